From an optimization exercise on the open Yosys and OpenROAD flow, aimed at small area and a short achievable clock period; shortcuts taken in it are not production practice.
Where RTL was checked, it was by simulation tests only, not by an equivalence proof against the original.
The runs stand in the order in which they began. Some may have run side by side, so a run need not build on the results above it, and the first need not be the original design.
Not every run is shown, and edits may drop behaviour that the tests do not exercise.
For runs 5, 8, 9, 15, 28 and 30, only the layout was checked, not whether the RTL still works.
The clock port is modelled as an ideal driver; clocking choices that lean on that would not hold on a real chip.

==> flow/design.v <==
module pe (
    input wire clk,
    input wire rst,
    input wire [31:0] a,
    input wire [31:0] b,
    output reg [31:0] c
);
always @(posedge clk or posedge rst) begin
    if (rst)
        c <= 0;
    else
        c <= c + (a * b);
end
endmodule
==> flow/run.sh <==
#!/bin/bash
# synth_recipe.tcl (not shown) runs the flow's synth.tcl, then flattens the netlist and writes it again
# the make line also repeats each setting of config.mk as NAME=value (left out here)
make -C /OpenROAD-flow-scripts/flow DESIGN_CONFIG=/design/flow/config.mk WORK_HOME=/design/flow/orfs CLKGATE_MAP_FILE= SYNTH_SCRIPT=/design/flow/synth_recipe.tcl finish
==> flow/config.mk <==
export PLATFORM = sky130hd
export DESIGN_NAME = pe
export DESIGN_NICKNAME = pe
export VERILOG_FILES = /design/flow/design.v
export SDC_FILE = /design/flow/constraint.sdc
export NUM_CORES = 4
export LEC_CHECK = 0
export CAP_MARGIN = 20
export CORE_MARGIN = 2
export CORE_UTILIZATION = 40
export SLEW_MARGIN = 20
==> flow/constraint.sdc <==
create_clock -name core_clock -period 9.0 [get_ports {clk}]
set_input_delay 1.8000 -clock core_clock [delete_from_list [all_inputs] [get_ports {clk}]]
set_output_delay 1.8000 -clock core_clock [all_outputs]
set_load 0.01 [all_outputs]
==> results of run 1 <==
[metal layers]
metal  share of wire [%]  GRT usage, %  wire, um  up-vias
met2                  48          37.5     22800      340
li1                    -             -         -     5530
met5               0.048             0        23        -
met1                  44          31.8     21200     6459
met3                 6.0          3.25      2880       53
met4                 1.8          4.12       864        4
[metrics by stage]
step,setup WS [ns],area [um^2],util (%),setup TNS [ns]
after floorplan,0.671,17600,-,0
after global placement,0.0326,19800,45.7,0
final,0.318,20000,46.2,0
after CTS,0.242,20000,46.2,0
after global routing,0.00762,20000,46.2,0
after detailed placement,-0.0193,19800,45.7,-0.0193
[worst paths after layout]
| path | startpoint | to | slack, ns | depth (start not counted) |
|---|---|---|---|---|
| worst min-delay path | c[0] | c[0] | 0.53 | 1 |
| worst max register to register | c[21] | c[30] | 2.18 | 23 |
| max in group asynchronous | rst | c[7] | 6.71 | 3 |
| min in group asynchronous | rst | c[13] | 1.95 | 3 |
| worst max-delay path | a[19] | c[30] | 0.32 | 24 |
| worst min register to register | c[0] | c[0] | 0.53 | 1 |
[what timing repair did]
item / in CTS / in global routing
hold buffers: 0 / 0
gates resized for setup: 0 / 5
endpoints found under the setup margin: 0 / 3
[area by class of cell]
type	count	area (um^2)	share of cell area, %
clock buffers	7	153	0.763
multi-input cells	1287	14700	73.6
repair buffers	169	1750	8.77
flip-flops and latches	32	801	4.00
well taps	585	732	3.66
diodes	1	2.50	0.0125
clock inverters	1	30.0	0.150
inverters	483	1810	9.06
[Yosys cell counts (2+ instances only)]
cell,n,area share [%]
a211oi_1,2,0.085
a211oi_2,2,0.14
a21o_1,17,0.72
a21oi_1,17,0.48
a31oi_1,2,0.071
and2_1,366,13
buf_2,2,0.057
clkbuf_1,80,1.7
dfrtp_1,32,4.5
fa_1,438,50
ha_1,124,8.8
inv_1,483,10
nand2_1,172,3.7
nand2b_1,2,0.071
nand4_1,2,0.071
nor2_1,12,0.26
nor3_1,3,0.085
o211a_1,2,0.11
o211ai_1,2,0.085
o21a_1,2,0.085
o21ai_0,4,0.11
o21ai_1,4,0.11
o21bai_1,3,0.13
o41ai_1,2,0.099
or2_2,4,0.14
xnor2_1,69,3.4
xor2_1,19,0.94
[cells by family (layout without fill, tap and decap cells)]
family | after synthesis | after routing | synth area share [%]
adders and majority gates | 562 | 562 | 58.6
DFF | 32 | 32 | 4.54
xor gates and xnor gates | 88 | 88 | 4.37
and+or+nand+nor | 568 | 568 | 17.6
other | 0 | 1 | 0
buffers and inverters | 565 | 660 | 12.1
AOI/OAI and AO/OA | 69 | 69 | 2.88
[worst max-delay path, stage by stage]
cell and delay (ns):
clkdlybuf4s50_1 0.57, buf_4 0.22, and2_1 0.17, fa_1 0.45, fa_1 0.50, fa_1 0.52, inv_1 0.07, fa_1 0.54
inv_1 0.05, fa_1 0.49, fa_1 0.50, fa_1 0.49, inv_1 0.05, fa_1 0.48, inv_1 0.06, ha_1 0.34
and3_1 0.21, nand2_1 0.11, nor4_2 0.25, o2111a_2 0.29, a211oi_4 0.07, o41ai_1 0.36, a21oi_1 0.13, xnor2_1 0.13
==> summary.txt, run 1 <==
Drt
  • WL/cell: 18.6 um
  • Residual DRC: 0
  • Antenna Violating Nets Remaining: 0
  • Via density: 4.83
  • DR vias: 12400
  • TritonRoute pass-1 iters: 5
  • DR iter-0 viols: approximately 750
  • Routed wire length: approximately 48000 um

Cells and area
  • Reg with most FFs: c
  • Largest regs: c x32
  • Share of cells above drive strength 1: 4.90%
  • Final non-filler cell total: between 2000 and 3000
  • Filler cells: between 4000 and 5000
  • Commonest non-fill, non-tap cell in the layout: inv_1
  • Most frequent cells in the layout: inv_1, fa_1, and2_1, nand2_1, ha_1
  • Final net count: approximately 2600
  • Largest register FFs: 32
  • Syn-to-layout area delta: 13.5%

Clock tree
  • H-tree depth: 2
  • CTS Buf Count: 5
  • CTS tree: yes
  • Post-CTS Setup Inserts: 0
  • Worst-path clk slew: 0.06 ns
  • Clock sink count: 32
  • Max clock buf depth: 2
  • Clock latency on the worst-skew pair: 0.29 ns
  • CTS Root Cell: clkbuf_16

Setup path
  • Crit path capture type: flop
  • CP Launch Type: input port
  • Critical path peak fanout: 10
  • Critical path class: in -> reg
  • Critical Path RT: 9.17 ns
  • Worst EP arrival: 8.85 ns

Yosys
  • Cell Area, Synth: about 0.018 mm^2
  • Yosys warnings: 1
  • Synth Net Count: 2512
  • Post-synthesis sequential area ratio: 4.54%
  • Unique masters post-synth: 44
  • Mapped Cells: 1884
  • FFs w/ async S/R, synth: 100%
  • FF+latch count, synth: 32
  • Post-synth EDFFs: 0
  • Ys flop type: dfrtp_1
  • Syn avg cell area: just over 9 um^2

Hold path
  • Hold/Removal Path Class: reg -> reg

Global routing
  • Largest net degree at the start of global routing: 33
  • GRT overflow: 0
  • Initial antenna violation count: 4
  • First-pass GRT wire length: 78300 um
  • Vias in the first global route: 14000
  • Gr usage total: 22.6%

Timing
  • Worst Tran Pin Value: 0.579 ns
  • Final Hold Viols: 0
  • Final worst-path cycle share: 96.5%
  • Max Clock Freq: 115 MHz
  • Final setup violation count: 0
  • Fin. max-slew vios: 0
  • Slew HR: slightly above 60%
  • Unrepaired setup endpoints after global routing: false
  • Hold WS: 0.533 ns
  • Clk_skew: between 0.007 and 0.008 ns
  • Fin crit period: 8.68 ns

Place
  • Cells after DPL: about 2600
  • Final Wtd Congestion: 0.906
  • I/O Buffers: 97
  • DPL Wire Length: 41600 um

Floorplan
  • Core footprint: 0.0433 mm^2
  • Initial Util: around 41%
  • Die area: 0.0457 mm^2
  • Chip Height: ~210 um
  • # rows: 76
  • Die W: 214 um
  • I/O pin count: 98

Flow run
  • # Max-Cap Violations: 0

Run status
  • Status: complete, no violations
Power of run 1 is left out: the tool's default activity adds up to more than one toggle a clock period on the data nets, which glitch-free logic cannot reach.
==> run 2, diff against run 1 <==
==> flow/design.v (replaced) <==
module pe (
    input wire clk,
    input wire rst,
    input wire [31:0] a,
    input wire [31:0] b,
    output wire [31:0] c
);
  reg [31:0] r0;
  reg [31:7] r1;
  reg [31:20] r2;
  reg [31:28] r3;
  wire [32:0] bx = {b, 1'b0};
  wire [15:0] one, two, neg;
  genvar gi;
  generate
    for (gi = 0; gi < 16; gi = gi + 1) begin : enc
      assign one[gi] = bx[2*gi+1] ^ bx[2*gi];
      assign two[gi] = (bx[2*gi+2] & ~bx[2*gi+1] & ~bx[2*gi]) | (~bx[2*gi+2] & bx[2*gi+1] & bx[2*gi]);
      assign neg[gi] = bx[2*gi+2];
    end
  endgenerate
  wire [31:0] pp0;
  wire x0 = one[0] & a[0];
  wire e0 = neg[0] & ~x0;
  assign pp0[31:1] = ((a[31:1] & {31{one[0]}}) | (a[30:0] & {31{two[0]}})) ^ {31{neg[0]}};
  assign pp0[0] = x0;
  wire [29:0] pp1;
  wire x1 = one[1] & a[0];
  wire e1 = neg[1] & ~x1;
  assign pp1[29:1] = ((a[29:1] & {29{one[1]}}) | (a[28:0] & {29{two[1]}})) ^ {29{neg[1]}};
  assign pp1[0] = x1;
  wire [27:0] pp2;
  wire x2 = one[2] & a[0];
  wire e2 = neg[2] & ~x2;
  assign pp2[27:1] = ((a[27:1] & {27{one[2]}}) | (a[26:0] & {27{two[2]}})) ^ {27{neg[2]}};
  assign pp2[0] = x2;
  wire [25:0] pp3;
  wire x3 = one[3] & a[0];
  wire e3 = neg[3] & ~x3;
  assign pp3[25:1] = ((a[25:1] & {25{one[3]}}) | (a[24:0] & {25{two[3]}})) ^ {25{neg[3]}};
  assign pp3[0] = x3;
  wire [23:0] pp4;
  wire x4 = one[4] & a[0];
  wire e4 = neg[4] & ~x4;
  assign pp4[23:1] = ((a[23:1] & {23{one[4]}}) | (a[22:0] & {23{two[4]}})) ^ {23{neg[4]}};
  assign pp4[0] = x4;
  wire [21:0] pp5;
  wire x5 = one[5] & a[0];
  wire e5 = neg[5] & ~x5;
  assign pp5[21:1] = ((a[21:1] & {21{one[5]}}) | (a[20:0] & {21{two[5]}})) ^ {21{neg[5]}};
  assign pp5[0] = x5;
  wire [19:0] pp6;
  wire x6 = one[6] & a[0];
  wire e6 = neg[6] & ~x6;
  assign pp6[19:1] = ((a[19:1] & {19{one[6]}}) | (a[18:0] & {19{two[6]}})) ^ {19{neg[6]}};
  assign pp6[0] = x6;
  wire [17:0] pp7;
  wire x7 = one[7] & a[0];
  wire e7 = neg[7] & ~x7;
  assign pp7[17:1] = ((a[17:1] & {17{one[7]}}) | (a[16:0] & {17{two[7]}})) ^ {17{neg[7]}};
  assign pp7[0] = x7;
  wire [15:0] pp8;
  wire x8 = one[8] & a[0];
  wire e8 = neg[8] & ~x8;
  assign pp8[15:1] = ((a[15:1] & {15{one[8]}}) | (a[14:0] & {15{two[8]}})) ^ {15{neg[8]}};
  assign pp8[0] = x8;
  wire [13:0] pp9;
  wire x9 = one[9] & a[0];
  wire e9 = neg[9] & ~x9;
  assign pp9[13:1] = ((a[13:1] & {13{one[9]}}) | (a[12:0] & {13{two[9]}})) ^ {13{neg[9]}};
  assign pp9[0] = x9;
  wire [11:0] pp10;
  wire x10 = one[10] & a[0];
  wire e10 = neg[10] & ~x10;
  assign pp10[11:1] = ((a[11:1] & {11{one[10]}}) | (a[10:0] & {11{two[10]}})) ^ {11{neg[10]}};
  assign pp10[0] = x10;
  wire [9:0] pp11;
  wire x11 = one[11] & a[0];
  wire e11 = neg[11] & ~x11;
  assign pp11[9:1] = ((a[9:1] & {9{one[11]}}) | (a[8:0] & {9{two[11]}})) ^ {9{neg[11]}};
  assign pp11[0] = x11;
  wire [7:0] pp12;
  wire x12 = one[12] & a[0];
  wire e12 = neg[12] & ~x12;
  assign pp12[7:1] = ((a[7:1] & {7{one[12]}}) | (a[6:0] & {7{two[12]}})) ^ {7{neg[12]}};
  assign pp12[0] = x12;
  wire [5:0] pp13;
  wire x13 = one[13] & a[0];
  wire e13 = neg[13] & ~x13;
  assign pp13[5:1] = ((a[5:1] & {5{one[13]}}) | (a[4:0] & {5{two[13]}})) ^ {5{neg[13]}};
  assign pp13[0] = x13;
  wire [3:0] pp14;
  wire x14 = one[14] & a[0];
  wire e14 = neg[14] & ~x14;
  assign pp14[3:1] = ((a[3:1] & {3{one[14]}}) | (a[2:0] & {3{two[14]}})) ^ {3{neg[14]}};
  assign pp14[0] = x14;
  wire [1:0] pp15;
  wire x15 = one[15] & a[0];
  wire e15 = neg[15] & ~x15;
  assign pp15[1:1] = ((a[1:1] & {1{one[15]}}) | (a[0:0] & {1{two[15]}})) ^ {1{neg[15]}};
  assign pp15[0] = x15;
  wire s1, k2;
  ha u1 (.a(r0[0]), .b(x0), .s(s1), .co(k2));
  wire s3, k4;
  fa u3 (.a(r0[1]), .b(e0), .c(pp0[1]), .s(s3), .co(k4));
  wire s5, k6;
  ha u5 (.a(k2), .b(s3), .s(s5), .co(k6));
  wire s7, k8;
  fa u7 (.a(r0[2]), .b(pp0[2]), .c(x1), .s(s7), .co(k8));
  wire s9, k10;
  fa u9 (.a(k4), .b(s7), .c(k6), .s(s9), .co(k10));
  wire s11, k12;
  fa u11 (.a(r0[3]), .b(e1), .c(pp0[3]), .s(s11), .co(k12));
  wire s13, k14;
  fa u13 (.a(pp1[1]), .b(k8), .c(s11), .s(s13), .co(k14));
  wire s15, k16;
  ha u15 (.a(s13), .b(k10), .s(s15), .co(k16));
  wire s17, k18;
  fa u17 (.a(r0[4]), .b(pp0[4]), .c(pp1[2]), .s(s17), .co(k18));
  wire s19, k20;
  fa u19 (.a(x2), .b(k12), .c(s17), .s(s19), .co(k20));
  wire s21, k22;
  fa u21 (.a(k14), .b(s19), .c(k16), .s(s21), .co(k22));
  wire s23, k24;
  fa u23 (.a(r0[5]), .b(e2), .c(pp0[5]), .s(s23), .co(k24));
  wire s25, k26;
  fa u25 (.a(pp1[3]), .b(pp2[1]), .c(k18), .s(s25), .co(k26));
  wire s27, k28;
  fa u27 (.a(s23), .b(k20), .c(s25), .s(s27), .co(k28));
  wire s29, k30;
  ha u29 (.a(s27), .b(k22), .s(s29), .co(k30));
  wire s31, k32;
  fa u31 (.a(r0[6]), .b(pp0[6]), .c(pp1[4]), .s(s31), .co(k32));
  wire s33, k34;
  fa u33 (.a(pp2[2]), .b(x3), .c(k24), .s(s33), .co(k34));
  wire s35, k36;
  fa u35 (.a(s31), .b(k26), .c(s33), .s(s35), .co(k36));
  wire s37, k38;
  fa u37 (.a(k28), .b(s35), .c(k30), .s(s37), .co(k38));
  wire s39, k40;
  fa u39 (.a(r0[7]), .b(r1[7]), .c(e3), .s(s39), .co(k40));
  wire s41, k42;
  fa u41 (.a(pp0[7]), .b(pp1[5]), .c(pp2[3]), .s(s41), .co(k42));
  wire s43, k44;
  fa u43 (.a(pp3[1]), .b(s39), .c(k32), .s(s43), .co(k44));
  wire s45, k46;
  fa u45 (.a(s41), .b(k34), .c(s43), .s(s45), .co(k46));
  wire s47, k48;
  ha u47 (.a(k36), .b(s45), .s(s47), .co(k48));
  wire s49, k50;
  fa u49 (.a(r0[8]), .b(r1[8]), .c(pp0[8]), .s(s49), .co(k50));
  wire s51, k52;
  fa u51 (.a(pp1[6]), .b(pp2[4]), .c(pp3[2]), .s(s51), .co(k52));
  wire s53, k54;
  fa u53 (.a(x4), .b(k40), .c(k42), .s(s53), .co(k54));
  wire s55, k56;
  fa u55 (.a(s49), .b(s51), .c(k44), .s(s55), .co(k56));
  wire s57, k58;
  fa u57 (.a(s53), .b(k46), .c(s55), .s(s57), .co(k58));
  wire s59, k60;
  fa u59 (.a(r0[9]), .b(r1[9]), .c(e4), .s(s59), .co(k60));
  wire s61, k62;
  fa u61 (.a(pp0[9]), .b(pp1[7]), .c(pp2[5]), .s(s61), .co(k62));
  wire s63, k64;
  fa u63 (.a(pp3[3]), .b(pp4[1]), .c(s59), .s(s63), .co(k64));
  wire s65, k66;
  fa u65 (.a(k50), .b(k52), .c(s61), .s(s65), .co(k66));
  wire s67, k68;
  fa u67 (.a(s63), .b(k54), .c(s65), .s(s67), .co(k68));
  wire s69, k70;
  ha u69 (.a(k56), .b(s67), .s(s69), .co(k70));
  wire s71, k72;
  fa u71 (.a(r0[10]), .b(r1[10]), .c(pp0[10]), .s(s71), .co(k72));
  wire s73, k74;
  fa u73 (.a(pp1[8]), .b(pp2[6]), .c(pp3[4]), .s(s73), .co(k74));
  wire s75, k76;
  fa u75 (.a(pp4[2]), .b(x5), .c(k60), .s(s75), .co(k76));
  wire s77, k78;
  fa u77 (.a(k62), .b(s71), .c(s73), .s(s77), .co(k78));
  wire s79, k80;
  fa u79 (.a(k64), .b(s75), .c(k66), .s(s79), .co(k80));
  wire s81, k82;
  fa u81 (.a(s77), .b(k68), .c(s79), .s(s81), .co(k82));
  wire s83, k84;
  fa u83 (.a(r0[11]), .b(r1[11]), .c(e5), .s(s83), .co(k84));
  wire s85, k86;
  fa u85 (.a(pp0[11]), .b(pp1[9]), .c(pp2[7]), .s(s85), .co(k86));
  wire s87, k88;
  fa u87 (.a(pp3[5]), .b(pp4[3]), .c(pp5[1]), .s(s87), .co(k88));
  wire s89, k90;
  fa u89 (.a(s83), .b(k72), .c(k74), .s(s89), .co(k90));
  wire s91, k92;
  fa u91 (.a(s85), .b(s87), .c(k76), .s(s91), .co(k92));
  wire s93, k94;
  fa u93 (.a(s89), .b(k78), .c(s91), .s(s93), .co(k94));
  wire s95, k96;
  ha u95 (.a(k80), .b(s93), .s(s95), .co(k96));
  wire s97, k98;
  fa u97 (.a(r0[12]), .b(r1[12]), .c(pp0[12]), .s(s97), .co(k98));
  wire s99, k100;
  fa u99 (.a(pp1[10]), .b(pp2[8]), .c(pp3[6]), .s(s99), .co(k100));
  wire s101, k102;
  fa u101 (.a(pp4[4]), .b(pp5[2]), .c(x6), .s(s101), .co(k102));
  wire s103, k104;
  fa u103 (.a(k84), .b(k86), .c(k88), .s(s103), .co(k104));
  wire s105, k106;
  fa u105 (.a(s97), .b(s101), .c(s99), .s(s105), .co(k106));
  wire s107, k108;
  fa u107 (.a(k90), .b(s103), .c(k92), .s(s107), .co(k108));
  wire s109, k110;
  fa u109 (.a(s105), .b(k94), .c(s107), .s(s109), .co(k110));
  wire s111, k112;
  fa u111 (.a(r0[13]), .b(r1[13]), .c(e6), .s(s111), .co(k112));
  wire s113, k114;
  fa u113 (.a(pp0[13]), .b(pp1[11]), .c(pp2[9]), .s(s113), .co(k114));
  wire s115, k116;
  fa u115 (.a(pp3[7]), .b(pp4[5]), .c(pp5[3]), .s(s115), .co(k116));
  wire s117, k118;
  fa u117 (.a(pp6[1]), .b(s111), .c(k98), .s(s117), .co(k118));
  wire s119, k120;
  fa u119 (.a(k100), .b(k102), .c(s113), .s(s119), .co(k120));
  wire s121, k122;
  fa u121 (.a(s115), .b(k104), .c(s117), .s(s121), .co(k122));
  wire s123, k124;
  fa u123 (.a(k106), .b(s119), .c(s121), .s(s123), .co(k124));
  wire s125, k126;
  ha u125 (.a(k108), .b(s123), .s(s125), .co(k126));
  wire s127, k128;
  fa u127 (.a(r0[14]), .b(r1[14]), .c(pp0[14]), .s(s127), .co(k128));
  wire s129, k130;
  fa u129 (.a(pp1[12]), .b(pp2[10]), .c(pp3[8]), .s(s129), .co(k130));
  wire s131, k132;
  fa u131 (.a(pp4[6]), .b(pp5[4]), .c(pp6[2]), .s(s131), .co(k132));
  wire s133, k134;
  fa u133 (.a(x7), .b(k112), .c(k114), .s(s133), .co(k134));
  wire s135, k136;
  fa u135 (.a(k116), .b(s127), .c(s129), .s(s135), .co(k136));
  wire s137, k138;
  fa u137 (.a(s131), .b(k118), .c(s133), .s(s137), .co(k138));
  wire s139, k140;
  fa u139 (.a(k120), .b(s135), .c(k122), .s(s139), .co(k140));
  wire s141, k142;
  fa u141 (.a(s137), .b(k124), .c(s139), .s(s141), .co(k142));
  wire s143, k144;
  fa u143 (.a(r0[15]), .b(r1[15]), .c(e7), .s(s143), .co(k144));
  wire s145, k146;
  fa u145 (.a(pp0[15]), .b(pp1[13]), .c(pp2[11]), .s(s145), .co(k146));
  wire s147, k148;
  fa u147 (.a(pp3[9]), .b(pp4[7]), .c(pp5[5]), .s(s147), .co(k148));
  wire s149, k150;
  fa u149 (.a(pp6[3]), .b(pp7[1]), .c(s143), .s(s149), .co(k150));
  wire s151, k152;
  fa u151 (.a(k128), .b(k130), .c(k132), .s(s151), .co(k152));
  wire s153, k154;
  fa u153 (.a(s145), .b(s147), .c(s149), .s(s153), .co(k154));
  wire s155, k156;
  fa u155 (.a(k134), .b(k136), .c(s151), .s(s155), .co(k156));
  wire s157, k158;
  fa u157 (.a(s153), .b(k138), .c(s155), .s(s157), .co(k158));
  wire s159, k160;
  ha u159 (.a(k140), .b(s157), .s(s159), .co(k160));
  wire s161, k162;
  fa u161 (.a(r0[16]), .b(r1[16]), .c(pp0[16]), .s(s161), .co(k162));
  wire s163, k164;
  fa u163 (.a(pp1[14]), .b(pp2[12]), .c(pp3[10]), .s(s163), .co(k164));
  wire s165, k166;
  fa u165 (.a(pp4[8]), .b(pp5[6]), .c(pp6[4]), .s(s165), .co(k166));
  wire s167, k168;
  fa u167 (.a(pp7[2]), .b(x8), .c(k144), .s(s167), .co(k168));
  wire s169, k170;
  fa u169 (.a(k146), .b(k148), .c(s161), .s(s169), .co(k170));
  wire s171, k172;
  fa u171 (.a(s163), .b(s165), .c(k150), .s(s171), .co(k172));
  wire s173, k174;
  fa u173 (.a(s167), .b(k152), .c(s169), .s(s173), .co(k174));
  wire s175, k176;
  fa u175 (.a(k154), .b(s171), .c(k156), .s(s175), .co(k176));
  wire s177, k178;
  fa u177 (.a(s173), .b(k158), .c(s175), .s(s177), .co(k178));
  wire s179, k180;
  fa u179 (.a(r0[17]), .b(r1[17]), .c(e8), .s(s179), .co(k180));
  wire s181, k182;
  fa u181 (.a(pp0[17]), .b(pp1[15]), .c(pp2[13]), .s(s181), .co(k182));
  wire s183, k184;
  fa u183 (.a(pp3[11]), .b(pp4[9]), .c(pp5[7]), .s(s183), .co(k184));
  wire s185, k186;
  fa u185 (.a(pp6[5]), .b(pp7[3]), .c(pp8[1]), .s(s185), .co(k186));
  wire s187, k188;
  fa u187 (.a(s179), .b(k162), .c(k164), .s(s187), .co(k188));
  wire s189, k190;
  fa u189 (.a(k166), .b(s181), .c(s183), .s(s189), .co(k190));
  wire s191, k192;
  fa u191 (.a(s185), .b(k168), .c(k170), .s(s191), .co(k192));
  wire s193, k194;
  fa u193 (.a(s187), .b(s189), .c(k172), .s(s193), .co(k194));
  wire s195, k196;
  fa u195 (.a(k174), .b(s191), .c(s193), .s(s195), .co(k196));
  wire s197, k198;
  ha u197 (.a(k176), .b(s195), .s(s197), .co(k198));
  wire s199, k200;
  fa u199 (.a(r0[18]), .b(r1[18]), .c(pp0[18]), .s(s199), .co(k200));
  wire s201, k202;
  fa u201 (.a(pp1[16]), .b(pp2[14]), .c(pp3[12]), .s(s201), .co(k202));
  wire s203, k204;
  fa u203 (.a(pp4[10]), .b(pp5[8]), .c(pp6[6]), .s(s203), .co(k204));
  wire s205, k206;
  fa u205 (.a(pp7[4]), .b(pp8[2]), .c(x9), .s(s205), .co(k206));
  wire s207, k208;
  fa u207 (.a(k180), .b(k182), .c(k184), .s(s207), .co(k208));
  wire s209, k210;
  fa u209 (.a(k186), .b(s199), .c(s201), .s(s209), .co(k210));
  wire s211, k212;
  fa u211 (.a(s203), .b(s205), .c(k188), .s(s211), .co(k212));
  wire s213, k214;
  fa u213 (.a(k190), .b(s207), .c(s209), .s(s213), .co(k214));
  wire s215, k216;
  fa u215 (.a(k192), .b(s211), .c(k194), .s(s215), .co(k216));
  wire s217, k218;
  fa u217 (.a(s213), .b(k196), .c(s215), .s(s217), .co(k218));
  wire s219, k220;
  fa u219 (.a(r0[19]), .b(r1[19]), .c(e9), .s(s219), .co(k220));
  wire s221, k222;
  fa u221 (.a(pp0[19]), .b(pp1[17]), .c(pp2[15]), .s(s221), .co(k222));
  wire s223, k224;
  fa u223 (.a(pp3[13]), .b(pp4[11]), .c(pp5[9]), .s(s223), .co(k224));
  wire s225, k226;
  fa u225 (.a(pp6[7]), .b(pp7[5]), .c(pp8[3]), .s(s225), .co(k226));
  wire s227, k228;
  fa u227 (.a(pp9[1]), .b(s219), .c(k200), .s(s227), .co(k228));
  wire s229, k230;
  fa u229 (.a(k202), .b(k204), .c(k206), .s(s229), .co(k230));
  wire s231, k232;
  fa u231 (.a(s221), .b(s223), .c(s225), .s(s231), .co(k232));
  wire s233, k234;
  fa u233 (.a(k208), .b(s227), .c(k210), .s(s233), .co(k234));
  wire s235, k236;
  fa u235 (.a(s229), .b(s231), .c(k212), .s(s235), .co(k236));
  wire s237, k238;
  fa u237 (.a(k214), .b(s233), .c(s235), .s(s237), .co(k238));
  wire s239, k240;
  ha u239 (.a(k216), .b(s237), .s(s239), .co(k240));
  wire s241, k242;
  fa u241 (.a(r0[20]), .b(r1[20]), .c(r2[20]), .s(s241), .co(k242));
  wire s243, k244;
  fa u243 (.a(s241), .b(pp0[20]), .c(pp1[18]), .s(s243), .co(k244));
  wire s245, k246;
  fa u245 (.a(pp2[16]), .b(pp3[14]), .c(pp4[12]), .s(s245), .co(k246));
  wire s247, k248;
  fa u247 (.a(pp5[10]), .b(pp6[8]), .c(pp7[6]), .s(s247), .co(k248));
  wire s249, k250;
  fa u249 (.a(pp8[4]), .b(pp9[2]), .c(x10), .s(s249), .co(k250));
  wire s251, k252;
  fa u251 (.a(k220), .b(k222), .c(k224), .s(s251), .co(k252));
  wire s253, k254;
  fa u253 (.a(k226), .b(s243), .c(s245), .s(s253), .co(k254));
  wire s255, k256;
  fa u255 (.a(s247), .b(s249), .c(k228), .s(s255), .co(k256));
  wire s257, k258;
  fa u257 (.a(k230), .b(s251), .c(k232), .s(s257), .co(k258));
  wire s259, k260;
  fa u259 (.a(s253), .b(s255), .c(k234), .s(s259), .co(k260));
  wire s261, k262;
  fa u261 (.a(s257), .b(k236), .c(s259), .s(s261), .co(k262));
  wire s263, k264;
  fa u263 (.a(r0[21]), .b(r1[21]), .c(r2[21]), .s(s263), .co(k264));
  wire s265, k266;
  fa u265 (.a(k242), .b(s263), .c(e10), .s(s265), .co(k266));
  wire s267, k268;
  fa u267 (.a(pp0[21]), .b(pp10[1]), .c(pp1[19]), .s(s267), .co(k268));
  wire s269, k270;
  fa u269 (.a(pp2[17]), .b(pp3[15]), .c(pp4[13]), .s(s269), .co(k270));
  wire s271, k272;
  fa u271 (.a(pp5[11]), .b(pp6[9]), .c(pp7[7]), .s(s271), .co(k272));
  wire s273, k274;
  fa u273 (.a(pp8[5]), .b(pp9[3]), .c(s265), .s(s273), .co(k274));
  wire s275, k276;
  fa u275 (.a(k244), .b(k246), .c(k248), .s(s275), .co(k276));
  wire s277, k278;
  fa u277 (.a(k250), .b(s267), .c(s269), .s(s277), .co(k278));
  wire s279, k280;
  fa u279 (.a(s271), .b(s273), .c(k252), .s(s279), .co(k280));
  wire s281, k282;
  fa u281 (.a(k254), .b(s275), .c(s277), .s(s281), .co(k282));
  wire s283, k284;
  fa u283 (.a(k256), .b(s279), .c(k258), .s(s283), .co(k284));
  wire s285, k286;
  ha u285 (.a(s281), .b(k260), .s(s285), .co(k286));
  wire s287, k288;
  fa u287 (.a(r0[22]), .b(r1[22]), .c(r2[22]), .s(s287), .co(k288));
  wire s289, k290;
  fa u289 (.a(k264), .b(s287), .c(pp0[22]), .s(s289), .co(k290));
  wire s291, k292;
  fa u291 (.a(pp10[2]), .b(pp1[20]), .c(pp2[18]), .s(s291), .co(k292));
  wire s293, k294;
  fa u293 (.a(pp3[16]), .b(pp4[14]), .c(pp5[12]), .s(s293), .co(k294));
  wire s295, k296;
  fa u295 (.a(pp6[10]), .b(pp7[8]), .c(pp8[6]), .s(s295), .co(k296));
  wire s297, k298;
  fa u297 (.a(pp9[4]), .b(x11), .c(k266), .s(s297), .co(k298));
  wire s299, k300;
  fa u299 (.a(k268), .b(k270), .c(k272), .s(s299), .co(k300));
  wire s301, k302;
  fa u301 (.a(s289), .b(s291), .c(s293), .s(s301), .co(k302));
  wire s303, k304;
  fa u303 (.a(s295), .b(k274), .c(s297), .s(s303), .co(k304));
  wire s305, k306;
  fa u305 (.a(k276), .b(k278), .c(s299), .s(s305), .co(k306));
  wire s307, k308;
  fa u307 (.a(s301), .b(s303), .c(k280), .s(s307), .co(k308));
  wire s309, k310;
  fa u309 (.a(k282), .b(s305), .c(s307), .s(s309), .co(k310));
  wire s311, k312;
  fa u311 (.a(r0[23]), .b(r1[23]), .c(r2[23]), .s(s311), .co(k312));
  wire s313, k314;
  fa u313 (.a(k288), .b(s311), .c(e11), .s(s313), .co(k314));
  wire s315, k316;
  fa u315 (.a(pp0[23]), .b(pp10[3]), .c(pp11[1]), .s(s315), .co(k316));
  wire s317, k318;
  fa u317 (.a(pp1[21]), .b(pp2[19]), .c(pp3[17]), .s(s317), .co(k318));
  wire s319, k320;
  fa u319 (.a(pp4[15]), .b(pp5[13]), .c(pp6[11]), .s(s319), .co(k320));
  wire s321, k322;
  fa u321 (.a(pp7[9]), .b(pp8[7]), .c(pp9[5]), .s(s321), .co(k322));
  wire s323, k324;
  fa u323 (.a(s313), .b(k290), .c(k292), .s(s323), .co(k324));
  wire s325, k326;
  fa u325 (.a(k294), .b(k296), .c(s315), .s(s325), .co(k326));
  wire s327, k328;
  fa u327 (.a(s317), .b(s319), .c(s321), .s(s327), .co(k328));
  wire s329, k330;
  fa u329 (.a(k298), .b(k300), .c(s323), .s(s329), .co(k330));
  wire s331, k332;
  fa u331 (.a(k302), .b(s325), .c(s327), .s(s331), .co(k332));
  wire s333, k334;
  fa u333 (.a(k304), .b(k306), .c(s329), .s(s333), .co(k334));
  wire s335, k336;
  ha u335 (.a(s331), .b(k308), .s(s335), .co(k336));
  wire s337, k338;
  fa u337 (.a(r0[24]), .b(r1[24]), .c(r2[24]), .s(s337), .co(k338));
  wire s339, k340;
  fa u339 (.a(k312), .b(s337), .c(pp0[24]), .s(s339), .co(k340));
  wire s341, k342;
  fa u341 (.a(pp10[4]), .b(pp11[2]), .c(pp1[22]), .s(s341), .co(k342));
  wire s343, k344;
  fa u343 (.a(pp2[20]), .b(pp3[18]), .c(pp4[16]), .s(s343), .co(k344));
  wire s345, k346;
  fa u345 (.a(pp5[14]), .b(pp6[12]), .c(pp7[10]), .s(s345), .co(k346));
  wire s347, k348;
  fa u347 (.a(pp8[8]), .b(pp9[6]), .c(x12), .s(s347), .co(k348));
  wire s349, k350;
  fa u349 (.a(k314), .b(k316), .c(k318), .s(s349), .co(k350));
  wire s351, k352;
  fa u351 (.a(k320), .b(k322), .c(s339), .s(s351), .co(k352));
  wire s353, k354;
  fa u353 (.a(s341), .b(s343), .c(s345), .s(s353), .co(k354));
  wire s355, k356;
  fa u355 (.a(s347), .b(k324), .c(k326), .s(s355), .co(k356));
  wire s357, k358;
  fa u357 (.a(s349), .b(s351), .c(k328), .s(s357), .co(k358));
  wire s359, k360;
  fa u359 (.a(s353), .b(k330), .c(s355), .s(s359), .co(k360));
  wire s361, k362;
  fa u361 (.a(k332), .b(s357), .c(k334), .s(s361), .co(k362));
  wire s363, k364;
  fa u363 (.a(r0[25]), .b(r1[25]), .c(r2[25]), .s(s363), .co(k364));
  wire s365, k366;
  fa u365 (.a(k338), .b(s363), .c(e12), .s(s365), .co(k366));
  wire s367, k368;
  fa u367 (.a(pp0[25]), .b(pp10[5]), .c(pp11[3]), .s(s367), .co(k368));
  wire s369, k370;
  fa u369 (.a(pp12[1]), .b(pp1[23]), .c(pp2[21]), .s(s369), .co(k370));
  wire s371, k372;
  fa u371 (.a(pp3[19]), .b(pp4[17]), .c(pp5[15]), .s(s371), .co(k372));
  wire s373, k374;
  fa u373 (.a(pp6[13]), .b(pp7[11]), .c(pp8[9]), .s(s373), .co(k374));
  wire s375, k376;
  fa u375 (.a(pp9[7]), .b(s365), .c(k340), .s(s375), .co(k376));
  wire s377, k378;
  fa u377 (.a(k342), .b(k344), .c(k346), .s(s377), .co(k378));
  wire s379, k380;
  fa u379 (.a(k348), .b(s367), .c(s369), .s(s379), .co(k380));
  wire s381, k382;
  fa u381 (.a(s371), .b(s373), .c(k350), .s(s381), .co(k382));
  wire s383, k384;
  fa u383 (.a(k352), .b(s375), .c(s377), .s(s383), .co(k384));
  wire s385, k386;
  fa u385 (.a(k354), .b(s379), .c(k356), .s(s385), .co(k386));
  wire s387, k388;
  fa u387 (.a(s381), .b(k358), .c(s383), .s(s387), .co(k388));
  wire s389, k390;
  ha u389 (.a(s385), .b(k360), .s(s389), .co(k390));
  wire s391, k392;
  fa u391 (.a(r0[26]), .b(r1[26]), .c(r2[26]), .s(s391), .co(k392));
  wire s393, k394;
  fa u393 (.a(k364), .b(s391), .c(pp0[26]), .s(s393), .co(k394));
  wire s395, k396;
  fa u395 (.a(pp10[6]), .b(pp11[4]), .c(pp12[2]), .s(s395), .co(k396));
  wire s397, k398;
  fa u397 (.a(pp1[24]), .b(pp2[22]), .c(pp3[20]), .s(s397), .co(k398));
  wire s399, k400;
  fa u399 (.a(pp4[18]), .b(pp5[16]), .c(pp6[14]), .s(s399), .co(k400));
  wire s401, k402;
  fa u401 (.a(pp7[12]), .b(pp8[10]), .c(pp9[8]), .s(s401), .co(k402));
  wire s403, k404;
  fa u403 (.a(x13), .b(k366), .c(k368), .s(s403), .co(k404));
  wire s405, k406;
  fa u405 (.a(k370), .b(k372), .c(k374), .s(s405), .co(k406));
  wire s407, k408;
  fa u407 (.a(s393), .b(s395), .c(s397), .s(s407), .co(k408));
  wire s409, k410;
  fa u409 (.a(s399), .b(s401), .c(k376), .s(s409), .co(k410));
  wire s411, k412;
  fa u411 (.a(k378), .b(s403), .c(k380), .s(s411), .co(k412));
  wire s413, k414;
  fa u413 (.a(s405), .b(s407), .c(k382), .s(s413), .co(k414));
  wire s415, k416;
  fa u415 (.a(s409), .b(k384), .c(s411), .s(s415), .co(k416));
  wire s417, k418;
  fa u417 (.a(k386), .b(s413), .c(k388), .s(s417), .co(k418));
  wire s419, k420;
  fa u419 (.a(r0[27]), .b(r1[27]), .c(r2[27]), .s(s419), .co(k420));
  wire s421, k422;
  fa u421 (.a(k392), .b(s419), .c(e13), .s(s421), .co(k422));
  wire s423, k424;
  fa u423 (.a(pp0[27]), .b(pp10[7]), .c(pp11[5]), .s(s423), .co(k424));
  wire s425, k426;
  fa u425 (.a(pp12[3]), .b(pp13[1]), .c(pp1[25]), .s(s425), .co(k426));
  wire s427, k428;
  fa u427 (.a(pp2[23]), .b(pp3[21]), .c(pp4[19]), .s(s427), .co(k428));
  wire s429, k430;
  fa u429 (.a(pp5[17]), .b(pp6[15]), .c(pp7[13]), .s(s429), .co(k430));
  wire s431, k432;
  fa u431 (.a(pp8[11]), .b(pp9[9]), .c(s421), .s(s431), .co(k432));
  wire s433, k434;
  fa u433 (.a(k394), .b(k396), .c(k398), .s(s433), .co(k434));
  wire s435, k436;
  fa u435 (.a(k400), .b(k402), .c(s423), .s(s435), .co(k436));
  wire s437, k438;
  fa u437 (.a(s425), .b(s427), .c(s429), .s(s437), .co(k438));
  wire s439, k440;
  fa u439 (.a(s431), .b(k404), .c(k406), .s(s439), .co(k440));
  wire s441, k442;
  fa u441 (.a(k408), .b(s433), .c(s435), .s(s441), .co(k442));
  wire s443, k444;
  fa u443 (.a(s437), .b(k410), .c(k412), .s(s443), .co(k444));
  wire s445, k446;
  fa u445 (.a(s439), .b(s441), .c(k414), .s(s445), .co(k446));
  wire s447, k448;
  ha u447 (.a(k416), .b(s443), .s(s447), .co(k448));
  wire s449, k450;
  fa u449 (.a(r0[28]), .b(r1[28]), .c(r2[28]), .s(s449), .co(k450));
  wire s451, k452;
  fa u451 (.a(r3[28]), .b(k420), .c(s449), .s(s451), .co(k452));
  wire s453, k454;
  fa u453 (.a(s451), .b(pp0[28]), .c(pp10[8]), .s(s453), .co(k454));
  wire s455, k456;
  fa u455 (.a(pp11[6]), .b(pp12[4]), .c(pp13[2]), .s(s455), .co(k456));
  wire s457, k458;
  fa u457 (.a(pp1[26]), .b(pp2[24]), .c(pp3[22]), .s(s457), .co(k458));
  wire s459, k460;
  fa u459 (.a(pp4[20]), .b(pp5[18]), .c(pp6[16]), .s(s459), .co(k460));
  wire s461, k462;
  fa u461 (.a(pp7[14]), .b(pp8[12]), .c(pp9[10]), .s(s461), .co(k462));
  wire s463, k464;
  fa u463 (.a(x14), .b(k422), .c(k424), .s(s463), .co(k464));
  wire s465, k466;
  fa u465 (.a(k426), .b(k428), .c(k430), .s(s465), .co(k466));
  wire s467, k468;
  fa u467 (.a(s453), .b(s455), .c(s457), .s(s467), .co(k468));
  wire s469, k470;
  fa u469 (.a(s459), .b(s461), .c(k432), .s(s469), .co(k470));
  wire s471, k472;
  fa u471 (.a(k434), .b(s463), .c(k436), .s(s471), .co(k472));
  wire s473, k474;
  fa u473 (.a(s465), .b(k438), .c(s467), .s(s473), .co(k474));
  wire s475, k476;
  fa u475 (.a(s469), .b(k440), .c(k442), .s(s475), .co(k476));
  wire s477, k478;
  fa u477 (.a(s471), .b(s473), .c(k444), .s(s477), .co(k478));
  wire s479, k480;
  fa u479 (.a(r0[29]), .b(r1[29]), .c(r2[29]), .s(s479), .co(k480));
  wire s481, k482;
  fa u481 (.a(r3[29]), .b(k450), .c(s479), .s(s481), .co(k482));
  wire s483, k484;
  fa u483 (.a(k452), .b(s481), .c(e14), .s(s483), .co(k484));
  wire s485, k486;
  fa u485 (.a(pp0[29]), .b(pp10[9]), .c(pp11[7]), .s(s485), .co(k486));
  wire s487, k488;
  fa u487 (.a(pp12[5]), .b(pp13[3]), .c(pp14[1]), .s(s487), .co(k488));
  wire s489, k490;
  fa u489 (.a(pp1[27]), .b(pp2[25]), .c(pp3[23]), .s(s489), .co(k490));
  wire s491, k492;
  fa u491 (.a(pp4[21]), .b(pp5[19]), .c(pp6[17]), .s(s491), .co(k492));
  wire s493, k494;
  fa u493 (.a(pp7[15]), .b(pp8[13]), .c(pp9[11]), .s(s493), .co(k494));
  wire s495, k496;
  fa u495 (.a(s483), .b(k454), .c(k456), .s(s495), .co(k496));
  wire s497, k498;
  fa u497 (.a(k458), .b(k460), .c(k462), .s(s497), .co(k498));
  wire s499, k500;
  fa u499 (.a(s485), .b(s487), .c(s489), .s(s499), .co(k500));
  wire s501, k502;
  fa u501 (.a(s491), .b(s493), .c(k464), .s(s501), .co(k502));
  wire s503, k504;
  fa u503 (.a(k466), .b(s495), .c(k468), .s(s503), .co(k504));
  wire s505, k506;
  fa u505 (.a(s497), .b(s499), .c(k470), .s(s505), .co(k506));
  wire s507, k508;
  fa u507 (.a(s501), .b(k472), .c(k474), .s(s507), .co(k508));
  wire s509, k510;
  ha u509 (.a(s503), .b(s505), .s(s509), .co(k510));
  wire s511, k512;
  fa u511 (.a(r0[30]), .b(r1[30]), .c(r2[30]), .s(s511), .co(k512));
  wire s513, k514;
  fa u513 (.a(r3[30]), .b(k480), .c(s511), .s(s513), .co(k514));
  wire s515, k516;
  fa u515 (.a(k482), .b(s513), .c(pp0[30]), .s(s515), .co(k516));
  wire s517, k518;
  fa u517 (.a(pp10[10]), .b(pp11[8]), .c(pp12[6]), .s(s517), .co(k518));
  wire s519, k520;
  fa u519 (.a(pp13[4]), .b(pp14[2]), .c(pp1[28]), .s(s519), .co(k520));
  wire s521, k522;
  fa u521 (.a(pp2[26]), .b(pp3[24]), .c(pp4[22]), .s(s521), .co(k522));
  wire s523, k524;
  fa u523 (.a(pp5[20]), .b(pp6[18]), .c(pp7[16]), .s(s523), .co(k524));
  wire s525, k526;
  fa u525 (.a(pp8[14]), .b(pp9[12]), .c(x15), .s(s525), .co(k526));
  wire s527, k528;
  fa u527 (.a(k484), .b(k486), .c(k488), .s(s527), .co(k528));
  wire s529, k530;
  fa u529 (.a(k490), .b(k492), .c(k494), .s(s529), .co(k530));
  wire s531, k532;
  fa u531 (.a(s515), .b(s517), .c(s519), .s(s531), .co(k532));
  wire s533, k534;
  fa u533 (.a(s521), .b(s523), .c(s525), .s(s533), .co(k534));
  wire s535, k536;
  fa u535 (.a(k496), .b(k498), .c(s527), .s(s535), .co(k536));
  wire s537, k538;
  fa u537 (.a(s529), .b(k500), .c(s531), .s(s537), .co(k538));
  wire s539, k540;
  fa u539 (.a(s533), .b(k502), .c(k504), .s(s539), .co(k540));
  wire s541, k542;
  fa u541 (.a(s535), .b(k506), .c(s537), .s(s541), .co(k542));
  wire s543, k544;
  fa u543 (.a(r0[31]), .b(r1[31]), .c(r2[31]), .s(s543), .co(k544));
  wire s545, k546;
  fa u545 (.a(r3[31]), .b(k512), .c(s543), .s(s545), .co(k546));
  wire s547, k548;
  fa u547 (.a(k514), .b(s545), .c(e15), .s(s547), .co(k548));
  wire s549, k550;
  fa u549 (.a(pp0[31]), .b(pp10[11]), .c(pp11[9]), .s(s549), .co(k550));
  wire s551, k552;
  fa u551 (.a(pp12[7]), .b(pp13[5]), .c(pp14[3]), .s(s551), .co(k552));
  wire s553, k554;
  fa u553 (.a(pp15[1]), .b(pp1[29]), .c(pp2[27]), .s(s553), .co(k554));
  wire s555, k556;
  fa u555 (.a(pp3[25]), .b(pp4[23]), .c(pp5[21]), .s(s555), .co(k556));
  wire s557, k558;
  fa u557 (.a(pp6[19]), .b(pp7[17]), .c(pp8[15]), .s(s557), .co(k558));
  wire s559, k560;
  fa u559 (.a(pp9[13]), .b(s547), .c(k516), .s(s559), .co(k560));
  wire s561, k562;
  fa u561 (.a(k518), .b(k520), .c(k522), .s(s561), .co(k562));
  wire s563, k564;
  fa u563 (.a(k524), .b(k526), .c(s549), .s(s563), .co(k564));
  wire s565, k566;
  fa u565 (.a(s551), .b(s553), .c(s555), .s(s565), .co(k566));
  wire s567, k568;
  fa u567 (.a(s557), .b(k528), .c(k530), .s(s567), .co(k568));
  wire s569, k570;
  fa u569 (.a(s559), .b(k532), .c(s561), .s(s569), .co(k570));
  wire s571, k572;
  fa u571 (.a(k534), .b(s563), .c(s565), .s(s571), .co(k572));
  wire s573, k574;
  fa u573 (.a(k536), .b(s567), .c(k538), .s(s573), .co(k574));
  wire s575, k576;
  ha u575 (.a(s569), .b(s571), .s(s575), .co(k576));
  wire [31:0] n0;
  wire [31:7] n1;
  wire [31:20] n2;
  wire [31:28] n3;
  assign n0[0] = s1;
  assign n0[1] = s5;
  assign n0[2] = s9;
  assign n0[3] = s15;
  assign n0[4] = s21;
  assign n0[5] = s29;
  assign n0[6] = s37;
  assign n0[7] = s47;
  assign n1[7] = k38;
  assign n0[8] = k48;
  assign n1[8] = s57;
  assign n0[9] = k58;
  assign n1[9] = s69;
  assign n0[10] = k70;
  assign n1[10] = s81;
  assign n0[11] = k82;
  assign n1[11] = s95;
  assign n0[12] = k96;
  assign n1[12] = s109;
  assign n0[13] = k110;
  assign n1[13] = s125;
  assign n0[14] = k126;
  assign n1[14] = s141;
  assign n0[15] = k142;
  assign n1[15] = s159;
  assign n0[16] = k160;
  assign n1[16] = s177;
  assign n0[17] = k178;
  assign n1[17] = s197;
  assign n0[18] = k198;
  assign n1[18] = s217;
  assign n0[19] = k218;
  assign n1[19] = s239;
  assign n0[20] = k238;
  assign n1[20] = s261;
  assign n2[20] = k240;
  assign n0[21] = s283;
  assign n1[21] = s285;
  assign n2[21] = k262;
  assign n0[22] = k284;
  assign n1[22] = k286;
  assign n2[22] = s309;
  assign n0[23] = s333;
  assign n1[23] = s335;
  assign n2[23] = k310;
  assign n0[24] = k336;
  assign n1[24] = s359;
  assign n2[24] = s361;
  assign n0[25] = s387;
  assign n1[25] = s389;
  assign n2[25] = k362;
  assign n0[26] = s415;
  assign n1[26] = k390;
  assign n2[26] = s417;
  assign n0[27] = s445;
  assign n1[27] = s447;
  assign n2[27] = k418;
  assign n0[28] = s475;
  assign n1[28] = k446;
  assign n2[28] = k448;
  assign n3[28] = s477;
  assign n0[29] = k476;
  assign n1[29] = s509;
  assign n2[29] = s507;
  assign n3[29] = k478;
  assign n0[30] = k510;
  assign n1[30] = k508;
  assign n2[30] = s539;
  assign n3[30] = s541;
  assign n0[31] = k540;
  assign n1[31] = s575;
  assign n2[31] = k542;
  assign n3[31] = s573;
  always @(posedge clk or posedge rst) begin
    if (rst) begin
      r0 <= 32'd0;
      r1 <= 25'd0;
      r2 <= 12'd0;
      r3 <= 4'd0;
    end else begin
      r0 <= n0;
      r1 <= n1;
      r2 <= n2;
      r3 <= n3;
    end
  end
  assign c[6:0] = r0[6:0];
  wire s100001, k100002;
  fa u100001 (.a(r0[20]), .b(r1[20]), .c(r2[20]), .s(s100001), .co(k100002));
  wire s100003, k100004;
  fa u100003 (.a(r0[21]), .b(r1[21]), .c(r2[21]), .s(s100003), .co(k100004));
  wire s100005, k100006;
  fa u100005 (.a(r0[22]), .b(r1[22]), .c(r2[22]), .s(s100005), .co(k100006));
  wire s100007, k100008;
  fa u100007 (.a(r0[23]), .b(r1[23]), .c(r2[23]), .s(s100007), .co(k100008));
  wire s100009, k100010;
  fa u100009 (.a(r0[24]), .b(r1[24]), .c(r2[24]), .s(s100009), .co(k100010));
  wire s100011, k100012;
  fa u100011 (.a(r0[25]), .b(r1[25]), .c(r2[25]), .s(s100011), .co(k100012));
  wire s100013, k100014;
  fa u100013 (.a(r0[26]), .b(r1[26]), .c(r2[26]), .s(s100013), .co(k100014));
  wire s100015, k100016;
  fa u100015 (.a(r0[27]), .b(r1[27]), .c(r2[27]), .s(s100015), .co(k100016));
  wire s100017, k100018;
  fa u100017 (.a(r0[28]), .b(r1[28]), .c(r2[28]), .s(s100017), .co(k100018));
  wire s100019, k100020;
  fa u100019 (.a(r3[28]), .b(k100016), .c(s100017), .s(s100019), .co(k100020));
  wire s100021, k100022;
  fa u100021 (.a(r0[29]), .b(r1[29]), .c(r2[29]), .s(s100021), .co(k100022));
  wire s100023, k100024;
  fa u100023 (.a(r3[29]), .b(k100018), .c(s100021), .s(s100023), .co(k100024));
  wire s100025, k100026;
  fa u100025 (.a(r0[30]), .b(r1[30]), .c(r2[30]), .s(s100025), .co(k100026));
  wire s100027, k100028;
  fa u100027 (.a(r3[30]), .b(k100022), .c(s100025), .s(s100027), .co(k100028));
  wire s100029, k100030;
  fa u100029 (.a(r0[31]), .b(r1[31]), .c(r2[31]), .s(s100029), .co(k100030));
  wire s100031, k100032;
  fa u100031 (.a(r3[31]), .b(k100026), .c(s100029), .s(s100031), .co(k100032));
  wire [24:0] ax = {k100028, k100024, k100020, s100019, k100014, k100012, k100010, k100008, k100006, k100004, k100002, s100001, r0[19], r0[18], r0[17], r0[16], r0[15], r0[14], r0[13], r0[12], r0[11], r0[10], r0[9], r0[8], r0[7]};
  wire [24:0] bxx = {s100031, s100027, s100023, 1'b0, s100015, s100013, s100011, s100009, s100007, s100005, s100003, 1'b0, r1[19], r1[18], r1[17], r1[16], r1[15], r1[14], r1[13], r1[12], r1[11], r1[10], r1[9], r1[8], r1[7]};
  wire [24:0] p0 = ax ^ bxx;
  wire [24:0] g0 = ax & bxx;
  wire bg1 = g0[1] | (p0[1] & g0[0]);
  wire bg2 = g0[3] | (p0[3] & g0[2]);
  wire bp2 = p0[3] & p0[2];
  wire bg3 = g0[5] | (p0[5] & g0[4]);
  wire bp3 = p0[5] & p0[4];
  wire bg4 = g0[7] | (p0[7] & g0[6]);
  wire bp4 = p0[7] & p0[6];
  wire bg5 = g0[9] | (p0[9] & g0[8]);
  wire bp5 = p0[9] & p0[8];
  wire bg6 = g0[11] | (p0[11] & g0[10]);
  wire bp6 = p0[11] & p0[10];
  wire bg7 = g0[13] | (p0[13] & g0[12]);
  wire bp7 = p0[13] & p0[12];
  wire bg8 = g0[15] | (p0[15] & g0[14]);
  wire bp8 = p0[15] & p0[14];
  wire bg9 = g0[17] | (p0[17] & g0[16]);
  wire bp9 = p0[17] & p0[16];
  wire bg10 = g0[19] | (p0[19] & g0[18]);
  wire bp10 = p0[19] & p0[18];
  wire bg11 = g0[21] | (p0[21] & g0[20]);
  wire bp11 = p0[21] & p0[20];
  wire bg12 = g0[23] | (p0[23] & g0[22]);
  wire bp12 = p0[23] & p0[22];
  wire bg13 = bg2 | (bp2 & bg1);
  wire bg14 = bg4 | (bp4 & bg3);
  wire bp14 = bp4 & bp3;
  wire bg15 = bg6 | (bp6 & bg5);
  wire bp15 = bp6 & bp5;
  wire bg16 = bg8 | (bp8 & bg7);
  wire bp16 = bp8 & bp7;
  wire bg17 = bg10 | (bp10 & bg9);
  wire bp17 = bp10 & bp9;
  wire bg18 = bg12 | (bp12 & bg11);
  wire bp18 = bp12 & bp11;
  wire bg19 = bg14 | (bp14 & bg13);
  wire bg20 = bg16 | (bp16 & bg15);
  wire bp20 = bp16 & bp15;
  wire bg21 = bg18 | (bp18 & bg17);
  wire bp21 = bp18 & bp17;
  wire bg22 = bg20 | (bp20 & bg19);
  wire bg23 = bg21 | (bp21 & bg22);
  wire bg24 = bg15 | (bp15 & bg19);
  wire bg25 = bg17 | (bp17 & bg22);
  wire bg26 = bg3 | (bp3 & bg13);
  wire bg27 = bg5 | (bp5 & bg19);
  wire bg28 = bg7 | (bp7 & bg24);
  wire bg29 = bg9 | (bp9 & bg22);
  wire bg30 = bg11 | (bp11 & bg25);
  wire bg31 = g0[2] | (p0[2] & bg1);
  wire bg32 = g0[4] | (p0[4] & bg13);
  wire bg33 = g0[6] | (p0[6] & bg26);
  wire bg34 = g0[8] | (p0[8] & bg19);
  wire bg35 = g0[10] | (p0[10] & bg27);
  wire bg36 = g0[12] | (p0[12] & bg24);
  wire bg37 = g0[14] | (p0[14] & bg28);
  wire bg38 = g0[16] | (p0[16] & bg22);
  wire bg39 = g0[18] | (p0[18] & bg29);
  wire bg40 = g0[20] | (p0[20] & bg25);
  wire bg41 = g0[22] | (p0[22] & bg30);
  wire bg42 = g0[24] | (p0[24] & bg23);
  assign c[7] = p0[0];
  assign c[8] = p0[1] ^ g0[0];
  assign c[9] = p0[2] ^ bg1;
  assign c[10] = p0[3] ^ bg31;
  assign c[11] = p0[4] ^ bg13;
  assign c[12] = p0[5] ^ bg32;
  assign c[13] = p0[6] ^ bg26;
  assign c[14] = p0[7] ^ bg33;
  assign c[15] = p0[8] ^ bg19;
  assign c[16] = p0[9] ^ bg34;
  assign c[17] = p0[10] ^ bg27;
  assign c[18] = p0[11] ^ bg35;
  assign c[19] = p0[12] ^ bg24;
  assign c[20] = p0[13] ^ bg36;
  assign c[21] = p0[14] ^ bg28;
  assign c[22] = p0[15] ^ bg37;
  assign c[23] = p0[16] ^ bg22;
  assign c[24] = p0[17] ^ bg38;
  assign c[25] = p0[18] ^ bg29;
  assign c[26] = p0[19] ^ bg39;
  assign c[27] = p0[20] ^ bg25;
  assign c[28] = p0[21] ^ bg40;
  assign c[29] = p0[22] ^ bg30;
  assign c[30] = p0[23] ^ bg41;
  assign c[31] = p0[24] ^ bg23;
endmodule
module fa (
    input wire a,
    input wire b,
    input wire c,
    output wire s,
    output wire co
);
  assign s = a ^ b ^ c;
  assign co = (a & b) | (a & c) | (b & c);
endmodule
module ha (
    input wire a,
    input wire b,
    output wire s,
    output wire co
);
  assign s = a ^ b;
  assign co = a & b;
endmodule
==> flow/flow/run.sh (new file) <==
#!/bin/bash
set -euo pipefail
export BUFFER_PORTS_ARGS="-buffer_cell sky130_fd_sc_hd__buf_2"
bash standard.sh > standard.log 2>&1
==> flow/standard.sh (new file) <==
#!/bin/bash
# synth_recipe.tcl (not shown) runs the flow's synth.tcl, then flattens the netlist and writes it again
# the make line also repeats each setting of config.mk as NAME=value (left out here)
make -C /OpenROAD-flow-scripts/flow DESIGN_CONFIG=/design/flow/config.mk WORK_HOME=/design/flow/orfs CLKGATE_MAP_FILE= SYNTH_SCRIPT=/design/flow/synth_recipe.tcl "${@:-finish}"
--- a/flow/config.mk
+++ b/flow/config.mk
@@ -5,7 +5,10 @@
 export SDC_FILE = /design/flow/constraint.sdc
 export NUM_CORES = 4
 export LEC_CHECK = 0
+export ABC_AREA = 1
 export CAP_MARGIN = 20
 export CORE_MARGIN = 2
 export CORE_UTILIZATION = 40
+export SETUP_SLACK_MARGIN = 3.4
 export SLEW_MARGIN = 20
+export SYNTH_HIERARCHICAL = 1
removed: flow/run.sh
==> summary.txt, run 2 <==
Drt
  • Via density: 5.79 (+20%)
  • DR iter-0 viols: 935 (+25%)
  • Residual DRC: 0 (unchanged)
  • WL/cell: 23.4 um (+26%)
  • DR vias: 10400 (-16%)
  • Antenna Violating Nets Remaining: 0 (unchanged)
  • TritonRoute pass-1 iters: 6 (+1)
  • Routed wire length: 42000 um (-12%)

Place
  • DPL Wire Length: 31000 um (-25%)
  • Pre-CTS WS: 2.77 ns (+2.79 ns)
  • Placed inst area: 0.0147 mm^2 (-26%)
  • Final Wtd Congestion: 0.892 (-1.6%)
  • I/O Buffers: 97 (unchanged)

Timing
  • Max Clock Freq: 183 MHz (+59%)
  • Clk_skew: 0.0125 ns (+0.00480 ns)
  • Final Hold Viols: 0 (unchanged)
  • Setup_tns: 0 ns (unchanged)
  • Slew HR: 30.7% (-31 points)
  • Unrepaired setup endpoints after global routing: true
  • Worst Tran Pin Value: 1.04 ns (+0.459 ns)
  • Final worst-path cycle share: 60.8% (-36 points)
  • Final setup violation count: 0 (unchanged)
  • Fin worst setup slack: 3.53 ns (+3.21 ns)
  • Fin crit period: 5.47 ns (-3.21 ns)
  • Fin. max-slew vios: 0 (unchanged)

Yosys
  • Top-count cell post-synth: fa_1
  • Syn avg cell area: 10.7 um^2 (+14%)
  • Synth Net Count: 1728 (-31%)
  • Ys flop type: dfrtp_1
  • Yosys warnings: 7 (+6)
  • Area leader, netlist: fa_1
  • Cell Area, Synth: 0.0141 mm^2 (-20%)
  • Unique masters post-synth: 29 (-34%)
  • Mapped Cells: 1325 (-30%)
  • FFs w/ async S/R, synth: 100% (unchanged)
  • Yosys top cell area share: 42.3% (-7.4 points)
  • Synth cell count leaders: fa_1, xor2_1, o22ai_1
  • Post-synthesis sequential area ratio: 12.9% (+8.4 points)
  • Post-synth EDFFs: 0 (unchanged)
  • Top cells by area, synth: fa_1, xor2_1, dfrtp_1
  • FF+latch count, synth: 73 (+130%)

Setup path
  • Capture point of the critical path: r1[19]
  • CP Launch Type: input port
  • Critical Path RT: 9.24 ns (+0.07 ns)
  • Worst r2r dst: r3[28]
  • Critical path peak fanout: 34 (+24)
  • Launch point of the worst path: b[3]
  • FF-to-FF Start: r0[28]
  • Worst EP arrival: 5.71 ns (-3.14 ns)
  • Crit path capture type: flop
  • FF-to-FF setup slack: 5.36 ns (+3.18 ns)
  • Critical path class: in -> reg
  • R2R depth: 6 (-74%)

Cells and area
  • Post-Route Utilization: 43.4% (-2.9 points)
  • Fin area: 0.0150 mm^2 (-25%)
  • Commonest non-fill, non-tap cell in the layout: fa_1
  • Final net count: 1736 (-33%)
  • Syn-to-layout area delta: 6.40%
  • Area occupied by registers: 0.00183 mm^2 (+130%)
  • Largest regs: r0 x32, r1 x25, r2 x12
  • Reg with most FFs: r0
  • Most frequent cells in the layout: fa_1, xor2_1, o22ai_1, buf_2, inv_1
  • Largest register FFs: 32 (unchanged)
  • Area occupied by multi-input gates: 0.0113 mm^2 (-23%)
  • Diodes inserted: 0 (-1)
  • Share of cells above drive strength 1: 13.4% (+8.5 points)
  • Filler cells: 3380 (-19%)

Clock tree
  • Max clock buf depth: 2 (unchanged)
  • H-tree depth: 3 (+1)
  • CTS tree: yes
  • CTS Root Cell: clkbuf_16
  • Worst-path clk slew: 0.07 ns (about the same)
  • CTS Buf Count: 9 (+4)
  • Clock latency on the worst-skew pair: 0.37 ns (+0.08 ns)
  • Clock sink count: 73 (+130%)

Flow run
  • # Max-Cap Violations: 0 (unchanged)

Hold path
  • Hold/Removal Path Class: reg -> reg
  • Hold path start: r0[0]

Floorplan
  • Die area: 0.0369 mm^2 (-19%)
  • Core footprint: 0.0347 mm^2 (-20%)
  • # rows: 68 (-11%)
  • I/O pin count: 98 (unchanged)
  • Chip Height: 192 um (-10%)
  • Initial Util: 40.7% (about the same)
  • Die W: 192 um (-10%)

Global routing
  • First-pass GRT wire length: 66100 um (-16%)
  • Largest net degree at the start of global routing: 74 (+120%)
  • Vias in the first global route: 11000 (-21%)
  • GRT overflow: 0 (unchanged)
  • Gr usage total: 24.0% (+1.4 points)
  • Initial antenna violation count: 0 (-4)

Run status
  • Status: complete, no violations
==> run 2: cell types whose count changed in the layout (fill, tap and decap cells not counted), sizes merged, moves of 13 or more <==
cell	change
a21o	-17
and2	-367
buf	+46
clkdlybuf4s50	-95
dfrtp	+41
fa	-139
ha	-86
inv	-395
nand2	-105
nor2	+38
o21ai	+13
o22ai	+252
xnor2	-64
xor2	+244
==> run 2: worst min path at each step <==
stage	endpoint	slack, ns	cells past startpoint
global route	r0[0]	0.56	1
CTS	r0[0]	0.50	1
finish	r0[0]	0.50	1
detailed placement	r0[0]	0.49	1
global placement	r0[0]	0.49	1
floorplan	r0[0]	0.48	1
==> run 2: metal layers <==
metal / global-route usage [%] / part of all wire [%] / wire [um]
met1: 32.4 / 41 / 17100
met2: 39.2 / 49 / 20600
met3: 4.92 / 7.8 / 3300
met4: 6.64 / 2.4 / 1000
met5: 0 / 0 / 0
==> run 2: cell type report <==
| cell class | count | share of cell area, % |
|---|---|---|
| multi-input cells | 1034 | 75.3 |
| flip-flops and latches | 73 | 12.1 |
| inverters | 95 | 2.37 |
| clock buffers | 10 | 1.52 |
| repair buffers | 120 | 4.75 |
| well taps | 455 | 3.78 |
| clock inverters | 4 | 0.150 |
==> run 2: critical path: stages <==
cell,delay [ns]
buf_2,0.08
clkbuf_8,0.37
nor2_1,0.11
a21oi_2,0.14
buf_6,0.32
o22ai_1,0.13
xor2_1,0.19
fa_1,0.52
fa_1,0.41
fa_1,0.40
fa_1,0.51
fa_1,0.41
ha_1,0.29
==> run 2: cell families (layout without fill, tap and decap cells) <==
logic type | after synthesis | count (layout) | synth area share (%)
AO/OA/AOI/OAI | 301 | 303 | 13.9
XOR/XNOR | 268 | 268 | 16.6
adder cells (fa/ha/maj) | 337 | 337 | 45.7
buffers and inverters | 220 | 229 | 7.33
flip-flops | 73 | 73 | 12.9
AND/OR/NAND/NOR | 126 | 126 | 3.61
==> run 2: stage by stage <==
step	instances	hold WS, ns
after floorplan	1325	0.480
after CTS	1787	0.505
after detailed placement	1771	0.490
final	1791	0.498
after global placement	1771	0.490
after global routing	1791	0.561
==> run 2: Yosys stat by module, one instance, submodules excluded <==
module | copies in the design | cell area (um^2) | flops+latches
fa | 287 | 20.0 | 0
ha | 17 | 12.5 | 0
pe | 1 | 8190 | 73
==> run 2: repair_timing <==
item / 4_1_cts / 5_1_grt
buffers inserted: 0 / 3
gates cloned: 2 / 0
resized for setup: 9 / 11
endpoints found under the setup margin: 23 / 11
pin swaps: 1 / 0
hold buffers: 0 / 0
Power of run 2 is not shown: the default activity estimate is doubtful for this run.
==> run 3, diff against run 2 <==
--- a/flow/config.mk
+++ b/flow/config.mk
@@ -8,7 +8,8 @@
 export ABC_AREA = 1
 export CAP_MARGIN = 20
 export CORE_MARGIN = 2
-export CORE_UTILIZATION = 40
+export CORE_UTILIZATION = 65
+export PLACE_DENSITY = 0.8
 export SETUP_SLACK_MARGIN = 3.4
 export SLEW_MARGIN = 20
 export SYNTH_HIERARCHICAL = 1
==> summary.txt, run 3 <==
Run status
  • Status: complete, no violations

Setup path
  • Crit path capture type: flop
  • Critical path peak fanout: 31 (-8.8%)
  • Crit path buffers/inverters: 4 (+1)
  • FF-to-FF Start: r0[28]
  • Worst EP arrival: 5.74 ns (+0.03 ns)
  • CP max stage delay: 0.56 ns (+0.04 ns)
  • CP Launch Type: input port
  • Most numerous cell on the critical path: fa_1
  • Critical-path cell list: buf_2 > inv_1 > buf_4 > nand2_2 > buf_4 > o22ai_1 > xor2_1 > fa_1 > fa_1 > fa_1 > fa_1 > fa_1
  • CP top delay family: adder cells
  • Critical Path RT: 9.22 ns (-0.02 ns)
  • Crit-path slowest cell: fa_1
  • Launch point of the worst path: b[0]
  • Critical path class: in -> reg

Timing
  • Slew HR: 30.4% (-0.38 points)
  • Fin crit period: 5.52 ns (+0.0455 ns)
  • Unrepaired setup endpoints after global routing: true
  • Worst Tran Pin Value: 1.04 ns (+0.000468 ns)
  • Final setup violation count: 0 (unchanged)
  • Clk_skew: 0.00946 ns (-0.00302 ns)
  • Final Hold Viols: 0 (unchanged)
  • Setup_tns: 0 ns (unchanged)
  • Fin. max-slew vios: 0 (unchanged)
  • Max Clock Freq: 181 MHz (-0.82%)
  • Final worst-path cycle share: 61.3% (+0.51 points)

Floorplan
  • Core footprint: 0.0212 mm^2 (-39%)
  • Die W: 152 um (-21%)
  • Die area: 0.0230 mm^2 (-38%)
  • I/O pin count: 98 (unchanged)
  • Initial Util: 66.7% (+26 points)
  • # rows: 53 (-22%)
  • Chip Height: 152 um (-21%)

Yosys
  • Post-synthesis sequential area ratio: 12.9% (unchanged)
  • Post-synth EDFFs: 0 (unchanged)
  • Ys flop type: dfrtp_1
  • Cell Area, Synth: 0.0141 mm^2 (unchanged)
  • Yosys top cell area share: 42.3% (unchanged)
  • Syn avg cell area: 10.7 um^2 (unchanged)
  • Synth Net Count: 1728 (unchanged)
  • Unique masters post-synth: 29 (unchanged)
  • Synth cell count leaders: fa_1, xor2_1, o22ai_1
  • FFs w/ async S/R, synth: 100% (unchanged)
  • FF+latch count, synth: 73 (unchanged)
  • Area leader, netlist: fa_1
  • Top-count cell post-synth: fa_1
  • Mapped Cells: 1325 (unchanged)
  • Top cells by area, synth: fa_1, xor2_1, dfrtp_1
  • Yosys warnings: 7 (unchanged)

Cells and area
  • Share of cells above drive strength 1: 13.1% (-0.26 points)
  • Reg with most FFs: r0
  • Most frequent cells in the layout: fa_1, xor2_1, o22ai_1, buf_2, inv_1
  • Diodes inserted: 0 (unchanged)
  • Largest regs: r0 x32, r1 x25, r2 x12
  • Final net count: 1730 (-0.35%)
  • Syn-to-layout area delta: 4.46%
  • Commonest non-fill, non-tap cell in the layout: fa_1
  • Largest register FFs: 32 (unchanged)

Drt
  • DR iter-0 viols: 1104 (+18%)
  • Antenna Violating Nets Remaining: 0 (unchanged)
  • WL/cell: 24.1 um (+2.9%)
  • Via density: 6.63 (+15%)
  • DR vias: 10700 (+2.8%)
  • TritonRoute pass-1 iters: 7 (+1)
  • Residual DRC: 0 (unchanged)
  • Routed wire length: 38800 um (-7.7%)

Flow run
  • # Max-Cap Violations: 0 (unchanged)

Place
  • I/O Buffers: 97 (unchanged)
  • Final Wtd Congestion: 0.891 (about the same)
  • DPL Wire Length: 28200 um (-9.0%)

Hold path
  • Hold path start: r0[0]
  • Hold/Removal Path Class: reg -> reg

Clock tree
  • Clock sink count: 73 (unchanged)
  • CTS Buf Count: 9 (unchanged)
  • CTS Root Cell: clkbuf_16
  • # hold bufs at CTS: 0 (unchanged)
  • H-tree depth: 3 (unchanged)
  • CTS tree: yes
  • Max clock buf depth: 2 (unchanged)
  • Worst-path clk slew: 0.07 ns (about the same)
  • Clock latency on the worst-skew pair: 0.36 ns (about the same)
  • Post-CTS Setup Inserts: 0 (unchanged)

Global routing
  • Initial antenna violation count: 0 (unchanged)
  • GRT overflow: 0 (unchanged)
  • Vias in the first global route: 11400 (+3.5%)
  • Gr usage total: 36.3% (+12 points)
  • First-pass GRT wire length: 61900 um (-6.3%)
  • Largest net degree at the start of global routing: 74 (unchanged)
==> run 3: cell counts after synthesis <==
Identical to the previous run, type by type.
==> run 3: area by class of cell <==
class | instances | area (um^2)
Fill cell | 1582 | 6450
Clock inverter | 3 | 17.5
Inverter | 95 | 357
Timing Repair Buffer | 114 | 648
Multi-Input combinational cell | 1034 | 11300
Clock buffer | 13 | 240
Sequential cell | 73 | 1830
Tap cell | 275 | 344
==> run 3: repair_timing <==
action	4_1_cts	5_1_grt
cloned	1	1
gates resized for setup	12	7
endpoints found under the setup margin	26	20
endpoints found under the hold margin	0	0
pin swaps	1	1
==> run 3: worst paths after layout <==
path,slack [ns],cells past startpoint,endpoint
max,3.48,12,r1[18]
min,0.54,1,r0[0]
max reg2reg,5.34,6,r3[28]
min reg2reg,0.54,1,r0[0]
max in group asynchronous,6.87,4,r0[25]
min in group asynchronous,1.54,3,r1[8]
==> run 3: cells by family (layout without fill, tap and decap cells) <==
kind of cell | count (synthesis) | after routing | synth area share (%)
buf+inv | 220 | 225 | 7.33
simple gates | 126 | 126 | 3.61
xor+xnor | 268 | 268 | 16.6
fa+ha+maj | 337 | 337 | 45.7
flops | 73 | 73 | 12.9
compound gates | 301 | 303 | 13.9
==> run 3: per-layer routing <==
layer,GRT usage (%),vias up,part of all wire [%]
met5,0,-,0
met4,15.3,0,4.2
met3,7.34,159,10
met2,59.9,700,49
met1,47.4,5399,36
li1,-,4394,-
==> run 3: Yosys stat by module (local to each module, per instance) <==
module	cell area [um^2]	cells
fa	20.0	1
ha	12.5	1
pe	8190	1021
==> run 3: metrics by stage <==
step / cell area (um^2) / hold slack [ns] / std cells / utilization, % / setup WS [ns]
after floorplan: 14100 / 0.480 / 1325 / - / 3.78
after global placement: 14400 / 0.487 / 1588 / 67.9 / 2.87
after detailed placement: 14400 / 0.520 / 1588 / 67.9 / 2.78
after CTS: 14700 / 0.535 / 1605 / 69.4 / 3.36
after global routing: 14800 / 0.556 / 1607 / 69.6 / 3.38
final: 14800 / 0.537 / 1607 / 69.6 / 3.48
Power of run 3 is not shown: the default activity estimate is doubtful for this run.
==> run 4, diff against run 3 <==
--- a/flow/design.v
+++ b/flow/design.v
@@ -6,9 +6,9 @@
     output wire [31:0] c
 );
   reg [31:0] r0;
-  reg [31:7] r1;
-  reg [31:20] r2;
-  reg [31:28] r3;
+  reg [31:6] r1;
+  reg [31:16] r2;
+  reg [31:26] r3;
   wire [32:0] bx = {b, 1'b0};
   wire [15:0] one, two, neg;
   genvar gi;
@@ -130,13 +130,13 @@
   wire s29, k30;
   ha u29 (.a(s27), .b(k22), .s(s29), .co(k30));
   wire s31, k32;
-  fa u31 (.a(r0[6]), .b(pp0[6]), .c(pp1[4]), .s(s31), .co(k32));
+  fa u31 (.a(r0[6]), .b(r1[6]), .c(pp0[6]), .s(s31), .co(k32));
   wire s33, k34;
-  fa u33 (.a(pp2[2]), .b(x3), .c(k24), .s(s33), .co(k34));
+  fa u33 (.a(pp1[4]), .b(pp2[2]), .c(x3), .s(s33), .co(k34));
   wire s35, k36;
-  fa u35 (.a(s31), .b(k26), .c(s33), .s(s35), .co(k36));
+  fa u35 (.a(k24), .b(s31), .c(s33), .s(s35), .co(k36));
   wire s37, k38;
-  fa u37 (.a(k28), .b(s35), .c(k30), .s(s37), .co(k38));
+  fa u37 (.a(k26), .b(s35), .c(k28), .s(s37), .co(k38));
   wire s39, k40;
   fa u39 (.a(r0[7]), .b(r1[7]), .c(e3), .s(s39), .co(k40));
   wire s41, k42;
@@ -144,7 +144,7 @@
   wire s43, k44;
   fa u43 (.a(pp3[1]), .b(s39), .c(k32), .s(s43), .co(k44));
   wire s45, k46;
-  fa u45 (.a(s41), .b(k34), .c(s43), .s(s45), .co(k46));
+  fa u45 (.a(k34), .b(s41), .c(s43), .s(s45), .co(k46));
   wire s47, k48;
   ha u47 (.a(k36), .b(s45), .s(s47), .co(k48));
   wire s49, k50;
@@ -260,107 +260,107 @@
   wire s159, k160;
   ha u159 (.a(k140), .b(s157), .s(s159), .co(k160));
   wire s161, k162;
-  fa u161 (.a(r0[16]), .b(r1[16]), .c(pp0[16]), .s(s161), .co(k162));
+  fa u161 (.a(r0[16]), .b(r1[16]), .c(r2[16]), .s(s161), .co(k162));
   wire s163, k164;
-  fa u163 (.a(pp1[14]), .b(pp2[12]), .c(pp3[10]), .s(s163), .co(k164));
+  fa u163 (.a(s161), .b(pp0[16]), .c(pp1[14]), .s(s163), .co(k164));
   wire s165, k166;
-  fa u165 (.a(pp4[8]), .b(pp5[6]), .c(pp6[4]), .s(s165), .co(k166));
+  fa u165 (.a(pp2[12]), .b(pp3[10]), .c(pp4[8]), .s(s165), .co(k166));
   wire s167, k168;
-  fa u167 (.a(pp7[2]), .b(x8), .c(k144), .s(s167), .co(k168));
+  fa u167 (.a(pp5[6]), .b(pp6[4]), .c(pp7[2]), .s(s167), .co(k168));
   wire s169, k170;
-  fa u169 (.a(k146), .b(k148), .c(s161), .s(s169), .co(k170));
+  fa u169 (.a(x8), .b(k144), .c(k146), .s(s169), .co(k170));
   wire s171, k172;
-  fa u171 (.a(s163), .b(s165), .c(k150), .s(s171), .co(k172));
+  fa u171 (.a(k148), .b(s163), .c(s165), .s(s171), .co(k172));
   wire s173, k174;
-  fa u173 (.a(s167), .b(k152), .c(s169), .s(s173), .co(k174));
+  fa u173 (.a(s167), .b(k150), .c(k152), .s(s173), .co(k174));
   wire s175, k176;
-  fa u175 (.a(k154), .b(s171), .c(k156), .s(s175), .co(k176));
+  fa u175 (.a(s169), .b(s171), .c(k154), .s(s175), .co(k176));
   wire s177, k178;
-  fa u177 (.a(s173), .b(k158), .c(s175), .s(s177), .co(k178));
+  fa u177 (.a(k156), .b(s173), .c(s175), .s(s177), .co(k178));
   wire s179, k180;
-  fa u179 (.a(r0[17]), .b(r1[17]), .c(e8), .s(s179), .co(k180));
+  fa u179 (.a(r0[17]), .b(r1[17]), .c(r2[17]), .s(s179), .co(k180));
   wire s181, k182;
-  fa u181 (.a(pp0[17]), .b(pp1[15]), .c(pp2[13]), .s(s181), .co(k182));
+  fa u181 (.a(k162), .b(s179), .c(e8), .s(s181), .co(k182));
   wire s183, k184;
-  fa u183 (.a(pp3[11]), .b(pp4[9]), .c(pp5[7]), .s(s183), .co(k184));
+  fa u183 (.a(pp0[17]), .b(pp1[15]), .c(pp2[13]), .s(s183), .co(k184));
   wire s185, k186;
-  fa u185 (.a(pp6[5]), .b(pp7[3]), .c(pp8[1]), .s(s185), .co(k186));
+  fa u185 (.a(pp3[11]), .b(pp4[9]), .c(pp5[7]), .s(s185), .co(k186));
   wire s187, k188;
-  fa u187 (.a(s179), .b(k162), .c(k164), .s(s187), .co(k188));
+  fa u187 (.a(pp6[5]), .b(pp7[3]), .c(pp8[1]), .s(s187), .co(k188));
   wire s189, k190;
-  fa u189 (.a(k166), .b(s181), .c(s183), .s(s189), .co(k190));
+  fa u189 (.a(s181), .b(k164), .c(k166), .s(s189), .co(k190));
   wire s191, k192;
-  fa u191 (.a(s185), .b(k168), .c(k170), .s(s191), .co(k192));
+  fa u191 (.a(k168), .b(s183), .c(s185), .s(s191), .co(k192));
   wire s193, k194;
-  fa u193 (.a(s187), .b(s189), .c(k172), .s(s193), .co(k194));
+  fa u193 (.a(s187), .b(k170), .c(s189), .s(s193), .co(k194));
   wire s195, k196;
-  fa u195 (.a(k174), .b(s191), .c(s193), .s(s195), .co(k196));
+  fa u195 (.a(k172), .b(s191), .c(k174), .s(s195), .co(k196));
   wire s197, k198;
-  ha u197 (.a(k176), .b(s195), .s(s197), .co(k198));
+  ha u197 (.a(s193), .b(k176), .s(s197), .co(k198));
   wire s199, k200;
-  fa u199 (.a(r0[18]), .b(r1[18]), .c(pp0[18]), .s(s199), .co(k200));
+  fa u199 (.a(r0[18]), .b(r1[18]), .c(r2[18]), .s(s199), .co(k200));
   wire s201, k202;
-  fa u201 (.a(pp1[16]), .b(pp2[14]), .c(pp3[12]), .s(s201), .co(k202));
+  fa u201 (.a(k180), .b(s199), .c(pp0[18]), .s(s201), .co(k202));
   wire s203, k204;
-  fa u203 (.a(pp4[10]), .b(pp5[8]), .c(pp6[6]), .s(s203), .co(k204));
+  fa u203 (.a(pp1[16]), .b(pp2[14]), .c(pp3[12]), .s(s203), .co(k204));
   wire s205, k206;
-  fa u205 (.a(pp7[4]), .b(pp8[2]), .c(x9), .s(s205), .co(k206));
+  fa u205 (.a(pp4[10]), .b(pp5[8]), .c(pp6[6]), .s(s205), .co(k206));
   wire s207, k208;
-  fa u207 (.a(k180), .b(k182), .c(k184), .s(s207), .co(k208));
+  fa u207 (.a(pp7[4]), .b(pp8[2]), .c(x9), .s(s207), .co(k208));
   wire s209, k210;
-  fa u209 (.a(k186), .b(s199), .c(s201), .s(s209), .co(k210));
+  fa u209 (.a(k182), .b(k184), .c(k186), .s(s209), .co(k210));
   wire s211, k212;
-  fa u211 (.a(s203), .b(s205), .c(k188), .s(s211), .co(k212));
+  fa u211 (.a(k188), .b(s201), .c(s203), .s(s211), .co(k212));
   wire s213, k214;
-  fa u213 (.a(k190), .b(s207), .c(s209), .s(s213), .co(k214));
+  fa u213 (.a(s205), .b(s207), .c(k190), .s(s213), .co(k214));
   wire s215, k216;
-  fa u215 (.a(k192), .b(s211), .c(k194), .s(s215), .co(k216));
+  fa u215 (.a(k192), .b(s209), .c(s211), .s(s215), .co(k216));
   wire s217, k218;
-  fa u217 (.a(s213), .b(k196), .c(s215), .s(s217), .co(k218));
+  fa u217 (.a(k194), .b(s213), .c(s215), .s(s217), .co(k218));
   wire s219, k220;
-  fa u219 (.a(r0[19]), .b(r1[19]), .c(e9), .s(s219), .co(k220));
+  fa u219 (.a(r0[19]), .b(r1[19]), .c(r2[19]), .s(s219), .co(k220));
   wire s221, k222;
-  fa u221 (.a(pp0[19]), .b(pp1[17]), .c(pp2[15]), .s(s221), .co(k222));
+  fa u221 (.a(k200), .b(s219), .c(e9), .s(s221), .co(k222));
   wire s223, k224;
-  fa u223 (.a(pp3[13]), .b(pp4[11]), .c(pp5[9]), .s(s223), .co(k224));
+  fa u223 (.a(pp0[19]), .b(pp1[17]), .c(pp2[15]), .s(s223), .co(k224));
   wire s225, k226;
-  fa u225 (.a(pp6[7]), .b(pp7[5]), .c(pp8[3]), .s(s225), .co(k226));
+  fa u225 (.a(pp3[13]), .b(pp4[11]), .c(pp5[9]), .s(s225), .co(k226));
   wire s227, k228;
-  fa u227 (.a(pp9[1]), .b(s219), .c(k200), .s(s227), .co(k228));
+  fa u227 (.a(pp6[7]), .b(pp7[5]), .c(pp8[3]), .s(s227), .co(k228));
   wire s229, k230;
-  fa u229 (.a(k202), .b(k204), .c(k206), .s(s229), .co(k230));
+  fa u229 (.a(pp9[1]), .b(s221), .c(k202), .s(s229), .co(k230));
   wire s231, k232;
-  fa u231 (.a(s221), .b(s223), .c(s225), .s(s231), .co(k232));
+  fa u231 (.a(k204), .b(k206), .c(k208), .s(s231), .co(k232));
   wire s233, k234;
-  fa u233 (.a(k208), .b(s227), .c(k210), .s(s233), .co(k234));
+  fa u233 (.a(s223), .b(s225), .c(s227), .s(s233), .co(k234));
   wire s235, k236;
-  fa u235 (.a(s229), .b(s231), .c(k212), .s(s235), .co(k236));
+  fa u235 (.a(k210), .b(s229), .c(k212), .s(s235), .co(k236));
   wire s237, k238;
-  fa u237 (.a(k214), .b(s233), .c(s235), .s(s237), .co(k238));
+  fa u237 (.a(s231), .b(s233), .c(k214), .s(s237), .co(k238));
   wire s239, k240;
-  ha u239 (.a(k216), .b(s237), .s(s239), .co(k240));
+  ha u239 (.a(k216), .b(s235), .s(s239), .co(k240));
   wire s241, k242;
   fa u241 (.a(r0[20]), .b(r1[20]), .c(r2[20]), .s(s241), .co(k242));
   wire s243, k244;
-  fa u243 (.a(s241), .b(pp0[20]), .c(pp1[18]), .s(s243), .co(k244));
+  fa u243 (.a(k220), .b(s241), .c(pp0[20]), .s(s243), .co(k244));
   wire s245, k246;
-  fa u245 (.a(pp2[16]), .b(pp3[14]), .c(pp4[12]), .s(s245), .co(k246));
+  fa u245 (.a(pp1[18]), .b(pp2[16]), .c(pp3[14]), .s(s245), .co(k246));
   wire s247, k248;
-  fa u247 (.a(pp5[10]), .b(pp6[8]), .c(pp7[6]), .s(s247), .co(k248));
+  fa u247 (.a(pp4[12]), .b(pp5[10]), .c(pp6[8]), .s(s247), .co(k248));
   wire s249, k250;
-  fa u249 (.a(pp8[4]), .b(pp9[2]), .c(x10), .s(s249), .co(k250));
+  fa u249 (.a(pp7[6]), .b(pp8[4]), .c(pp9[2]), .s(s249), .co(k250));
   wire s251, k252;
-  fa u251 (.a(k220), .b(k222), .c(k224), .s(s251), .co(k252));
+  fa u251 (.a(x10), .b(k222), .c(k224), .s(s251), .co(k252));
   wire s253, k254;
-  fa u253 (.a(k226), .b(s243), .c(s245), .s(s253), .co(k254));
+  fa u253 (.a(k226), .b(k228), .c(s243), .s(s253), .co(k254));
   wire s255, k256;
-  fa u255 (.a(s247), .b(s249), .c(k228), .s(s255), .co(k256));
+  fa u255 (.a(s245), .b(s247), .c(s249), .s(s255), .co(k256));
   wire s257, k258;
-  fa u257 (.a(k230), .b(s251), .c(k232), .s(s257), .co(k258));
+  fa u257 (.a(k230), .b(k232), .c(s251), .s(s257), .co(k258));
   wire s259, k260;
-  fa u259 (.a(s253), .b(s255), .c(k234), .s(s259), .co(k260));
+  fa u259 (.a(s253), .b(k234), .c(s255), .s(s259), .co(k260));
   wire s261, k262;
-  fa u261 (.a(s257), .b(k236), .c(s259), .s(s261), .co(k262));
+  fa u261 (.a(k236), .b(s257), .c(s259), .s(s261), .co(k262));
   wire s263, k264;
   fa u263 (.a(r0[21]), .b(r1[21]), .c(r2[21]), .s(s263), .co(k264));
   wire s265, k266;
@@ -380,11 +380,11 @@
   wire s279, k280;
   fa u279 (.a(s271), .b(s273), .c(k252), .s(s279), .co(k280));
   wire s281, k282;
-  fa u281 (.a(k254), .b(s275), .c(s277), .s(s281), .co(k282));
+  fa u281 (.a(k254), .b(s275), .c(k256), .s(s281), .co(k282));
   wire s283, k284;
-  fa u283 (.a(k256), .b(s279), .c(k258), .s(s283), .co(k284));
+  fa u283 (.a(s277), .b(k258), .c(s279), .s(s283), .co(k284));
   wire s285, k286;
-  ha u285 (.a(s281), .b(k260), .s(s285), .co(k286));
+  ha u285 (.a(k260), .b(s281), .s(s285), .co(k286));
   wire s287, k288;
   fa u287 (.a(r0[22]), .b(r1[22]), .c(r2[22]), .s(s287), .co(k288));
   wire s289, k290;
@@ -408,7 +408,7 @@
   wire s307, k308;
   fa u307 (.a(s301), .b(s303), .c(k280), .s(s307), .co(k308));
   wire s309, k310;
-  fa u309 (.a(k282), .b(s305), .c(s307), .s(s309), .co(k310));
+  fa u309 (.a(k282), .b(s305), .c(k286), .s(s309), .co(k310));
   wire s311, k312;
   fa u311 (.a(r0[23]), .b(r1[23]), .c(r2[23]), .s(s311), .co(k312));
   wire s313, k314;
@@ -492,91 +492,91 @@
   wire s391, k392;
   fa u391 (.a(r0[26]), .b(r1[26]), .c(r2[26]), .s(s391), .co(k392));
   wire s393, k394;
-  fa u393 (.a(k364), .b(s391), .c(pp0[26]), .s(s393), .co(k394));
+  fa u393 (.a(r3[26]), .b(k364), .c(s391), .s(s393), .co(k394));
   wire s395, k396;
-  fa u395 (.a(pp10[6]), .b(pp11[4]), .c(pp12[2]), .s(s395), .co(k396));
+  fa u395 (.a(s393), .b(pp0[26]), .c(pp10[6]), .s(s395), .co(k396));
   wire s397, k398;
-  fa u397 (.a(pp1[24]), .b(pp2[22]), .c(pp3[20]), .s(s397), .co(k398));
+  fa u397 (.a(pp11[4]), .b(pp12[2]), .c(pp1[24]), .s(s397), .co(k398));
   wire s399, k400;
-  fa u399 (.a(pp4[18]), .b(pp5[16]), .c(pp6[14]), .s(s399), .co(k400));
+  fa u399 (.a(pp2[22]), .b(pp3[20]), .c(pp4[18]), .s(s399), .co(k400));
   wire s401, k402;
-  fa u401 (.a(pp7[12]), .b(pp8[10]), .c(pp9[8]), .s(s401), .co(k402));
+  fa u401 (.a(pp5[16]), .b(pp6[14]), .c(pp7[12]), .s(s401), .co(k402));
   wire s403, k404;
-  fa u403 (.a(x13), .b(k366), .c(k368), .s(s403), .co(k404));
+  fa u403 (.a(pp8[10]), .b(pp9[8]), .c(x13), .s(s403), .co(k404));
   wire s405, k406;
-  fa u405 (.a(k370), .b(k372), .c(k374), .s(s405), .co(k406));
+  fa u405 (.a(k366), .b(k368), .c(k370), .s(s405), .co(k406));
   wire s407, k408;
-  fa u407 (.a(s393), .b(s395), .c(s397), .s(s407), .co(k408));
+  fa u407 (.a(k372), .b(k374), .c(s395), .s(s407), .co(k408));
   wire s409, k410;
-  fa u409 (.a(s399), .b(s401), .c(k376), .s(s409), .co(k410));
+  fa u409 (.a(s397), .b(s399), .c(s401), .s(s409), .co(k410));
   wire s411, k412;
-  fa u411 (.a(k378), .b(s403), .c(k380), .s(s411), .co(k412));
+  fa u411 (.a(s403), .b(k376), .c(k378), .s(s411), .co(k412));
   wire s413, k414;
-  fa u413 (.a(s405), .b(s407), .c(k382), .s(s413), .co(k414));
+  fa u413 (.a(k380), .b(s405), .c(s407), .s(s413), .co(k414));
   wire s415, k416;
-  fa u415 (.a(s409), .b(k384), .c(s411), .s(s415), .co(k416));
+  fa u415 (.a(s409), .b(k382), .c(k384), .s(s415), .co(k416));
   wire s417, k418;
-  fa u417 (.a(k386), .b(s413), .c(k388), .s(s417), .co(k418));
+  fa u417 (.a(s411), .b(s413), .c(k386), .s(s417), .co(k418));
   wire s419, k420;
   fa u419 (.a(r0[27]), .b(r1[27]), .c(r2[27]), .s(s419), .co(k420));
   wire s421, k422;
-  fa u421 (.a(k392), .b(s419), .c(e13), .s(s421), .co(k422));
+  fa u421 (.a(r3[27]), .b(k392), .c(s419), .s(s421), .co(k422));
   wire s423, k424;
-  fa u423 (.a(pp0[27]), .b(pp10[7]), .c(pp11[5]), .s(s423), .co(k424));
+  fa u423 (.a(k394), .b(s421), .c(e13), .s(s423), .co(k424));
   wire s425, k426;
-  fa u425 (.a(pp12[3]), .b(pp13[1]), .c(pp1[25]), .s(s425), .co(k426));
+  fa u425 (.a(pp0[27]), .b(pp10[7]), .c(pp11[5]), .s(s425), .co(k426));
   wire s427, k428;
-  fa u427 (.a(pp2[23]), .b(pp3[21]), .c(pp4[19]), .s(s427), .co(k428));
+  fa u427 (.a(pp12[3]), .b(pp13[1]), .c(pp1[25]), .s(s427), .co(k428));
   wire s429, k430;
-  fa u429 (.a(pp5[17]), .b(pp6[15]), .c(pp7[13]), .s(s429), .co(k430));
+  fa u429 (.a(pp2[23]), .b(pp3[21]), .c(pp4[19]), .s(s429), .co(k430));
   wire s431, k432;
-  fa u431 (.a(pp8[11]), .b(pp9[9]), .c(s421), .s(s431), .co(k432));
+  fa u431 (.a(pp5[17]), .b(pp6[15]), .c(pp7[13]), .s(s431), .co(k432));
   wire s433, k434;
-  fa u433 (.a(k394), .b(k396), .c(k398), .s(s433), .co(k434));
+  fa u433 (.a(pp8[11]), .b(pp9[9]), .c(s423), .s(s433), .co(k434));
   wire s435, k436;
-  fa u435 (.a(k400), .b(k402), .c(s423), .s(s435), .co(k436));
+  fa u435 (.a(k396), .b(k398), .c(k400), .s(s435), .co(k436));
   wire s437, k438;
-  fa u437 (.a(s425), .b(s427), .c(s429), .s(s437), .co(k438));
+  fa u437 (.a(k402), .b(k404), .c(s425), .s(s437), .co(k438));
   wire s439, k440;
-  fa u439 (.a(s431), .b(k404), .c(k406), .s(s439), .co(k440));
+  fa u439 (.a(s427), .b(s429), .c(s431), .s(s439), .co(k440));
   wire s441, k442;
-  fa u441 (.a(k408), .b(s433), .c(s435), .s(s441), .co(k442));
+  fa u441 (.a(s433), .b(k406), .c(k408), .s(s441), .co(k442));
   wire s443, k444;
-  fa u443 (.a(s437), .b(k410), .c(k412), .s(s443), .co(k444));
+  fa u443 (.a(s435), .b(k410), .c(s437), .s(s443), .co(k444));
   wire s445, k446;
-  fa u445 (.a(s439), .b(s441), .c(k414), .s(s445), .co(k446));
+  fa u445 (.a(s439), .b(k412), .c(k414), .s(s445), .co(k446));
   wire s447, k448;
-  ha u447 (.a(k416), .b(s443), .s(s447), .co(k448));
+  ha u447 (.a(s441), .b(s443), .s(s447), .co(k448));
   wire s449, k450;
   fa u449 (.a(r0[28]), .b(r1[28]), .c(r2[28]), .s(s449), .co(k450));
   wire s451, k452;
   fa u451 (.a(r3[28]), .b(k420), .c(s449), .s(s451), .co(k452));
   wire s453, k454;
-  fa u453 (.a(s451), .b(pp0[28]), .c(pp10[8]), .s(s453), .co(k454));
+  fa u453 (.a(k422), .b(s451), .c(pp0[28]), .s(s453), .co(k454));
   wire s455, k456;
-  fa u455 (.a(pp11[6]), .b(pp12[4]), .c(pp13[2]), .s(s455), .co(k456));
+  fa u455 (.a(pp10[8]), .b(pp11[6]), .c(pp12[4]), .s(s455), .co(k456));
   wire s457, k458;
-  fa u457 (.a(pp1[26]), .b(pp2[24]), .c(pp3[22]), .s(s457), .co(k458));
+  fa u457 (.a(pp13[2]), .b(pp1[26]), .c(pp2[24]), .s(s457), .co(k458));
   wire s459, k460;
-  fa u459 (.a(pp4[20]), .b(pp5[18]), .c(pp6[16]), .s(s459), .co(k460));
+  fa u459 (.a(pp3[22]), .b(pp4[20]), .c(pp5[18]), .s(s459), .co(k460));
   wire s461, k462;
-  fa u461 (.a(pp7[14]), .b(pp8[12]), .c(pp9[10]), .s(s461), .co(k462));
+  fa u461 (.a(pp6[16]), .b(pp7[14]), .c(pp8[12]), .s(s461), .co(k462));
   wire s463, k464;
-  fa u463 (.a(x14), .b(k422), .c(k424), .s(s463), .co(k464));
+  fa u463 (.a(pp9[10]), .b(x14), .c(k424), .s(s463), .co(k464));
   wire s465, k466;
   fa u465 (.a(k426), .b(k428), .c(k430), .s(s465), .co(k466));
   wire s467, k468;
-  fa u467 (.a(s453), .b(s455), .c(s457), .s(s467), .co(k468));
+  fa u467 (.a(k432), .b(s453), .c(s455), .s(s467), .co(k468));
   wire s469, k470;
-  fa u469 (.a(s459), .b(s461), .c(k432), .s(s469), .co(k470));
+  fa u469 (.a(s457), .b(s459), .c(s461), .s(s469), .co(k470));
   wire s471, k472;
   fa u471 (.a(k434), .b(s463), .c(k436), .s(s471), .co(k472));
   wire s473, k474;
-  fa u473 (.a(s465), .b(k438), .c(s467), .s(s473), .co(k474));
+  fa u473 (.a(k438), .b(s465), .c(k440), .s(s473), .co(k474));
   wire s475, k476;
-  fa u475 (.a(s469), .b(k440), .c(k442), .s(s475), .co(k476));
+  fa u475 (.a(s467), .b(s469), .c(k442), .s(s475), .co(k476));
   wire s477, k478;
-  fa u477 (.a(s471), .b(s473), .c(k444), .s(s477), .co(k478));
+  fa u477 (.a(s471), .b(k444), .c(s473), .s(s477), .co(k478));
   wire s479, k480;
   fa u479 (.a(r0[29]), .b(r1[29]), .c(r2[29]), .s(s479), .co(k480));
   wire s481, k482;
@@ -604,7 +604,7 @@
   wire s503, k504;
   fa u503 (.a(k466), .b(s495), .c(k468), .s(s503), .co(k504));
   wire s505, k506;
-  fa u505 (.a(s497), .b(s499), .c(k470), .s(s505), .co(k506));
+  fa u505 (.a(s497), .b(k470), .c(s499), .s(s505), .co(k506));
   wire s507, k508;
   fa u507 (.a(s501), .b(k472), .c(k474), .s(s507), .co(k508));
   wire s509, k510;
@@ -636,9 +636,9 @@
   wire s535, k536;
   fa u535 (.a(k496), .b(k498), .c(s527), .s(s535), .co(k536));
   wire s537, k538;
-  fa u537 (.a(s529), .b(k500), .c(s531), .s(s537), .co(k538));
+  fa u537 (.a(s529), .b(k500), .c(k502), .s(s537), .co(k538));
   wire s539, k540;
-  fa u539 (.a(s533), .b(k502), .c(k504), .s(s539), .co(k540));
+  fa u539 (.a(s531), .b(s533), .c(k504), .s(s539), .co(k540));
   wire s541, k542;
   fa u541 (.a(s535), .b(k506), .c(s537), .s(s541), .co(k542));
   wire s543, k544;
@@ -676,9 +676,9 @@
   wire s575, k576;
   ha u575 (.a(s569), .b(s571), .s(s575), .co(k576));
   wire [31:0] n0;
-  wire [31:7] n1;
-  wire [31:20] n2;
-  wire [31:28] n3;
+  wire [31:6] n1;
+  wire [31:16] n2;
+  wire [31:26] n3;
   assign n0[0] = s1;
   assign n0[1] = s5;
   assign n0[2] = s9;
@@ -686,6 +686,7 @@
   assign n0[4] = s21;
   assign n0[5] = s29;
   assign n0[6] = s37;
+  assign n1[6] = k30;
   assign n0[7] = s47;
   assign n1[7] = k38;
   assign n0[8] = k48;
@@ -704,22 +705,26 @@
   assign n1[14] = s141;
   assign n0[15] = k142;
   assign n1[15] = s159;
-  assign n0[16] = k160;
+  assign n0[16] = k158;
   assign n1[16] = s177;
-  assign n0[17] = k178;
+  assign n2[16] = k160;
+  assign n0[17] = s195;
   assign n1[17] = s197;
-  assign n0[18] = k198;
-  assign n1[18] = s217;
-  assign n0[19] = k218;
+  assign n2[17] = k178;
+  assign n0[18] = k196;
+  assign n1[18] = k198;
+  assign n2[18] = s217;
+  assign n0[19] = s237;
   assign n1[19] = s239;
+  assign n2[19] = k218;
   assign n0[20] = k238;
-  assign n1[20] = s261;
-  assign n2[20] = k240;
-  assign n0[21] = s283;
-  assign n1[21] = s285;
+  assign n1[20] = k240;
+  assign n2[20] = s261;
+  assign n0[21] = s285;
+  assign n1[21] = s283;
   assign n2[21] = k262;
-  assign n0[22] = k284;
-  assign n1[22] = k286;
+  assign n0[22] = s307;
+  assign n1[22] = k284;
   assign n2[22] = s309;
   assign n0[23] = s333;
   assign n1[23] = s335;
@@ -730,34 +735,36 @@
   assign n0[25] = s387;
   assign n1[25] = s389;
   assign n2[25] = k362;
-  assign n0[26] = s415;
-  assign n1[26] = k390;
-  assign n2[26] = s417;
-  assign n0[27] = s445;
+  assign n0[26] = k388;
+  assign n1[26] = s415;
+  assign n2[26] = k390;
+  assign n3[26] = s417;
+  assign n0[27] = k416;
   assign n1[27] = s447;
-  assign n2[27] = k418;
-  assign n0[28] = s475;
+  assign n2[27] = s445;
+  assign n3[27] = k418;
+  assign n0[28] = k448;
   assign n1[28] = k446;
-  assign n2[28] = k448;
+  assign n2[28] = s475;
   assign n3[28] = s477;
   assign n0[29] = k476;
-  assign n1[29] = s509;
-  assign n2[29] = s507;
-  assign n3[29] = k478;
-  assign n0[30] = k510;
-  assign n1[30] = k508;
+  assign n1[29] = s507;
+  assign n2[29] = k478;
+  assign n3[29] = s509;
+  assign n0[30] = k508;
+  assign n1[30] = k510;
   assign n2[30] = s539;
   assign n3[30] = s541;
   assign n0[31] = k540;
   assign n1[31] = s575;
-  assign n2[31] = k542;
-  assign n3[31] = s573;
+  assign n2[31] = s573;
+  assign n3[31] = k542;
   always @(posedge clk or posedge rst) begin
     if (rst) begin
       r0 <= 32'd0;
-      r1 <= 25'd0;
-      r2 <= 12'd0;
-      r3 <= 4'd0;
+      r1 <= 26'd0;
+      r2 <= 16'd0;
+      r3 <= 6'd0;
     end else begin
       r0 <= n0;
       r1 <= n1;
@@ -765,43 +772,55 @@
       r3 <= n3;
     end
   end
-  assign c[6:0] = r0[6:0];
+  assign c[5:0] = r0[5:0];
   wire s100001, k100002;
-  fa u100001 (.a(r0[20]), .b(r1[20]), .c(r2[20]), .s(s100001), .co(k100002));
+  fa u100001 (.a(r0[16]), .b(r1[16]), .c(r2[16]), .s(s100001), .co(k100002));
   wire s100003, k100004;
-  fa u100003 (.a(r0[21]), .b(r1[21]), .c(r2[21]), .s(s100003), .co(k100004));
+  fa u100003 (.a(r0[17]), .b(r1[17]), .c(r2[17]), .s(s100003), .co(k100004));
   wire s100005, k100006;
-  fa u100005 (.a(r0[22]), .b(r1[22]), .c(r2[22]), .s(s100005), .co(k100006));
+  fa u100005 (.a(r0[18]), .b(r1[18]), .c(r2[18]), .s(s100005), .co(k100006));
   wire s100007, k100008;
-  fa u100007 (.a(r0[23]), .b(r1[23]), .c(r2[23]), .s(s100007), .co(k100008));
+  fa u100007 (.a(r0[19]), .b(r1[19]), .c(r2[19]), .s(s100007), .co(k100008));
   wire s100009, k100010;
-  fa u100009 (.a(r0[24]), .b(r1[24]), .c(r2[24]), .s(s100009), .co(k100010));
+  fa u100009 (.a(r0[20]), .b(r1[20]), .c(r2[20]), .s(s100009), .co(k100010));
   wire s100011, k100012;
-  fa u100011 (.a(r0[25]), .b(r1[25]), .c(r2[25]), .s(s100011), .co(k100012));
+  fa u100011 (.a(r0[21]), .b(r1[21]), .c(r2[21]), .s(s100011), .co(k100012));
   wire s100013, k100014;
-  fa u100013 (.a(r0[26]), .b(r1[26]), .c(r2[26]), .s(s100013), .co(k100014));
+  fa u100013 (.a(r0[22]), .b(r1[22]), .c(r2[22]), .s(s100013), .co(k100014));
   wire s100015, k100016;
-  fa u100015 (.a(r0[27]), .b(r1[27]), .c(r2[27]), .s(s100015), .co(k100016));
+  fa u100015 (.a(r0[23]), .b(r1[23]), .c(r2[23]), .s(s100015), .co(k100016));
   wire s100017, k100018;
-  fa u100017 (.a(r0[28]), .b(r1[28]), .c(r2[28]), .s(s100017), .co(k100018));
+  fa u100017 (.a(r0[24]), .b(r1[24]), .c(r2[24]), .s(s100017), .co(k100018));
   wire s100019, k100020;
-  fa u100019 (.a(r3[28]), .b(k100016), .c(s100017), .s(s100019), .co(k100020));
+  fa u100019 (.a(r0[25]), .b(r1[25]), .c(r2[25]), .s(s100019), .co(k100020));
   wire s100021, k100022;
-  fa u100021 (.a(r0[29]), .b(r1[29]), .c(r2[29]), .s(s100021), .co(k100022));
+  fa u100021 (.a(r0[26]), .b(r1[26]), .c(r2[26]), .s(s100021), .co(k100022));
   wire s100023, k100024;
-  fa u100023 (.a(r3[29]), .b(k100018), .c(s100021), .s(s100023), .co(k100024));
+  fa u100023 (.a(r3[26]), .b(k100020), .c(s100021), .s(s100023), .co(k100024));
   wire s100025, k100026;
-  fa u100025 (.a(r0[30]), .b(r1[30]), .c(r2[30]), .s(s100025), .co(k100026));
+  fa u100025 (.a(r0[27]), .b(r1[27]), .c(r2[27]), .s(s100025), .co(k100026));
   wire s100027, k100028;
-  fa u100027 (.a(r3[30]), .b(k100022), .c(s100025), .s(s100027), .co(k100028));
+  fa u100027 (.a(r3[27]), .b(k100022), .c(s100025), .s(s100027), .co(k100028));
   wire s100029, k100030;
-  fa u100029 (.a(r0[31]), .b(r1[31]), .c(r2[31]), .s(s100029), .co(k100030));
+  fa u100029 (.a(r0[28]), .b(r1[28]), .c(r2[28]), .s(s100029), .co(k100030));
   wire s100031, k100032;
-  fa u100031 (.a(r3[31]), .b(k100026), .c(s100029), .s(s100031), .co(k100032));
-  wire [24:0] ax = {k100028, k100024, k100020, s100019, k100014, k100012, k100010, k100008, k100006, k100004, k100002, s100001, r0[19], r0[18], r0[17], r0[16], r0[15], r0[14], r0[13], r0[12], r0[11], r0[10], r0[9], r0[8], r0[7]};
-  wire [24:0] bxx = {s100031, s100027, s100023, 1'b0, s100015, s100013, s100011, s100009, s100007, s100005, s100003, 1'b0, r1[19], r1[18], r1[17], r1[16], r1[15], r1[14], r1[13], r1[12], r1[11], r1[10], r1[9], r1[8], r1[7]};
-  wire [24:0] p0 = ax ^ bxx;
-  wire [24:0] g0 = ax & bxx;
+  fa u100031 (.a(r3[28]), .b(k100026), .c(s100029), .s(s100031), .co(k100032));
+  wire s100033, k100034;
+  fa u100033 (.a(r0[29]), .b(r1[29]), .c(r2[29]), .s(s100033), .co(k100034));
+  wire s100035, k100036;
+  fa u100035 (.a(r3[29]), .b(k100030), .c(s100033), .s(s100035), .co(k100036));
+  wire s100037, k100038;
+  fa u100037 (.a(r0[30]), .b(r1[30]), .c(r2[30]), .s(s100037), .co(k100038));
+  wire s100039, k100040;
+  fa u100039 (.a(r3[30]), .b(k100034), .c(s100037), .s(s100039), .co(k100040));
+  wire s100041, k100042;
+  fa u100041 (.a(r0[31]), .b(r1[31]), .c(r2[31]), .s(s100041), .co(k100042));
+  wire s100043, k100044;
+  fa u100043 (.a(r3[31]), .b(k100038), .c(s100041), .s(s100043), .co(k100044));
+  wire [25:0] ax = {k100040, k100036, k100032, k100028, k100024, s100023, k100018, k100016, k100014, k100012, k100010, k100008, k100006, k100004, k100002, s100001, r0[15], r0[14], r0[13], r0[12], r0[11], r0[10], r0[9], r0[8], r0[7], r0[6]};
+  wire [25:0] bxx = {s100043, s100039, s100035, s100031, s100027, 1'b0, s100019, s100017, s100015, s100013, s100011, s100009, s100007, s100005, s100003, 1'b0, r1[15], r1[14], r1[13], r1[12], r1[11], r1[10], r1[9], r1[8], r1[7], r1[6]};
+  wire [25:0] p0 = ax ^ bxx;
+  wire [25:0] g0 = ax & bxx;
   wire bg1 = g0[1] | (p0[1] & g0[0]);
   wire bg2 = g0[3] | (p0[3] & g0[2]);
   wire bp2 = p0[3] & p0[2];
@@ -825,68 +844,72 @@
   wire bp11 = p0[21] & p0[20];
   wire bg12 = g0[23] | (p0[23] & g0[22]);
   wire bp12 = p0[23] & p0[22];
-  wire bg13 = bg2 | (bp2 & bg1);
-  wire bg14 = bg4 | (bp4 & bg3);
-  wire bp14 = bp4 & bp3;
-  wire bg15 = bg6 | (bp6 & bg5);
-  wire bp15 = bp6 & bp5;
-  wire bg16 = bg8 | (bp8 & bg7);
-  wire bp16 = bp8 & bp7;
-  wire bg17 = bg10 | (bp10 & bg9);
-  wire bp17 = bp10 & bp9;
-  wire bg18 = bg12 | (bp12 & bg11);
-  wire bp18 = bp12 & bp11;
-  wire bg19 = bg14 | (bp14 & bg13);
-  wire bg20 = bg16 | (bp16 & bg15);
-  wire bp20 = bp16 & bp15;
-  wire bg21 = bg18 | (bp18 & bg17);
-  wire bp21 = bp18 & bp17;
-  wire bg22 = bg20 | (bp20 & bg19);
-  wire bg23 = bg21 | (bp21 & bg22);
-  wire bg24 = bg15 | (bp15 & bg19);
-  wire bg25 = bg17 | (bp17 & bg22);
-  wire bg26 = bg3 | (bp3 & bg13);
-  wire bg27 = bg5 | (bp5 & bg19);
-  wire bg28 = bg7 | (bp7 & bg24);
-  wire bg29 = bg9 | (bp9 & bg22);
-  wire bg30 = bg11 | (bp11 & bg25);
-  wire bg31 = g0[2] | (p0[2] & bg1);
-  wire bg32 = g0[4] | (p0[4] & bg13);
-  wire bg33 = g0[6] | (p0[6] & bg26);
-  wire bg34 = g0[8] | (p0[8] & bg19);
-  wire bg35 = g0[10] | (p0[10] & bg27);
-  wire bg36 = g0[12] | (p0[12] & bg24);
-  wire bg37 = g0[14] | (p0[14] & bg28);
-  wire bg38 = g0[16] | (p0[16] & bg22);
-  wire bg39 = g0[18] | (p0[18] & bg29);
-  wire bg40 = g0[20] | (p0[20] & bg25);
-  wire bg41 = g0[22] | (p0[22] & bg30);
-  wire bg42 = g0[24] | (p0[24] & bg23);
-  assign c[7] = p0[0];
-  assign c[8] = p0[1] ^ g0[0];
-  assign c[9] = p0[2] ^ bg1;
-  assign c[10] = p0[3] ^ bg31;
-  assign c[11] = p0[4] ^ bg13;
-  assign c[12] = p0[5] ^ bg32;
-  assign c[13] = p0[6] ^ bg26;
-  assign c[14] = p0[7] ^ bg33;
-  assign c[15] = p0[8] ^ bg19;
-  assign c[16] = p0[9] ^ bg34;
-  assign c[17] = p0[10] ^ bg27;
-  assign c[18] = p0[11] ^ bg35;
-  assign c[19] = p0[12] ^ bg24;
-  assign c[20] = p0[13] ^ bg36;
-  assign c[21] = p0[14] ^ bg28;
-  assign c[22] = p0[15] ^ bg37;
-  assign c[23] = p0[16] ^ bg22;
-  assign c[24] = p0[17] ^ bg38;
-  assign c[25] = p0[18] ^ bg29;
-  assign c[26] = p0[19] ^ bg39;
-  assign c[27] = p0[20] ^ bg25;
-  assign c[28] = p0[21] ^ bg40;
-  assign c[29] = p0[22] ^ bg30;
-  assign c[30] = p0[23] ^ bg41;
-  assign c[31] = p0[24] ^ bg23;
+  wire bg13 = g0[25] | (p0[25] & g0[24]);
+  wire bp13 = p0[25] & p0[24];
+  wire bg14 = bg2 | (bp2 & bg1);
+  wire bg15 = bg4 | (bp4 & bg3);
+  wire bp15 = bp4 & bp3;
+  wire bg16 = bg6 | (bp6 & bg5);
+  wire bp16 = bp6 & bp5;
+  wire bg17 = bg8 | (bp8 & bg7);
+  wire bp17 = bp8 & bp7;
+  wire bg18 = bg10 | (bp10 & bg9);
+  wire bp18 = bp10 & bp9;
+  wire bg19 = bg12 | (bp12 & bg11);
+  wire bp19 = bp12 & bp11;
+  wire bg20 = bg15 | (bp15 & bg14);
+  wire bg21 = bg17 | (bp17 & bg16);
+  wire bp21 = bp17 & bp16;
+  wire bg22 = bg19 | (bp19 & bg18);
+  wire bp22 = bp19 & bp18;
+  wire bg23 = bg21 | (bp21 & bg20);
+  wire bg24 = bg22 | (bp22 & bg23);
+  wire bg25 = bg16 | (bp16 & bg20);
+  wire bg26 = bg18 | (bp18 & bg23);
+  wire bg27 = bg3 | (bp3 & bg14);
+  wire bg28 = bg5 | (bp5 & bg20);
+  wire bg29 = bg7 | (bp7 & bg25);
+  wire bg30 = bg9 | (bp9 & bg23);
+  wire bg31 = bg11 | (bp11 & bg26);
+  wire bg32 = bg13 | (bp13 & bg24);
+  wire bg33 = g0[2] | (p0[2] & bg1);
+  wire bg34 = g0[4] | (p0[4] & bg14);
+  wire bg35 = g0[6] | (p0[6] & bg27);
+  wire bg36 = g0[8] | (p0[8] & bg20);
+  wire bg37 = g0[10] | (p0[10] & bg28);
+  wire bg38 = g0[12] | (p0[12] & bg25);
+  wire bg39 = g0[14] | (p0[14] & bg29);
+  wire bg40 = g0[16] | (p0[16] & bg23);
+  wire bg41 = g0[18] | (p0[18] & bg30);
+  wire bg42 = g0[20] | (p0[20] & bg26);
+  wire bg43 = g0[22] | (p0[22] & bg31);
+  wire bg44 = g0[24] | (p0[24] & bg24);
+  assign c[6] = p0[0];
+  assign c[7] = p0[1] ^ g0[0];
+  assign c[8] = p0[2] ^ bg1;
+  assign c[9] = p0[3] ^ bg33;
+  assign c[10] = p0[4] ^ bg14;
+  assign c[11] = p0[5] ^ bg34;
+  assign c[12] = p0[6] ^ bg27;
+  assign c[13] = p0[7] ^ bg35;
+  assign c[14] = p0[8] ^ bg20;
+  assign c[15] = p0[9] ^ bg36;
+  assign c[16] = p0[10] ^ bg28;
+  assign c[17] = p0[11] ^ bg37;
+  assign c[18] = p0[12] ^ bg25;
+  assign c[19] = p0[13] ^ bg38;
+  assign c[20] = p0[14] ^ bg29;
+  assign c[21] = p0[15] ^ bg39;
+  assign c[22] = p0[16] ^ bg23;
+  assign c[23] = p0[17] ^ bg40;
+  assign c[24] = p0[18] ^ bg30;
+  assign c[25] = p0[19] ^ bg41;
+  assign c[26] = p0[20] ^ bg26;
+  assign c[27] = p0[21] ^ bg42;
+  assign c[28] = p0[22] ^ bg31;
+  assign c[29] = p0[23] ^ bg43;
+  assign c[30] = p0[24] ^ bg24;
+  assign c[31] = p0[25] ^ bg44;
 endmodule
 module fa (
     input wire a,
--- a/flow/config.mk
+++ b/flow/config.mk
@@ -8,8 +8,8 @@
 export ABC_AREA = 1
 export CAP_MARGIN = 20
 export CORE_MARGIN = 2
-export CORE_UTILIZATION = 65
-export PLACE_DENSITY = 0.8
-export SETUP_SLACK_MARGIN = 3.4
+export CORE_UTILIZATION = 40
+export SETUP_SLACK_MARGIN = 3.9
 export SLEW_MARGIN = 20
 export SYNTH_HIERARCHICAL = 1
+export TNS_END_PERCENT = 0
==> summary.txt, run 4 <==
Run status
  • Status: complete, no violations

Timing
  • Hold WS: 0.508 ns (-0.0287 ns)
  • Fin. max-slew vios: 0 (unchanged)
  • Slew HR: 35.3% (+4.9 points)
  • Max Clock Freq: 195 MHz (+7.9%)
  • Final setup violation count: 0 (unchanged)
  • Clk_skew: 0.0137 ns (+0.00426 ns)
  • Unrepaired setup endpoints after global routing: true
  • Final worst-path cycle share: 56.8% (-4.5 points)
  • Fin worst setup slack: 3.88 ns (+0.402 ns)
  • Final Hold Viols: 0 (unchanged)
  • Fin crit period: 5.12 ns (-0.402 ns)
  • Worst Tran Pin Value: 0.970 ns (-0.0680 ns)
  • Setup_tns: 0 ns (unchanged)

Cells and area
  • Final net count: 1767 (+2.1%)
  • Largest regs: r0 x32, r1 x26, r2 x16
  • Most frequent cells in the layout: fa_1, xor2_1, o22ai_1, buf_2, inv_1
  • Syn-to-layout area delta: 9.56%
  • Diodes inserted: 0 (unchanged)
  • Largest register FFs: 32 (unchanged)
  • Commonest non-fill, non-tap cell in the layout: fa_1
  • Share of cells above drive strength 1: 15.9% (+2.8 points)
  • Reg with most FFs: r0

Place
  • I/O Buffers: 97 (unchanged)
  • DPL Wire Length: 31600 um (+12%)
  • Final Wtd Congestion: 0.899 (+0.84%)
  • Pre-CTS WS: 2.75 ns (-0.0274 ns)

Hold path
  • Hold Path Depth: 1 (unchanged)
  • Hold path start: r0[0]
  • Hold/Removal Path Class: reg -> reg
  • Worst Hold End: r0[0]

Drt
  • Highest Signal Layer: met4
  • Antenna Violating Nets Remaining: 0 (unchanged)
  • TritonRoute pass-1 iters: 5 (-2)
  • Met1 wire length: 18300 um (+31%)
  • DR iter-0 viols: 1132 (+2.5%)
  • DR vias: 10700 (+0.21%)
  • Metal2 WL: 19700 um (+2.8%)
  • Routed wire length: 44800 um (+16%)
  • WL/cell: 24.6 um (+2.0%)
  • Met3 WL post-DR: 5210 um (+31%)
  • Via density: 5.86 (-12%)
  • Residual DRC: 0 (unchanged)

Setup path
  • Crit path capture type: flop
  • Most numerous cell on the critical path: fa_1
  • Crit path buffers/inverters: 3 (-1)
  • CP top delay family: adder cells
  • CP Launch Type: input port
  • Crit-path slowest cell: fa_1
  • R2R depth: 7 (+1)
  • Worst r2r dst: r3[30]
  • Critical Path RT: 9.23 ns (about the same)
  • Critical path class: in -> reg
  • Critical path peak fanout: 17 (-45%)
  • CP max stage delay: 0.50 ns (-0.06 ns)
  • Critical-path cell list: buf_2 > clkinvlp_4 > buf_4 > o22ai_1 > xor2_1 > fa_1 > fa_1 > fa_1 > fa_1 > fa_1
  • FF-to-FF Start: r0[27]
  • Worst EP arrival: 5.34 ns (-0.40 ns)
  • FF-to-FF setup slack: 5.19 ns (-0.15 ns)

Global routing
  • GRT overflow: 0 (unchanged)
  • Gr usage total: 24.2% (-12 points)
  • First-pass GRT wire length: 68600 um (+11%)
  • Initial antenna violation count: 0 (unchanged)
  • Vias in the first global route: 11200 (-2.3%)
  • Largest net degree at the start of global routing: 47 (-36%)

Yosys
  • Mapped Cells: 1336 (+0.83%)
  • FFs w/ async S/R, synth: 100% (unchanged)
  • Post-synthesis sequential area ratio: 13.9% (+0.96 points)
  • Top cells by area, synth: fa_1, xor2_1, dfrtp_1
  • Top-count cell post-synth: fa_1
  • Post-synth EDFFs: 0 (unchanged)
  • Yosys top cell area share: 42.2% (-0.14 points)
  • Syn avg cell area: 10.8 um^2 (+1.2%)
  • Ys flop type: dfrtp_1
  • Synth Net Count: 1746 (+1.0%)
  • Synth cell count leaders: fa_1, xor2_1, o22ai_1
  • FF+latch count, synth: 80 (+9.6%)
  • Unique masters post-synth: 28 (-3.4%)
  • Cell Area, Synth: 0.0144 mm^2 (+2.0%)
  • Yosys warnings: 7 (unchanged)
  • Area leader, netlist: fa_1

Floorplan
  • I/O pin count: 98 (unchanged)
  • Die area: 0.0376 mm^2 (+64%)
  • Die W: 194 um (+28%)
  • # rows: 69 (+30%)
  • Core footprint: 0.0356 mm^2 (+68%)
  • Initial Util: 40.6% (-26 points)
  • Chip Height: 194 um (+28%)

Clock tree
  • Clock latency on the worst-skew pair: 0.36 ns (about the same)
  • CTS tree: yes
  • CTS Root Cell: clkbuf_16
  • Worst-path clk slew: 0.06 ns (about the same)
  • # hold bufs at CTS: 0 (unchanged)
  • H-tree depth: 3 (unchanged)
  • CTS Buf Count: 9 (unchanged)
  • Clock sink count: 80 (+9.6%)
  • Max clock buf depth: 2 (unchanged)

Flow run
  • # Max-Cap Violations: 0 (unchanged)
-- run 4: cell count changes in the layout (fill, tap and decap cells not counted), moves of 3 or more --
cell	previous run	this run
dfrtp_1	73	79
nand2_4	0	5
a21oi_1	12	8
o21ai_0	21	18
buf_4	20	25
buf_6	2	7
clkbuf_1	4	1
clkbuf_16	9	12
nand2_1	56	50
buf_12	1	7
fa_2	0	4
nor2_4	0	3
clkinvlp_4	1	4
buf_2	91	87
-- run 4: Yosys stat by module, one instance, submodules excluded --
module | area [um^2] | cells | copies in the design
fa | 20.0 | 1 | 293
ha | 12.5 | 1 | 17
pe | 8350 | 1026 | 1
-- run 4: worst max-delay path by stage --
| stage | startpoint | endpoint | slack (ns) | cells after the start |
|---|---|---|---|---|
| 2_1_floorplan | b[1] | r2[24] | 4.02 | 13 |
| 3_3_place_gp | b[3] | r1[14] | 2.86 | 11 |
| 3_5_place_dp | b[3] | r1[14] | 2.75 | 11 |
| 4_1_cts | a[13] | r2[24] | 3.84 | 9 |
| 5_1_grt | r0[21] | c[25] | 3.82 | 13 |
| 6_report | a[1] | r2[24] | 3.88 | 10 |
-- run 4: kinds of logic after synthesis --
group / share of synthesized area [%]
AOI/OAI and AO/OA: 13.5
xor gates and xnor gates: 16.3
adders and majority gates: 45.7
buffers and inverters: 7.19
DFF: 13.9
and+or+nand+nor: 3.47
-- run 4: what timing repair did --
action,in CTS,in global routing
buffers inserted,3,10
cloned,2,3
pin swaps,4,8
resized for setup,42,45
endpoints found under the setup margin,76,34
-- run 4: per-stage QoR --
step / std cells / area (um^2) / util (%)
after floorplan: 1336 / 14400 / -
after global placement: 1789 / 15000 / 42.1
after detailed placement: 1789 / 15000 / 42.1
after CTS: 1809 / 15500 / 43.5
after global routing: 1822 / 15800 / 44.4
final: 1822 / 15800 / 44.4
-- run 4: routing by layer --
metal | global-route usage (%) | vias up
met4 | 7.88 | 0
met2 | 35.1 | 663
met5 | 0 | -
met3 | 8.31 | 100
li1 | - | 4449
met1 | 33.9 | 5462
-- run 4: final cells by class --
class / count / area, um^2
timing repair buffer: 132 / 955
tap: 461 / 577
multi-input combinational: 1037 / 11600
inverter: 97 / 382
clock inverter: 5 / 82.6
sequential: 80 / 2000
clock buffer: 10 / 229
fill: 3372 / 19800
Power of run 4 is not shown: the default activity estimate is doubtful for this run.
==> run 5, diff against run 4 <==
--- a/flow/design.v
+++ b/flow/design.v
@@ -6,9 +6,9 @@
     output wire [31:0] c
 );
   reg [31:0] r0;
-  reg [31:6] r1;
-  reg [31:16] r2;
-  reg [31:26] r3;
+  reg [31:5] r1;
+  reg [31:12] r2;
+  reg [31:22] r3;
   wire [32:0] bx = {b, 1'b0};
   wire [15:0] one, two, neg;
   genvar gi;
@@ -122,21 +122,21 @@
   wire s21, k22;
   fa u21 (.a(k14), .b(s19), .c(k16), .s(s21), .co(k22));
   wire s23, k24;
-  fa u23 (.a(r0[5]), .b(e2), .c(pp0[5]), .s(s23), .co(k24));
+  fa u23 (.a(r0[5]), .b(r1[5]), .c(e2), .s(s23), .co(k24));
   wire s25, k26;
-  fa u25 (.a(pp1[3]), .b(pp2[1]), .c(k18), .s(s25), .co(k26));
+  fa u25 (.a(pp0[5]), .b(pp1[3]), .c(pp2[1]), .s(s25), .co(k26));
   wire s27, k28;
-  fa u27 (.a(s23), .b(k20), .c(s25), .s(s27), .co(k28));
+  fa u27 (.a(s23), .b(k18), .c(s25), .s(s27), .co(k28));
   wire s29, k30;
-  ha u29 (.a(s27), .b(k22), .s(s29), .co(k30));
+  ha u29 (.a(k20), .b(s27), .s(s29), .co(k30));
   wire s31, k32;
   fa u31 (.a(r0[6]), .b(r1[6]), .c(pp0[6]), .s(s31), .co(k32));
   wire s33, k34;
   fa u33 (.a(pp1[4]), .b(pp2[2]), .c(x3), .s(s33), .co(k34));
   wire s35, k36;
-  fa u35 (.a(k24), .b(s31), .c(s33), .s(s35), .co(k36));
+  fa u35 (.a(k24), .b(k26), .c(s31), .s(s35), .co(k36));
   wire s37, k38;
-  fa u37 (.a(k26), .b(s35), .c(k28), .s(s37), .co(k38));
+  fa u37 (.a(s33), .b(k28), .c(s35), .s(s37), .co(k38));
   wire s39, k40;
   fa u39 (.a(r0[7]), .b(r1[7]), .c(e3), .s(s39), .co(k40));
   wire s41, k42;
@@ -144,9 +144,9 @@
   wire s43, k44;
   fa u43 (.a(pp3[1]), .b(s39), .c(k32), .s(s43), .co(k44));
   wire s45, k46;
-  fa u45 (.a(k34), .b(s41), .c(s43), .s(s45), .co(k46));
+  fa u45 (.a(k34), .b(s41), .c(k36), .s(s45), .co(k46));
   wire s47, k48;
-  ha u47 (.a(k36), .b(s45), .s(s47), .co(k48));
+  ha u47 (.a(s43), .b(k38), .s(s47), .co(k48));
   wire s49, k50;
   fa u49 (.a(r0[8]), .b(r1[8]), .c(pp0[8]), .s(s49), .co(k50));
   wire s51, k52;
@@ -196,87 +196,87 @@
   wire s95, k96;
   ha u95 (.a(k80), .b(s93), .s(s95), .co(k96));
   wire s97, k98;
-  fa u97 (.a(r0[12]), .b(r1[12]), .c(pp0[12]), .s(s97), .co(k98));
+  fa u97 (.a(r0[12]), .b(r1[12]), .c(r2[12]), .s(s97), .co(k98));
   wire s99, k100;
-  fa u99 (.a(pp1[10]), .b(pp2[8]), .c(pp3[6]), .s(s99), .co(k100));
+  fa u99 (.a(s97), .b(pp0[12]), .c(pp1[10]), .s(s99), .co(k100));
   wire s101, k102;
-  fa u101 (.a(pp4[4]), .b(pp5[2]), .c(x6), .s(s101), .co(k102));
+  fa u101 (.a(pp2[8]), .b(pp3[6]), .c(pp4[4]), .s(s101), .co(k102));
   wire s103, k104;
-  fa u103 (.a(k84), .b(k86), .c(k88), .s(s103), .co(k104));
+  fa u103 (.a(pp5[2]), .b(x6), .c(k84), .s(s103), .co(k104));
   wire s105, k106;
-  fa u105 (.a(s97), .b(s101), .c(s99), .s(s105), .co(k106));
+  fa u105 (.a(k86), .b(k88), .c(s99), .s(s105), .co(k106));
   wire s107, k108;
-  fa u107 (.a(k90), .b(s103), .c(k92), .s(s107), .co(k108));
+  fa u107 (.a(s101), .b(s103), .c(k90), .s(s107), .co(k108));
   wire s109, k110;
-  fa u109 (.a(s105), .b(k94), .c(s107), .s(s109), .co(k110));
+  fa u109 (.a(k92), .b(s105), .c(s107), .s(s109), .co(k110));
   wire s111, k112;
-  fa u111 (.a(r0[13]), .b(r1[13]), .c(e6), .s(s111), .co(k112));
+  fa u111 (.a(r0[13]), .b(r1[13]), .c(r2[13]), .s(s111), .co(k112));
   wire s113, k114;
-  fa u113 (.a(pp0[13]), .b(pp1[11]), .c(pp2[9]), .s(s113), .co(k114));
+  fa u113 (.a(k98), .b(s111), .c(e6), .s(s113), .co(k114));
   wire s115, k116;
-  fa u115 (.a(pp3[7]), .b(pp4[5]), .c(pp5[3]), .s(s115), .co(k116));
+  fa u115 (.a(pp0[13]), .b(pp1[11]), .c(pp2[9]), .s(s115), .co(k116));
   wire s117, k118;
-  fa u117 (.a(pp6[1]), .b(s111), .c(k98), .s(s117), .co(k118));
+  fa u117 (.a(pp3[7]), .b(pp4[5]), .c(pp5[3]), .s(s117), .co(k118));
   wire s119, k120;
-  fa u119 (.a(k100), .b(k102), .c(s113), .s(s119), .co(k120));
+  fa u119 (.a(pp6[1]), .b(s113), .c(k100), .s(s119), .co(k120));
   wire s121, k122;
-  fa u121 (.a(s115), .b(k104), .c(s117), .s(s121), .co(k122));
+  fa u121 (.a(k102), .b(s115), .c(s117), .s(s121), .co(k122));
   wire s123, k124;
-  fa u123 (.a(k106), .b(s119), .c(s121), .s(s123), .co(k124));
+  fa u123 (.a(k104), .b(k106), .c(s119), .s(s123), .co(k124));
   wire s125, k126;
-  ha u125 (.a(k108), .b(s123), .s(s125), .co(k126));
+  ha u125 (.a(s121), .b(k108), .s(s125), .co(k126));
   wire s127, k128;
-  fa u127 (.a(r0[14]), .b(r1[14]), .c(pp0[14]), .s(s127), .co(k128));
+  fa u127 (.a(r0[14]), .b(r1[14]), .c(r2[14]), .s(s127), .co(k128));
   wire s129, k130;
-  fa u129 (.a(pp1[12]), .b(pp2[10]), .c(pp3[8]), .s(s129), .co(k130));
+  fa u129 (.a(k112), .b(s127), .c(pp0[14]), .s(s129), .co(k130));
   wire s131, k132;
-  fa u131 (.a(pp4[6]), .b(pp5[4]), .c(pp6[2]), .s(s131), .co(k132));
+  fa u131 (.a(pp1[12]), .b(pp2[10]), .c(pp3[8]), .s(s131), .co(k132));
   wire s133, k134;
-  fa u133 (.a(x7), .b(k112), .c(k114), .s(s133), .co(k134));
+  fa u133 (.a(pp4[6]), .b(pp5[4]), .c(pp6[2]), .s(s133), .co(k134));
   wire s135, k136;
-  fa u135 (.a(k116), .b(s127), .c(s129), .s(s135), .co(k136));
+  fa u135 (.a(x7), .b(k114), .c(k116), .s(s135), .co(k136));
   wire s137, k138;
-  fa u137 (.a(s131), .b(k118), .c(s133), .s(s137), .co(k138));
+  fa u137 (.a(k118), .b(s129), .c(s131), .s(s137), .co(k138));
   wire s139, k140;
-  fa u139 (.a(k120), .b(s135), .c(k122), .s(s139), .co(k140));
+  fa u139 (.a(s133), .b(k120), .c(s135), .s(s139), .co(k140));
   wire s141, k142;
-  fa u141 (.a(s137), .b(k124), .c(s139), .s(s141), .co(k142));
+  fa u141 (.a(k122), .b(s137), .c(k124), .s(s141), .co(k142));
   wire s143, k144;
-  fa u143 (.a(r0[15]), .b(r1[15]), .c(e7), .s(s143), .co(k144));
+  fa u143 (.a(r0[15]), .b(r1[15]), .c(r2[15]), .s(s143), .co(k144));
   wire s145, k146;
-  fa u145 (.a(pp0[15]), .b(pp1[13]), .c(pp2[11]), .s(s145), .co(k146));
+  fa u145 (.a(k128), .b(s143), .c(e7), .s(s145), .co(k146));
   wire s147, k148;
-  fa u147 (.a(pp3[9]), .b(pp4[7]), .c(pp5[5]), .s(s147), .co(k148));
+  fa u147 (.a(pp0[15]), .b(pp1[13]), .c(pp2[11]), .s(s147), .co(k148));
   wire s149, k150;
-  fa u149 (.a(pp6[3]), .b(pp7[1]), .c(s143), .s(s149), .co(k150));
+  fa u149 (.a(pp3[9]), .b(pp4[7]), .c(pp5[5]), .s(s149), .co(k150));
   wire s151, k152;
-  fa u151 (.a(k128), .b(k130), .c(k132), .s(s151), .co(k152));
+  fa u151 (.a(pp6[3]), .b(pp7[1]), .c(s145), .s(s151), .co(k152));
   wire s153, k154;
-  fa u153 (.a(s145), .b(s147), .c(s149), .s(s153), .co(k154));
+  fa u153 (.a(k130), .b(k132), .c(k134), .s(s153), .co(k154));
   wire s155, k156;
-  fa u155 (.a(k134), .b(k136), .c(s151), .s(s155), .co(k156));
+  fa u155 (.a(s147), .b(s149), .c(s151), .s(s155), .co(k156));
   wire s157, k158;
-  fa u157 (.a(s153), .b(k138), .c(s155), .s(s157), .co(k158));
+  fa u157 (.a(k136), .b(k138), .c(s153), .s(s157), .co(k158));
   wire s159, k160;
-  ha u159 (.a(k140), .b(s157), .s(s159), .co(k160));
+  ha u159 (.a(s155), .b(k140), .s(s159), .co(k160));
   wire s161, k162;
   fa u161 (.a(r0[16]), .b(r1[16]), .c(r2[16]), .s(s161), .co(k162));
   wire s163, k164;
-  fa u163 (.a(s161), .b(pp0[16]), .c(pp1[14]), .s(s163), .co(k164));
+  fa u163 (.a(k144), .b(s161), .c(pp0[16]), .s(s163), .co(k164));
   wire s165, k166;
-  fa u165 (.a(pp2[12]), .b(pp3[10]), .c(pp4[8]), .s(s165), .co(k166));
+  fa u165 (.a(pp1[14]), .b(pp2[12]), .c(pp3[10]), .s(s165), .co(k166));
   wire s167, k168;
-  fa u167 (.a(pp5[6]), .b(pp6[4]), .c(pp7[2]), .s(s167), .co(k168));
+  fa u167 (.a(pp4[8]), .b(pp5[6]), .c(pp6[4]), .s(s167), .co(k168));
   wire s169, k170;
-  fa u169 (.a(x8), .b(k144), .c(k146), .s(s169), .co(k170));
+  fa u169 (.a(pp7[2]), .b(x8), .c(k146), .s(s169), .co(k170));
   wire s171, k172;
-  fa u171 (.a(k148), .b(s163), .c(s165), .s(s171), .co(k172));
+  fa u171 (.a(k148), .b(k150), .c(s163), .s(s171), .co(k172));
   wire s173, k174;
-  fa u173 (.a(s167), .b(k150), .c(k152), .s(s173), .co(k174));
+  fa u173 (.a(s165), .b(s167), .c(k152), .s(s173), .co(k174));
   wire s175, k176;
-  fa u175 (.a(s169), .b(s171), .c(k154), .s(s175), .co(k176));
+  fa u175 (.a(s169), .b(k154), .c(s171), .s(s175), .co(k176));
   wire s177, k178;
-  fa u177 (.a(k156), .b(s173), .c(s175), .s(s177), .co(k178));
+  fa u177 (.a(k156), .b(s173), .c(k158), .s(s177), .co(k178));
   wire s179, k180;
   fa u179 (.a(r0[17]), .b(r1[17]), .c(r2[17]), .s(s179), .co(k180));
   wire s181, k182;
@@ -292,11 +292,11 @@
   wire s191, k192;
   fa u191 (.a(k168), .b(s183), .c(s185), .s(s191), .co(k192));
   wire s193, k194;
-  fa u193 (.a(s187), .b(k170), .c(s189), .s(s193), .co(k194));
+  fa u193 (.a(s187), .b(k170), .c(k172), .s(s193), .co(k194));
   wire s195, k196;
-  fa u195 (.a(k172), .b(s191), .c(k174), .s(s195), .co(k196));
+  fa u195 (.a(s189), .b(s191), .c(k174), .s(s195), .co(k196));
   wire s197, k198;
-  ha u197 (.a(s193), .b(k176), .s(s197), .co(k198));
+  ha u197 (.a(k176), .b(s193), .s(s197), .co(k198));
   wire s199, k200;
   fa u199 (.a(r0[18]), .b(r1[18]), .c(r2[18]), .s(s199), .co(k200));
   wire s201, k202;
@@ -316,7 +316,7 @@
   wire s215, k216;
   fa u215 (.a(k192), .b(s209), .c(s211), .s(s215), .co(k216));
   wire s217, k218;
-  fa u217 (.a(k194), .b(s213), .c(s215), .s(s217), .co(k218));
+  fa u217 (.a(k194), .b(s213), .c(k196), .s(s217), .co(k218));
   wire s219, k220;
   fa u219 (.a(r0[19]), .b(r1[19]), .c(r2[19]), .s(s219), .co(k220));
   wire s221, k222;
@@ -388,135 +388,135 @@
   wire s287, k288;
   fa u287 (.a(r0[22]), .b(r1[22]), .c(r2[22]), .s(s287), .co(k288));
   wire s289, k290;
-  fa u289 (.a(k264), .b(s287), .c(pp0[22]), .s(s289), .co(k290));
+  fa u289 (.a(r3[22]), .b(k264), .c(s287), .s(s289), .co(k290));
   wire s291, k292;
-  fa u291 (.a(pp10[2]), .b(pp1[20]), .c(pp2[18]), .s(s291), .co(k292));
+  fa u291 (.a(s289), .b(pp0[22]), .c(pp10[2]), .s(s291), .co(k292));
   wire s293, k294;
-  fa u293 (.a(pp3[16]), .b(pp4[14]), .c(pp5[12]), .s(s293), .co(k294));
+  fa u293 (.a(pp1[20]), .b(pp2[18]), .c(pp3[16]), .s(s293), .co(k294));
   wire s295, k296;
-  fa u295 (.a(pp6[10]), .b(pp7[8]), .c(pp8[6]), .s(s295), .co(k296));
+  fa u295 (.a(pp4[14]), .b(pp5[12]), .c(pp6[10]), .s(s295), .co(k296));
   wire s297, k298;
-  fa u297 (.a(pp9[4]), .b(x11), .c(k266), .s(s297), .co(k298));
+  fa u297 (.a(pp7[8]), .b(pp8[6]), .c(pp9[4]), .s(s297), .co(k298));
   wire s299, k300;
-  fa u299 (.a(k268), .b(k270), .c(k272), .s(s299), .co(k300));
+  fa u299 (.a(x11), .b(k266), .c(k268), .s(s299), .co(k300));
   wire s301, k302;
-  fa u301 (.a(s289), .b(s291), .c(s293), .s(s301), .co(k302));
+  fa u301 (.a(k270), .b(k272), .c(s291), .s(s301), .co(k302));
   wire s303, k304;
-  fa u303 (.a(s295), .b(k274), .c(s297), .s(s303), .co(k304));
+  fa u303 (.a(s293), .b(s295), .c(s297), .s(s303), .co(k304));
   wire s305, k306;
-  fa u305 (.a(k276), .b(k278), .c(s299), .s(s305), .co(k306));
+  fa u305 (.a(k274), .b(k276), .c(s299), .s(s305), .co(k306));
   wire s307, k308;
-  fa u307 (.a(s301), .b(s303), .c(k280), .s(s307), .co(k308));
+  fa u307 (.a(k278), .b(s301), .c(s303), .s(s307), .co(k308));
   wire s309, k310;
-  fa u309 (.a(k282), .b(s305), .c(k286), .s(s309), .co(k310));
+  fa u309 (.a(k280), .b(k282), .c(s305), .s(s309), .co(k310));
   wire s311, k312;
   fa u311 (.a(r0[23]), .b(r1[23]), .c(r2[23]), .s(s311), .co(k312));
   wire s313, k314;
-  fa u313 (.a(k288), .b(s311), .c(e11), .s(s313), .co(k314));
+  fa u313 (.a(r3[23]), .b(k288), .c(s311), .s(s313), .co(k314));
   wire s315, k316;
-  fa u315 (.a(pp0[23]), .b(pp10[3]), .c(pp11[1]), .s(s315), .co(k316));
+  fa u315 (.a(k290), .b(s313), .c(e11), .s(s315), .co(k316));
   wire s317, k318;
-  fa u317 (.a(pp1[21]), .b(pp2[19]), .c(pp3[17]), .s(s317), .co(k318));
+  fa u317 (.a(pp0[23]), .b(pp10[3]), .c(pp11[1]), .s(s317), .co(k318));
   wire s319, k320;
-  fa u319 (.a(pp4[15]), .b(pp5[13]), .c(pp6[11]), .s(s319), .co(k320));
+  fa u319 (.a(pp1[21]), .b(pp2[19]), .c(pp3[17]), .s(s319), .co(k320));
   wire s321, k322;
-  fa u321 (.a(pp7[9]), .b(pp8[7]), .c(pp9[5]), .s(s321), .co(k322));
+  fa u321 (.a(pp4[15]), .b(pp5[13]), .c(pp6[11]), .s(s321), .co(k322));
   wire s323, k324;
-  fa u323 (.a(s313), .b(k290), .c(k292), .s(s323), .co(k324));
+  fa u323 (.a(pp7[9]), .b(pp8[7]), .c(pp9[5]), .s(s323), .co(k324));
   wire s325, k326;
-  fa u325 (.a(k294), .b(k296), .c(s315), .s(s325), .co(k326));
+  fa u325 (.a(s315), .b(k292), .c(k294), .s(s325), .co(k326));
   wire s327, k328;
-  fa u327 (.a(s317), .b(s319), .c(s321), .s(s327), .co(k328));
+  fa u327 (.a(k296), .b(k298), .c(s317), .s(s327), .co(k328));
   wire s329, k330;
-  fa u329 (.a(k298), .b(k300), .c(s323), .s(s329), .co(k330));
+  fa u329 (.a(s319), .b(s321), .c(s323), .s(s329), .co(k330));
   wire s331, k332;
-  fa u331 (.a(k302), .b(s325), .c(s327), .s(s331), .co(k332));
+  fa u331 (.a(k300), .b(k302), .c(s325), .s(s331), .co(k332));
   wire s333, k334;
-  fa u333 (.a(k304), .b(k306), .c(s329), .s(s333), .co(k334));
+  fa u333 (.a(k304), .b(s327), .c(s329), .s(s333), .co(k334));
   wire s335, k336;
-  ha u335 (.a(s331), .b(k308), .s(s335), .co(k336));
+  ha u335 (.a(k306), .b(s331), .s(s335), .co(k336));
   wire s337, k338;
   fa u337 (.a(r0[24]), .b(r1[24]), .c(r2[24]), .s(s337), .co(k338));
   wire s339, k340;
-  fa u339 (.a(k312), .b(s337), .c(pp0[24]), .s(s339), .co(k340));
+  fa u339 (.a(r3[24]), .b(k312), .c(s337), .s(s339), .co(k340));
   wire s341, k342;
-  fa u341 (.a(pp10[4]), .b(pp11[2]), .c(pp1[22]), .s(s341), .co(k342));
+  fa u341 (.a(k314), .b(s339), .c(pp0[24]), .s(s341), .co(k342));
   wire s343, k344;
-  fa u343 (.a(pp2[20]), .b(pp3[18]), .c(pp4[16]), .s(s343), .co(k344));
+  fa u343 (.a(pp10[4]), .b(pp11[2]), .c(pp1[22]), .s(s343), .co(k344));
   wire s345, k346;
-  fa u345 (.a(pp5[14]), .b(pp6[12]), .c(pp7[10]), .s(s345), .co(k346));
+  fa u345 (.a(pp2[20]), .b(pp3[18]), .c(pp4[16]), .s(s345), .co(k346));
   wire s347, k348;
-  fa u347 (.a(pp8[8]), .b(pp9[6]), .c(x12), .s(s347), .co(k348));
+  fa u347 (.a(pp5[14]), .b(pp6[12]), .c(pp7[10]), .s(s347), .co(k348));
   wire s349, k350;
-  fa u349 (.a(k314), .b(k316), .c(k318), .s(s349), .co(k350));
+  fa u349 (.a(pp8[8]), .b(pp9[6]), .c(x12), .s(s349), .co(k350));
   wire s351, k352;
-  fa u351 (.a(k320), .b(k322), .c(s339), .s(s351), .co(k352));
+  fa u351 (.a(k316), .b(k318), .c(k320), .s(s351), .co(k352));
   wire s353, k354;
-  fa u353 (.a(s341), .b(s343), .c(s345), .s(s353), .co(k354));
+  fa u353 (.a(k322), .b(k324), .c(s341), .s(s353), .co(k354));
   wire s355, k356;
-  fa u355 (.a(s347), .b(k324), .c(k326), .s(s355), .co(k356));
+  fa u355 (.a(s343), .b(s345), .c(s347), .s(s355), .co(k356));
   wire s357, k358;
-  fa u357 (.a(s349), .b(s351), .c(k328), .s(s357), .co(k358));
+  fa u357 (.a(s349), .b(k326), .c(k328), .s(s357), .co(k358));
   wire s359, k360;
-  fa u359 (.a(s353), .b(k330), .c(s355), .s(s359), .co(k360));
+  fa u359 (.a(s351), .b(s353), .c(k330), .s(s359), .co(k360));
   wire s361, k362;
-  fa u361 (.a(k332), .b(s357), .c(k334), .s(s361), .co(k362));
+  fa u361 (.a(s355), .b(k332), .c(s357), .s(s361), .co(k362));
   wire s363, k364;
   fa u363 (.a(r0[25]), .b(r1[25]), .c(r2[25]), .s(s363), .co(k364));
   wire s365, k366;
-  fa u365 (.a(k338), .b(s363), .c(e12), .s(s365), .co(k366));
+  fa u365 (.a(r3[25]), .b(k338), .c(s363), .s(s365), .co(k366));
   wire s367, k368;
-  fa u367 (.a(pp0[25]), .b(pp10[5]), .c(pp11[3]), .s(s367), .co(k368));
+  fa u367 (.a(k340), .b(s365), .c(e12), .s(s367), .co(k368));
   wire s369, k370;
-  fa u369 (.a(pp12[1]), .b(pp1[23]), .c(pp2[21]), .s(s369), .co(k370));
+  fa u369 (.a(pp0[25]), .b(pp10[5]), .c(pp11[3]), .s(s369), .co(k370));
   wire s371, k372;
-  fa u371 (.a(pp3[19]), .b(pp4[17]), .c(pp5[15]), .s(s371), .co(k372));
+  fa u371 (.a(pp12[1]), .b(pp1[23]), .c(pp2[21]), .s(s371), .co(k372));
   wire s373, k374;
-  fa u373 (.a(pp6[13]), .b(pp7[11]), .c(pp8[9]), .s(s373), .co(k374));
+  fa u373 (.a(pp3[19]), .b(pp4[17]), .c(pp5[15]), .s(s373), .co(k374));
   wire s375, k376;
-  fa u375 (.a(pp9[7]), .b(s365), .c(k340), .s(s375), .co(k376));
+  fa u375 (.a(pp6[13]), .b(pp7[11]), .c(pp8[9]), .s(s375), .co(k376));
   wire s377, k378;
-  fa u377 (.a(k342), .b(k344), .c(k346), .s(s377), .co(k378));
+  fa u377 (.a(pp9[7]), .b(s367), .c(k342), .s(s377), .co(k378));
   wire s379, k380;
-  fa u379 (.a(k348), .b(s367), .c(s369), .s(s379), .co(k380));
+  fa u379 (.a(k344), .b(k346), .c(k348), .s(s379), .co(k380));
   wire s381, k382;
-  fa u381 (.a(s371), .b(s373), .c(k350), .s(s381), .co(k382));
+  fa u381 (.a(k350), .b(s369), .c(s371), .s(s381), .co(k382));
   wire s383, k384;
-  fa u383 (.a(k352), .b(s375), .c(s377), .s(s383), .co(k384));
+  fa u383 (.a(s373), .b(s375), .c(k352), .s(s383), .co(k384));
   wire s385, k386;
-  fa u385 (.a(k354), .b(s379), .c(k356), .s(s385), .co(k386));
+  fa u385 (.a(k354), .b(s377), .c(s379), .s(s385), .co(k386));
   wire s387, k388;
-  fa u387 (.a(s381), .b(k358), .c(s383), .s(s387), .co(k388));
+  fa u387 (.a(k356), .b(s381), .c(k358), .s(s387), .co(k388));
   wire s389, k390;
-  ha u389 (.a(s385), .b(k360), .s(s389), .co(k390));
+  ha u389 (.a(s383), .b(k360), .s(s389), .co(k390));
   wire s391, k392;
   fa u391 (.a(r0[26]), .b(r1[26]), .c(r2[26]), .s(s391), .co(k392));
   wire s393, k394;
   fa u393 (.a(r3[26]), .b(k364), .c(s391), .s(s393), .co(k394));
   wire s395, k396;
-  fa u395 (.a(s393), .b(pp0[26]), .c(pp10[6]), .s(s395), .co(k396));
+  fa u395 (.a(k366), .b(s393), .c(pp0[26]), .s(s395), .co(k396));
   wire s397, k398;
-  fa u397 (.a(pp11[4]), .b(pp12[2]), .c(pp1[24]), .s(s397), .co(k398));
+  fa u397 (.a(pp10[6]), .b(pp11[4]), .c(pp12[2]), .s(s397), .co(k398));
   wire s399, k400;
-  fa u399 (.a(pp2[22]), .b(pp3[20]), .c(pp4[18]), .s(s399), .co(k400));
+  fa u399 (.a(pp1[24]), .b(pp2[22]), .c(pp3[20]), .s(s399), .co(k400));
   wire s401, k402;
-  fa u401 (.a(pp5[16]), .b(pp6[14]), .c(pp7[12]), .s(s401), .co(k402));
+  fa u401 (.a(pp4[18]), .b(pp5[16]), .c(pp6[14]), .s(s401), .co(k402));
   wire s403, k404;
-  fa u403 (.a(pp8[10]), .b(pp9[8]), .c(x13), .s(s403), .co(k404));
+  fa u403 (.a(pp7[12]), .b(pp8[10]), .c(pp9[8]), .s(s403), .co(k404));
   wire s405, k406;
-  fa u405 (.a(k366), .b(k368), .c(k370), .s(s405), .co(k406));
+  fa u405 (.a(x13), .b(k368), .c(k370), .s(s405), .co(k406));
   wire s407, k408;
-  fa u407 (.a(k372), .b(k374), .c(s395), .s(s407), .co(k408));
+  fa u407 (.a(k372), .b(k374), .c(k376), .s(s407), .co(k408));
   wire s409, k410;
-  fa u409 (.a(s397), .b(s399), .c(s401), .s(s409), .co(k410));
+  fa u409 (.a(s395), .b(s397), .c(s399), .s(s409), .co(k410));
   wire s411, k412;
-  fa u411 (.a(s403), .b(k376), .c(k378), .s(s411), .co(k412));
+  fa u411 (.a(s401), .b(s403), .c(k378), .s(s411), .co(k412));
   wire s413, k414;
-  fa u413 (.a(k380), .b(s405), .c(s407), .s(s413), .co(k414));
+  fa u413 (.a(k380), .b(s405), .c(k382), .s(s413), .co(k414));
   wire s415, k416;
-  fa u415 (.a(s409), .b(k382), .c(k384), .s(s415), .co(k416));
+  fa u415 (.a(s407), .b(s409), .c(k384), .s(s415), .co(k416));
   wire s417, k418;
-  fa u417 (.a(s411), .b(s413), .c(k386), .s(s417), .co(k418));
+  fa u417 (.a(s411), .b(k386), .c(s413), .s(s417), .co(k418));
   wire s419, k420;
   fa u419 (.a(r0[27]), .b(r1[27]), .c(r2[27]), .s(s419), .co(k420));
   wire s421, k422;
@@ -542,7 +542,7 @@
   wire s441, k442;
   fa u441 (.a(s433), .b(k406), .c(k408), .s(s441), .co(k442));
   wire s443, k444;
-  fa u443 (.a(s435), .b(k410), .c(s437), .s(s443), .co(k444));
+  fa u443 (.a(k410), .b(s435), .c(s437), .s(s443), .co(k444));
   wire s445, k446;
   fa u445 (.a(s439), .b(k412), .c(k414), .s(s445), .co(k446));
   wire s447, k448;
@@ -676,19 +676,20 @@
   wire s575, k576;
   ha u575 (.a(s569), .b(s571), .s(s575), .co(k576));
   wire [31:0] n0;
-  wire [31:6] n1;
-  wire [31:16] n2;
-  wire [31:26] n3;
+  wire [31:5] n1;
+  wire [31:12] n2;
+  wire [31:22] n3;
   assign n0[0] = s1;
   assign n0[1] = s5;
   assign n0[2] = s9;
   assign n0[3] = s15;
   assign n0[4] = s21;
   assign n0[5] = s29;
-  assign n0[6] = s37;
-  assign n1[6] = k30;
-  assign n0[7] = s47;
-  assign n1[7] = k38;
+  assign n1[5] = k22;
+  assign n0[6] = k30;
+  assign n1[6] = s37;
+  assign n0[7] = s45;
+  assign n1[7] = s47;
   assign n0[8] = k48;
   assign n1[8] = s57;
   assign n0[9] = k58;
@@ -697,21 +698,25 @@
   assign n1[10] = s81;
   assign n0[11] = k82;
   assign n1[11] = s95;
-  assign n0[12] = k96;
-  assign n1[12] = s109;
-  assign n0[13] = k110;
+  assign n0[12] = k94;
+  assign n1[12] = k96;
+  assign n2[12] = s109;
+  assign n0[13] = s123;
   assign n1[13] = s125;
-  assign n0[14] = k126;
-  assign n1[14] = s141;
-  assign n0[15] = k142;
+  assign n2[13] = k110;
+  assign n0[14] = s139;
+  assign n1[14] = k126;
+  assign n2[14] = s141;
+  assign n0[15] = s157;
   assign n1[15] = s159;
-  assign n0[16] = k158;
-  assign n1[16] = s177;
-  assign n2[16] = k160;
+  assign n2[15] = k142;
+  assign n0[16] = s175;
+  assign n1[16] = k160;
+  assign n2[16] = s177;
   assign n0[17] = s195;
   assign n1[17] = s197;
   assign n2[17] = k178;
-  assign n0[18] = k196;
+  assign n0[18] = s215;
   assign n1[18] = k198;
   assign n2[18] = s217;
   assign n0[19] = s237;
@@ -724,27 +729,31 @@
   assign n1[21] = s283;
   assign n2[21] = k262;
   assign n0[22] = s307;
-  assign n1[22] = k284;
-  assign n2[22] = s309;
-  assign n0[23] = s333;
-  assign n1[23] = s335;
-  assign n2[23] = k310;
-  assign n0[24] = k336;
+  assign n1[22] = k286;
+  assign n2[22] = k284;
+  assign n3[22] = s309;
+  assign n0[23] = k308;
+  assign n1[23] = s333;
+  assign n2[23] = s335;
+  assign n3[23] = k310;
+  assign n0[24] = k334;
   assign n1[24] = s359;
-  assign n2[24] = s361;
-  assign n0[25] = s387;
+  assign n2[24] = k336;
+  assign n3[24] = s361;
+  assign n0[25] = s385;
   assign n1[25] = s389;
-  assign n2[25] = k362;
-  assign n0[26] = k388;
-  assign n1[26] = s415;
-  assign n2[26] = k390;
+  assign n2[25] = s387;
+  assign n3[25] = k362;
+  assign n0[26] = k390;
+  assign n1[26] = k388;
+  assign n2[26] = s415;
   assign n3[26] = s417;
   assign n0[27] = k416;
-  assign n1[27] = s447;
+  assign n1[27] = k418;
   assign n2[27] = s445;
-  assign n3[27] = k418;
-  assign n0[28] = k448;
-  assign n1[28] = k446;
+  assign n3[27] = s447;
+  assign n0[28] = k446;
+  assign n1[28] = k448;
   assign n2[28] = s475;
   assign n3[28] = s477;
   assign n0[29] = k476;
@@ -762,9 +771,9 @@
   always @(posedge clk or posedge rst) begin
     if (rst) begin
       r0 <= 32'd0;
-      r1 <= 26'd0;
-      r2 <= 16'd0;
-      r3 <= 6'd0;
+      r1 <= 27'd0;
+      r2 <= 20'd0;
+      r3 <= 10'd0;
     end else begin
       r0 <= n0;
       r1 <= n1;
@@ -772,55 +781,71 @@
       r3 <= n3;
     end
   end
-  assign c[5:0] = r0[5:0];
+  assign c[4:0] = r0[4:0];
   wire s100001, k100002;
-  fa u100001 (.a(r0[16]), .b(r1[16]), .c(r2[16]), .s(s100001), .co(k100002));
+  fa u100001 (.a(r0[12]), .b(r1[12]), .c(r2[12]), .s(s100001), .co(k100002));
   wire s100003, k100004;
-  fa u100003 (.a(r0[17]), .b(r1[17]), .c(r2[17]), .s(s100003), .co(k100004));
+  fa u100003 (.a(r0[13]), .b(r1[13]), .c(r2[13]), .s(s100003), .co(k100004));
   wire s100005, k100006;
-  fa u100005 (.a(r0[18]), .b(r1[18]), .c(r2[18]), .s(s100005), .co(k100006));
+  fa u100005 (.a(r0[14]), .b(r1[14]), .c(r2[14]), .s(s100005), .co(k100006));
   wire s100007, k100008;
-  fa u100007 (.a(r0[19]), .b(r1[19]), .c(r2[19]), .s(s100007), .co(k100008));
+  fa u100007 (.a(r0[15]), .b(r1[15]), .c(r2[15]), .s(s100007), .co(k100008));
   wire s100009, k100010;
-  fa u100009 (.a(r0[20]), .b(r1[20]), .c(r2[20]), .s(s100009), .co(k100010));
+  fa u100009 (.a(r0[16]), .b(r1[16]), .c(r2[16]), .s(s100009), .co(k100010));
   wire s100011, k100012;
-  fa u100011 (.a(r0[21]), .b(r1[21]), .c(r2[21]), .s(s100011), .co(k100012));
+  fa u100011 (.a(r0[17]), .b(r1[17]), .c(r2[17]), .s(s100011), .co(k100012));
   wire s100013, k100014;
-  fa u100013 (.a(r0[22]), .b(r1[22]), .c(r2[22]), .s(s100013), .co(k100014));
+  fa u100013 (.a(r0[18]), .b(r1[18]), .c(r2[18]), .s(s100013), .co(k100014));
   wire s100015, k100016;
-  fa u100015 (.a(r0[23]), .b(r1[23]), .c(r2[23]), .s(s100015), .co(k100016));
+  fa u100015 (.a(r0[19]), .b(r1[19]), .c(r2[19]), .s(s100015), .co(k100016));
   wire s100017, k100018;
-  fa u100017 (.a(r0[24]), .b(r1[24]), .c(r2[24]), .s(s100017), .co(k100018));
+  fa u100017 (.a(r0[20]), .b(r1[20]), .c(r2[20]), .s(s100017), .co(k100018));
   wire s100019, k100020;
-  fa u100019 (.a(r0[25]), .b(r1[25]), .c(r2[25]), .s(s100019), .co(k100020));
+  fa u100019 (.a(r0[21]), .b(r1[21]), .c(r2[21]), .s(s100019), .co(k100020));
   wire s100021, k100022;
-  fa u100021 (.a(r0[26]), .b(r1[26]), .c(r2[26]), .s(s100021), .co(k100022));
+  fa u100021 (.a(r0[22]), .b(r1[22]), .c(r2[22]), .s(s100021), .co(k100022));
   wire s100023, k100024;
-  fa u100023 (.a(r3[26]), .b(k100020), .c(s100021), .s(s100023), .co(k100024));
+  fa u100023 (.a(r3[22]), .b(k100020), .c(s100021), .s(s100023), .co(k100024));
   wire s100025, k100026;
-  fa u100025 (.a(r0[27]), .b(r1[27]), .c(r2[27]), .s(s100025), .co(k100026));
+  fa u100025 (.a(r0[23]), .b(r1[23]), .c(r2[23]), .s(s100025), .co(k100026));
   wire s100027, k100028;
-  fa u100027 (.a(r3[27]), .b(k100022), .c(s100025), .s(s100027), .co(k100028));
+  fa u100027 (.a(r3[23]), .b(k100022), .c(s100025), .s(s100027), .co(k100028));
   wire s100029, k100030;
-  fa u100029 (.a(r0[28]), .b(r1[28]), .c(r2[28]), .s(s100029), .co(k100030));
+  fa u100029 (.a(r0[24]), .b(r1[24]), .c(r2[24]), .s(s100029), .co(k100030));
   wire s100031, k100032;
-  fa u100031 (.a(r3[28]), .b(k100026), .c(s100029), .s(s100031), .co(k100032));
+  fa u100031 (.a(r3[24]), .b(k100026), .c(s100029), .s(s100031), .co(k100032));
   wire s100033, k100034;
-  fa u100033 (.a(r0[29]), .b(r1[29]), .c(r2[29]), .s(s100033), .co(k100034));
+  fa u100033 (.a(r0[25]), .b(r1[25]), .c(r2[25]), .s(s100033), .co(k100034));
   wire s100035, k100036;
-  fa u100035 (.a(r3[29]), .b(k100030), .c(s100033), .s(s100035), .co(k100036));
+  fa u100035 (.a(r3[25]), .b(k100030), .c(s100033), .s(s100035), .co(k100036));
   wire s100037, k100038;
-  fa u100037 (.a(r0[30]), .b(r1[30]), .c(r2[30]), .s(s100037), .co(k100038));
+  fa u100037 (.a(r0[26]), .b(r1[26]), .c(r2[26]), .s(s100037), .co(k100038));
   wire s100039, k100040;
-  fa u100039 (.a(r3[30]), .b(k100034), .c(s100037), .s(s100039), .co(k100040));
+  fa u100039 (.a(r3[26]), .b(k100034), .c(s100037), .s(s100039), .co(k100040));
   wire s100041, k100042;
-  fa u100041 (.a(r0[31]), .b(r1[31]), .c(r2[31]), .s(s100041), .co(k100042));
+  fa u100041 (.a(r0[27]), .b(r1[27]), .c(r2[27]), .s(s100041), .co(k100042));
   wire s100043, k100044;
-  fa u100043 (.a(r3[31]), .b(k100038), .c(s100041), .s(s100043), .co(k100044));
-  wire [25:0] ax = {k100040, k100036, k100032, k100028, k100024, s100023, k100018, k100016, k100014, k100012, k100010, k100008, k100006, k100004, k100002, s100001, r0[15], r0[14], r0[13], r0[12], r0[11], r0[10], r0[9], r0[8], r0[7], r0[6]};
-  wire [25:0] bxx = {s100043, s100039, s100035, s100031, s100027, 1'b0, s100019, s100017, s100015, s100013, s100011, s100009, s100007, s100005, s100003, 1'b0, r1[15], r1[14], r1[13], r1[12], r1[11], r1[10], r1[9], r1[8], r1[7], r1[6]};
-  wire [25:0] p0 = ax ^ bxx;
-  wire [25:0] g0 = ax & bxx;
+  fa u100043 (.a(r3[27]), .b(k100038), .c(s100041), .s(s100043), .co(k100044));
+  wire s100045, k100046;
+  fa u100045 (.a(r0[28]), .b(r1[28]), .c(r2[28]), .s(s100045), .co(k100046));
+  wire s100047, k100048;
+  fa u100047 (.a(r3[28]), .b(k100042), .c(s100045), .s(s100047), .co(k100048));
+  wire s100049, k100050;
+  fa u100049 (.a(r0[29]), .b(r1[29]), .c(r2[29]), .s(s100049), .co(k100050));
+  wire s100051, k100052;
+  fa u100051 (.a(r3[29]), .b(k100046), .c(s100049), .s(s100051), .co(k100052));
+  wire s100053, k100054;
+  fa u100053 (.a(r0[30]), .b(r1[30]), .c(r2[30]), .s(s100053), .co(k100054));
+  wire s100055, k100056;
+  fa u100055 (.a(r3[30]), .b(k100050), .c(s100053), .s(s100055), .co(k100056));
+  wire s100057, k100058;
+  fa u100057 (.a(r0[31]), .b(r1[31]), .c(r2[31]), .s(s100057), .co(k100058));
+  wire s100059, k100060;
+  fa u100059 (.a(r3[31]), .b(k100054), .c(s100057), .s(s100059), .co(k100060));
+  wire [26:0] ax = {k100056, k100052, k100048, k100044, k100040, k100036, k100032, k100028, k100024, s100023, k100018, k100016, k100014, k100012, k100010, k100008, k100006, k100004, k100002, s100001, r0[11], r0[10], r0[9], r0[8], r0[7], r0[6], r0[5]};
+  wire [26:0] bxx = {s100059, s100055, s100051, s100047, s100043, s100039, s100035, s100031, s100027, 1'b0, s100019, s100017, s100015, s100013, s100011, s100009, s100007, s100005, s100003, 1'b0, r1[11], r1[10], r1[9], r1[8], r1[7], r1[6], r1[5]};
+  wire [26:0] p0 = ax ^ bxx;
+  wire [26:0] g0 = ax & bxx;
   wire bg1 = g0[1] | (p0[1] & g0[0]);
   wire bg2 = g0[3] | (p0[3] & g0[2]);
   wire bp2 = p0[3] & p0[2];
@@ -884,32 +909,34 @@
   wire bg42 = g0[20] | (p0[20] & bg26);
   wire bg43 = g0[22] | (p0[22] & bg31);
   wire bg44 = g0[24] | (p0[24] & bg24);
-  assign c[6] = p0[0];
-  assign c[7] = p0[1] ^ g0[0];
-  assign c[8] = p0[2] ^ bg1;
-  assign c[9] = p0[3] ^ bg33;
-  assign c[10] = p0[4] ^ bg14;
-  assign c[11] = p0[5] ^ bg34;
-  assign c[12] = p0[6] ^ bg27;
-  assign c[13] = p0[7] ^ bg35;
-  assign c[14] = p0[8] ^ bg20;
-  assign c[15] = p0[9] ^ bg36;
-  assign c[16] = p0[10] ^ bg28;
-  assign c[17] = p0[11] ^ bg37;
-  assign c[18] = p0[12] ^ bg25;
-  assign c[19] = p0[13] ^ bg38;
-  assign c[20] = p0[14] ^ bg29;
-  assign c[21] = p0[15] ^ bg39;
-  assign c[22] = p0[16] ^ bg23;
-  assign c[23] = p0[17] ^ bg40;
-  assign c[24] = p0[18] ^ bg30;
-  assign c[25] = p0[19] ^ bg41;
-  assign c[26] = p0[20] ^ bg26;
-  assign c[27] = p0[21] ^ bg42;
-  assign c[28] = p0[22] ^ bg31;
-  assign c[29] = p0[23] ^ bg43;
-  assign c[30] = p0[24] ^ bg24;
-  assign c[31] = p0[25] ^ bg44;
+  wire bg45 = g0[26] | (p0[26] & bg32);
+  assign c[5] = p0[0];
+  assign c[6] = p0[1] ^ g0[0];
+  assign c[7] = p0[2] ^ bg1;
+  assign c[8] = p0[3] ^ bg33;
+  assign c[9] = p0[4] ^ bg14;
+  assign c[10] = p0[5] ^ bg34;
+  assign c[11] = p0[6] ^ bg27;
+  assign c[12] = p0[7] ^ bg35;
+  assign c[13] = p0[8] ^ bg20;
+  assign c[14] = p0[9] ^ bg36;
+  assign c[15] = p0[10] ^ bg28;
+  assign c[16] = p0[11] ^ bg37;
+  assign c[17] = p0[12] ^ bg25;
+  assign c[18] = p0[13] ^ bg38;
+  assign c[19] = p0[14] ^ bg29;
+  assign c[20] = p0[15] ^ bg39;
+  assign c[21] = p0[16] ^ bg23;
+  assign c[22] = p0[17] ^ bg40;
+  assign c[23] = p0[18] ^ bg30;
+  assign c[24] = p0[19] ^ bg41;
+  assign c[25] = p0[20] ^ bg26;
+  assign c[26] = p0[21] ^ bg42;
+  assign c[27] = p0[22] ^ bg31;
+  assign c[28] = p0[23] ^ bg43;
+  assign c[29] = p0[24] ^ bg24;
+  assign c[30] = p0[25] ^ bg44;
+  assign c[31] = p0[26] ^ bg32;
 endmodule
 module fa (
     input wire a,
--- a/flow/config.mk
+++ b/flow/config.mk
@@ -9,7 +9,7 @@
 export CAP_MARGIN = 20
 export CORE_MARGIN = 2
 export CORE_UTILIZATION = 40
-export SETUP_SLACK_MARGIN = 3.9
+export SETUP_SLACK_MARGIN = 4.2
 export SLEW_MARGIN = 20
 export SYNTH_HIERARCHICAL = 1
 export TNS_END_PERCENT = 0
==> summary.txt, run 5 <==
Drt
  • WL/cell: 24.3 um (-1.1%)
  • DR iter-0 viols: 957 (-15%)
  • TritonRoute pass-1 iters: 9 (+4)
  • Antenna Violating Nets Remaining: 0 (unchanged)
  • DR vias: 10700 (+0.70%)
  • Routed wire length: 44300 um (-1.2%)
  • Via density: 5.90 (+0.76%)
  • Residual DRC: 0 (unchanged)

Clock tree
  • CTS Root Cell: clkbuf_16
  • # hold bufs at CTS: 0 (unchanged)
  • CTS Buf Count: 9 (unchanged)
  • CTS tree: yes
  • Worst-path clk slew: 0.07 ns (about the same)
  • Clock latency on the worst-skew pair: 0.36 ns (about the same)
  • H-tree depth: 3 (unchanged)
  • Max clock buf depth: 2 (unchanged)
  • Clock sink count: 89 (+11%)

Yosys
  • Cell Area, Synth: 0.0147 mm^2 (+2.0%)
  • Yosys top cell area share: 42.7% (+0.54 points)
  • FF+latch count, synth: 89 (+11%)
  • Mapped Cells: 1333 (-0.22%)
  • Top cells by area, synth: fa_1, xor2_1, dfrtp_1
  • Unique masters post-synth: 31 (+11%)
  • Syn avg cell area: 11.0 um^2 (+2.2%)
  • Top-count cell post-synth: fa_1
  • Ys flop type: dfrtp_1
  • FFs w/ async S/R, synth: 100% (unchanged)
  • Yosys warnings: 7 (unchanged)
  • Post-synth EDFFs: 0 (unchanged)
  • Post-synthesis sequential area ratio: 15.1% (+1.3 points)
  • Synth Net Count: 1753 (+0.40%)
  • Synth cell count leaders: fa_1, xor2_1, o22ai_1
  • Area leader, netlist: fa_1

Timing
  • Setup_tns: 0 ns (unchanged)
  • Fin crit period: 5.06 ns (-0.0592 ns)
  • Slew HR: 27.8% (-7.4 points)
  • Fin. max-slew vios: 0 (unchanged)
  • Final worst-path cycle share: 56.2% (-0.66 points)
  • Clk_skew: 0.0139 ns (+0.000158 ns)
  • Final setup violation count: 0 (unchanged)
  • Fin worst setup slack: 3.94 ns (+0.0592 ns)
  • Max Clock Freq: 198 MHz (+1.2%)
  • Unrepaired setup endpoints after global routing: true
  • Worst Tran Pin Value: 1.08 ns (+0.111 ns)
  • Final Hold Viols: 0 (unchanged)

Cells and area
  • Largest regs: r0 x32, r1 x27, r2 x20
  • Post-Route Utilization: 44.0% (-0.43 points)
  • Final net count: 1770 (+0.17%)
  • Diodes inserted: 0 (unchanged)
  • Commonest non-fill, non-tap cell in the layout: fa_1
  • Reg with most FFs: r0
  • Most frequent cells in the layout: fa_1, xor2_1, o22ai_1, dfrtp_1, buf_2
  • Final non-filler cell total: 1821 (-0.055%)
  • Share of cells above drive strength 1: 16.4% (+0.46 points)
  • Syn-to-layout area delta: 8.99%
  • Largest register FFs: 32 (unchanged)

Place
  • Final Wtd Congestion: 0.856 (-4.8%)
  • Pre-CTS WS: 2.86 ns (+0.107 ns)
  • Cells after DPL: 1787 (-0.11%)
  • I/O Buffers: 97 (unchanged)
  • DPL Wire Length: 31400 um (-0.73%)

Setup path
  • CP Launch Type: input port
  • FF-to-FF Start: r0[27]
  • Worst EP arrival: 5.28 ns (-0.06 ns)
  • R2R depth: 8 (+1)
  • FF-to-FF setup slack: 5.16 ns (-0.03 ns)
  • Crit path capture type: flop
  • Critical path class: in -> reg
  • Worst r2r dst: r3[30]
  • Critical Path RT: 9.22 ns (about the same)
  • Critical path peak fanout: 21 (+4)

Hold path
  • Hold/Removal Path Class: reg -> reg
  • Hold path start: r0[0]
  • Hold Path Depth: 1 (unchanged)
  • Worst Hold End: r0[0]

Floorplan
  • Initial Util: 40.4% (-0.18 points)
  • Die area: 0.0383 mm^2 (+1.9%)
  • I/O pin count: 98 (unchanged)
  • # rows: 70 (+1.4%)
  • Die W: 196 um (+0.96%)
  • Chip Height: 196 um (+0.96%)
  • Core footprint: 0.0364 mm^2 (+2.4%)

Global routing
  • Largest net degree at the start of global routing: 49 (+4.3%)
  • Vias in the first global route: 11600 (+4.3%)
  • GRT overflow: 0 (unchanged)
  • Initial antenna violation count: 0 (unchanged)
  • Gr usage total: 23.9% (-0.26 points)
  • First-pass GRT wire length: 69500 um (+1.2%)

Flow run
  • # Max-Cap Violations: 0 (unchanged)

Run status
  • Status: complete, no violations
[run 5: final cells by class]
cell class                      instances  area (um^2)
Clock buffer                           11          243
Clock inverter                          3         42.5
Fill cell                            3466        20400
Inverter                               83          323
Multi-Input combinational cell       1040        11900
Sequential cell                        89         2230
Tap cell                              468          586
Timing Repair Buffer                  126          749
Timing Repair inverter                  1         5.00
[run 5: how the worst max path moves through the flow]
| stage | to | slack (ns) | cells past startpoint | start |
|---|---|---|---|---|
| after floorplan | r2[20] | 4.16 | 10 | b[3] |
| after global placement | r1[31] | 2.49 | 9 | b[0] |
| after detailed placement | r2[18] | 2.86 | 10 | b[0] |
| after CTS | c[30] | 3.92 | 11 | r2[26] |
| after global routing | c[30] | 3.84 | 14 | r0[14] |
| final | r2[20] | 3.94 | 9 | b[15] |
[run 5: what timing repair did]
item                       4_1_cts  5_1_grt
pin swaps                       16       15
buffers inserted                13        6
setup endpoints to repair      101       81
cloned                           1        0
resized for setup               37       13
[run 5: critical path, cell delays in order]
cell     delay, ns
buf_4         0.34
or2_2         0.19
nand2_1       0.44
o22ai_1       0.38
xor2_1        0.22
fa_1          0.48
fa_1          0.49
fa_1          0.51
fa_1          0.42
[run 5: cells by family after synthesis]
family,Yosys count,share of synthesized area (%)
fa+ha+maj,354,46.1
compound gates,288,12.5
xor+xnor,269,16.0
buf+inv,204,5.83
simple gates,116,3.33
flops,89,15.1
mux,13,1.05
[run 5: per-stage QoR]
| step | hold slack, ns | instance area, um^2 |
|---|---|---|
| floorplan | 0.480 | 14800 |
| global placement | 0.498 | 15400 |
| detailed placement | 0.499 | 15400 |
| CTS | 0.519 | 15900 |
| global route | 0.536 | 16000 |
| finish | 0.523 | 16000 |
[run 5: layer usage]
metal  vias up  wire (um)  track usage (%)
met3       102       3550             3.92
met1      5598      18000             32.4
met4         0       1290             7.55
met5         -          0                0
met2       597      21500             39.5
li1       4452          -                -
[run 5: modules after synthesis, one instance, submodules excluded]
| module | cells | flops+latches | times used | cell area, um^2 |
|---|---|---|---|---|
| pe | 1015 | 89 | 1 | 8470 |
| fa | 1 | 0 | 301 | 20.0 |
| ha | 1 | 0 | 17 | 12.5 |
Power of run 5 is not shown: default switching activity piles up to over one toggle a cycle in this logic, so the estimate is an artifact.
==> run 6, diff against run 5 <==
==> flow/design.v: back to that of run 4 <==
==> summary.txt, run 6 <==
Cells and area
  • Final net count: 1782 (+0.68%)
  • Diodes inserted: 0 (unchanged)
  • Reg with most FFs: r0
  • Commonest non-fill, non-tap cell in the layout: fa_1
  • Largest register FFs: 32 (unchanged)
  • Syn-to-layout area delta: 11.6%
  • Filler cells: 3333 (-3.8%)
  • Most frequent cells in the layout: fa_1, xor2_1, o22ai_1, buf_2, inv_1
  • Largest regs: r0 x32, r1 x26, r2 x16
  • Share of cells above drive strength 1: 18.9% (+2.5 points)
  • Post-Route Utilization: 45.3% (+1.2 points)

Timing
  • Slew HR: 42.7% (+15 points)
  • Final setup violation count: 0 (unchanged)
  • Setup_tns: 0 ns (unchanged)
  • Fin crit period: 5.01 ns (-0.0452 ns)
  • Hold WS: 0.507 ns (-0.0162 ns)
  • Max Clock Freq: 200 MHz (+0.90%)
  • Final Hold Viols: 0 (unchanged)
  • Fin. max-slew vios: 0 (unchanged)
  • Unrepaired setup endpoints after global routing: true
  • Final worst-path cycle share: 55.7% (-0.50 points)
  • Clk_skew: 0.0119 ns (-0.00201 ns)
  • Worst Tran Pin Value: 0.859 ns (-0.222 ns)

Yosys
  • Top-count cell post-synth: fa_1
  • Ys flop type: dfrtp_1
  • Post-synth EDFFs: 0 (unchanged)
  • Mapped Cells: 1336 (+0.23%)
  • FFs w/ async S/R, synth: 100% (unchanged)
  • Yosys top cell area share: 42.2% (-0.54 points)
  • Post-synthesis mux area share: 0% (-1.0 points)
  • Cell Area, Synth: 0.0144 mm^2 (-1.9%)
  • Simple-Gate Fraction of Synth Area: 3.47% (+0.14 points)
  • Unique masters post-synth: 28 (-9.7%)
  • Synth Area in XOR/XNOR: 16.3% (+0.32 points)
  • Post-synthesis sequential area ratio: 13.9% (-1.3 points)
  • Area leader, netlist: fa_1
  • Syn avg cell area: 10.8 um^2 (-2.2%)
  • Synth Net Count: 1746 (-0.40%)
  • Yosys warnings: 7 (unchanged)
  • Synth cell count leaders: fa_1, xor2_1, o22ai_1
  • Synth Area in Compound Gates: 13.5% (+0.97 points)
  • FF+latch count, synth: 80 (-10%)
  • Top cells by area, synth: fa_1, xor2_1, dfrtp_1
  • Main combinational cell family by area after synthesis: adder cells
  • Adder-cell share of the synthesized area: 45.7% (-0.48 points)

Setup path
  • Critical Path RT: 9.23 ns (about the same)
  • Crit-path slowest cell: fa_1
  • Crit path buffers/inverters: 2 (+1)
  • Critical path peak fanout: 28 (+33%)
  • Critical path class: in -> reg
  • CP Launch Type: input port
  • Worst EP arrival: 5.24 ns (-0.04 ns)
  • Most numerous cell on the critical path: fa_1
  • CP max stage delay: 0.50 ns (about the same)
  • CP top delay family: adder cells
  • Crit path capture type: flop
  • Critical-path cell list: buf_6 > nor2_1 > a21oi_1 > buf_4 > o22ai_1 > xor2_1 > fa_1 > fa_2 > fa_1 > fa_2 > fa_1

Floorplan
  • I/O pin count: 98 (unchanged)
  • Initial Util: 40.6% (+0.18 points)
  • Die area: 0.0376 mm^2 (-1.9%)
  • # rows: 69 (-1.4%)
  • Core footprint: 0.0356 mm^2 (-2.4%)
  • Chip Height: 194 um (-0.95%)
  • Die W: 194 um (-0.95%)

Clock tree
  • CTS tree: yes
  • Clock sink count: 80 (-10%)
  • Max clock buf depth: 2 (unchanged)
  • CTS Root Cell: clkbuf_16
  • Clock latency on the worst-skew pair: 0.36 ns (about the same)
  • H-tree depth: 3 (unchanged)
  • CTS Buf Count: 9 (unchanged)
  • Worst-path clk slew: 0.06 ns (about the same)

Place
  • I/O Buffers: 97 (unchanged)
  • DPL Wire Length: 31700 um (+1.2%)
  • Final Wtd Congestion: 0.903 (+5.6%)

Drt
  • DR vias: 10800 (+0.87%)
  • TritonRoute pass-1 iters: 5 (-4)
  • Antenna Violating Nets Remaining: 0 (unchanged)
  • WL/cell: 24.6 um (+1.3%)
  • Via density: 5.90 (about the same)
  • Residual DRC: 0 (unchanged)
  • DR iter-0 viols: 1415 (+48%)
  • Routed wire length: 45300 um (+2.2%)

Global routing
  • Vias in the first global route: 11500 (-1.4%)
  • Gr usage total: 24.4% (+0.55 points)
  • GRT overflow: 0 (unchanged)
  • Largest net degree at the start of global routing: 47 (-4.1%)
  • First-pass GRT wire length: 69400 um (-0.17%)
  • Initial antenna violation count: 0 (unchanged)

Flow run
  • # Max-Cap Violations: 0 (unchanged)

Run status
  • Status: complete, no violations

Hold path
  • Hold/Removal Path Class: reg -> reg
run 6: layout make-up:
type | instances | area (um^2) | share of cell area (%)
Sequential cell | 80 | 2000 | 12.4
Tap cell | 461 | 577 | 3.58
Clock inverter | 5 | 81.3 | 0.505
Multi-Input combinational cell | 1037 | 11700 | 73.0
Clock buffer | 10 | 239 | 1.48
Timing Repair Buffer | 147 | 1070 | 6.62
Inverter | 97 | 380 | 2.36
run 6: Yosys stat by module (local to each module, per instance):
module	flops+latches	times used	area, um^2
pe	80	1	8350
fa	0	293	20.0
ha	0	17	12.5
run 6: worst reg2reg max path, delay by kind of cell (launching register included):
family | cells | cell delay, ns
flops | 1 | 0.42
fa+ha+maj | 7 | 3.22
run 6: what timing repair did:
item / in CTS / in global routing
hold buffers: 0 / 0
pin swaps: 13 / 22
hold endpoints to repair: 0 / 0
gates cloned: 2 / 1
setup endpoints to repair: 88 / 63
setup buffers: 19 / 12
resized for setup: 78 / 29
run 6: metal layers:
layer / GRT usage [%] / vias to the layer above / routed length (um)
met5: 0 / - / 0
met4: 8.19 / 0 / 1400
met3: 6.99 / 105 / 4820
met2: 36.4 / 702 / 20300
met1: 34.4 / 5553 / 18800
li1: - / 4482 / -
run 6: path summary, 6_finish.rpt:
path                        start  slack [ns]  endpoint  cells past startpoint
max                          b[9]        3.99    r2[24]                     11
min                         r0[0]        0.51     r0[0]                      1
max reg2reg                r0[27]        5.23    r3[30]                      7
min reg2reg                 r0[0]        0.51     r0[0]                      1
max in group asynchronous     rst        6.44    r2[20]                      3
min in group asynchronous     rst        1.51     r0[0]                      2
run 6: cells by family after synthesis:
family / Yosys count
and+or+nand+nor: 125
xor gates and xnor gates: 269
buffers and inverters: 221
AOI/OAI and AO/OA: 297
DFF: 80
adders and majority gates: 344
run 6: through the flow:
stage,cells,cell area (um^2),worst slack (ns)
after global routing,1837,16100,3.92
after global placement,1788,15000,2.72
after floorplan,1336,14500,4.14
final,1837,16100,3.99
after CTS,1824,15800,4.03
after detailed placement,1788,15000,2.71
Power of run 6 is not shown: the default activity estimate is doubtful for this run.
==> run 7, diff against run 6 <==
--- a/flow/config.mk
+++ b/flow/config.mk
@@ -9,7 +9,9 @@
 export CAP_MARGIN = 20
 export CORE_MARGIN = 2
 export CORE_UTILIZATION = 40
-export SETUP_SLACK_MARGIN = 4.2
+export CTS_BUF_LIST = sky130_fd_sc_hd__clkbuf_8
+export CTS_CLUSTER_SIZE = 30
+export SETUP_SLACK_MARGIN = 3.9
 export SLEW_MARGIN = 20
 export SYNTH_HIERARCHICAL = 1
 export TNS_END_PERCENT = 0
==> summary.txt, run 7 <==
Setup path
  • Worst EP arrival: 5.33 ns (+0.09 ns)
  • CP Launch Type: input port
  • Most numerous cell on the critical path: fa_1
  • Crit-path slowest cell: fa_1
  • Crit path capture type: flop
  • Critical path class: in -> reg
  • Crit path buffers/inverters: 2 (unchanged)
  • Critical-path cell list: buf_6 > nor2_1 > inv_1 > nand2_2 > o22ai_1 > xor2_1 > fa_1 > fa_1 > fa_1 > fa_1 > fa_1
  • Critical path peak fanout: 26 (-7.1%)
  • CP top delay family: adder cells
  • CP max stage delay: 0.49 ns (about the same)
  • Critical Path RT: 9.27 ns (+0.04 ns)

Drt
  • Routed wire length: 44400 um (-1.9%)
  • Antenna Violating Nets Remaining: 0 (unchanged)
  • TritonRoute pass-1 iters: 8 (+3)
  • DR vias: 10600 (-2.3%)
  • Residual DRC: 0 (unchanged)
  • Via density: 5.81 (-1.6%)
  • WL/cell: 24.3 um (-1.2%)
  • DR iter-0 viols: 1187 (-16%)

Floorplan
  • Die area: 0.0376 mm^2 (unchanged)
  • I/O pin count: 98 (unchanged)
  • Die W: 194 um (unchanged)
  • # rows: 69 (unchanged)
  • Initial Util: 40.6% (unchanged)
  • Core footprint: 0.0356 mm^2 (unchanged)
  • Chip Height: 194 um (unchanged)

Cells and area
  • Filler cells: 3378 (+1.4%)
  • Diodes inserted: 0 (unchanged)
  • Reg with most FFs: r0
  • Largest regs: r0 x32, r1 x26, r2 x16
  • Post-Route Utilization: 44.3% (-0.93 points)
  • Final net count: 1769 (-0.73%)
  • Share of cells above drive strength 1: 16.5% (-2.4 points)
  • Largest register FFs: 32 (unchanged)
  • Most frequent cells in the layout: fa_1, xor2_1, o22ai_1, buf_2, inv_1
  • Final non-filler cell total: 1824 (-0.71%)
  • Commonest non-fill, non-tap cell in the layout: fa_1
  • Syn-to-layout area delta: 9.26%

Yosys
  • Syn avg cell area: 10.8 um^2 (unchanged)
  • Top cells by area, synth: fa_1, xor2_1, dfrtp_1
  • Yosys top cell area share: 42.2% (unchanged)
  • Post-synthesis sequential area ratio: 13.9% (unchanged)
  • Top-count cell post-synth: fa_1
  • Cell Area, Synth: 0.0144 mm^2 (unchanged)
  • Area leader, netlist: fa_1
  • Mapped Cells: 1336 (unchanged)
  • Synth Net Count: 1746 (unchanged)
  • FF+latch count, synth: 80 (unchanged)
  • Unique masters post-synth: 28 (unchanged)
  • Ys flop type: dfrtp_1
  • Post-synth EDFFs: 0 (unchanged)
  • FFs w/ async S/R, synth: 100% (unchanged)
  • Yosys warnings: 7 (unchanged)
  • Synth cell count leaders: fa_1, xor2_1, o22ai_1

Clock tree
  • Clock latency on the worst-skew pair: 0.42 ns (+0.06 ns)
  • # hold bufs at CTS: 0 (unchanged)
  • CTS Buf Count: 9 (unchanged)
  • Max clock buf depth: 2 (unchanged)
  • H-tree depth: 3 (unchanged)
  • CTS tree: yes
  • Clock sink count: 80 (unchanged)
  • CTS Root Cell: clkbuf_8
  • Worst-path clk slew: 0.08 ns (+0.02 ns)

Place
  • DPL Wire Length: 31600 um (-0.50%)
  • I/O Buffers: 97 (unchanged)
  • Cells after DPL: 1789 (+0.056%)
  • Final Wtd Congestion: 0.899 (-0.54%)

Global routing
  • GRT overflow: 0 (unchanged)
  • Largest net degree at the start of global routing: 47 (unchanged)
  • Gr usage total: 24.0% (-0.39 points)
  • Initial antenna violation count: 0 (unchanged)
  • First-pass GRT wire length: 68500 um (-1.2%)
  • Vias in the first global route: 11100 (-3.5%)

Timing
  • Final Hold Viols: 0 (unchanged)
  • Clk_skew: 0.0287 ns (+0.0168 ns)
  • Max Clock Freq: 198 MHz (-0.89%)
  • Fin. max-slew vios: 0 (unchanged)
  • Unrepaired setup endpoints after global routing: true
  • Setup_tns: 0 ns (unchanged)
  • Slew HR: 31.4% (-11 points)
  • Hold WS: 0.514 ns (+0.00654 ns)
  • Final setup violation count: 0 (unchanged)
  • Worst Tran Pin Value: 1.03 ns (+0.169 ns)
  • Fin crit period: 5.06 ns (+0.0451 ns)
  • Final worst-path cycle share: 56.2% (+0.50 points)

Run status
  • Status: complete, no violations

Flow run
  • # Max-Cap Violations: 0 (unchanged)

Hold path
  • Hold/Removal Path Class: reg -> reg
[run 7: changes by cell type in the layout (fill, tap and decap cells not counted), moves of 5 or more]
| cell | change |
|---|---|
| buf_4 | -13 |
| fa_1 | +13 |
| fa_2 | -13 |
| clkbuf_16 | -8 |
| clkbuf_8 | +8 |
| nand2_4 | -5 |
[run 7: cell type report]
class	instances	area [um^2]	area share [%]
Timing Repair Buffer	134	948	6.02
Sequential cell	80	2000	12.7
Inverter	97	378	2.40
Clock buffer	9	124	0.786
Clock inverter	6	86.3	0.548
Multi-Input combinational cell	1037	11600	73.9
Tap cell	461	577	3.66
[run 7: timing repair]
item,CTS,global route
buffers inserted,0,16
pin swaps,4,9
endpoints found under the setup margin,77,33
resized for setup,38,56
cloned,2,2
[run 7: worst register-to-register path: cells and delay by family, from the launching register on]
family | cells | cell delay (ns)
DFF | 1 | 0.42
adders and majority gates | 7 | 3.27
[run 7: cell families after synthesis]
group                      after synthesis  share of synthesized area (%)
adders and majority gates              344                           45.7
AOI/OAI and AO/OA                      297                           13.5
xor gates and xnor gates               269                           16.3
buffers and inverters                  221                           7.19
and+or+nand+nor                        125                           3.47
DFF                                     80                           13.9
[run 7: path summary, 6_finish.rpt]
kind | startpoint | end | slack (ns) | cells after the start
max | b[11] | r2[24] | 3.94 | 11
min | r0[0] | r0[0] | 0.51 | 1
max reg2reg | r0[27] | r3[30] | 5.18 | 7
min reg2reg | r0[0] | r0[0] | 0.51 | 1
max in group asynchronous | rst | r0[15] | 6.46 | 3
min in group asynchronous | rst | r3[27] | 1.46 | 2
[run 7: metrics by stage]
step	setup slack [ns]	area, um^2
finish	3.94	15800
floorplan	4.02	14400
CTS	3.84	15300
detailed placement	2.75	15000
global route	3.82	15800
global placement	2.86	15000
[run 7: per-module statistics from Yosys, one instance, submodules excluded]
module | flops+latches | cell area [um^2] | copies in the design | cells inside
fa | 0 | 20.0 | 293 | 1
pe | 80 | 8350 | 1 | 1026
ha | 0 | 12.5 | 17 | 1
[run 7: per-layer routing]
metal	track usage (%)	wire [um]	part of all wire, %	vias up
li1	-	-	-	4450
met1	34.7	18900	43	5464
met2	35.3	20000	45	618
met3	6.99	4520	10	64
met4	6.96	1030	2.3	0
met5	0	0	0	-
Power of run 7 is not shown: the default activity estimate is doubtful for this run.
==> run 8: too many edits to list; what changed since run 7 <==
flow/design.v: 932 -> 921 lines; modules unchanged: 2
  pe: edited, 913 -> 902 lines, shown in part
==> module pe, changes in run 8, first 50 of 914 lines <==
@@ -5,10 +5,7 @@
     input wire [31:0] b,
     output wire [31:0] c
 );
-  reg [31:0] r0;
-  reg [31:6] r1;
-  reg [31:16] r2;
-  reg [31:26] r3;
+  reg [72:0] st;
   wire [32:0] bx = {b, 1'b0};
   wire [15:0] one, two, neg;
   genvar gi;
@@ -100,29 +97,29 @@
   assign pp15[1:1] = ((a[1:1] & {1{one[15]}}) | (a[0:0] & {1{two[15]}})) ^ {1{neg[15]}};
   assign pp15[0] = x15;
   wire s1, k2;
-  ha u1 (.a(r0[0]), .b(x0), .s(s1), .co(k2));
+  ha u1 (.a(st[0]), .b(x0), .s(s1), .co(k2));
   wire s3, k4;
-  fa u3 (.a(r0[1]), .b(e0), .c(pp0[1]), .s(s3), .co(k4));
+  fa u3 (.a(st[1]), .b(e0), .c(pp0[1]), .s(s3), .co(k4));
   wire s5, k6;
   ha u5 (.a(k2), .b(s3), .s(s5), .co(k6));
   wire s7, k8;
-  fa u7 (.a(r0[2]), .b(pp0[2]), .c(x1), .s(s7), .co(k8));
+  fa u7 (.a(st[2]), .b(pp0[2]), .c(x1), .s(s7), .co(k8));
   wire s9, k10;
   fa u9 (.a(k4), .b(s7), .c(k6), .s(s9), .co(k10));
   wire s11, k12;
-  fa u11 (.a(r0[3]), .b(e1), .c(pp0[3]), .s(s11), .co(k12));
+  fa u11 (.a(st[3]), .b(e1), .c(pp0[3]), .s(s11), .co(k12));
   wire s13, k14;
   fa u13 (.a(pp1[1]), .b(k8), .c(s11), .s(s13), .co(k14));
   wire s15, k16;
   ha u15 (.a(s13), .b(k10), .s(s15), .co(k16));
   wire s17, k18;
-  fa u17 (.a(r0[4]), .b(pp0[4]), .c(pp1[2]), .s(s17), .co(k18));
+  fa u17 (.a(st[4]), .b(pp0[4]), .c(pp1[2]), .s(s17), .co(k18));
   wire s19, k20;
   fa u19 (.a(x2), .b(k12), .c(s17), .s(s19), .co(k20));
   wire s21, k22;
   fa u21 (.a(k14), .b(s19), .c(k16), .s(s21), .co(k22));
   wire s23, k24;
-  fa u23 (.a(r0[5]), .b(e2), .c(pp0[5]), .s(s23), .co(k24));
+  fa u23 (.a(st[5]), .b(e2), .c(pp0[5]), .s(s23), .co(k24));
   wire s25, k26;
   fa u25 (.a(pp1[3]), .b(pp2[1]), .c(k18), .s(s25), .co(k26));
   wire s27, k28;
@@ -130,7 +127,7 @@
   wire s29, k30;
==> summary.txt, run 8 <==
Cells and area
  • Syn-to-layout area delta: 6.37%
  • Largest regs: st x73
  • Final net count: 1725 (-2.5%)
  • Diodes inserted: 0 (unchanged)
  • Largest register FFs: 73 (+130%)
  • Final non-filler cell total: 1780 (-2.4%)
  • Filler cells: 3280 (-2.9%)
  • Commonest non-fill, non-tap cell in the layout: fa_1
  • Share of cells above drive strength 1: 14.3% (-2.2 points)
  • Most frequent cells in the layout: fa_1, xor2_1, o22ai_1, buf_2, inv_1
  • Reg with most FFs: st

Hold path
  • Hold Path Depth: 1 (unchanged)
  • Hold path start: st[0]
  • Hold/Removal Path Class: reg -> reg

Setup path
  • Critical path class: in -> reg
  • Launch point of the worst path: b[9]
  • R2R depth: 10 (+3)
  • Critical path peak fanout: 28 (+7.7%)
  • FF-to-FF Start: st[46]
  • Most numerous cell on the critical path: fa_1
  • Critical-path cell list: buf_4 > nor2_1 > a21oi_1 > buf_4 > o22ai_1 > xor2_1 > fa_1 > fa_1 > fa_1 > fa_1 > ha_1
  • Critical Path RT: 9.28 ns (about the same)
  • Crit path capture type: flop
  • CP Launch Type: input port
  • CP max stage delay: 0.57 ns (+0.08 ns)
  • Worst EP arrival: 5.73 ns (+0.40 ns)
  • Crit-path slowest cell: fa_1

Floorplan
  • Core footprint: 0.0346 mm^2 (-2.6%)
  • Die W: 192 um (-1.0%)
  • # rows: 68 (-1.4%)
  • Initial Util: 40.8% (+0.25 points)
  • Chip Height: 192 um (-1.0%)
  • Die area: 0.0369 mm^2 (-2.0%)
  • I/O pin count: 98 (unchanged)

Drt
  • WL/cell: 25.1 um (+3.1%)
  • Residual DRC: 0 (unchanged)
  • Via density: 5.96 (+2.6%)
  • Antenna Violating Nets Remaining: 0 (unchanged)
  • DR vias: 10600 (+0.11%)
  • DR iter-0 viols: 1323 (+11%)
  • Routed wire length: 44700 um (+0.63%)
  • TritonRoute pass-1 iters: 6 (-2)

Timing
  • Unrepaired setup endpoints after global routing: true
  • Fin. max-slew vios: 0 (unchanged)
  • Final setup violation count: 0 (unchanged)
  • Fin crit period: 5.45 ns (+0.397 ns)
  • Slew HR: 24.5% (-6.9 points)
  • Setup_tns: 0 ns (unchanged)
  • Final worst-path cycle share: 60.6% (+4.4 points)
  • Final Hold Viols: 0 (unchanged)
  • Worst Tran Pin Value: 1.13 ns (+0.103 ns)
  • Max Clock Freq: 183 MHz (-7.3%)
  • Clk_skew: 0.0258 ns (-0.00287 ns)

Yosys
  • Syn avg cell area: 10.8 um^2 (-0.41%)
  • Synth cell count leaders: fa_1, xor2_1, o22ai_1
  • FF+latch count, synth: 73 (-8.8%)
  • Ys flop type: dfrtp_1
  • Area leader, netlist: fa_1
  • Post-synth EDFFs: 0 (unchanged)
  • Yosys top cell area share: 42.9% (+0.74 points)
  • Cell Area, Synth: 0.0141 mm^2 (-2.0%)
  • Top cells by area, synth: fa_1, xor2_1, dfrtp_1
  • Post-synthesis sequential area ratio: 12.9% (-0.95 points)
  • Synth Net Count: 1719 (-1.5%)
  • Top-count cell post-synth: fa_1
  • Yosys warnings: 7 (unchanged)
  • Mapped Cells: 1314 (-1.6%)
  • Unique masters post-synth: 29 (+3.6%)
  • FFs w/ async S/R, synth: 100% (unchanged)

Global routing
  • GRT overflow: 0 (unchanged)
  • Largest net degree at the start of global routing: 74 (+57%)
  • Gr usage total: 25.1% (+1.1 points)
  • Vias in the first global route: 11200 (+1.1%)
  • First-pass GRT wire length: 68300 um (-0.39%)
  • Initial antenna violation count: 0 (unchanged)

Clock tree
  • CTS Root Cell: clkbuf_8
  • Clock sink count: 73 (-8.8%)
  • # hold bufs at CTS: 0 (unchanged)
  • CTS tree: yes
  • Worst-path clk slew: 0.10 ns (+0.02 ns)
  • Max clock buf depth: 2 (unchanged)
  • H-tree depth: 3 (unchanged)
  • CTS Buf Count: 9 (unchanged)
  • Clock latency on the worst-skew pair: 0.39 ns (-0.03 ns)

Place
  • Cells after DPL: 1757 (-1.8%)
  • DPL Wire Length: 31200 um (-1.2%)
  • I/O Buffers: 97 (unchanged)
  • Final Wtd Congestion: 0.934 (+4.0%)

Flow run
  • # Max-Cap Violations: 0 (unchanged)

Run status
  • Status: complete, no violations
## run 8: worst max-delay path, delay by kind of cell
family | cells | cell delay, ns
simple gates | 1 | 0.12
xor+xnor | 1 | 0.26
fa+ha+maj | 5 | 2.18
compound gates | 2 | 0.54
buf+inv | 2 | 0.82
## run 8: what timing repair did
action | 4_1_cts | 5_1_grt
endpoints found under the setup margin | 78 | 69
pin swaps | 3 | 3
resized for setup | 28 | 5
gates cloned | 1 | 1
buffers inserted | 4 | 0
## run 8: area by class of cell
class / instances / area [um^2] / area share [%]
Sequential cell: 73 / 1830 / 12.2
Clock buffer: 9 / 124 / 0.824
Timing Repair Buffer: 117 / 697 / 4.64
Clock inverter: 7 / 72.6 / 0.483
Multi-Input combinational cell: 1024 / 11400 / 75.7
Tap cell: 455 / 569 / 3.79
Inverter: 95 / 358 / 2.38
## run 8: logic make-up after synthesis
family / after synthesis / share of synthesized area (%)
compound gates: 295 / 13.6
xor+xnor: 268 / 16.6
fa+ha+maj: 339 / 46.1
buf+inv: 219 / 7.29
flops: 73 / 12.9
simple gates: 120 / 3.43
## run 8: worst paths after layout
path,endpoint,slack [ns]
worst max-delay path,st[39],3.55
worst max register to register,st[69],4.48
worst min register to register,st[0],0.52
worst min-delay path,st[0],0.52
max in group asynchronous,st[34],6.93
min in group asynchronous,st[1],1.48
## run 8: per-layer routing
layer  vias to the layer above  wire [um]  GRT usage (%)  share of wire (%)
met5                         -          0              0                  0
met3                        76       5410           7.60                 12
met2                       712      20000           37.7                 45
li1                       4348          -              -                  -
met4                         0       1090           7.25                2.4
met1                      5472      18200           35.2                 41
## run 8: Yosys stat by module, one instance, submodules excluded
module | cells | area [um^2] | flip-flops and latches | copies in the design
fa | 1 | 20.0 | 0 | 295
pe | 1002 | 8010 | 73 | 1
ha | 1 | 12.5 | 0 | 17
## run 8: per-stage QoR
stage               setup slack (ns)  hold slack (ns)  util (%)  area [um^2]
CTS                             3.59            0.533      43.2        15000
global route                    3.50            0.556      43.4        15000
finish                          3.55            0.522      43.4        15000
detailed placement              2.70            0.512      42.2        14600
global placement                2.77            0.484      42.2        14600
floorplan                       3.95            0.480         -        14100
Power of run 8 is not shown: the default activity estimate is doubtful for this run.
## Run 9: large edit since run 8, in outline
flow/design.v: 921 -> 941 lines; modules unchanged: 2
  pe: edited, 902 -> 922 lines, shown in part
==> module pe, changes in run 9, first 46 of 875 lines <==
@@ -5,7 +5,7 @@
     input wire [31:0] b,
     output wire [31:0] c
 );
-  reg [72:0] st;
+  reg [80:0] st;
   wire [32:0] bx = {b, 1'b0};
   wire [15:0] one, two, neg;
   genvar gi;
@@ -155,19 +155,19 @@
   wire s57, k58;
   fa u57 (.a(s53), .b(k46), .c(s55), .s(s57), .co(k58));
   wire s59, k60;
-  fa u59 (.a(st[11]), .b(e4), .c(pp0[9]), .s(s59), .co(k60));
+  fa u59 (.a(st[11]), .b(st[12]), .c(e4), .s(s59), .co(k60));
   wire s61, k62;
-  fa u61 (.a(pp1[7]), .b(pp2[5]), .c(pp3[3]), .s(s61), .co(k62));
+  fa u61 (.a(pp0[9]), .b(pp1[7]), .c(pp2[5]), .s(s61), .co(k62));
   wire s63, k64;
-  fa u63 (.a(pp4[1]), .b(k50), .c(k52), .s(s63), .co(k64));
+  fa u63 (.a(pp3[3]), .b(pp4[1]), .c(s59), .s(s63), .co(k64));
   wire s65, k66;
-  fa u65 (.a(s59), .b(s61), .c(k54), .s(s65), .co(k66));
+  fa u65 (.a(k50), .b(k52), .c(s61), .s(s65), .co(k66));
   wire s67, k68;
-  fa u67 (.a(s63), .b(k56), .c(s65), .s(s67), .co(k68));
+  fa u67 (.a(s63), .b(k54), .c(s65), .s(s67), .co(k68));
   wire s69, k70;
-  ha u69 (.a(k58), .b(s67), .s(s69), .co(k70));
+  ha u69 (.a(k56), .b(s67), .s(s69), .co(k70));
   wire s71, k72;
-  fa u71 (.a(st[12]), .b(st[13]), .c(pp0[10]), .s(s71), .co(k72));
+  fa u71 (.a(st[13]), .b(st[14]), .c(pp0[10]), .s(s71), .co(k72));
   wire s73, k74;
   fa u73 (.a(pp1[8]), .b(pp2[6]), .c(pp3[4]), .s(s73), .co(k74));
   wire s75, k76;
@@ -175,11 +175,11 @@
   wire s77, k78;
   fa u77 (.a(k62), .b(s71), .c(s73), .s(s77), .co(k78));
   wire s79, k80;
-  fa u79 (.a(k64), .b(s75), .c(s77), .s(s79), .co(k80));
+  fa u79 (.a(k64), .b(s75), .c(k66), .s(s79), .co(k80));
   wire s81, k82;
-  fa u81 (.a(k66), .b(s79), .c(k68), .s(s81), .co(k82));
+  fa u81 (.a(s77), .b(k68), .c(s79), .s(s81), .co(k82));
   wire s83, k84;
==> summary.txt, run 9 <==
Run status
  • Status: complete, no violations

Yosys
  • Post-synth EDFFs: 0 (unchanged)
  • Cell Area, Synth: 0.0144 mm^2 (+2.2%)
  • Synth Net Count: 1733 (+0.81%)
  • Unique masters post-synth: 29 (unchanged)
  • FFs w/ async S/R, synth: 100% (unchanged)
  • Yosys top cell area share: 42.8% (-0.090 points)
  • Mapped Cells: 1321 (+0.53%)
  • FF+latch count, synth: 81 (+11%)
  • Top cells by area, synth: fa_1, xor2_1, dfrtp_1
  • Post-synthesis sequential area ratio: 14.0% (+1.1 points)
  • Yosys warnings: 7 (unchanged)
  • Syn avg cell area: 10.9 um^2 (+1.7%)
  • Top-count cell post-synth: fa_1
  • Ys flop type: dfrtp_1
  • Synth cell count leaders: fa_1, xor2_1, o22ai_1
  • Area leader, netlist: fa_1

Cells and area
  • Area occupied by multi-input gates: 0.0116 mm^2 (+1.8%)
  • Reg with most FFs: st
  • Syn-to-layout area delta: 6.52%
  • Largest register FFs: 81 (+11%)
  • Area occupied by registers: 0.00203 mm^2 (+11%)
  • Share of cells above drive strength 1: 15.0% (+0.69 points)
  • Fin area: 0.0154 mm^2 (+2.3%)
  • Diodes inserted: 0 (unchanged)
  • Filler cells: 3363 (+2.5%)
  • Most frequent cells in the layout: fa_1, xor2_1, o22ai_1, buf_2, dfrtp_1
  • Final non-filler cell total: 1798 (+1.0%)
  • Largest regs: st x81
  • Commonest non-fill, non-tap cell in the layout: fa_1
  • Final net count: 1744 (+1.1%)

Timing
  • Max Clock Freq: 189 MHz (+3.2%)
  • Fin crit period: 5.29 ns (-0.168 ns)
  • Unrepaired setup endpoints after global routing: true
  • Worst Tran Pin Value: 1.11 ns (-0.0184 ns)
  • Fin worst setup slack: 3.71 ns (+0.168 ns)
  • Slew HR: 25.3% (+0.85 points)
  • Setup_tns: 0 ns (unchanged)
  • Final worst-path cycle share: 58.7% (-1.9 points)
  • Final Hold Viols: 0 (unchanged)
  • Fin. max-slew vios: 0 (unchanged)
  • Clk_skew: 0.0204 ns (-0.00542 ns)
  • Final setup violation count: 0 (unchanged)

Setup path
  • CP max stage delay: 0.58 ns (about the same)
  • CP Launch Type: input port
  • Crit-path slowest cell: fa_1
  • Crit path capture type: flop
  • Worst EP arrival: 5.56 ns (-0.17 ns)
  • Critical-path cell list: buf_4 > nor2_2 > inv_1 > nand2_2 > o22ai_1 > xor2_1 > fa_1 > fa_1 > fa_1 > fa_1
  • Critical Path RT: 9.28 ns (about the same)
  • Most numerous cell on the critical path: fa_1
  • Critical path class: in -> reg
  • Critical path peak fanout: 33 (+18%)

Global routing
  • Largest net degree at the start of global routing: 47 (-36%)
  • Gr usage total: 24.4% (-0.76 points)
  • Vias in the first global route: 11500 (+2.4%)
  • Initial antenna violation count: 0 (unchanged)
  • GRT overflow: 0 (unchanged)
  • First-pass GRT wire length: 69700 um (+2.1%)

Drt
  • DR iter-0 viols: 1108 (-16%)
  • Highest Signal Layer: met4
  • DR vias: 10700 (+0.86%)
  • Met3 WL post-DR: 5670 um (+4.8%)
  • TritonRoute pass-1 iters: 8 (+2)
  • Met1 wire length: 18400 um (+0.84%)
  • Via density: 5.95 (-0.15%)
  • Routed wire length: 45100 um (+0.95%)
  • Antenna Violating Nets Remaining: 0 (unchanged)
  • Metal2 WL: 19700 um (-1.3%)
  • WL/cell: 25.1 um (about the same)
  • Residual DRC: 0 (unchanged)

Place
  • DPL Wire Length: 31700 um (+1.7%)
  • Pre-CTS WS: 2.77 ns (+0.0759 ns)
  • Cells after DPL: 1769 (+0.68%)
  • I/O Buffers: 97 (unchanged)
  • Final Wtd Congestion: 0.894 (-4.3%)
  • Placed inst area: 0.0149 mm^2 (+2.1%)

Floorplan
  • Chip Height: 194 um (+1.1%)
  • Initial Util: 40.6% (-0.21 points)
  • Die W: 194 um (+1.1%)
  • I/O pin count: 98 (unchanged)
  • # rows: 69 (+1.5%)
  • Die area: 0.0376 mm^2 (+2.1%)
  • Core footprint: 0.0356 mm^2 (+2.7%)

Clock tree
  • CTS Buf Count: 9 (unchanged)
  • Max clock buf depth: 2 (unchanged)
  • CTS Root Cell: clkbuf_8
  • H-tree depth: 3 (unchanged)
  • CTS tree: yes
  • Worst-path clk slew: 0.09 ns (about the same)
  • Clock latency on the worst-skew pair: 0.40 ns (about the same)
  • Clock sink count: 81 (+11%)
  • # hold bufs at CTS: 0 (unchanged)

Hold path
  • Hold/Removal Path Class: reg -> reg

Flow run
  • # Max-Cap Violations: 0 (unchanged)
-- run 9: cell types whose count changed in the layout (fill, tap and decap cells not counted), moves of 3 or more --
cell	previous run	this run
buf_4	21	27
nor2_1	44	47
fa_2	7	11
dfrtp_1	72	80
buf_6	3	0
inv_1	84	72
-- run 9: Yosys stat by module (local to each module, per instance) --
module	cell area [um^2]	copies in the design
pe	8200	1
fa	20.0	301
ha	12.5	17
-- run 9: stage by stage --
stage | util (%) | hold slack [ns]
final | 43.3 | 0.514
after global routing | 43.3 | 0.526
after CTS | 42.9 | 0.513
after detailed placement | 42.0 | 0.493
after global placement | 42.0 | 0.493
after floorplan | - | 0.480
-- run 9: path summary, 6_finish.rpt --
check,from,end,slack (ns),depth (start not counted)
setup / recovery,b[5],st[40],3.71,10
hold / removal,st[0],st[0],0.51,1
setup reg to reg,st[60],st[79],4.56,10
hold reg to reg,st[0],st[0],0.51,1
max in group asynchronous,rst,st[48],6.42,3
min in group asynchronous,rst,st[5],1.48,2
-- run 9: layout make-up --
type,instances,share of cell area (%)
clock buffers,9,0.805
clock inverters,7,0.268
inverters,82,2.01
multi-input cells,1036,75.3
flip-flops and latches,81,13.2
well taps,461,3.75
repair buffers,122,4.68
-- run 9: layer usage --
layer	GRT usage, %	vias to the layer above
met1	34.0	5508
met4	8.22	0
met2	35.3	714
met3	8.78	93
li1	-	4384
met5	0	-
-- run 9: cells by family after synthesis --
family	Yosys count	share of synthesized area [%]
simple gates	126	3.53
xor+xnor	269	16.3
compound gates	293	13.3
fa+ha+maj	346	46.0
buf+inv	206	6.79
flops	81	14.0
-- run 9: worst max-delay path: cells and delay by family --
family	cells	cell delay, ns
XOR/XNOR	1	0.22
adder cells (fa/ha/maj)	4	1.97
AO/OA/AOI/OAI	1	0.35
AND/OR/NAND/NOR	2	0.56
buffers and inverters	2	0.61
-- run 9: timing repair --
action                     4_1_cts  5_1_grt
buffers inserted                 5        5
cloned                           1        1
setup endpoints to repair       88       72
gates resized for setup         25       11
pin swaps                        6        6
Power of run 9 is not shown: the default activity estimate is doubtful for this run.
==> run 10, diff against run 9 <==
==> flow/design.v (replaced) <==
module pe (
    input wire clk,
    input wire rst,
    input wire [31:0] a,
    input wire [31:0] b,
    output wire [31:0] c
);
  reg [63:0] st;
  wire [32:0] bx = {b, 1'b0};
  wire [15:0] one, two, neg;
  genvar gi;
  generate
    for (gi = 0; gi < 16; gi = gi + 1) begin : enc
      assign one[gi] = bx[2*gi+1] ^ bx[2*gi];
      assign two[gi] = (bx[2*gi+2] & ~bx[2*gi+1] & ~bx[2*gi]) | (~bx[2*gi+2] & bx[2*gi+1] & bx[2*gi]);
      assign neg[gi] = bx[2*gi+2];
    end
  endgenerate
  wire [31:0] pp0;
  wire x0 = one[0] & a[0];
  wire e0 = neg[0] & ~x0;
  assign pp0[31:1] = ((a[31:1] & {31{one[0]}}) | (a[30:0] & {31{two[0]}})) ^ {31{neg[0]}};
  assign pp0[0] = x0;
  wire [29:0] pp1;
  wire x1 = one[1] & a[0];
  wire e1 = neg[1] & ~x1;
  assign pp1[29:1] = ((a[29:1] & {29{one[1]}}) | (a[28:0] & {29{two[1]}})) ^ {29{neg[1]}};
  assign pp1[0] = x1;
  wire [27:0] pp2;
  wire x2 = one[2] & a[0];
  wire e2 = neg[2] & ~x2;
  assign pp2[27:1] = ((a[27:1] & {27{one[2]}}) | (a[26:0] & {27{two[2]}})) ^ {27{neg[2]}};
  assign pp2[0] = x2;
  wire [25:0] pp3;
  wire x3 = one[3] & a[0];
  wire e3 = neg[3] & ~x3;
  assign pp3[25:1] = ((a[25:1] & {25{one[3]}}) | (a[24:0] & {25{two[3]}})) ^ {25{neg[3]}};
  assign pp3[0] = x3;
  wire [23:0] pp4;
  wire x4 = one[4] & a[0];
  wire e4 = neg[4] & ~x4;
  assign pp4[23:1] = ((a[23:1] & {23{one[4]}}) | (a[22:0] & {23{two[4]}})) ^ {23{neg[4]}};
  assign pp4[0] = x4;
  wire [21:0] pp5;
  wire x5 = one[5] & a[0];
  wire e5 = neg[5] & ~x5;
  assign pp5[21:1] = ((a[21:1] & {21{one[5]}}) | (a[20:0] & {21{two[5]}})) ^ {21{neg[5]}};
  assign pp5[0] = x5;
  wire [19:0] pp6;
  wire x6 = one[6] & a[0];
  wire e6 = neg[6] & ~x6;
  assign pp6[19:1] = ((a[19:1] & {19{one[6]}}) | (a[18:0] & {19{two[6]}})) ^ {19{neg[6]}};
  assign pp6[0] = x6;
  wire [17:0] pp7;
  wire x7 = one[7] & a[0];
  wire e7 = neg[7] & ~x7;
  assign pp7[17:1] = ((a[17:1] & {17{one[7]}}) | (a[16:0] & {17{two[7]}})) ^ {17{neg[7]}};
  assign pp7[0] = x7;
  wire [15:0] pp8;
  wire x8 = one[8] & a[0];
  wire e8 = neg[8] & ~x8;
  assign pp8[15:1] = ((a[15:1] & {15{one[8]}}) | (a[14:0] & {15{two[8]}})) ^ {15{neg[8]}};
  assign pp8[0] = x8;
  wire [13:0] pp9;
  wire x9 = one[9] & a[0];
  wire e9 = neg[9] & ~x9;
  assign pp9[13:1] = ((a[13:1] & {13{one[9]}}) | (a[12:0] & {13{two[9]}})) ^ {13{neg[9]}};
  assign pp9[0] = x9;
  wire [11:0] pp10;
  wire x10 = one[10] & a[0];
  wire e10 = neg[10] & ~x10;
  assign pp10[11:1] = ((a[11:1] & {11{one[10]}}) | (a[10:0] & {11{two[10]}})) ^ {11{neg[10]}};
  assign pp10[0] = x10;
  wire [9:0] pp11;
  wire x11 = one[11] & a[0];
  wire e11 = neg[11] & ~x11;
  assign pp11[9:1] = ((a[9:1] & {9{one[11]}}) | (a[8:0] & {9{two[11]}})) ^ {9{neg[11]}};
  assign pp11[0] = x11;
  wire [7:0] pp12;
  wire x12 = one[12] & a[0];
  wire e12 = neg[12] & ~x12;
  assign pp12[7:1] = ((a[7:1] & {7{one[12]}}) | (a[6:0] & {7{two[12]}})) ^ {7{neg[12]}};
  assign pp12[0] = x12;
  wire [5:0] pp13;
  wire x13 = one[13] & a[0];
  wire e13 = neg[13] & ~x13;
  assign pp13[5:1] = ((a[5:1] & {5{one[13]}}) | (a[4:0] & {5{two[13]}})) ^ {5{neg[13]}};
  assign pp13[0] = x13;
  wire [3:0] pp14;
  wire x14 = one[14] & a[0];
  wire e14 = neg[14] & ~x14;
  assign pp14[3:1] = ((a[3:1] & {3{one[14]}}) | (a[2:0] & {3{two[14]}})) ^ {3{neg[14]}};
  assign pp14[0] = x14;
  wire [1:0] pp15;
  wire x15 = one[15] & a[0];
  wire e15 = neg[15] & ~x15;
  assign pp15[1:1] = ((a[1:1] & {1{one[15]}}) | (a[0:0] & {1{two[15]}})) ^ {1{neg[15]}};
  assign pp15[0] = x15;
  wire s1, k2;
  ha u1 (.a(st[0]), .b(x0), .s(s1), .co(k2));
  wire s3, k4;
  fa u3 (.a(st[1]), .b(e0), .c(pp0[1]), .s(s3), .co(k4));
  wire s5, k6;
  ha u5 (.a(k2), .b(s3), .s(s5), .co(k6));
  wire s7, k8;
  fa u7 (.a(st[2]), .b(pp0[2]), .c(x1), .s(s7), .co(k8));
  wire s9, k10;
  fa u9 (.a(k4), .b(s7), .c(k6), .s(s9), .co(k10));
  wire s11, k12;
  fa u11 (.a(st[3]), .b(e1), .c(pp0[3]), .s(s11), .co(k12));
  wire s13, k14;
  fa u13 (.a(pp1[1]), .b(k8), .c(s11), .s(s13), .co(k14));
  wire s15, k16;
  ha u15 (.a(s13), .b(k10), .s(s15), .co(k16));
  wire s17, k18;
  fa u17 (.a(st[4]), .b(pp0[4]), .c(pp1[2]), .s(s17), .co(k18));
  wire s19, k20;
  fa u19 (.a(x2), .b(k12), .c(s17), .s(s19), .co(k20));
  wire s21, k22;
  fa u21 (.a(k14), .b(s19), .c(k16), .s(s21), .co(k22));
  wire s23, k24;
  fa u23 (.a(st[5]), .b(e2), .c(pp0[5]), .s(s23), .co(k24));
  wire s25, k26;
  fa u25 (.a(pp1[3]), .b(pp2[1]), .c(k18), .s(s25), .co(k26));
  wire s27, k28;
  fa u27 (.a(s23), .b(k20), .c(s25), .s(s27), .co(k28));
  wire s29, k30;
  ha u29 (.a(s27), .b(k22), .s(s29), .co(k30));
  wire s31, k32;
  fa u31 (.a(st[6]), .b(pp0[6]), .c(pp1[4]), .s(s31), .co(k32));
  wire s33, k34;
  fa u33 (.a(pp2[2]), .b(x3), .c(k24), .s(s33), .co(k34));
  wire s35, k36;
  fa u35 (.a(s31), .b(k26), .c(s33), .s(s35), .co(k36));
  wire s37, k38;
  fa u37 (.a(k28), .b(s35), .c(k30), .s(s37), .co(k38));
  wire s39, k40;
  fa u39 (.a(st[7]), .b(st[8]), .c(e3), .s(s39), .co(k40));
  wire s41, k42;
  fa u41 (.a(pp0[7]), .b(pp1[5]), .c(pp2[3]), .s(s41), .co(k42));
  wire s43, k44;
  fa u43 (.a(pp3[1]), .b(s39), .c(k32), .s(s43), .co(k44));
  wire s45, k46;
  fa u45 (.a(s41), .b(k34), .c(s43), .s(s45), .co(k46));
  wire s47, k48;
  ha u47 (.a(k36), .b(s45), .s(s47), .co(k48));
  wire s49, k50;
  fa u49 (.a(st[9]), .b(pp0[8]), .c(pp1[6]), .s(s49), .co(k50));
  wire s51, k52;
  fa u51 (.a(pp2[4]), .b(pp3[2]), .c(x4), .s(s51), .co(k52));
  wire s53, k54;
  fa u53 (.a(k40), .b(k42), .c(s49), .s(s53), .co(k54));
  wire s55, k56;
  fa u55 (.a(s51), .b(k44), .c(s53), .s(s55), .co(k56));
  wire s57, k58;
  fa u57 (.a(k46), .b(s55), .c(k48), .s(s57), .co(k58));
  wire s59, k60;
  fa u59 (.a(st[10]), .b(e4), .c(pp0[9]), .s(s59), .co(k60));
  wire s61, k62;
  fa u61 (.a(pp1[7]), .b(pp2[5]), .c(pp3[3]), .s(s61), .co(k62));
  wire s63, k64;
  fa u63 (.a(pp4[1]), .b(k50), .c(k52), .s(s63), .co(k64));
  wire s65, k66;
  fa u65 (.a(s59), .b(s61), .c(k54), .s(s65), .co(k66));
  wire s67, k68;
  fa u67 (.a(s63), .b(k56), .c(s65), .s(s67), .co(k68));
  wire s69, k70;
  ha u69 (.a(s67), .b(k58), .s(s69), .co(k70));
  wire s71, k72;
  fa u71 (.a(st[11]), .b(st[12]), .c(pp0[10]), .s(s71), .co(k72));
  wire s73, k74;
  fa u73 (.a(pp1[8]), .b(pp2[6]), .c(pp3[4]), .s(s73), .co(k74));
  wire s75, k76;
  fa u75 (.a(pp4[2]), .b(x5), .c(k60), .s(s75), .co(k76));
  wire s77, k78;
  fa u77 (.a(k62), .b(s71), .c(s73), .s(s77), .co(k78));
  wire s79, k80;
  fa u79 (.a(k64), .b(s75), .c(s77), .s(s79), .co(k80));
  wire s81, k82;
  fa u81 (.a(k66), .b(s79), .c(k68), .s(s81), .co(k82));
  wire s83, k84;
  fa u83 (.a(st[13]), .b(st[14]), .c(e5), .s(s83), .co(k84));
  wire s85, k86;
  fa u85 (.a(pp0[11]), .b(pp1[9]), .c(pp2[7]), .s(s85), .co(k86));
  wire s87, k88;
  fa u87 (.a(pp3[5]), .b(pp4[3]), .c(pp5[1]), .s(s87), .co(k88));
  wire s89, k90;
  fa u89 (.a(s83), .b(k72), .c(k74), .s(s89), .co(k90));
  wire s91, k92;
  fa u91 (.a(s85), .b(s87), .c(k76), .s(s91), .co(k92));
  wire s93, k94;
  fa u93 (.a(s89), .b(k78), .c(s91), .s(s93), .co(k94));
  wire s95, k96;
  ha u95 (.a(k80), .b(s93), .s(s95), .co(k96));
  wire s97, k98;
  fa u97 (.a(st[15]), .b(pp0[12]), .c(pp1[10]), .s(s97), .co(k98));
  wire s99, k100;
  fa u99 (.a(pp2[8]), .b(pp3[6]), .c(pp4[4]), .s(s99), .co(k100));
  wire s101, k102;
  fa u101 (.a(pp5[2]), .b(x6), .c(k84), .s(s101), .co(k102));
  wire s103, k104;
  fa u103 (.a(k86), .b(k88), .c(s97), .s(s103), .co(k104));
  wire s105, k106;
  fa u105 (.a(s99), .b(s101), .c(k90), .s(s105), .co(k106));
  wire s107, k108;
  fa u107 (.a(s103), .b(k92), .c(s105), .s(s107), .co(k108));
  wire s109, k110;
  fa u109 (.a(k94), .b(s107), .c(k96), .s(s109), .co(k110));
  wire s111, k112;
  fa u111 (.a(st[16]), .b(st[17]), .c(e6), .s(s111), .co(k112));
  wire s113, k114;
  fa u113 (.a(pp0[13]), .b(pp1[11]), .c(pp2[9]), .s(s113), .co(k114));
  wire s115, k116;
  fa u115 (.a(pp3[7]), .b(pp4[5]), .c(pp5[3]), .s(s115), .co(k116));
  wire s117, k118;
  fa u117 (.a(pp6[1]), .b(s111), .c(k98), .s(s117), .co(k118));
  wire s119, k120;
  fa u119 (.a(k100), .b(s113), .c(s115), .s(s119), .co(k120));
  wire s121, k122;
  fa u121 (.a(k102), .b(k104), .c(s117), .s(s121), .co(k122));
  wire s123, k124;
  fa u123 (.a(s119), .b(k106), .c(s121), .s(s123), .co(k124));
  wire s125, k126;
  ha u125 (.a(k108), .b(s123), .s(s125), .co(k126));
  wire s127, k128;
  fa u127 (.a(st[18]), .b(st[19]), .c(pp0[14]), .s(s127), .co(k128));
  wire s129, k130;
  fa u129 (.a(pp1[12]), .b(pp2[10]), .c(pp3[8]), .s(s129), .co(k130));
  wire s131, k132;
  fa u131 (.a(pp4[6]), .b(pp5[4]), .c(pp6[2]), .s(s131), .co(k132));
  wire s133, k134;
  fa u133 (.a(x7), .b(k112), .c(k114), .s(s133), .co(k134));
  wire s135, k136;
  fa u135 (.a(k116), .b(s127), .c(s129), .s(s135), .co(k136));
  wire s137, k138;
  fa u137 (.a(s131), .b(k118), .c(s133), .s(s137), .co(k138));
  wire s139, k140;
  fa u139 (.a(k120), .b(s135), .c(k122), .s(s139), .co(k140));
  wire s141, k142;
  fa u141 (.a(s137), .b(s139), .c(k124), .s(s141), .co(k142));
  wire s143, k144;
  fa u143 (.a(st[20]), .b(st[21]), .c(e7), .s(s143), .co(k144));
  wire s145, k146;
  fa u145 (.a(pp0[15]), .b(pp1[13]), .c(pp2[11]), .s(s145), .co(k146));
  wire s147, k148;
  fa u147 (.a(pp3[9]), .b(pp4[7]), .c(pp5[5]), .s(s147), .co(k148));
  wire s149, k150;
  fa u149 (.a(pp6[3]), .b(pp7[1]), .c(s143), .s(s149), .co(k150));
  wire s151, k152;
  fa u151 (.a(k128), .b(k130), .c(k132), .s(s151), .co(k152));
  wire s153, k154;
  fa u153 (.a(s145), .b(s147), .c(s149), .s(s153), .co(k154));
  wire s155, k156;
  fa u155 (.a(k134), .b(k136), .c(s151), .s(s155), .co(k156));
  wire s157, k158;
  fa u157 (.a(s153), .b(k138), .c(s155), .s(s157), .co(k158));
  wire s159, k160;
  ha u159 (.a(k140), .b(s157), .s(s159), .co(k160));
  wire s161, k162;
  fa u161 (.a(st[22]), .b(st[23]), .c(pp0[16]), .s(s161), .co(k162));
  wire s163, k164;
  fa u163 (.a(pp1[14]), .b(pp2[12]), .c(pp3[10]), .s(s163), .co(k164));
  wire s165, k166;
  fa u165 (.a(pp4[8]), .b(pp5[6]), .c(pp6[4]), .s(s165), .co(k166));
  wire s167, k168;
  fa u167 (.a(pp7[2]), .b(x8), .c(k144), .s(s167), .co(k168));
  wire s169, k170;
  fa u169 (.a(k146), .b(k148), .c(s161), .s(s169), .co(k170));
  wire s171, k172;
  fa u171 (.a(s163), .b(s165), .c(k150), .s(s171), .co(k172));
  wire s173, k174;
  fa u173 (.a(s167), .b(k152), .c(s169), .s(s173), .co(k174));
  wire s175, k176;
  fa u175 (.a(k154), .b(s171), .c(k156), .s(s175), .co(k176));
  wire s177, k178;
  fa u177 (.a(s173), .b(k158), .c(s175), .s(s177), .co(k178));
  wire s179, k180;
  fa u179 (.a(st[24]), .b(st[25]), .c(e8), .s(s179), .co(k180));
  wire s181, k182;
  fa u181 (.a(pp0[17]), .b(pp1[15]), .c(pp2[13]), .s(s181), .co(k182));
  wire s183, k184;
  fa u183 (.a(pp3[11]), .b(pp4[9]), .c(pp5[7]), .s(s183), .co(k184));
  wire s185, k186;
  fa u185 (.a(pp6[5]), .b(pp7[3]), .c(pp8[1]), .s(s185), .co(k186));
  wire s187, k188;
  fa u187 (.a(s179), .b(k162), .c(k164), .s(s187), .co(k188));
  wire s189, k190;
  fa u189 (.a(k166), .b(s181), .c(s183), .s(s189), .co(k190));
  wire s191, k192;
  fa u191 (.a(s185), .b(k168), .c(k170), .s(s191), .co(k192));
  wire s193, k194;
  fa u193 (.a(s187), .b(s189), .c(k172), .s(s193), .co(k194));
  wire s195, k196;
  fa u195 (.a(k174), .b(s191), .c(s193), .s(s195), .co(k196));
  wire s197, k198;
  ha u197 (.a(k176), .b(s195), .s(s197), .co(k198));
  wire s199, k200;
  fa u199 (.a(st[26]), .b(st[27]), .c(pp0[18]), .s(s199), .co(k200));
  wire s201, k202;
  fa u201 (.a(pp1[16]), .b(pp2[14]), .c(pp3[12]), .s(s201), .co(k202));
  wire s203, k204;
  fa u203 (.a(pp4[10]), .b(pp5[8]), .c(pp6[6]), .s(s203), .co(k204));
  wire s205, k206;
  fa u205 (.a(pp7[4]), .b(pp8[2]), .c(x9), .s(s205), .co(k206));
  wire s207, k208;
  fa u207 (.a(k180), .b(k182), .c(k184), .s(s207), .co(k208));
  wire s209, k210;
  fa u209 (.a(k186), .b(s199), .c(s201), .s(s209), .co(k210));
  wire s211, k212;
  fa u211 (.a(s203), .b(s205), .c(k188), .s(s211), .co(k212));
  wire s213, k214;
  fa u213 (.a(k190), .b(s207), .c(s209), .s(s213), .co(k214));
  wire s215, k216;
  fa u215 (.a(k192), .b(s211), .c(k194), .s(s215), .co(k216));
  wire s217, k218;
  fa u217 (.a(s213), .b(k196), .c(s215), .s(s217), .co(k218));
  wire s219, k220;
  fa u219 (.a(st[28]), .b(st[29]), .c(st[30]), .s(s219), .co(k220));
  wire s221, k222;
  fa u221 (.a(s219), .b(e9), .c(pp0[19]), .s(s221), .co(k222));
  wire s223, k224;
  fa u223 (.a(pp1[17]), .b(pp2[15]), .c(pp3[13]), .s(s223), .co(k224));
  wire s225, k226;
  fa u225 (.a(pp4[11]), .b(pp5[9]), .c(pp6[7]), .s(s225), .co(k226));
  wire s227, k228;
  fa u227 (.a(pp7[5]), .b(pp8[3]), .c(pp9[1]), .s(s227), .co(k228));
  wire s229, k230;
  fa u229 (.a(k200), .b(k202), .c(k204), .s(s229), .co(k230));
  wire s231, k232;
  fa u231 (.a(k206), .b(s221), .c(s223), .s(s231), .co(k232));
  wire s233, k234;
  fa u233 (.a(s225), .b(s227), .c(k208), .s(s233), .co(k234));
  wire s235, k236;
  fa u235 (.a(k210), .b(s229), .c(s231), .s(s235), .co(k236));
  wire s237, k238;
  fa u237 (.a(k212), .b(s233), .c(k214), .s(s237), .co(k238));
  wire s239, k240;
  ha u239 (.a(s235), .b(k216), .s(s239), .co(k240));
  wire s241, k242;
  fa u241 (.a(st[31]), .b(st[32]), .c(k220), .s(s241), .co(k242));
  wire s243, k244;
  fa u243 (.a(s241), .b(pp0[20]), .c(pp1[18]), .s(s243), .co(k244));
  wire s245, k246;
  fa u245 (.a(pp2[16]), .b(pp3[14]), .c(pp4[12]), .s(s245), .co(k246));
  wire s247, k248;
  fa u247 (.a(pp5[10]), .b(pp6[8]), .c(pp7[6]), .s(s247), .co(k248));
  wire s249, k250;
  fa u249 (.a(pp8[4]), .b(pp9[2]), .c(x10), .s(s249), .co(k250));
  wire s251, k252;
  fa u251 (.a(k222), .b(k224), .c(k226), .s(s251), .co(k252));
  wire s253, k254;
  fa u253 (.a(k228), .b(s243), .c(s245), .s(s253), .co(k254));
  wire s255, k256;
  fa u255 (.a(s247), .b(s249), .c(k230), .s(s255), .co(k256));
  wire s257, k258;
  fa u257 (.a(k232), .b(s251), .c(s253), .s(s257), .co(k258));
  wire s259, k260;
  fa u259 (.a(k234), .b(s255), .c(k236), .s(s259), .co(k260));
  wire s261, k262;
  fa u261 (.a(s257), .b(k238), .c(s259), .s(s261), .co(k262));
  wire s263, k264;
  fa u263 (.a(st[33]), .b(st[34]), .c(st[35]), .s(s263), .co(k264));
  wire s265, k266;
  fa u265 (.a(s263), .b(k242), .c(e10), .s(s265), .co(k266));
  wire s267, k268;
  fa u267 (.a(pp0[21]), .b(pp10[1]), .c(pp1[19]), .s(s267), .co(k268));
  wire s269, k270;
  fa u269 (.a(pp2[17]), .b(pp3[15]), .c(pp4[13]), .s(s269), .co(k270));
  wire s271, k272;
  fa u271 (.a(pp5[11]), .b(pp6[9]), .c(pp7[7]), .s(s271), .co(k272));
  wire s273, k274;
  fa u273 (.a(pp8[5]), .b(pp9[3]), .c(s265), .s(s273), .co(k274));
  wire s275, k276;
  fa u275 (.a(k244), .b(k246), .c(k248), .s(s275), .co(k276));
  wire s277, k278;
  fa u277 (.a(k250), .b(s267), .c(s269), .s(s277), .co(k278));
  wire s279, k280;
  fa u279 (.a(s271), .b(s273), .c(k252), .s(s279), .co(k280));
  wire s281, k282;
  fa u281 (.a(k254), .b(s275), .c(s277), .s(s281), .co(k282));
  wire s283, k284;
  fa u283 (.a(k256), .b(s279), .c(k258), .s(s283), .co(k284));
  wire s285, k286;
  ha u285 (.a(s281), .b(k260), .s(s285), .co(k286));
  wire s287, k288;
  fa u287 (.a(st[36]), .b(st[37]), .c(k264), .s(s287), .co(k288));
  wire s289, k290;
  fa u289 (.a(s287), .b(pp0[22]), .c(pp10[2]), .s(s289), .co(k290));
  wire s291, k292;
  fa u291 (.a(pp1[20]), .b(pp2[18]), .c(pp3[16]), .s(s291), .co(k292));
  wire s293, k294;
  fa u293 (.a(pp4[14]), .b(pp5[12]), .c(pp6[10]), .s(s293), .co(k294));
  wire s295, k296;
  fa u295 (.a(pp7[8]), .b(pp8[6]), .c(pp9[4]), .s(s295), .co(k296));
  wire s297, k298;
  fa u297 (.a(x11), .b(k266), .c(k268), .s(s297), .co(k298));
  wire s299, k300;
  fa u299 (.a(k270), .b(k272), .c(s289), .s(s299), .co(k300));
  wire s301, k302;
  fa u301 (.a(s291), .b(s293), .c(s295), .s(s301), .co(k302));
  wire s303, k304;
  fa u303 (.a(k274), .b(k276), .c(s297), .s(s303), .co(k304));
  wire s305, k306;
  fa u305 (.a(k278), .b(s299), .c(s301), .s(s305), .co(k306));
  wire s307, k308;
  fa u307 (.a(k280), .b(s303), .c(k282), .s(s307), .co(k308));
  wire s309, k310;
  fa u309 (.a(s305), .b(k284), .c(s307), .s(s309), .co(k310));
  wire s311, k312;
  fa u311 (.a(st[38]), .b(st[39]), .c(st[40]), .s(s311), .co(k312));
  wire s313, k314;
  fa u313 (.a(s311), .b(k288), .c(e11), .s(s313), .co(k314));
  wire s315, k316;
  fa u315 (.a(pp0[23]), .b(pp10[3]), .c(pp11[1]), .s(s315), .co(k316));
  wire s317, k318;
  fa u317 (.a(pp1[21]), .b(pp2[19]), .c(pp3[17]), .s(s317), .co(k318));
  wire s319, k320;
  fa u319 (.a(pp4[15]), .b(pp5[13]), .c(pp6[11]), .s(s319), .co(k320));
  wire s321, k322;
  fa u321 (.a(pp7[9]), .b(pp8[7]), .c(pp9[5]), .s(s321), .co(k322));
  wire s323, k324;
  fa u323 (.a(s313), .b(k290), .c(k292), .s(s323), .co(k324));
  wire s325, k326;
  fa u325 (.a(k294), .b(k296), .c(s315), .s(s325), .co(k326));
  wire s327, k328;
  fa u327 (.a(s317), .b(s319), .c(s321), .s(s327), .co(k328));
  wire s329, k330;
  fa u329 (.a(k298), .b(k300), .c(s323), .s(s329), .co(k330));
  wire s331, k332;
  fa u331 (.a(k302), .b(s325), .c(s327), .s(s331), .co(k332));
  wire s333, k334;
  fa u333 (.a(k304), .b(s329), .c(k306), .s(s333), .co(k334));
  wire s335, k336;
  ha u335 (.a(s331), .b(k308), .s(s335), .co(k336));
  wire s337, k338;
  fa u337 (.a(st[41]), .b(st[42]), .c(k312), .s(s337), .co(k338));
  wire s339, k340;
  fa u339 (.a(s337), .b(pp0[24]), .c(pp10[4]), .s(s339), .co(k340));
  wire s341, k342;
  fa u341 (.a(pp11[2]), .b(pp1[22]), .c(pp2[20]), .s(s341), .co(k342));
  wire s343, k344;
  fa u343 (.a(pp3[18]), .b(pp4[16]), .c(pp5[14]), .s(s343), .co(k344));
  wire s345, k346;
  fa u345 (.a(pp6[12]), .b(pp7[10]), .c(pp8[8]), .s(s345), .co(k346));
  wire s347, k348;
  fa u347 (.a(pp9[6]), .b(x12), .c(k314), .s(s347), .co(k348));
  wire s349, k350;
  fa u349 (.a(k316), .b(k318), .c(k320), .s(s349), .co(k350));
  wire s351, k352;
  fa u351 (.a(k322), .b(s339), .c(s341), .s(s351), .co(k352));
  wire s353, k354;
  fa u353 (.a(s343), .b(s345), .c(s347), .s(s353), .co(k354));
  wire s355, k356;
  fa u355 (.a(k324), .b(k326), .c(s349), .s(s355), .co(k356));
  wire s357, k358;
  fa u357 (.a(k328), .b(s351), .c(s353), .s(s357), .co(k358));
  wire s359, k360;
  fa u359 (.a(k330), .b(s355), .c(k332), .s(s359), .co(k360));
  wire s361, k362;
  fa u361 (.a(s357), .b(k334), .c(s359), .s(s361), .co(k362));
  wire s363, k364;
  fa u363 (.a(st[43]), .b(st[44]), .c(st[45]), .s(s363), .co(k364));
  wire s365, k366;
  fa u365 (.a(s363), .b(k338), .c(e12), .s(s365), .co(k366));
  wire s367, k368;
  fa u367 (.a(pp0[25]), .b(pp10[5]), .c(pp11[3]), .s(s367), .co(k368));
  wire s369, k370;
  fa u369 (.a(pp12[1]), .b(pp1[23]), .c(pp2[21]), .s(s369), .co(k370));
  wire s371, k372;
  fa u371 (.a(pp3[19]), .b(pp4[17]), .c(pp5[15]), .s(s371), .co(k372));
  wire s373, k374;
  fa u373 (.a(pp6[13]), .b(pp7[11]), .c(pp8[9]), .s(s373), .co(k374));
  wire s375, k376;
  fa u375 (.a(pp9[7]), .b(s365), .c(k340), .s(s375), .co(k376));
  wire s377, k378;
  fa u377 (.a(k342), .b(k344), .c(k346), .s(s377), .co(k378));
  wire s379, k380;
  fa u379 (.a(s367), .b(s369), .c(s371), .s(s379), .co(k380));
  wire s381, k382;
  fa u381 (.a(s373), .b(k348), .c(k350), .s(s381), .co(k382));
  wire s383, k384;
  fa u383 (.a(s375), .b(k352), .c(s377), .s(s383), .co(k384));
  wire s385, k386;
  fa u385 (.a(s379), .b(k354), .c(k356), .s(s385), .co(k386));
  wire s387, k388;
  fa u387 (.a(s381), .b(s383), .c(k358), .s(s387), .co(k388));
  wire s389, k390;
  ha u389 (.a(s385), .b(k360), .s(s389), .co(k390));
  wire s391, k392;
  fa u391 (.a(st[46]), .b(st[47]), .c(st[48]), .s(s391), .co(k392));
  wire s393, k394;
  fa u393 (.a(k364), .b(s391), .c(pp0[26]), .s(s393), .co(k394));
  wire s395, k396;
  fa u395 (.a(pp10[6]), .b(pp11[4]), .c(pp12[2]), .s(s395), .co(k396));
  wire s397, k398;
  fa u397 (.a(pp1[24]), .b(pp2[22]), .c(pp3[20]), .s(s397), .co(k398));
  wire s399, k400;
  fa u399 (.a(pp4[18]), .b(pp5[16]), .c(pp6[14]), .s(s399), .co(k400));
  wire s401, k402;
  fa u401 (.a(pp7[12]), .b(pp8[10]), .c(pp9[8]), .s(s401), .co(k402));
  wire s403, k404;
  fa u403 (.a(x13), .b(k366), .c(k368), .s(s403), .co(k404));
  wire s405, k406;
  fa u405 (.a(k370), .b(k372), .c(k374), .s(s405), .co(k406));
  wire s407, k408;
  fa u407 (.a(s393), .b(s395), .c(s397), .s(s407), .co(k408));
  wire s409, k410;
  fa u409 (.a(s399), .b(s401), .c(k376), .s(s409), .co(k410));
  wire s411, k412;
  fa u411 (.a(k378), .b(s403), .c(s405), .s(s411), .co(k412));
  wire s413, k414;
  fa u413 (.a(k380), .b(s407), .c(k382), .s(s413), .co(k414));
  wire s415, k416;
  fa u415 (.a(s409), .b(k384), .c(s411), .s(s415), .co(k416));
  wire s417, k418;
  fa u417 (.a(k386), .b(s413), .c(s415), .s(s417), .co(k418));
  wire s419, k420;
  fa u419 (.a(st[49]), .b(st[50]), .c(st[51]), .s(s419), .co(k420));
  wire s421, k422;
  fa u421 (.a(k392), .b(s419), .c(e13), .s(s421), .co(k422));
  wire s423, k424;
  fa u423 (.a(pp0[27]), .b(pp10[7]), .c(pp11[5]), .s(s423), .co(k424));
  wire s425, k426;
  fa u425 (.a(pp12[3]), .b(pp13[1]), .c(pp1[25]), .s(s425), .co(k426));
  wire s427, k428;
  fa u427 (.a(pp2[23]), .b(pp3[21]), .c(pp4[19]), .s(s427), .co(k428));
  wire s429, k430;
  fa u429 (.a(pp5[17]), .b(pp6[15]), .c(pp7[13]), .s(s429), .co(k430));
  wire s431, k432;
  fa u431 (.a(pp8[11]), .b(pp9[9]), .c(s421), .s(s431), .co(k432));
  wire s433, k434;
  fa u433 (.a(k394), .b(k396), .c(k398), .s(s433), .co(k434));
  wire s435, k436;
  fa u435 (.a(k400), .b(k402), .c(s423), .s(s435), .co(k436));
  wire s437, k438;
  fa u437 (.a(s425), .b(s427), .c(s429), .s(s437), .co(k438));
  wire s439, k440;
  fa u439 (.a(s431), .b(k404), .c(k406), .s(s439), .co(k440));
  wire s441, k442;
  fa u441 (.a(k408), .b(s433), .c(s435), .s(s441), .co(k442));
  wire s443, k444;
  fa u443 (.a(s437), .b(k410), .c(k412), .s(s443), .co(k444));
  wire s445, k446;
  fa u445 (.a(s439), .b(s441), .c(k414), .s(s445), .co(k446));
  wire s447, k448;
  ha u447 (.a(k416), .b(s443), .s(s447), .co(k448));
  wire s449, k450;
  fa u449 (.a(st[52]), .b(st[53]), .c(st[54]), .s(s449), .co(k450));
  wire s451, k452;
  fa u451 (.a(k420), .b(s449), .c(pp0[28]), .s(s451), .co(k452));
  wire s453, k454;
  fa u453 (.a(pp10[8]), .b(pp11[6]), .c(pp12[4]), .s(s453), .co(k454));
  wire s455, k456;
  fa u455 (.a(pp13[2]), .b(pp1[26]), .c(pp2[24]), .s(s455), .co(k456));
  wire s457, k458;
  fa u457 (.a(pp3[22]), .b(pp4[20]), .c(pp5[18]), .s(s457), .co(k458));
  wire s459, k460;
  fa u459 (.a(pp6[16]), .b(pp7[14]), .c(pp8[12]), .s(s459), .co(k460));
  wire s461, k462;
  fa u461 (.a(pp9[10]), .b(x14), .c(k422), .s(s461), .co(k462));
  wire s463, k464;
  fa u463 (.a(k424), .b(k426), .c(k428), .s(s463), .co(k464));
  wire s465, k466;
  fa u465 (.a(k430), .b(s451), .c(s453), .s(s465), .co(k466));
  wire s467, k468;
  fa u467 (.a(s455), .b(s457), .c(s459), .s(s467), .co(k468));
  wire s469, k470;
  fa u469 (.a(k432), .b(s461), .c(k434), .s(s469), .co(k470));
  wire s471, k472;
  fa u471 (.a(k436), .b(s463), .c(k438), .s(s471), .co(k472));
  wire s473, k474;
  fa u473 (.a(s465), .b(s467), .c(k440), .s(s473), .co(k474));
  wire s475, k476;
  fa u475 (.a(s469), .b(k442), .c(s471), .s(s475), .co(k476));
  wire s477, k478;
  fa u477 (.a(k444), .b(s473), .c(s475), .s(s477), .co(k478));
  wire s479, k480;
  fa u479 (.a(st[55]), .b(st[56]), .c(st[57]), .s(s479), .co(k480));
  wire s481, k482;
  fa u481 (.a(k450), .b(s479), .c(e14), .s(s481), .co(k482));
  wire s483, k484;
  fa u483 (.a(pp0[29]), .b(pp10[9]), .c(pp11[7]), .s(s483), .co(k484));
  wire s485, k486;
  fa u485 (.a(pp12[5]), .b(pp13[3]), .c(pp14[1]), .s(s485), .co(k486));
  wire s487, k488;
  fa u487 (.a(pp1[27]), .b(pp2[25]), .c(pp3[23]), .s(s487), .co(k488));
  wire s489, k490;
  fa u489 (.a(pp4[21]), .b(pp5[19]), .c(pp6[17]), .s(s489), .co(k490));
  wire s491, k492;
  fa u491 (.a(pp7[15]), .b(pp8[13]), .c(pp9[11]), .s(s491), .co(k492));
  wire s493, k494;
  fa u493 (.a(s481), .b(k452), .c(k454), .s(s493), .co(k494));
  wire s495, k496;
  fa u495 (.a(k456), .b(k458), .c(k460), .s(s495), .co(k496));
  wire s497, k498;
  fa u497 (.a(s483), .b(s485), .c(s487), .s(s497), .co(k498));
  wire s499, k500;
  fa u499 (.a(s489), .b(s491), .c(k462), .s(s499), .co(k500));
  wire s501, k502;
  fa u501 (.a(k464), .b(s493), .c(k466), .s(s501), .co(k502));
  wire s503, k504;
  fa u503 (.a(s495), .b(k468), .c(s497), .s(s503), .co(k504));
  wire s505, k506;
  fa u505 (.a(s499), .b(k470), .c(k472), .s(s505), .co(k506));
  wire s507, k508;
  fa u507 (.a(s501), .b(s503), .c(k474), .s(s507), .co(k508));
  wire s509, k510;
  ha u509 (.a(s505), .b(k476), .s(s509), .co(k510));
  wire s511, k512;
  fa u511 (.a(st[58]), .b(st[59]), .c(st[60]), .s(s511), .co(k512));
  wire s513, k514;
  fa u513 (.a(k480), .b(s511), .c(pp0[30]), .s(s513), .co(k514));
  wire s515, k516;
  fa u515 (.a(pp10[10]), .b(pp11[8]), .c(pp12[6]), .s(s515), .co(k516));
  wire s517, k518;
  fa u517 (.a(pp13[4]), .b(pp14[2]), .c(pp1[28]), .s(s517), .co(k518));
  wire s519, k520;
  fa u519 (.a(pp2[26]), .b(pp3[24]), .c(pp4[22]), .s(s519), .co(k520));
  wire s521, k522;
  fa u521 (.a(pp5[20]), .b(pp6[18]), .c(pp7[16]), .s(s521), .co(k522));
  wire s523, k524;
  fa u523 (.a(pp8[14]), .b(pp9[12]), .c(x15), .s(s523), .co(k524));
  wire s525, k526;
  fa u525 (.a(k482), .b(k484), .c(k486), .s(s525), .co(k526));
  wire s527, k528;
  fa u527 (.a(k488), .b(k490), .c(k492), .s(s527), .co(k528));
  wire s529, k530;
  fa u529 (.a(s513), .b(s515), .c(s517), .s(s529), .co(k530));
  wire s531, k532;
  fa u531 (.a(s519), .b(s521), .c(s523), .s(s531), .co(k532));
  wire s533, k534;
  fa u533 (.a(k494), .b(k496), .c(s525), .s(s533), .co(k534));
  wire s535, k536;
  fa u535 (.a(s527), .b(k498), .c(k500), .s(s535), .co(k536));
  wire s537, k538;
  fa u537 (.a(s529), .b(s531), .c(k502), .s(s537), .co(k538));
  wire s539, k540;
  fa u539 (.a(s533), .b(k504), .c(s535), .s(s539), .co(k540));
  wire s541, k542;
  fa u541 (.a(k506), .b(s537), .c(s539), .s(s541), .co(k542));
  wire s543, k544;
  fa u543 (.a(st[61]), .b(st[62]), .c(st[63]), .s(s543), .co(k544));
  wire s545, k546;
  fa u545 (.a(k512), .b(s543), .c(e15), .s(s545), .co(k546));
  wire s547, k548;
  fa u547 (.a(pp0[31]), .b(pp10[11]), .c(pp11[9]), .s(s547), .co(k548));
  wire s549, k550;
  fa u549 (.a(pp12[7]), .b(pp13[5]), .c(pp14[3]), .s(s549), .co(k550));
  wire s551, k552;
  fa u551 (.a(pp15[1]), .b(pp1[29]), .c(pp2[27]), .s(s551), .co(k552));
  wire s553, k554;
  fa u553 (.a(pp3[25]), .b(pp4[23]), .c(pp5[21]), .s(s553), .co(k554));
  wire s555, k556;
  fa u555 (.a(pp6[19]), .b(pp7[17]), .c(pp8[15]), .s(s555), .co(k556));
  wire s557, k558;
  fa u557 (.a(pp9[13]), .b(s545), .c(k514), .s(s557), .co(k558));
  wire s559, k560;
  fa u559 (.a(k516), .b(k518), .c(k520), .s(s559), .co(k560));
  wire s561, k562;
  fa u561 (.a(k522), .b(k524), .c(s547), .s(s561), .co(k562));
  wire s563, k564;
  fa u563 (.a(s549), .b(s551), .c(s553), .s(s563), .co(k564));
  wire s565, k566;
  fa u565 (.a(s555), .b(k526), .c(k528), .s(s565), .co(k566));
  wire s567, k568;
  fa u567 (.a(s557), .b(k530), .c(s559), .s(s567), .co(k568));
  wire s569, k570;
  fa u569 (.a(k532), .b(s561), .c(s563), .s(s569), .co(k570));
  wire s571, k572;
  fa u571 (.a(k534), .b(s565), .c(k536), .s(s571), .co(k572));
  wire s573, k574;
  fa u573 (.a(s567), .b(s569), .c(k538), .s(s573), .co(k574));
  wire s575, k576;
  ha u575 (.a(s571), .b(k540), .s(s575), .co(k576));
  wire [63:0] nx;
  assign nx[0] = s1;
  assign nx[1] = s5;
  assign nx[2] = s9;
  assign nx[3] = s15;
  assign nx[4] = s21;
  assign nx[5] = s29;
  assign nx[6] = s37;
  assign nx[7] = s47;
  assign nx[8] = k38;
  assign nx[9] = s57;
  assign nx[10] = s69;
  assign nx[11] = k70;
  assign nx[12] = s81;
  assign nx[13] = s95;
  assign nx[14] = k82;
  assign nx[15] = s109;
  assign nx[16] = s125;
  assign nx[17] = k110;
  assign nx[18] = k126;
  assign nx[19] = s141;
  assign nx[20] = k142;
  assign nx[21] = s159;
  assign nx[22] = k160;
  assign nx[23] = s177;
  assign nx[24] = k178;
  assign nx[25] = s197;
  assign nx[26] = k198;
  assign nx[27] = s217;
  assign nx[28] = s237;
  assign nx[29] = s239;
  assign nx[30] = k218;
  assign nx[31] = k240;
  assign nx[32] = s261;
  assign nx[33] = s283;
  assign nx[34] = s285;
  assign nx[35] = k262;
  assign nx[36] = k286;
  assign nx[37] = s309;
  assign nx[38] = s333;
  assign nx[39] = s335;
  assign nx[40] = k310;
  assign nx[41] = k336;
  assign nx[42] = s361;
  assign nx[43] = s387;
  assign nx[44] = s389;
  assign nx[45] = k362;
  assign nx[46] = k388;
  assign nx[47] = k390;
  assign nx[48] = s417;
  assign nx[49] = s445;
  assign nx[50] = s447;
  assign nx[51] = k418;
  assign nx[52] = k446;
  assign nx[53] = k448;
  assign nx[54] = s477;
  assign nx[55] = s507;
  assign nx[56] = s509;
  assign nx[57] = k478;
  assign nx[58] = k508;
  assign nx[59] = k510;
  assign nx[60] = s541;
  assign nx[61] = s573;
  assign nx[62] = s575;
  assign nx[63] = k542;
  always @(posedge clk or posedge rst) begin
    if (rst)
      st <= 64'd0;
    else
      st <= nx;
  end
  assign c[0] = st[0];
  assign c[1] = st[1];
  assign c[2] = st[2];
  assign c[3] = st[3];
  assign c[4] = st[4];
  assign c[5] = st[5];
  assign c[6] = st[6];
  wire s100001, k100002;
  fa u100001 (.a(st[28]), .b(st[29]), .c(st[30]), .s(s100001), .co(k100002));
  wire s100003, k100004;
  fa u100003 (.a(st[31]), .b(st[32]), .c(k100002), .s(s100003), .co(k100004));
  wire s100005, k100006;
  fa u100005 (.a(st[33]), .b(st[34]), .c(st[35]), .s(s100005), .co(k100006));
  wire s100007, k100008;
  fa u100007 (.a(st[36]), .b(st[37]), .c(k100006), .s(s100007), .co(k100008));
  wire s100009, k100010;
  fa u100009 (.a(st[38]), .b(st[39]), .c(st[40]), .s(s100009), .co(k100010));
  wire s100011, k100012;
  fa u100011 (.a(st[41]), .b(st[42]), .c(k100010), .s(s100011), .co(k100012));
  wire s100013, k100014;
  fa u100013 (.a(st[43]), .b(st[44]), .c(st[45]), .s(s100013), .co(k100014));
  wire s100015, k100016;
  fa u100015 (.a(st[46]), .b(st[47]), .c(st[48]), .s(s100015), .co(k100016));
  wire s100017, k100018;
  fa u100017 (.a(st[49]), .b(st[50]), .c(st[51]), .s(s100017), .co(k100018));
  wire s100019, k100020;
  fa u100019 (.a(st[52]), .b(st[53]), .c(st[54]), .s(s100019), .co(k100020));
  wire s100021, k100022;
  fa u100021 (.a(st[55]), .b(st[56]), .c(st[57]), .s(s100021), .co(k100022));
  wire s100023, k100024;
  fa u100023 (.a(st[58]), .b(st[59]), .c(st[60]), .s(s100023), .co(k100024));
  wire s100025, k100026;
  fa u100025 (.a(st[61]), .b(st[62]), .c(st[63]), .s(s100025), .co(k100026));
  wire [24:0] ax = {k100024, k100022, k100020, k100018, k100016, k100014, s100013, s100011, s100009, s100007, s100005, s100003, s100001, st[26], st[24], st[22], st[20], st[18], st[16], st[15], st[13], st[11], st[10], st[9], st[7]};
  wire [24:0] bxx = {s100025, s100023, s100021, s100019, s100017, s100015, k100012, 1'b0, k100008, 1'b0, k100004, 1'b0, 1'b0, st[27], st[25], st[23], st[21], st[19], st[17], 1'b0, st[14], st[12], 1'b0, 1'b0, st[8]};
  wire [24:0] p0 = ax ^ bxx;
  wire [24:0] g0 = ax & bxx;
  wire bg1 = g0[1] | (p0[1] & g0[0]);
  wire bg2 = g0[3] | (p0[3] & g0[2]);
  wire bp2 = p0[3] & p0[2];
  wire bg3 = g0[5] | (p0[5] & g0[4]);
  wire bp3 = p0[5] & p0[4];
  wire bg4 = g0[7] | (p0[7] & g0[6]);
  wire bp4 = p0[7] & p0[6];
  wire bg5 = g0[9] | (p0[9] & g0[8]);
  wire bp5 = p0[9] & p0[8];
  wire bg6 = g0[11] | (p0[11] & g0[10]);
  wire bp6 = p0[11] & p0[10];
  wire bg7 = g0[13] | (p0[13] & g0[12]);
  wire bp7 = p0[13] & p0[12];
  wire bg8 = g0[15] | (p0[15] & g0[14]);
  wire bp8 = p0[15] & p0[14];
  wire bg9 = g0[17] | (p0[17] & g0[16]);
  wire bp9 = p0[17] & p0[16];
  wire bg10 = g0[19] | (p0[19] & g0[18]);
  wire bp10 = p0[19] & p0[18];
  wire bg11 = g0[21] | (p0[21] & g0[20]);
  wire bp11 = p0[21] & p0[20];
  wire bg12 = g0[23] | (p0[23] & g0[22]);
  wire bp12 = p0[23] & p0[22];
  wire bg13 = bg2 | (bp2 & bg1);
  wire bg14 = bg4 | (bp4 & bg3);
  wire bp14 = bp4 & bp3;
  wire bg15 = bg6 | (bp6 & bg5);
  wire bp15 = bp6 & bp5;
  wire bg16 = bg8 | (bp8 & bg7);
  wire bp16 = bp8 & bp7;
  wire bg17 = bg10 | (bp10 & bg9);
  wire bp17 = bp10 & bp9;
  wire bg18 = bg12 | (bp12 & bg11);
  wire bp18 = bp12 & bp11;
  wire bg19 = bg14 | (bp14 & bg13);
  wire bg20 = bg16 | (bp16 & bg15);
  wire bp20 = bp16 & bp15;
  wire bg21 = bg18 | (bp18 & bg17);
  wire bp21 = bp18 & bp17;
  wire bg22 = bg20 | (bp20 & bg19);
  wire bg23 = bg21 | (bp21 & bg22);
  wire bg24 = bg15 | (bp15 & bg19);
  wire bg25 = bg17 | (bp17 & bg22);
  wire bg26 = bg3 | (bp3 & bg13);
  wire bg27 = bg5 | (bp5 & bg19);
  wire bg28 = bg7 | (bp7 & bg24);
  wire bg29 = bg9 | (bp9 & bg22);
  wire bg30 = bg11 | (bp11 & bg25);
  wire bg31 = g0[2] | (p0[2] & bg1);
  wire bg32 = g0[4] | (p0[4] & bg13);
  wire bg33 = g0[6] | (p0[6] & bg26);
  wire bg34 = g0[8] | (p0[8] & bg19);
  wire bg35 = g0[10] | (p0[10] & bg27);
  wire bg36 = g0[12] | (p0[12] & bg24);
  wire bg37 = g0[14] | (p0[14] & bg28);
  wire bg38 = g0[16] | (p0[16] & bg22);
  wire bg39 = g0[18] | (p0[18] & bg29);
  wire bg40 = g0[20] | (p0[20] & bg25);
  wire bg41 = g0[22] | (p0[22] & bg30);
  wire bg42 = g0[24] | (p0[24] & bg23);
  assign c[7] = p0[0];
  assign c[8] = p0[1] ^ g0[0];
  assign c[9] = p0[2] ^ bg1;
  assign c[10] = p0[3] ^ bg31;
  assign c[11] = p0[4] ^ bg13;
  assign c[12] = p0[5] ^ bg32;
  assign c[13] = p0[6] ^ bg26;
  assign c[14] = p0[7] ^ bg33;
  assign c[15] = p0[8] ^ bg19;
  assign c[16] = p0[9] ^ bg34;
  assign c[17] = p0[10] ^ bg27;
  assign c[18] = p0[11] ^ bg35;
  assign c[19] = p0[12] ^ bg24;
  assign c[20] = p0[13] ^ bg36;
  assign c[21] = p0[14] ^ bg28;
  assign c[22] = p0[15] ^ bg37;
  assign c[23] = p0[16] ^ bg22;
  assign c[24] = p0[17] ^ bg38;
  assign c[25] = p0[18] ^ bg29;
  assign c[26] = p0[19] ^ bg39;
  assign c[27] = p0[20] ^ bg25;
  assign c[28] = p0[21] ^ bg40;
  assign c[29] = p0[22] ^ bg30;
  assign c[30] = p0[23] ^ bg41;
  assign c[31] = p0[24] ^ bg23;
endmodule
module fa (
    input wire a,
    input wire b,
    input wire c,
    output wire s,
    output wire co
);
  assign s = a ^ b ^ c;
  assign co = (a & b) | (a & c) | (b & c);
endmodule
module ha (
    input wire a,
    input wire b,
    output wire s,
    output wire co
);
  assign s = a ^ b;
  assign co = a & b;
endmodule
==> summary.txt, run 10 <==
Floorplan
  • Core footprint: 0.0336 mm^2 (-5.5%)
  • # rows: 67 (-2.9%)
  • Die area: 0.0358 mm^2 (-4.9%)
  • Initial Util: 40.8% (+0.21 points)
  • Die W: 189 um (-2.5%)
  • Chip Height: 189 um (-2.5%)
  • I/O pin count: 98 (unchanged)

Cells and area
  • Post-Route Utilization: 47.1% (+3.8 points)
  • Share of cells above drive strength 1: 22.2% (+7.3 points)
  • Largest register FFs: 64 (-21%)
  • Fin area: 0.0158 mm^2 (+2.8%)
  • Reg with most FFs: st
  • Commonest non-fill, non-tap cell in the layout: fa_1
  • Largest regs: st x64
  • Filler cells: 3082 (-8.4%)
  • Syn-to-layout area delta: 15.3%
  • Most frequent cells in the layout: fa_1, xor2_1, o22ai_1, buf_2, inv_1
  • Diodes inserted: 0 (unchanged)
  • Final net count: 1754 (+0.57%)

Setup path
  • R2R depth: 8 (-2)
  • Launch point of the worst path: b[5]
  • Capture point of the critical path: st[54]
  • Worst r2r dst: st[37]
  • FF-to-FF Start: st[28]
  • FF-to-FF setup slack: 4.98 ns (+0.42 ns)
  • Critical path class: in -> reg
  • Crit path capture type: flop
  • Critical Path RT: 9.26 ns (-0.02 ns)
  • Critical path peak fanout: 17 (-48%)
  • CP Launch Type: input port
  • Worst EP arrival: 5.38 ns (-0.18 ns)

Yosys
  • Cell Area, Synth: 0.0137 mm^2 (-5.0%)
  • Post-synth EDFFs: 0 (unchanged)
  • Top-count cell post-synth: fa_1
  • Ys flop type: dfrtp_1
  • FFs w/ async S/R, synth: 100% (unchanged)
  • Syn avg cell area: 10.6 um^2 (-3.2%)
  • Area leader, netlist: fa_1
  • Post-synthesis sequential area ratio: 11.7% (-2.4 points)
  • Synth cell count leaders: fa_1, xor2_1, o22ai_1
  • Unique masters post-synth: 30 (+3.4%)
  • FF+latch count, synth: 64 (-21%)
  • Synth Net Count: 1693 (-2.3%)
  • Mapped Cells: 1297 (-1.8%)
  • Yosys top cell area share: 42.8% (-0.077 points)
  • Top cells by area, synth: fa_1, xor2_1, dfrtp_1
  • Yosys warnings: 7 (unchanged)

Timing
  • Final worst-path cycle share: 56.8% (-1.9 points)
  • Clk_skew: 0.0134 ns (-0.00702 ns)
  • Setup_tns: 0 ns (unchanged)
  • Slew HR: 39.0% (+14 points)
  • Final Hold Viols: 0 (unchanged)
  • Worst Tran Pin Value: 0.915 ns (-0.198 ns)
  • Final setup violation count: 0 (unchanged)
  • Fin crit period: 5.12 ns (-0.170 ns)
  • Fin. max-slew vios: 0 (unchanged)
  • Max Clock Freq: 195 MHz (+3.3%)
  • Unrepaired setup endpoints after global routing: true

Clock tree
  • Clock latency on the worst-skew pair: 0.38 ns (-0.02 ns)
  • Worst-path clk slew: 0.09 ns (about the same)
  • Max clock buf depth: 2 (unchanged)
  • # hold bufs at CTS: 0 (unchanged)
  • CTS Root Cell: clkbuf_8
  • CTS Buf Count: 9 (unchanged)
  • CTS tree: yes
  • H-tree depth: 3 (unchanged)
  • Clock sink count: 64 (-21%)

Drt
  • TritonRoute pass-1 iters: 6 (-2)
  • DR vias: 10900 (+1.6%)
  • Via density: 6.00 (+0.89%)
  • WL/cell: 25.2 um (+0.48%)
  • Routed wire length: 45700 um (+1.2%)
  • Antenna Violating Nets Remaining: 0 (unchanged)
  • Residual DRC: 0 (unchanged)
  • DR iter-0 viols: 1831 (+65%)

Hold path
  • Hold/Removal Path Class: reg -> reg
  • Hold Path Depth: 1 (unchanged)

Place
  • Final Wtd Congestion: 0.848 (-5.1%)
  • DPL Wire Length: 29300 um (-7.7%)
  • Placed inst area: 0.0142 mm^2 (-4.7%)
  • I/O Buffers: 97 (unchanged)

Global routing
  • First-pass GRT wire length: 67500 um (-3.1%)
  • Vias in the first global route: 11400 (-0.72%)
  • Gr usage total: 24.8% (+0.43 points)
  • Initial antenna violation count: 0 (unchanged)
  • GRT overflow: 0 (unchanged)
  • Largest net degree at the start of global routing: 65 (+38%)

Flow run
  • # Max-Cap Violations: 0 (unchanged)

Run status
  • Status: complete, no violations
run 10: worst min path at each step:
stage	from	end
4_1_cts	st[0]	st[0]
5_1_grt	st[0]	st[0]
6_report	st[0]	st[0]
3_5_place_dp	st[0]	st[0]
2_1_floorplan	st[0]	st[0]
3_3_place_gp	st[0]	st[0]
run 10: final cells by class:
cell class | instances | area (um^2) | share of cell area, %
multi-input combinational | 1023 | 11600 | 73.3
sequential | 64 | 1600 | 10.1
timing repair buffer | 165 | 1470 | 9.30
tap | 448 | 561 | 3.54
inverter | 90 | 379 | 2.40
clock buffer | 10 | 138 | 0.870
clock inverter | 6 | 43.8 | 0.277
timing repair inverter | 5 | 35.0 | 0.221
run 10: cell families after synthesis:
family	after synthesis	share of synthesized area, %
buffers and inverters	215	7.36
xor gates and xnor gates	268	17.1
DFF	64	11.7
AOI/OAI and AO/OA	296	14.0
adders and majority gates	330	46.1
and+or+nand+nor	124	3.73
run 10: worst max-delay path, stage by stage:
cell	delay [ns]
buf_16	0.16
nor2_4	0.07
buf_4	0.15
a21oi_2	0.42
o22ai_1	0.14
xor2_1	0.19
fa_1	0.48
fa_1	0.55
fa_1	0.44
fa_1	0.55
fa_1	0.42
run 10: per-layer routing:
layer / GRT usage, % / wire (um)
met1: 33.2 / 17700
met2: 40.3 / 21600
met5: 0 / 0
met4: 8.14 / 1150
met3: 5.21 / 5140
run 10: per-module statistics from Yosys, one instance, submodules excluded:
| module | flip-flops and latches | cell area [um^2] | cells | times used |
|---|---|---|---|---|
| fa | 0 | 20.0 | 1 | 284 |
| ha | 0 | 12.5 | 1 | 17 |
| pe | 64 | 7820 | 996 | 1 |
run 10: per-stage QoR:
step                      setup WS, ns  hold WS, ns  instances
after floorplan                   3.89        0.480       1297
after global placement            2.08        0.502       1730
after detailed placement          1.93        0.507       1730
after CTS                         3.82        0.528       1767
after global routing              3.86        0.540       1811
final                             3.88        0.528       1811
run 10: timing repair:
item / CTS / global route
gates cloned: 3 / 15
setup endpoints to repair: 70 / 33
pin swaps: 8 / 29
buffers inserted: 18 / 29
resized for setup: 67 / 113
Power of run 10 is not shown: the default activity estimate is doubtful for this run.
==> run 11, diff against run 10 <==
==> flow/flow/run.sh (replaced) <==
#!/bin/bash
set -euo pipefail
export BUFFER_PORTS_ARGS="-buffer_cell sky130_fd_sc_hd__buf_2"
export POST_CTS_TCL="$(pwd)/flow/post_cts.tcl"
bash standard.sh > standard.log 2>&1
==> flow/flow/post_cts.tcl (new file) <==
# Second setup repair pass after CTS, then legalize again.
puts "post_cts: second repair_timing pass"
repair_timing -setup -setup_margin $::env(SETUP_SLACK_MARGIN) -repair_tns 0 \
  -match_cell_footprint -verbose
detailed_placement
check_placement -verbose
report_worst_slack -max
==> summary.txt, run 11 <==
Run status
  • Status: complete, no violations

Cells and area
  • Commonest non-fill, non-tap cell in the layout: fa_1
  • Largest regs: st x64
  • Final non-filler cell total: 1796 (-0.83%)
  • Largest register FFs: 64 (unchanged)
  • Syn-to-layout area delta: 13.2%
  • Fin area: 0.0155 mm^2 (-1.8%)
  • Share of cells above drive strength 1: 20.3% (-2.0 points)
  • Final net count: 1739 (-0.86%)
  • Diodes inserted: 0 (unchanged)
  • Reg with most FFs: st
  • Most frequent cells in the layout: fa_1, xor2_1, o22ai_1, buf_2, inv_1
  • Filler cells: 3116 (+1.1%)

Timing
  • Clk_skew: 0.0145 ns (+0.00107 ns)
  • Unrepaired setup endpoints after global routing: true
  • Fin crit period: 5.11 ns (-0.00960 ns)
  • Slew HR: 39.3% (+0.34 points)
  • Final setup violation count: 0 (unchanged)
  • Fin. max-slew vios: 0 (unchanged)
  • Max Clock Freq: 196 MHz (+0.19%)
  • Worst Tran Pin Value: 0.910 ns (-0.00514 ns)
  • Setup_tns: 0 ns (unchanged)
  • Fin worst setup slack: 3.89 ns (+0.00960 ns)
  • Final Hold Viols: 0 (unchanged)
  • Final worst-path cycle share: 56.7% (-0.11 points)

Yosys
  • Area leader, netlist: fa_1
  • Cell Area, Synth: 0.0137 mm^2 (unchanged)
  • FFs w/ async S/R, synth: 100% (unchanged)
  • Syn avg cell area: 10.6 um^2 (unchanged)
  • FF+latch count, synth: 64 (unchanged)
  • Unique masters post-synth: 30 (unchanged)
  • Top cells by area, synth: fa_1, xor2_1, dfrtp_1
  • Post-synthesis sequential area ratio: 11.7% (unchanged)
  • Post-synth EDFFs: 0 (unchanged)
  • Ys flop type: dfrtp_1
  • Mapped Cells: 1297 (unchanged)
  • Synth Net Count: 1693 (unchanged)
  • Yosys warnings: 7 (unchanged)
  • Synth cell count leaders: fa_1, xor2_1, o22ai_1
  • Yosys top cell area share: 42.8% (unchanged)
  • Top-count cell post-synth: fa_1

Place
  • DPL Wire Length: 29300 um (unchanged)
  • Final Wtd Congestion: 0.848 (unchanged)
  • I/O Buffers: 97 (unchanged)
  • Placed inst area: 0.0142 mm^2 (unchanged)
  • Pre-CTS WS: 1.93 ns (unchanged)
  • Cells after DPL: 1730 (unchanged)

Drt
  • Via density: 5.91 (-1.5%)
  • WL/cell: 24.7 um (-2.2%)
  • Routed wire length: 44300 um (-3.0%)
  • DR iter-0 viols: 1352 (-26%)
  • Residual DRC: 0 (unchanged)
  • DR vias: 10600 (-2.3%)
  • TritonRoute pass-1 iters: 6 (unchanged)
  • Antenna Violating Nets Remaining: 0 (unchanged)

Global routing
  • First-pass GRT wire length: 67900 um (+0.50%)
  • Vias in the first global route: 11400 (+0.062%)
  • GRT overflow: 0 (unchanged)
  • Gr usage total: 25.0% (+0.20 points)
  • Initial antenna violation count: 0 (unchanged)
  • Largest net degree at the start of global routing: 65 (unchanged)

Setup path
  • Critical Path RT: 9.26 ns (about the same)
  • Critical path peak fanout: 17 (unchanged)
  • Worst EP arrival: 5.37 ns (about the same)
  • CP Launch Type: input port
  • Critical path class: in -> reg
  • Crit path capture type: flop
  • FF-to-FF setup slack: 4.99 ns (about the same)

Floorplan
  • I/O pin count: 98 (unchanged)
  • Chip Height: 189 um (unchanged)
  • Die area: 0.0358 mm^2 (unchanged)
  • # rows: 67 (unchanged)
  • Core footprint: 0.0336 mm^2 (unchanged)
  • Initial Util: 40.8% (unchanged)
  • Die W: 189 um (unchanged)

Clock tree
  • Clock sink count: 64 (unchanged)
  • Worst-path clk slew: 0.09 ns (about the same)
  • Clock latency on the worst-skew pair: 0.38 ns (about the same)
  • CTS tree: yes

Hold path
  • Hold/Removal Path Class: reg -> reg

Flow run
  • # Max-Cap Violations: 0 (unchanged)
## run 11: cells by family after synthesis
logic type / count (synthesis) / synth area share [%]
AND/OR/NAND/NOR: 124 / 3.73
XOR/XNOR: 268 / 17.1
flip-flops: 64 / 11.7
adder cells (fa/ha/maj): 330 / 46.1
AO/OA/AOI/OAI: 296 / 14.0
buffers and inverters: 215 / 7.36
## run 11: Yosys stat by module (local to each module, per instance)
module / flops+latches / cells inside
pe: 64 / 996
fa: 0 / 1
ha: 0 / 1
## run 11: routing by layer
| metal | part of all wire (%) | wire, um | vias up | track usage (%) |
|---|---|---|---|---|
| met2 | 47 | 21000 | 637 | 40.7 |
| met4 | 2.8 | 1230 | 0 | 7.87 |
| met3 | 10 | 4540 | 100 | 5.54 |
| met1 | 40 | 17500 | 5484 | 33.4 |
| li1 | - | - | 4399 | - |
| met5 | 0 | 0 | - | 0 |
## run 11: worst max-delay path, cell delays in order
cell and delay, ns:
buf_16 0.15, nand2_2 0.17, nor2_4 0.09, a21oi_2 0.38, o22ai_1 0.14, xor2_1 0.19, fa_1 0.48, fa_1 0.54
fa_1 0.43, fa_1 0.54, fa_1 0.43
## run 11: final timing paths
kind	startpoint	depth (start not counted)	endpoint
hold reg to reg	st[0]	1	st[0]
hold / removal	st[0]	1	st[0]
max in group asynchronous	rst	3	st[44]
setup / recovery	b[5]	11	st[54]
min in group asynchronous	rst	3	st[7]
setup reg to reg	st[28]	8	st[37]
## run 11: through the flow
stage	utilization (%)	hold slack [ns]
finish	46.2	0.525
global placement	42.3	0.502
global route	46.2	0.540
floorplan	-	0.480
detailed placement	42.3	0.507
## run 11: layout make-up
class                      instances  area, um^2  area share (%)
multi-input combinational       1023       11500            74.1
clock buffer                      10         138           0.886
timing repair inverter             3        22.5           0.145
sequential                        64        1600            10.3
tap                              448         561            3.61
inverter                          90         369            2.38
clock inverter                     6        43.8           0.282
timing repair buffer             152        1290            8.29
Power of run 11 is not shown: the default activity estimate is doubtful for this run.
==> run 12, diff against run 11 <==
==> flow/flow/run.sh (replaced) <==
#!/bin/bash
set -euo pipefail
export BUFFER_PORTS_ARGS="-buffer_cell sky130_fd_sc_hd__buf_2"
bash standard.sh > standard.log 2>&1
--- a/flow/config.mk
+++ b/flow/config.mk
@@ -11,7 +11,7 @@
 export CORE_UTILIZATION = 40
 export CTS_BUF_LIST = sky130_fd_sc_hd__clkbuf_8
 export CTS_CLUSTER_SIZE = 30
-export SETUP_SLACK_MARGIN = 3.9
+export SETUP_SLACK_MARGIN = 3.3
 export SLEW_MARGIN = 20
 export SYNTH_HIERARCHICAL = 1
 export TNS_END_PERCENT = 0
removed: flow/flow/post_cts.tcl
==> summary.txt, run 12 <==
Setup path
  • Critical path class: in -> reg
  • Worst EP arrival: 5.85 ns (+0.48 ns)
  • Critical Path RT: 9.27 ns (about the same)
  • Critical path peak fanout: 34 (+17)
  • CP Launch Type: input port
  • Crit path capture type: flop

Cells and area
  • Largest regs: st x64
  • Share of cells above drive strength 1: 13.6% (-6.7 points)
  • Final non-filler cell total: 1754 (-2.3%)
  • Most frequent cells in the layout: fa_1, xor2_1, o22ai_1, buf_2, inv_1
  • Reg with most FFs: st
  • Commonest non-fill, non-tap cell in the layout: fa_1
  • Syn-to-layout area delta: 6.02%
  • Largest register FFs: 64 (unchanged)
  • Final net count: 1695 (-2.5%)

Yosys
  • Yosys top cell area share: 42.8% (unchanged)
  • Mapped Cells: 1297 (unchanged)
  • Post-synthesis sequential area ratio: 11.7% (unchanged)
  • Unique masters post-synth: 30 (unchanged)
  • Yosys warnings: 7 (unchanged)
  • Top-count cell post-synth: fa_1
  • Cell Area, Synth: 0.0137 mm^2 (unchanged)
  • Top cells by area, synth: fa_1, xor2_1, dfrtp_1
  • FFs w/ async S/R, synth: 100% (unchanged)
  • Synth Net Count: 1693 (unchanged)
  • Syn avg cell area: 10.6 um^2 (unchanged)
  • Ys flop type: dfrtp_1
  • Post-synth EDFFs: 0 (unchanged)
  • Synth cell count leaders: fa_1, xor2_1, o22ai_1
  • FF+latch count, synth: 64 (unchanged)
  • Area leader, netlist: fa_1

Clock tree
  • Clock sink count: 64 (unchanged)
  • Worst-path clk slew: 0.09 ns (about the same)
  • Max clock buf depth: 2
  • CTS tree: yes
  • Clock latency on the worst-skew pair: 0.39 ns (about the same)
  • CTS Root Cell: clkbuf_8
  • CTS Buf Count: 9
  • H-tree depth: 3

Global routing
  • Vias in the first global route: 10600 (-6.7%)
  • Initial antenna violation count: 1 (+1)
  • Gr usage total: 23.9% (-1.1 points)
  • First-pass GRT wire length: 64600 um (-4.8%)
  • GRT overflow: 0 (unchanged)
  • Largest net degree at the start of global routing: 65 (unchanged)

Drt
  • Routed wire length: 42100 um (-5.0%)
  • Via density: 5.83 (-1.5%)
  • Residual DRC: 0 (unchanged)
  • DR iter-0 viols: 918 (-32%)
  • TritonRoute pass-1 iters: 7 (+1)
  • WL/cell: 24.0 um (-2.7%)
  • Antenna Violating Nets Remaining: 0 (unchanged)
  • DR vias: 10200 (-3.8%)

Floorplan
  • I/O pin count: 98 (unchanged)
  • # rows: 67 (unchanged)
  • Initial Util: 40.8% (unchanged)
  • Chip Height: 189 um (unchanged)
  • Core footprint: 0.0336 mm^2 (unchanged)
  • Die area: 0.0358 mm^2 (unchanged)
  • Die W: 189 um (unchanged)

Timing
  • Worst Tran Pin Value: 1.01 ns (+0.105 ns)
  • Fin crit period: 5.58 ns (+0.474 ns)
  • Fin. max-slew vios: 0 (unchanged)
  • Setup_tns: 0 ns (unchanged)
  • Slew HR: 32.3% (-7.1 points)
  • Max Clock Freq: 179 MHz (-8.5%)
  • Final worst-path cycle share: 62.0% (+5.3 points)
  • Final setup violation count: 0 (unchanged)
  • Final Hold Viols: 0 (unchanged)
  • Clk_skew: 0.00926 ns (-0.00521 ns)
  • Unrepaired setup endpoints after global routing: false

Flow run
  • # Max-Cap Violations: 0 (unchanged)

Place
  • DPL Wire Length: 30000 um (+2.3%)
  • I/O Buffers: 97 (unchanged)
  • Final Wtd Congestion: 0.862 (+1.6%)
  • Cells after DPL: 1730 (unchanged)

Run status
  • Status: complete, no violations

Hold path
  • Hold/Removal Path Class: reg -> reg
run 12: changes by cell type in the layout (fill, tap and decap cells not counted), moves of 7 or more:
cell        delta
buf_4         -19
nor2_1        +12
clkinvlp_4     -8
fa_1          +19
nand2_4        -7
fa_2          -19
nand2_1        +7
nor2_4         -7
buf_12        -16
run 12: stage by stage:
stage | area [um^2] | worst slack [ns] | util (%) | hold slack [ns]
after floorplan | 13700 | 3.78 | - | 0.480
final | 14500 | 3.42 | 43.3 | 0.526
after CTS | 14500 | 3.23 | 43.0 | 0.547
after detailed placement | 14200 | 2.18 | 42.2 | 0.527
after global placement | 14200 | 2.34 | 42.2 | 0.521
after global routing | 14500 | 3.31 | 43.3 | 0.545
run 12: area by class of cell:
type / instances / area (um^2)
Clock inverter: 7 / 80.1
Fill cell: 3194 / 19100
Tap cell: 448 / 561
Sequential cell: 64 / 1600
Inverter: 90 / 342
Clock buffer: 9 / 124
Multi-Input combinational cell: 1020 / 11200
Timing Repair Buffer: 114 / 649
Antenna cell: 2 / 5.00
run 12: Yosys stat by module (local to each module, per instance):
module,flops+latches,cells,cell area (um^2)
fa,0,1,20.0
ha,0,1,12.5
pe,64,996,7820
run 12: cell families (layout without fill, tap and decap cells):
group	after synthesis	in the layout	share of synthesized area (%)
adder cells (fa/ha/maj)	330	330	46.1
AO/OA/AOI/OAI	296	298	14.0
XOR/XNOR	268	268	17.1
buffers and inverters	215	220	7.36
AND/OR/NAND/NOR	124	124	3.73
flip-flops	64	64	11.7
other	0	2	0
run 12: final timing paths:
check	from	slack, ns	cells past startpoint	to
hold / removal	st[0]	0.53	1	st[0]
hold reg to reg	st[0]	0.53	1	st[0]
min in group asynchronous	rst	1.66	3	st[1]
setup reg to reg	st[33]	5.06	7	st[42]
max in group asynchronous	rst	6.76	3	st[34]
setup / recovery	b[3]	3.42	11	st[32]
run 12: routing by layer:
metal	vias up	share of wire, %	global-route usage, %
met3	101	10	6.23
met1	5242	41	33.2
met5	-	0	0
met2	572	45	36.2
li1	4306	-	-
met4	0	3.8	8.92
run 12: what timing repair did:
action | 4_1_cts | 5_1_grt
pin swaps | 1 | 1
cloned | 1 | 1
gates resized for setup | 12 | 12
hold buffers | 0 | 0
buffers inserted | 0 | 3
endpoints found under the setup margin | 58 | 27
run 12: worst max-delay path: stages:
cell,delay (ns)
buf_2,0.09
buf_6,0.36
nor2_2,0.16
a21oi_2,0.72
o22ai_1,0.17
xor2_1,0.21
fa_1,0.55
fa_1,0.45
fa_1,0.41
fa_1,0.51
fa_1,0.40
Power of run 12 is not shown: the default activity estimate is doubtful for this run.
==> run 13, diff against run 12 <==
--- a/flow/config.mk
+++ b/flow/config.mk
@@ -11,7 +11,7 @@
 export CORE_UTILIZATION = 40
 export CTS_BUF_LIST = sky130_fd_sc_hd__clkbuf_8
 export CTS_CLUSTER_SIZE = 30
-export SETUP_SLACK_MARGIN = 3.3
+export SETUP_SLACK_MARGIN = 3.6
 export SLEW_MARGIN = 20
 export SYNTH_HIERARCHICAL = 1
 export TNS_END_PERCENT = 0
==> summary.txt, run 13 <==
Global routing
  • Largest net degree at the start of global routing: 65 (unchanged)
  • Gr usage total: 24.1% (+0.17 points)
  • Initial antenna violation count: 1 (unchanged)
  • First-pass GRT wire length: 65100 um (+0.74%)
  • GRT overflow: 0 (unchanged)
  • Vias in the first global route: 10700 (+0.94%)

Flow run
  • # Max-Cap Violations: 0 (unchanged)

Setup path
  • Critical path peak fanout: 32 (-5.9%)
  • CP top delay family: adder cells
  • Crit path buffers/inverters: 2 (unchanged)
  • Critical-path cell list: clkbuf_8 > nand2_1 > nor2_1 > a21oi_2 > buf_4 > o22ai_1 > xor2_1 > fa_1 > fa_1 > fa_1 > fa_1 > fa_1
  • Crit path capture type: flop
  • Launch point of the worst path: b[7]
  • Critical path class: in -> reg
  • FF-to-FF Start: st[33]
  • Worst EP arrival: 5.61 ns (-0.24 ns)
  • Crit-path slowest cell: fa_1
  • Most numerous cell on the critical path: fa_1
  • CP max stage delay: 0.59 ns (-0.13 ns)
  • CP Launch Type: input port
  • Critical Path RT: 9.28 ns (about the same)

Timing
  • Worst Tran Pin Value: 1.02 ns (+0.00857 ns)
  • Setup_tns: 0 ns (unchanged)
  • Final Hold Viols: 0 (unchanged)
  • Slew HR: 31.7% (-0.57 points)
  • Fin crit period: 5.33 ns (-0.250 ns)
  • Final worst-path cycle share: 59.2% (-2.8 points)
  • Clk_skew: 0.00927 ns (+0.00000866 ns)
  • Max Clock Freq: 188 MHz (+4.7%)
  • Unrepaired setup endpoints after global routing: true
  • Final setup violation count: 0 (unchanged)
  • Fin. max-slew vios: 0 (unchanged)

Yosys
  • FFs w/ async S/R, synth: 100% (unchanged)
  • Cell Area, Synth: 0.0137 mm^2 (unchanged)
  • Synth cell count leaders: fa_1, xor2_1, o22ai_1
  • Post-synth EDFFs: 0 (unchanged)
  • Top-count cell post-synth: fa_1
  • Synth Net Count: 1693 (unchanged)
  • FF+latch count, synth: 64 (unchanged)
  • Top cells by area, synth: fa_1, xor2_1, dfrtp_1
  • Ys flop type: dfrtp_1
  • Unique masters post-synth: 30 (unchanged)
  • Yosys warnings: 7 (unchanged)
  • Post-synthesis sequential area ratio: 11.7% (unchanged)
  • Syn avg cell area: 10.6 um^2 (unchanged)
  • Area leader, netlist: fa_1
  • Mapped Cells: 1297 (unchanged)
  • Yosys top cell area share: 42.8% (unchanged)

Place
  • DPL Wire Length: 30000 um (unchanged)
  • I/O Buffers: 97 (unchanged)
  • Final Wtd Congestion: 0.862 (unchanged)

Cells and area
  • Filler cells: 3166 (-0.88%)
  • Syn-to-layout area delta: 7.85%
  • Reg with most FFs: st
  • Most frequent cells in the layout: fa_1, xor2_1, o22ai_1, buf_2, inv_1
  • Largest regs: st x64
  • Final net count: 1705 (+0.59%)
  • Commonest non-fill, non-tap cell in the layout: fa_1
  • Share of cells above drive strength 1: 14.6% (+1.0 points)
  • Largest register FFs: 64 (unchanged)

Clock tree
  • Max clock buf depth: 2 (unchanged)
  • CTS tree: yes
  • Clock latency on the worst-skew pair: 0.39 ns (about the same)
  • Clock sink count: 64 (unchanged)
  • CTS Buf Count: 9 (unchanged)
  • CTS Root Cell: clkbuf_8
  • Worst-path clk slew: 0.09 ns (about the same)
  • H-tree depth: 3 (unchanged)
  • # hold bufs at CTS: 0 (unchanged)

Floorplan
  • Die area: 0.0358 mm^2 (unchanged)
  • I/O pin count: 98 (unchanged)
  • # rows: 67 (unchanged)
  • Initial Util: 40.8% (unchanged)
  • Chip Height: 189 um (unchanged)
  • Die W: 189 um (unchanged)
  • Core footprint: 0.0336 mm^2 (unchanged)

Hold path
  • Hold/Removal Path Class: reg -> reg
  • Hold path start: st[0]

Drt
  • DR vias: 10300 (+0.29%)
  • DR iter-0 viols: 1042 (+14%)
  • Via density: 5.81 (-0.28%)
  • WL/cell: 24.0 um (about the same)
  • TritonRoute pass-1 iters: 5 (-2)
  • Routed wire length: 42300 um (+0.65%)
  • Antenna Violating Nets Remaining: 0 (unchanged)
  • Residual DRC: 0 (unchanged)

Run status
  • Status: complete, no violations
run 13: per-module statistics from Yosys, one instance, submodules excluded:
module / flip-flops and latches / copies in the design / cell area (um^2) / cells inside
pe: 64 / 1 / 7820 / 996
fa: 0 / 284 / 20.0 / 1
ha: 0 / 17 / 12.5 / 1
run 13: metrics by stage:
step | hold WS, ns | worst slack, ns | cells | util, % | instance area, um^2
after floorplan | 0.480 | 3.78 | 1297 | - | 13700
after global placement | 0.521 | 2.34 | 1730 | 42.2 | 14200
after detailed placement | 0.527 | 2.18 | 1730 | 42.2 | 14200
after CTS | 0.547 | 3.52 | 1750 | 43.3 | 14500
after global routing | 0.545 | 3.58 | 1762 | 44.0 | 14800
final | 0.526 | 3.67 | 1764 | 44.0 | 14800
run 13: final cells by class:
class	count	area, um^2	area share (%)
repair buffers	122	808	5.46
diodes	2	5.00	0.0338
flip-flops and latches	64	1600	10.8
repair inverters	1	5.00	0.0338
multi-input cells	1021	11300	76.2
well taps	448	561	3.79
clock buffers	9	124	0.837
inverters	90	342	2.31
clock inverters	7	80.1	0.541
run 13: cell families (layout without fill, tap and decap cells):
logic type | Yosys count | after routing | synth area share, %
other | 0 | 2 | 0
and+or+nand+nor | 124 | 124 | 3.73
adders and majority gates | 330 | 330 | 46.1
AOI/OAI and AO/OA | 296 | 299 | 14.0
xor gates and xnor gates | 268 | 268 | 17.1
buffers and inverters | 215 | 229 | 7.36
DFF | 64 | 64 | 11.7
run 13: layer usage:
metal / track usage [%] / part of all wire [%] / vias to the layer above
met5: 0 / 0 / -
met4: 9.13 / 3.5 / 0
met3: 6.27 / 10 / 91
met2: 36.3 / 45 / 586
met1: 33.4 / 41 / 5241
li1: - / - / 4333
run 13: path summary, 6_finish.rpt:
check	endpoint	slack, ns	cells after the start
max	st[54]	3.67	12
min in group asynchronous	st[1]	1.65	3
max reg2reg	st[42]	5.05	7
min	st[0]	0.53	1
max in group asynchronous	st[34]	6.76	3
min reg2reg	st[0]	0.53	1
run 13: repair_timing:
item,in CTS,in global routing
setup buffers,2,9
setup endpoints to repair,61,35
resized for setup,30,26
cloned,2,2
pin swaps,2,4
Power of run 13 is not shown: the default activity estimate is doubtful for this run.
==> run 14, diff against run 13 <==
--- a/flow/config.mk
+++ b/flow/config.mk
@@ -11,6 +11,7 @@
 export CORE_UTILIZATION = 40
 export CTS_BUF_LIST = sky130_fd_sc_hd__clkbuf_8
 export CTS_CLUSTER_SIZE = 30
+export GPL_ROUTABILITY_DRIVEN = 0
 export SETUP_SLACK_MARGIN = 3.6
 export SLEW_MARGIN = 20
 export SYNTH_HIERARCHICAL = 1
==> summary.txt, run 14 <==
Flow run
  • # Max-Cap Violations: 0 (unchanged)

Global routing
  • First-pass GRT wire length: 65100 um (unchanged)
  • Largest net degree at the start of global routing: 65 (unchanged)
  • Vias in the first global route: 10700 (unchanged)
  • Gr usage total: 24.1% (unchanged)
  • GRT overflow: 0 (unchanged)
  • Initial antenna violation count: 1 (unchanged)

Yosys
  • Yosys warnings: 7 (unchanged)
  • Area leader, netlist: fa_1
  • FFs w/ async S/R, synth: 100% (unchanged)
  • Unique masters post-synth: 30 (unchanged)
  • Mapped Cells: 1297 (unchanged)
  • Cell Area, Synth: 0.0137 mm^2 (unchanged)
  • Ys flop type: dfrtp_1
  • Top cells by area, synth: fa_1, xor2_1, dfrtp_1
  • FF+latch count, synth: 64 (unchanged)
  • Yosys top cell area share: 42.8% (unchanged)
  • Synth cell count leaders: fa_1, xor2_1, o22ai_1
  • Post-synthesis sequential area ratio: 11.7% (unchanged)
  • Post-synth EDFFs: 0 (unchanged)
  • Top-count cell post-synth: fa_1
  • Syn avg cell area: 10.6 um^2 (unchanged)
  • Synth Net Count: 1693 (unchanged)

Timing
  • Worst Tran Pin Value: 1.02 ns (unchanged)
  • Clk_skew: 0.00927 ns (unchanged)
  • Max Clock Freq: 188 MHz (unchanged)
  • Setup_tns: 0 ns (unchanged)
  • Final setup violation count: 0 (unchanged)
  • Final Hold Viols: 0 (unchanged)
  • Unrepaired setup endpoints after global routing: true
  • Final worst-path cycle share: 59.2% (unchanged)
  • Fin crit period: 5.33 ns (unchanged)
  • Hold WS: 0.526 ns (unchanged)
  • Fin. max-slew vios: 0 (unchanged)
  • Slew HR: 31.7% (unchanged)

Clock tree
  • # hold bufs at CTS: 0 (unchanged)
  • H-tree depth: 3 (unchanged)
  • Worst-path clk slew: 0.09 ns (about the same)
  • Clock sink count: 64 (unchanged)
  • Max clock buf depth: 2 (unchanged)
  • Clock latency on the worst-skew pair: 0.39 ns (about the same)
  • CTS Buf Count: 9 (unchanged)
  • CTS Root Cell: clkbuf_8
  • CTS tree: yes

Floorplan
  • Chip Height: 189 um (unchanged)
  • Initial Util: 40.8% (unchanged)
  • Die W: 189 um (unchanged)
  • Core footprint: 0.0336 mm^2 (unchanged)
  • Die area: 0.0358 mm^2 (unchanged)
  • # rows: 67 (unchanged)
  • I/O pin count: 98 (unchanged)

Setup path
  • Crit path capture type: flop
  • CP Launch Type: input port
  • Critical path class: in -> reg
  • Worst EP arrival: 5.61 ns (about the same)
  • Critical Path RT: 9.28 ns (about the same)
  • Critical path peak fanout: 32 (unchanged)

Cells and area
  • Largest regs: st x64
  • Most frequent cells in the layout: fa_1, xor2_1, o22ai_1, buf_2, inv_1
  • Final net count: 1705 (unchanged)
  • Reg with most FFs: st
  • Commonest non-fill, non-tap cell in the layout: fa_1
  • Syn-to-layout area delta: 7.85% (unchanged)
  • Filler cells: 3166 (unchanged)
  • Largest register FFs: 64 (unchanged)
  • Share of cells above drive strength 1: 14.6% (unchanged)

Hold path
  • Hold/Removal Path Class: reg -> reg

Drt
  • DR vias: 10300 (unchanged)
  • WL/cell: 24.0 um (unchanged)
  • Via density: 5.81 (unchanged)
  • DR iter-0 viols: 1042 (unchanged)
  • TritonRoute pass-1 iters: 5 (unchanged)
  • Residual DRC: 0 (unchanged)
  • Antenna Violating Nets Remaining: 0 (unchanged)
  • Routed wire length: 42300 um (unchanged)

Place
  • I/O Buffers: 97 (unchanged)
  • DPL Wire Length: 30000 um (unchanged)

Run status
  • Status: complete, no violations
[run 14: cell counts in the layout (fill, tap and decap cells not counted)]
No cell type changed its count.
[run 14: worst paths after layout]
kind | from | to | slack [ns] | cells after the start
setup / recovery | b[7] | st[54] | 3.67 | 12
hold / removal | st[0] | st[0] | 0.53 | 1
setup reg to reg | st[33] | st[42] | 5.05 | 7
hold reg to reg | st[0] | st[0] | 0.53 | 1
max in group asynchronous | rst | st[34] | 6.76 | 3
min in group asynchronous | rst | st[1] | 1.65 | 3
[run 14: final cells by class]
type	instances	area, um^2	area share [%]
inverter	90	342	2.31
sequential	64	1600	10.8
timing repair buffer	122	808	5.46
antenna	2	5.00	0.0338
clock buffer	9	124	0.837
timing repair inverter	1	5.00	0.0338
tap	448	561	3.79
clock inverter	7	80.1	0.541
multi-input combinational	1021	11300	76.2
[run 14: cells by family after synthesis]
group | after synthesis | share of synthesized area, %
adders and majority gates | 330 | 46.1
AOI/OAI and AO/OA | 296 | 14.0
xor gates and xnor gates | 268 | 17.1
buffers and inverters | 215 | 7.36
and+or+nand+nor | 124 | 3.73
DFF | 64 | 11.7
[run 14: per-module statistics from Yosys (local to each module, per instance)]
| module | copies in the design | cell area (um^2) | cells |
|---|---|---|---|
| fa | 284 | 20.0 | 1 |
| ha | 17 | 12.5 | 1 |
| pe | 1 | 7820 | 996 |
[run 14: layer usage]
metal | global-route usage (%) | vias to the layer above | share of wire, %
met5 | 0 | - | 0
met4 | 9.13 | 0 | 3.5
met3 | 6.27 | 91 | 10
met2 | 36.3 | 586 | 45
met1 | 33.4 | 5241 | 41
li1 | - | 4333 | -
[run 14: repair_timing]
action                     4_1_cts  5_1_grt
resized for setup               30       26
pin swaps                        2        4
setup endpoints to repair       61       35
setup buffers                    2        9
gates cloned                     2        2
[run 14: critical path, cell delays in order]
cell	delay [ns]
clkbuf_8	0.26
nand2_1	0.21
nor2_1	0.07
a21oi_2	0.11
buf_4	0.31
o22ai_1	0.13
xor2_1	0.20
fa_1	0.49
fa_1	0.51
fa_1	0.59
fa_1	0.45
fa_1	0.44
[run 14: metrics by stage]
step / util (%) / std cells / setup slack [ns] / cell area, um^2
floorplan: - / 1297 / 3.78 / 13700
global placement: 42.2 / 1730 / 2.34 / 14200
detailed placement: 42.2 / 1730 / 2.18 / 14200
CTS: 43.3 / 1750 / 3.52 / 14500
global route: 44.0 / 1762 / 3.58 / 14800
finish: 44.0 / 1764 / 3.67 / 14800
Power of run 14 is not shown: the default activity estimate is doubtful for this run.
==> run 15, diff against run 14 <==
--- a/flow/design.v
+++ b/flow/design.v
@@ -13,7 +13,7 @@
     for (gi = 0; gi < 16; gi = gi + 1) begin : enc
       assign one[gi] = bx[2*gi+1] ^ bx[2*gi];
       assign two[gi] = (bx[2*gi+2] & ~bx[2*gi+1] & ~bx[2*gi]) | (~bx[2*gi+2] & bx[2*gi+1] & bx[2*gi]);
-      assign neg[gi] = bx[2*gi+2];
+      assign neg[gi] = bx[2*gi+2] & ~(bx[2*gi+1] & bx[2*gi]);
     end
   endgenerate
   wire [31:0] pp0;
--- a/flow/config.mk
+++ b/flow/config.mk
@@ -11,7 +11,6 @@
 export CORE_UTILIZATION = 40
 export CTS_BUF_LIST = sky130_fd_sc_hd__clkbuf_8
 export CTS_CLUSTER_SIZE = 30
-export GPL_ROUTABILITY_DRIVEN = 0
 export SETUP_SLACK_MARGIN = 3.6
 export SLEW_MARGIN = 20
 export SYNTH_HIERARCHICAL = 1
==> summary.txt, run 15 <==
Run status
  • Status: complete, no violations

Timing
  • Max Clock Freq: 185 MHz (-1.3%)
  • Clk_skew: 0.0173 ns (+0.00800 ns)
  • Final setup violation count: 0 (unchanged)
  • Worst Tran Pin Value: 1.07 ns (+0.0513 ns)
  • Unrepaired setup endpoints after global routing: true
  • Setup_tns: 0 ns (unchanged)
  • Fin. max-slew vios: 0 (unchanged)
  • Final Hold Viols: 0 (unchanged)
  • Final worst-path cycle share: 60.0% (+0.75 points)
  • Slew HR: 28.3% (-3.4 points)
  • Fin crit period: 5.40 ns (+0.0675 ns)

Yosys
  • Post-synth EDFFs: 0 (unchanged)
  • Syn avg cell area: 10.7 um^2 (+1.1%)
  • Area leader, netlist: fa_1
  • Top cells by area, synth: fa_1, xor2_1, dfrtp_1
  • Top-count cell post-synth: fa_1
  • Cell Area, Synth: 0.0138 mm^2 (+0.83%)
  • Mapped Cells: 1293 (-0.31%)
  • FF+latch count, synth: 64 (unchanged)
  • FFs w/ async S/R, synth: 100% (unchanged)
  • Ys flop type: dfrtp_1
  • Unique masters post-synth: 32 (+6.7%)
  • Synth cell count leaders: fa_1, o22ai_1, xor2_1
  • Yosys top cell area share: 42.4% (-0.35 points)
  • Yosys warnings: 7 (unchanged)
  • Post-synthesis sequential area ratio: 11.6% (-0.096 points)
  • Synth Net Count: 1704 (+0.65%)

Setup path
  • FF-to-FF setup slack: 5.10 ns (+0.05 ns)
  • Critical path class: in -> reg
  • Worst EP arrival: 5.66 ns (+0.05 ns)
  • R2R depth: 7 (unchanged)
  • Crit path capture type: flop
  • FF-to-FF Start: st[28]
  • Worst r2r dst: st[37]
  • Critical Path RT: 9.26 ns (-0.02 ns)
  • Critical path peak fanout: 11 (-66%)
  • CP Launch Type: input port

Global routing
  • Gr usage total: 24.6% (+0.46 points)
  • Vias in the first global route: 11100 (+3.4%)
  • Initial antenna violation count: 0 (-1)
  • First-pass GRT wire length: 66800 um (+2.7%)
  • GRT overflow: 0 (unchanged)
  • Largest net degree at the start of global routing: 65 (unchanged)

Clock tree
  • Clock sink count: 64 (unchanged)
  • Clock latency on the worst-skew pair: 0.38 ns (about the same)
  • Max clock buf depth: 2 (unchanged)
  • CTS Root Cell: clkbuf_8
  • Worst-path clk slew: 0.09 ns (about the same)
  • CTS Buf Count: 9 (unchanged)
  • # hold bufs at CTS: 0 (unchanged)
  • CTS tree: yes
  • H-tree depth: 3 (unchanged)

Flow run
  • # Max-Cap Violations: 0 (unchanged)

Floorplan
  • Die W: 190 um (+0.40%)
  • Core footprint: 0.0343 mm^2 (+2.0%)
  • Die area: 0.0361 mm^2 (+0.81%)
  • Initial Util: 40.3% (-0.47 points)
  • Chip Height: 190 um (+0.40%)
  • I/O pin count: 98 (unchanged)
  • # rows: 68 (+1.5%)

Place
  • Final Wtd Congestion: about 0.87
  • Placed inst area: 0.0145 mm^2 (+2.0%)
  • I/O Buffers: 97 (unchanged)
  • DPL Wire Length: 30900 um (+2.9%)

Drt
  • WL/cell: 24.0 um (-0.20%)
  • DR iter-0 viols: 1186 (+14%)
  • Via density: 5.84 (+0.49%)
  • Antenna Violating Nets Remaining: 0 (unchanged)
  • Residual DRC: 0 (unchanged)
  • Routed wire length: 42700 um (+0.87%)
  • TritonRoute pass-1 iters: 5 (unchanged)
  • DR vias: 10400 (+1.6%)

Cells and area
  • Filler cells: 3274 (+3.4%)
  • Final net count: 1734 (+1.7%)
  • Syn-to-layout area delta: 7.71%
  • Diodes inserted: 0 (-2)
  • Most frequent cells in the layout: fa_1, o22ai_1, xor2_1, buf_2, inv_1
  • Largest regs: st x64
  • Reg with most FFs: st
  • Share of cells above drive strength 1: 15.4% (+0.75 points)
  • Largest register FFs: 64 (unchanged)
  • Commonest non-fill, non-tap cell in the layout: fa_1
  • Fin area: 0.0149 mm^2 (+0.69%)

Hold path
  • Hold path start: st[0]
  • Worst Hold End: st[0]
  • Hold Path Depth: 1 (unchanged)
  • Hold/Removal Path Class: reg -> reg
## run 15: cell families after synthesis
logic type / Yosys count / share of synthesized area [%]
compound gates: 295 / 14.0
buf+inv: 211 / 6.91
simple gates: 110 / 3.48
fa+ha+maj: 345 / 47.1
xor+xnor: 268 / 17.0
flops: 64 / 11.6
## run 15: worst max-delay path, stage by stage
cell,delay [ns]
buf_2,0.15
inv_1,0.23
nor2_1,0.09
o21ai_2,0.52
o22ai_1,0.18
xor2_1,0.30
fa_1,0.49
fa_1,0.46
fa_1,0.48
fa_1,0.52
fa_1,0.42
## run 15: worst max path at each step
stage / startpoint / end / depth (start not counted)
after floorplan: b[1] / st[60] / 11
after global placement: b[1] / st[42] / 10
after detailed placement: b[0] / st[60] / 10
after CTS: b[0] / st[54] / 10
after global routing: b[21] / st[54] / 11
final: b[21] / st[60] / 11
## run 15: final cells by class
class,instances,area [um^2],share of cell area (%)
well taps,455,569,3.82
clock buffers,10,138,0.924
multi-input cells,1020,11400,76.4
repair buffers,121,684,4.59
inverters,103,417,2.80
clock inverters,6,76.3,0.512
flip-flops and latches,64,1600,10.7
repair inverters,4,27.5,0.185
## run 15: routing by layer
layer | vias to the layer above | GRT usage [%] | share of wire [%]
li1 | 4377 | - | -
met1 | 5354 | 34.9 | 42
met2 | 600 | 38.1 | 46
met3 | 81 | 4.19 | 9.1
met4 | 0 | 8.56 | 3.5
met5 | - | 0 | 0
## run 15: what timing repair did
action	CTS	global route
pin swaps	3	3
gates cloned	1	5
setup buffers	4	2
resized for setup	13	17
endpoints found under the setup margin	61	44
## run 15: stage by stage
stage	utilization (%)	instances	worst slack (ns)	hold WS, ns
global placement	42.2	1755	2.34	0.507
detailed placement	42.2	1755	2.25	0.498
finish	43.5	1783	3.60	0.516
floorplan	-	1293	3.60	0.480
CTS	43.1	1776	3.53	0.522
global route	43.5	1783	3.55	0.537
## run 15: per-module statistics from Yosys (local to each module, per instance)
module	area, um^2	times used	cells	flip-flops and latches
pe	7940	1	992	64
ha	12.5	17	1	0
fa	20.0	284	1	0
Power of run 15 is not shown: the default activity estimate is doubtful for this run.
==> run 16, diff against run 15 <==
--- a/flow/design.v
+++ b/flow/design.v
@@ -13,7 +13,7 @@
     for (gi = 0; gi < 16; gi = gi + 1) begin : enc
       assign one[gi] = bx[2*gi+1] ^ bx[2*gi];
       assign two[gi] = (bx[2*gi+2] & ~bx[2*gi+1] & ~bx[2*gi]) | (~bx[2*gi+2] & bx[2*gi+1] & bx[2*gi]);
-      assign neg[gi] = bx[2*gi+2] & ~(bx[2*gi+1] & bx[2*gi]);
+      assign neg[gi] = bx[2*gi+2];
     end
   endgenerate
   wire [31:0] pp0;
==> flow/flow/run.sh (replaced) <==
#!/bin/bash
set -euo pipefail
export BUFFER_PORTS_ARGS="-buffer_cell sky130_fd_sc_hd__buf_1"
bash standard.sh > standard.log 2>&1
==> summary.txt, run 16 <==
Clock tree
  • CTS Buf Count: 9 (unchanged)
  • Max clock buf depth: 2 (unchanged)
  • H-tree depth: 3 (unchanged)
  • CTS Root Cell: clkbuf_8
  • Worst-path clk slew: 0.09 ns (about the same)
  • CTS tree: yes
  • Clock sink count: 64 (unchanged)
  • Clock latency on the worst-skew pair: 0.38 ns (about the same)

Setup path
  • Critical path class: in -> reg
  • Crit path capture type: flop
  • Critical path peak fanout: 31 (+20)
  • Worst EP arrival: 5.65 ns (about the same)
  • Critical Path RT: 9.26 ns (about the same)
  • CP Launch Type: input port

Flow run
  • # Max-Cap Violations: 0 (unchanged)

Floorplan
  • Initial Util: 40.8% (+0.47 points)
  • Core footprint: 0.0336 mm^2 (-2.0%)
  • # rows: 67 (-1.5%)
  • Die W: 189 um (-0.40%)
  • Die area: 0.0358 mm^2 (-0.80%)
  • Chip Height: 189 um (-0.40%)
  • I/O pin count: 98 (unchanged)

Cells and area
  • Reg with most FFs: st
  • Largest regs: st x64
  • Commonest non-fill, non-tap cell in the layout: fa_1
  • Syn-to-layout area delta: 7.34%
  • Area occupied by registers: 0.00160 mm^2 (unchanged)
  • Most frequent cells in the layout: fa_1, xor2_1, o22ai_1, buf_1, inv_1
  • Share of cells above drive strength 1: 8.92% (-6.4 points)
  • Filler cells: 3203 (-2.2%)
  • Largest register FFs: 64 (unchanged)
  • Diodes inserted: 0 (unchanged)
  • Final net count: 1714 (-1.2%)
  • Area occupied by multi-input gates: 0.0113 mm^2 (-1.0%)

Timing
  • Unrepaired setup endpoints after global routing: true
  • Final worst-path cycle share: 59.9% (about the same)
  • Final setup violation count: 0 (unchanged)
  • Worst Tran Pin Value: 1.07 ns (-0.00504 ns)
  • Slew HR: 28.6% (+0.34 points)
  • Fin crit period: 5.40 ns (-0.00217 ns)
  • Final Hold Viols: 0 (unchanged)
  • Fin. max-slew vios: 0 (unchanged)
  • Setup_tns: 0 ns (unchanged)
  • Clk_skew: 0.00944 ns (-0.00783 ns)
  • Max Clock Freq: 185 MHz (about the same)

Run status
  • Status: complete, no violations

Yosys
  • Unique masters post-synth: 30 (-6.3%)
  • Mapped Cells: 1297 (+0.31%)
  • Yosys warnings: 7 (unchanged)
  • Ys flop type: dfrtp_1
  • Synth cell count leaders: fa_1, xor2_1, o22ai_1
  • Synth Net Count: 1693 (-0.65%)
  • Cell Area, Synth: 0.0137 mm^2 (-0.82%)
  • Yosys top cell area share: 42.8% (+0.35 points)
  • Area leader, netlist: fa_1
  • Post-synthesis sequential area ratio: 11.7% (+0.096 points)
  • FFs w/ async S/R, synth: 100% (unchanged)
  • FF+latch count, synth: 64 (unchanged)
  • Top-count cell post-synth: fa_1
  • Post-synth EDFFs: 0 (unchanged)
  • Top cells by area, synth: fa_1, xor2_1, dfrtp_1
  • Syn avg cell area: 10.6 um^2 (-1.1%)

Global routing
  • First-pass GRT wire length: 65700 um (-1.7%)
  • M2 GR Usage: 36.8% (-1.2 points)
  • Gr busiest metal: met2
  • Initial antenna violation count: 0 (unchanged)
  • GR Layer Usage met3: 5.17% (+0.98 points)
  • Vias in the first global route: 10900 (-1.2%)
  • GRT overflow: 0 (unchanged)
  • Gr usage total: 24.4% (-0.19 points)
  • Largest net degree at the start of global routing: 65 (unchanged)
  • Grt met1 use: 34.7% (-0.25 points)

Place
  • DPL Wire Length: 30100 um (-2.4%)
  • I/O Buffers: 97 (unchanged)
  • Final Wtd Congestion: 0.866 (-0.70%)

Drt
  • Routed wire length: 42200 um (-1.2%)
  • DR vias: 10400 (-0.41%)
  • DR iter-0 viols: 953 (-20%)
  • WL/cell: 23.8 um (-0.57%)
  • Antenna Violating Nets Remaining: 0 (unchanged)
  • Residual DRC: 0 (unchanged)
  • TritonRoute pass-1 iters: 6 (+1)
  • Via density: 5.85 (+0.26%)

Hold path
  • Hold/Removal Path Class: reg -> reg
-- run 16: changes by cell type after synthesis, moves of 7 or more --
cell / delta
buf_2: +40
xnor2_1: -25
xor2_1: +25
clkbuf_1: -23
nor2_1: +16
ha_1: -15
nor3_1: -10
o21ai_1: -10
buf_4: +9
a21oi_2: +8
nand2_1: +8
o21ai_2: -7
-- run 16: stage by stage --
step	instances	hold slack (ns)	utilization (%)	setup slack [ns]	instance area, um^2
after floorplan	1297	0.480	-	3.78	13700
after CTS	1766	0.527	43.4	3.59	14600
final	1771	0.517	43.8	3.60	14700
after global placement	1739	0.495	42.1	2.71	14100
after global routing	1771	0.547	43.8	3.50	14700
after detailed placement	1739	0.504	42.1	2.66	14100
-- run 16: final timing paths --
| check | depth (start not counted) | to | start | slack (ns) |
|---|---|---|---|---|
| worst min register to register | 1 | st[0] | st[0] | 0.52 |
| worst min-delay path | 1 | st[0] | st[0] | 0.52 |
| worst max register to register | 7 | st[42] | st[33] | 5.05 |
| min in group asynchronous | 3 | st[0] | rst | 1.63 |
| max in group asynchronous | 3 | st[36] | rst | 6.76 |
| worst max-delay path | 10 | st[37] | b[7] | 3.60 |
-- run 16: logic make-up after synthesis --
kind of cell	after synthesis	synth area share, %
AOI/OAI and AO/OA	296	14.0
buffers and inverters	215	7.36
adders and majority gates	330	46.1
and+or+nand+nor	124	3.73
DFF	64	11.7
xor gates and xnor gates	268	17.1
-- run 16: area by class of cell --
class / count / area share (%)
inverters: 90 / 2.33
repair buffers: 132 / 5.03
repair inverters: 1 / 0.0510
multi-input cells: 1020 / 76.5
clock inverters: 6 / 0.459
well taps: 448 / 3.81
flip-flops and latches: 64 / 10.9
clock buffers: 10 / 0.935
-- run 16: modules after synthesis, one instance, submodules excluded --
module,area (um^2),copies in the design,flip-flops and latches
ha,12.5,17,0
fa,20.0,284,0
pe,7820,1,64
-- run 16: per-layer routing --
layer  wire length (um)  vias up  part of all wire [%]
met2              18900      559                    45
met4               1560        0                   3.7
met5                  0        -                     0
met1              17800     5380                    42
met3               3880       89                   9.2
li1                   -     4341                     -
-- run 16: critical path, stage by stage --
cell and delay [ns]:
buf_4 0.45, nor2_2 0.19, a21oi_4 0.44, o22ai_1 0.16
xor2_1 0.19, fa_1 0.45, fa_1 0.45, fa_1 0.50
fa_1 0.55, fa_1 0.44
-- run 16: timing repair --
action,CTS,global route
hold buffers,0,0
setup endpoints to repair,56,29
pin swaps,0,2
resized for setup,26,27
cloned,3,0
buffers inserted,8,5
Power of run 16 is not shown: the default activity estimate is doubtful for this run.
==> run 17, diff against run 16 <==
==> flow/flow/run.sh (replaced) <==
#!/bin/bash
set -euo pipefail
export BUFFER_PORTS_ARGS="-buffer_cell sky130_fd_sc_hd__buf_2"
bash standard.sh > standard.log 2>&1
--- a/flow/config.mk
+++ b/flow/config.mk
@@ -12,6 +12,6 @@
 export CTS_BUF_LIST = sky130_fd_sc_hd__clkbuf_8
 export CTS_CLUSTER_SIZE = 30
 export SETUP_SLACK_MARGIN = 3.6
-export SLEW_MARGIN = 20
+export SLEW_MARGIN = 75
 export SYNTH_HIERARCHICAL = 1
 export TNS_END_PERCENT = 0
==> summary.txt, run 17 <==
Setup path
  • Critical-path cell list: buf_12 > nand2_1 > nor2_2 > a21oi_4 > buf_4 > buf_2 > o22ai_1 > xor2_1 > fa_1 > fa_1 > fa_1 > fa_1 > fa_1
  • Most numerous cell on the critical path: fa_1
  • Critical Path RT: 9.26 ns (about the same)
  • Crit path buffers/inverters: 3 (+2)
  • Launch point of the worst path: b[5]
  • CP max stage delay: 0.58 ns (+0.03 ns)
  • CP top delay family: adder cells
  • Critical path class: in -> reg
  • Crit-path slowest cell: fa_1
  • FF-to-FF Start: st[38]
  • Crit path capture type: flop
  • Critical path peak fanout: 32 (+3.2%)
  • Worst EP arrival: 5.58 ns (-0.07 ns)
  • CP Launch Type: input port

Timing
  • Final setup violation count: 0 (unchanged)
  • Slew HR: 72.6% (+44 points)
  • Setup_tns: 0 ns (unchanged)
  • Fin crit period: 5.33 ns (-0.0675 ns)
  • Clk_skew: 0.0106 ns (+0.00120 ns)
  • Worst Tran Pin Value: 0.409 ns (-0.661 ns)
  • Unrepaired setup endpoints after global routing: true
  • Fin. max-slew vios: 0 (unchanged)
  • Final Hold Viols: 0 (unchanged)
  • Final worst-path cycle share: 59.2% (-0.75 points)
  • Max Clock Freq: 188 MHz (+1.3%)

Floorplan
  • Initial Util: 40.8% (unchanged)
  • Die W: 189 um (unchanged)
  • # rows: 67 (unchanged)
  • Die area: 0.0358 mm^2 (unchanged)
  • I/O pin count: 98 (unchanged)
  • Chip Height: 189 um (unchanged)
  • Core footprint: 0.0336 mm^2 (unchanged)

Global routing
  • Largest net degree at the start of global routing: 47 (-28%)
  • Vias in the first global route: 10700 (-2.1%)
  • GRT overflow: 0 (unchanged)
  • Initial antenna violation count: 0 (unchanged)
  • First-pass GRT wire length: 65700 um (about the same)
  • Gr usage total: 24.3% (-0.091 points)

Place
  • DPL Wire Length: 31100 um (+3.3%)
  • Cells after DPL: 1749 (+0.58%)
  • Final Wtd Congestion: 0.862 (-0.50%)
  • I/O Buffers: 97 (unchanged)
  • Placed inst area: 0.0146 mm^2 (+3.4%)

Hold path
  • Hold path start: st[0]
  • Hold/Removal Path Class: reg -> reg

Cells and area
  • Fin area: 0.0151 mm^2 (+2.4%)
  • Syn-to-layout area delta: 9.90%
  • Share of cells above drive strength 1: 17.4% (+8.5 points)
  • Most frequent cells in the layout: fa_1, xor2_1, o22ai_1, buf_2, inv_1
  • Reg with most FFs: st
  • Final net count: 1721 (+0.41%)
  • Largest regs: st x64
  • Filler cells: 3149 (-1.7%)
  • Commonest non-fill, non-tap cell in the layout: fa_1
  • Final non-filler cell total: 1780 (+0.51%)
  • Largest register FFs: 64 (unchanged)

Yosys
  • Syn avg cell area: 10.6 um^2 (unchanged)
  • Top-count cell post-synth: fa_1
  • Area leader, netlist: fa_1
  • Mapped Cells: 1297 (unchanged)
  • Yosys warnings: 7 (unchanged)
  • FF+latch count, synth: 64 (unchanged)
  • Top cells by area, synth: fa_1, xor2_1, dfrtp_1
  • Synth cell count leaders: fa_1, xor2_1, o22ai_1
  • Ys flop type: dfrtp_1
  • Yosys top cell area share: 42.8% (unchanged)
  • Cell Area, Synth: 0.0137 mm^2 (unchanged)
  • FFs w/ async S/R, synth: 100% (unchanged)
  • Post-synth EDFFs: 0 (unchanged)
  • Unique masters post-synth: 30 (unchanged)
  • Synth Net Count: 1693 (unchanged)
  • Post-synthesis sequential area ratio: 11.7% (unchanged)

Drt
  • Via density: 5.82 (-0.53%)
  • Antenna Violating Nets Remaining: 0 (unchanged)
  • Residual DRC: 0 (unchanged)
  • DR vias: 10400 (-0.029%)
  • TritonRoute pass-1 iters: 5 (-1)
  • WL/cell: 23.8 um (-0.27%)
  • DR iter-0 viols: 913 (-4.2%)
  • Routed wire length: 42300 um (+0.23%)

Flow run
  • # Max-Cap Violations: 0 (unchanged)

Clock tree
  • Worst-path clk slew: 0.09 ns (about the same)
  • H-tree depth: 3 (unchanged)
  • CTS Buf Count: 9 (unchanged)
  • CTS tree: yes
  • Clock sink count: 64 (unchanged)
  • CTS Root Cell: clkbuf_8
  • Max clock buf depth: 2 (unchanged)
  • Clock latency on the worst-skew pair: 0.38 ns (about the same)

Run status
  • Status: complete, no violations
[run 17: cell count changes in the layout (fill, tap and decap cells not counted), moves of 5 or more]
cell / before / now
buf_1: 87 / 0
buf_6: 6 / 11
inv_1: 77 / 65
inv_2: 5 / 10
buf_2: 2 / 94
inv_4: 0 / 6
nand2_4: 2 / 9
[run 17: area by class of cell]
| type | instances | area, um^2 | share of cell area, % |
|---|---|---|---|
| Multi-Input combinational cell | 1018 | 11300 | 74.9 |
| Antenna cell | 2 | 5.00 | 0.0332 |
| Sequential cell | 64 | 1600 | 10.6 |
| Timing Repair Buffer | 142 | 1030 | 6.86 |
| Clock inverter | 7 | 80.1 | 0.531 |
| Clock buffer | 9 | 124 | 0.822 |
| Tap cell | 448 | 561 | 3.72 |
| Inverter | 90 | 373 | 2.47 |
[run 17: metal layers]
layer  wire length [um]  part of all wire, %  up-vias  track usage, %
met5                  0                    0        -               0
met4               1040                  2.5        0            6.16
met3               3630                  8.6       67            4.67
met2              19800                   47      546            38.1
met1              17800                   42     5409            34.7
li1                   -                    -     4344               -
[run 17: kinds of logic (layout without fill, tap and decap cells)]
logic type                 Yosys count  after routing  synth area share, %
other                                0              2                    0
buffers and inverters              215            248                 7.36
xor gates and xnor gates           268            268                 17.1
DFF                                 64             64                 11.7
adders and majority gates          330            330                 46.1
AOI/OAI and AO/OA                  296            296                 14.0
and+or+nand+nor                    124            124                 3.73
[run 17: final timing paths]
path	cells after the start	endpoint	slack, ns
min reg2reg	1	st[0]	0.53
min in group asynchronous	3	st[0]	1.37
min	1	st[0]	0.53
max reg2reg	7	st[48]	5.09
max in group asynchronous	4	st[34]	7.26
max	13	st[27]	3.67
[run 17: worst reg2reg max path: stages (launching register included)]
cell and delay, ns:
dfrtp_1 0.44, fa_1 0.46, fa_1 0.41, fa_1 0.58
fa_1 0.46, fa_1 0.48, fa_1 0.54, fa_1 0.42
[run 17: repair_timing]
action	CTS	global route
setup buffers	0	9
setup endpoints to repair	10	23
hold buffers	0	0
cloned	1	0
pin swaps	0	4
gates resized for setup	2	7
[run 17: per-module statistics from Yosys (local to each module, per instance)]
module / times used / cell area, um^2
fa: 284 / 20.0
ha: 17 / 12.5
pe: 1 / 7820
[run 17: through the flow]
| stage | util [%] | hold slack (ns) | worst slack (ns) |
|---|---|---|---|
| floorplan | - | 0.480 | 3.78 |
| global placement | 42.2 | 0.521 | 2.34 |
| detailed placement | 43.5 | 0.532 | 3.06 |
| CTS | 44.2 | 0.553 | 3.61 |
| global route | 44.8 | 0.551 | 3.56 |
| finish | 44.9 | 0.532 | 3.67 |
Power of run 17 is not shown: the default activity estimate is doubtful for this run.
==> run 18, diff against run 17 <==
--- a/flow/config.mk
+++ b/flow/config.mk
@@ -12,6 +12,6 @@
 export CTS_BUF_LIST = sky130_fd_sc_hd__clkbuf_8
 export CTS_CLUSTER_SIZE = 30
 export SETUP_SLACK_MARGIN = 3.6
-export SLEW_MARGIN = 75
+export SLEW_MARGIN = 60
 export SYNTH_HIERARCHICAL = 1
 export TNS_END_PERCENT = 0
==> summary.txt, run 18 <==
Drt
  • Antenna Violating Nets Remaining: 0 (unchanged)
  • Residual DRC: 0 (unchanged)
  • Via density: 5.77 (-0.95%)
  • WL/cell: 23.6 um (-0.54%)
  • DR iter-0 viols: 972 (+6.5%)
  • DR vias: 10200 (-1.9%)
  • TritonRoute pass-1 iters: 7 (+2)
  • Routed wire length: 41600 um (-1.5%)

Global routing
  • Gr usage total: 24.2% (-0.11 points)
  • First-pass GRT wire length: 65500 um (-0.25%)
  • Initial antenna violation count: 1 (+1)
  • Largest net degree at the start of global routing: 65 (+38%)
  • Vias in the first global route: 10800 (+0.32%)
  • GRT overflow: 0 (unchanged)

Yosys
  • Unique masters post-synth: 30 (unchanged)
  • Synth Net Count: 1693 (unchanged)
  • Cell Area, Synth: 0.0137 mm^2 (unchanged)
  • Post-synthesis sequential area ratio: 11.7% (unchanged)
  • Top-count cell post-synth: fa_1
  • Top cells by area, synth: fa_1, xor2_1, dfrtp_1
  • Yosys warnings: 7 (unchanged)
  • Synth cell count leaders: fa_1, xor2_1, o22ai_1
  • Syn avg cell area: 10.6 um^2 (unchanged)
  • FFs w/ async S/R, synth: 100% (unchanged)
  • Area leader, netlist: fa_1
  • FF+latch count, synth: 64 (unchanged)
  • Mapped Cells: 1297 (unchanged)
  • Post-synth EDFFs: 0 (unchanged)
  • Yosys top cell area share: 42.8% (unchanged)
  • Ys flop type: dfrtp_1

Timing
  • Slew HR: 60.4% (-12 points)
  • Max Clock Freq: 186 MHz (-0.76%)
  • Fin crit period: 5.37 ns (+0.0407 ns)
  • Clk_skew: 0.00993 ns (-0.000715 ns)
  • Final Hold Viols: 0 (unchanged)
  • Final worst-path cycle share: 59.7% (+0.45 points)
  • Fin. max-slew vios: 0 (unchanged)
  • Final setup violation count: 0 (unchanged)
  • Worst Tran Pin Value: 0.593 ns (+0.184 ns)
  • Unrepaired setup endpoints after global routing: true
  • Setup_tns: 0 ns (unchanged)

Floorplan
  • Die area: 0.0358 mm^2 (unchanged)
  • Initial Util: 40.8% (unchanged)
  • Core footprint: 0.0336 mm^2 (unchanged)
  • I/O pin count: 98 (unchanged)
  • Die W: 189 um (unchanged)
  • Chip Height: 189 um (unchanged)
  • # rows: 67 (unchanged)

Setup path
  • CP Launch Type: input port
  • Critical path peak fanout: 16 (-50%)
  • Crit path capture type: flop
  • Critical Path RT: 9.25 ns (about the same)
  • Critical path class: in -> reg
  • Worst EP arrival: 5.62 ns (+0.04 ns)

Cells and area
  • Syn-to-layout area delta: 7.72%
  • Final net count: 1705 (-0.93%)
  • Share of cells above drive strength 1: 15.1% (-2.3 points)
  • Filler cells: 3179 (+0.95%)
  • Post-Route Utilization: 44.0% (-0.89 points)
  • Largest regs: st x64
  • Reg with most FFs: st
  • Largest register FFs: 64 (unchanged)
  • Commonest non-fill, non-tap cell in the layout: fa_1
  • Most frequent cells in the layout: fa_1, xor2_1, o22ai_1, buf_2, inv_1

Run status
  • Status: complete, no violations

Clock tree
  • CTS Buf Count: 9 (unchanged)
  • Clock latency on the worst-skew pair: 0.38 ns (about the same)
  • Worst-path clk slew: 0.09 ns (about the same)
  • CTS Root Cell: clkbuf_8
  • Clock sink count: 64 (unchanged)
  • Max clock buf depth: 2 (unchanged)
  • H-tree depth: 3 (unchanged)
  • # hold bufs at CTS: 0 (unchanged)
  • CTS tree: yes

Flow run
  • # Max-Cap Violations: 0 (unchanged)

Hold path
  • Hold/Removal Path Class: reg -> reg

Place
  • I/O Buffers: 97 (unchanged)
  • Final Wtd Congestion: 0.862 (unchanged)
  • DPL Wire Length: 30700 um (-1.4%)
run 18: metal layers:
metal  track usage, %  vias up  wire length (um)
met2             37.3      536             19200
met4             7.18        0              1010
li1                 -     4317                 -
met1             33.9     5259             17500
met5                0        -                 0
met3             5.76       57              3930
run 18: path summary, 6_finish.rpt:
path	start	endpoint	slack [ns]	cells after the start
min in group asynchronous	rst	st[59]	1.42	3
min	st[0]	st[0]	0.54	1
max reg2reg	st[28]	st[37]	4.99	8
max	b[21]	st[48]	3.63	11
max in group asynchronous	rst	st[36]	7.10	4
min reg2reg	st[0]	st[0]	0.54	1
run 18: per-module statistics from Yosys, one instance, submodules excluded:
module,area [um^2],times used,cells inside
ha,12.5,17,1
pe,7820,1,996
fa,20.0,284,1
run 18: final cells by class:
type / count / area [um^2] / share of cell area, %
Timing Repair Buffer: 126 / 831 / 5.62
Inverter: 90 / 345 / 2.34
Tap cell: 448 / 561 / 3.79
Antenna cell: 1 / 2.50 / 0.0169
Multi-Input combinational cell: 1018 / 11200 / 76.0
Clock buffer: 9 / 124 / 0.838
Sequential cell: 64 / 1600 / 10.8
Clock inverter: 7 / 80.1 / 0.542
run 18: through the flow:
stage	instances	area (um^2)	hold slack [ns]	worst slack, ns
final	1763	14800	0.536	3.63
after global routing	1762	14800	0.555	3.55
after CTS	1756	14600	0.556	3.52
after detailed placement	1738	14400	0.535	2.85
after global placement	1730	14200	0.521	2.34
after floorplan	1297	13700	0.480	3.78
run 18: repair_timing:
action / in CTS / in global routing
setup endpoints to repair: 35 / 27
resized for setup: 5 / 18
setup buffers: 2 / 4
pin swaps: 0 / 2
run 18: cell families after synthesis:
group,count (synthesis),share of synthesized area [%]
adders and majority gates,330,46.1
AOI/OAI and AO/OA,296,14.0
xor gates and xnor gates,268,17.1
buffers and inverters,215,7.36
and+or+nand+nor,124,3.73
DFF,64,11.7
run 18: worst max-delay path: stages:
cell	delay, ns
clkbuf_4	0.25
nor2_1	0.27
inv_1	0.07
nand2_1	0.43
o22ai_1	0.17
xor2_1	0.19
fa_1	0.48
fa_1	0.49
fa_1	0.58
fa_1	0.44
fa_1	0.44
Power of run 18 is not shown: the default activity estimate is doubtful for this run.
==> run 19, diff against run 18 <==
--- a/flow/config.mk
+++ b/flow/config.mk
@@ -11,7 +11,7 @@
 export CORE_UTILIZATION = 40
 export CTS_BUF_LIST = sky130_fd_sc_hd__clkbuf_8
 export CTS_CLUSTER_SIZE = 30
-export SETUP_SLACK_MARGIN = 3.6
-export SLEW_MARGIN = 60
+export SETUP_SLACK_MARGIN = 3.9
+export SLEW_MARGIN = 75
 export SYNTH_HIERARCHICAL = 1
 export TNS_END_PERCENT = 0
==> summary.txt, run 19 <==
Setup path
  • CP Launch Type: input port
  • FF-to-FF Start: st[28]
  • Crit-path slowest cell: fa_1
  • Critical path class: in -> reg
  • Critical-path cell list: buf_16 > nand2_2 > nor2_2 > a21oi_4 > buf_4 > buf_4 > o22ai_1 > xor2_1 > fa_2 > fa_1 > fa_1 > fa_1 > fa_1
  • Crit path capture type: flop
  • Worst EP arrival: 5.40 ns (-0.22 ns)
  • Critical path peak fanout: 16 (unchanged)
  • Launch point of the worst path: b[5]
  • CP max stage delay: 0.51 ns (-0.07 ns)
  • Critical Path RT: 9.25 ns (about the same)
  • Most numerous cell on the critical path: fa_1

Cells and area
  • Commonest non-fill, non-tap cell in the layout: fa_1
  • Largest register FFs: 64 (unchanged)
  • Most frequent cells in the layout: fa_1, xor2_1, o22ai_1, buf_2, inv_1
  • Largest regs: st x64
  • Share of cells above drive strength 1: 19.6% (+4.4 points)
  • Reg with most FFs: st
  • Final net count: 1731 (+1.5%)
  • Diodes inserted: 0 (-1)
  • Syn-to-layout area delta: 11.9%

Clock tree
  • Clock sink count: 64 (unchanged)
  • Clock latency on the worst-skew pair: 0.39 ns (about the same)
  • Worst-path clk slew: 0.10 ns (about the same)
  • CTS Root Cell: clkbuf_8
  • CTS Buf Count: 9 (unchanged)
  • H-tree depth: 3 (unchanged)
  • CTS tree: yes
  • Max clock buf depth: 2 (unchanged)
  • # hold bufs at CTS: 0 (unchanged)

Yosys
  • Main combinational cell family by area after synthesis: adder cells
  • Syn avg cell area: 10.6 um^2 (unchanged)
  • Mapped Cells: 1297 (unchanged)
  • Simple-Gate Fraction of Synth Area: 3.73% (unchanged)
  • Ys flop type: dfrtp_1
  • Post-synthesis mux area share: 0% (unchanged)
  • Top cells by area, synth: fa_1, xor2_1, dfrtp_1
  • Synth Area in XOR/XNOR: 17.1% (unchanged)
  • Area leader, netlist: fa_1
  • Synth cell count leaders: fa_1, xor2_1, o22ai_1
  • Top-count cell post-synth: fa_1
  • Adder-cell share of the synthesized area: 46.1% (unchanged)
  • Synth Area in Compound Gates: 14.0% (unchanged)
  • FF+latch count, synth: 64 (unchanged)
  • Post-synth EDFFs: 0 (unchanged)
  • Unique masters post-synth: 30 (unchanged)
  • Cell Area, Synth: 0.0137 mm^2 (unchanged)
  • Yosys warnings: 7 (unchanged)
  • Post-synthesis sequential area ratio: 11.7% (unchanged)
  • Synth Net Count: 1693 (unchanged)
  • FFs w/ async S/R, synth: 100% (unchanged)
  • Yosys top cell area share: 42.8% (unchanged)

Hold path
  • Hold path start: st[0]
  • Hold/Removal Path Class: reg -> reg

Place
  • Final Wtd Congestion: 0.848 (-1.6%)
  • DPL Wire Length: 30500 um (-0.66%)
  • I/O Buffers: 97 (unchanged)

Drt
  • Antenna Violating Nets Remaining: 0 (unchanged)
  • Routed wire length: 42600 um (+2.3%)
  • Via density: 5.82 (+0.96%)
  • Residual DRC: 0 (unchanged)
  • DR iter-0 viols: 1271 (+31%)
  • TritonRoute pass-1 iters: 7 (unchanged)
  • DR vias: 10400 (+2.4%)
  • WL/cell: 23.8 um (+0.82%)

Floorplan
  • Core footprint: 0.0336 mm^2 (unchanged)
  • Die area: 0.0358 mm^2 (unchanged)
  • # rows: 67 (unchanged)
  • I/O pin count: 98 (unchanged)
  • Chip Height: 189 um (unchanged)
  • Die W: 189 um (unchanged)
  • Initial Util: 40.8% (unchanged)

Global routing
  • Largest net degree at the start of global routing: 36 (-45%)
  • Vias in the first global route: 11200 (+4.5%)
  • First-pass GRT wire length: 67000 um (+2.3%)
  • Initial antenna violation count: 0 (-1)
  • GRT overflow: 0 (unchanged)
  • Gr usage total: 24.6% (+0.47 points)

Timing
  • Final setup violation count: 0 (unchanged)
  • Worst Tran Pin Value: 0.371 ns (-0.222 ns)
  • Unrepaired setup endpoints after global routing: true
  • Fin crit period: 5.15 ns (-0.214 ns)
  • Final worst-path cycle share: 57.3% (-2.4 points)
  • Clk_skew: 0.0159 ns (+0.00599 ns)
  • Final Hold Viols: 0 (unchanged)
  • Slew HR: 75.3% (+15 points)
  • Fin. max-slew vios: 0 (unchanged)
  • Max Clock Freq: 194 MHz (+4.2%)
  • Setup_tns: 0 ns (unchanged)

Run status
  • Status: complete, no violations

Flow run
  • # Max-Cap Violations: 0 (unchanged)
[run 19: cell counts after synthesis]
No cell type changed its count.
[run 19: critical path: cells and delay by family]
family | cells | cell delay (ns)
AO/OA/AOI/OAI | 2 | 0.21
buffers and inverters | 3 | 0.50
AND/OR/NAND/NOR | 2 | 0.27
XOR/XNOR | 1 | 0.28
adder cells (fa/ha/maj) | 5 | 2.32
[run 19: stage by stage]
step / worst slack [ns] / hold WS (ns) / utilization (%) / cells / instance area [um^2]
3_5_place_dp: 3.19 / 0.513 / 43.6 / 1747 / 14700
5_1_grt: 3.80 / 0.556 / 45.7 / 1788 / 15300
4_1_cts: 3.85 / 0.536 / 44.9 / 1771 / 15100
6_report: 3.85 / 0.536 / 45.7 / 1788 / 15300
2_1_floorplan: 3.89 / 0.480 / - / 1297 / 13800
3_3_place_gp: 2.08 / 0.502 / 42.3 / 1730 / 14200
[run 19: kinds of logic (layout without fill, tap and decap cells)]
logic type      Yosys count  after routing
flops                    64             64
simple gates            124            124
compound gates          296            296
buf+inv                 215            258
fa+ha+maj               330            330
xor+xnor                268            268
[run 19: timing repair]
item                       in CTS  in global routing
gates resized for setup        24                 20
buffers inserted                6                 14
setup endpoints to repair      31                 25
gates cloned                    2                  1
pin swaps                       5                  9
[run 19: routing by layer]
layer  GRT usage (%)  wire length (um)
met1            32.9             17500
met2            40.0             20500
met3            5.89              3570
met4            7.36              1010
met5               0                 0
[run 19: worst paths after layout]
check / cells past startpoint / to / slack, ns
worst min-delay path: 1 / st[0] / 0.54
max in group asynchronous: 4 / st[42] / 7.24
worst min register to register: 1 / st[0] / 0.54
min in group asynchronous: 3 / st[8] / 1.35
worst max register to register: 8 / st[37] / 4.96
worst max-delay path: 13 / st[42] / 3.85
[run 19: per-module statistics from Yosys, one instance, submodules excluded]
module,cells,flip-flops and latches,cell area (um^2),times used
pe,996,64,7820,1
fa,1,0,20.0,284
ha,1,0,12.5,17
[run 19: final cells by class]
cell class,instances,area [um^2]
Clock buffer,10,138
Clock inverter,6,83.8
Fill cell,3155,18300
Inverter,90,372
Multi-Input combinational cell,1018,11400
Sequential cell,64,1600
Tap cell,448,561
Timing Repair Buffer,152,1230
Power of run 19 is not shown: the default activity estimate is doubtful for this run.
==> run 20, diff against run 19 <==
==> flow/flow/run.sh (replaced) <==
#!/bin/bash
set -euo pipefail
export BUFFER_PORTS_ARGS="-buffer_cell sky130_fd_sc_hd__buf_2"
export PRE_RESIZE_TCL="$(pwd)/flow/pre_resize.tcl"
bash standard.sh > standard.log 2>&1
==> flow/flow/pre_resize.tcl (new file) <==
# Limit fanout for the repair_design call that follows (placement stage only).
puts "pre_resize: set_max_fanout 12"
set_max_fanout 12 [current_design]
--- a/flow/config.mk
+++ b/flow/config.mk
@@ -11,7 +11,7 @@
 export CORE_UTILIZATION = 40
 export CTS_BUF_LIST = sky130_fd_sc_hd__clkbuf_8
 export CTS_CLUSTER_SIZE = 30
-export SETUP_SLACK_MARGIN = 3.9
-export SLEW_MARGIN = 75
+export SETUP_SLACK_MARGIN = 3.6
+export SLEW_MARGIN = 20
 export SYNTH_HIERARCHICAL = 1
 export TNS_END_PERCENT = 0
==> summary.txt, run 20 <==
Cells and area
  • Most frequent cells in the layout: fa_1, xor2_1, o22ai_1, buf_2, inv_1
  • Final net count: 1812 (+4.7%)
  • Largest register FFs: 64 (unchanged)
  • Diodes inserted: 0 (unchanged)
  • Share of cells above drive strength 1: 19.8% (+0.29 points)
  • Commonest non-fill, non-tap cell in the layout: fa_1
  • Largest regs: st x64
  • Syn-to-layout area delta: 15.4%
  • Filler cells: 3126 (-0.92%)
  • Post-Route Utilization: 47.1% (+1.4 points)
  • Reg with most FFs: st

Setup path
  • Critical Path RT: 9.27 ns (+0.02 ns)
  • Launch point of the worst path: b[15]
  • CP Launch Type: input port
  • Crit path capture type: flop
  • Worst EP arrival: 5.69 ns (+0.29 ns)
  • Critical path peak fanout: 12 (-4)
  • Critical path class: in -> reg
  • FF-to-FF Start: st[28]

Timing
  • Fin crit period: 5.42 ns (+0.266 ns)
  • Worst Tran Pin Value: 0.863 ns (+0.492 ns)
  • Max Clock Freq: 184 MHz (-4.9%)
  • Clk_skew: 0.0120 ns (-0.00387 ns)
  • Final worst-path cycle share: 60.2% (+3.0 points)
  • Unrepaired setup endpoints after global routing: true
  • Fin. max-slew vios: 0 (unchanged)
  • Final setup violation count: 0 (unchanged)
  • Final Hold Viols: 0 (unchanged)
  • Slew HR: 42.5% (-33 points)

Yosys
  • Syn avg cell area: 10.6 um^2 (unchanged)
  • Unique masters post-synth: 30 (unchanged)
  • Synth Net Count: 1693 (unchanged)
  • Yosys top cell area share: 42.8% (unchanged)
  • FF+latch count, synth: 64 (unchanged)
  • Mapped Cells: 1297 (unchanged)
  • Post-synthesis sequential area ratio: 11.7% (unchanged)
  • Cell Area, Synth: 0.0137 mm^2 (unchanged)
  • Ys flop type: dfrtp_1
  • Synth cell count leaders: fa_1, xor2_1, o22ai_1
  • FFs w/ async S/R, synth: 100% (unchanged)
  • Top cells by area, synth: fa_1, xor2_1, dfrtp_1
  • Post-synth EDFFs: 0 (unchanged)
  • Top-count cell post-synth: fa_1
  • Yosys warnings: 7 (unchanged)
  • Area leader, netlist: fa_1

Place
  • I/O Buffers: 97 (unchanged)
  • Final Wtd Congestion: 0.862 (+1.6%)
  • DPL Wire Length: 37900 um (+24%)

Clock tree
  • Worst-path clk slew: 0.08 ns (-0.02 ns)
  • Clock sink count: 64 (unchanged)
  • CTS Root Cell: clkbuf_8
  • Max clock buf depth: 2 (unchanged)
  • Clock latency on the worst-skew pair: 0.40 ns (about the same)
  • CTS Buf Count: 9 (unchanged)
  • CTS tree: yes
  • H-tree depth: 3 (unchanged)

Drt
  • Via density: 5.90 (+1.4%)
  • Antenna Violating Nets Remaining: 0 (unchanged)
  • WL/cell: 25.5 um (+7.3%)
  • DR iter-0 viols: 1254 (-1.3%)
  • Routed wire length: 47700 um (+12%)
  • DR vias: 11000 (+5.9%)
  • TritonRoute pass-1 iters: 6 (-1)
  • Residual DRC: 0 (unchanged)

Floorplan
  • Chip Height: 189 um (unchanged)
  • # rows: 67 (unchanged)
  • I/O pin count: 98 (unchanged)
  • Core footprint: 0.0336 mm^2 (unchanged)
  • Die W: 189 um (unchanged)
  • Die area: 0.0358 mm^2 (unchanged)
  • Initial Util: 40.8% (unchanged)

Hold path
  • Hold/Removal Path Class: reg -> reg
  • Hold path start: st[0]

Run status
  • Status: complete, no violations

Global routing
  • Initial antenna violation count: 1 (+1)
  • Largest net degree at the start of global routing: 13 (-64%)
  • Gr usage total: 27.4% (+2.7 points)
  • Vias in the first global route: 11800 (+4.7%)
  • First-pass GRT wire length: 72700 um (+8.5%)
  • GRT overflow: 0 (unchanged)

Flow run
  • # Max-Cap Violations: 0 (unchanged)
run 20: cells by family after synthesis:
kind of cell / share of synthesized area [%]
fa+ha+maj: 46.1
buf+inv: 7.36
flops: 11.7
simple gates: 3.73
xor+xnor: 17.1
compound gates: 14.0
run 20: worst max-delay path: stages:
cell	delay, ns
buf_2	0.14
clkdlybuf4s50_1	1.06
xor2_1	0.21
fa_1	0.51
fa_1	0.47
fa_1	0.58
fa_1	0.46
fa_1	0.44
run 20: per-layer routing:
layer	up-vias	track usage (%)	routed length [um]
li1	4526	-	-
met1	5656	36.4	18800
met2	717	42.4	21900
met3	130	7.21	5030
met4	2	11.7	1980
met5	-	0	13
run 20: Yosys stat by module (local to each module, per instance):
| module | cells inside | copies in the design | cell area [um^2] |
|---|---|---|---|
| pe | 996 | 1 | 7820 |
| ha | 1 | 17 | 12.5 |
| fa | 1 | 284 | 20.0 |
run 20: worst paths after layout:
check | slack (ns) | end | cells after the start
min in group asynchronous | 1.34 | st[8] | 3
worst min register to register | 0.52 | st[0] | 1
worst min-delay path | 0.52 | st[0] | 1
worst max-delay path | 3.58 | st[54] | 8
max in group asynchronous | 5.40 | st[29] | 5
worst max register to register | 5.03 | st[37] | 8
run 20: through the flow:
step / std cells / hold slack, ns / instance area [um^2] / worst slack (ns) / setup TNS, ns
finish: 1869 / 0.525 / 15800 / 3.58 / 0
global route: 1869 / 0.544 / 15800 / 3.51 / 0
CTS: 1863 / 0.544 / 15600 / 3.57 / 0
detailed placement: 1843 / 0.523 / 15300 / -0.281 / -3.03
global placement: 1730 / 0.521 / 14200 / 2.34 / 0
floorplan: 1297 / 0.480 / 13700 / 3.78 / 0
run 20: layout make-up:
class,count,area (um^2),area share (%)
Clock buffer,9,124,0.783
Clock inverter,7,120,0.759
Inverter,90,338,2.13
Multi-Input combinational cell,1018,11300,71.3
Sequential cell,64,1600,10.1
Tap cell,448,561,3.54
Timing Repair Buffer,233,1800,11.4
run 20: timing repair:
action                     CTS  global route
setup endpoints to repair   65            28
gates resized for setup    427           105
pin swaps                    2            13
hold buffers                 0             0
hold endpoints to repair     0             0
setup buffers                4             6
Power of run 20 is not shown: the default activity estimate is doubtful for this run.
==> run 21, diff against run 20 <==
==> flow/flow/run.sh (replaced) <==
#!/bin/bash
set -euo pipefail
export BUFFER_PORTS_ARGS="-buffer_cell sky130_fd_sc_hd__buf_2"
export SETUP_MOVE_SEQUENCE="unbuffer,sizeup,swap"
bash standard.sh > standard.log 2>&1
--- a/flow/config.mk
+++ b/flow/config.mk
@@ -11,7 +11,7 @@
 export CORE_UTILIZATION = 40
 export CTS_BUF_LIST = sky130_fd_sc_hd__clkbuf_8
 export CTS_CLUSTER_SIZE = 30
-export SETUP_SLACK_MARGIN = 3.6
+export SETUP_SLACK_MARGIN = 3.8
 export SLEW_MARGIN = 20
 export SYNTH_HIERARCHICAL = 1
 export TNS_END_PERCENT = 0
removed: flow/flow/pre_resize.tcl
==> summary.txt, run 21 <==
Clock tree
  • CTS tree: yes
  • CTS Root Cell: clkbuf_8
  • CTS Buf Count: 9 (unchanged)
  • Clock sink count: 64 (unchanged)
  • H-tree depth: 3 (unchanged)
  • Max clock buf depth: 2 (unchanged)
  • Clock latency on the worst-skew pair: 0.41 ns (about the same)
  • Worst-path clk slew: 0.08 ns (about the same)
  • # hold bufs at CTS: 0 (unchanged)

Timing
  • Clk_skew: 0.0145 ns (+0.00247 ns)
  • Setup_tns: 0 ns (unchanged)
  • Fin crit period: 5.54 ns (+0.123 ns)
  • Final Hold Viols: 0 (unchanged)
  • Worst Tran Pin Value: 1.06 ns (+0.198 ns)
  • Slew HR: 29.2% (-13 points)
  • Max Clock Freq: 180 MHz (-2.2%)
  • Fin worst setup slack: 3.46 ns (-0.123 ns)
  • Fin. max-slew vios: 0 (unchanged)
  • Final worst-path cycle share: 61.6% (+1.4 points)
  • Unrepaired setup endpoints after global routing: true
  • Final setup violation count: 0 (unchanged)

Global routing
  • GRT overflow: 0 (unchanged)
  • Vias in the first global route: 10900 (-7.7%)
  • Gr usage total: 24.6% (-2.8 points)
  • Largest net degree at the start of global routing: 65 (+52)
  • First-pass GRT wire length: 66500 um (-8.4%)
  • Initial antenna violation count: 0 (-1)

Cells and area
  • Largest register FFs: 64 (unchanged)
  • Final net count: 1690 (-6.7%)
  • Commonest non-fill, non-tap cell in the layout: fa_1
  • Reg with most FFs: st
  • Syn-to-layout area delta: 6.44%
  • Most frequent cells in the layout: fa_1, xor2_1, o22ai_1, buf_2, inv_1
  • Largest regs: st x64
  • Share of cells above drive strength 1: 14.3% (-5.5 points)
  • Fin area: 0.0146 mm^2 (-7.7%)
  • Diodes inserted: 0 (unchanged)

Yosys
  • FFs w/ async S/R, synth: 100% (unchanged)
  • Post-synth EDFFs: 0 (unchanged)
  • Yosys top cell area share: 42.8% (unchanged)
  • Area leader, netlist: fa_1
  • Top-count cell post-synth: fa_1
  • Top cells by area, synth: fa_1, xor2_1, dfrtp_1
  • Unique masters post-synth: 30 (unchanged)
  • Cell Area, Synth: 0.0137 mm^2 (unchanged)
  • Yosys warnings: 7 (unchanged)
  • Ys flop type: dfrtp_1
  • Syn avg cell area: 10.6 um^2 (unchanged)
  • FF+latch count, synth: 64 (unchanged)
  • Post-synthesis sequential area ratio: 11.7% (unchanged)
  • Mapped Cells: 1297 (unchanged)
  • Synth Net Count: 1693 (unchanged)
  • Synth cell count leaders: fa_1, xor2_1, o22ai_1

Drt
  • Antenna Violating Nets Remaining: 0 (unchanged)
  • TritonRoute pass-1 iters: 5 (-1)
  • Routed wire length: 42000 um (-12%)
  • WL/cell: 24.1 um (-5.8%)
  • DR iter-0 viols: 959 (-24%)
  • Via density: 5.89 (-0.24%)
  • Residual DRC: 0 (unchanged)
  • DR vias: 10300 (-6.8%)

Floorplan
  • I/O pin count: 98 (unchanged)
  • Initial Util: 40.8% (unchanged)
  • # rows: 67 (unchanged)
  • Die W: 189 um (unchanged)
  • Core footprint: 0.0336 mm^2 (unchanged)
  • Chip Height: 189 um (unchanged)
  • Die area: 0.0358 mm^2 (unchanged)

Setup path
  • Worst r2r dst: st[42]
  • CP Launch Type: input port
  • FF-to-FF Start: st[33]
  • Crit path capture type: flop
  • Critical path class: in -> reg
  • Worst EP arrival: 5.82 ns (+0.13 ns)
  • Critical Path RT: 9.28 ns (about the same)
  • Critical path peak fanout: 34 (+22)
  • FF-to-FF setup slack: 5.07 ns (+0.04 ns)
  • R2R depth: 7 (-1)

Flow run
  • # Max-Cap Violations: 0 (unchanged)

Hold path
  • Hold/Removal Path Class: reg -> reg
  • Hold Path Depth: 1 (unchanged)
  • Hold path start: st[0]
  • Worst Hold End: st[0]

Place
  • I/O Buffers: 97 (unchanged)
  • DPL Wire Length: 30000 um (-21%)
  • Placed inst area: 0.0142 mm^2 (-7.3%)
  • Pre-CTS WS: 1.88 ns (+2.16 ns)
  • Final Wtd Congestion: 0.899 (+4.4%)

Run status
  • Status: complete, no violations
[run 21: kinds of logic (layout without fill, tap and decap cells)]
| group | after synthesis | after routing | synth area share [%] |
|---|---|---|---|
| AOI/OAI and AO/OA | 296 | 296 | 14.0 |
| xor gates and xnor gates | 268 | 268 | 17.1 |
| adders and majority gates | 330 | 330 | 46.1 |
| buffers and inverters | 215 | 216 | 7.36 |
| DFF | 64 | 64 | 11.7 |
| and+or+nand+nor | 124 | 124 | 3.73 |
[run 21: repair_timing]
action | 4_1_cts | 5_1_grt
pin swaps | 6 | 7
cloned | 0 | 0
setup endpoints to repair | 69 | 60
gates resized for setup | 38 | 9
setup buffers | 0 | 0
[run 21: critical path, cell delays in order]
cell     delay, ns
buf_2         0.11
buf_12        0.26
nor2_2        0.10
a21oi_4       0.77
o22ai_1       0.17
xor2_1        0.20
fa_1          0.44
fa_1          0.50
fa_1          0.58
fa_1          0.43
fa_1          0.44
[run 21: final cells by class]
type / instances / area [um^2]
multi-input cells: 1018 / 11200
flip-flops and latches: 64 / 1600
repair buffers: 111 / 646
inverters: 90 / 343
clock buffers: 12 / 165
well taps: 448 / 561
fillers: 3240 / 19000
clock inverters: 3 / 40.0
[run 21: routing by layer]
| layer | part of all wire, % | track usage (%) |
|---|---|---|
| met3 | 9.2 | 5.73 |
| met1 | 42 | 35.0 |
| met4 | 2.9 | 7.90 |
| met5 | 0 | 0 |
| met2 | 45 | 37.1 |
[run 21: how the worst max path moves through the flow]
| stage | start | depth (start not counted) | slack (ns) | to |
|---|---|---|---|---|
| after floorplan | b[1] | 13 | 3.80 | st[60] |
| after global placement | b[0] | 10 | 2.16 | st[42] |
| after detailed placement | b[0] | 10 | 1.88 | st[42] |
| after CTS | b[3] | 11 | 3.56 | st[42] |
| after global routing | b[3] | 11 | 3.32 | st[54] |
| final | b[3] | 11 | 3.46 | st[48] |
[run 21: metrics by stage]
step,hold WS (ns),utilization [%],instances
6_report,0.525,43.4,1746
5_1_grt,0.553,43.4,1746
4_1_cts,0.535,43.3,1746
3_5_place_dp,0.517,42.2,1731
3_3_place_gp,0.519,42.2,1731
2_1_floorplan,0.480,-,1297
[run 21: modules after synthesis (local to each module, per instance)]
module	flip-flops and latches	times used	cells inside	area, um^2
pe	64	1	996	7820
fa	0	284	1	20.0
ha	0	17	1	12.5
Power of run 21 is not shown: the default activity estimate is doubtful for this run.
==> run 22, diff against run 21 <==
==> flow/flow/run.sh (replaced) <==
#!/bin/bash
set -euo pipefail
export BUFFER_PORTS_ARGS="-buffer_cell sky130_fd_sc_hd__buf_2"
export POST_CTS_TCL="$(pwd)/flow/post_cts.tcl"
bash standard.sh > standard.log 2>&1
==> flow/flow/post_cts.tcl (new file) <==
# Second setup repair pass after CTS, then legalize again.
puts "post_cts: second repair_timing pass"
repair_timing -setup -setup_margin $::env(SETUP_SLACK_MARGIN) -repair_tns 0 \
  -match_cell_footprint -verbose
detailed_placement
check_placement -verbose
report_worst_slack -max
--- a/flow/config.mk
+++ b/flow/config.mk
@@ -11,7 +11,7 @@
 export CORE_UTILIZATION = 40
 export CTS_BUF_LIST = sky130_fd_sc_hd__clkbuf_8
 export CTS_CLUSTER_SIZE = 30
-export SETUP_SLACK_MARGIN = 3.8
+export SETUP_SLACK_MARGIN = 3.7
 export SLEW_MARGIN = 20
 export SYNTH_HIERARCHICAL = 1
 export TNS_END_PERCENT = 0
==> summary.txt, run 22 <==
Floorplan
  • # rows: 67 (unchanged)
  • Initial Util: 40.8% (unchanged)
  • Die area: 0.0358 mm^2 (unchanged)
  • I/O pin count: 98 (unchanged)
  • Chip Height: 189 um (unchanged)
  • Core footprint: 0.0336 mm^2 (unchanged)
  • Die W: 189 um (unchanged)

Timing
  • Setup_tns: 0 ns (unchanged)
  • Final worst-path cycle share: 58.9% (-2.7 points)
  • Final Hold Viols: 0 (unchanged)
  • Slew HR: 37.5% (+8.4 points)
  • Final setup violation count: 0 (unchanged)
  • Max Clock Freq: 189 MHz (+4.6%)
  • Fin. max-slew vios: 0 (unchanged)
  • Clk_skew: 0.00848 ns (-0.00603 ns)
  • Worst Tran Pin Value: 0.936 ns (-0.125 ns)
  • Unrepaired setup endpoints after global routing: true
  • Fin crit period: 5.30 ns (-0.244 ns)

Setup path
  • Critical path class: in -> reg
  • Critical Path RT: 9.27 ns (about the same)
  • FF-to-FF Start: st[28]
  • Critical path peak fanout: 33 (-2.9%)
  • Crit path capture type: flop
  • Worst EP arrival: 5.57 ns (-0.25 ns)
  • Launch point of the worst path: b[5]
  • CP Launch Type: input port

Cells and area
  • Final net count: 1713 (+1.4%)
  • Largest register FFs: 64 (unchanged)
  • Reg with most FFs: st
  • Largest regs: st x64
  • Most frequent cells in the layout: fa_1, xor2_1, o22ai_1, buf_2, inv_1
  • Final non-filler cell total: 1772 (+1.5%)
  • Share of cells above drive strength 1: 15.6% (+1.3 points)
  • Syn-to-layout area delta: 9.14%
  • Fin area: 0.0150 mm^2 (+2.5%)
  • Filler cells: 3152 (-2.7%)
  • Commonest non-fill, non-tap cell in the layout: fa_1

Yosys
  • Ys flop type: dfrtp_1
  • Cell Area, Synth: 0.0137 mm^2 (unchanged)
  • Synth cell count leaders: fa_1, xor2_1, o22ai_1
  • Yosys top cell area share: 42.8% (unchanged)
  • Mapped Cells: 1297 (unchanged)
  • Top-count cell post-synth: fa_1
  • Unique masters post-synth: 30 (unchanged)
  • Synth Net Count: 1693 (unchanged)
  • Top cells by area, synth: fa_1, xor2_1, dfrtp_1
  • Post-synthesis sequential area ratio: 11.7% (unchanged)
  • Syn avg cell area: 10.6 um^2 (unchanged)
  • FF+latch count, synth: 64 (unchanged)
  • Area leader, netlist: fa_1
  • FFs w/ async S/R, synth: 100% (unchanged)
  • Yosys warnings: 7 (unchanged)
  • Post-synth EDFFs: 0 (unchanged)

Clock tree
  • Clock sink count: 64 (unchanged)
  • CTS tree: yes
  • Clock latency on the worst-skew pair: 0.39 ns (-0.02 ns)
  • Worst-path clk slew: 0.09 ns (about the same)

Place
  • Placed inst area: 0.0142 mm^2 (about the same)
  • Final Wtd Congestion: 0.862 (-4.2%)
  • Cells after DPL: 1730 (-0.058%)
  • DPL Wire Length: 30000 um (-0.12%)
  • I/O Buffers: 97 (unchanged)

Global routing
  • Largest net degree at the start of global routing: 65 (unchanged)
  • First-pass GRT wire length: 65500 um (-1.6%)
  • Vias in the first global route: 10800 (-0.79%)
  • GRT overflow: 0 (unchanged)
  • Initial antenna violation count: 1 (+1)
  • Gr usage total: 24.3% (-0.29 points)

Drt
  • Via density: 5.87 (-0.28%)
  • TritonRoute pass-1 iters: 5 (unchanged)
  • DR iter-0 viols: 1041 (+8.6%)
  • Residual DRC: 0 (unchanged)
  • DR vias: 10400 (+1.2%)
  • Antenna Violating Nets Remaining: 0 (unchanged)
  • WL/cell: 24.4 um (+1.3%)
  • Routed wire length: 43200 um (+2.8%)

Flow run
  • # Max-Cap Violations: 0 (unchanged)

Run status
  • Status: complete, no violations

Hold path
  • Hold path start: st[0]
  • Hold/Removal Path Class: reg -> reg
## run 22: cell counts after synthesis
Identical to the previous run, type by type.
## run 22: path summary, 6_finish.rpt
kind | depth (start not counted) | to | slack, ns
worst min register to register | 1 | st[0] | 0.53
worst max-delay path | 11 | st[42] | 3.70
worst min-delay path | 1 | st[0] | 0.53
worst max register to register | 9 | st[37] | 4.89
max in group asynchronous | 3 | st[34] | 6.76
min in group asynchronous | 3 | st[1] | 1.66
## run 22: kinds of logic (layout without fill, tap and decap cells)
family / count (synthesis) / in the layout / share of synthesized area (%)
AOI/OAI and AO/OA: 296 / 299 / 14.0
xor gates and xnor gates: 268 / 268 / 17.1
adders and majority gates: 330 / 330 / 46.1
buffers and inverters: 215 / 237 / 7.36
DFF: 64 / 64 / 11.7
other: 0 / 2 / 0
and+or+nand+nor: 124 / 124 / 3.73
## run 22: Yosys stat by module, one instance, submodules excluded
module  flip-flops and latches  times used
pe                          64           1
fa                           0         284
ha                           0          17
## run 22: final cells by class
class                           instances  area (um^2)  share of cell area [%]
Clock buffer                            9          124                   0.827
Timing Repair inverter                  1         7.51                  0.0501
Clock inverter                          7         80.1                   0.535
Inverter                               90          347                    2.31
Antenna cell                            2         5.00                  0.0334
Multi-Input combinational cell       1021        11300                    75.6
Timing Repair Buffer                  130          921                    6.15
Sequential cell                        64         1600                    10.7
Tap cell                              448          561                    3.74
## run 22: critical path, cell delays in order
cell and delay, ns:
buf_12 0.24, nand2_1 0.25, nor2_4 0.33, a21oi_2 0.16, o22ai_1 0.18, xor2_1 0.21
fa_1 0.50, fa_1 0.49, fa_1 0.45, fa_1 0.53, fa_1 0.42
## run 22: layer usage
metal | vias up | part of all wire (%) | GRT usage, %
met4 | 0 | 3.0 | 8.38
met5 | - | 0 | 0
met3 | 90 | 11 | 6.27
met2 | 647 | 45 | 37.0
met1 | 5323 | 41 | 33.6
li1 | 4344 | - | -
## run 22: metrics by stage
step	worst slack (ns)	util (%)	hold slack, ns
final	3.70	44.5	0.526
after global routing	3.63	44.5	0.545
after detailed placement	2.18	42.2	0.527
after global placement	2.34	42.2	0.521
after floorplan	3.78	-	0.480
Power of run 22 is not shown: the default activity estimate is doubtful for this run.
==> run 23, diff against run 22 <==
==> flow/flow/run.sh (replaced) <==
#!/bin/bash
set -euo pipefail
export BUFFER_PORTS_ARGS="-buffer_cell sky130_fd_sc_hd__buf_2"
bash standard.sh > standard.log 2>&1
--- a/flow/config.mk
+++ b/flow/config.mk
@@ -10,8 +10,9 @@
 export CORE_MARGIN = 2
 export CORE_UTILIZATION = 40
 export CTS_BUF_LIST = sky130_fd_sc_hd__clkbuf_8
-export CTS_CLUSTER_SIZE = 30
-export SETUP_SLACK_MARGIN = 3.7
+export CTS_CLUSTER_DIAMETER = 120
+export CTS_CLUSTER_SIZE = 50
+export SETUP_SLACK_MARGIN = 3.6
 export SLEW_MARGIN = 20
 export SYNTH_HIERARCHICAL = 1
 export TNS_END_PERCENT = 0
removed: flow/flow/post_cts.tcl
==> summary.txt, run 23 <==
Run status
  • Status: complete, no violations

Clock tree
  • Worst-path clk slew: 0.09 ns (about the same)
  • CTS Buf Count: 9
  • CTS Root Cell: clkbuf_8
  • Max clock buf depth: 2
  • CTS tree: yes
  • H-tree depth: 3
  • Clock latency on the worst-skew pair: 0.39 ns (about the same)
  • Clock sink count: 64 (unchanged)

Global routing
  • Initial antenna violation count: 1 (unchanged)
  • GRT overflow: 0 (unchanged)
  • Largest net degree at the start of global routing: 65 (unchanged)
  • First-pass GRT wire length: 65100 um (-0.68%)
  • Vias in the first global route: 10700 (-0.48%)
  • Gr usage total: 24.1% (-0.17 points)

Drt
  • Routed wire length: 42300 um (-2.0%)
  • Via density: 5.81 (-1.0%)
  • Antenna Violating Nets Remaining: 0 (unchanged)
  • DR vias: 10300 (-1.5%)
  • DR iter-0 viols: 1042 (+0.096%)
  • WL/cell: 24.0 um (-1.6%)
  • Residual DRC: 0 (unchanged)
  • TritonRoute pass-1 iters: 5 (unchanged)

Setup path
  • Crit-path slowest cell: fa_1
  • Critical path class: in -> reg
  • CP max stage delay: 0.59 ns (+0.06 ns)
  • Critical path peak fanout: 32 (-3.0%)
  • Critical-path cell list: clkbuf_8 > nand2_1 > nor2_1 > a21oi_2 > buf_4 > o22ai_1 > xor2_1 > fa_1 > fa_1 > fa_1 > fa_1 > fa_1
  • Critical Path RT: 9.28 ns (about the same)
  • CP Launch Type: input port
  • Crit path buffers/inverters: 2 (+1)
  • Crit path capture type: flop
  • Most numerous cell on the critical path: fa_1
  • CP top delay family: adder cells
  • FF-to-FF setup slack: 5.05 ns (+0.16 ns)
  • Worst EP arrival: 5.61 ns (+0.04 ns)

Floorplan
  • Die W: 189 um (unchanged)
  • I/O pin count: 98 (unchanged)
  • Initial Util: 40.8% (unchanged)
  • # rows: 67 (unchanged)
  • Core footprint: 0.0336 mm^2 (unchanged)
  • Die area: 0.0358 mm^2 (unchanged)
  • Chip Height: 189 um (unchanged)

Yosys
  • Yosys warnings: 7 (unchanged)
  • Ys flop type: dfrtp_1
  • Post-synth EDFFs: 0 (unchanged)
  • Cell Area, Synth: 0.0137 mm^2 (unchanged)
  • Simple-Gate Fraction of Synth Area: 3.73% (unchanged)
  • Synth Area in XOR/XNOR: 17.1% (unchanged)
  • Adder-cell share of the synthesized area: 46.1% (unchanged)
  • FF+latch count, synth: 64 (unchanged)
  • Post-synthesis sequential area ratio: 11.7% (unchanged)
  • FFs w/ async S/R, synth: 100% (unchanged)
  • Synth Area in Compound Gates: 14.0% (unchanged)
  • Syn avg cell area: 10.6 um^2 (unchanged)
  • Unique masters post-synth: 30 (unchanged)
  • Main combinational cell family by area after synthesis: adder cells
  • Synth Net Count: 1693 (unchanged)
  • Top cells by area, synth: fa_1, xor2_1, dfrtp_1
  • Area leader, netlist: fa_1
  • Yosys top cell area share: 42.8% (unchanged)
  • Synth cell count leaders: fa_1, xor2_1, o22ai_1
  • Post-synthesis mux area share: 0% (unchanged)
  • Top-count cell post-synth: fa_1
  • Mapped Cells: 1297 (unchanged)

Cells and area
  • Fin area: 0.0148 mm^2 (-1.2%)
  • Filler cells: 3166 (+0.44%)
  • Final net count: 1705 (-0.47%)
  • Most frequent cells in the layout: fa_1, xor2_1, o22ai_1, buf_2, inv_1
  • Reg with most FFs: st
  • Largest regs: st x64
  • Commonest non-fill, non-tap cell in the layout: fa_1
  • Share of cells above drive strength 1: 14.6% (-0.97 points)
  • Syn-to-layout area delta: 7.85%
  • Largest register FFs: 64 (unchanged)

Place
  • Placed inst area: 0.0142 mm^2 (unchanged)
  • DPL Wire Length: 30000 um (unchanged)
  • Pre-CTS WS: 2.18 ns (unchanged)
  • I/O Buffers: 97 (unchanged)
  • Final Wtd Congestion: 0.862 (unchanged)

Timing
  • Unrepaired setup endpoints after global routing: true
  • Slew HR: 31.7% (-5.8 points)
  • Clk_skew: 0.00927 ns (+0.000784 ns)
  • Fin crit period: 5.33 ns (+0.0301 ns)
  • Final setup violation count: 0 (unchanged)
  • Final Hold Viols: 0 (unchanged)
  • Max Clock Freq: 188 MHz (-0.57%)
  • Fin. max-slew vios: 0 (unchanged)
  • Final worst-path cycle share: 59.2% (+0.33 points)
  • Fin worst setup slack: 3.67 ns (-0.0301 ns)
  • Worst Tran Pin Value: 1.02 ns (+0.0873 ns)
  • Setup_tns: 0 ns (unchanged)

Flow run
  • # Max-Cap Violations: 0 (unchanged)

Hold path
  • Hold/Removal Path Class: reg -> reg
-- run 23: logic make-up (layout without fill, tap and decap cells) --
family                   count (synthesis)  in the layout
buffers and inverters                  215            229
flip-flops                              64             64
AND/OR/NAND/NOR                        124            124
other                                    0              2
XOR/XNOR                               268            268
adder cells (fa/ha/maj)                330            330
AO/OA/AOI/OAI                          296            299
-- run 23: path summary, 6_finish.rpt --
kind | from | to | cells after the start
worst max-delay path | b[7] | st[54] | 12
worst min-delay path | st[0] | st[0] | 1
worst max register to register | st[33] | st[42] | 7
max in group asynchronous | rst | st[34] | 3
min in group asynchronous | rst | st[1] | 3
worst min register to register | st[0] | st[0] | 1
-- run 23: per-stage QoR --
step	hold slack (ns)	cells	utilization (%)
2_1_floorplan	0.480	1297	-
3_3_place_gp	0.521	1730	42.2
3_5_place_dp	0.527	1730	42.2
4_1_cts	0.547	1750	43.3
5_1_grt	0.545	1762	44.0
6_report	0.526	1764	44.0
-- run 23: final cells by class --
cell class | count | area [um^2] | area share (%)
tap | 448 | 561 | 3.79
clock buffer | 9 | 124 | 0.837
sequential | 64 | 1600 | 10.8
timing repair inverter | 1 | 5.00 | 0.0338
multi-input combinational | 1021 | 11300 | 76.2
inverter | 90 | 342 | 2.31
timing repair buffer | 122 | 808 | 5.46
antenna | 2 | 5.00 | 0.0338
clock inverter | 7 | 80.1 | 0.541
-- run 23: modules after synthesis (local to each module, per instance) --
module,cell area [um^2],times used,flip-flops and latches
fa,20.0,284,0
ha,12.5,17,0
pe,7820,1,64
-- run 23: per-layer routing --
metal	global-route usage [%]	routed length, um	vias to the layer above
li1	-	-	4333
met1	33.4	17400	5241
met2	36.3	19100	586
met3	6.27	4340	91
met4	9.13	1480	0
met5	0	0	-
-- run 23: repair_timing --
action | 4_1_cts | 5_1_grt
setup endpoints to repair | 61 | 35
gates cloned | 2 | 2
pin swaps | 2 | 4
hold buffers | 0 | 0
buffers inserted | 2 | 9
gates resized for setup | 30 | 26
Power of run 23 is not shown: the default activity estimate is doubtful for this run.
==> run 24, diff against run 23 <==
--- a/flow/config.mk
+++ b/flow/config.mk
@@ -10,9 +10,7 @@
 export CORE_MARGIN = 2
 export CORE_UTILIZATION = 40
 export CTS_BUF_LIST = sky130_fd_sc_hd__clkbuf_8
-export CTS_CLUSTER_DIAMETER = 120
-export CTS_CLUSTER_SIZE = 50
+export CTS_CLUSTER_SIZE = 30
 export SETUP_SLACK_MARGIN = 3.6
 export SLEW_MARGIN = 20
 export SYNTH_HIERARCHICAL = 1
-export TNS_END_PERCENT = 0
==> summary.txt, run 24 <==
Clock tree
  • Max clock buf depth: 2 (unchanged)
  • CTS Buf Count: 9 (unchanged)
  • CTS tree: yes
  • Clock sink count: 64 (unchanged)
  • H-tree depth: 3 (unchanged)
  • CTS Root Cell: clkbuf_8
  • # hold bufs at CTS: 0 (unchanged)
  • Worst-path clk slew: 0.09 ns (about the same)
  • Clock latency on the worst-skew pair: 0.39 ns (about the same)

Yosys
  • FFs w/ async S/R, synth: 100% (unchanged)
  • Post-synthesis mux area share: 0% (unchanged)
  • Yosys top cell area share: 42.8% (unchanged)
  • Adder-cell share of the synthesized area: 46.1% (unchanged)
  • Top cells by area, synth: fa_1, xor2_1, dfrtp_1
  • Ys flop type: dfrtp_1
  • Mapped Cells: 1297 (unchanged)
  • Unique masters post-synth: 30 (unchanged)
  • Top-count cell post-synth: fa_1
  • Area leader, netlist: fa_1
  • Main combinational cell family by area after synthesis: adder cells
  • Simple-Gate Fraction of Synth Area: 3.73% (unchanged)
  • Synth Area in Compound Gates: 14.0% (unchanged)
  • Synth Area in XOR/XNOR: 17.1% (unchanged)
  • Synth cell count leaders: fa_1, xor2_1, o22ai_1
  • FF+latch count, synth: 64 (unchanged)
  • Post-synth EDFFs: 0 (unchanged)
  • Post-synthesis sequential area ratio: 11.7% (unchanged)
  • Synth Net Count: 1693 (unchanged)
  • Yosys warnings: 7 (unchanged)
  • Syn avg cell area: 10.6 um^2 (unchanged)
  • Cell Area, Synth: 0.0137 mm^2 (unchanged)

Place
  • I/O Buffers: 97 (unchanged)
  • Final Wtd Congestion: 0.862 (unchanged)
  • DPL Wire Length: 30000 um (unchanged)

Setup path
  • Worst r2r dst: st[37]
  • FF-to-FF setup slack: 5.04 ns (about the same)
  • Worst EP arrival: 5.62 ns (about the same)
  • Critical Path RT: 9.26 ns (-0.02 ns)
  • Crit path capture type: flop
  • Launch point of the worst path: b[5]
  • FF-to-FF Start: st[28]
  • Critical path peak fanout: 33 (+3.1%)
  • R2R depth: 8 (+1)
  • CP Launch Type: input port
  • Critical path class: in -> reg

Hold path
  • Worst Hold End: st[0]
  • Hold path start: st[0]
  • Hold/Removal Path Class: reg -> reg
  • Hold Path Depth: 1 (unchanged)

Timing
  • Setup_tns: 0 ns (unchanged)
  • Final Hold Viols: 0 (unchanged)
  • Clk_skew: 0.00929 ns (+0.0000241 ns)
  • Unrepaired setup endpoints after global routing: false
  • Max Clock Freq: 187 MHz (-0.53%)
  • Final worst-path cycle share: 59.5% (+0.32 points)
  • Final setup violation count: 0 (unchanged)
  • Worst Tran Pin Value: 1.01 ns (-0.0161 ns)
  • Slew HR: 32.8% (+1.1 points)
  • Fin. max-slew vios: 0 (unchanged)
  • Fin crit period: 5.36 ns (+0.0286 ns)

Cells and area
  • Commonest non-fill, non-tap cell in the layout: fa_1
  • Final net count: 1708 (+0.18%)
  • Largest register FFs: 64 (unchanged)
  • Largest regs: st x64
  • Most frequent cells in the layout: fa_1, xor2_1, o22ai_1, buf_2, inv_1
  • Reg with most FFs: st
  • Share of cells above drive strength 1: 14.9% (+0.27 points)
  • Syn-to-layout area delta: 8.13%

Global routing
  • Initial antenna violation count: 1 (unchanged)
  • Vias in the first global route: 10700 (+0.22%)
  • Gr usage total: 24.2% (+0.068 points)
  • GRT overflow: 0 (unchanged)
  • First-pass GRT wire length: 65200 um (+0.24%)
  • Largest net degree at the start of global routing: 65 (unchanged)

Run status
  • Status: complete, no violations

Floorplan
  • Initial Util: 40.8% (unchanged)
  • Chip Height: 189 um (unchanged)
  • # rows: 67 (unchanged)
  • Core footprint: 0.0336 mm^2 (unchanged)
  • Die W: 189 um (unchanged)
  • Die area: 0.0358 mm^2 (unchanged)
  • I/O pin count: 98 (unchanged)

Drt
  • DR vias: 10300 (+0.71%)
  • WL/cell: 24.2 um (+0.74%)
  • Via density: 5.84 (+0.54%)
  • DR iter-0 viols: 977 (-6.2%)
  • Routed wire length: 42700 um (+0.91%)
  • Residual DRC: 0 (unchanged)
  • Antenna Violating Nets Remaining: 0 (unchanged)
  • TritonRoute pass-1 iters: 5 (unchanged)

Flow run
  • # Max-Cap Violations: 0 (unchanged)
run 24: critical path: stages:
cell	delay, ns
buf_8	0.30
nand2_1	0.28
nor2_4	0.31
a21oi_2	0.16
o22ai_1	0.19
xor2_1	0.21
fa_1	0.49
fa_1	0.48
fa_1	0.45
fa_1	0.53
fa_1	0.42
run 24: repair_timing:
action | CTS | global route
pin swaps | 4 | 3
resized for setup | 34 | 27
hold endpoints to repair | 0 | 0
setup endpoints to repair | 61 | 27
cloned | 2 | 2
buffers inserted | 9 | 6
run 24: metrics by stage:
step	instance area (um^2)	utilization [%]	setup slack, ns	std cells	hold slack [ns]
2_1_floorplan	13700	-	3.78	1297	0.480
3_5_place_dp	14200	42.2	2.18	1730	0.527
4_1_cts	14600	43.6	3.60	1757	0.547
3_3_place_gp	14200	42.2	2.34	1730	0.521
6_report	14800	44.1	3.64	1767	0.526
5_1_grt	14800	44.1	3.55	1765	0.545
run 24: area by class of cell:
type	instances	area (um^2)
tap	448	561
multi-input combinational	1021	11300
inverter	90	343
clock buffer	9	124
clock inverter	7	80.1
antenna	2	5.00
fill	3161	18800
sequential	64	1600
timing repair buffer	125	828
timing repair inverter	1	5.00
run 24: cell families (layout without fill, tap and decap cells):
family                   Yosys count  count (layout)
AO/OA/AOI/OAI                    296             299
XOR/XNOR                         268             268
buffers and inverters            215             232
adder cells (fa/ha/maj)          330             330
other                              0               2
AND/OR/NAND/NOR                  124             124
flip-flops                        64              64
run 24: routing by layer:
layer	wire, um	vias up	GRT usage (%)
li1	-	4329	-
met1	17500	5282	33.4
met2	19300	636	37.1
met3	4560	77	6.30
met4	1380	0	7.90
met5	0	-	0
run 24: how the worst max path moves through the flow:
stage	slack, ns	depth (start not counted)	to
after CTS	3.60	10	st[42]
after global placement	2.34	10	st[42]
final	3.64	11	st[42]
after detailed placement	2.18	10	st[42]
after global routing	3.55	11	st[42]
after floorplan	3.78	13	st[27]
run 24: Yosys stat by module (local to each module, per instance):
module / flops+latches / cell area, um^2 / cells
pe: 64 / 7820 / 996
fa: 0 / 20.0 / 1
ha: 0 / 12.5 / 1
Power of run 24 is not shown: the default activity estimate is doubtful for this run.
==> run 25, diff against run 24 <==
--- a/flow/config.mk
+++ b/flow/config.mk
@@ -11,6 +11,7 @@
 export CORE_UTILIZATION = 40
 export CTS_BUF_LIST = sky130_fd_sc_hd__clkbuf_8
 export CTS_CLUSTER_SIZE = 30
-export SETUP_SLACK_MARGIN = 3.6
+export SETUP_SLACK_MARGIN = 3.75
 export SLEW_MARGIN = 20
 export SYNTH_HIERARCHICAL = 1
+export TNS_END_PERCENT = 5
==> summary.txt, run 25 <==
Yosys
  • Mapped Cells: 1297 (unchanged)
  • Syn avg cell area: 10.6 um^2 (unchanged)
  • Yosys top cell area share: 42.8% (unchanged)
  • Post-synthesis sequential area ratio: 11.7% (unchanged)
  • Main combinational cell family by area after synthesis: adder cells
  • Synth Net Count: 1693 (unchanged)
  • Synth Area in Compound Gates: 14.0% (unchanged)
  • Ys flop type: dfrtp_1
  • FF+latch count, synth: 64 (unchanged)
  • Cell Area, Synth: 0.0137 mm^2 (unchanged)
  • Top-count cell post-synth: fa_1
  • Top cells by area, synth: fa_1, xor2_1, dfrtp_1
  • Simple-Gate Fraction of Synth Area: 3.73% (unchanged)
  • Yosys warnings: 7 (unchanged)
  • Post-synthesis mux area share: 0% (unchanged)
  • Adder-cell share of the synthesized area: 46.1% (unchanged)
  • Unique masters post-synth: 30 (unchanged)
  • Synth Area in XOR/XNOR: 17.1% (unchanged)
  • FFs w/ async S/R, synth: 100% (unchanged)
  • Post-synth EDFFs: 0 (unchanged)
  • Synth cell count leaders: fa_1, xor2_1, o22ai_1
  • Area leader, netlist: fa_1

Timing
  • Fin crit period: 5.17 ns (-0.186 ns)
  • Fin. max-slew vios: 0 (unchanged)
  • Clk_skew: 0.00892 ns (-0.000370 ns)
  • Worst Tran Pin Value: 0.947 ns (-0.0607 ns)
  • Setup_tns: 0 ns (unchanged)
  • Final worst-path cycle share: 57.5% (-2.1 points)
  • Final setup violation count: 0 (unchanged)
  • Slew HR: 36.8% (+4.0 points)
  • Max Clock Freq: 193 MHz (+3.6%)
  • Final Hold Viols: 0 (unchanged)
  • Unrepaired setup endpoints after global routing: true

Setup path
  • Critical path peak fanout: 23 (-30%)
  • Crit-path slowest cell: inv_1
  • Critical-path cell list: buf_2 > inv_1 > o22ai_1 > xor2_1 > fa_1 > fa_1 > fa_1 > fa_1 > fa_1
  • Critical Path RT: 9.27 ns (about the same)
  • Crit path capture type: flop
  • CP Launch Type: input port
  • Worst EP arrival: 5.45 ns (-0.17 ns)
  • Crit path buffers/inverters: 2 (+1)
  • CP max stage delay: 0.67 ns (+0.14 ns)
  • Critical path class: in -> reg
  • CP top delay family: adder cells
  • Most numerous cell on the critical path: fa_1

Clock tree
  • Worst-path clk slew: 0.10 ns (about the same)
  • Clock latency on the worst-skew pair: 0.39 ns (about the same)
  • H-tree depth: 3 (unchanged)
  • CTS tree: yes
  • CTS Buf Count: 9 (unchanged)
  • CTS Root Cell: clkbuf_8
  • Max clock buf depth: 2 (unchanged)
  • Clock sink count: 64 (unchanged)

Drt
  • Routed wire length: 43300 um (+1.4%)
  • DR iter-0 viols: 1045 (+7.0%)
  • Antenna Violating Nets Remaining: 0 (unchanged)
  • DR vias: 10500 (+1.3%)
  • WL/cell: 24.4 um (+0.73%)
  • Residual DRC: 0 (unchanged)
  • TritonRoute pass-1 iters: 5 (unchanged)
  • Via density: 5.88 (+0.66%)

Cells and area
  • Filler cells: 3130 (-0.98%)
  • Syn-to-layout area delta: 10.5%
  • Share of cells above drive strength 1: 16.5% (+1.6 points)
  • Largest register FFs: 64 (unchanged)
  • Reg with most FFs: st
  • Most frequent cells in the layout: fa_1, xor2_1, o22ai_1, buf_2, inv_1
  • Commonest non-fill, non-tap cell in the layout: fa_1
  • Largest regs: st x64
  • Final net count: 1720 (+0.70%)

Global routing
  • Initial antenna violation count: 1 (unchanged)
  • Gr usage total: 24.3% (+0.16 points)
  • Largest net degree at the start of global routing: 65 (unchanged)
  • Vias in the first global route: 10800 (+0.66%)
  • GRT overflow: 0 (unchanged)
  • First-pass GRT wire length: 65600 um (+0.63%)

Floorplan
  • I/O pin count: 98 (unchanged)
  • Chip Height: 189 um (unchanged)
  • Initial Util: 40.8% (unchanged)
  • Die W: 189 um (unchanged)
  • Core footprint: 0.0336 mm^2 (unchanged)
  • Die area: 0.0358 mm^2 (unchanged)
  • # rows: 67 (unchanged)

Run status
  • Status: complete, no violations

Place
  • I/O Buffers: 97 (unchanged)
  • Final Wtd Congestion: 0.862 (unchanged)
  • DPL Wire Length: 30000 um (unchanged)

Hold path
  • Hold/Removal Path Class: reg -> reg

Flow run
  • # Max-Cap Violations: 0 (unchanged)
[run 25: cell counts after synthesis]
No cell type changed its count.
[run 25: cell type report]
cell class / instances / area [um^2] / area share (%)
multi-input combinational: 1021 / 11400 / 74.9
sequential: 64 / 1600 / 10.6
timing repair buffer: 137 / 1070 / 7.09
tap: 448 / 561 / 3.70
inverter: 90 / 350 / 2.31
clock buffer: 9 / 124 / 0.817
clock inverter: 7 / 80.1 / 0.528
timing repair inverter: 1 / 7.51 / 0.0495
antenna: 2 / 5.00 / 0.0330
[run 25: routing by layer]
| layer | vias up | share of wire, % | wire (um) | track usage [%] |
|---|---|---|---|---|
| met3 | 89 | 9.8 | 4230 | 5.91 |
| met1 | 5425 | 41 | 17900 | 33.9 |
| met5 | - | 0 | 0 | 0 |
| met2 | 594 | 46 | 19800 | 37.1 |
| li1 | 4355 | - | - | - |
| met4 | 0 | 3.2 | 1410 | 8.59 |
[run 25: logic make-up (layout without fill, tap and decap cells)]
family / count (synthesis) / in the layout
flip-flops: 64 / 64
adder cells (fa/ha/maj): 330 / 330
AND/OR/NAND/NOR: 124 / 124
AO/OA/AOI/OAI: 296 / 299
XOR/XNOR: 268 / 268
other: 0 / 2
buffers and inverters: 215 / 244
[run 25: per-module statistics from Yosys (local to each module, per instance)]
module	cells inside	cell area, um^2	flops+latches
fa	1	20.0	0
pe	996	7820	64
ha	1	12.5	0
[run 25: through the flow]
| stage | std cells | utilization (%) | instance area (um^2) | hold WS (ns) | worst slack, ns |
|---|---|---|---|---|---|
| 2_1_floorplan | 1297 | - | 13700 | 0.480 | 3.78 |
| 3_3_place_gp | 1730 | 42.2 | 14200 | 0.521 | 2.34 |
| 3_5_place_dp | 1730 | 42.2 | 14200 | 0.527 | 2.18 |
| 4_1_cts | 1763 | 44.0 | 14800 | 0.547 | 3.68 |
| 5_1_grt | 1777 | 45.1 | 15200 | 0.545 | 3.72 |
| 6_report | 1779 | 45.1 | 15200 | 0.526 | 3.83 |
[run 25: final timing paths]
path                       startpoint      to  slack, ns  cells after the start
min in group asynchronous         rst   st[1]       1.65                      3
max in group asynchronous         rst  st[34]       6.76                      3
setup / recovery                 a[9]  st[54]       3.83                      9
hold / removal                  st[0]   st[0]       0.53                      1
hold reg to reg                 st[0]   st[0]       0.53                      1
setup reg to reg               st[28]  st[37]       4.90                      9
[run 25: repair_timing]
| item | CTS | global route |
|---|---|---|
| cloned | 3 | 3 |
| resized for setup | 48 | 40 |
| setup buffers | 14 | 11 |
| pin swaps | 6 | 10 |
| setup endpoints to repair | 67 | 33 |
| hold buffers | 0 | 0 |
[run 25: worst reg2reg max path, cell delays in order, from the launching register on]
cell,delay (ns)
dfrtp_1,0.42
buf_4,0.14
buf_4,0.12
fa_1,0.42
fa_1,0.51
fa_1,0.47
fa_1,0.46
fa_1,0.49
fa_1,0.53
fa_1,0.41
Power of run 25 is not shown: the default activity estimate is doubtful for this run.
==> run 26, diff against run 25 <==
--- a/flow/config.mk
+++ b/flow/config.mk
@@ -11,7 +11,7 @@
 export CORE_UTILIZATION = 40
 export CTS_BUF_LIST = sky130_fd_sc_hd__clkbuf_8
 export CTS_CLUSTER_SIZE = 30
-export SETUP_SLACK_MARGIN = 3.75
+export SETUP_SLACK_MARGIN = 3.9
 export SLEW_MARGIN = 20
 export SYNTH_HIERARCHICAL = 1
 export TNS_END_PERCENT = 5
==> summary.txt, run 26 <==
Global routing
  • Vias in the first global route: 11400 (+5.2%)
  • First-pass GRT wire length: 67600 um (+3.0%)
  • GRT overflow: 0 (unchanged)
  • Gr usage total: 24.9% (+0.52 points)
  • Largest net degree at the start of global routing: 65 (unchanged)
  • Initial antenna violation count: 0 (-1)

Yosys
  • Cell Area, Synth: 0.0137 mm^2 (unchanged)
  • Adder-cell share of the synthesized area: 46.1% (unchanged)
  • FF+latch count, synth: 64 (unchanged)
  • Ys flop type: dfrtp_1
  • Unique masters post-synth: 30 (unchanged)
  • Syn avg cell area: 10.6 um^2 (unchanged)
  • Synth Area in Compound Gates: 14.0% (unchanged)
  • FFs w/ async S/R, synth: 100% (unchanged)
  • Area leader, netlist: fa_1
  • Synth Area in XOR/XNOR: 17.1% (unchanged)
  • Top cells by area, synth: fa_1, xor2_1, dfrtp_1
  • Post-synthesis mux area share: 0% (unchanged)
  • Post-synthesis sequential area ratio: 11.7% (unchanged)
  • Top-count cell post-synth: fa_1
  • Post-synth EDFFs: 0 (unchanged)
  • Mapped Cells: 1297 (unchanged)
  • Simple-Gate Fraction of Synth Area: 3.73% (unchanged)
  • Synth Net Count: 1693 (unchanged)
  • Main combinational cell family by area after synthesis: adder cells
  • Yosys warnings: 7 (unchanged)
  • Synth cell count leaders: fa_1, xor2_1, o22ai_1
  • Yosys top cell area share: 42.8% (unchanged)

Timing
  • Final setup violation count: 0 (unchanged)
  • Slew HR: 39.1% (+2.3 points)
  • Fin. max-slew vios: 0 (unchanged)
  • Fin crit period: 5.10 ns (-0.0704 ns)
  • Clk_skew: 0.0176 ns (+0.00865 ns)
  • Final worst-path cycle share: 56.7% (-0.78 points)
  • Worst Tran Pin Value: 0.914 ns (-0.0328 ns)
  • Max Clock Freq: 196 MHz (+1.4%)
  • Final Hold Viols: 0 (unchanged)
  • Unrepaired setup endpoints after global routing: true
  • Setup_tns: 0 ns (unchanged)

Drt
  • Antenna Violating Nets Remaining: 0 (unchanged)
  • Via density: 6.01 (+2.2%)
  • TritonRoute pass-1 iters: 8 (+3)
  • DR iter-0 viols: 1656 (+58%)
  • DR vias: 10800 (+3.5%)
  • Routed wire length: 45300 um (+4.5%)
  • WL/cell: 25.1 um (+3.2%)
  • Residual DRC: 0 (unchanged)

Cells and area
  • Area occupied by multi-input gates: 0.0115 mm^2 (+1.7%)
  • Area occupied by registers: 0.00160 mm^2 (unchanged)
  • Syn-to-layout area delta: 14.7%
  • Filler cells: 3088 (-1.3%)
  • Final net count: 1745 (+1.5%)
  • Share of cells above drive strength 1: 21.1% (+4.6 points)
  • Post-Route Utilization: 46.8% (+1.7 points)
  • Commonest non-fill, non-tap cell in the layout: fa_1
  • Largest register FFs: 64 (unchanged)
  • Diodes inserted: 0 (-2)
  • Reg with most FFs: st
  • Largest regs: st x64
  • Most frequent cells in the layout: fa_1, xor2_1, o22ai_1, buf_2, inv_1
  • Fin area: 0.0157 mm^2 (+3.8%)

Place
  • DPL Wire Length: 29300 um (-2.3%)
  • Final Wtd Congestion: 0.848 (-1.6%)
  • Placed inst area: 0.0142 mm^2 (+0.28%)
  • I/O Buffers: 97 (unchanged)

Floorplan
  • Initial Util: 40.8% (unchanged)
  • # rows: 67 (unchanged)
  • Die W: 189 um (unchanged)
  • I/O pin count: 98 (unchanged)
  • Core footprint: 0.0336 mm^2 (unchanged)
  • Chip Height: 189 um (unchanged)
  • Die area: 0.0358 mm^2 (unchanged)

Flow run
  • # Max-Cap Violations: 0 (unchanged)

Setup path
  • Worst EP arrival: 5.37 ns (-0.08 ns)
  • Worst r2r dst: st[37]
  • Critical Path RT: 9.27 ns (about the same)
  • CP Launch Type: input port
  • Capture point of the critical path: st[54]
  • FF-to-FF setup slack: 4.99 ns (+0.09 ns)
  • Critical path peak fanout: 17 (-26%)
  • Critical path class: in -> reg
  • R2R depth: 8 (-1)
  • FF-to-FF Start: st[28]
  • Crit path capture type: flop
  • Launch point of the worst path: b[5]

Clock tree
  • Clock sink count: 64 (unchanged)
  • CTS tree: yes
  • CTS Buf Count: 9 (unchanged)
  • Worst-path clk slew: 0.09 ns (about the same)
  • Clock latency on the worst-skew pair: 0.39 ns (about the same)
  • H-tree depth: 3 (unchanged)
  • CTS Root Cell: clkbuf_8
  • # hold bufs at CTS: 0 (unchanged)
  • Max clock buf depth: 2 (unchanged)

Hold path
  • Hold/Removal Path Class: reg -> reg

Run status
  • Status: complete, no violations
-- run 26: Yosys stat by module, one instance, submodules excluded --
module  cells inside  copies in the design  area, um^2  flip-flops and latches
pe               996                     1        7820                      64
ha                 1                    17        12.5                       0
fa                 1                   284        20.0                       0
-- run 26: cells by family after synthesis --
family / after synthesis
fa+ha+maj: 330
compound gates: 296
xor+xnor: 268
buf+inv: 215
simple gates: 124
flops: 64
-- run 26: how the worst min path moves through the flow --
stage	startpoint	to	slack (ns)	depth (start not counted)
global placement	st[0]	st[0]	0.50	1
floorplan	st[0]	st[0]	0.48	1
detailed placement	st[0]	st[0]	0.51	1
global route	st[0]	st[0]	0.54	1
finish	st[0]	st[0]	0.54	1
CTS	st[0]	st[0]	0.53	1
-- run 26: area by class of cell --
type / instances / area share, %
Multi-Input combinational cell: 1023 / 73.4
Sequential cell: 64 / 10.2
Timing Repair Buffer: 158 / 9.18
Tap cell: 448 / 3.56
Inverter: 90 / 2.39
Clock buffer: 10 / 0.875
Clock inverter: 6 / 0.278
Timing Repair inverter: 3 / 0.143
-- run 26: worst max-delay path, stage by stage --
cell     delay (ns)
buf_16         0.15
nand2_2        0.17
nor2_4         0.09
a21oi_2        0.40
o22ai_1        0.15
xor2_1         0.19
fa_1           0.48
fa_1           0.54
fa_1           0.43
fa_1           0.54
fa_1           0.42
-- run 26: layer usage --
layer | up-vias | GRT usage, % | part of all wire, %
met2 | 742 | 40.4 | 47
met4 | 0 | 7.96 | 2.7
li1 | 4419 | - | -
met3 | 115 | 5.21 | 11
met5 | - | 0 | 0
met1 | 5553 | 33.3 | 39
-- run 26: metrics by stage --
step           hold WS (ns)  worst slack, ns  instances
3_3_place_gp          0.502             2.08       1730
6_report              0.536             3.90       1802
4_1_cts               0.528             3.82       1770
3_5_place_dp          0.507             1.93       1730
5_1_grt               0.540             3.87       1802
2_1_floorplan         0.480             3.89       1297
-- run 26: repair_timing --
action                                  4_1_cts  5_1_grt
setup buffers                                21       18
gates resized for setup                      69       97
gates cloned                                  3       14
pin swaps                                     8       16
endpoints found under the setup margin       70       30
hold endpoints to repair                      0        0
Power of run 26 is not shown: the default activity estimate is doubtful for this run.
==> run 27, diff against run 26 <==
--- a/flow/config.mk
+++ b/flow/config.mk
@@ -11,7 +11,7 @@
 export CORE_UTILIZATION = 40
 export CTS_BUF_LIST = sky130_fd_sc_hd__clkbuf_8
 export CTS_CLUSTER_SIZE = 30
-export SETUP_SLACK_MARGIN = 3.9
+export SETUP_SLACK_MARGIN = 4.05
 export SLEW_MARGIN = 20
 export SYNTH_HIERARCHICAL = 1
 export TNS_END_PERCENT = 5
==> summary.txt, run 27 <==
Run status
  • Status: complete, no violations

Cells and area
  • Largest register FFs: 64 (unchanged)
  • Most frequent cells in the layout: fa_1, xor2_1, o22ai_1, buf_2, inv_1
  • Syn-to-layout area delta: 12.6%
  • Filler cells: 3112 (+0.78%)
  • Commonest non-fill, non-tap cell in the layout: fa_1
  • Largest regs: st x64
  • Post-Route Utilization: 46.0% (-0.84 points)
  • Share of cells above drive strength 1: 20.4% (-0.76 points)
  • Reg with most FFs: st
  • Final net count: 1727 (-1.0%)
  • Diodes inserted: 0 (unchanged)

Yosys
  • Area leader, netlist: fa_1
  • Post-synth EDFFs: 0 (unchanged)
  • Cell Area, Synth: 0.0137 mm^2 (unchanged)
  • Yosys warnings: 7 (unchanged)
  • Post-synthesis sequential area ratio: 11.7% (unchanged)
  • Unique masters post-synth: 30 (unchanged)
  • Top cells by area, synth: fa_1, xor2_1, dfrtp_1
  • Synth cell count leaders: fa_1, xor2_1, o22ai_1
  • Mapped Cells: 1297 (unchanged)
  • Syn avg cell area: 10.6 um^2 (unchanged)
  • Ys flop type: dfrtp_1
  • FF+latch count, synth: 64 (unchanged)
  • Yosys top cell area share: 42.8% (unchanged)
  • Top-count cell post-synth: fa_1
  • Synth Net Count: 1693 (unchanged)
  • FFs w/ async S/R, synth: 100% (unchanged)

Hold path
  • Hold/Removal Path Class: reg -> reg

Flow run
  • # Max-Cap Violations: 0 (unchanged)

Timing
  • Slew HR: 39.7% (+0.60 points)
  • Final Hold Viols: 0 (unchanged)
  • Unrepaired setup endpoints after global routing: true
  • Final worst-path cycle share: 56.2% (-0.51 points)
  • Fin crit period: 5.06 ns (-0.0457 ns)
  • Setup_tns: 0 ns (unchanged)
  • Fin. max-slew vios: 0 (unchanged)
  • Max Clock Freq: 198 MHz (+0.90%)
  • Final setup violation count: 0 (unchanged)
  • Hold WS: 0.517 ns (-0.0190 ns)
  • Clk_skew: 0.00835 ns (-0.00922 ns)
  • Worst Tran Pin Value: 0.905 ns (-0.00897 ns)

Setup path
  • Critical Path RT: 9.28 ns (about the same)
  • CP Launch Type: input port
  • Critical path peak fanout: 23 (+6)
  • Worst EP arrival: 5.34 ns (-0.03 ns)
  • Crit path capture type: flop
  • Critical path class: in -> reg

Drt
  • Routed wire length: 42300 um (-6.5%)
  • DR vias: 10500 (-3.4%)
  • WL/cell: 23.7 um (-5.6%)
  • Antenna Violating Nets Remaining: 0 (unchanged)
  • Residual DRC: 0 (unchanged)
  • Via density: 5.87 (-2.4%)
  • TritonRoute pass-1 iters: 6 (-2)
  • DR iter-0 viols: 962 (-42%)

Clock tree
  • Clock sink count: 64 (unchanged)
  • Max clock buf depth: 2 (unchanged)
  • Clock latency on the worst-skew pair: 0.40 ns (about the same)
  • CTS tree: yes
  • Worst-path clk slew: 0.08 ns (about the same)
  • CTS Root Cell: clkbuf_8
  • # hold bufs at CTS: 0 (unchanged)
  • H-tree depth: 3 (unchanged)
  • CTS Buf Count: 9 (unchanged)

Floorplan
  • Die area: 0.0358 mm^2 (unchanged)
  • I/O pin count: 98 (unchanged)
  • Chip Height: 189 um (unchanged)
  • Initial Util: 40.8% (unchanged)
  • Core footprint: 0.0336 mm^2 (unchanged)
  • Die W: 189 um (unchanged)
  • # rows: 67 (unchanged)

Place
  • I/O Buffers: 97 (unchanged)
  • Final Wtd Congestion: 0.866 (+2.1%)
  • DPL Wire Length: 29300 um (-0.15%)

Global routing
  • Largest net degree at the start of global routing: 65 (unchanged)
  • Vias in the first global route: 11300 (-0.76%)
  • Gr usage total: 24.8% (-0.088 points)
  • GRT overflow: 0 (unchanged)
  • First-pass GRT wire length: 67300 um (-0.50%)
  • Initial antenna violation count: 0 (unchanged)
==> run 27: cell counts after synthesis <==
No cell type changed its count.
==> run 27: area by class of cell <==
class	instances	area, um^2	area share (%)
Multi-Input combinational cell	1021	11500	74.6
Tap cell	448	561	3.63
Timing Repair Buffer	145	1160	7.52
Sequential cell	64	1600	10.4
Clock buffer	9	124	0.802
Clock inverter	7	111	0.721
Inverter	90	359	2.32
==> run 27: routing by layer <==
layer,up-vias,GRT usage (%),part of all wire (%)
met5,-,0,0
met4,0,6.85,2.2
met3,77,4.32,8.0
met2,578,40.3,48
met1,5444,34.2,41
li1,4366,-,-
==> run 27: per-module statistics from Yosys, one instance, submodules excluded <==
module / copies in the design / cell area [um^2] / cells inside / flip-flops and latches
fa: 284 / 20.0 / 1 / 0
ha: 17 / 12.5 / 1 / 0
pe: 1 / 7820 / 996 / 64
==> run 27: path summary, 6_finish.rpt <==
path / from / to / slack, ns / cells past startpoint
min in group asynchronous: rst / st[35] / 1.67 / 3
min: st[0] / st[0] / 0.52 / 1
min reg2reg: st[0] / st[0] / 0.52 / 1
max reg2reg: st[28] / st[37] / 5.07 / 8
max in group asynchronous: rst / st[63] / 6.75 / 3
max: a[9] / st[60] / 3.94 / 9
==> run 27: logic make-up (layout without fill, tap and decap cells) <==
group	Yosys count	in the layout	share of synthesized area [%]
fa+ha+maj	330	330	46.1
compound gates	296	298	14.0
xor+xnor	268	268	17.1
buf+inv	215	251	7.36
simple gates	124	125	3.73
flops	64	64	11.7
==> run 27: metrics by stage <==
stage	cells	worst slack, ns	area (um^2)
floorplan	1297	3.91	13900
global placement	1730	2.61	14300
detailed placement	1730	2.57	14300
CTS	1784	3.97	15400
global route	1784	3.83	15400
finish	1784	3.94	15400
==> run 27: repair_timing <==
| action | in CTS | in global routing |
|---|---|---|
| pin swaps | 20 | 3 |
| setup buffers | 33 | 0 |
| gates cloned | 5 | 0 |
| endpoints found under the setup margin | 65 | 35 |
| resized for setup | 116 | 8 |
==> run 27: critical path, cell delays in order <==
cell        delay, ns
buf_2            0.10
clkinvlp_4       0.49
o22ai_1          0.39
xor2_1           0.22
fa_2             0.48
fa_2             0.41
fa_1             0.49
fa_1             0.55
fa_1             0.41
Power of run 27 is not shown: the default activity estimate is doubtful for this run.
==> run 28, diff against run 27 <==
--- a/flow/design.v
+++ b/flow/design.v
@@ -5,7 +5,7 @@
     input wire [31:0] b,
     output wire [31:0] c
 );
-  reg [63:0] st;
+  reg [60:0] st;
   wire [32:0] bx = {b, 1'b0};
   wire [15:0] one, two, neg;
   genvar gi;
@@ -179,51 +179,51 @@
   wire s81, k82;
   fa u81 (.a(k66), .b(s79), .c(k68), .s(s81), .co(k82));
   wire s83, k84;
-  fa u83 (.a(st[13]), .b(st[14]), .c(e5), .s(s83), .co(k84));
+  fa u83 (.a(st[13]), .b(e5), .c(pp0[11]), .s(s83), .co(k84));
   wire s85, k86;
-  fa u85 (.a(pp0[11]), .b(pp1[9]), .c(pp2[7]), .s(s85), .co(k86));
+  fa u85 (.a(pp1[9]), .b(pp2[7]), .c(pp3[5]), .s(s85), .co(k86));
   wire s87, k88;
-  fa u87 (.a(pp3[5]), .b(pp4[3]), .c(pp5[1]), .s(s87), .co(k88));
+  fa u87 (.a(pp4[3]), .b(pp5[1]), .c(k72), .s(s87), .co(k88));
   wire s89, k90;
-  fa u89 (.a(s83), .b(k72), .c(k74), .s(s89), .co(k90));
+  fa u89 (.a(k74), .b(s83), .c(s85), .s(s89), .co(k90));
   wire s91, k92;
-  fa u91 (.a(s85), .b(s87), .c(k76), .s(s91), .co(k92));
+  fa u91 (.a(k76), .b(s87), .c(k78), .s(s91), .co(k92));
   wire s93, k94;
-  fa u93 (.a(s89), .b(k78), .c(s91), .s(s93), .co(k94));
+  fa u93 (.a(s89), .b(k80), .c(s91), .s(s93), .co(k94));
   wire s95, k96;
-  ha u95 (.a(k80), .b(s93), .s(s95), .co(k96));
+  ha u95 (.a(s93), .b(k82), .s(s95), .co(k96));
   wire s97, k98;
-  fa u97 (.a(st[15]), .b(pp0[12]), .c(pp1[10]), .s(s97), .co(k98));
+  fa u97 (.a(st[14]), .b(st[15]), .c(pp0[12]), .s(s97), .co(k98));
   wire s99, k100;
-  fa u99 (.a(pp2[8]), .b(pp3[6]), .c(pp4[4]), .s(s99), .co(k100));
+  fa u99 (.a(pp1[10]), .b(pp2[8]), .c(pp3[6]), .s(s99), .co(k100));
   wire s101, k102;
-  fa u101 (.a(pp5[2]), .b(x6), .c(k84), .s(s101), .co(k102));
+  fa u101 (.a(pp4[4]), .b(pp5[2]), .c(x6), .s(s101), .co(k102));
   wire s103, k104;
-  fa u103 (.a(k86), .b(k88), .c(s97), .s(s103), .co(k104));
+  fa u103 (.a(k84), .b(k86), .c(s97), .s(s103), .co(k104));
   wire s105, k106;
-  fa u105 (.a(s99), .b(s101), .c(k90), .s(s105), .co(k106));
+  fa u105 (.a(s101), .b(s99), .c(k88), .s(s105), .co(k106));
   wire s107, k108;
-  fa u107 (.a(s103), .b(k92), .c(s105), .s(s107), .co(k108));
+  fa u107 (.a(k90), .b(s103), .c(s105), .s(s107), .co(k108));
   wire s109, k110;
-  fa u109 (.a(k94), .b(s107), .c(k96), .s(s109), .co(k110));
+  fa u109 (.a(k92), .b(s107), .c(k94), .s(s109), .co(k110));
   wire s111, k112;
-  fa u111 (.a(st[16]), .b(st[17]), .c(e6), .s(s111), .co(k112));
+  fa u111 (.a(st[16]), .b(e6), .c(pp0[13]), .s(s111), .co(k112));
   wire s113, k114;
-  fa u113 (.a(pp0[13]), .b(pp1[11]), .c(pp2[9]), .s(s113), .co(k114));
+  fa u113 (.a(pp1[11]), .b(pp2[9]), .c(pp3[7]), .s(s113), .co(k114));
   wire s115, k116;
-  fa u115 (.a(pp3[7]), .b(pp4[5]), .c(pp5[3]), .s(s115), .co(k116));
+  fa u115 (.a(pp4[5]), .b(pp5[3]), .c(pp6[1]), .s(s115), .co(k116));
   wire s117, k118;
-  fa u117 (.a(pp6[1]), .b(s111), .c(k98), .s(s117), .co(k118));
+  fa u117 (.a(k98), .b(k100), .c(k102), .s(s117), .co(k118));
   wire s119, k120;
-  fa u119 (.a(k100), .b(s113), .c(s115), .s(s119), .co(k120));
+  fa u119 (.a(s111), .b(s113), .c(s115), .s(s119), .co(k120));
   wire s121, k122;
-  fa u121 (.a(k102), .b(k104), .c(s117), .s(s121), .co(k122));
+  fa u121 (.a(k104), .b(s117), .c(s119), .s(s121), .co(k122));
   wire s123, k124;
-  fa u123 (.a(s119), .b(k106), .c(s121), .s(s123), .co(k124));
+  fa u123 (.a(k106), .b(s121), .c(k108), .s(s123), .co(k124));
   wire s125, k126;
-  ha u125 (.a(k108), .b(s123), .s(s125), .co(k126));
+  ha u125 (.a(s123), .b(k110), .s(s125), .co(k126));
   wire s127, k128;
-  fa u127 (.a(st[18]), .b(st[19]), .c(pp0[14]), .s(s127), .co(k128));
+  fa u127 (.a(st[17]), .b(st[18]), .c(pp0[14]), .s(s127), .co(k128));
   wire s129, k130;
   fa u129 (.a(pp1[12]), .b(pp2[10]), .c(pp3[8]), .s(s129), .co(k130));
   wire s131, k132;
@@ -235,11 +235,11 @@
   wire s137, k138;
   fa u137 (.a(s131), .b(k118), .c(s133), .s(s137), .co(k138));
   wire s139, k140;
-  fa u139 (.a(k120), .b(s135), .c(k122), .s(s139), .co(k140));
+  fa u139 (.a(k120), .b(s135), .c(s137), .s(s139), .co(k140));
   wire s141, k142;
-  fa u141 (.a(s137), .b(s139), .c(k124), .s(s141), .co(k142));
+  fa u141 (.a(k122), .b(s139), .c(k124), .s(s141), .co(k142));
   wire s143, k144;
-  fa u143 (.a(st[20]), .b(st[21]), .c(e7), .s(s143), .co(k144));
+  fa u143 (.a(st[19]), .b(st[20]), .c(e7), .s(s143), .co(k144));
   wire s145, k146;
   fa u145 (.a(pp0[15]), .b(pp1[13]), .c(pp2[11]), .s(s145), .co(k146));
   wire s147, k148;
@@ -257,7 +257,7 @@
   wire s159, k160;
   ha u159 (.a(k140), .b(s157), .s(s159), .co(k160));
   wire s161, k162;
-  fa u161 (.a(st[22]), .b(st[23]), .c(pp0[16]), .s(s161), .co(k162));
+  fa u161 (.a(st[21]), .b(st[22]), .c(pp0[16]), .s(s161), .co(k162));
   wire s163, k164;
   fa u163 (.a(pp1[14]), .b(pp2[12]), .c(pp3[10]), .s(s163), .co(k164));
   wire s165, k166;
@@ -275,7 +275,7 @@
   wire s177, k178;
   fa u177 (.a(s173), .b(k158), .c(s175), .s(s177), .co(k178));
   wire s179, k180;
-  fa u179 (.a(st[24]), .b(st[25]), .c(e8), .s(s179), .co(k180));
+  fa u179 (.a(st[23]), .b(st[24]), .c(e8), .s(s179), .co(k180));
   wire s181, k182;
   fa u181 (.a(pp0[17]), .b(pp1[15]), .c(pp2[13]), .s(s181), .co(k182));
   wire s183, k184;
@@ -295,7 +295,7 @@
   wire s197, k198;
   ha u197 (.a(k176), .b(s195), .s(s197), .co(k198));
   wire s199, k200;
-  fa u199 (.a(st[26]), .b(st[27]), .c(pp0[18]), .s(s199), .co(k200));
+  fa u199 (.a(st[25]), .b(st[26]), .c(pp0[18]), .s(s199), .co(k200));
   wire s201, k202;
   fa u201 (.a(pp1[16]), .b(pp2[14]), .c(pp3[12]), .s(s201), .co(k202));
   wire s203, k204;
@@ -315,29 +315,29 @@
   wire s217, k218;
   fa u217 (.a(s213), .b(k196), .c(s215), .s(s217), .co(k218));
   wire s219, k220;
-  fa u219 (.a(st[28]), .b(st[29]), .c(st[30]), .s(s219), .co(k220));
+  fa u219 (.a(st[27]), .b(st[28]), .c(e9), .s(s219), .co(k220));
   wire s221, k222;
-  fa u221 (.a(s219), .b(e9), .c(pp0[19]), .s(s221), .co(k222));
+  fa u221 (.a(pp0[19]), .b(pp1[17]), .c(pp2[15]), .s(s221), .co(k222));
   wire s223, k224;
-  fa u223 (.a(pp1[17]), .b(pp2[15]), .c(pp3[13]), .s(s223), .co(k224));
+  fa u223 (.a(pp3[13]), .b(pp4[11]), .c(pp5[9]), .s(s223), .co(k224));
   wire s225, k226;
-  fa u225 (.a(pp4[11]), .b(pp5[9]), .c(pp6[7]), .s(s225), .co(k226));
+  fa u225 (.a(pp6[7]), .b(pp7[5]), .c(pp8[3]), .s(s225), .co(k226));
   wire s227, k228;
-  fa u227 (.a(pp7[5]), .b(pp8[3]), .c(pp9[1]), .s(s227), .co(k228));
+  fa u227 (.a(pp9[1]), .b(s219), .c(k200), .s(s227), .co(k228));
   wire s229, k230;
-  fa u229 (.a(k200), .b(k202), .c(k204), .s(s229), .co(k230));
+  fa u229 (.a(k202), .b(k204), .c(k206), .s(s229), .co(k230));
   wire s231, k232;
-  fa u231 (.a(k206), .b(s221), .c(s223), .s(s231), .co(k232));
+  fa u231 (.a(s221), .b(s223), .c(s225), .s(s231), .co(k232));
   wire s233, k234;
-  fa u233 (.a(s225), .b(s227), .c(k208), .s(s233), .co(k234));
+  fa u233 (.a(k208), .b(s227), .c(k210), .s(s233), .co(k234));
   wire s235, k236;
-  fa u235 (.a(k210), .b(s229), .c(s231), .s(s235), .co(k236));
+  fa u235 (.a(s229), .b(s231), .c(k212), .s(s235), .co(k236));
   wire s237, k238;
-  fa u237 (.a(k212), .b(s233), .c(k214), .s(s237), .co(k238));
+  fa u237 (.a(k214), .b(s233), .c(s235), .s(s237), .co(k238));
   wire s239, k240;
-  ha u239 (.a(s235), .b(k216), .s(s239), .co(k240));
+  ha u239 (.a(k216), .b(s237), .s(s239), .co(k240));
   wire s241, k242;
-  fa u241 (.a(st[31]), .b(st[32]), .c(k220), .s(s241), .co(k242));
+  fa u241 (.a(st[29]), .b(st[30]), .c(st[31]), .s(s241), .co(k242));
   wire s243, k244;
   fa u243 (.a(s241), .b(pp0[20]), .c(pp1[18]), .s(s243), .co(k244));
   wire s245, k246;
@@ -347,43 +347,43 @@
   wire s249, k250;
   fa u249 (.a(pp8[4]), .b(pp9[2]), .c(x10), .s(s249), .co(k250));
   wire s251, k252;
-  fa u251 (.a(k222), .b(k224), .c(k226), .s(s251), .co(k252));
+  fa u251 (.a(k220), .b(k222), .c(k224), .s(s251), .co(k252));
   wire s253, k254;
-  fa u253 (.a(k228), .b(s243), .c(s245), .s(s253), .co(k254));
+  fa u253 (.a(k226), .b(s243), .c(s245), .s(s253), .co(k254));
   wire s255, k256;
-  fa u255 (.a(s247), .b(s249), .c(k230), .s(s255), .co(k256));
+  fa u255 (.a(s247), .b(s249), .c(k228), .s(s255), .co(k256));
   wire s257, k258;
-  fa u257 (.a(k232), .b(s251), .c(s253), .s(s257), .co(k258));
+  fa u257 (.a(k230), .b(s251), .c(k232), .s(s257), .co(k258));
   wire s259, k260;
-  fa u259 (.a(k234), .b(s255), .c(k236), .s(s259), .co(k260));
+  fa u259 (.a(s253), .b(s255), .c(k234), .s(s259), .co(k260));
   wire s261, k262;
-  fa u261 (.a(s257), .b(k238), .c(s259), .s(s261), .co(k262));
+  fa u261 (.a(s257), .b(k236), .c(s259), .s(s261), .co(k262));
   wire s263, k264;
-  fa u263 (.a(st[33]), .b(st[34]), .c(st[35]), .s(s263), .co(k264));
+  fa u263 (.a(st[32]), .b(st[33]), .c(k242), .s(s263), .co(k264));
   wire s265, k266;
-  fa u265 (.a(s263), .b(k242), .c(e10), .s(s265), .co(k266));
+  fa u265 (.a(s263), .b(e10), .c(pp0[21]), .s(s265), .co(k266));
   wire s267, k268;
-  fa u267 (.a(pp0[21]), .b(pp10[1]), .c(pp1[19]), .s(s267), .co(k268));
+  fa u267 (.a(pp10[1]), .b(pp1[19]), .c(pp2[17]), .s(s267), .co(k268));
   wire s269, k270;
-  fa u269 (.a(pp2[17]), .b(pp3[15]), .c(pp4[13]), .s(s269), .co(k270));
+  fa u269 (.a(pp3[15]), .b(pp4[13]), .c(pp5[11]), .s(s269), .co(k270));
   wire s271, k272;
-  fa u271 (.a(pp5[11]), .b(pp6[9]), .c(pp7[7]), .s(s271), .co(k272));
+  fa u271 (.a(pp6[9]), .b(pp7[7]), .c(pp8[5]), .s(s271), .co(k272));
   wire s273, k274;
-  fa u273 (.a(pp8[5]), .b(pp9[3]), .c(s265), .s(s273), .co(k274));
+  fa u273 (.a(pp9[3]), .b(k244), .c(k246), .s(s273), .co(k274));
   wire s275, k276;
-  fa u275 (.a(k244), .b(k246), .c(k248), .s(s275), .co(k276));
+  fa u275 (.a(k248), .b(k250), .c(s265), .s(s275), .co(k276));
   wire s277, k278;
-  fa u277 (.a(k250), .b(s267), .c(s269), .s(s277), .co(k278));
+  fa u277 (.a(s267), .b(s269), .c(s271), .s(s277), .co(k278));
   wire s279, k280;
-  fa u279 (.a(s271), .b(s273), .c(k252), .s(s279), .co(k280));
+  fa u279 (.a(k252), .b(s273), .c(k254), .s(s279), .co(k280));
   wire s281, k282;
-  fa u281 (.a(k254), .b(s275), .c(s277), .s(s281), .co(k282));
+  fa u281 (.a(s275), .b(s277), .c(k256), .s(s281), .co(k282));
   wire s283, k284;
-  fa u283 (.a(k256), .b(s279), .c(k258), .s(s283), .co(k284));
+  fa u283 (.a(k258), .b(s279), .c(s281), .s(s283), .co(k284));
   wire s285, k286;
-  ha u285 (.a(s281), .b(k260), .s(s285), .co(k286));
+  ha u285 (.a(k260), .b(s283), .s(s285), .co(k286));
   wire s287, k288;
-  fa u287 (.a(st[36]), .b(st[37]), .c(k264), .s(s287), .co(k288));
+  fa u287 (.a(st[34]), .b(st[35]), .c(k264), .s(s287), .co(k288));
   wire s289, k290;
   fa u289 (.a(s287), .b(pp0[22]), .c(pp10[2]), .s(s289), .co(k290));
   wire s291, k292;
@@ -403,11 +403,11 @@
   wire s305, k306;
   fa u305 (.a(k278), .b(s299), .c(s301), .s(s305), .co(k306));
   wire s307, k308;
-  fa u307 (.a(k280), .b(s303), .c(k282), .s(s307), .co(k308));
+  fa u307 (.a(k280), .b(s303), .c(s305), .s(s307), .co(k308));
   wire s309, k310;
-  fa u309 (.a(s305), .b(k284), .c(s307), .s(s309), .co(k310));
+  fa u309 (.a(k282), .b(s307), .c(k284), .s(s309), .co(k310));
   wire s311, k312;
-  fa u311 (.a(st[38]), .b(st[39]), .c(st[40]), .s(s311), .co(k312));
+  fa u311 (.a(st[36]), .b(st[37]), .c(st[38]), .s(s311), .co(k312));
   wire s313, k314;
   fa u313 (.a(s311), .b(k288), .c(e11), .s(s313), .co(k314));
   wire s315, k316;
@@ -433,7 +433,7 @@
   wire s335, k336;
   ha u335 (.a(s331), .b(k308), .s(s335), .co(k336));
   wire s337, k338;
-  fa u337 (.a(st[41]), .b(st[42]), .c(k312), .s(s337), .co(k338));
+  fa u337 (.a(st[39]), .b(st[40]), .c(k312), .s(s337), .co(k338));
   wire s339, k340;
   fa u339 (.a(s337), .b(pp0[24]), .c(pp10[4]), .s(s339), .co(k340));
   wire s341, k342;
@@ -459,7 +459,7 @@
   wire s361, k362;
   fa u361 (.a(s357), .b(k334), .c(s359), .s(s361), .co(k362));
   wire s363, k364;
-  fa u363 (.a(st[43]), .b(st[44]), .c(st[45]), .s(s363), .co(k364));
+  fa u363 (.a(st[41]), .b(st[42]), .c(st[43]), .s(s363), .co(k364));
   wire s365, k366;
   fa u365 (.a(s363), .b(k338), .c(e12), .s(s365), .co(k366));
   wire s367, k368;
@@ -487,7 +487,7 @@
   wire s389, k390;
   ha u389 (.a(s385), .b(k360), .s(s389), .co(k390));
   wire s391, k392;
-  fa u391 (.a(st[46]), .b(st[47]), .c(st[48]), .s(s391), .co(k392));
+  fa u391 (.a(st[44]), .b(st[45]), .c(st[46]), .s(s391), .co(k392));
   wire s393, k394;
   fa u393 (.a(k364), .b(s391), .c(pp0[26]), .s(s393), .co(k394));
   wire s395, k396;
@@ -515,7 +515,7 @@
   wire s417, k418;
   fa u417 (.a(k386), .b(s413), .c(s415), .s(s417), .co(k418));
   wire s419, k420;
-  fa u419 (.a(st[49]), .b(st[50]), .c(st[51]), .s(s419), .co(k420));
+  fa u419 (.a(st[47]), .b(st[48]), .c(st[49]), .s(s419), .co(k420));
   wire s421, k422;
   fa u421 (.a(k392), .b(s419), .c(e13), .s(s421), .co(k422));
   wire s423, k424;
@@ -545,39 +545,39 @@
   wire s447, k448;
   ha u447 (.a(k416), .b(s443), .s(s447), .co(k448));
   wire s449, k450;
-  fa u449 (.a(st[52]), .b(st[53]), .c(st[54]), .s(s449), .co(k450));
+  fa u449 (.a(st[50]), .b(st[51]), .c(k420), .s(s449), .co(k450));
   wire s451, k452;
-  fa u451 (.a(k420), .b(s449), .c(pp0[28]), .s(s451), .co(k452));
+  fa u451 (.a(s449), .b(pp0[28]), .c(pp10[8]), .s(s451), .co(k452));
   wire s453, k454;
-  fa u453 (.a(pp10[8]), .b(pp11[6]), .c(pp12[4]), .s(s453), .co(k454));
+  fa u453 (.a(pp11[6]), .b(pp12[4]), .c(pp13[2]), .s(s453), .co(k454));
   wire s455, k456;
-  fa u455 (.a(pp13[2]), .b(pp1[26]), .c(pp2[24]), .s(s455), .co(k456));
+  fa u455 (.a(pp1[26]), .b(pp2[24]), .c(pp3[22]), .s(s455), .co(k456));
   wire s457, k458;
-  fa u457 (.a(pp3[22]), .b(pp4[20]), .c(pp5[18]), .s(s457), .co(k458));
+  fa u457 (.a(pp4[20]), .b(pp5[18]), .c(pp6[16]), .s(s457), .co(k458));
   wire s459, k460;
-  fa u459 (.a(pp6[16]), .b(pp7[14]), .c(pp8[12]), .s(s459), .co(k460));
+  fa u459 (.a(pp7[14]), .b(pp8[12]), .c(pp9[10]), .s(s459), .co(k460));
   wire s461, k462;
-  fa u461 (.a(pp9[10]), .b(x14), .c(k422), .s(s461), .co(k462));
+  fa u461 (.a(x14), .b(k422), .c(k424), .s(s461), .co(k462));
   wire s463, k464;
-  fa u463 (.a(k424), .b(k426), .c(k428), .s(s463), .co(k464));
+  fa u463 (.a(k426), .b(k428), .c(k430), .s(s463), .co(k464));
   wire s465, k466;
-  fa u465 (.a(k430), .b(s451), .c(s453), .s(s465), .co(k466));
+  fa u465 (.a(s451), .b(s453), .c(s455), .s(s465), .co(k466));
   wire s467, k468;
-  fa u467 (.a(s455), .b(s457), .c(s459), .s(s467), .co(k468));
+  fa u467 (.a(s457), .b(s459), .c(k432), .s(s467), .co(k468));
   wire s469, k470;
-  fa u469 (.a(k432), .b(s461), .c(k434), .s(s469), .co(k470));
+  fa u469 (.a(k434), .b(s461), .c(k436), .s(s469), .co(k470));
   wire s471, k472;
-  fa u471 (.a(k436), .b(s463), .c(k438), .s(s471), .co(k472));
+  fa u471 (.a(s463), .b(k438), .c(s465), .s(s471), .co(k472));
   wire s473, k474;
-  fa u473 (.a(s465), .b(s467), .c(k440), .s(s473), .co(k474));
+  fa u473 (.a(s467), .b(k440), .c(k442), .s(s473), .co(k474));
   wire s475, k476;
-  fa u475 (.a(s469), .b(k442), .c(s471), .s(s475), .co(k476));
+  fa u475 (.a(s469), .b(s471), .c(k444), .s(s475), .co(k476));
   wire s477, k478;
-  fa u477 (.a(k444), .b(s473), .c(s475), .s(s477), .co(k478));
+  fa u477 (.a(s473), .b(k446), .c(k448), .s(s477), .co(k478));
   wire s479, k480;
-  fa u479 (.a(st[55]), .b(st[56]), .c(st[57]), .s(s479), .co(k480));
+  fa u479 (.a(st[52]), .b(st[53]), .c(st[54]), .s(s479), .co(k480));
   wire s481, k482;
-  fa u481 (.a(k450), .b(s479), .c(e14), .s(s481), .co(k482));
+  fa u481 (.a(s479), .b(k450), .c(e14), .s(s481), .co(k482));
   wire s483, k484;
   fa u483 (.a(pp0[29]), .b(pp10[9]), .c(pp11[7]), .s(s483), .co(k484));
   wire s485, k486;
@@ -599,7 +599,7 @@
   wire s501, k502;
   fa u501 (.a(k464), .b(s493), .c(k466), .s(s501), .co(k502));
   wire s503, k504;
-  fa u503 (.a(s495), .b(k468), .c(s497), .s(s503), .co(k504));
+  fa u503 (.a(s495), .b(s497), .c(k468), .s(s503), .co(k504));
   wire s505, k506;
   fa u505 (.a(s499), .b(k470), .c(k472), .s(s505), .co(k506));
   wire s507, k508;
@@ -607,7 +607,7 @@
   wire s509, k510;
   ha u509 (.a(s505), .b(k476), .s(s509), .co(k510));
   wire s511, k512;
-  fa u511 (.a(st[58]), .b(st[59]), .c(st[60]), .s(s511), .co(k512));
+  fa u511 (.a(st[55]), .b(st[56]), .c(st[57]), .s(s511), .co(k512));
   wire s513, k514;
   fa u513 (.a(k480), .b(s511), .c(pp0[30]), .s(s513), .co(k514));
   wire s515, k516;
@@ -631,15 +631,15 @@
   wire s533, k534;
   fa u533 (.a(k494), .b(k496), .c(s525), .s(s533), .co(k534));
   wire s535, k536;
-  fa u535 (.a(s527), .b(k498), .c(k500), .s(s535), .co(k536));
+  fa u535 (.a(s527), .b(k498), .c(s529), .s(s535), .co(k536));
   wire s537, k538;
-  fa u537 (.a(s529), .b(s531), .c(k502), .s(s537), .co(k538));
+  fa u537 (.a(s531), .b(k500), .c(k502), .s(s537), .co(k538));
   wire s539, k540;
   fa u539 (.a(s533), .b(k504), .c(s535), .s(s539), .co(k540));
   wire s541, k542;
   fa u541 (.a(k506), .b(s537), .c(s539), .s(s541), .co(k542));
   wire s543, k544;
-  fa u543 (.a(st[61]), .b(st[62]), .c(st[63]), .s(s543), .co(k544));
+  fa u543 (.a(st[58]), .b(st[59]), .c(st[60]), .s(s543), .co(k544));
   wire s545, k546;
   fa u545 (.a(k512), .b(s543), .c(e15), .s(s545), .co(k546));
   wire s547, k548;
@@ -671,8 +671,8 @@
   wire s573, k574;
   fa u573 (.a(s567), .b(s569), .c(k538), .s(s573), .co(k574));
   wire s575, k576;
-  ha u575 (.a(s571), .b(k540), .s(s575), .co(k576));
-  wire [63:0] nx;
+  ha u575 (.a(k540), .b(s571), .s(s575), .co(k576));
+  wire [60:0] nx;
   assign nx[0] = s1;
   assign nx[1] = s5;
   assign nx[2] = s9;
@@ -687,59 +687,56 @@
   assign nx[11] = k70;
   assign nx[12] = s81;
   assign nx[13] = s95;
-  assign nx[14] = k82;
-  assign nx[15] = s109;
+  assign nx[14] = s109;
+  assign nx[15] = k96;
   assign nx[16] = s125;
-  assign nx[17] = k110;
-  assign nx[18] = k126;
-  assign nx[19] = s141;
+  assign nx[17] = k126;
+  assign nx[18] = s141;
+  assign nx[19] = s159;
   assign nx[20] = k142;
-  assign nx[21] = s159;
-  assign nx[22] = k160;
-  assign nx[23] = s177;
-  assign nx[24] = k178;
-  assign nx[25] = s197;
-  assign nx[26] = k198;
-  assign nx[27] = s217;
-  assign nx[28] = s237;
-  assign nx[29] = s239;
-  assign nx[30] = k218;
+  assign nx[21] = k160;
+  assign nx[22] = s177;
+  assign nx[23] = k178;
+  assign nx[24] = s197;
+  assign nx[25] = k198;
+  assign nx[26] = s217;
+  assign nx[27] = k218;
+  assign nx[28] = s239;
+  assign nx[29] = k238;
+  assign nx[30] = s261;
   assign nx[31] = k240;
-  assign nx[32] = s261;
-  assign nx[33] = s283;
-  assign nx[34] = s285;
-  assign nx[35] = k262;
-  assign nx[36] = k286;
-  assign nx[37] = s309;
-  assign nx[38] = s333;
-  assign nx[39] = s335;
-  assign nx[40] = k310;
-  assign nx[41] = k336;
-  assign nx[42] = s361;
-  assign nx[43] = s387;
-  assign nx[44] = s389;
-  assign nx[45] = k362;
-  assign nx[46] = k388;
-  assign nx[47] = k390;
-  assign nx[48] = s417;
-  assign nx[49] = s445;
-  assign nx[50] = s447;
-  assign nx[51] = k418;
-  assign nx[52] = k446;
-  assign nx[53] = k448;
-  assign nx[54] = s477;
-  assign nx[55] = s507;
-  assign nx[56] = s509;
-  assign nx[57] = k478;
-  assign nx[58] = k508;
-  assign nx[59] = k510;
-  assign nx[60] = s541;
-  assign nx[61] = s573;
-  assign nx[62] = s575;
-  assign nx[63] = k542;
+  assign nx[32] = k262;
+  assign nx[33] = s285;
+  assign nx[34] = k286;
+  assign nx[35] = s309;
+  assign nx[36] = s333;
+  assign nx[37] = s335;
+  assign nx[38] = k310;
+  assign nx[39] = k336;
+  assign nx[40] = s361;
+  assign nx[41] = s387;
+  assign nx[42] = s389;
+  assign nx[43] = k362;
+  assign nx[44] = k388;
+  assign nx[45] = k390;
+  assign nx[46] = s417;
+  assign nx[47] = s445;
+  assign nx[48] = s447;
+  assign nx[49] = k418;
+  assign nx[50] = s475;
+  assign nx[51] = s477;
+  assign nx[52] = s507;
+  assign nx[53] = s509;
+  assign nx[54] = k478;
+  assign nx[55] = k508;
+  assign nx[56] = k510;
+  assign nx[57] = s541;
+  assign nx[58] = s573;
+  assign nx[59] = s575;
+  assign nx[60] = k542;
   always @(posedge clk or posedge rst) begin
     if (rst)
-      st <= 64'd0;
+      st <= 61'd0;
     else
       st <= nx;
   end
@@ -751,33 +748,31 @@
   assign c[5] = st[5];
   assign c[6] = st[6];
   wire s100001, k100002;
-  fa u100001 (.a(st[28]), .b(st[29]), .c(st[30]), .s(s100001), .co(k100002));
+  fa u100001 (.a(st[29]), .b(st[30]), .c(st[31]), .s(s100001), .co(k100002));
   wire s100003, k100004;
-  fa u100003 (.a(st[31]), .b(st[32]), .c(k100002), .s(s100003), .co(k100004));
+  fa u100003 (.a(st[32]), .b(st[33]), .c(k100002), .s(s100003), .co(k100004));
   wire s100005, k100006;
-  fa u100005 (.a(st[33]), .b(st[34]), .c(st[35]), .s(s100005), .co(k100006));
+  fa u100005 (.a(st[34]), .b(st[35]), .c(k100004), .s(s100005), .co(k100006));
   wire s100007, k100008;
-  fa u100007 (.a(st[36]), .b(st[37]), .c(k100006), .s(s100007), .co(k100008));
+  fa u100007 (.a(st[36]), .b(st[37]), .c(st[38]), .s(s100007), .co(k100008));
   wire s100009, k100010;
-  fa u100009 (.a(st[38]), .b(st[39]), .c(st[40]), .s(s100009), .co(k100010));
+  fa u100009 (.a(st[39]), .b(st[40]), .c(k100008), .s(s100009), .co(k100010));
   wire s100011, k100012;
-  fa u100011 (.a(st[41]), .b(st[42]), .c(k100010), .s(s100011), .co(k100012));
+  fa u100011 (.a(st[41]), .b(st[42]), .c(st[43]), .s(s100011), .co(k100012));
   wire s100013, k100014;
-  fa u100013 (.a(st[43]), .b(st[44]), .c(st[45]), .s(s100013), .co(k100014));
+  fa u100013 (.a(st[44]), .b(st[45]), .c(st[46]), .s(s100013), .co(k100014));
   wire s100015, k100016;
-  fa u100015 (.a(st[46]), .b(st[47]), .c(st[48]), .s(s100015), .co(k100016));
+  fa u100015 (.a(st[47]), .b(st[48]), .c(st[49]), .s(s100015), .co(k100016));
   wire s100017, k100018;
-  fa u100017 (.a(st[49]), .b(st[50]), .c(st[51]), .s(s100017), .co(k100018));
+  fa u100017 (.a(st[50]), .b(st[51]), .c(k100016), .s(s100017), .co(k100018));
   wire s100019, k100020;
   fa u100019 (.a(st[52]), .b(st[53]), .c(st[54]), .s(s100019), .co(k100020));
   wire s100021, k100022;
   fa u100021 (.a(st[55]), .b(st[56]), .c(st[57]), .s(s100021), .co(k100022));
   wire s100023, k100024;
   fa u100023 (.a(st[58]), .b(st[59]), .c(st[60]), .s(s100023), .co(k100024));
-  wire s100025, k100026;
-  fa u100025 (.a(st[61]), .b(st[62]), .c(st[63]), .s(s100025), .co(k100026));
-  wire [24:0] ax = {k100024, k100022, k100020, k100018, k100016, k100014, s100013, s100011, s100009, s100007, s100005, s100003, s100001, st[26], st[24], st[22], st[20], st[18], st[16], st[15], st[13], st[11], st[10], st[9], st[7]};
-  wire [24:0] bxx = {s100025, s100023, s100021, s100019, s100017, s100015, k100012, 1'b0, k100008, 1'b0, k100004, 1'b0, 1'b0, st[27], st[25], st[23], st[21], st[19], st[17], 1'b0, st[14], st[12], 1'b0, 1'b0, st[8]};
+  wire [24:0] ax = {k100022, k100020, s100019, s100017, k100014, k100012, s100011, s100009, s100007, s100005, s100003, s100001, st[27], st[25], st[23], st[21], st[19], st[17], st[16], st[14], st[13], st[11], st[10], st[9], st[7]};
+  wire [24:0] bxx = {s100023, s100021, k100018, 1'b0, s100015, s100013, k100010, 1'b0, k100006, 1'b0, 1'b0, 1'b0, st[28], st[26], st[24], st[22], st[20], st[18], 1'b0, st[15], 1'b0, st[12], 1'b0, 1'b0, st[8]};
   wire [24:0] p0 = ax ^ bxx;
   wire [24:0] g0 = ax & bxx;
   wire bg1 = g0[1] | (p0[1] & g0[0]);
==> summary.txt, run 28 <==
Timing
  • Clk_skew: 0.0112 ns (+0.00285 ns)
  • Final Hold Viols: 0 (unchanged)
  • Unrepaired setup endpoints after global routing: true
  • Slew HR: 43.5% (+3.8 points)
  • Fin crit period: 5.28 ns (+0.228 ns)
  • Max Clock Freq: 189 MHz (-4.3%)
  • Final worst-path cycle share: 58.7% (+2.5 points)
  • Setup_tns: 0 ns (unchanged)
  • Final setup violation count: 0 (unchanged)
  • Fin. max-slew vios: 0 (unchanged)
  • Worst Tran Pin Value: 0.848 ns (-0.0570 ns)

Yosys
  • Top-count cell post-synth: fa_1
  • Unique masters post-synth: 29 (-3.3%)
  • Top cells by area, synth: fa_1, xor2_1, dfrtp_1
  • Post-synth EDFFs: 0 (unchanged)
  • Post-synthesis sequential area ratio: 11.2% (-0.44 points)
  • Yosys top cell area share: 42.7% (about the same)
  • FFs w/ async S/R, synth: 100% (unchanged)
  • Ys flop type: dfrtp_1
  • Yosys warnings: 7 (unchanged)
  • Mapped Cells: 1285 (-0.93%)
  • Cell Area, Synth: 0.0136 mm^2 (-0.99%)
  • Syn avg cell area: 10.6 um^2 (about the same)
  • FF+latch count, synth: 61 (-4.7%)
  • Synth cell count leaders: fa_1, xor2_1, o22ai_1
  • Area leader, netlist: fa_1
  • Synth Net Count: 1678 (-0.89%)

Drt
  • Via density: 6.04 (+2.9%)
  • DR iter-0 viols: 1273 (+32%)
  • Routed wire length: 46500 um (+9.9%)
  • Antenna Violating Nets Remaining: 0 (unchanged)
  • DR vias: 10900 (+4.1%)
  • Residual DRC: 0 (unchanged)
  • WL/cell: 25.8 um (+8.6%)
  • TritonRoute pass-1 iters: 6 (unchanged)

Setup path
  • CP Launch Type: input port
  • Critical path class: in -> reg
  • Worst EP arrival: 5.55 ns (+0.21 ns)
  • Crit path capture type: flop
  • Critical Path RT: 9.26 ns (-0.02 ns)
  • Critical path peak fanout: 16 (-30%)

Cells and area
  • Most frequent cells in the layout: fa_1, xor2_1, o22ai_1, buf_2, inv_1
  • Filler cells: 3025 (-2.8%)
  • Area occupied by registers: 0.00153 mm^2 (-4.7%)
  • Commonest non-fill, non-tap cell in the layout: fa_1
  • Syn-to-layout area delta: 17.3%
  • Reg with most FFs: st
  • Largest register FFs: 61 (-4.7%)
  • Diodes inserted: 0 (unchanged)
  • Area occupied by multi-input gates: 0.0115 mm^2 (about the same)
  • Final net count: 1745 (+1.0%)
  • Largest regs: st x61
  • Share of cells above drive strength 1: 22.5% (+2.1 points)

Place
  • I/O Buffers: 97 (unchanged)
  • Final Wtd Congestion: 0.869 (+0.44%)
  • DPL Wire Length: 29000 um (-1.0%)

Floorplan
  • Initial Util: 40.6% (-0.20 points)
  • Chip Height: 188 um (-0.49%)
  • Die W: 188 um (-0.49%)
  • Core footprint: 0.0334 mm^2 (-0.50%)
  • I/O pin count: 98 (unchanged)
  • Die area: 0.0354 mm^2 (-0.98%)
  • # rows: 67 (unchanged)

Clock tree
  • Worst-path clk slew: 0.09 ns (about the same)
  • H-tree depth: 3 (unchanged)
  • CTS tree: yes
  • # hold bufs at CTS: 0 (unchanged)
  • CTS Buf Count: 9 (unchanged)
  • Max clock buf depth: 2 (unchanged)
  • Clock latency on the worst-skew pair: 0.39 ns (about the same)
  • Clock sink count: 61 (-4.7%)
  • CTS Root Cell: clkbuf_8

Global routing
  • Initial antenna violation count: 0 (unchanged)
  • GRT overflow: 0 (unchanged)
  • Gr usage total: 27.2% (+2.4 points)
  • Vias in the first global route: 11900 (+5.4%)
  • Largest net degree at the start of global routing: 62 (-4.6%)
  • First-pass GRT wire length: 72400 um (+7.7%)

Flow run
  • # Max-Cap Violations: 0 (unchanged)

Run status
  • Status: complete, no violations

Hold path
  • Hold/Removal Path Class: reg -> reg
run 28: logic make-up (layout without fill, tap and decap cells):
kind of cell,after synthesis,after routing,share of synthesized area (%)
buf+inv,211,277,7.39
compound gates,297,300,14.3
flops,61,61,11.2
simple gates,121,124,3.66
fa+ha+maj,327,327,46.1
xor+xnor,268,268,17.3
run 28: modules after synthesis (local to each module, per instance):
module | flops+latches | area [um^2]
fa | 0 | 20.0
ha | 0 | 12.5
pe | 61 | 7700
run 28: worst max-delay path, stage by stage:
cell	delay [ns]
buf_4	0.27
nor2_1	0.11
inv_1	0.06
nand2_1	0.31
o22ai_1	0.31
xor2_1	0.23
fa_1	0.49
fa_1	0.55
fa_1	0.43
fa_1	0.56
fa_1	0.43
run 28: path summary, 6_finish.rpt:
| check | startpoint | to | slack (ns) | cells after the start |
|---|---|---|---|---|
| min in group asynchronous | rst | st[34] | 1.66 | 3 |
| min reg2reg | st[0] | st[0] | 0.54 | 1 |
| max reg2reg | st[31] | st[35] | 4.47 | 10 |
| min | st[0] | st[0] | 0.54 | 1 |
| max in group asynchronous | rst | st[53] | 6.80 | 3 |
| max | b[21] | st[57] | 3.72 | 11 |
run 28: layout make-up:
cell class	instances	share of cell area, %
clock buffers	9	0.778
well taps	448	3.52
repair inverters	2	0.0943
multi-input cells	1019	72.4
clock inverters	7	0.723
flip-flops and latches	61	9.58
repair buffers	173	10.7
inverters	86	2.23
run 28: per-layer routing:
metal / GRT usage [%] / share of wire, %
met1: 35.6 / 38
met4: 13.1 / 5.7
met3: 5.85 / 10
met2: 43.1 / 46
met5: 0 / 0
run 28: stage by stage:
| step | instances | hold WS [ns] | cell area [um^2] | worst slack, ns | utilization [%] |
|---|---|---|---|---|---|
| after floorplan | 1285 | 0.480 | 13700 | 3.84 | - |
| after global placement | 1718 | 0.498 | 14100 | 2.00 | 42.3 |
| after detailed placement | 1718 | 0.502 | 14100 | 1.95 | 42.3 |
| after CTS | 1804 | 0.524 | 15900 | 3.64 | 47.6 |
| after global routing | 1805 | 0.553 | 15900 | 3.58 | 47.6 |
| final | 1805 | 0.535 | 15900 | 3.72 | 47.6 |
run 28: what timing repair did:
| item | in CTS | in global routing |
|---|---|---|
| hold endpoints to repair | 0 | 0 |
| cloned | 18 | 0 |
| setup endpoints to repair | 68 | 54 |
| setup buffers | 52 | 1 |
| pin swaps | 39 | 8 |
| resized for setup | 157 | 2 |
Power of run 28 is not shown: the default activity estimate is doubtful for this run.
==> run 29, diff against run 28 <==
==> flow/design.v: back to that of run 10 <==
--- a/flow/config.mk
+++ b/flow/config.mk
@@ -11,7 +11,7 @@
 export CORE_UTILIZATION = 40
 export CTS_BUF_LIST = sky130_fd_sc_hd__clkbuf_8
 export CTS_CLUSTER_SIZE = 30
-export SETUP_SLACK_MARGIN = 4.05
+export SETUP_SLACK_MARGIN = 4.2
 export SLEW_MARGIN = 20
 export SYNTH_HIERARCHICAL = 1
 export TNS_END_PERCENT = 5
==> summary.txt, run 29 <==
Setup path
  • FF-to-FF setup slack: 4.98 ns (+0.51 ns)
  • Most numerous cell on the critical path: fa_2
  • R2R depth: 8 (-2)
  • Capture point of the critical path: st[60]
  • Critical path peak fanout: 9 (-7)
  • Worst r2r dst: st[42]
  • CP Launch Type: input port
  • Critical Path RT: 9.33 ns (+0.07 ns)
  • Critical path class: in -> reg
  • FF-to-FF Start: st[33]
  • Crit path capture type: flop
  • Critical-path cell list: buf_2 > clkinv_1 > o22ai_2 > xor2_1 > fa_2 > fa_2 > fa_1 > fa_1 > fa_2
  • Crit-path slowest cell: fa_1
  • CP max stage delay: 0.57 ns (about the same)
  • Worst EP arrival: 5.39 ns (-0.16 ns)
  • Launch point of the worst path: a[23]

Yosys
  • Synth Area in XOR/XNOR: 17.1% (-0.17 points)
  • Area leader, netlist: fa_1
  • Post-synthesis mux area share: 0% (unchanged)
  • Simple-Gate Fraction of Synth Area: 3.73% (+0.073 points)
  • Yosys warnings: 7 (unchanged)
  • Top-count cell post-synth: fa_1
  • Yosys top cell area share: 42.8% (about the same)
  • Synth Area in Compound Gates: 14.0% (-0.29 points)
  • Mapped Cells: 1297 (+0.93%)
  • Ys flop type: dfrtp_1
  • Synth Net Count: 1693 (+0.89%)
  • FF+latch count, synth: 64 (+4.9%)
  • Cell Area, Synth: 0.0137 mm^2 (+1.0%)
  • Post-synth EDFFs: 0 (unchanged)
  • Unique masters post-synth: 30 (+3.4%)
  • Main combinational cell family by area after synthesis: adder cells
  • FFs w/ async S/R, synth: 100% (unchanged)
  • Top cells by area, synth: fa_1, xor2_1, dfrtp_1
  • Adder-cell share of the synthesized area: 46.1% (about the same)
  • Synth cell count leaders: fa_1, xor2_1, o22ai_1
  • Post-synthesis sequential area ratio: 11.7% (+0.44 points)
  • Syn avg cell area: 10.6 um^2 (about the same)

Drt
  • DR vias: 11100 (+2.1%)
  • Routed wire length: 47400 um (+1.9%)
  • DR iter-0 viols: 1168 (-8.2%)
  • WL/cell: 25.9 um (+0.53%)
  • Antenna Violating Nets Remaining: 0 (unchanged)
  • Via density: 6.08 (+0.73%)
  • TritonRoute pass-1 iters: 7 (+1)
  • Residual DRC: 0 (unchanged)

Cells and area
  • Most frequent cells in the layout: xor2_1, fa_1, o22ai_1, buf_2, inv_1
  • Area occupied by registers: 0.00160 mm^2 (+4.9%)
  • Reg with most FFs: st
  • Final non-filler cell total: 1829 (+1.3%)
  • Largest regs: st x64
  • Final net count: 1772 (+1.5%)
  • Largest register FFs: 64 (+4.9%)
  • Diodes inserted: 0 (unchanged)
  • Syn-to-layout area delta: 19.5%
  • Share of cells above drive strength 1: 27.0% (+4.5 points)
  • Area occupied by multi-input gates: 0.0119 mm^2 (+3.4%)
  • Filler cells: 2991 (-1.1%)
  • Commonest non-fill, non-tap cell in the layout: xor2_1

Timing
  • Worst Tran Pin Value: 0.911 ns (+0.0634 ns)
  • Final setup violation count: 0 (unchanged)
  • Hold WS: 0.516 ns (-0.0194 ns)
  • Unrepaired setup endpoints after global routing: true
  • Final Hold Viols: 0 (unchanged)
  • Fin crit period: 5.07 ns (-0.219 ns)
  • Setup_tns: 0 ns (unchanged)
  • Final worst-path cycle share: 56.3% (-2.4 points)
  • Fin worst setup slack: 3.93 ns (+0.219 ns)
  • Slew HR: 39.2% (-4.2 points)
  • Clk_skew: 0.0128 ns (+0.00158 ns)
  • Fin. max-slew vios: 0 (unchanged)
  • Max Clock Freq: 197 MHz (+4.3%)

Place
  • Cells after DPL: 1731 (+0.76%)
  • Final Wtd Congestion: 0.866 (-0.38%)
  • I/O Buffers: 97 (unchanged)
  • DPL Wire Length: 29400 um (+1.3%)
  • Pre-CTS WS: 2.28 ns (+0.330 ns)

Floorplan
  • I/O pin count: 98 (unchanged)
  • Die area: 0.0358 mm^2 (+0.98%)
  • Core footprint: 0.0336 mm^2 (+0.50%)
  • Chip Height: 189 um (+0.49%)
  • Initial Util: 40.8% (+0.20 points)
  • # rows: 67 (unchanged)
  • Die W: 189 um (+0.49%)

Global routing
  • Gr usage total: 26.2% (-0.99 points)
  • Largest net degree at the start of global routing: 65 (+4.8%)
  • Initial antenna violation count: 0 (unchanged)
  • Vias in the first global route: 11500 (-3.6%)
  • GRT overflow: 0 (unchanged)
  • First-pass GRT wire length: 70500 um (-2.7%)

Run status
  • Status: complete, no violations

Clock tree
  • # hold bufs at CTS: 0 (unchanged)
  • H-tree depth: 3 (unchanged)
  • Worst-path clk slew: 0.09 ns (about the same)
  • Max clock buf depth: 2 (unchanged)
  • CTS Root Cell: clkbuf_8
  • CTS Buf Count: 9 (unchanged)
  • Clock sink count: 64 (+4.9%)
  • Clock latency on the worst-skew pair: 0.39 ns (about the same)
  • CTS tree: yes

Flow run
  • # Max-Cap Violations: 0 (unchanged)

Hold path
  • Hold/Removal Path Class: reg -> reg
## run 29: how the worst min path moves through the flow
stage                     slack, ns  cells after the start  startpoint  endpoint
after floorplan                0.48                      1       st[0]     st[0]
after global placement         0.49                      1       st[0]     st[0]
after detailed placement       0.50                      1       st[0]     st[0]
after CTS                      0.52                      1       st[0]     st[0]
after global routing           0.56                      1       st[0]     st[0]
final                          0.52                      1       st[0]     st[0]
## run 29: timing repair
item / CTS / global route
buffers inserted: 36 / 25
pin swaps: 32 / 57
hold endpoints to repair: 0 / 0
setup endpoints to repair: 71 / 55
cloned: 13 / 8
gates resized for setup: 127 / 109
## run 29: layout make-up
class	instances	share of cell area, %
sequential	64	9.77
inverter	90	2.32
clock inverter	7	0.389
multi-input combinational	1025	72.7
timing repair buffer	182	10.5
tap	448	3.42
timing repair inverter	4	0.183
clock buffer	9	0.755
## run 29: modules after synthesis (local to each module, per instance)
module	cells inside	flops+latches	copies in the design
fa	1	0	284
ha	1	0	17
pe	996	64	1
## run 29: logic make-up after synthesis
kind of cell / count (synthesis)
AO/OA/AOI/OAI: 296
XOR/XNOR: 268
adder cells (fa/ha/maj): 330
buffers and inverters: 215
flip-flops: 64
AND/OR/NAND/NOR: 124
## run 29: worst max-delay path, delay by kind of cell
family / cells / cell delay [ns]
xor+xnor: 1 / 0.31
buf+inv: 2 / 0.53
compound gates: 1 / 0.33
fa+ha+maj: 5 / 2.42
## run 29: layer usage
layer,global-route usage [%],vias to the layer above,wire length [um]
met5,0,-,0
met4,9.92,0,2320
met3,5.95,176,4670
met2,42.1,776,22200
met1,34.7,5700,18200
li1,-,4470,-
## run 29: per-stage QoR
stage | util (%) | cell area [um^2]
3_3_place_gp | 42.6 | 14300
4_1_cts | 46.4 | 15600
6_report | 48.8 | 16400
5_1_grt | 48.8 | 16400
2_1_floorplan | - | 13900
3_5_place_dp | 42.6 | 14300
Power of run 29 is not shown: the default activity estimate is doubtful for this run.
==> run 30, diff against run 29 <==
--- a/flow/design.v
+++ b/flow/design.v
@@ -13,7 +13,7 @@
     for (gi = 0; gi < 16; gi = gi + 1) begin : enc
       assign one[gi] = bx[2*gi+1] ^ bx[2*gi];
       assign two[gi] = (bx[2*gi+2] & ~bx[2*gi+1] & ~bx[2*gi]) | (~bx[2*gi+2] & bx[2*gi+1] & bx[2*gi]);
-      assign neg[gi] = bx[2*gi+2];
+      assign neg[gi] = bx[2*gi+2] & ~(bx[2*gi+1] & bx[2*gi]);
     end
   endgenerate
   wire [31:0] pp0;
--- a/flow/config.mk
+++ b/flow/config.mk
@@ -11,7 +11,7 @@
 export CORE_UTILIZATION = 40
 export CTS_BUF_LIST = sky130_fd_sc_hd__clkbuf_8
 export CTS_CLUSTER_SIZE = 30
-export SETUP_SLACK_MARGIN = 4.2
+export SETUP_SLACK_MARGIN = 4.05
 export SLEW_MARGIN = 20
 export SYNTH_HIERARCHICAL = 1
 export TNS_END_PERCENT = 5
==> summary.txt, run 30 <==
Run status
  • Status: complete, no violations

Cells and area
  • Share of cells above drive strength 1: 23.7% (-3.3 points)
  • Most frequent cells in the layout: fa_1, xor2_1, o22ai_1, buf_2, inv_1
  • Commonest non-fill, non-tap cell in the layout: fa_1
  • Largest regs: st x64
  • Reg with most FFs: st
  • Largest register FFs: 64 (unchanged)
  • Diodes inserted: 0 (unchanged)
  • Final net count: 1800 (+1.6%)
  • Syn-to-layout area delta: 16.1%

Yosys
  • Synth Net Count: 1704 (+0.65%)
  • Post-synth EDFFs: 0 (unchanged)
  • Ys flop type: dfrtp_1
  • Post-synthesis sequential area ratio: 11.6% (-0.096 points)
  • Cell Area, Synth: 0.0138 mm^2 (+0.83%)
  • Top cells by area, synth: fa_1, xor2_1, dfrtp_1
  • Yosys warnings: 7 (unchanged)
  • Synth cell count leaders: fa_1, o22ai_1, xor2_1
  • FF+latch count, synth: 64 (unchanged)
  • Syn avg cell area: 10.7 um^2 (+1.1%)
  • Top-count cell post-synth: fa_1
  • FFs w/ async S/R, synth: 100% (unchanged)
  • Area leader, netlist: fa_1
  • Unique masters post-synth: 32 (+6.7%)
  • Mapped Cells: 1293 (-0.31%)
  • Yosys top cell area share: 42.4% (-0.35 points)

Global routing
  • Initial antenna violation count: 0 (unchanged)
  • Vias in the first global route: 11600 (+0.75%)
  • GRT overflow: 0 (unchanged)
  • First-pass GRT wire length: 70400 um (-0.15%)
  • Largest net degree at the start of global routing: 65 (unchanged)
  • Gr usage total: 26.1% (-0.17 points)

Setup path
  • Critical path peak fanout: 15 (+6)
  • Crit path capture type: flop
  • Critical Path RT: 9.25 ns (-0.08 ns)
  • Worst EP arrival: 5.34 ns (-0.05 ns)
  • Critical path class: in -> reg
  • CP Launch Type: input port

Flow run
  • # Max-Cap Violations: 0 (unchanged)

Floorplan
  • Chip Height: 190 um (+0.40%)
  • # rows: 68 (+1.5%)
  • Core footprint: 0.0343 mm^2 (+2.0%)
  • I/O pin count: 98 (unchanged)
  • Initial Util: 40.3% (-0.47 points)
  • Die W: 190 um (+0.40%)
  • Die area: 0.0361 mm^2 (+0.81%)

Clock tree
  • Clock latency on the worst-skew pair: 0.41 ns (+0.02 ns)
  • CTS Root Cell: clkbuf_8
  • # hold bufs at CTS: 0 (unchanged)
  • Clock sink count: 64 (unchanged)
  • Max clock buf depth: 2 (unchanged)
  • CTS Buf Count: 9 (unchanged)
  • H-tree depth: 3 (unchanged)
  • Worst-path clk slew: 0.11 ns (+0.02 ns)
  • CTS tree: yes

Timing
  • Final worst-path cycle share: 56.5% (+0.26 points)
  • Final Hold Viols: 0 (unchanged)
  • Max Clock Freq: 197 MHz (-0.46%)
  • Clk_skew: 0.0354 ns (+0.0226 ns)
  • Slew HR: 40.2% (+0.99 points)
  • Setup_tns: 0 ns (unchanged)
  • Worst Tran Pin Value: 0.897 ns (-0.0148 ns)
  • Final setup violation count: 0 (unchanged)
  • Fin. max-slew vios: 0 (unchanged)
  • Unrepaired setup endpoints after global routing: true
  • Fin crit period: 5.09 ns (+0.0232 ns)

Drt
  • Antenna Violating Nets Remaining: 0 (unchanged)
  • Routed wire length: 46300 um (-2.3%)
  • DR vias: 11000 (-0.85%)
  • DR iter-0 viols: 1308 (+12%)
  • TritonRoute pass-1 iters: 6 (-1)
  • Via density: 5.96 (-1.9%)
  • Residual DRC: 0 (unchanged)
  • WL/cell: 25.0 um (-3.3%)

Place
  • DPL Wire Length: 30000 um (+2.2%)
  • I/O Buffers: 97 (unchanged)
  • Final Wtd Congestion: 0.871 (+0.51%)

Hold path
  • Hold/Removal Path Class: reg -> reg
-- run 30: worst paths after layout --
check                      cells past startpoint  startpoint  slack [ns]     end
max                                           11        b[1]        3.91  st[37]
min                                            1       st[0]        0.54   st[0]
max reg2reg                                    8      st[33]        4.98  st[42]
min reg2reg                                    1       st[0]        0.54   st[0]
max in group asynchronous                      3         rst        6.74  st[10]
min in group asynchronous                      3         rst        1.67  st[54]
-- run 30: layout make-up --
class                      count  area [um^2]
sequential                    64         1600
tap                          455          569
clock inverter                 5         47.5
timing repair inverter        10         71.3
timing repair buffer         178         1460
clock buffer                  11          151
multi-input combinational   1023        11700
fill                        3126        18200
inverter                     103          473
-- run 30: worst max-delay path: stages --
cell and delay, ns:
buf_2 0.14, buf_12 0.14, ha_4 0.33, clkinv_8 0.14
o22ai_2 0.18, xor2_1 0.31, fa_1 0.48, fa_1 0.44
fa_1 0.44, fa_1 0.52, fa_1 0.41
-- run 30: Yosys stat by module (local to each module, per instance) --
module	flops+latches	copies in the design	cells inside	cell area, um^2
pe	64	1	992	7940
fa	0	284	1	20.0
ha	0	17	1	12.5
-- run 30: what timing repair did --
item,4_1_cts,5_1_grt
pin swaps,27,21
hold endpoints to repair,0,0
cloned,13,7
resized for setup,80,43
buffers inserted,51,10
endpoints found under the setup margin,70,37
-- run 30: cells by family after synthesis --
family                   synth area share [%]
XOR/XNOR                                 17.0
adder cells (fa/ha/maj)                  47.1
buffers and inverters                    6.91
AND/OR/NAND/NOR                          3.48
flip-flops                               11.6
AO/OA/AOI/OAI                            14.0
-- run 30: layer usage --
metal | global-route usage, % | wire length [um] | vias to the layer above
met5 | 0 | 0 | -
met4 | 9.00 | 1880 | 0
met3 | 5.96 | 5160 | 136
met2 | 40.0 | 20700 | 771
met1 | 36.4 | 18500 | 5594
li1 | - | - | 4527
-- run 30: stage by stage --
step           util (%)  cells  setup slack (ns)  hold WS (ns)  instance area, um^2
2_1_floorplan         -   1293              3.91         0.480                14000
3_3_place_gp       42.3   1752              2.19         0.505                14500
3_5_place_dp       42.3   1752              2.08         0.512                14500
4_1_cts            45.9   1832              3.96         0.539                15700
5_1_grt            46.9   1849              3.87         0.589                16100
6_report           46.9   1849              3.91         0.539                16100
Power of run 30 is not shown: the default activity estimate is doubtful for this run.

==> separate check: timing with driven ports <==
How much do the figures lean on ideal ports? The routed layouts below were timed once more, with nothing changed but the port constraints. Step 1 (the two cells are an assumption about what drives the block):
set clk [get_ports {clk}]
set_driving_cell -lib_cell sky130_fd_sc_hd__clkbuf_16 $clk
set_driving_cell -lib_cell sky130_fd_sc_hd__buf_2 [delete_from_list [all_inputs] $clk]
Step 2 adds t to the input delays and takes it off the output delays; t is the mean of the earliest and latest rising clock arrival at the registers after step 1. Input paths then give back, and output paths get back, about the clock's delay inside the block. Slacks: ideal / step 1 / step 2; pairs: ideal / step 1.
| run | shift t [ns] | slack for setup (ns) | hold slack, ns |
|---|---|---|---|
| run 1 | 0.323 | 0.318 / 0.336 / 0.013 | 0.533 / 0.533 / 0.533 |
| run 2 | 0.409 | 3.528 / 3.537 / 3.127 | 0.498 / 0.498 / 0.498 |
| run 3 | 0.402 | 3.482 / 3.506 / 3.104 | 0.537 / 0.537 / 0.537 |
| run 4 | 0.406 | 3.885 / 3.899 / 3.493 | 0.508 / 0.508 / 0.508 |
| run 5 | 0.405 | 3.944 / 3.904 / 3.549 | 0.523 / 0.523 / 0.523 |
| run 6 | 0.406 | 3.989 / 3.979 / 3.596 | 0.507 / 0.507 / 0.507 |
| run 7 | 0.445 | 3.944 / 3.916 / 3.494 | 0.514 / 0.514 / 0.514 |
| run 8 | 0.425 | 3.547 / 3.566 / 3.141 | 0.522 / 0.522 / 0.522 |
| run 9 | 0.432 | 3.715 / 3.673 / 3.303 | 0.514 / 0.514 / 0.514 |
| run 10 | 0.428 | 3.885 / 3.765 / 3.337 | 0.527 / 0.527 / 0.527 |
| run 11 | 0.424 | 3.894 / 3.836 / 3.411 | 0.525 / 0.525 / 0.525 |
| run 12 | 0.434 | 3.420 / 3.443 / 3.008 | 0.526 / 0.526 / 0.526 |
| run 13 | 0.435 | 3.670 / 3.681 / 3.251 | 0.526 / 0.526 / 0.526 |
| run 14 | 0.435 | 3.670 / 3.681 / 3.251 | 0.526 / 0.526 / 0.526 |
| run 15 | 0.427 | 3.603 / 3.629 / 3.202 | 0.516 / 0.516 / 0.516 |
| run 16 | 0.430 | 3.605 / 3.618 / 3.188 | 0.517 / 0.517 / 0.517 |
| run 17 | 0.428 | 3.672 / 3.673 / 3.245 | 0.532 / 0.532 / 0.532 |
| run 18 | 0.424 | 3.631 / 3.648 / 3.224 | 0.536 / 0.536 / 0.536 |
| run 19 | 0.426 | 3.846 / 3.752 / 3.326 | 0.536 / 0.536 / 0.536 |
| run 20 | 0.438 | 3.580 / 3.598 / 3.160 | 0.525 / 0.525 / 0.525 |
| run 21 | 0.450 | 3.457 / 3.480 / 3.031 | 0.525 / 0.525 / 0.525 |
| run 22 | 0.434 | 3.700 / 3.685 / 3.251 | 0.526 / 0.526 / 0.526 |
| run 23 | 0.435 | 3.670 / 3.681 / 3.251 | 0.526 / 0.526 / 0.526 |
| run 24 | 0.434 | 3.642 / 3.637 / 3.203 | 0.526 / 0.526 / 0.526 |
| run 25 | 0.434 | 3.827 / 3.797 / 3.372 | 0.526 / 0.526 / 0.526 |
| run 26 | 0.432 | 3.898 / 3.841 / 3.409 | 0.536 / 0.536 / 0.536 |
| run 27 | 0.445 | 3.943 / 3.934 / 3.489 | 0.517 / 0.517 / 0.517 |
| run 28 | 0.432 | 3.716 / 3.725 / 3.298 | 0.535 / 0.535 / 0.535 |
| run 29 | 0.430 | 3.935 / 3.857 / 3.426 | 0.516 / 0.516 / 0.516 |
| run 30 | 0.439 | 3.912 / 3.939 / 3.500 | 0.539 / 0.539 / 0.539 |
After both steps every run listed still meets setup and hold. The setup slack of run 10, which loses most, moves by -0.120 ns with the drivers and by -0.548 ns with both steps.
